Source: an optimization exercise on an open RTL-to-GDS flow (aim: small area, a short achievable clock period and few clock cycles per item). Production flows keep margins and buffers that such runs may drop. Where RTL was checked, it was by simulation tests only, not by an equivalence proof against the original. Order is by start time. A run may have started before the one above it ended, and the first run may already hold edits. Some runs may be left out. An edit can pass the tests and still lose a function that they never use. For runs 2, 3, 20, 21, 24, 27, 28 and 31, only the layout was checked, not whether the RTL still works. Power and IR drop assume default switching activity.

==> flow/design.v <==
module FSM(
    input wire  CLK,
    input wire  START,
    input wire  NRST,
    output reg  EN1,
    output reg  EN2,
    output reg  EN3,
    output reg  OUT_STROBE
);
parameter IDLE  = 2'b00;
parameter C0    = 2'b01;
parameter C1    = 2'b10;
parameter STOP  = 2'b11;
reg     [1:0]   state;
always @(posedge CLK or negedge NRST) begin
    if(!NRST)   state <= IDLE;
    else case(state)
        IDLE:   if(START)   state   <= C0;
                else        state   <= IDLE;
        C0:                 state   <= C1;
        C1:                 state   <= STOP;
        STOP:               state   <= STOP;
    endcase
end
always @(*) begin
    case(state)
        IDLE:   begin       EN1         <= 1'b1;
                            EN2         <= 1'b0;
                            EN3         <= 1'b0;
                            OUT_STROBE  <= 1'b0;
        end
        C0:     begin       EN1         <= 1'b1;
                            EN2         <= 1'b1;
                            EN3         <= 1'b0;
                            OUT_STROBE  <= 1'b0;
        end
        C1:     begin       EN1         <= 1'b1;
                            EN2         <= 1'b1;
                            EN3         <= 1'b1;
                            OUT_STROBE  <= 1'b0;
        end
        STOP:   begin       EN1         <= 1'b0;
                            EN2         <= 1'b0;
                            EN3         <= 1'b0;
                            OUT_STROBE  <= 1'b1;
        end
    endcase
end
endmodule
module Multiplier(
    input   wire            CLK,
    input   wire            NRST,
    input   wire            EN,
    input   wire    [7:0]   A,
    input   wire    [7:0]   B,    
    output  reg     [15:0]  C
);
wire [15:0] P;
assign P = $signed(A) * $signed(B);
always @(posedge CLK or negedge NRST) begin
    if(!NRST)       C   <= 0;
    else if(EN)     C   <= P;
end
endmodule
module Accumulator(
    input wire          CLK,
    input wire          NRST,
    input wire          EN2,
    input wire          EN3,
    input wire  [15:0]  IN,
    output reg  [16:0]  OUT
);
    reg [16:0]  FF;
    wire [16:0] D;
always @(posedge CLK or negedge NRST) begin
    if(!NRST) begin
        FF  <= 0;
        OUT <= 0;
    end else begin
        if(EN2) FF <= D;
        if(EN3) OUT <= D;
    end
end
assign D = $signed({IN[15],IN}) + $signed(FF);
endmodule
module MatrixMultiplier(
input   wire            CLK,
input   wire            NRST,  
input   wire            START,
input   wire    [7:0]   A,
input   wire    [7:0]   B,
output  wire    [16:0]  OUT,
output  wire            OUT_STROBE
);
wire            [15:0]  C;
wire                    EN1;
wire                    EN2;
wire                    EN3;
FSM U1(
    .CLK(CLK),
    .START(START),
    .NRST(NRST),
    .EN1(EN1),
    .EN2(EN2),
    .EN3(EN3),
    .OUT_STROBE(OUT_STROBE)
);
Multiplier U2(
    .CLK(CLK),
    .NRST(NRST),
    .EN(EN1),
    .A(A),
    .B(B),
    .C(C)
);
Accumulator U3(
    .CLK(CLK),
    .NRST(NRST),
    .EN2(EN2),
    .EN3(EN3),
    .IN(C),
    .OUT(OUT)
);
endmodule
==> flow/run.sh <==
#!/bin/bash
# synth_recipe.tcl (not shown) runs the flow's synth.tcl, then flattens the netlist and writes it again
# the make line also repeats each setting of config.mk as NAME=value (left out here)
make -C /OpenROAD-flow-scripts/flow DESIGN_CONFIG=/design/flow/config.mk WORK_HOME=/design/flow/orfs CLKGATE_MAP_FILE= SYNTH_SCRIPT=/design/flow/synth_recipe.tcl finish
==> flow/config.mk <==
export PLATFORM = sky130hd
export DESIGN_NAME = MatrixMultiplier
export DESIGN_NICKNAME = MatrixMultiplier
export VERILOG_FILES = /design/flow/design.v
export SDC_FILE = /design/flow/constraint.sdc
export NUM_CORES = 4
export LEC_CHECK = 0
export CAP_MARGIN = 20
export CORE_MARGIN = 2
export CORE_UTILIZATION = 40
export SLEW_MARGIN = 20
==> flow/constraint.sdc <==
create_clock -name core_clock -period 5.5 [get_ports {CLK}]
set_input_delay 1.1000 -clock core_clock [delete_from_list [all_inputs] [get_ports {CLK}]]
set_output_delay 1.1000 -clock core_clock [all_outputs]
set_load 0.01 [all_outputs]
==> flow_metrics.py, run 1 <==
metrics = {
    "outcome": {
        "outcome": "no timing/DRC/antenna violations",
    },
    "logic_synthesis": {
        "avgSynthCellArea_um2": 9.60,
        "synth_area_um2": 5390,
        "synth_nets": 685,
        "synth.most_common_cell": "inv_1",
        "synth_cells": 561,
        "yosysTopAreaCell": "dfrtp_1",
        "synth_edf_count": 0,
        "synth-seq-area-share": 0.242,
        "synthFlopType": "dfrtp_1",
        "ys_ff_latch": 52,
        "synthTopCellsByArea": "dfrtp_1 24%, fa_1 21%, ha_1 11%",
        "synth_top_area_share": 0.242,
        "yosys-top-cells-count": "90 x inv_1, 56 x fa_1, 52 x dfrtp_1",
        "synth_cell_type_count": 55,
        "yosys_warnings": 3,
        "async_reset_ff_frac": 1.00,
    },
    "sta": {
        "final_max_slew_viol_count": 0,
        "worst_pin_slew_ns": 0.971,
        "holdWs_ns": 0.495,
        "post-route-min-period_ns": 5.21,
        "fin_crit_sh": 0.948,
        "relSlewSlack": 0.353,
        "rsz0062_at_grt": "false",
        "fmax_mhz": 192,
        "clock-skew-final_ns": 0.00343,
        "final-hold-violation-count": 0,
        "setup_ws_ns": 0.287,
        "finalSetupViolCount": 0,
    },
    "die": {
        "die_w_um": 120,
        "std_cell_rows": 42,
        "die-height_um": 120,
        "die_area_um2": 14400,
        "start_util": 0.408,
        "core_um2": 13200,
        "ioPinCount": 37,
    },
    "power_and_ir_drop": {
        "p_total_mw": 3.44,
        "p_per_area_nw_per_um2": 540,
        "p_int_mw": 1.92,
        "power_frac_clock": 0.102,
        "power_frac_seq": 0.189,
        "ir_worst_vdd_uv": 210,
        "power.leakage_nw": 3.00,
        "swShare": 0.441,
        "p_sw_mw": 1.52,
        "power_frac_comb": 0.709,
    },
    "worst_setup_path": {
        "start_kind": "input pin",
        "critPathKind": "input pin to register",
        "cp_max_fo": 5,
        "critPathArrivalTime_ns": 5.38,
        "cp-end-kind": "register",
        "required_ns": 5.67,
    },
    "detailed_routing": {
        "viasPerCell": 4.99,
        "dr.first_iter.drc_count": 161,
        "drt-met1-wl_um": 5180,
        "wl_met2_um": 5180,
        "drt-total-wl_um": 10900,
        "dr.pass1.iters": 4,
        "drc": 0,
        "ant_nets": 0,
        "wl_met3_um": 282,
        "highest_layer": "met4",
        "vias": 4024,
        "wl_per_cell_um": 13.5,
    },
    "finish": {
        "layout.cells.non_filler": 806,
        "num-nets-final": 753,
        "area_delta_synth_final_pct": 18.2,
        "utilization": 0.482,
        "antenna_cells": 0,
        "final_layout_size_suffix_gt1_frac": 0.135,
    },
    "grt": {
        "grt_remaining_overflow": 0,
        "grt_max_degree": 53,
        "grt_usage": 0.164,
        "grt_pass1_wl_um": 19500,
        "first_global_vias": 4251,
        "antenna_found_initial": 0,
    },
    "clock_tree": {
        "h-tree-depth": 2,
        "path_clk_slew_ns": 0.06,
        "cts_tree": "built",
        "numCtsBuffers": 5,
        "cts.sinks": 52,
        "clock_latency_ns": 0.30,
        "cts_setup_buffers": 0,
        "cts_buffer_depth": 2,
        "cts_root_buf": "clkbuf_16",
    },
    "placement": {
        "dpl.hpwl_um": 8820,
        "place_inst": 798,
        "post-place-ws_ns": -0.0675,
        "place_congestion": 0.881,
        "portBuffers": 36,
    },
    "flow_run": {
        "drv_cap": 0,
    },
    "hold_path": {
        "hold_class": "register to register",
    },
}
## cell type report
type | instances | area, um2
well taps | 176 | 220
repair buffers | 72 | 633
inverters | 90 | 338
clock inverters | 3 | 42.5
flip-flops and latches | 52 | 1300
fillers | 1222 | 6830
clock buffers | 5 | 125
multi-input cells | 408 | 3700
## power groups by stage
| stage | clock network, mW | registers (mW) | logic [mW] |
|---|---|---|---|
| 6_report | 0.351 | 0.648 | 2.44 |
| 5_1_grt | 0.379 | 0.672 | 2.75 |
| 4_1_cts | 0.361 | 0.652 | 2.44 |
| 3_5_place_dp | 0 | 0.657 | 2.42 |
| 3_3_place_gp | 0 | 0.655 | 2.36 |
| 2_1_floorplan | 0 | 0.660 | 1.72 |
## final timing paths
path | start | end | slack, ns | cells after the start
hold reg to reg | U2.C[8] | U2.C[8] | 0.49 | 2
hold / removal | U2.C[8] | U2.C[8] | 0.49 | 2
max in group asynchronous | NRST | U3.OUT[12] | 4.14 | 2
setup / recovery | A[7] | U2.C[14] | 0.29 | 17
setup reg to reg | U1.state[1] | U3.FF[16] | 3.03 | 6
min in group asynchronous | NRST | U3.FF[3] | 0.92 | 2
## placed cells by master (no fill, tap or decap), types with 3 or more instances in the layout
master / instances
xnor2_1: 16
dlymetal6s2s_1: 3
inv_1: 90
buf_4: 36
and2_1: 31
nor3_1: 8
a21o_1: 11
nor2b_1: 6
nor2_1: 31
xor2_1: 8
a21oi_1: 17
a211oi_1: 8
fa_1: 56
o311ai_0: 3
dfrtp_1: 52
clkdlybuf4s50_1: 32
nand4_1: 3
nand3_1: 5
mux2_2: 26
nand2b_1: 6
ha_1: 49
nand2_1: 50
o21a_1: 5
a311o_1: 3
o21ai_0: 26
clkbuf_16: 5
## repair_timing
action,4_1_cts,5_1_grt
gates resized for setup,0,4
endpoints found under the setup margin,0,3
hold buffers,0,0
## per-stage QoR
step / TNS (ns) / area [um2]
6_report: 0 / 6360
5_1_grt: 0 / 6360
4_1_cts: 0 / 6350
3_5_place_dp: -0.149 / 6180
3_3_place_gp: -0.0000484 / 6180
2_1_floorplan: 0 / 5390
## state kept, by name, summed over array words and instances (netlist names)
register  flops
U1.state      2
U2.C         16
U3.FF        17
U3.OUT       17
## critical path: stages
cell and delay, ns:
clkdlybuf4s50_1 0.58, nand2_1 0.16, buf_4 0.17, fa_1 0.50, inv_1 0.05, fa_1 0.46
fa_1 0.54, inv_1 0.05, fa_1 0.52, inv_1 0.04, ha_1 0.31, o21a_1 0.17
o21ai_0 0.20, nand2b_1 0.08, a31oi_1 0.20, xor2_1 0.15, o21ai_0 0.08
## cell families after synthesis
family / Yosys count / synth area share
multiplexers: 28 / 0.0581
flip-flops: 52 / 0.242
adder cells (fa/ha/maj): 105 / 0.322
AO/OA/AOI/OAI: 96 / 0.125
AND/OR/NAND/NOR: 155 / 0.143
buffers and inverters: 101 / 0.0713
XOR/XNOR: 24 / 0.0390
## per-layer routing
layer / global-route usage / up-vias
li1: - / 1994
met1: 0.209 / 1938
met2: 0.290 / 75
met3: 0.0195 / 17
met4: 0.0529 / 0
met5: 0 / -
Testbench counts, summed over its fixed seeds: cycles 7,200, items 2,400.
==> inputs of run 2 (changes only) <==
==> flow/design.v (replaced) <==
module FSM(
    input  wire CLK,
    input  wire NRST,
    input  wire START,
    output reg  FIRST,    
    output reg  DONE,     
    output wire IDLE
);
assign IDLE = ~FIRST & ~DONE;
always @(posedge CLK or negedge NRST) begin
    if (!NRST) begin
        FIRST <= 1'b0;
        DONE  <= 1'b0;
    end else begin
        FIRST <= IDLE & START;
        DONE  <= DONE | FIRST;
    end
end
endmodule
module Multiplier(
    input  wire [7:0]  A,
    input  wire [7:0]  B,
    output wire [15:0] P
);
assign P = $signed(A) * $signed(B);
endmodule
module Accumulator(
    input  wire         CLK,
    input  wire         CLR,     
    input  wire         HOLD,    
    input  wire [7:0]   A,
    input  wire [7:0]   B,
    output wire [16:0]  OUT
);
wire [7:0] Ag = A & {8{~HOLD}};
reg st_0_0;
wire st_0_1 = 1'b0;
reg st_1_0;
wire st_1_1 = 1'b0;
reg st_2_0;
wire st_2_1 = 1'b0;
reg st_3_0;
wire st_3_1 = 1'b0;
reg st_4_0;
wire st_4_1 = 1'b0;
reg st_5_0;
wire st_5_1 = 1'b0;
reg st_6_0;
wire st_6_1 = 1'b0;
reg st_7_0;
reg st_7_1;
reg st_8_0;
reg st_8_1;
reg st_9_0;
reg st_9_1;
reg st_10_0;
reg st_10_1;
reg st_11_0;
reg st_11_1;
reg st_12_0;
reg st_12_1;
reg st_13_0;
reg st_13_1;
reg st_14_0;
reg st_14_1;
reg st_15_0;
wire st_15_1 = 1'b0;
reg st_16_0;
wire st_16_1 = 1'b0;
wire pp_0_0 = (Ag[0] & B[0]);
wire pp_0_1 = (Ag[0] & B[1]);
wire pp_0_2 = (Ag[0] & B[2]);
wire pp_0_3 = (Ag[0] & B[3]);
wire pp_0_4 = (Ag[0] & B[4]);
wire pp_0_5 = (Ag[0] & B[5]);
wire pp_0_6 = (Ag[0] & B[6]);
wire pp_0_7 = ~(Ag[0] & B[7]);
wire pp_1_0 = (Ag[1] & B[0]);
wire pp_1_1 = (Ag[1] & B[1]);
wire pp_1_2 = (Ag[1] & B[2]);
wire pp_1_3 = (Ag[1] & B[3]);
wire pp_1_4 = (Ag[1] & B[4]);
wire pp_1_5 = (Ag[1] & B[5]);
wire pp_1_6 = (Ag[1] & B[6]);
wire pp_1_7 = ~(Ag[1] & B[7]);
wire pp_2_0 = (Ag[2] & B[0]);
wire pp_2_1 = (Ag[2] & B[1]);
wire pp_2_2 = (Ag[2] & B[2]);
wire pp_2_3 = (Ag[2] & B[3]);
wire pp_2_4 = (Ag[2] & B[4]);
wire pp_2_5 = (Ag[2] & B[5]);
wire pp_2_6 = (Ag[2] & B[6]);
wire pp_2_7 = ~(Ag[2] & B[7]);
wire pp_3_0 = (Ag[3] & B[0]);
wire pp_3_1 = (Ag[3] & B[1]);
wire pp_3_2 = (Ag[3] & B[2]);
wire pp_3_3 = (Ag[3] & B[3]);
wire pp_3_4 = (Ag[3] & B[4]);
wire pp_3_5 = (Ag[3] & B[5]);
wire pp_3_6 = (Ag[3] & B[6]);
wire pp_3_7 = ~(Ag[3] & B[7]);
wire pp_4_0 = (Ag[4] & B[0]);
wire pp_4_1 = (Ag[4] & B[1]);
wire pp_4_2 = (Ag[4] & B[2]);
wire pp_4_3 = (Ag[4] & B[3]);
wire pp_4_4 = (Ag[4] & B[4]);
wire pp_4_5 = (Ag[4] & B[5]);
wire pp_4_6 = (Ag[4] & B[6]);
wire pp_4_7 = ~(Ag[4] & B[7]);
wire pp_5_0 = (Ag[5] & B[0]);
wire pp_5_1 = (Ag[5] & B[1]);
wire pp_5_2 = (Ag[5] & B[2]);
wire pp_5_3 = (Ag[5] & B[3]);
wire pp_5_4 = (Ag[5] & B[4]);
wire pp_5_5 = (Ag[5] & B[5]);
wire pp_5_6 = (Ag[5] & B[6]);
wire pp_5_7 = ~(Ag[5] & B[7]);
wire pp_6_0 = (Ag[6] & B[0]);
wire pp_6_1 = (Ag[6] & B[1]);
wire pp_6_2 = (Ag[6] & B[2]);
wire pp_6_3 = (Ag[6] & B[3]);
wire pp_6_4 = (Ag[6] & B[4]);
wire pp_6_5 = (Ag[6] & B[5]);
wire pp_6_6 = (Ag[6] & B[6]);
wire pp_6_7 = ~(Ag[6] & B[7]);
wire pp_7_0 = ~(Ag[7] & B[0]);
wire pp_7_1 = ~(Ag[7] & B[1]);
wire pp_7_2 = ~(Ag[7] & B[2]);
wire pp_7_3 = ~(Ag[7] & B[3]);
wire pp_7_4 = ~(Ag[7] & B[4]);
wire pp_7_5 = ~(Ag[7] & B[5]);
wire pp_7_6 = ~(Ag[7] & B[6]);
wire pp_7_7 = (Ag[7] & B[7]);
wire sg_0_0 = st_0_0 & ~CLR;
wire sg_0_1 = st_0_1 & ~CLR;
wire sg_1_0 = st_1_0 & ~CLR;
wire sg_1_1 = st_1_1 & ~CLR;
wire sg_2_0 = st_2_0 & ~CLR;
wire sg_2_1 = st_2_1 & ~CLR;
wire sg_3_0 = st_3_0 & ~CLR;
wire sg_3_1 = st_3_1 & ~CLR;
wire sg_4_0 = st_4_0 & ~CLR;
wire sg_4_1 = st_4_1 & ~CLR;
wire sg_5_0 = st_5_0 & ~CLR;
wire sg_5_1 = st_5_1 & ~CLR;
wire sg_6_0 = st_6_0 & ~CLR;
wire sg_6_1 = st_6_1 & ~CLR;
wire sg_7_0 = st_7_0 & ~CLR;
wire sg_7_1 = st_7_1 & ~CLR;
wire sg_8_0 = st_8_0 & ~CLR;
wire sg_8_1 = st_8_1 & ~CLR;
wire sg_9_0 = st_9_0 & ~CLR;
wire sg_9_1 = st_9_1 & ~CLR;
wire sg_10_0 = st_10_0 & ~CLR;
wire sg_10_1 = st_10_1 & ~CLR;
wire sg_11_0 = st_11_0 & ~CLR;
wire sg_11_1 = st_11_1 & ~CLR;
wire sg_12_0 = st_12_0 & ~CLR;
wire sg_12_1 = st_12_1 & ~CLR;
wire sg_13_0 = st_13_0 & ~CLR;
wire sg_13_1 = st_13_1 & ~CLR;
wire sg_14_0 = st_14_0 & ~CLR;
wire sg_14_1 = st_14_1 & ~CLR;
wire sg_15_0 = st_15_0 & ~CLR;
wire sg_15_1 = st_15_1 & ~CLR;
wire sg_16_0 = st_16_0 & ~CLR;
wire sg_16_1 = st_16_1 & ~CLR;
wire s1105 = sg_0_0 ^ sg_0_1 ^ pp_0_0;
wire c1106 = (sg_0_0 & sg_0_1) | (sg_0_0 & pp_0_0) | (sg_0_1 & pp_0_0);
wire s1107 = sg_1_0 ^ sg_1_1 ^ pp_0_1;
wire c1108 = (sg_1_0 & sg_1_1) | (sg_1_0 & pp_0_1) | (sg_1_1 & pp_0_1);
wire s1109 = pp_1_0 ^ c1106 ^ s1107;
wire c1110 = (pp_1_0 & c1106) | (pp_1_0 & s1107) | (c1106 & s1107);
wire s1111 = sg_2_0 ^ sg_2_1 ^ pp_0_2;
wire c1112 = (sg_2_0 & sg_2_1) | (sg_2_0 & pp_0_2) | (sg_2_1 & pp_0_2);
wire s1113 = pp_1_1 ^ pp_2_0 ^ c1108;
wire c1114 = (pp_1_1 & pp_2_0) | (pp_1_1 & c1108) | (pp_2_0 & c1108);
wire s1115 = s1111 ^ c1110 ^ s1113;
wire c1116 = (s1111 & c1110) | (s1111 & s1113) | (c1110 & s1113);
wire s1117 = sg_3_0 ^ sg_3_1 ^ pp_0_3;
wire c1118 = (sg_3_0 & sg_3_1) | (sg_3_0 & pp_0_3) | (sg_3_1 & pp_0_3);
wire s1119 = pp_1_2 ^ pp_2_1 ^ pp_3_0;
wire c1120 = (pp_1_2 & pp_2_1) | (pp_1_2 & pp_3_0) | (pp_2_1 & pp_3_0);
wire s1121 = c1112 ^ s1117 ^ s1119;
wire c1122 = (c1112 & s1117) | (c1112 & s1119) | (s1117 & s1119);
wire s1123 = c1114 ^ s1121 ^ c1116;
wire c1124 = (c1114 & s1121) | (c1114 & c1116) | (s1121 & c1116);
wire s1125 = sg_4_0 ^ sg_4_1 ^ pp_0_4;
wire c1126 = (sg_4_0 & sg_4_1) | (sg_4_0 & pp_0_4) | (sg_4_1 & pp_0_4);
wire s1127 = pp_1_3 ^ pp_2_2 ^ pp_3_1;
wire c1128 = (pp_1_3 & pp_2_2) | (pp_1_3 & pp_3_1) | (pp_2_2 & pp_3_1);
wire s1129 = pp_4_0 ^ c1118 ^ c1120;
wire c1130 = (pp_4_0 & c1118) | (pp_4_0 & c1120) | (c1118 & c1120);
wire s1131 = s1125 ^ s1127 ^ c1122;
wire c1132 = (s1125 & s1127) | (s1125 & c1122) | (s1127 & c1122);
wire s1133 = s1129 ^ s1131 ^ c1124;
wire c1134 = (s1129 & s1131) | (s1129 & c1124) | (s1131 & c1124);
wire s1135 = sg_5_0 ^ sg_5_1 ^ pp_0_5;
wire c1136 = (sg_5_0 & sg_5_1) | (sg_5_0 & pp_0_5) | (sg_5_1 & pp_0_5);
wire s1137 = pp_1_4 ^ pp_2_3 ^ pp_3_2;
wire c1138 = (pp_1_4 & pp_2_3) | (pp_1_4 & pp_3_2) | (pp_2_3 & pp_3_2);
wire s1139 = pp_4_1 ^ pp_5_0 ^ c1126;
wire c1140 = (pp_4_1 & pp_5_0) | (pp_4_1 & c1126) | (pp_5_0 & c1126);
wire s1141 = c1128 ^ s1135 ^ s1137;
wire c1142 = (c1128 & s1135) | (c1128 & s1137) | (s1135 & s1137);
wire s1143 = c1130 ^ s1139 ^ s1141;
wire c1144 = (c1130 & s1139) | (c1130 & s1141) | (s1139 & s1141);
wire s1145 = c1132 ^ s1143 ^ c1134;
wire c1146 = (c1132 & s1143) | (c1132 & c1134) | (s1143 & c1134);
wire s1147 = sg_6_0 ^ sg_6_1 ^ pp_0_6;
wire c1148 = (sg_6_0 & sg_6_1) | (sg_6_0 & pp_0_6) | (sg_6_1 & pp_0_6);
wire s1149 = pp_1_5 ^ pp_2_4 ^ pp_3_3;
wire c1150 = (pp_1_5 & pp_2_4) | (pp_1_5 & pp_3_3) | (pp_2_4 & pp_3_3);
wire s1151 = pp_4_2 ^ pp_5_1 ^ pp_6_0;
wire c1152 = (pp_4_2 & pp_5_1) | (pp_4_2 & pp_6_0) | (pp_5_1 & pp_6_0);
wire s1153 = c1136 ^ c1138 ^ s1147;
wire c1154 = (c1136 & c1138) | (c1136 & s1147) | (c1138 & s1147);
wire s1155 = s1149 ^ s1151 ^ c1140;
wire c1156 = (s1149 & s1151) | (s1149 & c1140) | (s1151 & c1140);
wire s1157 = c1142 ^ s1153 ^ s1155;
wire c1158 = (c1142 & s1153) | (c1142 & s1155) | (s1153 & s1155);
wire s1159 = c1144 ^ s1157 ^ c1146;
wire c1160 = (c1144 & s1157) | (c1144 & c1146) | (s1157 & c1146);
wire s1161 = sg_7_0 ^ sg_7_1 ^ pp_0_7;
wire c1162 = (sg_7_0 & sg_7_1) | (sg_7_0 & pp_0_7) | (sg_7_1 & pp_0_7);
wire s1163 = pp_1_6 ^ pp_2_5 ^ pp_3_4;
wire c1164 = (pp_1_6 & pp_2_5) | (pp_1_6 & pp_3_4) | (pp_2_5 & pp_3_4);
wire s1165 = pp_4_3 ^ pp_5_2 ^ pp_6_1;
wire c1166 = (pp_4_3 & pp_5_2) | (pp_4_3 & pp_6_1) | (pp_5_2 & pp_6_1);
wire s1167 = pp_7_0 ^ c1148 ^ c1150;
wire c1168 = (pp_7_0 & c1148) | (pp_7_0 & c1150) | (c1148 & c1150);
wire s1169 = c1152 ^ s1161 ^ s1163;
wire c1170 = (c1152 & s1161) | (c1152 & s1163) | (s1161 & s1163);
wire s1171 = s1165 ^ c1154 ^ s1167;
wire c1172 = (s1165 & c1154) | (s1165 & s1167) | (c1154 & s1167);
wire s1173 = s1169 ^ c1156 ^ s1171;
wire c1174 = (s1169 & c1156) | (s1169 & s1171) | (c1156 & s1171);
wire s1175 = c1158 ^ s1173;
wire c1176 = c1158 & s1173;
wire s1177 = 1'b1 ^ sg_8_0 ^ sg_8_1;
wire c1178 = (1'b1 & sg_8_0) | (1'b1 & sg_8_1) | (sg_8_0 & sg_8_1);
wire s1179 = pp_1_7 ^ pp_2_6 ^ pp_3_5;
wire c1180 = (pp_1_7 & pp_2_6) | (pp_1_7 & pp_3_5) | (pp_2_6 & pp_3_5);
wire s1181 = pp_4_4 ^ pp_5_3 ^ pp_6_2;
wire c1182 = (pp_4_4 & pp_5_3) | (pp_4_4 & pp_6_2) | (pp_5_3 & pp_6_2);
wire s1183 = pp_7_1 ^ s1177 ^ c1162;
wire c1184 = (pp_7_1 & s1177) | (pp_7_1 & c1162) | (s1177 & c1162);
wire s1185 = c1164 ^ c1166 ^ s1179;
wire c1186 = (c1164 & c1166) | (c1164 & s1179) | (c1166 & s1179);
wire s1187 = s1181 ^ c1168 ^ c1170;
wire c1188 = (s1181 & c1168) | (s1181 & c1170) | (c1168 & c1170);
wire s1189 = s1183 ^ s1185 ^ c1172;
wire c1190 = (s1183 & s1185) | (s1183 & c1172) | (s1185 & c1172);
wire s1191 = s1187 ^ c1174 ^ s1189;
wire c1192 = (s1187 & c1174) | (s1187 & s1189) | (c1174 & s1189);
wire s1193 = sg_9_0 ^ sg_9_1 ^ c1178;
wire c1194 = (sg_9_0 & sg_9_1) | (sg_9_0 & c1178) | (sg_9_1 & c1178);
wire s1195 = pp_2_7 ^ pp_3_6 ^ pp_4_5;
wire c1196 = (pp_2_7 & pp_3_6) | (pp_2_7 & pp_4_5) | (pp_3_6 & pp_4_5);
wire s1197 = pp_5_4 ^ pp_6_3 ^ pp_7_2;
wire c1198 = (pp_5_4 & pp_6_3) | (pp_5_4 & pp_7_2) | (pp_6_3 & pp_7_2);
wire s1199 = c1180 ^ c1182 ^ s1193;
wire c1200 = (c1180 & c1182) | (c1180 & s1193) | (c1182 & s1193);
wire s1201 = s1195 ^ s1197 ^ c1184;
wire c1202 = (s1195 & s1197) | (s1195 & c1184) | (s1197 & c1184);
wire s1203 = c1186 ^ s1199 ^ c1188;
wire c1204 = (c1186 & s1199) | (c1186 & c1188) | (s1199 & c1188);
wire s1205 = s1201 ^ c1190 ^ s1203;
wire c1206 = (s1201 & c1190) | (s1201 & s1203) | (c1190 & s1203);
wire s1207 = sg_10_0 ^ sg_10_1 ^ pp_3_7;
wire c1208 = (sg_10_0 & sg_10_1) | (sg_10_0 & pp_3_7) | (sg_10_1 & pp_3_7);
wire s1209 = pp_4_6 ^ pp_5_5 ^ pp_6_4;
wire c1210 = (pp_4_6 & pp_5_5) | (pp_4_6 & pp_6_4) | (pp_5_5 & pp_6_4);
wire s1211 = pp_7_3 ^ c1194 ^ c1196;
wire c1212 = (pp_7_3 & c1194) | (pp_7_3 & c1196) | (c1194 & c1196);
wire s1213 = c1198 ^ s1207 ^ s1209;
wire c1214 = (c1198 & s1207) | (c1198 & s1209) | (s1207 & s1209);
wire s1215 = c1200 ^ s1211 ^ s1213;
wire c1216 = (c1200 & s1211) | (c1200 & s1213) | (s1211 & s1213);
wire s1217 = c1202 ^ s1215 ^ c1204;
wire c1218 = (c1202 & s1215) | (c1202 & c1204) | (s1215 & c1204);
wire s1219 = sg_11_0 ^ sg_11_1 ^ pp_4_7;
wire c1220 = (sg_11_0 & sg_11_1) | (sg_11_0 & pp_4_7) | (sg_11_1 & pp_4_7);
wire s1221 = pp_5_6 ^ pp_6_5 ^ pp_7_4;
wire c1222 = (pp_5_6 & pp_6_5) | (pp_5_6 & pp_7_4) | (pp_6_5 & pp_7_4);
wire s1223 = c1208 ^ c1210 ^ s1219;
wire c1224 = (c1208 & c1210) | (c1208 & s1219) | (c1210 & s1219);
wire s1225 = s1221 ^ c1212 ^ c1214;
wire c1226 = (s1221 & c1212) | (s1221 & c1214) | (c1212 & c1214);
wire s1227 = s1223 ^ c1216 ^ s1225;
wire c1228 = (s1223 & c1216) | (s1223 & s1225) | (c1216 & s1225);
wire s1229 = sg_12_0 ^ sg_12_1 ^ pp_5_7;
wire c1230 = (sg_12_0 & sg_12_1) | (sg_12_0 & pp_5_7) | (sg_12_1 & pp_5_7);
wire s1231 = pp_6_6 ^ pp_7_5 ^ c1220;
wire c1232 = (pp_6_6 & pp_7_5) | (pp_6_6 & c1220) | (pp_7_5 & c1220);
wire s1233 = c1222 ^ s1229 ^ c1224;
wire c1234 = (c1222 & s1229) | (c1222 & c1224) | (s1229 & c1224);
wire s1235 = s1231 ^ c1226 ^ s1233;
wire c1236 = (s1231 & c1226) | (s1231 & s1233) | (c1226 & s1233);
wire s1237 = sg_13_0 ^ sg_13_1 ^ pp_6_7;
wire c1238 = (sg_13_0 & sg_13_1) | (sg_13_0 & pp_6_7) | (sg_13_1 & pp_6_7);
wire s1239 = pp_7_6 ^ c1230 ^ s1237;
wire c1240 = (pp_7_6 & c1230) | (pp_7_6 & s1237) | (c1230 & s1237);
wire s1241 = c1232 ^ s1239 ^ c1234;
wire c1242 = (c1232 & s1239) | (c1232 & c1234) | (s1239 & c1234);
wire s1243 = sg_14_0 ^ sg_14_1 ^ pp_7_7;
wire c1244 = (sg_14_0 & sg_14_1) | (sg_14_0 & pp_7_7) | (sg_14_1 & pp_7_7);
wire s1245 = c1238 ^ s1243 ^ c1240;
wire c1246 = (c1238 & s1243) | (c1238 & c1240) | (s1243 & c1240);
wire s1247 = 1'b1 ^ sg_15_0 ^ sg_15_1;
wire c1248 = (1'b1 & sg_15_0) | (1'b1 & sg_15_1) | (sg_15_0 & sg_15_1);
wire s1249 = s1247 ^ c1244 ^ c1246;
wire c1250 = (s1247 & c1244) | (s1247 & c1246) | (c1244 & c1246);
wire s1251 = 1'b1 ^ sg_16_0 ^ sg_16_1;
wire c1252 = (1'b1 & sg_16_0) | (1'b1 & sg_16_1) | (sg_16_0 & sg_16_1);
wire s1253 = c1248 ^ s1251 ^ c1250;
wire c1254 = (c1248 & s1251) | (c1248 & c1250) | (s1251 & c1250);
always @(posedge CLK) begin
    st_0_0 <= s1105;
    st_1_0 <= s1109;
    st_2_0 <= s1115;
    st_3_0 <= s1123;
    st_4_0 <= s1133;
    st_5_0 <= s1145;
    st_6_0 <= s1159;
    st_7_0 <= s1175;
    st_7_1 <= c1160;
    st_8_0 <= c1176;
    st_8_1 <= s1191;
    st_9_0 <= c1192;
    st_9_1 <= s1205;
    st_10_0 <= c1206;
    st_10_1 <= s1217;
    st_11_0 <= s1227;
    st_11_1 <= c1218;
    st_12_0 <= c1228;
    st_12_1 <= s1235;
    st_13_0 <= c1236;
    st_13_1 <= s1241;
    st_14_0 <= s1245;
    st_14_1 <= c1242;
    st_15_0 <= s1249;
    st_16_0 <= s1253;
end
wire [16:0] r0 = {st_16_0, st_15_0, st_14_0, st_13_0, st_12_0, st_11_0, st_10_0, st_9_0, st_8_0, st_7_0, st_6_0, st_5_0, st_4_0, st_3_0, st_2_0, st_1_0, st_0_0};
wire [16:0] r1 = {1'b0, 1'b0, st_14_1, st_13_1, st_12_1, st_11_1, st_10_1, st_9_1, st_8_1, st_7_1, 1'b0, 1'b0, 1'b0, 1'b0, 1'b0, 1'b0, 1'b0};
assign OUT = r0 + r1;
endmodule
module MatrixMultiplier(
input   wire            CLK,
input   wire            NRST,  
input   wire            START,
input   wire    [7:0]   A,
input   wire    [7:0]   B,
output  wire    [16:0]  OUT,
output  wire            OUT_STROBE
);
wire first, done, idle;
FSM U1(.CLK(CLK), .NRST(NRST), .START(START), .FIRST(first), .DONE(done), .IDLE(idle));
Accumulator U3(.CLK(CLK), .CLR(idle), .HOLD(done), .A(A), .B(B), .OUT(OUT));
assign OUT_STROBE = done;
endmodule
==> run 2 against run 1 <==
  * Fmax grew 17%
  * Power shrank 44%
  * Synthesized cell count shrank 43%
  * Hold slack gained 0.078 ns
  * Die area shrank 40%
  * Register-to-register slack lost 1.5 ns
==> flow_metrics.py, run 2 <==
metrics = {
    "finish": {
        "layout_commonest_cell": "fa_1",
        "antenna_cells": 0,
        "final_layout_size_suffix_gt1_frac": 0.0375,
        "multi_input_area_um2": 2290,
        "final_cell_mix": "64 x fa_1, 62 x inv_1, 53 x and2_1",
        "regArea_um2": 551,
        "num-nets-final": 448,
        "area_delta_synth_final_pct": 14.9,
        "n_fill_cell": 766,
        "final_cell_area_um2": 3610,
    },
    "worst_setup_path": {
        "critPathKind": "input pin to register",
        "rrSetupSlack_ns": 1.54,
        "r2r_start": "U1.DONE",
        "start_kind": "input pin",
        "cp-end-kind": "register",
        "worstReg2RegEnd": "U3.st_6_0",
        "critPathArrivalTime_ns": 4.61,
        "cp_max_fo": 8,
        "r2r_cells": 12,
        "required_ns": 5.67,
    },
    "logic_synthesis": {
        "synth_area_um2": 3150,
        "synth-seq-area-share": 0.175,
        "yosys_warnings": 2,
        "muxShareOfSynthArea": 0,
        "synth_cell_type_count": 30,
        "synth_nets": 417,
        "synth_edf_count": 0,
        "synthTopCellsByArea": "fa_1 41%, dfxtp_1 16%, and2_1 11%",
        "yosys-top-cells-count": "64 x fa_1, 62 x inv_1, 53 x and2_1",
        "synth-xor-area-share": 0.0251,
        "yosysTopAreaCell": "fa_1",
        "avgSynthCellArea_um2": 9.92,
        "synth_fa_ha_area_frac": 0.475,
        "ys_ff_latch": 27,
        "synth_top_area_share": 0.407,
        "synth.most_common_cell": "fa_1",
        "synthFlopType": "dfxtp_1",
        "async_reset_ff_frac": 0.0741,
        "synth-simple-area-share": 0.192,
        "synth_top_family_by_area": "adder cells",
        "synth_compound_area_frac": 0.0374,
        "synth_cells": 317,
    },
    "die": {
        "die_w_um": 92.7,
        "core_um2": 7690,
        "die-height_um": 92.7,
        "die_area_um2": 8590,
        "start_util": 0.409,
        "std_cell_rows": 32,
        "ioPinCount": 37,
    },
    "detailed_routing": {
        "drt-total-wl_um": 6390,
        "wl_per_cell_um": 14.2,
        "vias": 2028,
        "dr.pass1.iters": 4,
        "drc": 0,
        "ant_nets": 0,
        "dr.first_iter.drc_count": 61,
        "viasPerCell": 4.52,
    },
    "outcome": {
        "outcome": "no timing/DRC/antenna violations",
    },
    "sta": {
        "fin_tns_setup_ns": 0,
        "final-hold-violation-count": 0,
        "post-route-min-period_ns": 4.45,
        "rsz0062_at_grt": "false",
        "clock-skew-final_ns": 0.00343,
        "finalSetupViolCount": 0,
        "fmax_mhz": 225,
        "final_max_slew_viol_count": 0,
        "fin_crit_sh": 0.809,
        "relSlewSlack": 0.572,
        "worst_pin_slew_ns": 0.641,
    },
    "clock_tree": {
        "cts_tree": "built",
        "cts.sinks": 27,
        "clock_latency_ns": 0.28,
        "h-tree-depth": 1,
        "path_clk_slew_ns": 0.10,
        "cts_root_buf": "clkbuf_8",
        "numCtsBuffers": 3,
        "cts_setup_buffers": 0,
        "cts_buffer_depth": 2,
        "ctsResizeCount": 0,
        "hold_buffers": 0,
    },
    "hold_path": {
        "holdPathEnd": "U1.FIRST",
        "hold_class": "register to register",
        "hp-start": "U1.FIRST",
        "min_path_cells": 2,
    },
    "power_and_ir_drop": {
        "p_per_area_nw_per_um2": 535,
        "ir_worst_vdd_uv": 167,
        "power.leakage_nw": 1.67,
    },
    "grt": {
        "antenna_found_initial": 0,
        "grt_usage": 0.172,
        "first_global_vias": 2254,
        "grt_pass1_wl_um": 11400,
        "grt_remaining_overflow": 0,
        "grt_max_degree": 26,
    },
    "placement": {
        "dpl.hpwl_um": 5470,
        "portBuffers": 36,
        "place_congestion": 0.894,
        "placed_area_um2": 3570,
    },
    "flow_run": {
        "drv_cap": 0,
    },
}
run 2: cell types whose count changed in the layout (fill, tap and decap cells not counted), sizes merged, moves of 9 or more:
cell    delta
buf       -37
a21oi     -14
o21ai     -23
a211oi     -9
nand2     -12
dfxtp     +25
ha        -32
a21o      -10
inv       -27
nor2      -23
dfrtp     -50
mux2      -26
and2      +22
run 2: kinds of logic (layout without fill, tap and decap cells):
kind of cell | after synthesis | count (layout)
AOI/OAI and AO/OA | 14 | 14
xor gates and xnor gates | 9 | 9
adders and majority gates | 81 | 81
buffers and inverters | 73 | 103
DFF | 27 | 27
and+or+nand+nor | 113 | 113
run 2: critical path, cell delays in order:
cell,delay [ns]
clkdlybuf4s50_1,0.44
nor2b_1,0.39
nand2_1,0.15
fa_1,0.55
inv_1,0.05
fa_1,0.42
inv_1,0.09
fa_1,0.17
inv_1,0.05
fa_1,0.39
fa_1,0.40
fa_1,0.43
run 2: metal layers:
layer,vias up,GRT usage,part of all wire
li1,981,-,-
met1,1002,0.269,0.50
met2,40,0.260,0.46
met3,5,0.0163,0.031
met4,0,0.0404,0.012
met5,-,0,0
run 2: area by class of cell:
cell class | instances | area share
repair buffers | 36 | 0.0997
clock inverters | 1 | 0.00138
clock buffers | 3 | 0.0114
flip-flops and latches | 27 | 0.152
inverters | 63 | 0.0654
multi-input cells | 217 | 0.634
well taps | 102 | 0.0353
run 2: power by group:
part           total, mW  leakage (nW)  internal [mW]  switching, mW
Combinational       1.44          1.41          0.726          0.717
Sequential         0.374         0.233          0.312         0.0613
Clock              0.116        0.0255         0.0510         0.0655
Total               1.93          1.67           1.09          0.843
run 2: how the worst max path moves through the flow:
stage,startpoint,to,slack (ns),cells past startpoint
3_5_place_dp,A[1],U3.st_6_0,0.70,12
6_report,A[1],U3.st_6_0,1.05,12
2_1_floorplan,A[1],U3.st_6_0,1.43,11
4_1_cts,A[1],U3.st_6_0,1.01,12
5_1_grt,A[2],U3.st_6_0,0.80,12
3_3_place_gp,A[1],U3.st_6_0,0.85,12
run 2: stage by stage:
| step | power [mW] | hold slack [ns] | utilization | cells | worst slack [ns] |
|---|---|---|---|---|---|
| 2_1_floorplan | 1.35 | 0.542 | - | 317 | 1.43 |
| 3_3_place_gp | 1.81 | 0.560 | 0.464 | 445 | 0.854 |
| 3_5_place_dp | 1.85 | 0.560 | 0.464 | 445 | 0.702 |
| 4_1_cts | 1.97 | 0.579 | 0.470 | 449 | 1.01 |
| 5_1_grt | 2.22 | 0.600 | 0.470 | 449 | 0.803 |
| 6_report | 1.93 | 0.573 | 0.470 | 449 | 1.05 |
==> inputs of run 3 (changes only) <==
--- a/flow/config.mk
+++ b/flow/config.mk
@@ -8,4 +8,5 @@
 export CAP_MARGIN = 20
 export CORE_MARGIN = 2
 export CORE_UTILIZATION = 40
+export SETUP_SLACK_MARGIN = 2.0
 export SLEW_MARGIN = 20
==> run 3 against run 2 <==
  * Still clean
  * Fmax grew 15%
  * Cell area grew 10%
  * Clock power is essentially flat
  * Non-clock buffer count grew 21
  * Sequential share of layout area shrank 1.3 points
  * Sequential cell count is the same
  * Synthesized area is the same
  * Hold slack gained 0.026 ns
  * Die area is the same
  * Register-to-register slack gained 0.30 ns
==> flow_metrics.py, run 3 <==
metrics = {
    "outcome": {
        "outcome": "no timing/DRC/antenna violations",
    },
    "grt": {
        "grt_pass1_wl_um": 11900,
        "first_global_vias": 2484,
        "grt_max_degree": 26,
        "antenna_found_initial": 0,
        "grt_usage": 0.178,
        "grt_remaining_overflow": 0,
    },
    "detailed_routing": {
        "drt-total-wl_um": 6820,
        "dr.pass1.iters": 5,
        "ant_nets": 0,
        "wl_per_cell_um": 14.5,
        "dr.first_iter.drc_count": 54,
        "drc": 0,
        "viasPerCell": 4.59,
        "vias": 2157,
    },
    "worst_setup_path": {
        "critPathArrivalTime_ns": 4.09,
        "required_ns": 5.72,
        "cp_max_fo": 4,
        "cp-end-kind": "register",
        "critPathKind": "input pin to register",
        "start_kind": "input pin",
    },
    "sta": {
        "fin_crit_sh": 0.704,
        "rsz0062_at_grt": "true",
        "clock-skew-final_ns": 0.00792,
        "relSlewSlack": 0.771,
        "final-hold-violation-count": 0,
        "worst_pin_slew_ns": 0.343,
        "final_max_slew_viol_count": 0,
        "finalSetupViolCount": 0,
        "post-route-min-period_ns": 3.87,
        "fmax_mhz": 258,
        "setup_ws_ns": 1.63,
        "holdWs_ns": 0.598,
        "fin_tns_setup_ns": 0,
    },
    "logic_synthesis": {
        "synth-seq-area-share": 0.175,
        "yosys_warnings": 2,
        "avgSynthCellArea_um2": 9.92,
        "synth_nets": 417,
        "synth_cell_type_count": 30,
        "synth_edf_count": 0,
        "synthTopCellsByArea": "fa_1 41%, dfxtp_1 16%, and2_1 11%",
        "yosys-top-cells-count": "64 x fa_1, 62 x inv_1, 53 x and2_1",
        "async_reset_ff_frac": 0.0741,
        "synth_top_area_share": 0.407,
        "synth_cells": 317,
        "ys_ff_latch": 27,
        "synthFlopType": "dfxtp_1",
        "synth.most_common_cell": "fa_1",
        "yosysTopAreaCell": "fa_1",
        "synth_area_um2": 3150,
    },
    "hold_path": {
        "hold_class": "register to register",
    },
    "power_and_ir_drop": {
        "power_frac_seq": 0.188,
        "power.leakage_nw": 1.84,
        "power_frac_clock": 0.058,
        "p_sw_mw": 0.876,
        "power_frac_comb": 0.755,
        "swShare": 0.440,
        "p_int_mw": 1.11,
        "p_total_mw": 1.99,
        "ir_worst_vdd_uv": 153,
        "p_per_area_nw_per_um2": 499,
    },
    "clock_tree": {
        "numCtsBuffers": 3,
        "path_clk_slew_ns": 0.10,
        "cts_root_buf": "clkbuf_8",
        "cts_buffer_depth": 2,
        "h-tree-depth": 1,
        "hold_buffers": 0,
        "cts_tree": "built",
        "cts.sinks": 27,
        "clock_latency_ns": 0.28,
    },
    "die": {
        "start_util": 0.409,
        "die_area_um2": 8590,
        "die_w_um": 92.7,
        "ioPinCount": 37,
        "std_cell_rows": 32,
        "core_um2": 7690,
        "die-height_um": 92.7,
    },
    "placement": {
        "portBuffers": 36,
        "place_congestion": 0.827,
        "post-place-ws_ns": 1.02,
        "place_inst": 445,
        "placed_area_um2": 3610,
        "dpl.hpwl_um": 5240,
    },
    "flow_run": {
        "drv_cap": 0,
    },
    "finish": {
        "final_cell_area_um2": 3990,
        "utilization": 0.519,
        "num-nets-final": 469,
        "antenna_cells": 0,
        "layout.cells.non_filler": 470,
        "area_delta_synth_final_pct": 26.8,
        "layout_commonest_cell": "inv_1",
        "final_layout_size_suffix_gt1_frac": 0.310,
        "final_cell_mix": "46 x inv_1, 45 x fa_1, 40 x and2_1",
    },
}
## run 3: cell type report
| type | instances | area [um2] |
|---|---|---|
| clock buffer | 3 | 41.3 |
| clock inverter | 1 | 5.00 |
| fill | 731 | 3700 |
| inverter | 63 | 239 |
| multi-input combinational | 217 | 2480 |
| sequential | 27 | 556 |
| tap | 102 | 128 |
| timing repair buffer | 57 | 539 |
## run 3: power by group through the flow
| stage | clock (mW) | combinational, mW | sequential, mW |
|---|---|---|---|
| after floorplan | 0 | 1.01 | 0.356 |
| after global placement | 0 | 1.44 | 0.379 |
| after detailed placement | 0 | 1.47 | 0.379 |
| after CTS | 0.119 | 1.48 | 0.374 |
| after global routing | 0.128 | 1.75 | 0.387 |
| final | 0.115 | 1.50 | 0.374 |
## run 3: path summary, 6_finish.rpt
path	from	endpoint	cells past startpoint	slack, ns
worst max-delay path	A[2]	U3.st_6_0	11	1.63
worst min-delay path	U1.FIRST	U1.FIRST	2	0.60
worst max register to register	U1.DONE	U3.st_6_0	12	1.84
worst min register to register	U1.FIRST	U1.FIRST	2	0.60
max in group asynchronous	NRST	U1.DONE	1	4.38
min in group asynchronous	NRST	U1.FIRST	1	0.98
## run 3: critical path, cell delays in order
cell	delay, ns
buf_6	0.09
nor2b_4	0.14
buf_6	0.12
and2_4	0.14
fa_1	0.49
inv_2	0.04
fa_1	0.49
fa_1	0.57
inv_2	0.04
fa_2	0.36
fa_2	0.52
## run 3: logic make-up (layout without fill, tap and decap cells)
group                      count (synthesis)  after routing  synth area share
and+or+nand+nor                          113            113             0.192
xor gates and xnor gates                   9              9            0.0251
DFF                                       27             27             0.175
buffers and inverters                     73            124            0.0959
adders and majority gates                 81             81             0.475
AOI/OAI and AO/OA                         14             14            0.0374
## run 3: metal layers
layer / vias to the layer above / global-route usage / share of wire
met3: 6 / 0.0155 / 0.031
met5: - / 0 / 0
met1: 1086 / 0.261 / 0.49
met2: 43 / 0.290 / 0.46
met4: 0 / 0.0404 / 0.012
li1: 1022 / - / -
## run 3: what timing repair did
| item | 4_1_cts | 5_1_grt |
|---|---|---|
| setup buffers | 18 | 3 |
| setup endpoints to repair | 23 | 15 |
| pin swaps | 23 | 24 |
| gates resized for setup | 88 | 37 |
==> inputs of run 4 (changes only) <==
==> flow/design.v (replaced) <==
module FSM(
    input  wire CLK,
    input  wire NRST,
    input  wire START,
    output reg  FIRST,    
    output reg  DONE,     
    output wire IDLE
);
assign IDLE = ~FIRST & ~DONE;
always @(posedge CLK or negedge NRST) begin
    if (!NRST) begin
        FIRST <= 1'b0;
        DONE  <= 1'b0;
    end else begin
        FIRST <= IDLE & START;
        DONE  <= DONE | FIRST;
    end
end
endmodule
module Multiplier(
    input  wire [7:0]  A,
    input  wire [7:0]  B,
    output wire [15:0] P
);
assign P = $signed(A) * $signed(B);
endmodule
module Accumulator(
    input  wire         CLK,
    input  wire         CLR,     
    input  wire         HOLD,    
    input  wire [7:0]   A,
    input  wire [7:0]   B,
    output wire [16:0]  OUT
);
wire [7:0] Ag = A & {8{~HOLD}};
reg st_0_0;
wire st_0_1 = 1'b0;
reg st_1_0;
wire st_1_1 = 1'b0;
reg st_2_0;
wire st_2_1 = 1'b0;
reg st_3_0;
wire st_3_1 = 1'b0;
reg st_4_0;
wire st_4_1 = 1'b0;
reg st_5_0;
reg st_5_1;
reg st_6_0;
wire st_6_1 = 1'b0;
reg st_7_0;
reg st_7_1;
reg st_8_0;
reg st_8_1;
reg st_9_0;
reg st_9_1;
reg st_10_0;
reg st_10_1;
reg st_11_0;
reg st_11_1;
reg st_12_0;
reg st_12_1;
reg st_13_0;
reg st_13_1;
reg st_14_0;
reg st_14_1;
reg st_15_0;
wire st_15_1 = 1'b0;
reg st_16_0;
wire st_16_1 = 1'b0;
wire pp_0_0 = (Ag[0] & B[0]);
wire pp_0_1 = (Ag[0] & B[1]);
wire pp_0_2 = (Ag[0] & B[2]);
wire pp_0_3 = (Ag[0] & B[3]);
wire pp_0_4 = (Ag[0] & B[4]);
wire pp_0_5 = (Ag[0] & B[5]);
wire pp_0_6 = (Ag[0] & B[6]);
wire pp_0_7 = ~(Ag[0] & B[7]);
wire pp_1_0 = (Ag[1] & B[0]);
wire pp_1_1 = (Ag[1] & B[1]);
wire pp_1_2 = (Ag[1] & B[2]);
wire pp_1_3 = (Ag[1] & B[3]);
wire pp_1_4 = (Ag[1] & B[4]);
wire pp_1_5 = (Ag[1] & B[5]);
wire pp_1_6 = (Ag[1] & B[6]);
wire pp_1_7 = ~(Ag[1] & B[7]);
wire pp_2_0 = (Ag[2] & B[0]);
wire pp_2_1 = (Ag[2] & B[1]);
wire pp_2_2 = (Ag[2] & B[2]);
wire pp_2_3 = (Ag[2] & B[3]);
wire pp_2_4 = (Ag[2] & B[4]);
wire pp_2_5 = (Ag[2] & B[5]);
wire pp_2_6 = (Ag[2] & B[6]);
wire pp_2_7 = ~(Ag[2] & B[7]);
wire pp_3_0 = (Ag[3] & B[0]);
wire pp_3_1 = (Ag[3] & B[1]);
wire pp_3_2 = (Ag[3] & B[2]);
wire pp_3_3 = (Ag[3] & B[3]);
wire pp_3_4 = (Ag[3] & B[4]);
wire pp_3_5 = (Ag[3] & B[5]);
wire pp_3_6 = (Ag[3] & B[6]);
wire pp_3_7 = ~(Ag[3] & B[7]);
wire pp_4_0 = (Ag[4] & B[0]);
wire pp_4_1 = (Ag[4] & B[1]);
wire pp_4_2 = (Ag[4] & B[2]);
wire pp_4_3 = (Ag[4] & B[3]);
wire pp_4_4 = (Ag[4] & B[4]);
wire pp_4_5 = (Ag[4] & B[5]);
wire pp_4_6 = (Ag[4] & B[6]);
wire pp_4_7 = ~(Ag[4] & B[7]);
wire pp_5_0 = (Ag[5] & B[0]);
wire pp_5_1 = (Ag[5] & B[1]);
wire pp_5_2 = (Ag[5] & B[2]);
wire pp_5_3 = (Ag[5] & B[3]);
wire pp_5_4 = (Ag[5] & B[4]);
wire pp_5_5 = (Ag[5] & B[5]);
wire pp_5_6 = (Ag[5] & B[6]);
wire pp_5_7 = ~(Ag[5] & B[7]);
wire pp_6_0 = (Ag[6] & B[0]);
wire pp_6_1 = (Ag[6] & B[1]);
wire pp_6_2 = (Ag[6] & B[2]);
wire pp_6_3 = (Ag[6] & B[3]);
wire pp_6_4 = (Ag[6] & B[4]);
wire pp_6_5 = (Ag[6] & B[5]);
wire pp_6_6 = (Ag[6] & B[6]);
wire pp_6_7 = ~(Ag[6] & B[7]);
wire pp_7_0 = ~(Ag[7] & B[0]);
wire pp_7_1 = ~(Ag[7] & B[1]);
wire pp_7_2 = ~(Ag[7] & B[2]);
wire pp_7_3 = ~(Ag[7] & B[3]);
wire pp_7_4 = ~(Ag[7] & B[4]);
wire pp_7_5 = ~(Ag[7] & B[5]);
wire pp_7_6 = ~(Ag[7] & B[6]);
wire pp_7_7 = (Ag[7] & B[7]);
wire sg_0_0 = st_0_0 & ~CLR;
wire sg_0_1 = st_0_1 & ~CLR;
wire sg_1_0 = st_1_0 & ~CLR;
wire sg_1_1 = st_1_1 & ~CLR;
wire sg_2_0 = st_2_0 & ~CLR;
wire sg_2_1 = st_2_1 & ~CLR;
wire sg_3_0 = st_3_0 & ~CLR;
wire sg_3_1 = st_3_1 & ~CLR;
wire sg_4_0 = st_4_0 & ~CLR;
wire sg_4_1 = st_4_1 & ~CLR;
wire sg_5_0 = st_5_0 & ~CLR;
wire sg_5_1 = st_5_1 & ~CLR;
wire sg_6_0 = st_6_0 & ~CLR;
wire sg_6_1 = st_6_1 & ~CLR;
wire sg_7_0 = st_7_0 & ~CLR;
wire sg_7_1 = st_7_1 & ~CLR;
wire sg_8_0 = st_8_0 & ~CLR;
wire sg_8_1 = st_8_1 & ~CLR;
wire sg_9_0 = st_9_0 & ~CLR;
wire sg_9_1 = st_9_1 & ~CLR;
wire sg_10_0 = st_10_0 & ~CLR;
wire sg_10_1 = st_10_1 & ~CLR;
wire sg_11_0 = st_11_0 & ~CLR;
wire sg_11_1 = st_11_1 & ~CLR;
wire sg_12_0 = st_12_0 & ~CLR;
wire sg_12_1 = st_12_1 & ~CLR;
wire sg_13_0 = st_13_0 & ~CLR;
wire sg_13_1 = st_13_1 & ~CLR;
wire sg_14_0 = st_14_0 & ~CLR;
wire sg_14_1 = st_14_1 & ~CLR;
wire sg_15_0 = st_15_0 & ~CLR;
wire sg_15_1 = st_15_1 & ~CLR;
wire sg_16_0 = st_16_0 & ~CLR;
wire sg_16_1 = st_16_1 & ~CLR;
wire s959 = sg_0_0 ^ sg_0_1 ^ pp_0_0;
wire c960 = (sg_0_0 & sg_0_1) | (sg_0_0 & pp_0_0) | (sg_0_1 & pp_0_0);
wire s961 = sg_1_0 ^ sg_1_1 ^ pp_0_1;
wire c962 = (sg_1_0 & sg_1_1) | (sg_1_0 & pp_0_1) | (sg_1_1 & pp_0_1);
wire s963 = pp_1_0 ^ c960 ^ s961;
wire c964 = (pp_1_0 & c960) | (pp_1_0 & s961) | (c960 & s961);
wire s965 = sg_2_0 ^ sg_2_1 ^ pp_0_2;
wire c966 = (sg_2_0 & sg_2_1) | (sg_2_0 & pp_0_2) | (sg_2_1 & pp_0_2);
wire s967 = pp_1_1 ^ pp_2_0 ^ c962;
wire c968 = (pp_1_1 & pp_2_0) | (pp_1_1 & c962) | (pp_2_0 & c962);
wire s969 = s965 ^ c964 ^ s967;
wire c970 = (s965 & c964) | (s965 & s967) | (c964 & s967);
wire s971 = sg_3_0 ^ sg_3_1 ^ pp_0_3;
wire c972 = (sg_3_0 & sg_3_1) | (sg_3_0 & pp_0_3) | (sg_3_1 & pp_0_3);
wire s973 = pp_1_2 ^ pp_2_1 ^ pp_3_0;
wire c974 = (pp_1_2 & pp_2_1) | (pp_1_2 & pp_3_0) | (pp_2_1 & pp_3_0);
wire s975 = c966 ^ s971 ^ s973;
wire c976 = (c966 & s971) | (c966 & s973) | (s971 & s973);
wire s977 = c968 ^ s975 ^ c970;
wire c978 = (c968 & s975) | (c968 & c970) | (s975 & c970);
wire s979 = sg_4_0 ^ sg_4_1 ^ pp_0_4;
wire c980 = (sg_4_0 & sg_4_1) | (sg_4_0 & pp_0_4) | (sg_4_1 & pp_0_4);
wire s981 = pp_1_3 ^ pp_2_2 ^ pp_3_1;
wire c982 = (pp_1_3 & pp_2_2) | (pp_1_3 & pp_3_1) | (pp_2_2 & pp_3_1);
wire s983 = pp_4_0 ^ c972 ^ c974;
wire c984 = (pp_4_0 & c972) | (pp_4_0 & c974) | (c972 & c974);
wire s985 = s979 ^ s981 ^ c976;
wire c986 = (s979 & s981) | (s979 & c976) | (s981 & c976);
wire s987 = s983 ^ s985 ^ c978;
wire c988 = (s983 & s985) | (s983 & c978) | (s985 & c978);
wire s989 = sg_5_0 ^ sg_5_1 ^ pp_0_5;
wire c990 = (sg_5_0 & sg_5_1) | (sg_5_0 & pp_0_5) | (sg_5_1 & pp_0_5);
wire s991 = pp_1_4 ^ pp_2_3 ^ pp_3_2;
wire c992 = (pp_1_4 & pp_2_3) | (pp_1_4 & pp_3_2) | (pp_2_3 & pp_3_2);
wire s993 = pp_4_1 ^ pp_5_0 ^ c980;
wire c994 = (pp_4_1 & pp_5_0) | (pp_4_1 & c980) | (pp_5_0 & c980);
wire s995 = c982 ^ s989 ^ s991;
wire c996 = (c982 & s989) | (c982 & s991) | (s989 & s991);
wire s997 = c984 ^ s993 ^ s995;
wire c998 = (c984 & s993) | (c984 & s995) | (s993 & s995);
wire s999 = c986 ^ s997;
wire c1000 = c986 & s997;
wire s1001 = sg_6_0 ^ sg_6_1 ^ pp_0_6;
wire c1002 = (sg_6_0 & sg_6_1) | (sg_6_0 & pp_0_6) | (sg_6_1 & pp_0_6);
wire s1003 = pp_1_5 ^ pp_2_4 ^ pp_3_3;
wire c1004 = (pp_1_5 & pp_2_4) | (pp_1_5 & pp_3_3) | (pp_2_4 & pp_3_3);
wire s1005 = pp_4_2 ^ pp_5_1 ^ pp_6_0;
wire c1006 = (pp_4_2 & pp_5_1) | (pp_4_2 & pp_6_0) | (pp_5_1 & pp_6_0);
wire s1007 = c990 ^ c992 ^ s1001;
wire c1008 = (c990 & c992) | (c990 & s1001) | (c992 & s1001);
wire s1009 = s1003 ^ s1005 ^ c994;
wire c1010 = (s1003 & s1005) | (s1003 & c994) | (s1005 & c994);
wire s1011 = c996 ^ s1007 ^ s1009;
wire c1012 = (c996 & s1007) | (c996 & s1009) | (s1007 & s1009);
wire s1013 = c998 ^ c1000 ^ s1011;
wire c1014 = (c998 & c1000) | (c998 & s1011) | (c1000 & s1011);
wire s1015 = sg_7_0 ^ sg_7_1 ^ pp_0_7;
wire c1016 = (sg_7_0 & sg_7_1) | (sg_7_0 & pp_0_7) | (sg_7_1 & pp_0_7);
wire s1017 = pp_1_6 ^ pp_2_5 ^ pp_3_4;
wire c1018 = (pp_1_6 & pp_2_5) | (pp_1_6 & pp_3_4) | (pp_2_5 & pp_3_4);
wire s1019 = pp_4_3 ^ pp_5_2 ^ pp_6_1;
wire c1020 = (pp_4_3 & pp_5_2) | (pp_4_3 & pp_6_1) | (pp_5_2 & pp_6_1);
wire s1021 = pp_7_0 ^ c1002 ^ c1004;
wire c1022 = (pp_7_0 & c1002) | (pp_7_0 & c1004) | (c1002 & c1004);
wire s1023 = c1006 ^ s1015 ^ s1017;
wire c1024 = (c1006 & s1015) | (c1006 & s1017) | (s1015 & s1017);
wire s1025 = s1019 ^ c1008 ^ s1021;
wire c1026 = (s1019 & c1008) | (s1019 & s1021) | (c1008 & s1021);
wire s1027 = s1023 ^ c1010 ^ s1025;
wire c1028 = (s1023 & c1010) | (s1023 & s1025) | (c1010 & s1025);
wire s1029 = c1012 ^ s1027;
wire c1030 = c1012 & s1027;
wire s1031 = 1'b1 ^ sg_8_0 ^ sg_8_1;
wire c1032 = (1'b1 & sg_8_0) | (1'b1 & sg_8_1) | (sg_8_0 & sg_8_1);
wire s1033 = pp_1_7 ^ pp_2_6 ^ pp_3_5;
wire c1034 = (pp_1_7 & pp_2_6) | (pp_1_7 & pp_3_5) | (pp_2_6 & pp_3_5);
wire s1035 = pp_4_4 ^ pp_5_3 ^ pp_6_2;
wire c1036 = (pp_4_4 & pp_5_3) | (pp_4_4 & pp_6_2) | (pp_5_3 & pp_6_2);
wire s1037 = pp_7_1 ^ s1031 ^ c1016;
wire c1038 = (pp_7_1 & s1031) | (pp_7_1 & c1016) | (s1031 & c1016);
wire s1039 = c1018 ^ c1020 ^ s1033;
wire c1040 = (c1018 & c1020) | (c1018 & s1033) | (c1020 & s1033);
wire s1041 = s1035 ^ c1022 ^ c1024;
wire c1042 = (s1035 & c1022) | (s1035 & c1024) | (c1022 & c1024);
wire s1043 = s1037 ^ s1039 ^ c1026;
wire c1044 = (s1037 & s1039) | (s1037 & c1026) | (s1039 & c1026);
wire s1045 = s1041 ^ c1028 ^ s1043;
wire c1046 = (s1041 & c1028) | (s1041 & s1043) | (c1028 & s1043);
wire s1047 = sg_9_0 ^ sg_9_1 ^ c1032;
wire c1048 = (sg_9_0 & sg_9_1) | (sg_9_0 & c1032) | (sg_9_1 & c1032);
wire s1049 = pp_2_7 ^ pp_3_6 ^ pp_4_5;
wire c1050 = (pp_2_7 & pp_3_6) | (pp_2_7 & pp_4_5) | (pp_3_6 & pp_4_5);
wire s1051 = pp_5_4 ^ pp_6_3 ^ pp_7_2;
wire c1052 = (pp_5_4 & pp_6_3) | (pp_5_4 & pp_7_2) | (pp_6_3 & pp_7_2);
wire s1053 = c1034 ^ c1036 ^ s1047;
wire c1054 = (c1034 & c1036) | (c1034 & s1047) | (c1036 & s1047);
wire s1055 = s1049 ^ s1051 ^ c1038;
wire c1056 = (s1049 & s1051) | (s1049 & c1038) | (s1051 & c1038);
wire s1057 = c1040 ^ s1053 ^ c1042;
wire c1058 = (c1040 & s1053) | (c1040 & c1042) | (s1053 & c1042);
wire s1059 = s1055 ^ c1044 ^ s1057;
wire c1060 = (s1055 & c1044) | (s1055 & s1057) | (c1044 & s1057);
wire s1061 = sg_10_0 ^ sg_10_1 ^ pp_3_7;
wire c1062 = (sg_10_0 & sg_10_1) | (sg_10_0 & pp_3_7) | (sg_10_1 & pp_3_7);
wire s1063 = pp_4_6 ^ pp_5_5 ^ pp_6_4;
wire c1064 = (pp_4_6 & pp_5_5) | (pp_4_6 & pp_6_4) | (pp_5_5 & pp_6_4);
wire s1065 = pp_7_3 ^ c1048 ^ c1050;
wire c1066 = (pp_7_3 & c1048) | (pp_7_3 & c1050) | (c1048 & c1050);
wire s1067 = c1052 ^ s1061 ^ s1063;
wire c1068 = (c1052 & s1061) | (c1052 & s1063) | (s1061 & s1063);
wire s1069 = c1054 ^ s1065 ^ s1067;
wire c1070 = (c1054 & s1065) | (c1054 & s1067) | (s1065 & s1067);
wire s1071 = c1056 ^ s1069 ^ c1058;
wire c1072 = (c1056 & s1069) | (c1056 & c1058) | (s1069 & c1058);
wire s1073 = sg_11_0 ^ sg_11_1 ^ pp_4_7;
wire c1074 = (sg_11_0 & sg_11_1) | (sg_11_0 & pp_4_7) | (sg_11_1 & pp_4_7);
wire s1075 = pp_5_6 ^ pp_6_5 ^ pp_7_4;
wire c1076 = (pp_5_6 & pp_6_5) | (pp_5_6 & pp_7_4) | (pp_6_5 & pp_7_4);
wire s1077 = c1062 ^ c1064 ^ s1073;
wire c1078 = (c1062 & c1064) | (c1062 & s1073) | (c1064 & s1073);
wire s1079 = s1075 ^ c1066 ^ c1068;
wire c1080 = (s1075 & c1066) | (s1075 & c1068) | (c1066 & c1068);
wire s1081 = s1077 ^ c1070 ^ s1079;
wire c1082 = (s1077 & c1070) | (s1077 & s1079) | (c1070 & s1079);
wire s1083 = sg_12_0 ^ sg_12_1 ^ pp_5_7;
wire c1084 = (sg_12_0 & sg_12_1) | (sg_12_0 & pp_5_7) | (sg_12_1 & pp_5_7);
wire s1085 = pp_6_6 ^ pp_7_5 ^ c1074;
wire c1086 = (pp_6_6 & pp_7_5) | (pp_6_6 & c1074) | (pp_7_5 & c1074);
wire s1087 = c1076 ^ s1083 ^ c1078;
wire c1088 = (c1076 & s1083) | (c1076 & c1078) | (s1083 & c1078);
wire s1089 = s1085 ^ c1080 ^ s1087;
wire c1090 = (s1085 & c1080) | (s1085 & s1087) | (c1080 & s1087);
wire s1091 = sg_13_0 ^ sg_13_1 ^ pp_6_7;
wire c1092 = (sg_13_0 & sg_13_1) | (sg_13_0 & pp_6_7) | (sg_13_1 & pp_6_7);
wire s1093 = pp_7_6 ^ c1084 ^ s1091;
wire c1094 = (pp_7_6 & c1084) | (pp_7_6 & s1091) | (c1084 & s1091);
wire s1095 = c1086 ^ s1093 ^ c1088;
wire c1096 = (c1086 & s1093) | (c1086 & c1088) | (s1093 & c1088);
wire s1097 = sg_14_0 ^ sg_14_1 ^ pp_7_7;
wire c1098 = (sg_14_0 & sg_14_1) | (sg_14_0 & pp_7_7) | (sg_14_1 & pp_7_7);
wire s1099 = c1092 ^ s1097 ^ c1094;
wire c1100 = (c1092 & s1097) | (c1092 & c1094) | (s1097 & c1094);
wire s1101 = 1'b1 ^ sg_15_0 ^ sg_15_1;
wire c1102 = (1'b1 & sg_15_0) | (1'b1 & sg_15_1) | (sg_15_0 & sg_15_1);
wire s1103 = s1101 ^ c1098 ^ c1100;
wire c1104 = (s1101 & c1098) | (s1101 & c1100) | (c1098 & c1100);
wire s1105 = 1'b1 ^ sg_16_0 ^ sg_16_1;
wire c1106 = (1'b1 & sg_16_0) | (1'b1 & sg_16_1) | (sg_16_0 & sg_16_1);
wire s1107 = c1102 ^ s1105 ^ c1104;
wire c1108 = (c1102 & s1105) | (c1102 & c1104) | (s1105 & c1104);
always @(posedge CLK) begin
    st_0_0 <= s959;
    st_1_0 <= s963;
    st_2_0 <= s969;
    st_3_0 <= s977;
    st_4_0 <= s987;
    st_5_0 <= s999;
    st_5_1 <= c988;
    st_6_0 <= s1013;
    st_7_0 <= c1014;
    st_7_1 <= s1029;
    st_8_0 <= c1030;
    st_8_1 <= s1045;
    st_9_0 <= c1046;
    st_9_1 <= s1059;
    st_10_0 <= c1060;
    st_10_1 <= s1071;
    st_11_0 <= s1081;
    st_11_1 <= c1072;
    st_12_0 <= c1082;
    st_12_1 <= s1089;
    st_13_0 <= c1090;
    st_13_1 <= s1095;
    st_14_0 <= s1099;
    st_14_1 <= c1096;
    st_15_0 <= s1103;
    st_16_0 <= s1107;
end
wire [16:0] r0 = {st_16_0, st_15_0, st_14_0, st_13_0, st_12_0, st_11_0, st_10_0, st_9_0, st_8_0, st_7_0, st_6_0, st_5_0, st_4_0, st_3_0, st_2_0, st_1_0, st_0_0};
wire [16:0] r1 = {1'b0, 1'b0, st_14_1, st_13_1, st_12_1, st_11_1, st_10_1, st_9_1, st_8_1, st_7_1, 1'b0, st_5_1, 1'b0, 1'b0, 1'b0, 1'b0, 1'b0};
assign OUT = r0 + r1;
endmodule
module MatrixMultiplier(
input   wire            CLK,
input   wire            NRST,  
input   wire            START,
input   wire    [7:0]   A,
input   wire    [7:0]   B,
output  wire    [16:0]  OUT,
output  wire            OUT_STROBE
);
wire first, done, idle;
FSM U1(.CLK(CLK), .NRST(NRST), .START(START), .FIRST(first), .DONE(done), .IDLE(idle));
Accumulator U3(.CLK(CLK), .CLR(idle), .HOLD(done), .A(A), .B(B), .OUT(OUT));
assign OUT_STROBE = done;
endmodule
--- a/flow/config.mk
+++ b/flow/config.mk
@@ -8,5 +8,4 @@
 export CAP_MARGIN = 20
 export CORE_MARGIN = 2
 export CORE_UTILIZATION = 40
-export SETUP_SLACK_MARGIN = 2.0
 export SLEW_MARGIN = 20
==> run 4 against run 3 <==
  * Via count shrank 2.4%
  * Sequential power up 2%
  * Critical endpoint is now U3.st_8_1
  * Critical path depth did not move
  * Register-to-register slack lost 0.06 ns
  * Power increased by 1.6%
  * Synthesized area rose by 2.7%
  * Critical path type unchanged
  * Routed wire length shrank 10%
  * Clock-buffer cell count rose by 1
  * Fmax decreased by 7.3%
  * Worst setup slack worse by 0.31 ns
  * Sequential share of layout area grew 1.4 points
  * Still clean
==> flow_metrics.py, run 4 <==
metrics = {
    "worst_setup_path": {
        "critPathCapture": "U3.st_8_1",
        "critPathKind": "input pin to register",
        "r2r_start": "U1.DONE",
        "cp-end-kind": "register",
        "critPathArrivalTime_ns": 4.36,
        "r2r_cells": 9,
        "startpoint": "A[1]",
        "required_ns": 5.68,
        "start_kind": "input pin",
        "rrSetupSlack_ns": 1.78,
        "worstReg2RegEnd": "U3.st_6_0",
        "cp_max_fo": 8,
    },
    "clock_tree": {
        "cts_root_buf": "clkbuf_8",
        "cts_buffer_depth": 2,
        "cts.sinks": 28,
        "numCtsBuffers": 3,
        "hold_buffers": 0,
        "h-tree-depth": 1,
        "clock_latency_ns": 0.29,
        "path_clk_slew_ns": 0.11,
        "cts_setup_buffers": 0,
        "cts_tree": "built",
        "ctsResizeCount": 0,
    },
    "finish": {
        "area_delta_synth_final_pct": 15.0,
        "layout_commonest_cell": "fa_1",
        "num-nets-final": 460,
        "antenna_cells": 0,
        "final_layout_size_suffix_gt1_frac": 0.0279,
        "n_fill_cell": 776,
        "utilization": 0.478,
        "final_cell_mix": "63 x fa_1, 60 x inv_1, 50 x and2_1",
        "layout.cells.non_filler": 460,
    },
    "logic_synthesis": {
        "yosys-top-cells-count": "63 x fa_1, 60 x inv_1, 50 x and2_1",
        "synthTopCellsByArea": "fa_1 39%, dfxtp_1 16%, and2_1 9.7%",
        "yosys_warnings": 2,
        "synth-seq-area-share": 0.177,
        "synthFlopType": "dfxtp_1",
        "synth_cells": 327,
        "synth_area_um2": 3230,
        "yosysTopAreaCell": "fa_1",
        "ys_ff_latch": 28,
        "synth_nets": 428,
        "synth_cell_type_count": 34,
        "synth_edf_count": 0,
        "async_reset_ff_frac": 0.0714,
        "synth_top_area_share": 0.391,
        "avgSynthCellArea_um2": 9.88,
        "synth.most_common_cell": "fa_1",
    },
    "die": {
        "ioPinCount": 37,
        "start_util": 0.416,
        "core_um2": 7770,
        "std_cell_rows": 32,
        "die-height_um": 93.9,
        "die_w_um": 93.9,
        "die_area_um2": 8810,
    },
    "power_and_ir_drop": {
        "ir_worst_vdd_uv": 226,
        "power.leakage_nw": 1.68,
        "p_per_area_nw_per_um2": 545,
        "p_total_mw": 2.02,
    },
    "placement": {
        "place_congestion": 0.798,
        "portBuffers": 36,
        "dpl.hpwl_um": 5170,
        "place_inst": 456,
    },
    "grt": {
        "grt_max_degree": 27,
        "antenna_found_initial": 0,
        "grt_remaining_overflow": 0,
        "first_global_vias": 2349,
        "grt_usage": 0.161,
        "grt_pass1_wl_um": 11000,
    },
    "sta": {
        "final-hold-violation-count": 0,
        "fin_tns_setup_ns": 0,
        "fmax_mhz": 239,
        "rsz0062_at_grt": "false",
        "worst_pin_slew_ns": 0.789,
        "clock-skew-final_ns": 0.0178,
        "relSlewSlack": 0.474,
        "fin_crit_sh": 0.759,
        "finalSetupViolCount": 0,
        "post-route-min-period_ns": 4.18,
        "final_max_slew_viol_count": 0,
    },
    "detailed_routing": {
        "dr.pass1.iters": 4,
        "vias": 2106,
        "viasPerCell": 4.58,
        "drc": 0,
        "drt-total-wl_um": 6120,
        "dr.first_iter.drc_count": 44,
        "ant_nets": 0,
        "wl_per_cell_um": 13.3,
    },
    "hold_path": {
        "hold_class": "register to register",
    },
    "flow_run": {
        "drv_cap": 0,
    },
    "outcome": {
        "outcome": "no timing/DRC/antenna violations",
    },
}
-- run 4: cell count changes in the layout (fill, tap and decap cells not counted), moves of 12 or more --
| cell | delta |
|---|---|
| and2_4 | -13 |
| buf_4 | -12 |
| buf_6 | -12 |
| clkdlybuf4s50_1 | +20 |
| fa_1 | +18 |
| fa_2 | -19 |
| inv_1 | +14 |
| inv_2 | -16 |
-- run 4: cell families (layout without fill, tap and decap cells) --
| group | after synthesis | in the layout | share of synthesized area |
|---|---|---|---|
| xor gates and xnor gates | 11 | 11 | 0.0298 |
| buffers and inverters | 69 | 100 | 0.0876 |
| AOI/OAI and AO/OA | 17 | 17 | 0.0511 |
| DFF | 28 | 28 | 0.177 |
| adders and majority gates | 82 | 82 | 0.464 |
| and+or+nand+nor | 120 | 120 | 0.191 |
-- run 4: layout make-up --
class / instances / area [um2] / share of cell area
inverters: 60 / 225 / 0.0606
multi-input cells: 230 / 2380 / 0.640
repair buffers: 36 / 360 / 0.0970
clock buffers: 4 / 55.1 / 0.0148
well taps: 102 / 128 / 0.0344
flip-flops and latches: 28 / 571 / 0.154
-- run 4: stage by stage --
stage	cell area (um2)	hold slack, ns	setup WS, ns
floorplan	3230	0.532	1.67
finish	3710	0.569	1.32
CTS	3710	0.571	1.30
global placement	3660	0.549	1.04
detailed placement	3660	0.553	0.983
global route	3710	0.624	1.11
-- run 4: worst min path at each step --
stage,startpoint,endpoint,cells past startpoint
2_1_floorplan,U1.FIRST,U1.FIRST,2
3_3_place_gp,U1.FIRST,U1.FIRST,2
3_5_place_dp,U1.FIRST,U1.FIRST,2
4_1_cts,U1.FIRST,U1.FIRST,2
5_1_grt,U1.FIRST,U1.FIRST,2
6_report,U1.FIRST,U1.FIRST,2
-- run 4: power breakdown --
group / internal (mW) / switching (mW) / leakage (nW)
sequential: 0.320 / 0.0633 / 0.241
combinational: 0.754 / 0.751 / 1.41
clock: 0.0643 / 0.0713 / 0.0288
-- run 4: per-layer routing --
layer  vias to the layer above  GRT usage  routed length [um]  part of all wire
li1                       1036          -                   -                 -
met1                      1026      0.241                3140              0.51
met2                        39      0.257                2750              0.45
met3                         5     0.0128                 154             0.025
met4                         0     0.0362                  64             0.010
met5                         -          0                   0                 0
-- run 4: worst max-delay path, stage by stage --
cell             delay, ns
clkdlybuf4s50_1       0.44
nor2b_1               0.39
nand2_1               0.15
fa_1                  0.44
inv_1                 0.08
fa_1                  0.41
inv_1                 0.08
fa_1                  0.42
fa_1                  0.36
inv_1                 0.08
fa_1                  0.40
Testbench counts for the RTL of run 4, summed over its fixed seeds: cycles 4,800, items 2,400.
==> inputs of run 5 (changes only) <==
--- a/flow/config.mk
+++ b/flow/config.mk
@@ -8,4 +8,5 @@
 export CAP_MARGIN = 20
 export CORE_MARGIN = 2
 export CORE_UTILIZATION = 40
+export SETUP_SLACK_MARGIN = 3.0
 export SLEW_MARGIN = 20
==> run 5 against run 4 <==
  * Worst setup slack better by 0.65 ns
  * Via count up 11%
  * Still clean on timing, DRC and antenna
  * Sequential share of layout area down 2.0 points
  * Critical path depth up 2
  * Die area unchanged
  * Synthesized cell count unchanged
  * Cell count up 6.3%
  * Critical endpoint is now U3.st_9_1
  * Sequential cell count unchanged
  * Cell area up 19%
  * Global-route usage up 1.6 points
  * Sequential power up 9.7%
  * Combinational power up 17%
==> flow_metrics.py, run 5 <==
metrics = {
    "logic_synthesis": {
        "synth_top_area_share": 0.391,
        "avgSynthCellArea_um2": 9.88,
        "muxShareOfSynthArea": 0,
        "yosysTopAreaCell": "fa_1",
        "synth_area_um2": 3230,
        "synth_fa_ha_area_frac": 0.464,
        "synth-seq-area-share": 0.177,
        "synth_compound_area_frac": 0.0511,
        "yosys_warnings": 2,
        "synth_cells": 327,
        "yosys-top-cells-count": "63 x fa_1, 60 x inv_1, 50 x and2_1",
        "synth-simple-area-share": 0.191,
        "synthTopCellsByArea": "fa_1 39%, dfxtp_1 16%, and2_1 9.7%",
        "synth-xor-area-share": 0.0298,
        "ys_ff_latch": 28,
        "synth_cell_type_count": 34,
        "synth_nets": 428,
        "synth.most_common_cell": "fa_1",
        "async_reset_ff_frac": 0.0714,
        "synth_top_family_by_area": "adder cells",
        "synth_edf_count": 0,
        "synthFlopType": "dfxtp_1",
    },
    "power_and_ir_drop": {
        "power_frac_comb": 0.748,
        "power_frac_seq": 0.179,
        "p_per_area_nw_per_um2": 532,
        "power_frac_clock": 0.072,
        "power.leakage_nw": 1.91,
        "swShare": 0.443,
        "p_total_mw": 2.34,
        "ir_worst_vdd_uv": 224,
        "p_sw_mw": 1.04,
        "p_int_mw": 1.31,
    },
    "finish": {
        "final_layout_size_suffix_gt1_frac": 0.463,
        "antenna_cells": 0,
        "num-nets-final": 489,
        "final_cell_mix": "39 x inv_1, 36 x nand2_1, 35 x fa_1",
        "area_delta_synth_final_pct": 36.4,
        "layout.cells.non_filler": 489,
        "n_fill_cell": 699,
        "layout_commonest_cell": "inv_1",
    },
    "sta": {
        "final_max_slew_viol_count": 0,
        "rsz0062_at_grt": "true",
        "post-route-min-period_ns": 3.52,
        "relSlewSlack": 0.829,
        "finalSetupViolCount": 0,
        "holdWs_ns": 0.612,
        "final-hold-violation-count": 0,
        "fin_crit_sh": 0.640,
        "worst_pin_slew_ns": 0.256,
        "clock-skew-final_ns": 0.00436,
        "fmax_mhz": 284,
        "fin_tns_setup_ns": 0,
    },
    "clock_tree": {
        "cts_tree": "built",
        "cts_buffer_depth": 2,
        "path_clk_slew_ns": 0.11,
        "numCtsBuffers": 3,
        "cts_root_buf": "clkbuf_8",
        "hold_buffers": 0,
        "h-tree-depth": 1,
        "clock_latency_ns": 0.28,
        "cts.sinks": 28,
    },
    "worst_setup_path": {
        "critPathKind": "input pin to register",
        "start_kind": "input pin",
        "required_ns": 5.74,
        "critPathArrivalTime_ns": 3.76,
        "cp_max_fo": 3,
        "cp-end-kind": "register",
    },
    "placement": {
        "place_congestion": 0.801,
        "dpl.hpwl_um": 5230,
        "place_inst": 456,
        "portBuffers": 36,
    },
    "outcome": {
        "outcome": "no timing/DRC/antenna violations",
    },
    "grt": {
        "first_global_vias": 2591,
        "grt_max_degree": 17,
        "grt_pass1_wl_um": 12400,
        "grt_remaining_overflow": 0,
        "antenna_found_initial": 0,
        "grt_usage": 0.177,
    },
    "detailed_routing": {
        "viasPerCell": 4.78,
        "vias": 2336,
        "dr.pass1.iters": 4,
        "drc": 0,
        "wl_per_cell_um": 14.5,
        "drt-total-wl_um": 7070,
        "ant_nets": 0,
        "dr.first_iter.drc_count": 48,
    },
    "die": {
        "ioPinCount": 37,
        "std_cell_rows": 32,
        "die_w_um": 93.9,
        "die-height_um": 93.9,
        "core_um2": 7770,
        "die_area_um2": 8810,
        "start_util": 0.416,
    },
    "hold_path": {
        "hold_class": "register to register",
    },
    "flow_run": {
        "drv_cap": 0,
    },
}
[run 5: cell counts after synthesis]
No cell type changed its count.
[run 5: per-stage QoR]
| step | instance area (um2) | utilization | setup WS (ns) |
|---|---|---|---|
| after floorplan | 3330 | - | 1.85 |
| after global placement | 3760 | 0.484 | 1.09 |
| after detailed placement | 3760 | 0.484 | 1.03 |
| after CTS | 4300 | 0.554 | 1.93 |
| after global routing | 4410 | 0.567 | 1.91 |
| final | 4410 | 0.567 | 1.98 |
[run 5: worst paths after layout]
kind                            from         end  slack, ns  cells after the start
min in group asynchronous       NRST     U1.DONE       0.96                      1
hold / removal             U3.st_0_0   U3.st_0_0       0.61                      2
setup reg to reg             U1.DONE  U3.st_10_1       2.06                     10
setup / recovery                A[3]   U3.st_9_1       1.98                     13
max in group asynchronous       NRST     U1.DONE       4.40                      1
hold reg to reg            U3.st_0_0   U3.st_0_0       0.61                      2
[run 5: final cells by class]
type	instances	area [um2]	share of cell area
Clock buffer	3	41.3	0.00937
Tap cell	102	128	0.0290
Inverter	60	229	0.0520
Timing Repair Buffer	64	549	0.125
Timing Repair inverter	1	7.51	0.00170
Multi-Input combinational cell	230	2830	0.643
Sequential cell	28	588	0.133
Clock inverter	1	30.0	0.00682
[run 5: power by group through the flow]
stage               clock, mW  combinational, mW  sequential (mW)
floorplan                   0               1.08            0.374
global placement            0               1.52            0.393
detailed placement          0               1.55            0.395
CTS                     0.173               1.69            0.421
global route            0.180               2.02            0.434
finish                  0.170               1.75            0.420
[run 5: kinds of logic (layout without fill, tap and decap cells)]
group,after synthesis,count (layout)
simple gates,120,120
fa+ha+maj,82,82
buf+inv,69,129
flops,28,28
compound gates,17,17
xor+xnor,11,11
[run 5: worst max-delay path, stage by stage]
cell	delay [ns]
buf_6	0.09
nor2b_4	0.13
buf_6	0.12
and2_1	0.15
fa_1	0.50
inv_2	0.05
fa_2	0.35
inv_2	0.06
fa_1	0.15
inv_1	0.05
fa_1	0.47
inv_1	0.05
fa_2	0.50
[run 5: routing by layer]
metal  share of wire  global-route usage  vias to the layer above
li1                -                   -                     1099
met2            0.48               0.289                       37
met5               0                   0                        -
met3           0.025              0.0161                        7
met1            0.48               0.258                     1193
met4           0.011              0.0386                        0
[run 5: repair_timing]
item / 4_1_cts / 5_1_grt
cloned: 1 / 0
resized for setup: 197 / 36
endpoints found under the setup margin: 38 / 33
buffers inserted: 22 / 6
pin swaps: 46 / 24
==> inputs of run 6 (changes only) <==
--- a/flow/config.mk
+++ b/flow/config.mk
@@ -8,5 +8,5 @@
 export CAP_MARGIN = 20
 export CORE_MARGIN = 2
 export CORE_UTILIZATION = 40
-export SETUP_SLACK_MARGIN = 3.0
+export SETUP_SLACK_MARGIN = 1.5
 export SLEW_MARGIN = 20
==> run 6 against run 5 <==
  * Synthesized area unchanged
  * Worst setup slack lost 0.36 ns
  * Power decreased by 13%
  * Via count fell by 8.2%
  * Die area did not move
  * Clock-buffer cell count grew 1
  * Sequential share of layout area up 1.5 points
  * Cell area down 13%
  * Critical path type unchanged
  * Highest routed layer unchanged
==> flow_metrics.py, run 6 <==
metrics = {
    "grt": {
        "met1_usage": 0.243,
        "grt_usage": 0.162,
        "grt_pass1_wl_um": 11100,
        "met2_usage": 0.257,
        "antenna_found_initial": 0,
        "grt_remaining_overflow": 0,
        "grt_max_degree": 27,
        "gr-usage-met3": 0.0128,
        "top_usage_layer": "met2",
        "first_global_vias": 2355,
    },
    "finish": {
        "final_layout_size_suffix_gt1_frac": 0.0924,
        "num-nets-final": 470,
        "n_fill_cell": 768,
        "layout.cells.non_filler": 470,
        "area_delta_synth_final_pct": 19.3,
        "layout_commonest_cell": "fa_1",
        "final_cell_area_um2": 3850,
        "antenna_cells": 0,
        "final_cell_mix": "61 x fa_1, 58 x inv_1, 50 x and2_1",
    },
    "detailed_routing": {
        "wl_per_cell_um": 13.6,
        "dr.pass1.iters": 4,
        "ant_nets": 0,
        "drt-total-wl_um": 6400,
        "drc": 0,
        "viasPerCell": 4.56,
        "vias": 2145,
        "dr.first_iter.drc_count": 56,
    },
    "worst_setup_path": {
        "required_ns": 5.69,
        "critPathArrivalTime_ns": 4.07,
        "cp_max_fo": 6,
        "r2r_start": "U1.DONE",
        "start_kind": "input pin",
        "worstReg2RegEnd": "U3.st_6_0",
        "critPathKind": "input pin to register",
        "rrSetupSlack_ns": 1.79,
        "cp-end-kind": "register",
        "r2r_cells": 10,
    },
    "die": {
        "start_util": 0.416,
        "die_area_um2": 8810,
        "ioPinCount": 37,
        "die_w_um": 93.9,
        "std_cell_rows": 32,
        "die-height_um": 93.9,
        "core_um2": 7770,
    },
    "logic_synthesis": {
        "avgSynthCellArea_um2": 9.88,
        "async_reset_ff_frac": 0.0714,
        "synthFlopType": "dfxtp_1",
        "ys_ff_latch": 28,
        "synth_area_um2": 3230,
        "synthTopCellsByArea": "fa_1 39%, dfxtp_1 16%, and2_1 9.7%",
        "yosys_warnings": 2,
        "synth_edf_count": 0,
        "yosysTopAreaCell": "fa_1",
        "yosys-top-cells-count": "63 x fa_1, 60 x inv_1, 50 x and2_1",
        "synth-seq-area-share": 0.177,
        "synth_cell_type_count": 34,
        "synth_cells": 327,
        "synth_nets": 428,
        "synth_top_area_share": 0.391,
        "synth.most_common_cell": "fa_1",
    },
    "hold_path": {
        "min_path_cells": 2,
        "hold_class": "register to register",
        "hp-start": "U3.st_0_0",
        "holdPathEnd": "U3.st_0_0",
    },
    "clock_tree": {
        "cts_tree": "built",
        "numCtsBuffers": 3,
        "cts_root_buf": "clkbuf_8",
        "hold_buffers": 0,
        "path_clk_slew_ns": 0.12,
        "cts.sinks": 28,
        "h-tree-depth": 1,
        "cts_buffer_depth": 2,
        "clock_latency_ns": 0.29,
    },
    "sta": {
        "clock-skew-final_ns": 0.0194,
        "fin_tns_setup_ns": 0,
        "rsz0062_at_grt": "true",
        "worst_pin_slew_ns": 0.630,
        "final_max_slew_viol_count": 0,
        "relSlewSlack": 0.580,
        "finalSetupViolCount": 0,
        "final-hold-violation-count": 0,
        "fin_crit_sh": 0.706,
        "post-route-min-period_ns": 3.88,
        "fmax_mhz": 258,
        "setup_ws_ns": 1.62,
    },
    "power_and_ir_drop": {
        "ir_worst_vdd_uv": 228,
        "power.leakage_nw": 1.78,
        "p_int_mw": 1.15,
        "p_per_area_nw_per_um2": 530,
        "power_frac_comb": 0.745,
        "power_frac_clock": 0.067,
        "power_frac_seq": 0.188,
        "p_sw_mw": 0.894,
        "swShare": 0.438,
    },
    "placement": {
        "place_inst": 456,
        "portBuffers": 36,
        "dpl.hpwl_um": 5170,
        "place_congestion": 0.798,
        "placed_area_um2": 3660,
        "post-place-ws_ns": 0.983,
    },
    "flow_run": {
        "drv_cap": 0,
    },
    "outcome": {
        "outcome": "no timing/DRC/antenna violations",
    },
}
run 6: how the worst max path moves through the flow:
stage / start / endpoint / slack [ns]
global route: A[4] / U3.st_10_1 / 1.49
global placement: A[1] / U3.st_8_1 / 1.04
floorplan: A[1] / U3.st_8_1 / 1.67
detailed placement: A[1] / U3.st_8_1 / 0.98
finish: A[1] / U3.st_7_1 / 1.62
CTS: A[1] / U3.st_8_1 / 1.44
run 6: final cells by class:
type | count | area (um2) | area share
Multi-Input combinational cell | 230 | 2430 | 0.630
Sequential cell | 28 | 571 | 0.148
Timing Repair Buffer | 45 | 435 | 0.113
Inverter | 60 | 229 | 0.0595
Tap cell | 102 | 128 | 0.0331
Clock buffer | 4 | 55.1 | 0.0143
Timing Repair inverter | 1 | 7.51 | 0.00195
run 6: metrics by stage:
step | hold slack [ns] | total power [mW] | util
5_1_grt | 0.658 | 2.32 | 0.496
3_5_place_dp | 0.553 | 1.92 | 0.471
6_report | 0.601 | 2.04 | 0.496
3_3_place_gp | 0.549 | 1.88 | 0.471
4_1_cts | 0.571 | 2.06 | 0.480
2_1_floorplan | 0.532 | 1.41 | -
run 6: worst max-delay path: stages:
cell	delay, ns
clkdlybuf4s50_1	0.40
nor2b_4	0.14
and2_1	0.20
fa_1	0.46
fa_1	0.41
inv_1	0.09
fa_1	0.44
fa_2	0.53
inv_1	0.04
ha_1	0.27
run 6: layer usage:
layer / wire length (um) / vias up
li1: - / 1058
met1: 3240 / 1040
met2: 2890 / 41
met3: 178 / 6
met4: 93 / 0
met5: 0 / -
run 6: logic make-up after synthesis:
family	Yosys count	synth area share
compound gates	17	0.0511
xor+xnor	11	0.0298
flops	28	0.177
simple gates	120	0.191
buf+inv	69	0.0876
fa+ha+maj	82	0.464
run 6: power by group through the flow:
stage	registers, mW	logic [mW]	clock network [mW]
final	0.385	1.52	0.136
after global routing	0.399	1.77	0.146
after CTS	0.385	1.54	0.138
after detailed placement	0.389	1.53	0
after global placement	0.383	1.49	0
after floorplan	0.366	1.04	0
run 6: what timing repair did:
action | CTS | global route
resized for setup | 4 | 18
gates cloned | 0 | 1
setup buffers | 0 | 9
hold endpoints to repair | 0 | 0
setup endpoints to repair | 8 | 14
==> inputs of run 7 (changes only) <==
==> flow/flow/run.sh (new file) <==
#!/bin/bash
# Standard ORFS layout; only the port buffers are the plain buf_1 (sized up by repair as needed)
# instead of the delay-cell buffer buffer_ports picks by default.
set -euo pipefail
bash standard.sh "BUFFER_PORTS_ARGS=-buffer_cell sky130_fd_sc_hd__buf_1" finish > standard_make.log 2>&1
==> flow/standard.sh (new file) <==
#!/bin/bash
# synth_recipe.tcl (not shown) runs the flow's synth.tcl, then flattens the netlist and writes it again
# the make line also repeats each setting of config.mk as NAME=value (left out here)
make -C /OpenROAD-flow-scripts/flow DESIGN_CONFIG=/design/flow/config.mk WORK_HOME=/design/flow/orfs CLKGATE_MAP_FILE= SYNTH_SCRIPT=/design/flow/synth_recipe.tcl "${@:-finish}"
removed: flow/run.sh
==> run 7 against run 6 <==
  * Global-route usage decreased by 0.11 points
  * Clock power about the same
  * Largest power group unchanged
  * Cell area decreased by 9.4%
  * Largest cell class unchanged
  * Clock skew decreased by 0.0042 ns
  * Synthesized cell count unchanged
  * Highest routed layer unchanged
  * Worst setup slack improved by 0.056 ns
  * Die area unchanged
==> flow_metrics.py, run 7 <==
metrics = {
    "logic_synthesis": {
        "yosys_warnings": 2,
        "synthFlopType": "dfxtp_1",
        "ys_ff_latch": 28,
        "synth.most_common_cell": "fa_1",
        "synth_edf_count": 0,
        "yosysTopAreaCell": "fa_1",
        "synth_cell_type_count": 34,
        "synth_nets": 428,
        "synth_area_um2": 3230,
        "async_reset_ff_frac": 0.0714,
        "synthTopCellsByArea": "fa_1 39%, dfxtp_1 16%, and2_1 9.7%",
        "synth_top_area_share": 0.391,
        "synth-seq-area-share": 0.177,
        "yosys-top-cells-count": "63 x fa_1, 60 x inv_1, 50 x and2_1",
        "synth_cells": 327,
        "avgSynthCellArea_um2": 9.88,
    },
    "worst_setup_path": {
        "cp_max_fo": 8,
        "startpoint": "A[1]",
        "critPathKind": "input pin to register",
        "r2r_cells": 9,
        "critPathArrivalTime_ns": 4.00,
        "crit_family": "adder cells",
        "cp-end-kind": "register",
        "rrSetupSlack_ns": 1.80,
        "r2r_start": "U1.DONE",
        "critPathMostFrequentCell": "fa_1",
        "cp_cell_sequence": "buf_1 > nor2b_1 > nand2_1 > fa_1 > inv_1 > fa_1 > inv_1 > fa_1 > fa_1 > inv_1 > fa_1",
        "slowest_delay_ns": 0.44,
        "start_kind": "input pin",
        "critPathCapture": "U3.st_8_1",
        "path_buf_inv": 4,
        "worstReg2RegEnd": "U3.st_6_0",
        "cp_slowest_cell": "fa_1",
        "crit_cells": 11,
        "required_ns": 5.68,
    },
    "die": {
        "die_w_um": 93.9,
        "ioPinCount": 37,
        "die-height_um": 93.9,
        "std_cell_rows": 32,
        "start_util": 0.416,
        "core_um2": 7770,
        "die_area_um2": 8810,
    },
    "power_and_ir_drop": {
        "p_total_mw": 1.84,
        "power.leakage_nw": 1.59,
        "ir_worst_vdd_uv": 179,
        "p_per_area_nw_per_um2": 527,
    },
    "grt": {
        "grt_usage": 0.161,
        "grt_max_degree": 27,
        "grt_remaining_overflow": 0,
        "first_global_vias": 2368,
        "grt_pass1_wl_um": 11200,
        "antenna_found_initial": 0,
    },
    "finish": {
        "layout_commonest_cell": "fa_1",
        "antenna_cells": 0,
        "area_delta_synth_final_pct": 8.06,
        "final_layout_size_suffix_gt1_frac": 0.0279,
        "num-nets-final": 460,
        "multi_input_area_um2": 2380,
        "n_fill_cell": 763,
        "regArea_um2": 571,
        "final_cell_mix": "63 x fa_1, 60 x inv_1, 50 x and2_1",
    },
    "clock_tree": {
        "path_clk_slew_ns": 0.11,
        "ctsResizeCount": 0,
        "hold_buffers": 0,
        "cts_buffer_depth": 2,
        "numCtsBuffers": 3,
        "cts.sinks": 28,
        "cts_root_buf": "clkbuf_8",
        "cts_tree": "built",
        "clock_latency_ns": 0.28,
        "h-tree-depth": 1,
        "cts_setup_buffers": 0,
    },
    "detailed_routing": {
        "vias": 2096,
        "ant_nets": 0,
        "viasPerCell": 4.56,
        "dr.pass1.iters": 4,
        "drc": 0,
        "dr.first_iter.drc_count": 53,
        "drt-total-wl_um": 6060,
        "wl_per_cell_um": 13.2,
    },
    "outcome": {
        "outcome": "no timing/DRC/antenna violations",
    },
    "placement": {
        "dpl.hpwl_um": 5130,
        "portBuffers": 36,
        "place_congestion": 0.819,
    },
    "sta": {
        "post-route-min-period_ns": 3.83,
        "fin_tns_setup_ns": 0,
        "worst_pin_slew_ns": 0.755,
        "fmax_mhz": 261,
        "rsz0062_at_grt": "false",
        "clock-skew-final_ns": 0.0152,
        "finalSetupViolCount": 0,
        "relSlewSlack": 0.496,
        "fin_crit_sh": 0.696,
        "final_max_slew_viol_count": 0,
        "final-hold-violation-count": 0,
    },
    "hold_path": {
        "hold_class": "register to register",
    },
    "flow_run": {
        "drv_cap": 0,
    },
}
==> run 7: layout make-up <==
| class | count | share of cell area |
|---|---|---|
| clock buffer | 4 | 0.0158 |
| inverter | 60 | 0.0645 |
| multi-input combinational | 230 | 0.681 |
| sequential | 28 | 0.163 |
| tap | 102 | 0.0366 |
| timing repair buffer | 36 | 0.0387 |
==> run 7: worst min path at each step <==
stage               startpoint        to  slack, ns  cells past startpoint
floorplan             U1.FIRST  U1.FIRST       0.53                      2
global placement      U1.FIRST  U1.FIRST       0.55                      2
detailed placement    U1.FIRST  U1.FIRST       0.55                      2
CTS                   U1.FIRST  U1.FIRST       0.57                      2
global route              NRST  U1.FIRST       0.58                      1
finish                U1.FIRST  U1.FIRST       0.56                      2
==> run 7: report_power, final <==
| group | internal [mW] | switching [mW] | total (mW) |
|---|---|---|---|
| Sequential | 0.320 | 0.0603 | 0.380 |
| Clock | 0.0642 | 0.0696 | 0.134 |
| Combinational | 0.574 | 0.753 | 1.33 |
| Total | 0.957 | 0.883 | 1.84 |
==> run 7: cell families (layout without fill, tap and decap cells) <==
kind of cell,Yosys count,count (layout),share of synthesized area
buffers and inverters,69,100,0.0876
adder cells (fa/ha/maj),82,82,0.464
XOR/XNOR,11,11,0.0298
AO/OA/AOI/OAI,17,17,0.0511
flip-flops,28,28,0.177
AND/OR/NAND/NOR,120,120,0.191
==> run 7: layer usage <==
layer | global-route usage | wire length, um | vias up
li1 | - | - | 1039
met1 | 0.244 | 3210 | 1025
met2 | 0.253 | 2660 | 30
met3 | 0.0112 | 144 | 2
met4 | 0.0362 | 47 | 0
met5 | 0 | 0 | -
==> run 7: tightest hold or removal path, delay by kind of cell, from the launching register on <==
family           cells  cell delay (ns)
AND/OR/NAND/NOR      2             0.20
flip-flops           1             0.33
==> run 7: through the flow <==
stage	worst slack (ns)	hold WS (ns)	area, um2	std cells	util
after floorplan	1.67	0.532	3230	327	-
after global placement	1.43	0.548	3430	456	0.442
after detailed placement	1.34	0.553	3430	456	0.442
after CTS	1.65	0.568	3490	460	0.449
after global routing	1.52	0.576	3490	460	0.449
final	1.67	0.564	3490	460	0.449
==> inputs of run 8 (changes only) <==
==> flow/flow/run.sh (replaced) <==
#!/bin/bash
# Standard ORFS layout with two changes:
#  - after the standard synthesis, flow/fapol.py picks each full adder's polarity (a full
#    adder is self-dual) so that fewer inverters sit between adders; registers are untouched;
#  - the port buffers are buf_1 (sized up by repair as needed) instead of the delay-cell
#    buffer that buffer_ports picks by default.
set -euo pipefail
R=orfs/results/sky130hd/MatrixMultiplier/base
bash standard.sh synth > standard_synth.log 2>&1
cp $R/1_2_yosys.v yosys_netlist_orig.v
python3 flow/fapol.py yosys_netlist_orig.v $R/1_2_yosys.v > fapol.log 2>&1
rm -f $R/1_synth.odb $R/1_synth.sdc
bash standard.sh synth > standard_synth2.log 2>&1
bash standard.sh "BUFFER_PORTS_ARGS=-buffer_cell sky130_fd_sc_hd__buf_1" finish > standard_finish.log 2>&1
==> flow/flow/fapol.py (new file) <==
#!/usr/bin/env python3
"""Choose the polarity of each full adder in a Yosys netlist so that fewer inverters are needed.

A full adder is self-dual: inverting its three inputs inverts both outputs.  Yosys's
extract_fa picks each adder's polarity from whatever form ABC left the logic in, and puts
an inverter wherever two adders disagree.  This pass flips adders (swapping the nets on
their pins for the opposite-polarity nets) to minimise the inverters, then removes the
inverters left without loads.  Registers, ports and all other cells are untouched.

usage: fapol.py IN.v OUT.v
"""
import re, sys
from collections import defaultdict

src = open(sys.argv[1]).read()
OUTPINS = {'X', 'Y', 'Q', 'Q_N', 'SUM', 'COUT', 'HI', 'LO'}
cell_re = re.compile(r'^(\s*)(sky130_fd_sc_hd__\w+)\s+(\S+)\s*\((.*?)\);\n', re.S | re.M)
pin_re = re.compile(r'\.(\w+)\(\s*(.*?)\s*\)(?=\s*,|\s*$)', re.S)

cells = []   # [type, name, {pin: net}, order]
spans = []
for m in cell_re.finditer(src):
    pins = {}
    order = []
    for pm in pin_re.finditer(m.group(4)):
        pins[pm.group(1)] = pm.group(2).strip()
        order.append(pm.group(1))
    cells.append([m.group(2), m.group(3), pins, order])
    spans.append((m.start(), m.end()))
head = src[:spans[0][0]]
tail = src[spans[-1][1]:]
# port nets
ports = set()
for m in re.finditer(r'^\s*(input|output)\s+(\[(\d+):(\d+)\]\s+)?(\S+);', head, re.M):
    nm = m.group(5)
    if m.group(2):
        hi, lo = int(m.group(3)), int(m.group(4))
        for i in range(min(hi, lo), max(hi, lo) + 1):
            ports.add(f'{nm}[{i}]')
    ports.add(nm)

def is_inv(t): return re.match(r'sky130_fd_sc_hd__(clk)?inv_\d+$', t) is not None
def is_fa(t): return re.match(r'sky130_fd_sc_hd__fa_\d+$', t) is not None

driver = {}
for ci, (t, n, pins, _) in enumerate(cells):
    for p, net in pins.items():
        if p in OUTPINS:
            driver[net] = (ci, p)

def root(net):
    par = 0
    chain = [(net, 0)]
    while net in driver and is_inv(cells[driver[net][0]][0]):
        net = cells[driver[net][0]][2]['A']
        par ^= 1
        chain.append((net, par))
    return net, par

# consumers: (ci, pin) of non-inverter cells
roots = {}
cons = defaultdict(list)   # root -> [(ci, pin, parity)]
chainnets = defaultdict(dict)  # root -> {net: parity}
for ci, (t, n, pins, _) in enumerate(cells):
    for p, net in pins.items():
        if p in OUTPINS:
            continue
        r, par = root(net)
        if is_inv(t):
            continue
        cons[r].append((ci, p, par))
for net in list(driver.keys()) + list(ports):
    r, par = root(net)
    chainnets[r][net] = par
for r in list(cons.keys()):
    chainnets[r][r] = 0

# frozen roots: chain touches a port, or root not driven by a cell
frozen = set()
for r, nets in chainnets.items():
    if r not in driver or any(x in ports for x in nets):
        frozen.add(r)

fas = [ci for ci, c in enumerate(cells) if is_fa(c[0])]
flip = {ci: 0 for ci in fas}
for r in frozen:
    if r in driver and driver[r][0] in flip:
        del flip[driver[r][0]]   # its output polarity is pinned

def produced(r):
    if r in driver and driver[r][0] in flip:
        return flip[driver[r][0]]
    return 0

def root_cost(r):
    needs = set()
    for ci, p, par in cons[r]:
        q = par ^ (flip.get(ci, 0))
        # stored parity par is relative to the original netlist, where r carries r^0
        needs.add(q)
    if r in frozen:
        have = set(chainnets[r].values())
        return len(needs - have) + sum(1 for x, v in chainnets[r].items() if v == 1 and x != r)
    P = produced(r)
    return 1 if (needs - {P}) else 0

rootset = set(cons.keys()) | set(chainnets.keys())
def total():
    return sum(root_cost(r) for r in rootset)

# roots each FA touches
touch = defaultdict(set)
for r in rootset:
    for ci, p, par in cons[r]:
        if ci in flip:
            touch[ci].add(r)
    if r in driver and driver[r][0] in flip:
        touch[driver[r][0]].add(r)

before = total()
improved = True
while improved:
    improved = False
    for ci in flip:
        rs = touch[ci]
        c0 = sum(root_cost(r) for r in rs)
        flip[ci] ^= 1
        c1 = sum(root_cost(r) for r in rs)
        if c1 < c0:
            improved = True
        else:
            flip[ci] ^= 1
after = total()

# rewrite
newcells = []
ninv = [0]
invnet = {}
def get_inv(net):
    if net not in invnet:
        ninv[0] += 1
        nn = f'_fapol_n{ninv[0]}_'
        newcells.append(['sky130_fd_sc_hd__inv_1', f'_fapol_i{ninv[0]}_', {'A': net, 'Y': nn}, ['A', 'Y']])
        invnet[net] = nn
    return invnet[net]

for r in rootset:
    if r in frozen:
        have = {}
        for x, v in chainnets[r].items():
            have.setdefault(v, x)
        for ci, p, par in cons[r]:
            q = par ^ flip.get(ci, 0)
            if q in have:
                cells[ci][2][p] = have[q]
            else:
                cells[ci][2][p] = get_inv(have[1 - q])
        continue
    P = produced(r)
    for ci, p, par in cons[r]:
        q = par ^ flip.get(ci, 0)
        cells[ci][2][p] = r if q == P else get_inv(r)

# drop inverters without loads (repeat for chains)
used = defaultdict(int)
allcells = cells + newcells
dead = set()
while True:
    used = defaultdict(int)
    for k, c in enumerate(allcells):
        if k in dead:
            continue
        for p, net in c[2].items():
            if p not in OUTPINS:
                used[net] += 1
    more = False
    for k, c in enumerate(allcells):
        if k in dead or not is_inv(c[0]):
            continue
        y = c[2]['Y']
        if used[y] == 0 and y not in ports:
            dead.add(k); more = True
    if not more:
        break

kept_inv = sum(1 for k, c in enumerate(allcells) if k not in dead and is_inv(c[0]))
orig_inv = sum(1 for c in cells if is_inv(c[0]))
out = [head]
decl = ''.join(f'  wire {nn};\n' for nn in invnet.values())
out[0] = head.rstrip('\n') + '\n' + decl if decl else head
for k, (t, n, pins, order) in enumerate(allcells):
    if k in dead:
        continue
    body = ',\n'.join(f'    .{p}({pins[p]})' for p in order)
    # keep a space after escaped identifiers
    body = re.sub(r'(\\\S+)\)', r'\1 )', body)
    out.append(f'  {t} {n} (\n{body}\n  );\n')
out.append(tail)
open(sys.argv[2], 'w').write(''.join(out))
print(f'fapol: {len(fas)} full adders, {sum(flip.values())} flipped; inverters {orig_inv} -> {kept_inv} (cost {before} -> {after})', file=sys.stderr)
==> run 8 against run 7 <==
  * Still clean
  * Critical path depth fell by 3
  * Via count fell by 2.9%
  * Non-clock buffer count did not move
  * Die area fell by 3.0%
  * Core utilization fell by 0.44 points
  * Sequential cell count did not move
  * Worst setup slack got worse by 0.016 ns
  * Synthesized cell count fell by 8.3%
  * Critical endpoint is now U3.st_9_1
  * Largest power group unchanged
==> flow_metrics.py, run 8 <==
metrics = {
    "outcome": {
        "outcome": "no timing/DRC/antenna violations",
    },
    "sta": {
        "worst_pin_slew_ns": 0.601,
        "finalSetupViolCount": 0,
        "final_max_slew_viol_count": 0,
        "fin_tns_setup_ns": 0,
        "final-hold-violation-count": 0,
        "clock-skew-final_ns": 0.00662,
        "relSlewSlack": 0.599,
        "fmax_mhz": 260,
        "rsz0062_at_grt": "false",
        "post-route-min-period_ns": 3.84,
        "fin_crit_sh": 0.698,
    },
    "power_and_ir_drop": {
        "ir_worst_vdd_uv": 287,
        "p_per_area_nw_per_um2": 539,
        "p_total_mw": 1.83,
        "power.leakage_nw": 1.52,
    },
    "grt": {
        "grt_remaining_overflow": 0,
        "grt_max_degree": 27,
        "grt_usage": 0.157,
        "first_global_vias": 2204,
        "antenna_found_initial": 0,
        "grt_pass1_wl_um": 10600,
    },
    "finish": {
        "area_delta_synth_final_pct": 8.76,
        "n_fill_cell": 728,
        "layout_commonest_cell": "fa_1",
        "final_cell_mix": "63 x fa_1, 50 x and2_1, 44 x nand2_1",
        "final_layout_size_suffix_gt1_frac": 0.0392,
        "antenna_cells": 0,
        "regArea_um2": 571,
        "num-nets-final": 434,
        "multi_input_area_um2": 2380,
    },
    "worst_setup_path": {
        "cp_max_fo": 8,
        "required_ns": 5.65,
        "r2r_cells": 9,
        "critPathArrivalTime_ns": 3.99,
        "rrSetupSlack_ns": 1.87,
        "critPathKind": "input pin to register",
        "cp-end-kind": "register",
        "r2r_start": "U1.DONE",
        "worstReg2RegEnd": "U3.st_10_1",
        "start_kind": "input pin",
    },
    "detailed_routing": {
        "viasPerCell": 4.69,
        "drt-total-wl_um": 6130,
        "wl_per_cell_um": 14.1,
        "vias": 2036,
        "dr.pass1.iters": 4,
        "drc": 0,
        "dr.first_iter.drc_count": 69,
        "ant_nets": 0,
    },
    "die": {
        "core_um2": 7650,
        "die-height_um": 92.4,
        "start_util": 0.409,
        "die_w_um": 92.4,
        "std_cell_rows": 32,
        "die_area_um2": 8540,
        "ioPinCount": 37,
    },
    "flow_run": {
        "drv_cap": 0,
    },
    "clock_tree": {
        "ctsResizeCount": 0,
        "path_clk_slew_ns": 0.09,
        "hold_buffers": 0,
        "cts_root_buf": "clkbuf_8",
        "cts_setup_buffers": 0,
        "cts_tree": "built",
        "cts_buffer_depth": 2,
        "h-tree-depth": 1,
        "clock_latency_ns": 0.27,
        "numCtsBuffers": 3,
        "cts.sinks": 28,
    },
    "logic_synthesis": {
        "synth_nets": 401,
        "yosys_warnings": 2,
        "avgSynthCellArea_um2": 10.4,
        "synth_area_um2": 3130,
        "synth_cells": 300,
    },
    "placement": {
        "portBuffers": 36,
        "dpl.hpwl_um": 5030,
        "place_congestion": 0.796,
    },
    "hold_path": {
        "hold_class": "input pin to asynchronous set/reset pin",
    },
}
[run 8: stage by stage]
| step | util | worst slack (ns) | area [um2] | hold slack (ns) | std cells |
|---|---|---|---|---|---|
| final | 0.445 | 1.66 | 3400 | 0.589 | 434 |
| after global routing | 0.445 | 1.56 | 3400 | 0.586 | 434 |
| after CTS | 0.443 | 1.60 | 3390 | 0.583 | 433 |
| after detailed placement | 0.436 | 1.39 | 3330 | 0.567 | 429 |
| after global placement | 0.436 | 1.44 | 3330 | 0.547 | 429 |
| after floorplan | - | 1.69 | 3130 | 0.532 | 300 |
[run 8: area by class of cell]
type | instances | share of cell area
timing repair buffer | 36 | 0.0397
inverter | 33 | 0.0375
clock buffer | 4 | 0.0162
tap | 102 | 0.0375
sequential | 28 | 0.168
multi-input combinational | 230 | 0.699
timing repair inverter | 1 | 0.00221
[run 8: how the worst max path moves through the flow]
stage	startpoint	end	slack, ns	depth (start not counted)
after global routing	A[3]	U3.st_9_1	1.56	8
after global placement	A[3]	U3.st_9_1	1.44	8
after floorplan	A[1]	U3.st_8_1	1.69	8
after detailed placement	A[1]	U3.st_8_1	1.39	9
final	A[3]	U3.st_9_1	1.66	8
after CTS	U1.DONE	U3.st_9_1	1.60	9
[run 8: metal layers]
| metal | vias to the layer above | GRT usage | wire length, um |
|---|---|---|---|
| li1 | 985 | - | - |
| met1 | 1019 | 0.231 | 3090 |
| met2 | 28 | 0.253 | 2840 |
| met3 | 4 | 0.0187 | 146 |
| met4 | 0 | 0.0299 | 61 |
| met5 | - | 0 | 0 |
[run 8: critical path, cell delays in order]
cell and delay [ns]:
buf_1 0.06, nor2b_1 0.44, and2_1 0.22, fa_1 0.45, fa_1 0.41, fa_1 0.39
fa_1 0.50, fa_1 0.41
[run 8: where the power goes]
group	internal (mW)	switching (mW)	total, mW
sequential	0.320	0.0604	0.380
clock	0.0641	0.0643	0.128
combinational	0.578	0.748	1.33
total	0.961	0.873	1.83
==> inputs of run 9 (changes only) <==
--- a/flow/flow/run.sh
+++ b/flow/flow/run.sh
@@ -1,7 +1,8 @@
 #!/bin/bash
 # Standard ORFS layout with two changes:
 #  - after the standard synthesis, flow/fapol.py picks each full adder's polarity (a full
-#    adder is self-dual) so that fewer inverters sit between adders; registers are untouched;
+#    adder is self-dual) and swaps single-output gates for their complements, so that few
+#    inverters remain between adders; registers are untouched;
 #  - the port buffers are buf_1 (sized up by repair as needed) instead of the delay-cell
 #    buffer that buffer_ports picks by default.
 set -euo pipefail
--- a/flow/flow/fapol.py
+++ b/flow/flow/fapol.py
@@ -40,6 +40,23 @@
     ports.add(nm)
 
 def is_inv(t): return re.match(r'sky130_fd_sc_hd__(clk)?inv_\d+$', t) is not None
+COMP = {}
+for a, b in [('nand2', 'and2'), ('nor2', 'or2'), ('nand3', 'and3'), ('nor3', 'or3'),
+             ('nand4', 'and4'), ('nor4', 'or4'), ('xor2', 'xnor2'), ('a21oi', 'a21o'),
+             ('o21ai', 'o21a'), ('a22oi', 'a22o'), ('o22ai', 'o22a'), ('a211oi', 'a211o'),
+             ('o211ai', 'o211a'), ('a31oi', 'a31o'), ('o31ai', 'o31a'), ('a32oi', 'a32o'),
+             ('nor2b', 'or2b'), ('nand2b', 'and2b'), ('xor3', 'xnor3')]:
+    COMP[a] = b
+    COMP[b] = a
+def outpin(base):
+    if base in ('xor2', 'xor3'):
+        return 'X'
+    if base in ('xnor2', 'xnor3'):
+        return 'X' if base == 'xnor3' else 'Y'
+    return 'Y' if (base.endswith('i') or base.startswith('n')) else 'X'
+def swappable(t):
+    m = re.match(r'sky130_fd_sc_hd__(\w+?)_(\d+)$', t)
+    return m is not None and m.group(1) in COMP
 def is_fa(t): return re.match(r'sky130_fd_sc_hd__fa_\d+$', t) is not None
 
 driver = {}
@@ -101,6 +118,8 @@
     if r in frozen:
         have = set(chainnets[r].values())
         return len(needs - have) + sum(1 for x, v in chainnets[r].items() if v == 1 and x != r)
+    if r in driver and swappable(cells[driver[r][0]][0]) and r not in ports:
+        return 1 if len(needs) > 1 else 0
     P = produced(r)
     return 1 if (needs - {P}) else 0
 
@@ -118,6 +137,42 @@
         touch[driver[r][0]].add(r)
 
 before = total()
+# start from a 2-colouring of the adder-to-adder connections: flip[X] ^ flip[Y] should equal
+# the parity of the inverter chain between them (then that link needs no inverter)
+adj = defaultdict(list)
+for r in rootset:
+    if r in driver and driver[r][0] in flip:
+        x = driver[r][0]
+        for ci, p, par in cons[r]:
+            if ci in flip:
+                adj[x].append((ci, par))
+                adj[ci].append((x, par))
+seen = {}
+comps = []
+for s0 in flip:
+    if s0 in seen:
+        continue
+    seen[s0] = 0
+    comp = [s0]
+    stack = [s0]
+    while stack:
+        x = stack.pop()
+        for y, par in adj[x]:
+            if y not in seen:
+                seen[y] = seen[x] ^ par
+                comp.append(y)
+                stack.append(y)
+    comps.append(comp)
+for comp in comps:
+    best = None
+    for g in (0, 1):
+        for x in comp:
+            flip[x] = seen[x] ^ g
+        c = total()
+        if best is None or c < best[0]:
+            best = (c, g)
+    for x in comp:
+        flip[x] = seen[x] ^ best[1]
 improved = True
 while improved:
     improved = False
@@ -134,6 +189,7 @@
 
 # rewrite
 newcells = []
+swapped = [0]
 ninv = [0]
 invnet = {}
 def get_inv(net):
@@ -157,6 +213,18 @@
                 cells[ci][2][p] = get_inv(have[1 - q])
         continue
     P = produced(r)
+    needs = set(par ^ flip.get(ci, 0) for ci, p, par in cons[r])
+    if r in driver and swappable(cells[driver[r][0]][0]) and needs == {1}:
+        dc = cells[driver[r][0]]
+        m = re.match(r'sky130_fd_sc_hd__(\w+?)_(\d+)$', dc[0])
+        base = m.group(1); nb = COMP[base]
+        op, np_ = outpin(base), outpin(nb)
+        assert dc[2][op] == r
+        dc[0] = f'sky130_fd_sc_hd__{nb}_1'
+        del dc[2][op]; dc[2][np_] = r
+        dc[3] = [np_ if x == op else x for x in dc[3]]
+        swapped[0] += 1
+        P = 1
     for ci, p, par in cons[r]:
         q = par ^ flip.get(ci, 0)
         cells[ci][2][p] = r if q == P else get_inv(r)
@@ -197,4 +265,4 @@
     out.append(f'  {t} {n} (\n{body}\n  );\n')
 out.append(tail)
 open(sys.argv[2], 'w').write(''.join(out))
-print(f'fapol: {len(fas)} full adders, {sum(flip.values())} flipped; inverters {orig_inv} -> {kept_inv} (cost {before} -> {after})', file=sys.stderr)
+print(f'fapol: {len(fas)} full adders, {sum(flip.values())} flipped, {swapped[0]} gates swapped; inverters {orig_inv} -> {kept_inv} (cost {before} -> {after})', file=sys.stderr)
==> run 9 against run 8 <==
  * Clock-buffer cell count shrank 1
  * Core utilization increased by 0.23 points
  * Cell count decreased by 5.5%
  * First-iteration DRC count decreased by 29%
  * Critical path depth did not move
  * Synthesized cell count down 9.0%
  * Sequential power barely moved
  * Sequential share of layout area did not move
  * Clock skew grew 0.0015 ns
  * Register-to-register slack got worse by 0.02 ns
  * Via count down 2.7%
  * Still clean on timing, DRC and antenna
  * Global-route usage up 0.64 points
==> flow_metrics.py, run 9 <==
metrics = {
    "sta": {
        "finalSetupViolCount": 0,
        "fin_tns_setup_ns": 0,
        "final-hold-violation-count": 0,
        "final_max_slew_viol_count": 0,
        "fmax_mhz": 268,
        "setup_ws_ns": 1.77,
        "clock-skew-final_ns": 0.00809,
        "rsz0062_at_grt": "false",
        "post-route-min-period_ns": 3.73,
        "fin_crit_sh": 0.678,
        "relSlewSlack": 0.554,
        "worst_pin_slew_ns": 0.667,
    },
    "finish": {
        "layout_commonest_cell": "and2_1",
        "final_cell_area_um2": 3400,
        "num-nets-final": 410,
        "area_delta_synth_final_pct": 10.2,
        "final_layout_size_suffix_gt1_frac": 0.0519,
        "final_cell_mix": "74 x and2_1, 63 x fa_1, 36 x buf_1",
        "utilization": 0.447,
        "antenna_cells": 0,
    },
    "worst_setup_path": {
        "worstReg2RegEnd": "U3.st_8_1",
        "critPathKind": "input pin to register",
        "critPathArrivalTime_ns": 3.89,
        "r2r_start": "U1.DONE",
        "rrSetupSlack_ns": 1.85,
        "start_kind": "input pin",
        "required_ns": 5.67,
        "cp_max_fo": 8,
        "r2r_cells": 8,
        "cp-end-kind": "register",
    },
    "outcome": {
        "outcome": "no timing/DRC/antenna violations",
    },
    "logic_synthesis": {
        "yosys_warnings": 2,
        "synth_nets": 374,
        "avgSynthCellArea_um2": 11.3,
        "synth_area_um2": 3090,
        "synth_cells": 273,
    },
    "placement": {
        "placed_area_um2": 3290,
        "post-place-ws_ns": 1.42,
        "portBuffers": 36,
        "dpl.hpwl_um": 4980,
        "place_congestion": 0.763,
    },
    "power_and_ir_drop": {
        "p_per_area_nw_per_um2": 545,
        "power_frac_clock": 0.093,
        "p_sw_mw": 0.844,
        "p_int_mw": 1.01,
        "swShare": 0.456,
        "power_frac_seq": 0.204,
        "ir_worst_vdd_uv": 359,
        "power_frac_comb": 0.703,
        "power.leakage_nw": 1.44,
    },
    "die": {
        "start_util": 0.406,
        "die_w_um": 91.8,
        "core_um2": 7610,
        "ioPinCount": 37,
        "std_cell_rows": 32,
        "die-height_um": 91.8,
        "die_area_um2": 8440,
    },
    "clock_tree": {
        "path_clk_slew_ns": 0.11,
        "numCtsBuffers": 3,
        "clock_latency_ns": 0.29,
        "cts_root_buf": "clkbuf_8",
        "cts.sinks": 28,
        "hold_buffers": 0,
        "cts_tree": "built",
        "h-tree-depth": 1,
        "cts_buffer_depth": 2,
    },
    "detailed_routing": {
        "vias": 1982,
        "dr.first_iter.drc_count": 49,
        "viasPerCell": 4.83,
        "drc": 0,
        "dr.pass1.iters": 4,
        "drt-total-wl_um": 6030,
        "ant_nets": 0,
        "wl_per_cell_um": 14.7,
    },
    "grt": {
        "gr-usage-met3": 0.0181,
        "grt_max_degree": 27,
        "grt_pass1_wl_um": 10900,
        "grt_usage": 0.164,
        "top_usage_layer": "met2",
        "antenna_found_initial": 0,
        "met2_usage": 0.298,
        "met1_usage": 0.210,
        "grt_remaining_overflow": 0,
        "first_global_vias": 2281,
    },
    "flow_run": {
        "drv_cap": 0,
    },
    "hold_path": {
        "hold_class": "input pin to asynchronous set/reset pin",
    },
}
-- run 9: worst max-delay path: stages --
cell and delay [ns]:
buf_1 0.06, nor2b_1 0.40, nand2_1 0.14, fa_1 0.47
fa_1 0.42, fa_1 0.38, fa_1 0.51, fa_1 0.41
-- run 9: what timing repair did --
item | 4_1_cts | 5_1_grt
buffers inserted | 0 | 3
endpoints found under the setup margin | 0 | 6
gates resized for setup | 0 | 3
hold endpoints to repair | 0 | 0
-- run 9: metrics by stage --
step           total power, mW  hold WS (ns)  instances
2_1_floorplan             1.38         0.532        273
3_3_place_gp              1.68         0.549        402
3_5_place_dp              1.72         0.578        402
4_1_cts                   1.90         0.576        406
5_1_grt                   2.11         0.570        410
6_report                  1.85         0.575        410
-- run 9: cell type report --
cell class,instances,area (um2)
tap,102,128
multi-input combinational,230,2440
fill,775,4210
inverter,6,26.3
clock buffer,3,41.3
clock inverter,1,30.0
sequential,28,571
timing repair inverter,1,5.00
timing repair buffer,39,158
-- run 9: worst max path at each step --
| stage | startpoint | to | slack (ns) |
|---|---|---|---|
| after global routing | A[0] | U3.st_9_1 | 1.57 |
| after global placement | A[3] | U3.st_9_1 | 1.51 |
| after detailed placement | A[0] | U3.st_9_1 | 1.42 |
| after CTS | U1.DONE | U3.st_9_1 | 1.60 |
| after floorplan | A[2] | U3.st_9_1 | 1.75 |
| final | A[0] | U3.st_9_1 | 1.77 |
-- run 9: per-layer routing --
layer	share of wire	routed length [um]
met5	0	0
met4	0.011	65
met3	0.023	138
met2	0.52	3140
met1	0.45	2690
-- run 9: power by group through the flow --
stage	Combinational (mW)	Sequential, mW	Clock, mW
finish	1.30	0.378	0.173
global route	1.54	0.393	0.184
CTS	1.34	0.379	0.177
detailed placement	1.33	0.383	0
global placement	1.30	0.381	0
floorplan	1.02	0.363	0
==> inputs of run 10 (changes only) <==
--- a/flow/config.mk
+++ b/flow/config.mk
@@ -8,5 +8,5 @@
 export CAP_MARGIN = 20
 export CORE_MARGIN = 2
 export CORE_UTILIZATION = 40
-export SETUP_SLACK_MARGIN = 1.5
+export SETUP_SLACK_MARGIN = 2.5
 export SLEW_MARGIN = 20
==> run 10 against run 9 <==
  * Still clean
  * Combinational power up 19%
  * Die area unchanged
  * Synthesized cell count unchanged
  * Clock skew up 0.0031 ns
  * Register-to-register slack better by 0.28 ns
  * Clock-buffer cell count unchanged
  * Fmax up 6.2%
  * Core utilization up 6.7 points
  * First-iteration DRC count up 8.2%
  * Largest power group unchanged
==> flow_metrics.py, run 10 <==
metrics = {
    "placement": {
        "post-place-ws_ns": 1.55,
        "dpl.hpwl_um": 5190,
        "place_congestion": 0.792,
        "portBuffers": 36,
    },
    "clock_tree": {
        "cts.sinks": 28,
        "clock_latency_ns": 0.29,
        "path_clk_slew_ns": 0.11,
        "numCtsBuffers": 3,
        "hold_buffers": 0,
        "cts_tree": "built",
        "cts_buffer_depth": 2,
        "cts_root_buf": "clkbuf_8",
        "h-tree-depth": 1,
    },
    "finish": {
        "final_layout_size_suffix_gt1_frac": 0.358,
        "layout_commonest_cell": "and2_1",
        "num-nets-final": 429,
        "antenna_cells": 0,
        "final_cell_mix": "64 x and2_1, 33 x fa_1, 30 x fa_2",
        "area_delta_synth_final_pct": 26.8,
    },
    "die": {
        "die_area_um2": 8440,
        "die_w_um": 91.8,
        "ioPinCount": 37,
        "die-height_um": 91.8,
        "start_util": 0.406,
        "core_um2": 7610,
        "std_cell_rows": 32,
    },
    "sta": {
        "rsz0062_at_grt": "true",
        "relSlewSlack": 0.768,
        "setup_ws_ns": 1.99,
        "final-hold-violation-count": 0,
        "worst_pin_slew_ns": 0.348,
        "clock-skew-final_ns": 0.0112,
        "fmax_mhz": 285,
        "post-route-min-period_ns": 3.51,
        "final_max_slew_viol_count": 0,
        "finalSetupViolCount": 0,
        "fin_tns_setup_ns": 0,
        "holdWs_ns": 0.585,
        "fin_crit_sh": 0.638,
    },
    "power_and_ir_drop": {
        "p_per_area_nw_per_um2": 542,
        "power.leakage_nw": 1.56,
        "p_total_mw": 2.12,
        "ir_worst_vdd_uv": 404,
    },
    "worst_setup_path": {
        "critPathArrivalTime_ns": 3.74,
        "cp_cell_sequence": "buf_1 > nor2b_4 > and2_4 > fa_2 > fa_1 > fa_2 > fa_2 > fa_2",
        "slowest_delay_ns": 0.52,
        "critPathMostFrequentCell": "fa_2",
        "start_kind": "input pin",
        "required_ns": 5.73,
        "startpoint": "A[3]",
        "r2r_start": "U1.DONE",
        "cp_max_fo": 5,
        "cp_slowest_cell": "fa_1",
        "critPathKind": "input pin to register",
        "cp-end-kind": "register",
    },
    "grt": {
        "first_global_vias": 2446,
        "grt_max_degree": 17,
        "grt_pass1_wl_um": 12300,
        "grt_remaining_overflow": 0,
        "grt_usage": 0.186,
        "antenna_found_initial": 0,
    },
    "detailed_routing": {
        "dr.first_iter.drc_count": 53,
        "ant_nets": 0,
        "drc": 0,
        "wl_per_cell_um": 16.2,
        "vias": 2097,
        "drt-total-wl_um": 6940,
        "viasPerCell": 4.89,
        "dr.pass1.iters": 4,
    },
    "logic_synthesis": {
        "yosys_warnings": 2,
        "synth_nets": 374,
        "synth_cells": 273,
        "synth_area_um2": 3090,
        "avgSynthCellArea_um2": 11.3,
    },
    "hold_path": {
        "hold_class": "input pin to asynchronous set/reset pin",
    },
    "flow_run": {
        "drv_cap": 0,
    },
    "outcome": {
        "outcome": "no timing/DRC/antenna violations",
    },
}
-- run 10: path summary, 6_finish.rpt --
check	end	slack [ns]	cells past startpoint
max	U3.st_8_1	1.99	8
min	U1.DONE	0.58	1
max reg2reg	U3.st_6_0	2.13	9
min reg2reg	U3.st_0_0	0.65	2
max in group asynchronous	U1.DONE	4.76	1
min in group core_clock	U3.st_0_0	0.65	2
-- run 10: routing by layer --
metal,track usage,routed length [um],part of all wire
met1,0.238,2860,0.41
met5,0,0,0
met3,0.0296,226,0.033
met4,0.0261,51,0.0074
met2,0.340,3810,0.55
-- run 10: stage by stage --
step | instance area (um2) | cells | util
floorplan | 3160 | 273 | -
global placement | 3360 | 402 | 0.442
detailed placement | 3360 | 402 | 0.442
CTS | 3780 | 423 | 0.497
global route | 3910 | 429 | 0.514
finish | 3910 | 429 | 0.514
-- run 10: final cells by class --
type	instances	area [um2]
fillers	711	3690
multi-input cells	230	2760
flip-flops and latches	28	582
repair buffers	57	328
well taps	102	128
clock buffers	3	41.3
clock inverters	1	30.0
inverters	6	26.3
repair inverters	2	15.0
-- run 10: repair_timing --
action / in CTS / in global routing
endpoints found under the setup margin: 28 / 27
resized for setup: 58 / 25
setup buffers: 15 / 6
pin swaps: 18 / 15
gates cloned: 2 / 0
hold endpoints to repair: 0 / 0
-- run 10: report_power, final --
group | internal, mW | switching, mW
sequential | 0.324 | 0.0783
combinational | 0.756 | 0.792
clock | 0.0976 | 0.0711
total | 1.18 | 0.941
-- run 10: worst max-delay path, delay by kind of cell --
family | cells | cell delay (ns)
AND/OR/NAND/NOR | 2 | 0.29
adder cells (fa/ha/maj) | 5 | 2.26
buffers and inverters | 1 | 0.07
==> inputs of run 11 (changes only) <==
==> flow/flow/run.sh (replaced) <==
#!/bin/bash
# Standard ORFS layout with two changes:
#  - synthesis leaves full and half adders to ABC as plain gates (no ADDER_MAP_FILE);
#  - the port buffers are buf_1 (sized up by repair as needed) instead of the delay-cell
#    buffer that buffer_ports picks by default.
set -euo pipefail
bash standard.sh "ADDER_MAP_FILE=" "BUFFER_PORTS_ARGS=-buffer_cell sky130_fd_sc_hd__buf_1" finish > standard_finish.log 2>&1
--- a/flow/config.mk
+++ b/flow/config.mk
@@ -8,5 +8,5 @@
 export CAP_MARGIN = 20
 export CORE_MARGIN = 2
 export CORE_UTILIZATION = 40
-export SETUP_SLACK_MARGIN = 2.5
+export SETUP_SLACK_MARGIN = 1.5
 export SLEW_MARGIN = 20
removed: flow/flow/fapol.py
==> run 11 against run 10 <==
  * Still clean on timing, DRC and antenna
  * Sequential cell count did not move
  * Power rose by 0.27%
  * First-iteration DRC count rose to 2.9 times the previous value
  * Sequential power rose by 13%
  * Critical path type is now register to output pin
==> flow_metrics.py, run 11 <==
metrics = {
    "power_and_ir_drop": {
        "ir_worst_vdd_uv": 179,
        "p_per_area_nw_per_um2": 519,
        "power.leakage_nw": 1.47,
    },
    "logic_synthesis": {
        "synth_top_area_share": 0.169,
        "yosys_warnings": 2,
        "async_reset_ff_frac": 0.0714,
        "synthFlopType": "dfxtp_1",
        "synth_edf_count": 0,
        "synth_nets": 543,
        "yosysTopAreaCell": "xnor2_1",
        "synth-seq-area-share": 0.147,
        "synth_cells": 524,
        "ys_ff_latch": 28,
        "synth.most_common_cell": "nand2_1",
        "synthTopCellsByArea": "xnor2_1 17%, dfxtp_1 13%, maj3_1 9.3%",
        "avgSynthCellArea_um2": 7.43,
        "yosys-top-cells-count": "80 x nand2_1, 75 x xnor2_1, 55 x nor2_1",
        "synth_area_um2": 3890,
        "synth_cell_type_count": 53,
    },
    "worst_setup_path": {
        "critPathKind": "register to output pin",
        "required_ns": 4.40,
        "cp_cell_sequence": "a41oi_1 > o21ai_1 > o2111ai_1 > a31oi_1 > maj3_1 > a21oi_1 > nor2_1 > xor2_1 > buf_1",
        "cp_max_fo": 7,
        "start_kind": "register",
        "path_buf_inv": 1,
        "cp_slowest_cell": "dfxtp_1",
        "crit_family": "compound AO/OA/AOI/OAI gates",
        "critPathArrivalTime_ns": 2.66,
        "crit_cells": 9,
        "cp-end-kind": "output pin",
        "slowest_delay_ns": 0.50,
        "r2r_cells": 8,
    },
    "sta": {
        "setup_ws_ns": 1.74,
        "holdWs_ns": 0.499,
        "relSlewSlack": 0.433,
        "fin_tns_setup_ns": 0,
        "final_max_slew_viol_count": 0,
        "clock-skew-final_ns": 0.00617,
        "fin_crit_sh": 0.684,
        "fmax_mhz": 266,
        "final-hold-violation-count": 0,
        "finalSetupViolCount": 0,
        "post-route-min-period_ns": 3.76,
        "rsz0062_at_grt": "false",
        "worst_pin_slew_ns": 0.850,
    },
    "clock_tree": {
        "cts_buffer_depth": 2,
        "numCtsBuffers": 3,
        "cts_tree": "built",
        "h-tree-depth": 1,
        "cts.sinks": 28,
        "cts_root_buf": "clkbuf_8",
        "path_clk_slew_ns": 0.11,
        "clock_latency_ns": 0.29,
    },
    "outcome": {
        "outcome": "no timing/DRC/antenna violations",
    },
    "grt": {
        "grt_pass1_wl_um": 15100,
        "antenna_found_initial": 0,
        "grt_remaining_overflow": 0,
        "first_global_vias": 3205,
        "grt_max_degree": 53,
        "grt_usage": 0.178,
    },
    "detailed_routing": {
        "dr.first_iter.drc_count": 156,
        "ant_nets": 0,
        "dr.pass1.iters": 5,
        "vias": 3546,
        "viasPerCell": 5.36,
        "wl_per_cell_um": 14.2,
        "drc": 0,
        "drt-total-wl_um": 9380,
    },
    "die": {
        "std_cell_rows": 36,
        "die_area_um2": 10500,
        "die-height_um": 103,
        "ioPinCount": 37,
        "core_um2": 9590,
        "die_w_um": 103,
        "start_util": 0.406,
    },
    "finish": {
        "num-nets-final": 549,
        "layout_commonest_cell": "nand2_1",
        "antenna_cells": 0,
        "final_layout_size_suffix_gt1_frac": 0.0359,
        "utilization": 0.426,
        "area_delta_synth_final_pct": 5.04,
        "final_cell_area_um2": 4090,
        "final_cell_mix": "80 x nand2_1, 75 x xnor2_1, 55 x nor2_1",
    },
    "hold_path": {
        "min_path_cells": 1,
        "hold_class": "register to register",
    },
    "placement": {
        "portBuffers": 36,
        "dpl.hpwl_um": 7380,
        "place_congestion": 0.826,
        "post-place-ws_ns": 1.72,
        "placed_area_um2": 4040,
    },
    "flow_run": {
        "drv_cap": 0,
    },
}
run 11: cell count changes in the layout (fill, tap and decap cells not counted), moves of 18 or more:
cell	before	now
a21oi_1	0	18
and2_1	64	8
fa_1	33	0
fa_2	30	0
maj3_1	0	36
nand2_1	19	80
nor2_1	5	55
xnor2_1	8	75
xor2_1	3	32
run 11: report_power, final:
part	switching, mW	internal, mW	total, mW
logic	0.784	0.744	1.53
clock network	0.0780	0.0645	0.143
registers	0.139	0.315	0.454
run 11: worst paths after layout:
kind	slack, ns	from	to
worst max-delay path	1.74	U3.st_5_0	OUT[15]
worst min-delay path	0.50	U3.st_16_0	U3.st_16_0
worst max register to register	2.19	U1.DONE	U3.st_9_0
max in group asynchronous	4.81	NRST	U1.DONE
worst min register to register	0.50	U3.st_16_0	U3.st_16_0
min in group asynchronous	0.56	NRST	U1.DONE
run 11: layer usage:
| metal | vias to the layer above | part of all wire | GRT usage |
|---|---|---|---|
| met5 | - | 0 | 0 |
| li1 | 1796 | - | - |
| met2 | 79 | 0.48 | 0.305 |
| met1 | 1662 | 0.47 | 0.245 |
| met4 | 0 | 0.0099 | 0.0369 |
| met3 | 9 | 0.045 | 0.0142 |
run 11: cell families (layout without fill, tap and decap cells):
group | after synthesis | in the layout | synth area share
buffers and inverters | 45 | 50 | 0.0540
flip-flops | 28 | 28 | 0.147
XOR/XNOR | 117 | 117 | 0.300
AND/OR/NAND/NOR | 196 | 196 | 0.225
adder cells (fa/ha/maj) | 40 | 40 | 0.104
AO/OA/AOI/OAI | 98 | 98 | 0.171
run 11: per-stage QoR:
stage	cells	total power [mW]
after global placement	658	1.95
final	662	2.12
after detailed placement	658	2.00
after floorplan	524	1.72
after CTS	662	2.14
after global routing	662	2.33
run 11: repair_timing:
item	CTS	global route
gates resized for setup	0	1
endpoints found under the setup margin	0	2
hold buffers	0	0
buffers inserted	0	0
hold endpoints to repair	0	0
run 11: worst reg2reg max path, delay by kind of cell, from the launching register on:
kind	cells	cell delay [ns]
xor+xnor	3	0.83
fa+ha+maj	2	0.74
flops	1	0.92
simple gates	2	0.26
buf+inv	1	0.45
run 11: area by class of cell:
| class | instances | area, um2 |
|---|---|---|
| clock buffer | 4 | 55.1 |
| fill | 980 | 5500 |
| inverter | 7 | 26.3 |
| multi-input combinational | 451 | 3110 |
| sequential | 28 | 572 |
| tap | 133 | 166 |
| timing repair buffer | 39 | 158 |
==> inputs of run 12 (changes only) <==
==> flow/flow/run.sh (replaced) <==
#!/bin/bash
# Standard ORFS layout with two changes:
#  - after the standard synthesis, flow/fapol.py picks each full adder's polarity (a full
#    adder is self-dual) and swaps single-output gates for their complements, so that few
#    inverters remain between adders; registers are untouched;
#  - the port buffers are buf_1 (sized up by repair as needed) instead of the delay-cell
#    buffer that buffer_ports picks by default.
set -euo pipefail
R=orfs/results/sky130hd/MatrixMultiplier/base
bash standard.sh synth > standard_synth.log 2>&1
cp $R/1_2_yosys.v yosys_netlist_orig.v
python3 flow/fapol.py yosys_netlist_orig.v $R/1_2_yosys.v > fapol.log 2>&1
rm -f $R/1_synth.odb $R/1_synth.sdc
bash standard.sh synth > standard_synth2.log 2>&1
bash standard.sh "BUFFER_PORTS_ARGS=-buffer_cell sky130_fd_sc_hd__buf_1" finish > standard_finish.log 2>&1
==> flow/flow/fapol.py: back to that of run 9 <==
--- a/flow/config.mk
+++ b/flow/config.mk
@@ -7,6 +7,6 @@
 export LEC_CHECK = 0
 export CAP_MARGIN = 20
 export CORE_MARGIN = 2
-export CORE_UTILIZATION = 40
-export SETUP_SLACK_MARGIN = 1.5
+export CORE_UTILIZATION = 75
+export SETUP_SLACK_MARGIN = 2.0
 export SLEW_MARGIN = 20
==> run 12 against run 11 <==
  * Hold slack better by 0.079 ns
  * Still clean
  * Sequential share of layout area rose by 2.6 points
  * Cell area fell by 16%
  * Die area shrank 56%
  * Clock skew shrank 0.0026 ns
==> flow_metrics.py, run 12 <==
metrics = {
    "flow_run": {
        "drv_cap": 0,
    },
    "sta": {
        "fin_crit_sh": 0.641,
        "fin_tns_setup_ns": 0,
        "rsz0062_at_grt": "true",
        "clock-skew-final_ns": 0.00359,
        "finalSetupViolCount": 0,
        "final_max_slew_viol_count": 0,
        "final-hold-violation-count": 0,
        "fmax_mhz": 283,
        "relSlewSlack": 0.734,
        "post-route-min-period_ns": 3.53,
        "worst_pin_slew_ns": 0.397,
    },
    "detailed_routing": {
        "vias": 2070,
        "ant_nets": 0,
        "dr.pass1.iters": 4,
        "dr.first_iter.drc_count": 97,
        "wl_per_cell_um": 17.6,
        "drt-total-wl_um": 6360,
        "drc": 0,
        "viasPerCell": 5.73,
    },
    "worst_setup_path": {
        "required_ns": 5.67,
        "critPathKind": "input pin to register",
        "cp_cell_sequence": "buf_1 > and2_4 > fa_1 > fa_2 > fa_2 > fa_1 > fa_1",
        "rrSetupSlack_ns": 2.16,
        "crit_family": "adder cells",
        "start_kind": "input pin",
        "path_buf_inv": 1,
        "cp-end-kind": "register",
        "critPathMostFrequentCell": "fa_1",
        "slowest_delay_ns": 0.50,
        "cp_slowest_cell": "fa_1",
        "critPathArrivalTime_ns": 3.69,
        "cp_max_fo": 8,
    },
    "die": {
        "core_um2": 3970,
        "die_area_um2": 4650,
        "die-height_um": 68.2,
        "start_util": 0.777,
        "std_cell_rows": 23,
        "ioPinCount": 37,
        "die_w_um": 68.2,
    },
    "clock_tree": {
        "path_clk_slew_ns": 0.10,
        "h-tree-depth": 1,
        "cts_root_buf": "clkbuf_8",
        "cts_tree": "built",
        "cts.sinks": 28,
        "cts_buffer_depth": 2,
        "hold_buffers": 0,
        "clock_latency_ns": 0.28,
        "numCtsBuffers": 3,
    },
    "power_and_ir_drop": {
        "power.leakage_nw": 1.48,
        "ir_worst_vdd_uv": 449,
        "p_per_area_nw_per_um2": 556,
    },
    "placement": {
        "place_inst": 350,
        "placed_area_um2": 3280,
        "place_congestion": 0.883,
        "portBuffers": 36,
        "dpl.hpwl_um": 5000,
    },
    "grt": {
        "first_global_vias": 2221,
        "grt_pass1_wl_um": 10300,
        "grt_remaining_overflow": 0,
        "antenna_found_initial": 0,
        "grt_max_degree": 17,
        "grt_usage": 0.313,
    },
    "logic_synthesis": {
        "yosys_warnings": 2,
        "avgSynthCellArea_um2": 11.3,
        "synth_cells": 273,
        "synth_nets": 374,
        "synth_area_um2": 3090,
    },
    "finish": {
        "final_layout_size_suffix_gt1_frac": 0.145,
        "area_delta_synth_final_pct": 11.9,
        "antenna_cells": 0,
        "layout.cells.non_filler": 361,
        "final_cell_area_um2": 3450,
        "final_cell_mix": "70 x and2_1, 55 x fa_1, 33 x buf_1",
        "num-nets-final": 413,
        "layout_commonest_cell": "and2_1",
    },
    "outcome": {
        "outcome": "no timing/DRC/antenna violations",
    },
    "hold_path": {
        "hold_class": "input pin to asynchronous set/reset pin",
    },
}
## run 12: worst paths after layout
path                            from   endpoint  cells after the start
max reg2reg                  U1.DONE  U3.st_9_1                      8
max                             B[6]  U3.st_9_1                      7
min in group core_clock    U3.st_0_0  U3.st_0_0                      2
min                             NRST    U1.DONE                      1
max in group asynchronous       NRST    U1.DONE                      1
min reg2reg                U3.st_0_0  U3.st_0_0                      2
## run 12: power by group
group | internal, mW | switching (mW)
combinational | 0.623 | 0.750
sequential | 0.319 | 0.0592
clock | 0.0976 | 0.0720
## run 12: timing repair
item                       4_1_cts  5_1_grt
resized for setup               12        5
setup endpoints to repair       15        8
pin swaps                        2        1
cloned                           1        0
buffers inserted                 2        4
## run 12: routing by layer
metal | part of all wire | routed length [um] | up-vias | GRT usage
met5 | 0 | 0 | - | 0
met4 | 0.013 | 85 | 0 | 0.113
met3 | 0.034 | 217 | 9 | 0.0428
met2 | 0.54 | 3460 | 59 | 0.559
met1 | 0.41 | 2600 | 1060 | 0.387
li1 | - | - | 942 | -
## run 12: worst register-to-register path: stages (launching register included)
cell	delay [ns]
dfrtp_4	0.52
nor2_4	0.12
clkinvlp_4	0.17
and2_1	0.24
fa_1	0.52
fa_2	0.39
fa_2	0.35
fa_1	0.50
fa_1	0.41
## run 12: cell type report
class                   count  area, um2
clock buffers               3       41.3
fillers                   229        517
repair inverters            1       7.51
clock inverters             1       30.0
well taps                  50       62.6
repair buffers             42        184
flip-flops and latches     28        574
multi-input cells         230       2530
inverters                   6       26.3
## run 12: per-stage QoR
| stage | hold slack [ns] | setup slack (ns) | total power [mW] | utilization |
|---|---|---|---|---|
| global route | 0.582 | 1.96 | 2.14 | 0.870 |
| global placement | 0.549 | 1.66 | 1.66 | 0.826 |
| detailed placement | 0.566 | 1.62 | 1.73 | 0.826 |
| floorplan | 0.532 | 1.86 | 1.39 | - |
| finish | 0.578 | 1.97 | 1.92 | 0.870 |
| CTS | 0.576 | 1.97 | 1.92 | 0.856 |
==> inputs of run 13 (changes only) <==
--- a/flow/config.mk
+++ b/flow/config.mk
@@ -7,6 +7,6 @@
 export LEC_CHECK = 0
 export CAP_MARGIN = 20
 export CORE_MARGIN = 2
-export CORE_UTILIZATION = 75
-export SETUP_SLACK_MARGIN = 2.0
+export CORE_UTILIZATION = 60
+export SETUP_SLACK_MARGIN = 2.5
 export SLEW_MARGIN = 20
==> run 13 against run 12 <==
  * Critical path depth increased by 1
  * Synthesized area unchanged
  * Critical path type unchanged
  * Via count increased by 3.4%
  * Cell area increased by 11%
  * Hold slack improved by 0.0068 ns
  * Clock power increased by 4%
  * First-iteration DRC count decreased by 54%
  * Die area increased by 23%
  * Sequential share of layout area decreased by 1.4 points
  * Core utilization decreased by 11 points
  * Combinational power increased by about 10%
==> flow_metrics.py, run 13 <==
metrics = {
    "outcome": {
        "outcome": "no timing/DRC/antenna violations",
    },
    "clock_tree": {
        "clock_latency_ns": 0.30,
        "hold_buffers": 0,
        "cts_root_buf": "clkbuf_8",
        "path_clk_slew_ns": 0.10,
        "cts_buffer_depth": 2,
        "cts.sinks": 28,
        "cts_tree": "built",
        "h-tree-depth": 1,
        "numCtsBuffers": 3,
    },
    "grt": {
        "grt_pass1_wl_um": 10800,
        "grt_max_degree": 17,
        "grt_remaining_overflow": 0,
        "antenna_found_initial": 0,
        "grt_usage": 0.265,
        "first_global_vias": 2173,
    },
    "sta": {
        "finalSetupViolCount": 0,
        "fin_tns_setup_ns": 0,
        "setup_ws_ns": 2.02,
        "relSlewSlack": 0.763,
        "final-hold-violation-count": 0,
        "fin_crit_sh": 0.632,
        "post-route-min-period_ns": 3.48,
        "final_max_slew_viol_count": 0,
        "fmax_mhz": 288,
        "clock-skew-final_ns": 0.0134,
        "rsz0062_at_grt": "true",
        "worst_pin_slew_ns": 0.356,
        "holdWs_ns": 0.585,
    },
    "worst_setup_path": {
        "start_kind": "input pin",
        "critPathArrivalTime_ns": 3.65,
        "required_ns": 5.68,
        "cp_cell_sequence": "buf_1 > nor2b_4 > and2_4 > fa_2 > fa_1 > fa_2 > fa_1 > fa_2",
        "crit_family": "adder cells",
        "cp-end-kind": "register",
        "cp_max_fo": 6,
        "slowest_delay_ns": 0.56,
        "path_buf_inv": 1,
        "cp_slowest_cell": "fa_1",
        "critPathKind": "input pin to register",
        "critPathMostFrequentCell": "fa_2",
    },
    "die": {
        "die_area_um2": 5730,
        "ioPinCount": 37,
        "die_w_um": 75.7,
        "die-height_um": 75.7,
        "core_um2": 5040,
        "start_util": 0.612,
        "std_cell_rows": 26,
    },
    "finish": {
        "area_delta_synth_final_pct": 23.7,
        "final_cell_mix": "67 x and2_1, 32 x fa_2, 31 x fa_1",
        "n_fill_cell": 345,
        "utilization": 0.757,
        "layout_commonest_cell": "and2_1",
        "final_cell_area_um2": 3820,
        "antenna_cells": 0,
        "num-nets-final": 427,
        "layout.cells.non_filler": 395,
        "final_layout_size_suffix_gt1_frac": 0.351,
    },
    "placement": {
        "post-place-ws_ns": 1.61,
        "portBuffers": 36,
        "place_congestion": 0.874,
        "dpl.hpwl_um": 5000,
        "place_inst": 370,
        "placed_area_um2": 3320,
    },
    "logic_synthesis": {
        "synth_area_um2": 3090,
        "yosys_warnings": 2,
        "synth_nets": 374,
        "synth_cells": 273,
        "avgSynthCellArea_um2": 11.3,
    },
    "detailed_routing": {
        "wl_per_cell_um": 17.4,
        "ant_nets": 0,
        "vias": 2140,
        "dr.pass1.iters": 4,
        "dr.first_iter.drc_count": 45,
        "viasPerCell": 5.42,
        "drc": 0,
        "drt-total-wl_um": 6860,
    },
    "power_and_ir_drop": {
        "p_per_area_nw_per_um2": 547,
        "power.leakage_nw": 1.55,
        "ir_worst_vdd_uv": 389,
        "p_total_mw": 2.09,
    },
    "hold_path": {
        "hold_class": "input pin to asynchronous set/reset pin",
    },
    "flow_run": {
        "drv_cap": 0,
    },
}
[run 13: worst reg2reg max path, stage by stage, from the launching register on]
cell	delay, ns
dfrtp_4	0.50
nor2_4	0.21
clkinvlp_4	0.20
and2_1	0.22
fa_2	0.40
fa_2	0.40
fa_2	0.38
fa_1	0.56
fa_2	0.43
[run 13: repair_timing]
item                       CTS  global route
gates resized for setup     55            23
pin swaps                   17             8
setup buffers               17             1
setup endpoints to repair   28            26
cloned                       3             0
[run 13: report_power, final]
part | total, mW | switching [mW] | internal [mW]
sequential | 0.399 | 0.0757 | 0.323
clock | 0.177 | 0.0789 | 0.0978
combinational | 1.51 | 0.783 | 0.732
[run 13: final cells by class]
class / count / area (um2) / area share
clock buffers: 3 / 41.3 / 0.0108
clock inverters: 1 / 30.0 / 0.00786
inverters: 6 / 26.3 / 0.00688
multi-input cells: 230 / 2740 / 0.716
flip-flops and latches: 28 / 582 / 0.152
well taps: 70 / 87.6 / 0.0229
repair buffers: 54 / 294 / 0.0770
repair inverters: 3 / 22.5 / 0.00590
[run 13: metal layers]
metal / GRT usage / wire length (um) / up-vias
met3: 0.0410 / 283 / 21
met2: 0.446 / 3520 / 65
met5: 0 / 0 / -
met1: 0.342 / 2790 / 1077
met4: 0.115 / 260 / 0
li1: - / - / 977
[run 13: path summary, 6_finish.rpt]
| path | startpoint | endpoint | slack [ns] | cells after the start |
|---|---|---|---|---|
| worst max register to register | U1.DONE | U3.st_8_1 | 2.10 | 8 |
| min in group core_clock | U3.st_0_0 | U3.st_0_0 | 0.60 | 2 |
| worst min-delay path | NRST | U1.DONE | 0.59 | 1 |
| max in group asynchronous | NRST | U1.DONE | 4.76 | 1 |
| worst min register to register | U3.st_0_0 | U3.st_0_0 | 0.60 | 2 |
| worst max-delay path | A[3] | U3.st_8_1 | 2.02 | 8 |
==> inputs of run 14 (changes only) <==
--- a/flow/config.mk
+++ b/flow/config.mk
@@ -5,8 +5,9 @@
 export SDC_FILE = /design/flow/constraint.sdc
 export NUM_CORES = 4
 export LEC_CHECK = 0
+export ABC_AREA = 1
 export CAP_MARGIN = 20
 export CORE_MARGIN = 2
 export CORE_UTILIZATION = 60
-export SETUP_SLACK_MARGIN = 2.5
+export SETUP_SLACK_MARGIN = 2.0
 export SLEW_MARGIN = 20
==> run 14 against run 13 <==
  * Sequential share of layout area is 0.59 points higher
  * Still clean on timing, DRC and antenna
  * Non-clock buffer count is 3 lower
  * Fmax is 1.2% lower
  * Cell count is 18% higher
==> flow_metrics.py, run 14 <==
metrics = {
    "worst_setup_path": {
        "slowest_delay_ns": 0.54,
        "cp-end-kind": "register",
        "path_buf_inv": 2,
        "cp_max_fo": 4,
        "crit_family": "adder cells",
        "cp_slowest_cell": "fa_1",
        "required_ns": 5.66,
        "cp_cell_sequence": "clkbuf_2 > nand2_4 > inv_4 > and2_4 > fa_2 > fa_1 > fa_2 > fa_1 > fa_1",
        "critPathArrivalTime_ns": 3.68,
        "critPathMostFrequentCell": "fa_1",
        "critPathKind": "input pin to register",
        "start_kind": "input pin",
    },
    "sta": {
        "fin_tns_setup_ns": 0,
        "fmax_mhz": 284,
        "finalSetupViolCount": 0,
        "relSlewSlack": 0.822,
        "fin_crit_sh": 0.640,
        "rsz0062_at_grt": "true",
        "setup_ws_ns": 1.98,
        "final-hold-violation-count": 0,
        "clock-skew-final_ns": 0.0106,
        "post-route-min-period_ns": 3.52,
        "final_max_slew_viol_count": 0,
        "worst_pin_slew_ns": 0.267,
    },
    "grt": {
        "grt_remaining_overflow": 0,
        "antenna_found_initial": 0,
        "first_global_vias": 2400,
        "grt_usage": 0.253,
        "grt_pass1_wl_um": 11500,
        "grt_max_degree": 16,
    },
    "placement": {
        "portBuffers": 36,
        "post-place-ws_ns": 1.62,
        "placed_area_um2": 3410,
        "place_congestion": 0.871,
        "dpl.hpwl_um": 5610,
    },
    "clock_tree": {
        "cts_root_buf": "clkbuf_8",
        "h-tree-depth": 1,
        "clock_latency_ns": 0.28,
        "cts.sinks": 28,
        "cts_buffer_depth": 2,
        "hold_buffers": 0,
        "cts_tree": "built",
        "path_clk_slew_ns": 0.11,
        "numCtsBuffers": 3,
    },
    "detailed_routing": {
        "ant_nets": 0,
        "dr.pass1.iters": 5,
        "wl_per_cell_um": 14.1,
        "drt-total-wl_um": 6610,
        "viasPerCell": 4.94,
        "dr.first_iter.drc_count": 95,
        "vias": 2312,
        "drc": 0,
    },
    "power_and_ir_drop": {
        "p_per_area_nw_per_um2": 510,
        "ir_worst_vdd_uv": 336,
        "power.leakage_nw": 1.83,
    },
    "logic_synthesis": {
        "synth_area_um2": 3170,
        "yosys_warnings": 2,
        "synth_nets": 451,
        "synth_cells": 350,
        "avgSynthCellArea_um2": 9.05,
    },
    "finish": {
        "layout_commonest_cell": "fa_1",
        "area_delta_synth_final_pct": 13.8,
        "antenna_cells": 0,
        "utilization": 0.706,
        "num-nets-final": 500,
        "final_cell_area_um2": 3610,
        "final_layout_size_suffix_gt1_frac": 0.126,
        "final_cell_mix": "57 x fa_1, 55 x nand2_1, 50 x nor2_1",
    },
    "die": {
        "die-height_um": 76.7,
        "std_cell_rows": 26,
        "ioPinCount": 37,
        "die_w_um": 76.7,
        "start_util": 0.620,
        "die_area_um2": 5880,
        "core_um2": 5110,
    },
    "outcome": {
        "outcome": "no timing/DRC/antenna violations",
    },
    "flow_run": {
        "drv_cap": 0,
    },
    "hold_path": {
        "hold_class": "input pin to asynchronous set/reset pin",
    },
}
[run 14: final timing paths]
kind                       slack [ns]   endpoint  depth (start not counted)  startpoint
hold reg to reg                  0.62  U3.st_0_0                          3   U3.st_0_0
max in group asynchronous        4.80   U1.FIRST                          1        NRST
setup / recovery                 1.98  U3.st_8_1                          9        A[1]
setup reg to reg                 2.15  U3.st_8_1                          9     U1.DONE
hold / removal                   0.58    U1.DONE                          1        NRST
min in group core_clock          0.62  U3.st_0_0                          3   U3.st_0_0
[run 14: layout make-up]
class                   instances  area (um2)
repair buffers                 51         272
fillers                       440        1500
flip-flops and latches         28         571
well taps                      70        87.6
inverters                      49         194
clock buffers                   4        55.1
multi-input cells             266        2430
[run 14: through the flow]
stage | total power [mW] | instances | hold WS [ns]
CTS | 1.86 | 457 | 0.578
detailed placement | 1.71 | 450 | 0.611
floorplan | 1.39 | 350 | 0.549
global route | 2.10 | 468 | 0.582
global placement | 1.67 | 450 | 0.595
finish | 1.84 | 468 | 0.575
[run 14: repair_timing]
action	in CTS	in global routing
pin swaps	2	7
endpoints found under the setup margin	8	8
resized for setup	5	14
buffers inserted	3	11
[run 14: power breakdown]
group	internal [mW]	total, mW	switching (mW)
Sequential	0.321	0.377	0.0561
Combinational	0.569	1.33	0.758
Clock	0.0643	0.135	0.0709
[run 14: per-layer routing]
metal,wire length (um),track usage,vias to the layer above
met5,0,0,-
met4,23,0.0364,0
met3,379,0.0529,4
met2,3020,0.397,62
met1,3180,0.376,1106
li1,-,-,1140
==> inputs of run 15 (changes only) <==
==> flow/flow/run.sh (replaced) <==
#!/bin/bash
# Standard ORFS layout with these changes:
#  - after the standard synthesis, flow/fapol.py picks each full adder's polarity (a full
#    adder is self-dual) and swaps single-output gates for their complements, so that few
#    inverters remain between adders;
#  - flow/decomp.py then rebuilds the full adders on the worst paths (by OpenSTA on the
#    netlist) from two XORs and a majority gate, the latest input through one XOR;
#    registers and ports are untouched by both;
#  - the port buffers are buf_1 (sized up by repair as needed) instead of the delay-cell
#    buffer that buffer_ports picks by default.
set -euo pipefail
R=orfs/results/sky130hd/MatrixMultiplier/base
bash standard.sh synth > standard_synth.log 2>&1
cp $R/1_2_yosys.v yosys_netlist_orig.v
python3 flow/fapol.py yosys_netlist_orig.v netlist_fapol.v > fapol.log 2>&1
python3 flow/decomp.py netlist_fapol.v $R/1_2_yosys.v "$FLOW_HOME/platforms/sky130hd" constraint.sdc ${DECOMP_MAX:-20} > decomp.log 2>&1
rm -f $R/1_synth.odb $R/1_synth.sdc
bash standard.sh synth > standard_synth2.log 2>&1
bash standard.sh "BUFFER_PORTS_ARGS=-buffer_cell sky130_fd_sc_hd__buf_1" finish > standard_finish.log 2>&1
==> flow/flow/decomp.py (new file) <==
#!/usr/bin/env python3
"""Rebuild the slowest full adders of a netlist from faster gates.

The sky130 full-adder cell is dense but slow from every input to SUM.  For the adders on
the worst paths (by OpenSTA on the netlist, without wires) this pass builds
SUM = (x ^ y) ^ z and COUT = maj(x, y, z), with z the input that arrives last, so that z
reaches SUM through one XOR.  It repeats while the worst slack improves, up to a limit on
the number of adders rebuilt.  Registers, ports and all other cells are untouched.

usage: decomp.py IN.v OUT.v PLATFORM_DIR SDC [MAX_ADDERS]
"""
import re, sys, subprocess, os, tempfile

inp, outp, plat, sdc = sys.argv[1:5]
lib = plat + '/lib/sky130_fd_sc_hd__tt_025C_1v80.lib'
maxn = int(sys.argv[5]) if len(sys.argv) > 5 else 24
src = open(inp).read()
cell_re = re.compile(r'^(\s*)(sky130_fd_sc_hd__\w+)\s+(\S+)\s*\((.*?)\);\n', re.S | re.M)
pin_re = re.compile(r'\.(\w+)\(\s*(.*?)\s*\)(?=\s*,|\s*$)', re.S)
cells = []
spans = []
for m in cell_re.finditer(src):
    pins = {}
    order = []
    for pm in pin_re.finditer(m.group(4)):
        pins[pm.group(1)] = pm.group(2).strip()
        order.append(pm.group(1))
    cells.append([m.group(2), m.group(3), pins, order])
    spans.append((m.start(), m.end()))
head = src[:spans[0][0]]
tail = src[spans[-1][1]:]
newwires = []

def emit(path):
    out = [head.rstrip('\n') + '\n' + ''.join(f'  wire {w};\n' for w in newwires)]
    for t, n, pins, order in cells:
        body = ',\n'.join(f'    .{p}({pins[p]})' for p in order)
        body = re.sub(r'(\\\S+)\)', r'\1 )', body)
        out.append(f'  {t} {n} (\n{body}\n  );\n')
    out.append(tail)
    open(path, 'w').write(''.join(out))

def esc(n):
    return n if not n.startswith('\\') else n

def sta(path):
    tcl = f'''read_lef {plat}/lef/sky130_fd_sc_hd.tlef
read_lef {plat}/lef/sky130_fd_sc_hd_merged.lef
read_liberty {lib}
read_verilog {path}
link_design MatrixMultiplier
read_sdc {sdc}
puts "WS [worst_slack -max]"
foreach c [get_cells -filter "ref_name =~ sky130_fd_sc_hd__fa_*"] {{
  set nm [get_full_name $c]
  set line "FA $nm"
  foreach p {{A B CIN SUM COUT}} {{
    set pin [get_pins $nm/$p]
    append line " [get_property $pin slack_max] [get_property $pin arrival_max_rise] [get_property $pin arrival_max_fall]"
  }}
  puts $line
}}
'''
    tf = path + '.sta.tcl'
    open(tf, 'w').write(tcl)
    r = subprocess.run(['openroad', '-no_init', '-exit', tf], capture_output=True, text=True)
    log.write(r.stdout + r.stderr)
    ws = None
    fas = {}
    for line in r.stdout.splitlines():
        if line.startswith('WS '):
            ws = float(line.split()[1])
        elif line.startswith('FA '):
            f = line.split()
            name = f[1]
            v = [float(x) for x in f[2:]]
            arr = {p: max(v[3 * k + 1], v[3 * k + 2]) for k, p in enumerate(['A', 'B', 'CIN', 'SUM', 'COUT'])}
            slk = min(v[3 * 3], v[3 * 4])
            fas[name] = (slk, arr)
    return ws, fas

log = open(outp + '.log', 'w')
work = outp + '.tmp.v'
emit(work)
ws, fas = sta(work)
log.write(f'start WS {ws}\n')
print(f'decomp: start worst slack {ws:.3f}', file=sys.stderr)
byname = {c[1]: c for c in cells}
done = 0
k = 0
best = (ws, [list(map(lambda x: x if not isinstance(x, dict) else dict(x), c)) for c in cells], list(newwires))
while done < maxn:
    cand = [(s, n) for n, (s, a) in fas.items() if s < ws + 0.05]
    if not cand:
        break
    cand.sort()
    step = 0
    for s, n in cand:
        if done >= maxn:
            break
        c = byname[n]
        arr = fas[n][1]
        ins = sorted(['A', 'B', 'CIN'], key=lambda p: arr[p])
        x, y, z = (c[2][p] for p in ins)
        s_net, co_net = c[2]['SUM'], c[2]['COUT']
        k += 1
        t = f'_dc_t{k}_'
        newwires.append(t)
        # replace the adder cell in place by three gates
        c[0] = 'sky130_fd_sc_hd__xor2_1'
        c[1] = f'_dc_x{k}_'
        c[2] = {'A': x, 'B': y, 'X': t}
        c[3] = ['A', 'B', 'X']
        cells.append(['sky130_fd_sc_hd__xor2_1', f'_dc_s{k}_', {'A': t, 'B': z, 'X': s_net}, ['A', 'B', 'X']])
        cells.append(['sky130_fd_sc_hd__maj3_1', f'_dc_m{k}_', {'A': x, 'B': z, 'C': y, 'X': co_net}, ['A', 'B', 'C', 'X']])
        del byname[n]
        done += 1
        step += 1
    emit(work)
    ws2, fas2 = sta(work)
    log.write(f'step {step} adders, total {done}: WS {ws2}\n')
    print(f'decomp: {done} adders rebuilt, worst slack {ws2:.3f}', file=sys.stderr)
    if ws2 <= best[0] + 0.005:
        break
    best = (ws2, [[c[0], c[1], dict(c[2]), list(c[3])] for c in cells], list(newwires))
    ws, fas = ws2, fas2
    byname = {c[1]: c for c in cells}
cells = best[1]
newwires = best[2]
emit(outp)
print(f'decomp: kept worst slack {best[0]:.3f}', file=sys.stderr)
os.remove(work)
--- a/flow/flow/fapol.py
+++ b/flow/flow/fapol.py
@@ -48,6 +48,17 @@
              ('nor2b', 'or2b'), ('nand2b', 'and2b'), ('xor3', 'xnor3')]:
     COMP[a] = b
     COMP[b] = a
+AREA1 = {'nand2': 3.7536, 'and2': 6.256, 'nor2': 3.7536, 'or2': 6.256, 'nand3': 5.0048, 'and3': 6.256,
+         'nor3': 5.0048, 'or3': 6.256, 'nand4': 6.256, 'and4': 8.7584, 'nor4': 6.256, 'or4': 7.5072,
+         'xor2': 8.7584, 'xnor2': 8.7584, 'a21oi': 5.0048, 'a21o': 7.5072, 'o21ai': 5.0048, 'o21a': 7.5072,
+         'a22oi': 7.5072, 'a22o': 8.7584, 'o22ai': 6.256, 'o22a': 8.7584, 'a211oi': 7.5072, 'a211o': 8.7584,
+         'o211ai': 7.5072, 'o211a': 10.0096, 'a31oi': 6.256, 'a31o': 8.7584, 'o31ai': 7.5072, 'o31a': 8.7584,
+         'a32oi': 8.7584, 'a32o': 10.0096, 'nor2b': 6.256, 'or2b': 7.5072, 'nand2b': 6.256, 'and2b': 7.5072,
+         'xor3': 23.7728, 'xnor3': 22.5216}
+INV = 3.7536
+def swap_cost(t):
+    base = re.match(r'sky130_fd_sc_hd__(\w+?)_(\d+)$', t).group(1)
+    return AREA1[COMP[base]] - AREA1[base]
 def outpin(base):
     if base in ('xor2', 'xor3'):
         return 'X'
@@ -117,11 +128,14 @@
         needs.add(q)
     if r in frozen:
         have = set(chainnets[r].values())
-        return len(needs - have) + sum(1 for x, v in chainnets[r].items() if v == 1 and x != r)
+        return INV * (len(needs - have) + sum(1 for x, v in chainnets[r].items() if v == 1 and x != r))
     if r in driver and swappable(cells[driver[r][0]][0]) and r not in ports:
-        return 1 if len(needs) > 1 else 0
+        if needs == {1}:
+            return min(INV, swap_cost(cells[driver[r][0]][0]))
+        return INV if len(needs) > 1 else 0
     P = produced(r)
-    return 1 if (needs - {P}) else 0
+    pen = 5.0 if (r in driver and driver[r][0] in flip) else 0.0
+    return INV + pen if (needs - {P}) else 0
 
 rootset = set(cons.keys()) | set(chainnets.keys())
 def total():
@@ -214,7 +228,7 @@
         continue
     P = produced(r)
     needs = set(par ^ flip.get(ci, 0) for ci, p, par in cons[r])
-    if r in driver and swappable(cells[driver[r][0]][0]) and needs == {1}:
+    if r in driver and swappable(cells[driver[r][0]][0]) and needs == {1} and swap_cost(cells[driver[r][0]][0]) < INV:
         dc = cells[driver[r][0]]
         m = re.match(r'sky130_fd_sc_hd__(\w+?)_(\d+)$', dc[0])
         base = m.group(1); nb = COMP[base]
@@ -265,4 +279,4 @@
     out.append(f'  {t} {n} (\n{body}\n  );\n')
 out.append(tail)
 open(sys.argv[2], 'w').write(''.join(out))
-print(f'fapol: {len(fas)} full adders, {sum(flip.values())} flipped, {swapped[0]} gates swapped; inverters {orig_inv} -> {kept_inv} (cost {before} -> {after})', file=sys.stderr)
+print(f'fapol: {len(fas)} full adders, {sum(flip.values())} flipped, {swapped[0]} gates swapped; inverters {orig_inv} -> {kept_inv} (cost {before:.1f} -> {after:.1f} um2)', file=sys.stderr)
--- a/flow/config.mk
+++ b/flow/config.mk
@@ -5,7 +5,6 @@
 export SDC_FILE = /design/flow/constraint.sdc
 export NUM_CORES = 4
 export LEC_CHECK = 0
-export ABC_AREA = 1
 export CAP_MARGIN = 20
 export CORE_MARGIN = 2
 export CORE_UTILIZATION = 60
==> run 15 against run 14 <==
  * Synthesized area rose by 1.9%
  * Cell area fell by 1.8%
  * Power rose by 5.1%
  * Largest power group unchanged
  * Highest routed layer unchanged
==> flow_metrics.py, run 15 <==
metrics = {
    "sta": {
        "finalSetupViolCount": 0,
        "worst_pin_slew_ns": 0.470,
        "setup_ws_ns": 2.10,
        "final_max_slew_viol_count": 0,
        "clock-skew-final_ns": 0.00469,
        "fin_tns_setup_ns": 0,
        "rsz0062_at_grt": "true",
        "fin_crit_sh": 0.619,
        "post-route-min-period_ns": 3.40,
        "relSlewSlack": 0.686,
        "fmax_mhz": 294,
        "final-hold-violation-count": 0,
    },
    "finish": {
        "layout.cells.non_filler": 418,
        "n_fill_cell": 445,
        "area_delta_synth_final_pct": 9.61,
        "layout_commonest_cell": "and2_1",
        "num-nets-final": 431,
        "final_layout_size_suffix_gt1_frac": 0.0718,
        "final_cell_area_um2": 3540,
        "antenna_cells": 0,
        "final_cell_mix": "74 x and2_1, 44 x fa_1, 41 x xor2_1",
    },
    "grt": {
        "grt_max_degree": 17,
        "met1_usage": 0.368,
        "grt_pass1_wl_um": 11000,
        "grt_usage": 0.238,
        "gr-usage-met3": 0.0186,
        "top_usage_layer": "met2",
        "first_global_vias": 2285,
        "grt_remaining_overflow": 0,
        "met2_usage": 0.370,
        "antenna_found_initial": 0,
    },
    "logic_synthesis": {
        "synth_nets": 393,
        "avgSynthCellArea_um2": 10.4,
        "synth_cells": 311,
        "yosys_warnings": 2,
        "synth_area_um2": 3230,
    },
    "die": {
        "std_cell_rows": 26,
        "ioPinCount": 37,
        "die_area_um2": 5990,
        "start_util": 0.628,
        "core_um2": 5140,
        "die_w_um": 77.4,
        "die-height_um": 77.4,
    },
    "worst_setup_path": {
        "cp_max_fo": 8,
        "r2r_cells": 10,
        "cp-end-kind": "register",
        "start_kind": "input pin",
        "cp_cell_sequence": "buf_1 > nor2b_1 > and2_1 > fa_1 > fa_1 > fa_1 > fa_1",
        "slowest_delay_ns": 0.51,
        "critPathMostFrequentCell": "fa_1",
        "cp_slowest_cell": "fa_1",
        "critPathArrivalTime_ns": 3.58,
        "required_ns": 5.67,
        "critPathKind": "input pin to register",
    },
    "clock_tree": {
        "h-tree-depth": 1,
        "hold_buffers": 0,
        "cts_root_buf": "clkbuf_8",
        "cts.sinks": 28,
        "clock_latency_ns": 0.28,
        "numCtsBuffers": 3,
        "path_clk_slew_ns": 0.10,
        "cts_buffer_depth": 2,
        "cts_tree": "built",
    },
    "detailed_routing": {
        "dr.pass1.iters": 4,
        "viasPerCell": 5.29,
        "dr.first_iter.drc_count": 127,
        "vias": 2211,
        "wl_per_cell_um": 15.2,
        "drt-total-wl_um": 6370,
        "ant_nets": 0,
        "drc": 0,
    },
    "placement": {
        "portBuffers": 36,
        "post-place-ws_ns": 1.68,
        "placed_area_um2": 3390,
        "place_congestion": 0.873,
        "place_inst": 408,
        "dpl.hpwl_um": 5140,
    },
    "power_and_ir_drop": {
        "ir_worst_vdd_uv": 383,
        "p_per_area_nw_per_um2": 546,
        "power.leakage_nw": 1.57,
    },
    "outcome": {
        "outcome": "no timing/DRC/antenna violations",
    },
    "hold_path": {
        "hold_class": "input pin to asynchronous set/reset pin",
    },
    "flow_run": {
        "drv_cap": 0,
    },
}
run 15: layer usage:
metal  vias to the layer above  part of all wire
met5                         -                 0
met3                         6             0.041
met1                      1076              0.51
met4                         0            0.0066
li1                       1081                 -
met2                        48              0.44
run 15: report_power, final:
part | switching, mW | internal [mW]
logic | 0.754 | 0.633
registers | 0.0614 | 0.319
clock network | 0.0692 | 0.0976
total | 0.885 | 1.05
run 15: worst max-delay path: cells and delay by family:
family | cells | cell delay [ns]
adders and majority gates | 4 | 1.80
buffers and inverters | 1 | 0.06
and+or+nand+nor | 2 | 0.62
run 15: timing repair:
item,CTS,global route
buffers inserted,2,3
gates resized for setup,4,7
cloned,1,0
endpoints found under the setup margin,3,15
run 15: final timing paths:
path / to / startpoint / slack, ns
setup / recovery: U3.st_10_1 / A[4] / 2.10
hold / removal: U1.DONE / NRST / 0.58
setup reg to reg: U3.st_10_1 / U1.DONE / 2.13
hold reg to reg: U3.st_0_0 / U3.st_0_0 / 0.63
max in group asynchronous: U1.FIRST / NRST / 4.80
min in group core_clock: U3.st_0_0 / U3.st_0_0 / 0.63
run 15: per-stage QoR:
stage | utilization | hold slack (ns) | power (mW)
finish | 0.689 | 0.578 | 1.93
global route | 0.689 | 0.573 | 2.19
CTS | 0.680 | 0.571 | 1.96
detailed placement | 0.660 | 0.565 | 1.78
global placement | 0.660 | 0.560 | 1.74
floorplan | - | 0.532 | 1.48
run 15: layout make-up:
type / instances / area [um2] / area share
clock inverters: 1 / 30.0 / 0.00848
multi-input cells: 268 / 2600 / 0.736
repair buffers: 41 / 173 / 0.0488
repair inverters: 1 / 7.51 / 0.00212
flip-flops and latches: 28 / 571 / 0.161
clock buffers: 3 / 41.3 / 0.0117
well taps: 70 / 87.6 / 0.0247
inverters: 6 / 26.3 / 0.00742
==> inputs of run 16 (changes only) <==
--- a/flow/config.mk
+++ b/flow/config.mk
@@ -8,5 +8,5 @@
 export CAP_MARGIN = 20
 export CORE_MARGIN = 2
 export CORE_UTILIZATION = 60
-export SETUP_SLACK_MARGIN = 2.0
+export SETUP_SLACK_MARGIN = 2.3
 export SLEW_MARGIN = 20
==> run 16 against run 15 <==
  * Still clean
  * Cell area is 5.2% higher
  * Via count up 3.3%
  * Global-route usage is 0.56 points higher
  * Fmax up 5.2%
  * Largest power group unchanged
  * Register-to-register slack gained 0.20 ns
  * Largest cell class unchanged
  * Synthesized area did not move
  * Hold slack better by 0.0066 ns
==> flow_metrics.py, run 16 <==
metrics = {
    "outcome": {
        "outcome": "no timing/DRC/antenna violations",
    },
    "detailed_routing": {
        "wl_per_cell_um": 15.9,
        "drc": 0,
        "dr.first_iter.drc_count": 86,
        "vias": 2283,
        "dr.pass1.iters": 4,
        "drt-total-wl_um": 6720,
        "ant_nets": 0,
        "viasPerCell": 5.38,
    },
    "power_and_ir_drop": {
        "p_per_area_nw_per_um2": 528,
        "ir_worst_vdd_uv": 478,
        "p_total_mw": 1.97,
        "power.leakage_nw": 1.64,
    },
    "clock_tree": {
        "path_clk_slew_ns": 0.10,
        "cts_root_buf": "clkbuf_8",
        "cts.sinks": 28,
        "cts_buffer_depth": 2,
        "clock_latency_ns": 0.28,
        "h-tree-depth": 1,
        "cts_tree": "built",
        "numCtsBuffers": 3,
    },
    "die": {
        "die_area_um2": 5990,
        "die_w_um": 77.4,
        "start_util": 0.628,
        "ioPinCount": 37,
        "std_cell_rows": 26,
        "core_um2": 5140,
        "die-height_um": 77.4,
    },
    "sta": {
        "worst_pin_slew_ns": 0.338,
        "fmax_mhz": 309,
        "rsz0062_at_grt": "true",
        "clock-skew-final_ns": 0.00361,
        "final-hold-violation-count": 0,
        "post-route-min-period_ns": 3.23,
        "fin_crit_sh": 0.588,
        "fin_tns_setup_ns": 0,
        "relSlewSlack": 0.775,
        "finalSetupViolCount": 0,
        "final_max_slew_viol_count": 0,
    },
    "logic_synthesis": {
        "synth_nets": 393,
        "avgSynthCellArea_um2": 10.4,
        "yosys_warnings": 2,
        "synth_cells": 311,
        "synth_area_um2": 3230,
    },
    "finish": {
        "num-nets-final": 437,
        "final_cell_mix": "66 x and2_1, 41 x xor2_1, 32 x fa_1",
        "area_delta_synth_final_pct": 15.3,
        "regArea_um2": 574,
        "layout.cells.non_filler": 424,
        "final_layout_size_suffix_gt1_frac": 0.215,
        "layout_commonest_cell": "and2_1",
        "multi_input_area_um2": 2760,
        "antenna_cells": 0,
        "n_fill_cell": 423,
    },
    "placement": {
        "place_inst": 408,
        "portBuffers": 36,
        "dpl.hpwl_um": 5160,
        "place_congestion": 0.804,
    },
    "flow_run": {
        "drv_cap": 0,
    },
    "worst_setup_path": {
        "startpoint": "A[4]",
        "required_ns": 5.67,
        "cp_max_fo": 6,
        "critPathKind": "input pin to register",
        "r2r_start": "U1.DONE",
        "critPathArrivalTime_ns": 3.40,
        "cp-end-kind": "register",
        "start_kind": "input pin",
    },
    "hold_path": {
        "hold_class": "input pin to asynchronous set/reset pin",
    },
    "grt": {
        "grt_usage": 0.244,
        "antenna_found_initial": 0,
        "grt_pass1_wl_um": 11400,
        "grt_max_degree": 16,
        "first_global_vias": 2399,
        "grt_remaining_overflow": 0,
    },
}
run 16: layout make-up:
| cell class | count | share of cell area |
|---|---|---|
| multi-input cells | 268 | 0.741 |
| flip-flops and latches | 28 | 0.154 |
| repair buffers | 47 | 0.0602 |
| well taps | 70 | 0.0235 |
| clock buffers | 4 | 0.0121 |
| inverters | 6 | 0.00706 |
| repair inverters | 1 | 0.00202 |
run 16: critical path, cell delays in order:
cell and delay [ns]:
buf_1 0.08, nor2b_4 0.22, and2_1 0.17, fa_1 0.44
fa_1 0.48, fa_1 0.51, fa_1 0.40
run 16: path summary, 6_finish.rpt:
kind                               to  slack [ns]  depth (start not counted)
max                        U3.st_10_1        2.27                          7
min reg2reg                 U3.st_0_0        0.60                          2
max reg2reg                U3.st_10_1        2.33                         10
min                           U1.DONE        0.58                          1
min in group core_clock     U3.st_0_0        0.60                          2
max in group asynchronous     U1.DONE        4.78                          1
run 16: stage by stage:
stage / hold WS [ns] / util / instance area, um2 / setup WS (ns)
after floorplan: 0.532 / - / 3290 / 2.10
after global placement: 0.545 / 0.672 / 3460 / 1.78
after detailed placement: 0.557 / 0.672 / 3460 / 1.75
after CTS: 0.580 / 0.706 / 3630 / 2.28
after global routing: 0.584 / 0.724 / 3720 / 2.20
final: 0.584 / 0.724 / 3720 / 2.27
run 16: report_power, final:
part | internal (mW) | switching [mW] | leakage [nW] | total, mW
sequential | 0.320 | 0.0604 | 0.241 | 0.380
combinational | 0.675 | 0.794 | 1.38 | 1.47
clock | 0.0521 | 0.0649 | 0.0228 | 0.117
run 16: layer usage:
metal,routed length (um),global-route usage,share of wire
met3,258,0.0337,0.038
met5,0,0,0
met1,3220,0.341,0.48
met4,46,0.0304,0.0068
met2,3200,0.417,0.48
run 16: repair_timing:
action	in CTS	in global routing
endpoints found under the setup margin	22	17
buffers inserted	8	3
hold buffers	0	0
gates cloned	1	0
gates resized for setup	19	23
pin swaps	2	12
==> inputs of run 17 (changes only) <==
==> flow/flow/run.sh (replaced) <==
#!/bin/bash
# Standard ORFS layout with two changes:
#  - after the standard synthesis, flow/fapol.py picks each full adder's polarity (a full
#    adder is self-dual) and swaps single-output gates for their complements, so that few
#    inverters remain between adders; registers are untouched;
#  - the port buffers are buf_1 (sized up by repair as needed) instead of the delay-cell
#    buffer that buffer_ports picks by default.
set -euo pipefail
R=orfs/results/sky130hd/MatrixMultiplier/base
bash standard.sh synth > standard_synth.log 2>&1
cp $R/1_2_yosys.v yosys_netlist_orig.v
python3 flow/fapol.py yosys_netlist_orig.v $R/1_2_yosys.v > fapol.log 2>&1
rm -f $R/1_synth.odb $R/1_synth.sdc
bash standard.sh synth > standard_synth2.log 2>&1
bash standard.sh "BUFFER_PORTS_ARGS=-buffer_cell sky130_fd_sc_hd__buf_1" finish > standard_finish.log 2>&1
==> flow/flow/fapol.py: back to that of run 9 <==
removed: flow/flow/decomp.py
==> run 17 against run 16 <==
  * Still clean
  * Synthesized cell count decreased by 12%
  * Sequential power hardly changed
  * Cell area rose by 1.4%
  * Clock power increased by about 50%
  * Combinational power shrank 3%
  * Cell count down 6.4%
  * Sequential cell count did not move
  * Global-route usage is 1.8 points higher
  * Clock-buffer cell count shrank 1
  * Hold slack got worse by 0.0080 ns
  * Critical endpoint is now U3.st_9_1
==> flow_metrics.py, run 17 <==
metrics = {
    "worst_setup_path": {
        "cp-end-kind": "register",
        "crit_family": "adder cells",
        "critPathArrivalTime_ns": 3.72,
        "path_buf_inv": 1,
        "slowest_delay_ns": 0.53,
        "cp_slowest_cell": "fa_2",
        "required_ns": 5.69,
        "critPathKind": "input pin to register",
        "start_kind": "input pin",
        "cp_max_fo": 6,
        "cp_cell_sequence": "buf_1 > nor2b_4 > and2_4 > fa_1 > fa_2 > fa_2 > fa_2 > fa_1",
        "critPathMostFrequentCell": "fa_2",
    },
    "placement": {
        "dpl.hpwl_um": 4980,
        "portBuffers": 36,
        "placed_area_um2": 3320,
        "place_congestion": 0.855,
    },
    "grt": {
        "antenna_found_initial": 1,
        "grt_remaining_overflow": 0,
        "grt_usage": 0.262,
        "grt_max_degree": 17,
        "grt_pass1_wl_um": 10600,
        "first_global_vias": 2198,
    },
    "finish": {
        "final_cell_mix": "59 x and2_1, 33 x fa_1, 30 x fa_2, 30 x buf_1, 25 x dfxtp_1",
        "n_fill_cell": 375,
        "area_delta_synth_final_pct": 22.3,
        "layout_commonest_cell": "and2_1",
        "num-nets-final": 429,
        "final_cell_area_um2": 3780,
        "antenna_cells": 0,
        "final_layout_size_suffix_gt1_frac": 0.318,
    },
    "clock_tree": {
        "cts_tree": "built",
        "cts_root_buf": "clkbuf_8",
        "path_clk_slew_ns": 0.12,
        "clock_latency_ns": 0.30,
        "cts.sinks": 28,
        "hold_buffers": 0,
        "numCtsBuffers": 3,
        "h-tree-depth": 1,
        "cts_buffer_depth": 2,
    },
    "detailed_routing": {
        "drc": 0,
        "dr.pass1.iters": 4,
        "wl_per_cell_um": 16.9,
        "dr.first_iter.drc_count": 49,
        "ant_nets": 0,
        "viasPerCell": 5.38,
        "drt-total-wl_um": 6700,
        "vias": 2136,
    },
    "die": {
        "start_util": 0.612,
        "die_area_um2": 5730,
        "die-height_um": 75.7,
        "ioPinCount": 37,
        "core_um2": 5040,
        "die_w_um": 75.7,
        "std_cell_rows": 26,
    },
    "flow_run": {
        "drv_cap": 0,
    },
    "power_and_ir_drop": {
        "ir_worst_vdd_uv": 442,
        "p_per_area_nw_per_um2": 526,
        "power.leakage_nw": 1.57,
    },
    "logic_synthesis": {
        "synth_nets": 374,
        "avgSynthCellArea_um2": 11.3,
        "synth_cells": 273,
        "yosys_warnings": 2,
        "synth_area_um2": 3090,
    },
    "sta": {
        "final_max_slew_viol_count": 0,
        "fin_tns_setup_ns": 0,
        "final-hold-violation-count": 0,
        "relSlewSlack": 0.767,
        "worst_pin_slew_ns": 0.350,
        "rsz0062_at_grt": "true",
        "fmax_mhz": 283,
        "holdWs_ns": 0.576,
        "fin_crit_sh": 0.641,
        "finalSetupViolCount": 0,
        "post-route-min-period_ns": 3.53,
        "clock-skew-final_ns": 0.0128,
    },
    "hold_path": {
        "hold_class": "input pin to asynchronous set/reset pin",
    },
    "outcome": {
        "outcome": "no timing/DRC/antenna violations",
    },
}
## run 17: where the power goes
group          internal [mW]  switching, mW
Sequential             0.320         0.0612
Combinational          0.682          0.747
Clock                 0.0978         0.0780
Total                   1.10          0.887
## run 17: worst register-to-register path, cell delays in order (launching register included)
cell and delay, ns:
dfrtp_4 0.50, nor2_4 0.19, buf_12 0.13, clkinvlp_4 0.13
buf_6 0.15, and2_4 0.15, fa_2 0.60, fa_2 0.45
fa_2 0.54, fa_2 0.42
## run 17: what timing repair did
item                       CTS  global route
buffers inserted            15             5
setup endpoints to repair   22            21
resized for setup           37            29
pin swaps                   14            18
gates cloned                 2             1
## run 17: worst paths after layout
path	start	slack, ns	end	cells after the start
setup / recovery	A[3]	1.97	U3.st_9_1	8
hold / removal	NRST	0.58	U1.DONE	1
setup reg to reg	U1.DONE	2.14	U3.st_10_1	9
hold reg to reg	U3.st_0_0	0.61	U3.st_0_0	2
max in group asynchronous	NRST	4.78	U1.DONE	1
min in group core_clock	U3.st_0_0	0.61	U3.st_0_0	2
## run 17: per-layer routing
metal  GRT usage  wire length, um
met3      0.0344              235
met2       0.441             3400
met4      0.0682              130
met5           0               12
met1       0.362             2920
## run 17: final cells by class
type | count | area (um2) | share of cell area
clock inverter | 1 | 30.0 | 0.00795
timing repair buffer | 56 | 329 | 0.0871
clock buffer | 3 | 41.3 | 0.0109
timing repair inverter | 3 | 22.5 | 0.00596
multi-input combinational | 230 | 2660 | 0.705
inverter | 6 | 26.3 | 0.00696
sequential | 28 | 576 | 0.152
tap | 70 | 87.6 | 0.0232
## run 17: through the flow
step	utilization	std cells	total power, mW	worst slack [ns]
floorplan	-	273	1.40	1.86
global placement	0.659	370	1.68	1.62
detailed placement	0.659	370	1.72	1.57
CTS	0.722	391	1.95	2.00
global route	0.749	397	2.24	1.94
finish	0.749	397	1.99	1.97
==> inputs of run 18 (changes only) <==
--- a/flow/config.mk
+++ b/flow/config.mk
@@ -8,5 +8,5 @@
 export CAP_MARGIN = 20
 export CORE_MARGIN = 2
 export CORE_UTILIZATION = 60
-export SETUP_SLACK_MARGIN = 2.3
+export SETUP_SLACK_MARGIN = 2.0
 export SLEW_MARGIN = 20
==> run 18 against run 17 <==
  * Critical path type unchanged
  * Via count down 3.8%
  * Core utilization down 4.9 points
  * Sequential cell count unchanged
  * Clock power about the same
  * Routed wire length down 3.1%
  * Synthesized area unchanged
  * Sequential power about the same
  * Largest cell class unchanged
  * Non-clock buffer count down 10
  * Clock-buffer cell count unchanged
  * Clock skew down 0.0046 ns
  * Hold slack better by 0.010 ns
  * Critical path depth unchanged
==> flow_metrics.py, run 18 <==
metrics = {
    "detailed_routing": {
        "viasPerCell": 5.32,
        "dr.first_iter.drc_count": 75,
        "drt-total-wl_um": 6500,
        "dr.pass1.iters": 4,
        "drc": 0,
        "ant_nets": 0,
        "vias": 2055,
        "wl_per_cell_um": 16.8,
    },
    "grt": {
        "grt_remaining_overflow": 0,
        "grt_pass1_wl_um": 10800,
        "antenna_found_initial": 0,
        "first_global_vias": 2230,
        "grt_usage": 0.266,
        "grt_max_degree": 17,
    },
    "clock_tree": {
        "h-tree-depth": 1,
        "clock_latency_ns": 0.29,
        "numCtsBuffers": 3,
        "path_clk_slew_ns": 0.11,
        "cts_buffer_depth": 2,
        "cts_tree": "built",
        "cts_root_buf": "clkbuf_8",
        "cts.sinks": 28,
    },
    "die": {
        "core_um2": 5040,
        "die_w_um": 75.7,
        "start_util": 0.612,
        "std_cell_rows": 26,
        "die_area_um2": 5730,
        "die-height_um": 75.7,
        "ioPinCount": 37,
    },
    "outcome": {
        "outcome": "no timing/DRC/antenna violations",
    },
    "finish": {
        "antenna_cells": 0,
        "area_delta_synth_final_pct": 14.3,
        "utilization": 0.700,
        "final_layout_size_suffix_gt1_frac": 0.174,
        "num-nets-final": 418,
        "n_fill_cell": 407,
        "layout_commonest_cell": "and2_1",
        "final_cell_mix": "67 x and2_1, 55 x fa_1, 31 x buf_1",
    },
    "power_and_ir_drop": {
        "ir_worst_vdd_uv": 430,
        "power.leakage_nw": 1.51,
        "p_per_area_nw_per_um2": 539,
    },
    "placement": {
        "post-place-ws_ns": 1.60,
        "dpl.hpwl_um": 5080,
        "place_congestion": 0.812,
        "portBuffers": 36,
    },
    "worst_setup_path": {
        "cp-end-kind": "register",
        "critPathKind": "input pin to register",
        "critPathArrivalTime_ns": 3.64,
        "start_kind": "input pin",
        "required_ns": 5.67,
        "cp_max_fo": 8,
    },
    "sta": {
        "post-route-min-period_ns": 3.47,
        "fmax_mhz": 288,
        "rsz0062_at_grt": "true",
        "fin_crit_sh": 0.631,
        "finalSetupViolCount": 0,
        "clock-skew-final_ns": 0.00820,
        "fin_tns_setup_ns": 0,
        "holdWs_ns": 0.587,
        "relSlewSlack": 0.758,
        "setup_ws_ns": 2.03,
        "final-hold-violation-count": 0,
        "final_max_slew_viol_count": 0,
        "worst_pin_slew_ns": 0.361,
    },
    "logic_synthesis": {
        "synth_cells": 273,
        "synth_area_um2": 3090,
        "yosys_warnings": 2,
        "avgSynthCellArea_um2": 11.3,
        "synth_nets": 374,
    },
    "flow_run": {
        "drv_cap": 0,
    },
    "hold_path": {
        "hold_class": "input pin to asynchronous set/reset pin",
    },
}
==> run 18: cell types whose count changed in the layout (fill, tap and decap cells not counted), moves of 5 or more <==
| cell | delta |
|---|---|
| and2_1 | +8 |
| and2_4 | -8 |
| buf_2 | -5 |
| buf_4 | -6 |
| fa_1 | +22 |
| fa_2 | -22 |
==> run 18: metal layers <==
| layer | global-route usage | share of wire | vias to the layer above |
|---|---|---|---|
| met5 | 0 | 0 | - |
| met4 | 0.0877 | 0.020 | 0 |
| met3 | 0.0265 | 0.020 | 11 |
| met2 | 0.483 | 0.55 | 35 |
| met1 | 0.333 | 0.41 | 1052 |
| li1 | - | - | 957 |
==> run 18: critical path: stages <==
cell	delay, ns
buf_1	0.07
nor2b_4	0.22
and2_1	0.18
fa_1	0.44
fa_1	0.54
fa_1	0.42
ha_2	0.20
fa_1	0.45
==> run 18: final timing paths <==
check                           startpoint         to  slack (ns)  cells past startpoint
worst min register to register   U3.st_0_0  U3.st_0_0        0.63                      2
worst max-delay path                  A[0]  U3.st_6_0        2.03                      8
min in group core_clock          U3.st_0_0  U3.st_0_0        0.63                      2
worst max register to register     U1.DONE  U3.st_6_0        2.15                     10
max in group asynchronous             NRST    U1.DONE        4.75                      1
worst min-delay path                  NRST   U1.FIRST        0.59                      1
==> run 18: power by group <==
group / switching, mW / leakage [nW] / internal, mW / total (mW)
Combinational: 0.729 / 1.23 / 0.616 / 1.35
Sequential: 0.0626 / 0.241 / 0.319 / 0.382
Clock: 0.0767 / 0.0357 / 0.0977 / 0.174
==> run 18: repair_timing <==
| action | in CTS | in global routing |
|---|---|---|
| hold buffers | 0 | 0 |
| setup endpoints to repair | 17 | 9 |
| gates resized for setup | 12 | 10 |
| pin swaps | 2 | 3 |
| setup buffers | 6 | 4 |
| gates cloned | 2 | 0 |
==> run 18: cell type report <==
type | instances | area (um2) | area share
multi-input cells | 230 | 2530 | 0.716
flip-flops and latches | 28 | 574 | 0.163
repair buffers | 46 | 229 | 0.0649
well taps | 70 | 87.6 | 0.0248
clock buffers | 3 | 41.3 | 0.0117
clock inverters | 1 | 30.0 | 0.00851
inverters | 6 | 26.3 | 0.00744
repair inverters | 2 | 15.0 | 0.00425
==> run 18: stage by stage <==
stage	power, mW	area [um2]	std cells
floorplan	1.39	3140	273
CTS	1.93	3480	382
global placement	1.69	3300	370
detailed placement	1.73	3300	370
global route	2.14	3530	386
finish	1.90	3530	386
==> inputs of run 19 (changes only) <==
--- a/flow/config.mk
+++ b/flow/config.mk
@@ -8,5 +8,7 @@
 export CAP_MARGIN = 20
 export CORE_MARGIN = 2
 export CORE_UTILIZATION = 60
+export CTS_CLUSTER_DIAMETER = 200
+export CTS_CLUSTER_SIZE = 32
 export SETUP_SLACK_MARGIN = 2.0
 export SLEW_MARGIN = 20
==> run 19 against run 18 <==
  * Cell area shrank 2.1%
  * Combinational power hardly changed
  * Fmax down 0.44%
  * Largest power group unchanged
  * Critical endpoint unchanged
  * Critical path type unchanged
  * Non-clock buffer count shrank 7
==> flow_metrics.py, run 19 <==
metrics = {
    "outcome": {
        "outcome": "no timing/DRC/antenna violations",
    },
    "sta": {
        "relSlewSlack": 0.751,
        "post-route-min-period_ns": 3.49,
        "worst_pin_slew_ns": 0.369,
        "fin_crit_sh": 0.634,
        "finalSetupViolCount": 0,
        "fmax_mhz": 287,
        "fin_tns_setup_ns": 0,
        "final_max_slew_viol_count": 0,
        "rsz0062_at_grt": "true",
        "clock-skew-final_ns": 0.00551,
        "final-hold-violation-count": 0,
    },
    "hold_path": {
        "hold_class": "input pin to asynchronous set/reset pin",
    },
    "die": {
        "core_um2": 5040,
        "start_util": 0.612,
        "ioPinCount": 37,
        "std_cell_rows": 26,
        "die-height_um": 75.7,
        "die_w_um": 75.7,
        "die_area_um2": 5730,
    },
    "clock_tree": {
        "cts_buffer_depth": 2,
        "cts_root_buf": "clkbuf_8",
        "clock_latency_ns": 0.28,
        "numCtsBuffers": 3,
        "hold_buffers": 0,
        "cts.sinks": 28,
        "path_clk_slew_ns": 0.11,
        "h-tree-depth": 1,
        "cts_tree": "built",
    },
    "placement": {
        "place_congestion": 0.823,
        "dpl.hpwl_um": 5040,
        "portBuffers": 36,
    },
    "grt": {
        "antenna_found_initial": 0,
        "grt_remaining_overflow": 0,
        "grt_max_degree": 17,
        "grt_usage": 0.260,
        "grt_pass1_wl_um": 10700,
        "first_global_vias": 2232,
    },
    "detailed_routing": {
        "viasPerCell": 5.31,
        "drc": 0,
        "dr.first_iter.drc_count": 62,
        "drt-total-wl_um": 6330,
        "dr.pass1.iters": 4,
        "wl_per_cell_um": 16.7,
        "vias": 2012,
        "ant_nets": 0,
    },
    "logic_synthesis": {
        "yosys_warnings": 2,
        "synth_area_um2": 3090,
        "synth_nets": 374,
        "synth_cells": 273,
        "avgSynthCellArea_um2": 11.3,
    },
    "finish": {
        "multi_input_area_um2": 2520,
        "antenna_cells": 0,
        "num-nets-final": 411,
        "final_layout_size_suffix_gt1_frac": 0.149,
        "layout_commonest_cell": "and2_1",
        "regArea_um2": 572,
        "final_cell_mix": "68 x and2_1, 55 x fa_1, 32 x buf_1",
        "n_fill_cell": 409,
        "area_delta_synth_final_pct": 12.0,
        "utilization": 0.685,
    },
    "worst_setup_path": {
        "required_ns": 5.66,
        "critPathKind": "input pin to register",
        "start_kind": "input pin",
        "cp-end-kind": "register",
        "cp_max_fo": 8,
        "critPathArrivalTime_ns": 3.65,
    },
    "power_and_ir_drop": {
        "power.leakage_nw": 1.47,
        "ir_worst_vdd_uv": 427,
        "p_per_area_nw_per_um2": 546,
    },
    "flow_run": {
        "drv_cap": 0,
    },
}
-- run 19: changes by cell type in the layout (fill, tap and decap cells not counted) --
cell        delta
clkbuf_2       -2
and2_4         -1
dfrtp_4        -1
and2_1         +1
dfrtp_2        +1
buf_2          +1
clkinvlp_4     -1
buf_4          -6
buf_1          +1
buf_12         -1
clkinvlp_2     +1
-- run 19: worst paths after layout --
kind,to,cells past startpoint,slack (ns),from
worst max-delay path,U3.st_6_0,7,2.01,B[2]
worst min-delay path,U1.FIRST,1,0.57,NRST
worst max register to register,U3.st_8_1,8,2.11,U1.DONE
worst min register to register,U3.st_0_0,2,0.62,U3.st_0_0
max in group asynchronous,U1.DONE,1,4.79,NRST
min in group core_clock,U3.st_0_0,2,0.62,U3.st_0_0
-- run 19: report_power, final --
group	internal [mW]	total, mW	leakage, nW	switching [mW]
Combinational	0.609	1.34	1.19	0.730
Sequential	0.319	0.377	0.241	0.0580
Clock	0.0977	0.170	0.0357	0.0722
Total	1.03	1.89	1.47	0.860
-- run 19: critical path, stage by stage --
cell    delay [ns]
buf_1         0.30
and2_1        0.22
fa_1          0.42
fa_1          0.53
fa_1          0.42
ha_2          0.20
fa_1          0.46
-- run 19: routing by layer --
layer	part of all wire	global-route usage
met1	0.42	0.323
met2	0.53	0.471
met3	0.026	0.0384
met4	0.020	0.0721
met5	0	0
-- run 19: cell type report --
class	count	area share
multi-input combinational	230	0.730
sequential	28	0.165
timing repair buffer	39	0.0471
tap	70	0.0253
clock buffer	3	0.0119
clock inverter	1	0.00869
inverter	6	0.00760
timing repair inverter	2	0.00362
-- run 19: timing repair --
item                                    in CTS  in global routing
endpoints found under the setup margin      16                  7
buffers inserted                             3                  0
pin swaps                                    0                  3
gates resized for setup                     12                  6
cloned                                       1                  1
-- run 19: through the flow --
stage	std cells	power [mW]	area, um2	hold slack [ns]	setup slack, ns
6_report	379	1.89	3460	0.575	2.01
5_1_grt	379	2.13	3460	0.577	1.95
4_1_cts	378	1.92	3440	0.575	2.01
3_5_place_dp	370	1.73	3300	0.563	1.55
3_3_place_gp	370	1.69	3300	0.548	1.66
2_1_floorplan	273	1.39	3140	0.532	1.86
==> inputs of run 20 (changes only) <==
==> flow/design.v (replaced) <==
module FSM(
    input  wire CLK,
    input  wire NRST,
    input  wire START,
    output reg  FIRST,    
    output reg  DONE,     
    output wire IDLE
);
assign IDLE = ~FIRST & ~DONE;
always @(posedge CLK or negedge NRST) begin
    if (!NRST) begin
        FIRST <= 1'b0;
        DONE  <= 1'b0;
    end else begin
        FIRST <= IDLE & START;
        DONE  <= DONE | FIRST;
    end
end
endmodule
module Multiplier(
    input  wire [7:0]  A,
    input  wire [7:0]  B,
    output wire [15:0] P
);
assign P = $signed(A) * $signed(B);
endmodule
module Accumulator(
    input  wire         CLK,
    input  wire         CLR,     
    input  wire         HOLD,    
    input  wire [7:0]   A,
    input  wire [7:0]   B,
    output wire [16:0]  OUT
);
wire [16:0] OUTv;
wire [7:0] Ag = A & {8{~HOLD}};
wire EN = ~HOLD;
reg st_0_0;
reg st_0_1;
reg st_1_0;
reg st_2_0;
reg st_3_0;
reg st_4_0;
reg st_5_0;
reg st_5_1;
reg st_6_0;
reg st_6_1;
reg st_7_0;
reg st_7_1;
reg st_8_0;
reg st_8_1;
reg st_9_0;
reg st_9_1;
reg st_10_0;
reg st_10_1;
reg st_11_0;
reg st_11_1;
reg st_12_0;
reg st_12_1;
reg st_13_0;
reg st_13_1;
reg st_14_0;
reg st_14_1;
reg st_15_0;
reg st_16_0;
wire pp_0_0 = (Ag[0] & B[0]);
wire pp_0_1 = (Ag[0] & B[1]);
wire pp_0_2 = (Ag[0] & B[2]);
wire pp_0_3 = (Ag[0] & B[3]);
wire pp_0_4 = (Ag[0] & B[4]);
wire pp_0_5 = (Ag[0] & B[5]);
wire pp_0_6 = (Ag[0] & B[6]);
wire pp_0_7 = ~(Ag[0] & B[7]);
wire pp_1_0 = (Ag[1] & B[0]);
wire pp_1_1 = (Ag[1] & B[1]);
wire pp_1_2 = (Ag[1] & B[2]);
wire pp_1_3 = (Ag[1] & B[3]);
wire pp_1_4 = (Ag[1] & B[4]);
wire pp_1_5 = (Ag[1] & B[5]);
wire pp_1_6 = (Ag[1] & B[6]);
wire pp_1_7 = ~(Ag[1] & B[7]);
wire pp_2_0 = (Ag[2] & B[0]);
wire pp_2_1 = (Ag[2] & B[1]);
wire pp_2_2 = (Ag[2] & B[2]);
wire pp_2_3 = (Ag[2] & B[3]);
wire pp_2_4 = (Ag[2] & B[4]);
wire pp_2_5 = (Ag[2] & B[5]);
wire pp_2_6 = (Ag[2] & B[6]);
wire pp_2_7 = ~(Ag[2] & B[7]);
wire pp_3_0 = (Ag[3] & B[0]);
wire pp_3_1 = (Ag[3] & B[1]);
wire pp_3_2 = (Ag[3] & B[2]);
wire pp_3_3 = (Ag[3] & B[3]);
wire pp_3_4 = (Ag[3] & B[4]);
wire pp_3_5 = (Ag[3] & B[5]);
wire pp_3_6 = (Ag[3] & B[6]);
wire pp_3_7 = ~(Ag[3] & B[7]);
wire pp_4_0 = (Ag[4] & B[0]);
wire pp_4_1 = (Ag[4] & B[1]);
wire pp_4_2 = (Ag[4] & B[2]);
wire pp_4_3 = (Ag[4] & B[3]);
wire pp_4_4 = (Ag[4] & B[4]);
wire pp_4_5 = (Ag[4] & B[5]);
wire pp_4_6 = (Ag[4] & B[6]);
wire pp_4_7 = ~(Ag[4] & B[7]);
wire pp_5_0 = (Ag[5] & B[0]);
wire pp_5_1 = (Ag[5] & B[1]);
wire pp_5_2 = (Ag[5] & B[2]);
wire pp_5_3 = (Ag[5] & B[3]);
wire pp_5_4 = (Ag[5] & B[4]);
wire pp_5_5 = (Ag[5] & B[5]);
wire pp_5_6 = (Ag[5] & B[6]);
wire pp_5_7 = ~(Ag[5] & B[7]);
wire pp_6_0 = (Ag[6] & B[0]);
wire pp_6_1 = (Ag[6] & B[1]);
wire pp_6_2 = (Ag[6] & B[2]);
wire pp_6_3 = (Ag[6] & B[3]);
wire pp_6_4 = (Ag[6] & B[4]);
wire pp_6_5 = (Ag[6] & B[5]);
wire pp_6_6 = (Ag[6] & B[6]);
wire pp_6_7 = ~(Ag[6] & B[7]);
wire pp_7_0 = ~(Ag[7] & B[0]);
wire pp_7_1 = ~(Ag[7] & B[1]);
wire pp_7_2 = ~(Ag[7] & B[2]);
wire pp_7_3 = ~(Ag[7] & B[3]);
wire pp_7_4 = ~(Ag[7] & B[4]);
wire pp_7_5 = ~(Ag[7] & B[5]);
wire pp_7_6 = ~(Ag[7] & B[6]);
wire pp_7_7 = (Ag[7] & B[7]);
wire sg_0 = OUTv[0] & ~CLR;
wire sg_1 = OUTv[1] & ~CLR;
wire sg_2 = OUTv[2] & ~CLR;
wire sg_3 = OUTv[3] & ~CLR;
wire sg_4 = OUTv[4] & ~CLR;
wire sg_5 = OUTv[5] & ~CLR;
wire sg_6 = OUTv[6] & ~CLR;
wire sg_7 = OUTv[7] & ~CLR;
wire sg_8 = OUTv[8] & ~CLR;
wire sg_9 = OUTv[9] & ~CLR;
wire sg_10 = OUTv[10] & ~CLR;
wire sg_11 = OUTv[11] & ~CLR;
wire sg_12 = OUTv[12] & ~CLR;
wire sg_13 = OUTv[13] & ~CLR;
wire sg_14 = OUTv[14] & ~CLR;
wire sg_15 = OUTv[15] & ~CLR;
wire sg_16 = OUTv[16] & ~CLR;
wire s1 = sg_1 ^ pp_0_1 ^ pp_1_0;
wire c2 = (sg_1 & pp_0_1) | (sg_1 & pp_1_0) | (pp_0_1 & pp_1_0);
wire s3 = sg_2 ^ pp_0_2 ^ pp_1_1;
wire c4 = (sg_2 & pp_0_2) | (sg_2 & pp_1_1) | (pp_0_2 & pp_1_1);
wire s5 = pp_2_0 ^ c2 ^ s3;
wire c6 = (pp_2_0 & c2) | (pp_2_0 & s3) | (c2 & s3);
wire s7 = sg_3 ^ pp_0_3 ^ pp_1_2;
wire c8 = (sg_3 & pp_0_3) | (sg_3 & pp_1_2) | (pp_0_3 & pp_1_2);
wire s9 = pp_2_1 ^ pp_3_0 ^ c4;
wire c10 = (pp_2_1 & pp_3_0) | (pp_2_1 & c4) | (pp_3_0 & c4);
wire s11 = s7 ^ c6 ^ s9;
wire c12 = (s7 & c6) | (s7 & s9) | (c6 & s9);
wire s13 = sg_4 ^ pp_0_4 ^ pp_1_3;
wire c14 = (sg_4 & pp_0_4) | (sg_4 & pp_1_3) | (pp_0_4 & pp_1_3);
wire s15 = pp_2_2 ^ pp_3_1 ^ pp_4_0;
wire c16 = (pp_2_2 & pp_3_1) | (pp_2_2 & pp_4_0) | (pp_3_1 & pp_4_0);
wire s17 = c8 ^ s13 ^ s15;
wire c18 = (c8 & s13) | (c8 & s15) | (s13 & s15);
wire s19 = c10 ^ s17 ^ c12;
wire c20 = (c10 & s17) | (c10 & c12) | (s17 & c12);
wire s21 = sg_5 ^ pp_0_5 ^ pp_1_4;
wire c22 = (sg_5 & pp_0_5) | (sg_5 & pp_1_4) | (pp_0_5 & pp_1_4);
wire s23 = pp_2_3 ^ pp_3_2 ^ pp_4_1;
wire c24 = (pp_2_3 & pp_3_2) | (pp_2_3 & pp_4_1) | (pp_3_2 & pp_4_1);
wire s25 = pp_5_0 ^ c14 ^ c16;
wire c26 = (pp_5_0 & c14) | (pp_5_0 & c16) | (c14 & c16);
wire s27 = s21 ^ s23 ^ c18;
wire c28 = (s21 & s23) | (s21 & c18) | (s23 & c18);
wire s29 = s25 ^ s27;
wire c30 = s25 & s27;
wire s31 = sg_6 ^ pp_0_6 ^ pp_1_5;
wire c32 = (sg_6 & pp_0_6) | (sg_6 & pp_1_5) | (pp_0_6 & pp_1_5);
wire s33 = pp_2_4 ^ pp_3_3 ^ pp_4_2;
wire c34 = (pp_2_4 & pp_3_3) | (pp_2_4 & pp_4_2) | (pp_3_3 & pp_4_2);
wire s35 = pp_5_1 ^ pp_6_0 ^ c22;
wire c36 = (pp_5_1 & pp_6_0) | (pp_5_1 & c22) | (pp_6_0 & c22);
wire s37 = c24 ^ s31 ^ s33;
wire c38 = (c24 & s31) | (c24 & s33) | (s31 & s33);
wire s39 = c26 ^ s35 ^ s37;
wire c40 = (c26 & s35) | (c26 & s37) | (s35 & s37);
wire s41 = c28 ^ s39;
wire c42 = c28 & s39;
wire s43 = pp_0_7 ^ pp_1_6 ^ pp_2_5;
wire c44 = (pp_0_7 & pp_1_6) | (pp_0_7 & pp_2_5) | (pp_1_6 & pp_2_5);
wire s45 = pp_3_4 ^ pp_4_3 ^ pp_5_2;
wire c46 = (pp_3_4 & pp_4_3) | (pp_3_4 & pp_5_2) | (pp_4_3 & pp_5_2);
wire s47 = pp_6_1 ^ pp_7_0 ^ sg_7;
wire c48 = (pp_6_1 & pp_7_0) | (pp_6_1 & sg_7) | (pp_7_0 & sg_7);
wire s49 = c32 ^ c34 ^ s43;
wire c50 = (c32 & c34) | (c32 & s43) | (c34 & s43);
wire s51 = s45 ^ s47 ^ c36;
wire c52 = (s45 & s47) | (s45 & c36) | (s47 & c36);
wire s53 = c38 ^ s49 ^ s51;
wire c54 = (c38 & s49) | (c38 & s51) | (s49 & s51);
wire s55 = c40 ^ c42;
wire c56 = c40 & c42;
wire s57 = 1'b1 ^ pp_1_7 ^ pp_2_6;
wire c58 = (1'b1 & pp_1_7) | (1'b1 & pp_2_6) | (pp_1_7 & pp_2_6);
wire s59 = pp_3_5 ^ pp_4_4 ^ pp_5_3;
wire c60 = (pp_3_5 & pp_4_4) | (pp_3_5 & pp_5_3) | (pp_4_4 & pp_5_3);
wire s61 = pp_6_2 ^ pp_7_1 ^ sg_8;
wire c62 = (pp_6_2 & pp_7_1) | (pp_6_2 & sg_8) | (pp_7_1 & sg_8);
wire s63 = c44 ^ c46 ^ s57;
wire c64 = (c44 & c46) | (c44 & s57) | (c46 & s57);
wire s65 = s59 ^ c48 ^ s61;
wire c66 = (s59 & c48) | (s59 & s61) | (c48 & s61);
wire s67 = c50 ^ s63 ^ s65;
wire c68 = (c50 & s63) | (c50 & s65) | (s63 & s65);
wire s69 = c52 ^ c54 ^ s67;
wire c70 = (c52 & c54) | (c52 & s67) | (c54 & s67);
wire s71 = pp_2_7 ^ pp_3_6 ^ pp_4_5;
wire c72 = (pp_2_7 & pp_3_6) | (pp_2_7 & pp_4_5) | (pp_3_6 & pp_4_5);
wire s73 = pp_5_4 ^ pp_6_3 ^ pp_7_2;
wire c74 = (pp_5_4 & pp_6_3) | (pp_5_4 & pp_7_2) | (pp_6_3 & pp_7_2);
wire s75 = sg_9 ^ c58 ^ c60;
wire c76 = (sg_9 & c58) | (sg_9 & c60) | (c58 & c60);
wire s77 = s71 ^ s73 ^ c62;
wire c78 = (s71 & s73) | (s71 & c62) | (s73 & c62);
wire s79 = c64 ^ s75 ^ c66;
wire c80 = (c64 & s75) | (c64 & c66) | (s75 & c66);
wire s81 = s77 ^ c68 ^ s79;
wire c82 = (s77 & c68) | (s77 & s79) | (c68 & s79);
wire s83 = pp_3_7 ^ pp_4_6 ^ pp_5_5;
wire c84 = (pp_3_7 & pp_4_6) | (pp_3_7 & pp_5_5) | (pp_4_6 & pp_5_5);
wire s85 = pp_6_4 ^ pp_7_3 ^ sg_10;
wire c86 = (pp_6_4 & pp_7_3) | (pp_6_4 & sg_10) | (pp_7_3 & sg_10);
wire s87 = c72 ^ c74 ^ s83;
wire c88 = (c72 & c74) | (c72 & s83) | (c74 & s83);
wire s89 = s85 ^ c76 ^ c78;
wire c90 = (s85 & c76) | (s85 & c78) | (c76 & c78);
wire s91 = s87 ^ c80 ^ s89;
wire c92 = (s87 & c80) | (s87 & s89) | (c80 & s89);
wire s93 = pp_4_7 ^ pp_5_6 ^ pp_6_5;
wire c94 = (pp_4_7 & pp_5_6) | (pp_4_7 & pp_6_5) | (pp_5_6 & pp_6_5);
wire s95 = pp_7_4 ^ sg_11 ^ c84;
wire c96 = (pp_7_4 & sg_11) | (pp_7_4 & c84) | (sg_11 & c84);
wire s97 = s93 ^ c86 ^ c88;
wire c98 = (s93 & c86) | (s93 & c88) | (c86 & c88);
wire s99 = s95 ^ c90 ^ s97;
wire c100 = (s95 & c90) | (s95 & s97) | (c90 & s97);
wire s101 = pp_5_7 ^ pp_6_6 ^ pp_7_5;
wire c102 = (pp_5_7 & pp_6_6) | (pp_5_7 & pp_7_5) | (pp_6_6 & pp_7_5);
wire s103 = sg_12 ^ c94 ^ s101;
wire c104 = (sg_12 & c94) | (sg_12 & s101) | (c94 & s101);
wire s105 = c96 ^ s103 ^ c98;
wire c106 = (c96 & s103) | (c96 & c98) | (s103 & c98);
wire s107 = pp_6_7 ^ pp_7_6 ^ sg_13;
wire c108 = (pp_6_7 & pp_7_6) | (pp_6_7 & sg_13) | (pp_7_6 & sg_13);
wire s109 = c102 ^ s107 ^ c104;
wire c110 = (c102 & s107) | (c102 & c104) | (s107 & c104);
wire s111 = pp_7_7 ^ sg_14 ^ c108;
wire c112 = (pp_7_7 & sg_14) | (pp_7_7 & c108) | (sg_14 & c108);
wire s113 = 1'b1 ^ sg_15 ^ c112;
wire c114 = (1'b1 & sg_15) | (1'b1 & c112) | (sg_15 & c112);
wire s115 = 1'b1 ^ sg_16 ^ c114;
wire c116 = (1'b1 & sg_16) | (1'b1 & c114) | (sg_16 & c114);
always @(posedge CLK) begin
    st_0_0 <= sg_0;
    st_0_1 <= pp_0_0;
    st_1_0 <= s1;
    st_2_0 <= s5;
    st_3_0 <= s11;
    st_4_0 <= s19;
    st_5_0 <= c20;
    st_5_1 <= s29;
    st_6_0 <= c30;
    st_6_1 <= s41;
    st_7_0 <= s53;
    st_7_1 <= s55;
    st_8_0 <= c56;
    st_8_1 <= s69;
    st_9_0 <= c70;
    st_9_1 <= s81;
    st_10_0 <= c82;
    st_10_1 <= s91;
    st_11_0 <= c92;
    st_11_1 <= s99;
    st_12_0 <= c100;
    st_12_1 <= s105;
    st_13_0 <= s109;
    st_13_1 <= c106;
    st_14_0 <= s111;
    st_14_1 <= c110;
    st_15_0 <= s113;
    st_16_0 <= s115;
end
wire [16:0] r0 = {st_16_0, st_15_0, st_14_0, st_13_0, st_12_0, st_11_0, st_10_0, st_9_0, st_8_0, st_7_0, st_6_0, st_5_0, st_4_0, st_3_0, st_2_0, st_1_0, st_0_0};
wire [16:0] r1 = {1'b0, 1'b0, st_14_1, st_13_1, st_12_1, st_11_1, st_10_1, st_9_1, st_8_1, st_7_1, st_6_1, st_5_1, 1'b0, 1'b0, 1'b0, 1'b0, st_0_1};
wire [16:0] r2 = {1'b0, 1'b0, 1'b0, 1'b0, 1'b0, 1'b0, 1'b0, 1'b0, 1'b0, 1'b0, 1'b0, 1'b0, 1'b0, 1'b0, 1'b0, 1'b0, 1'b0};
assign OUTv = r0 + r1;
assign OUT = OUTv;
endmodule
module MatrixMultiplier(
input   wire            CLK,
input   wire            NRST,  
input   wire            START,
input   wire    [7:0]   A,
input   wire    [7:0]   B,
output  wire    [16:0]  OUT,
output  wire            OUT_STROBE
);
wire first, done, idle;
FSM U1(.CLK(CLK), .NRST(NRST), .START(START), .FIRST(first), .DONE(done), .IDLE(idle));
Accumulator U3(.CLK(CLK), .CLR(idle), .HOLD(done), .A(A), .B(B), .OUT(OUT));
assign OUT_STROBE = done;
endmodule
--- a/flow/config.mk
+++ b/flow/config.mk
@@ -8,7 +8,5 @@
 export CAP_MARGIN = 20
 export CORE_MARGIN = 2
 export CORE_UTILIZATION = 60
-export CTS_CLUSTER_DIAMETER = 200
-export CTS_CLUSTER_SIZE = 32
 export SETUP_SLACK_MARGIN = 2.0
 export SLEW_MARGIN = 20
==> run 20 against run 19 <==
  * Still clean
  * Synthesized cell count rose by 5.1%
  * Synthesized area fell by 2.3%
  * Non-clock buffer count rose by 10
  * Hold slack improved by 0.025 ns
  * Power rose by 11%
  * Routed wire length rose by 7.8%
  * Clock skew barely moved
  * Global-route usage fell by 0.48 points
  * Critical path type is now register to register
  * Largest power group unchanged
  * Highest routed layer unchanged
==> flow_metrics.py, run 20 <==
metrics = {
    "die": {
        "die_w_um": 74.9,
        "start_util": 0.630,
        "std_cell_rows": 25,
        "ioPinCount": 37,
        "die-height_um": 74.9,
        "core_um2": 4790,
        "die_area_um2": 5610,
    },
    "logic_synthesis": {
        "synth_nets": 375,
        "avgSynthCellArea_um2": 10.5,
        "synth_cells": 287,
        "yosys_warnings": 2,
        "synth_area_um2": 3020,
    },
    "worst_setup_path": {
        "critPathKind": "register to register",
        "cp_max_fo": 10,
        "r2r_cells": 8,
        "cp_cell_sequence": "nor2_4 > clkinvlp_4 > and2_1 > fa_2 > fa_2 > fa_1 > fa_2 > fa_1",
        "critPathArrivalTime_ns": 3.62,
        "critPathCapture": "U3.st_8_1",
        "rrSetupSlack_ns": 2.03,
        "startpoint": "U1.DONE",
        "path_buf_inv": 1,
        "r2r_start": "U1.DONE",
        "critPathMostFrequentCell": "fa_2",
        "worstReg2RegEnd": "U3.st_8_1",
        "start_kind": "register",
        "crit_family": "adder cells",
        "required_ns": 5.65,
        "slowest_delay_ns": 0.59,
        "cp_slowest_cell": "dfrtp_4",
        "cp-end-kind": "register",
        "crit_cells": 8,
    },
    "placement": {
        "placed_area_um2": 3220,
        "place_congestion": 0.861,
        "post-place-ws_ns": 1.52,
        "portBuffers": 36,
        "place_inst": 384,
        "dpl.hpwl_um": 5250,
    },
    "finish": {
        "final_cell_area_um2": 3540,
        "layout_commonest_cell": "and2_1",
        "layout.cells.non_filler": 405,
        "utilization": 0.740,
        "final_layout_size_suffix_gt1_frac": 0.163,
        "antenna_cells": 0,
        "area_delta_synth_final_pct": 17.4,
        "final_cell_mix": "62 x and2_1, 49 x fa_1, 36 x buf_1",
        "num-nets-final": 425,
    },
    "power_and_ir_drop": {
        "power_frac_clock": 0.088,
        "power_frac_seq": 0.190,
        "ir_worst_vdd_uv": 392,
        "p_per_area_nw_per_um2": 590,
        "power_frac_comb": 0.722,
        "power.leakage_nw": 1.54,
        "swShare": 0.469,
        "p_sw_mw": 0.980,
        "p_int_mw": 1.11,
    },
    "grt": {
        "first_global_vias": 2151,
        "grt_usage": 0.255,
        "grt_pass1_wl_um": 10500,
        "grt_remaining_overflow": 0,
        "antenna_found_initial": 0,
        "grt_max_degree": 15,
    },
    "clock_tree": {
        "cts_tree": "built",
        "cts.sinks": 30,
        "hold_buffers": 0,
        "cts_root_buf": "clkbuf_8",
        "numCtsBuffers": 5,
        "h-tree-depth": 2,
        "clock_latency_ns": 0.28,
        "path_clk_slew_ns": 0.06,
        "cts_buffer_depth": 2,
    },
    "detailed_routing": {
        "drt-total-wl_um": 6830,
        "viasPerCell": 5.60,
        "vias": 2266,
        "drc": 0,
        "wl_per_cell_um": 16.9,
        "ant_nets": 0,
        "dr.first_iter.drc_count": 135,
        "dr.pass1.iters": 4,
    },
    "outcome": {
        "outcome": "no timing/DRC/antenna violations",
    },
    "sta": {
        "setup_ws_ns": 2.03,
        "fin_crit_sh": 0.631,
        "post-route-min-period_ns": 3.47,
        "clock-skew-final_ns": 0.00510,
        "fin_tns_setup_ns": 0,
        "final-hold-violation-count": 0,
        "relSlewSlack": 0.721,
        "final_max_slew_viol_count": 0,
        "worst_pin_slew_ns": 0.416,
        "fmax_mhz": 288,
        "finalSetupViolCount": 0,
        "rsz0062_at_grt": "true",
    },
    "hold_path": {
        "hold_class": "input pin to asynchronous set/reset pin",
    },
    "flow_run": {
        "drv_cap": 0,
    },
}
-- run 20: cell types whose count changed in the layout (fill, tap and decap cells not counted), sizes merged, moves of 4 or more --
cell and change:
and3 +4, buf +12, fa -11, and2 -10, a21oi +7, o21ai +5
-- run 20: how the worst min path moves through the flow --
stage | endpoint | slack (ns) | depth (start not counted)
2_1_floorplan | U1.FIRST | 0.59 | 2
3_3_place_gp | U3.st_0_0 | 0.58 | 2
3_5_place_dp | U3.st_0_0 | 0.58 | 2
4_1_cts | U1.FIRST | 0.60 | 1
5_1_grt | U1.FIRST | 0.61 | 1
6_report | U1.FIRST | 0.60 | 1
-- run 20: per-stage QoR --
stage               hold slack [ns]  power [mW]
global placement              0.575        1.80
CTS                           0.604        2.06
global route                  0.606        2.33
detailed placement            0.576        1.84
finish                        0.600        2.09
floorplan                     0.592        1.45
-- run 20: worst reg2reg max path, cell delays in order, from the launching register on --
cell and delay [ns]:
dfrtp_4 0.59, nor2_4 0.22, clkinvlp_4 0.23, and2_1 0.24, fa_2 0.40, fa_2 0.37
fa_1 0.49, fa_2 0.37, fa_1 0.43
-- run 20: repair_timing --
item	4_1_cts	5_1_grt
pin swaps	2	3
endpoints found under the setup margin	8	8
setup buffers	2	11
resized for setup	13	15
-- run 20: final cells by class --
class                   instances  area (um2)
clock buffers                   7        86.3
clock inverters                 1        5.00
fillers                       379        1240
inverters                       9        37.5
multi-input cells             242        2480
flip-flops and latches         30         614
well taps                      67        83.8
repair buffers                 49         233
-- run 20: per-layer routing --
layer	track usage	share of wire
met2	0.382	0.47
met1	0.392	0.47
met4	0.0595	0.0081
met5	0	0
met3	0.0415	0.058
-- run 20: power by group through the flow --
stage / clock network, mW / registers, mW / logic, mW
finish: 0.183 / 0.397 / 1.51
global route: 0.199 / 0.406 / 1.72
CTS: 0.187 / 0.392 / 1.48
detailed placement: 0 / 0.390 / 1.45
global placement: 0 / 0.388 / 1.41
floorplan: 0 / 0.376 / 1.07
==> inputs of run 21 (changes only) <==
==> flow/design.v (replaced) <==
module FSM(
    input  wire CLK,
    input  wire NRST,
    input  wire START,
    output reg  RUN,      
    output reg  DONE,     
    output wire IDLE
);
assign IDLE = ~RUN;
always @(posedge CLK or negedge NRST) begin
    if (!NRST) begin
        RUN  <= 1'b0;
        DONE <= 1'b0;
    end else begin
        RUN  <= RUN | START;
        DONE <= RUN;
    end
end
endmodule
module Multiplier(
    input  wire [7:0]  A,
    input  wire [7:0]  B,
    output wire [15:0] P
);
assign P = $signed(A) * $signed(B);
endmodule
module Accumulator(
    input  wire         CLK,
    input  wire         CLR,     
    input  wire         HOLD,    
    input  wire [7:0]   A,
    input  wire [7:0]   B,
    output wire [16:0]  OUT
);
wire [7:0] Ag = A & {8{~HOLD}};
reg st_0_0;
wire st_0_1 = 1'b0;
reg st_1_0;
wire st_1_1 = 1'b0;
reg st_2_0;
wire st_2_1 = 1'b0;
reg st_3_0;
wire st_3_1 = 1'b0;
reg st_4_0;
wire st_4_1 = 1'b0;
reg st_5_0;
reg st_5_1;
reg st_6_0;
wire st_6_1 = 1'b0;
reg st_7_0;
reg st_7_1;
reg st_8_0;
reg st_8_1;
reg st_9_0;
reg st_9_1;
reg st_10_0;
reg st_10_1;
reg st_11_0;
reg st_11_1;
reg st_12_0;
reg st_12_1;
reg st_13_0;
reg st_13_1;
reg st_14_0;
reg st_14_1;
reg st_15_0;
wire st_15_1 = 1'b0;
reg st_16_0;
wire st_16_1 = 1'b0;
wire pp_0_0 = (Ag[0] & B[0]);
wire pp_0_1 = (Ag[0] & B[1]);
wire pp_0_2 = (Ag[0] & B[2]);
wire pp_0_3 = (Ag[0] & B[3]);
wire pp_0_4 = (Ag[0] & B[4]);
wire pp_0_5 = (Ag[0] & B[5]);
wire pp_0_6 = (Ag[0] & B[6]);
wire pp_0_7 = ~(Ag[0] & B[7]);
wire pp_1_0 = (Ag[1] & B[0]);
wire pp_1_1 = (Ag[1] & B[1]);
wire pp_1_2 = (Ag[1] & B[2]);
wire pp_1_3 = (Ag[1] & B[3]);
wire pp_1_4 = (Ag[1] & B[4]);
wire pp_1_5 = (Ag[1] & B[5]);
wire pp_1_6 = (Ag[1] & B[6]);
wire pp_1_7 = ~(Ag[1] & B[7]);
wire pp_2_0 = (Ag[2] & B[0]);
wire pp_2_1 = (Ag[2] & B[1]);
wire pp_2_2 = (Ag[2] & B[2]);
wire pp_2_3 = (Ag[2] & B[3]);
wire pp_2_4 = (Ag[2] & B[4]);
wire pp_2_5 = (Ag[2] & B[5]);
wire pp_2_6 = (Ag[2] & B[6]);
wire pp_2_7 = ~(Ag[2] & B[7]);
wire pp_3_0 = (Ag[3] & B[0]);
wire pp_3_1 = (Ag[3] & B[1]);
wire pp_3_2 = (Ag[3] & B[2]);
wire pp_3_3 = (Ag[3] & B[3]);
wire pp_3_4 = (Ag[3] & B[4]);
wire pp_3_5 = (Ag[3] & B[5]);
wire pp_3_6 = (Ag[3] & B[6]);
wire pp_3_7 = ~(Ag[3] & B[7]);
wire pp_4_0 = (Ag[4] & B[0]);
wire pp_4_1 = (Ag[4] & B[1]);
wire pp_4_2 = (Ag[4] & B[2]);
wire pp_4_3 = (Ag[4] & B[3]);
wire pp_4_4 = (Ag[4] & B[4]);
wire pp_4_5 = (Ag[4] & B[5]);
wire pp_4_6 = (Ag[4] & B[6]);
wire pp_4_7 = ~(Ag[4] & B[7]);
wire pp_5_0 = (Ag[5] & B[0]);
wire pp_5_1 = (Ag[5] & B[1]);
wire pp_5_2 = (Ag[5] & B[2]);
wire pp_5_3 = (Ag[5] & B[3]);
wire pp_5_4 = (Ag[5] & B[4]);
wire pp_5_5 = (Ag[5] & B[5]);
wire pp_5_6 = (Ag[5] & B[6]);
wire pp_5_7 = ~(Ag[5] & B[7]);
wire pp_6_0 = (Ag[6] & B[0]);
wire pp_6_1 = (Ag[6] & B[1]);
wire pp_6_2 = (Ag[6] & B[2]);
wire pp_6_3 = (Ag[6] & B[3]);
wire pp_6_4 = (Ag[6] & B[4]);
wire pp_6_5 = (Ag[6] & B[5]);
wire pp_6_6 = (Ag[6] & B[6]);
wire pp_6_7 = ~(Ag[6] & B[7]);
wire pp_7_0 = ~(Ag[7] & B[0]);
wire pp_7_1 = ~(Ag[7] & B[1]);
wire pp_7_2 = ~(Ag[7] & B[2]);
wire pp_7_3 = ~(Ag[7] & B[3]);
wire pp_7_4 = ~(Ag[7] & B[4]);
wire pp_7_5 = ~(Ag[7] & B[5]);
wire pp_7_6 = ~(Ag[7] & B[6]);
wire pp_7_7 = (Ag[7] & B[7]);
wire sg_0_0 = st_0_0 & ~CLR;
wire sg_0_1 = st_0_1 & ~CLR;
wire sg_1_0 = st_1_0 & ~CLR;
wire sg_1_1 = st_1_1 & ~CLR;
wire sg_2_0 = st_2_0 & ~CLR;
wire sg_2_1 = st_2_1 & ~CLR;
wire sg_3_0 = st_3_0 & ~CLR;
wire sg_3_1 = st_3_1 & ~CLR;
wire sg_4_0 = st_4_0 & ~CLR;
wire sg_4_1 = st_4_1 & ~CLR;
wire sg_5_0 = st_5_0 & ~CLR;
wire sg_5_1 = st_5_1 & ~CLR;
wire sg_6_0 = st_6_0 & ~CLR;
wire sg_6_1 = st_6_1 & ~CLR;
wire sg_7_0 = st_7_0 & ~CLR;
wire sg_7_1 = st_7_1 & ~CLR;
wire sg_8_0 = st_8_0 & ~CLR;
wire sg_8_1 = st_8_1 & ~CLR;
wire sg_9_0 = st_9_0 & ~CLR;
wire sg_9_1 = st_9_1 & ~CLR;
wire sg_10_0 = st_10_0 & ~CLR;
wire sg_10_1 = st_10_1 & ~CLR;
wire sg_11_0 = st_11_0 & ~CLR;
wire sg_11_1 = st_11_1 & ~CLR;
wire sg_12_0 = st_12_0 & ~CLR;
wire sg_12_1 = st_12_1 & ~CLR;
wire sg_13_0 = st_13_0 & ~CLR;
wire sg_13_1 = st_13_1 & ~CLR;
wire sg_14_0 = st_14_0 & ~CLR;
wire sg_14_1 = st_14_1 & ~CLR;
wire sg_15_0 = st_15_0 & ~CLR;
wire sg_15_1 = st_15_1 & ~CLR;
wire sg_16_0 = st_16_0 & ~CLR;
wire sg_16_1 = st_16_1 & ~CLR;
wire s959 = sg_0_0 ^ sg_0_1 ^ pp_0_0;
wire c960 = (sg_0_0 & sg_0_1) | (sg_0_0 & pp_0_0) | (sg_0_1 & pp_0_0);
wire s961 = sg_1_0 ^ sg_1_1 ^ pp_0_1;
wire c962 = (sg_1_0 & sg_1_1) | (sg_1_0 & pp_0_1) | (sg_1_1 & pp_0_1);
wire s963 = pp_1_0 ^ c960 ^ s961;
wire c964 = (pp_1_0 & c960) | (pp_1_0 & s961) | (c960 & s961);
wire s965 = sg_2_0 ^ sg_2_1 ^ pp_0_2;
wire c966 = (sg_2_0 & sg_2_1) | (sg_2_0 & pp_0_2) | (sg_2_1 & pp_0_2);
wire s967 = pp_1_1 ^ pp_2_0 ^ c962;
wire c968 = (pp_1_1 & pp_2_0) | (pp_1_1 & c962) | (pp_2_0 & c962);
wire s969 = s965 ^ c964 ^ s967;
wire c970 = (s965 & c964) | (s965 & s967) | (c964 & s967);
wire s971 = sg_3_0 ^ sg_3_1 ^ pp_0_3;
wire c972 = (sg_3_0 & sg_3_1) | (sg_3_0 & pp_0_3) | (sg_3_1 & pp_0_3);
wire s973 = pp_1_2 ^ pp_2_1 ^ pp_3_0;
wire c974 = (pp_1_2 & pp_2_1) | (pp_1_2 & pp_3_0) | (pp_2_1 & pp_3_0);
wire s975 = c966 ^ s971 ^ s973;
wire c976 = (c966 & s971) | (c966 & s973) | (s971 & s973);
wire s977 = c968 ^ s975 ^ c970;
wire c978 = (c968 & s975) | (c968 & c970) | (s975 & c970);
wire s979 = sg_4_0 ^ sg_4_1 ^ pp_0_4;
wire c980 = (sg_4_0 & sg_4_1) | (sg_4_0 & pp_0_4) | (sg_4_1 & pp_0_4);
wire s981 = pp_1_3 ^ pp_2_2 ^ pp_3_1;
wire c982 = (pp_1_3 & pp_2_2) | (pp_1_3 & pp_3_1) | (pp_2_2 & pp_3_1);
wire s983 = pp_4_0 ^ c972 ^ c974;
wire c984 = (pp_4_0 & c972) | (pp_4_0 & c974) | (c972 & c974);
wire s985 = s979 ^ s981 ^ c976;
wire c986 = (s979 & s981) | (s979 & c976) | (s981 & c976);
wire s987 = s983 ^ s985 ^ c978;
wire c988 = (s983 & s985) | (s983 & c978) | (s985 & c978);
wire s989 = sg_5_0 ^ sg_5_1 ^ pp_0_5;
wire c990 = (sg_5_0 & sg_5_1) | (sg_5_0 & pp_0_5) | (sg_5_1 & pp_0_5);
wire s991 = pp_1_4 ^ pp_2_3 ^ pp_3_2;
wire c992 = (pp_1_4 & pp_2_3) | (pp_1_4 & pp_3_2) | (pp_2_3 & pp_3_2);
wire s993 = pp_4_1 ^ pp_5_0 ^ c980;
wire c994 = (pp_4_1 & pp_5_0) | (pp_4_1 & c980) | (pp_5_0 & c980);
wire s995 = c982 ^ s989 ^ s991;
wire c996 = (c982 & s989) | (c982 & s991) | (s989 & s991);
wire s997 = c984 ^ s993 ^ s995;
wire c998 = (c984 & s993) | (c984 & s995) | (s993 & s995);
wire s999 = c986 ^ s997;
wire c1000 = c986 & s997;
wire s1001 = sg_6_0 ^ sg_6_1 ^ pp_0_6;
wire c1002 = (sg_6_0 & sg_6_1) | (sg_6_0 & pp_0_6) | (sg_6_1 & pp_0_6);
wire s1003 = pp_1_5 ^ pp_2_4 ^ pp_3_3;
wire c1004 = (pp_1_5 & pp_2_4) | (pp_1_5 & pp_3_3) | (pp_2_4 & pp_3_3);
wire s1005 = pp_4_2 ^ pp_5_1 ^ pp_6_0;
wire c1006 = (pp_4_2 & pp_5_1) | (pp_4_2 & pp_6_0) | (pp_5_1 & pp_6_0);
wire s1007 = c990 ^ c992 ^ s1001;
wire c1008 = (c990 & c992) | (c990 & s1001) | (c992 & s1001);
wire s1009 = s1003 ^ s1005 ^ c994;
wire c1010 = (s1003 & s1005) | (s1003 & c994) | (s1005 & c994);
wire s1011 = c996 ^ s1007 ^ s1009;
wire c1012 = (c996 & s1007) | (c996 & s1009) | (s1007 & s1009);
wire s1013 = c998 ^ c1000 ^ s1011;
wire c1014 = (c998 & c1000) | (c998 & s1011) | (c1000 & s1011);
wire s1015 = sg_7_0 ^ sg_7_1 ^ pp_0_7;
wire c1016 = (sg_7_0 & sg_7_1) | (sg_7_0 & pp_0_7) | (sg_7_1 & pp_0_7);
wire s1017 = pp_1_6 ^ pp_2_5 ^ pp_3_4;
wire c1018 = (pp_1_6 & pp_2_5) | (pp_1_6 & pp_3_4) | (pp_2_5 & pp_3_4);
wire s1019 = pp_4_3 ^ pp_5_2 ^ pp_6_1;
wire c1020 = (pp_4_3 & pp_5_2) | (pp_4_3 & pp_6_1) | (pp_5_2 & pp_6_1);
wire s1021 = pp_7_0 ^ c1002 ^ c1004;
wire c1022 = (pp_7_0 & c1002) | (pp_7_0 & c1004) | (c1002 & c1004);
wire s1023 = c1006 ^ s1015 ^ s1017;
wire c1024 = (c1006 & s1015) | (c1006 & s1017) | (s1015 & s1017);
wire s1025 = s1019 ^ c1008 ^ s1021;
wire c1026 = (s1019 & c1008) | (s1019 & s1021) | (c1008 & s1021);
wire s1027 = s1023 ^ c1010 ^ s1025;
wire c1028 = (s1023 & c1010) | (s1023 & s1025) | (c1010 & s1025);
wire s1029 = c1012 ^ s1027;
wire c1030 = c1012 & s1027;
wire s1031 = 1'b1 ^ sg_8_0 ^ sg_8_1;
wire c1032 = (1'b1 & sg_8_0) | (1'b1 & sg_8_1) | (sg_8_0 & sg_8_1);
wire s1033 = pp_1_7 ^ pp_2_6 ^ pp_3_5;
wire c1034 = (pp_1_7 & pp_2_6) | (pp_1_7 & pp_3_5) | (pp_2_6 & pp_3_5);
wire s1035 = pp_4_4 ^ pp_5_3 ^ pp_6_2;
wire c1036 = (pp_4_4 & pp_5_3) | (pp_4_4 & pp_6_2) | (pp_5_3 & pp_6_2);
wire s1037 = pp_7_1 ^ s1031 ^ c1016;
wire c1038 = (pp_7_1 & s1031) | (pp_7_1 & c1016) | (s1031 & c1016);
wire s1039 = c1018 ^ c1020 ^ s1033;
wire c1040 = (c1018 & c1020) | (c1018 & s1033) | (c1020 & s1033);
wire s1041 = s1035 ^ c1022 ^ c1024;
wire c1042 = (s1035 & c1022) | (s1035 & c1024) | (c1022 & c1024);
wire s1043 = s1037 ^ s1039 ^ c1026;
wire c1044 = (s1037 & s1039) | (s1037 & c1026) | (s1039 & c1026);
wire s1045 = s1041 ^ c1028 ^ s1043;
wire c1046 = (s1041 & c1028) | (s1041 & s1043) | (c1028 & s1043);
wire s1047 = sg_9_0 ^ sg_9_1 ^ c1032;
wire c1048 = (sg_9_0 & sg_9_1) | (sg_9_0 & c1032) | (sg_9_1 & c1032);
wire s1049 = pp_2_7 ^ pp_3_6 ^ pp_4_5;
wire c1050 = (pp_2_7 & pp_3_6) | (pp_2_7 & pp_4_5) | (pp_3_6 & pp_4_5);
wire s1051 = pp_5_4 ^ pp_6_3 ^ pp_7_2;
wire c1052 = (pp_5_4 & pp_6_3) | (pp_5_4 & pp_7_2) | (pp_6_3 & pp_7_2);
wire s1053 = c1034 ^ c1036 ^ s1047;
wire c1054 = (c1034 & c1036) | (c1034 & s1047) | (c1036 & s1047);
wire s1055 = s1049 ^ s1051 ^ c1038;
wire c1056 = (s1049 & s1051) | (s1049 & c1038) | (s1051 & c1038);
wire s1057 = c1040 ^ s1053 ^ c1042;
wire c1058 = (c1040 & s1053) | (c1040 & c1042) | (s1053 & c1042);
wire s1059 = s1055 ^ c1044 ^ s1057;
wire c1060 = (s1055 & c1044) | (s1055 & s1057) | (c1044 & s1057);
wire s1061 = sg_10_0 ^ sg_10_1 ^ pp_3_7;
wire c1062 = (sg_10_0 & sg_10_1) | (sg_10_0 & pp_3_7) | (sg_10_1 & pp_3_7);
wire s1063 = pp_4_6 ^ pp_5_5 ^ pp_6_4;
wire c1064 = (pp_4_6 & pp_5_5) | (pp_4_6 & pp_6_4) | (pp_5_5 & pp_6_4);
wire s1065 = pp_7_3 ^ c1048 ^ c1050;
wire c1066 = (pp_7_3 & c1048) | (pp_7_3 & c1050) | (c1048 & c1050);
wire s1067 = c1052 ^ s1061 ^ s1063;
wire c1068 = (c1052 & s1061) | (c1052 & s1063) | (s1061 & s1063);
wire s1069 = c1054 ^ s1065 ^ s1067;
wire c1070 = (c1054 & s1065) | (c1054 & s1067) | (s1065 & s1067);
wire s1071 = c1056 ^ s1069 ^ c1058;
wire c1072 = (c1056 & s1069) | (c1056 & c1058) | (s1069 & c1058);
wire s1073 = sg_11_0 ^ sg_11_1 ^ pp_4_7;
wire c1074 = (sg_11_0 & sg_11_1) | (sg_11_0 & pp_4_7) | (sg_11_1 & pp_4_7);
wire s1075 = pp_5_6 ^ pp_6_5 ^ pp_7_4;
wire c1076 = (pp_5_6 & pp_6_5) | (pp_5_6 & pp_7_4) | (pp_6_5 & pp_7_4);
wire s1077 = c1062 ^ c1064 ^ s1073;
wire c1078 = (c1062 & c1064) | (c1062 & s1073) | (c1064 & s1073);
wire s1079 = s1075 ^ c1066 ^ c1068;
wire c1080 = (s1075 & c1066) | (s1075 & c1068) | (c1066 & c1068);
wire s1081 = s1077 ^ c1070 ^ s1079;
wire c1082 = (s1077 & c1070) | (s1077 & s1079) | (c1070 & s1079);
wire s1083 = sg_12_0 ^ sg_12_1 ^ pp_5_7;
wire c1084 = (sg_12_0 & sg_12_1) | (sg_12_0 & pp_5_7) | (sg_12_1 & pp_5_7);
wire s1085 = pp_6_6 ^ pp_7_5 ^ c1074;
wire c1086 = (pp_6_6 & pp_7_5) | (pp_6_6 & c1074) | (pp_7_5 & c1074);
wire s1087 = c1076 ^ s1083 ^ c1078;
wire c1088 = (c1076 & s1083) | (c1076 & c1078) | (s1083 & c1078);
wire s1089 = s1085 ^ c1080 ^ s1087;
wire c1090 = (s1085 & c1080) | (s1085 & s1087) | (c1080 & s1087);
wire s1091 = sg_13_0 ^ sg_13_1 ^ pp_6_7;
wire c1092 = (sg_13_0 & sg_13_1) | (sg_13_0 & pp_6_7) | (sg_13_1 & pp_6_7);
wire s1093 = pp_7_6 ^ c1084 ^ s1091;
wire c1094 = (pp_7_6 & c1084) | (pp_7_6 & s1091) | (c1084 & s1091);
wire s1095 = c1086 ^ s1093 ^ c1088;
wire c1096 = (c1086 & s1093) | (c1086 & c1088) | (s1093 & c1088);
wire s1097 = sg_14_0 ^ sg_14_1 ^ pp_7_7;
wire c1098 = (sg_14_0 & sg_14_1) | (sg_14_0 & pp_7_7) | (sg_14_1 & pp_7_7);
wire s1099 = c1092 ^ s1097 ^ c1094;
wire c1100 = (c1092 & s1097) | (c1092 & c1094) | (s1097 & c1094);
wire s1101 = 1'b1 ^ sg_15_0 ^ sg_15_1;
wire c1102 = (1'b1 & sg_15_0) | (1'b1 & sg_15_1) | (sg_15_0 & sg_15_1);
wire s1103 = s1101 ^ c1098 ^ c1100;
wire c1104 = (s1101 & c1098) | (s1101 & c1100) | (c1098 & c1100);
wire s1105 = 1'b1 ^ sg_16_0 ^ sg_16_1;
wire c1106 = (1'b1 & sg_16_0) | (1'b1 & sg_16_1) | (sg_16_0 & sg_16_1);
wire s1107 = c1102 ^ s1105 ^ c1104;
wire c1108 = (c1102 & s1105) | (c1102 & c1104) | (s1105 & c1104);
always @(posedge CLK) begin
    st_0_0 <= s959;
    st_1_0 <= s963;
    st_2_0 <= s969;
    st_3_0 <= s977;
    st_4_0 <= s987;
    st_5_0 <= s999;
    st_5_1 <= c988;
    st_6_0 <= s1013;
    st_7_0 <= c1014;
    st_7_1 <= s1029;
    st_8_0 <= c1030;
    st_8_1 <= s1045;
    st_9_0 <= c1046;
    st_9_1 <= s1059;
    st_10_0 <= c1060;
    st_10_1 <= s1071;
    st_11_0 <= s1081;
    st_11_1 <= c1072;
    st_12_0 <= c1082;
    st_12_1 <= s1089;
    st_13_0 <= c1090;
    st_13_1 <= s1095;
    st_14_0 <= s1099;
    st_14_1 <= c1096;
    st_15_0 <= s1103;
    st_16_0 <= s1107;
end
wire [16:0] r0 = {st_16_0, st_15_0, st_14_0, st_13_0, st_12_0, st_11_0, st_10_0, st_9_0, st_8_0, st_7_0, st_6_0, st_5_0, st_4_0, st_3_0, st_2_0, st_1_0, st_0_0};
wire [16:0] r1 = {1'b0, 1'b0, st_14_1, st_13_1, st_12_1, st_11_1, st_10_1, st_9_1, st_8_1, st_7_1, 1'b0, st_5_1, 1'b0, 1'b0, 1'b0, 1'b0, 1'b0};
assign OUT = r0 + r1;
endmodule
module MatrixMultiplier(
input   wire            CLK,
input   wire            NRST,  
input   wire            START,
input   wire    [7:0]   A,
input   wire    [7:0]   B,
output  wire    [16:0]  OUT,
output  wire            OUT_STROBE
);
wire run, done, idle;
FSM U1(.CLK(CLK), .NRST(NRST), .START(START), .RUN(run), .DONE(done), .IDLE(idle));
Accumulator U3(.CLK(CLK), .CLR(idle), .HOLD(done), .A(A), .B(B), .OUT(OUT));
assign OUT_STROBE = done;
endmodule
==> run 21 against run 20 <==
  * Still clean
  * Global-route usage fell by 1.1 points
  * Hold slack worse by 0.031 ns
  * Clock skew grew 0.0049 ns
  * Fmax fell by 0.76%
  * Worst setup slack got worse by 0.027 ns
  * Via count down 13%
  * Sequential power decreased by 9.3%
  * First-iteration DRC count shrank 29%
  * Critical endpoint unchanged
  * Largest power group unchanged
==> flow_metrics.py, run 21 <==
metrics = {
    "outcome": {
        "outcome": "no timing/DRC/antenna violations",
    },
    "clock_tree": {
        "clock_latency_ns": 0.29,
        "cts_setup_buffers": 0,
        "hold_buffers": 0,
        "path_clk_slew_ns": 0.11,
        "numCtsBuffers": 3,
        "cts.sinks": 28,
        "cts_buffer_depth": 2,
        "cts_tree": "built",
        "cts_root_buf": "clkbuf_8",
        "h-tree-depth": 1,
    },
    "logic_synthesis": {
        "synth_nets": 372,
        "yosys_warnings": 2,
        "synth_cells": 271,
        "synth_area_um2": 3070,
        "avgSynthCellArea_um2": 11.3,
    },
    "detailed_routing": {
        "wl_per_cell_um": 15.8,
        "drc": 0,
        "dr.first_iter.drc_count": 96,
        "ant_nets": 0,
        "dr.pass1.iters": 4,
        "drt-total-wl_um": 5890,
        "viasPerCell": 5.27,
        "vias": 1966,
    },
    "grt": {
        "grt_max_degree": 29,
        "grt_pass1_wl_um": 10100,
        "met2_usage": 0.420,
        "top_usage_layer": "met2",
        "met1_usage": 0.334,
        "grt_remaining_overflow": 0,
        "antenna_found_initial": 0,
        "gr-usage-met3": 0.0344,
        "grt_usage": 0.244,
        "first_global_vias": 2085,
    },
    "flow_run": {
        "drv_cap": 0,
    },
    "finish": {
        "final_cell_area_um2": 3410,
        "final_layout_size_suffix_gt1_frac": 0.119,
        "layout_commonest_cell": "and2_1",
        "layout.cells.non_filler": 373,
        "num-nets-final": 405,
        "n_fill_cell": 431,
        "utilization": 0.680,
        "antenna_cells": 0,
        "area_delta_synth_final_pct": 10.9,
        "final_cell_mix": "69 x and2_1, 54 x fa_1, 34 x buf_1",
    },
    "sta": {
        "setup_ws_ns": 2.00,
        "rsz0062_at_grt": "true",
        "relSlewSlack": 0.491,
        "fmax_mhz": 286,
        "post-route-min-period_ns": 3.50,
        "final-hold-violation-count": 0,
        "clock-skew-final_ns": 0.0100,
        "worst_pin_slew_ns": 0.763,
        "fin_tns_setup_ns": 0,
        "final_max_slew_viol_count": 0,
        "fin_crit_sh": 0.635,
        "finalSetupViolCount": 0,
    },
    "power_and_ir_drop": {
        "swShare": 0.442,
        "power_frac_seq": 0.218,
        "p_per_area_nw_per_um2": 484,
        "power_frac_clock": 0.102,
        "power_frac_comb": 0.680,
        "p_sw_mw": 0.730,
        "p_int_mw": 0.921,
        "ir_worst_vdd_uv": 366,
        "power.leakage_nw": 1.42,
    },
    "worst_setup_path": {
        "rrSetupSlack_ns": 2.13,
        "worstReg2RegEnd": "U3.st_9_1",
        "r2r_start": "U1.RUN",
        "r2r_cells": 6,
        "start_kind": "input pin",
        "required_ns": 5.67,
        "cp_max_fo": 8,
        "critPathKind": "input pin to register",
        "critPathArrivalTime_ns": 3.66,
        "cp-end-kind": "register",
    },
    "die": {
        "die_area_um2": 5710,
        "core_um2": 5010,
        "die-height_um": 75.6,
        "ioPinCount": 37,
        "start_util": 0.614,
        "die_w_um": 75.6,
        "std_cell_rows": 26,
    },
    "placement": {
        "place_congestion": 0.814,
        "portBuffers": 36,
        "place_inst": 369,
        "dpl.hpwl_um": 4740,
        "placed_area_um2": 3300,
        "post-place-ws_ns": 1.63,
    },
    "hold_path": {
        "hold_class": "input pin to asynchronous set/reset pin",
    },
}
[run 21: how the worst max path moves through the flow]
stage	slack [ns]	from	depth (start not counted)	endpoint
final	2.00	A[2]	8	U3.st_8_1
after global routing	1.94	A[0]	8	U3.st_6_0
after CTS	2.00	A[1]	8	U3.st_8_1
after detailed placement	1.63	B[4]	7	U3.st_8_1
after global placement	1.64	A[4]	7	U3.st_6_0
after floorplan	1.81	A[2]	7	U3.st_8_1
[run 21: metrics by stage]
stage               total power, mW  hold WS [ns]
floorplan                      1.24         0.458
global placement               1.47         0.570
detailed placement             1.50         0.591
CTS                            1.68         0.561
global route                   1.89         0.559
finish                         1.65         0.569
[run 21: metal layers]
layer	wire length, um	vias up
met5	0	-
met4	44	0
met3	106	4
met2	3050	24
met1	2690	1006
li1	-	932
[run 21: critical path, cell delays in order]
cell,delay [ns]
buf_1,0.07
nor2b_4,0.14
and2_4,0.18
fa_2,0.39
fa_1,0.51
fa_2,0.45
fa_2,0.40
fa_1,0.42
[run 21: power groups by stage]
stage | Combinational (mW) | Clock, mW | Sequential, mW
floorplan | 0.891 | 0 | 0.349
global placement | 1.11 | 0 | 0.365
detailed placement | 1.13 | 0 | 0.366
CTS | 1.15 | 0.173 | 0.361
global route | 1.33 | 0.181 | 0.374
finish | 1.12 | 0.169 | 0.360
[run 21: layout make-up]
class / instances / area, um2 / area share
clock buffers: 3 / 41.3 / 0.0121
repair buffers: 36 / 138 / 0.0404
inverters: 4 / 15.0 / 0.00441
well taps: 70 / 87.6 / 0.0257
clock inverters: 1 / 30.0 / 0.00881
multi-input cells: 231 / 2530 / 0.741
flip-flops and latches: 28 / 571 / 0.167
[run 21: timing repair]
action                     4_1_cts  5_1_grt
pin swaps                        2        0
resized for setup                5        4
setup endpoints to repair        7        8
==> inputs of run 22 (changes only) <==
==> flow/design.v (replaced) <==
module FSM(
    input  wire CLK,
    input  wire NRST,
    input  wire START,
    output reg  RUN,      
    output reg  DONE,     
    output wire IDLE
);
assign IDLE = ~RUN;
always @(posedge CLK or negedge NRST) begin
    if (!NRST) begin
        RUN  <= 1'b0;
        DONE <= 1'b0;
    end else begin
        RUN  <= RUN | START;
        DONE <= RUN;
    end
end
endmodule
module Multiplier(
    input  wire [7:0]  A,
    input  wire [7:0]  B,
    output wire [15:0] P
);
assign P = $signed(A) * $signed(B);
endmodule
module Accumulator(
    input  wire         CLK,
    input  wire         CLR,     
    input  wire         HOLD,    
    input  wire [7:0]   A,
    input  wire [7:0]   B,
    output wire [16:0]  OUT
);
wire [16:0] OUTv;
wire [7:0] Ag = A & {8{~HOLD}};
wire EN = ~HOLD;
reg st_0_0;
reg st_0_1;
reg st_1_0;
reg st_2_0;
reg st_3_0;
reg st_4_0;
reg st_5_0;
reg st_5_1;
reg st_6_0;
reg st_6_1;
reg st_7_0;
reg st_7_1;
reg st_8_0;
reg st_8_1;
reg st_9_0;
reg st_9_1;
reg st_10_0;
reg st_10_1;
reg st_11_0;
reg st_11_1;
reg st_12_0;
reg st_12_1;
reg st_13_0;
reg st_13_1;
reg st_14_0;
reg st_14_1;
reg st_15_0;
reg st_16_0;
wire pp_0_0 = (Ag[0] & B[0]);
wire pp_0_1 = (Ag[0] & B[1]);
wire pp_0_2 = (Ag[0] & B[2]);
wire pp_0_3 = (Ag[0] & B[3]);
wire pp_0_4 = (Ag[0] & B[4]);
wire pp_0_5 = (Ag[0] & B[5]);
wire pp_0_6 = (Ag[0] & B[6]);
wire pp_0_7 = ~(Ag[0] & B[7]);
wire pp_1_0 = (Ag[1] & B[0]);
wire pp_1_1 = (Ag[1] & B[1]);
wire pp_1_2 = (Ag[1] & B[2]);
wire pp_1_3 = (Ag[1] & B[3]);
wire pp_1_4 = (Ag[1] & B[4]);
wire pp_1_5 = (Ag[1] & B[5]);
wire pp_1_6 = (Ag[1] & B[6]);
wire pp_1_7 = ~(Ag[1] & B[7]);
wire pp_2_0 = (Ag[2] & B[0]);
wire pp_2_1 = (Ag[2] & B[1]);
wire pp_2_2 = (Ag[2] & B[2]);
wire pp_2_3 = (Ag[2] & B[3]);
wire pp_2_4 = (Ag[2] & B[4]);
wire pp_2_5 = (Ag[2] & B[5]);
wire pp_2_6 = (Ag[2] & B[6]);
wire pp_2_7 = ~(Ag[2] & B[7]);
wire pp_3_0 = (Ag[3] & B[0]);
wire pp_3_1 = (Ag[3] & B[1]);
wire pp_3_2 = (Ag[3] & B[2]);
wire pp_3_3 = (Ag[3] & B[3]);
wire pp_3_4 = (Ag[3] & B[4]);
wire pp_3_5 = (Ag[3] & B[5]);
wire pp_3_6 = (Ag[3] & B[6]);
wire pp_3_7 = ~(Ag[3] & B[7]);
wire pp_4_0 = (Ag[4] & B[0]);
wire pp_4_1 = (Ag[4] & B[1]);
wire pp_4_2 = (Ag[4] & B[2]);
wire pp_4_3 = (Ag[4] & B[3]);
wire pp_4_4 = (Ag[4] & B[4]);
wire pp_4_5 = (Ag[4] & B[5]);
wire pp_4_6 = (Ag[4] & B[6]);
wire pp_4_7 = ~(Ag[4] & B[7]);
wire pp_5_0 = (Ag[5] & B[0]);
wire pp_5_1 = (Ag[5] & B[1]);
wire pp_5_2 = (Ag[5] & B[2]);
wire pp_5_3 = (Ag[5] & B[3]);
wire pp_5_4 = (Ag[5] & B[4]);
wire pp_5_5 = (Ag[5] & B[5]);
wire pp_5_6 = (Ag[5] & B[6]);
wire pp_5_7 = ~(Ag[5] & B[7]);
wire pp_6_0 = (Ag[6] & B[0]);
wire pp_6_1 = (Ag[6] & B[1]);
wire pp_6_2 = (Ag[6] & B[2]);
wire pp_6_3 = (Ag[6] & B[3]);
wire pp_6_4 = (Ag[6] & B[4]);
wire pp_6_5 = (Ag[6] & B[5]);
wire pp_6_6 = (Ag[6] & B[6]);
wire pp_6_7 = ~(Ag[6] & B[7]);
wire pp_7_0 = ~(Ag[7] & B[0]);
wire pp_7_1 = ~(Ag[7] & B[1]);
wire pp_7_2 = ~(Ag[7] & B[2]);
wire pp_7_3 = ~(Ag[7] & B[3]);
wire pp_7_4 = ~(Ag[7] & B[4]);
wire pp_7_5 = ~(Ag[7] & B[5]);
wire pp_7_6 = ~(Ag[7] & B[6]);
wire pp_7_7 = (Ag[7] & B[7]);
wire sg_0 = OUTv[0] & ~CLR;
wire sg_1 = OUTv[1] & ~CLR;
wire sg_2 = OUTv[2] & ~CLR;
wire sg_3 = OUTv[3] & ~CLR;
wire sg_4 = OUTv[4] & ~CLR;
wire sg_5 = OUTv[5] & ~CLR;
wire sg_6 = OUTv[6] & ~CLR;
wire sg_7 = OUTv[7] & ~CLR;
wire sg_8 = OUTv[8] & ~CLR;
wire sg_9 = OUTv[9] & ~CLR;
wire sg_10 = OUTv[10] & ~CLR;
wire sg_11 = OUTv[11] & ~CLR;
wire sg_12 = OUTv[12] & ~CLR;
wire sg_13 = OUTv[13] & ~CLR;
wire sg_14 = OUTv[14] & ~CLR;
wire sg_15 = OUTv[15] & ~CLR;
wire sg_16 = OUTv[16] & ~CLR;
wire s1 = sg_1 ^ pp_0_1 ^ pp_1_0;
wire c2 = (sg_1 & pp_0_1) | (sg_1 & pp_1_0) | (pp_0_1 & pp_1_0);
wire s3 = sg_2 ^ pp_0_2 ^ pp_1_1;
wire c4 = (sg_2 & pp_0_2) | (sg_2 & pp_1_1) | (pp_0_2 & pp_1_1);
wire s5 = pp_2_0 ^ c2 ^ s3;
wire c6 = (pp_2_0 & c2) | (pp_2_0 & s3) | (c2 & s3);
wire s7 = sg_3 ^ pp_0_3 ^ pp_1_2;
wire c8 = (sg_3 & pp_0_3) | (sg_3 & pp_1_2) | (pp_0_3 & pp_1_2);
wire s9 = pp_2_1 ^ pp_3_0 ^ c4;
wire c10 = (pp_2_1 & pp_3_0) | (pp_2_1 & c4) | (pp_3_0 & c4);
wire s11 = s7 ^ c6 ^ s9;
wire c12 = (s7 & c6) | (s7 & s9) | (c6 & s9);
wire s13 = sg_4 ^ pp_0_4 ^ pp_1_3;
wire c14 = (sg_4 & pp_0_4) | (sg_4 & pp_1_3) | (pp_0_4 & pp_1_3);
wire s15 = pp_2_2 ^ pp_3_1 ^ pp_4_0;
wire c16 = (pp_2_2 & pp_3_1) | (pp_2_2 & pp_4_0) | (pp_3_1 & pp_4_0);
wire s17 = c8 ^ s13 ^ s15;
wire c18 = (c8 & s13) | (c8 & s15) | (s13 & s15);
wire s19 = c10 ^ s17 ^ c12;
wire c20 = (c10 & s17) | (c10 & c12) | (s17 & c12);
wire s21 = sg_5 ^ pp_0_5 ^ pp_1_4;
wire c22 = (sg_5 & pp_0_5) | (sg_5 & pp_1_4) | (pp_0_5 & pp_1_4);
wire s23 = pp_2_3 ^ pp_3_2 ^ pp_4_1;
wire c24 = (pp_2_3 & pp_3_2) | (pp_2_3 & pp_4_1) | (pp_3_2 & pp_4_1);
wire s25 = pp_5_0 ^ c14 ^ c16;
wire c26 = (pp_5_0 & c14) | (pp_5_0 & c16) | (c14 & c16);
wire s27 = s21 ^ s23 ^ c18;
wire c28 = (s21 & s23) | (s21 & c18) | (s23 & c18);
wire s29 = s25 ^ s27;
wire c30 = s25 & s27;
wire s31 = sg_6 ^ pp_0_6 ^ pp_1_5;
wire c32 = (sg_6 & pp_0_6) | (sg_6 & pp_1_5) | (pp_0_6 & pp_1_5);
wire s33 = pp_2_4 ^ pp_3_3 ^ pp_4_2;
wire c34 = (pp_2_4 & pp_3_3) | (pp_2_4 & pp_4_2) | (pp_3_3 & pp_4_2);
wire s35 = pp_5_1 ^ pp_6_0 ^ c22;
wire c36 = (pp_5_1 & pp_6_0) | (pp_5_1 & c22) | (pp_6_0 & c22);
wire s37 = c24 ^ s31 ^ s33;
wire c38 = (c24 & s31) | (c24 & s33) | (s31 & s33);
wire s39 = c26 ^ s35 ^ s37;
wire c40 = (c26 & s35) | (c26 & s37) | (s35 & s37);
wire s41 = c28 ^ s39;
wire c42 = c28 & s39;
wire s43 = pp_0_7 ^ pp_1_6 ^ pp_2_5;
wire c44 = (pp_0_7 & pp_1_6) | (pp_0_7 & pp_2_5) | (pp_1_6 & pp_2_5);
wire s45 = pp_3_4 ^ pp_4_3 ^ pp_5_2;
wire c46 = (pp_3_4 & pp_4_3) | (pp_3_4 & pp_5_2) | (pp_4_3 & pp_5_2);
wire s47 = pp_6_1 ^ pp_7_0 ^ sg_7;
wire c48 = (pp_6_1 & pp_7_0) | (pp_6_1 & sg_7) | (pp_7_0 & sg_7);
wire s49 = c32 ^ c34 ^ s43;
wire c50 = (c32 & c34) | (c32 & s43) | (c34 & s43);
wire s51 = s45 ^ s47 ^ c36;
wire c52 = (s45 & s47) | (s45 & c36) | (s47 & c36);
wire s53 = c38 ^ s49 ^ s51;
wire c54 = (c38 & s49) | (c38 & s51) | (s49 & s51);
wire s55 = c40 ^ c42;
wire c56 = c40 & c42;
wire s57 = 1'b1 ^ pp_1_7 ^ pp_2_6;
wire c58 = (1'b1 & pp_1_7) | (1'b1 & pp_2_6) | (pp_1_7 & pp_2_6);
wire s59 = pp_3_5 ^ pp_4_4 ^ pp_5_3;
wire c60 = (pp_3_5 & pp_4_4) | (pp_3_5 & pp_5_3) | (pp_4_4 & pp_5_3);
wire s61 = pp_6_2 ^ pp_7_1 ^ sg_8;
wire c62 = (pp_6_2 & pp_7_1) | (pp_6_2 & sg_8) | (pp_7_1 & sg_8);
wire s63 = c44 ^ c46 ^ s57;
wire c64 = (c44 & c46) | (c44 & s57) | (c46 & s57);
wire s65 = s59 ^ c48 ^ s61;
wire c66 = (s59 & c48) | (s59 & s61) | (c48 & s61);
wire s67 = c50 ^ s63 ^ s65;
wire c68 = (c50 & s63) | (c50 & s65) | (s63 & s65);
wire s69 = c52 ^ c54 ^ s67;
wire c70 = (c52 & c54) | (c52 & s67) | (c54 & s67);
wire s71 = pp_2_7 ^ pp_3_6 ^ pp_4_5;
wire c72 = (pp_2_7 & pp_3_6) | (pp_2_7 & pp_4_5) | (pp_3_6 & pp_4_5);
wire s73 = pp_5_4 ^ pp_6_3 ^ pp_7_2;
wire c74 = (pp_5_4 & pp_6_3) | (pp_5_4 & pp_7_2) | (pp_6_3 & pp_7_2);
wire s75 = sg_9 ^ c58 ^ c60;
wire c76 = (sg_9 & c58) | (sg_9 & c60) | (c58 & c60);
wire s77 = s71 ^ s73 ^ c62;
wire c78 = (s71 & s73) | (s71 & c62) | (s73 & c62);
wire s79 = c64 ^ s75 ^ c66;
wire c80 = (c64 & s75) | (c64 & c66) | (s75 & c66);
wire s81 = s77 ^ c68 ^ s79;
wire c82 = (s77 & c68) | (s77 & s79) | (c68 & s79);
wire s83 = pp_3_7 ^ pp_4_6 ^ pp_5_5;
wire c84 = (pp_3_7 & pp_4_6) | (pp_3_7 & pp_5_5) | (pp_4_6 & pp_5_5);
wire s85 = pp_6_4 ^ pp_7_3 ^ sg_10;
wire c86 = (pp_6_4 & pp_7_3) | (pp_6_4 & sg_10) | (pp_7_3 & sg_10);
wire s87 = c72 ^ c74 ^ s83;
wire c88 = (c72 & c74) | (c72 & s83) | (c74 & s83);
wire s89 = s85 ^ c76 ^ c78;
wire c90 = (s85 & c76) | (s85 & c78) | (c76 & c78);
wire s91 = s87 ^ c80 ^ s89;
wire c92 = (s87 & c80) | (s87 & s89) | (c80 & s89);
wire s93 = pp_4_7 ^ pp_5_6 ^ pp_6_5;
wire c94 = (pp_4_7 & pp_5_6) | (pp_4_7 & pp_6_5) | (pp_5_6 & pp_6_5);
wire s95 = pp_7_4 ^ sg_11 ^ c84;
wire c96 = (pp_7_4 & sg_11) | (pp_7_4 & c84) | (sg_11 & c84);
wire s97 = s93 ^ c86 ^ c88;
wire c98 = (s93 & c86) | (s93 & c88) | (c86 & c88);
wire s99 = s95 ^ c90 ^ s97;
wire c100 = (s95 & c90) | (s95 & s97) | (c90 & s97);
wire s101 = pp_5_7 ^ pp_6_6 ^ pp_7_5;
wire c102 = (pp_5_7 & pp_6_6) | (pp_5_7 & pp_7_5) | (pp_6_6 & pp_7_5);
wire s103 = sg_12 ^ c94 ^ s101;
wire c104 = (sg_12 & c94) | (sg_12 & s101) | (c94 & s101);
wire s105 = c96 ^ s103 ^ c98;
wire c106 = (c96 & s103) | (c96 & c98) | (s103 & c98);
wire s107 = pp_6_7 ^ pp_7_6 ^ sg_13;
wire c108 = (pp_6_7 & pp_7_6) | (pp_6_7 & sg_13) | (pp_7_6 & sg_13);
wire s109 = c102 ^ s107 ^ c104;
wire c110 = (c102 & s107) | (c102 & c104) | (s107 & c104);
wire s111 = pp_7_7 ^ sg_14 ^ c108;
wire c112 = (pp_7_7 & sg_14) | (pp_7_7 & c108) | (sg_14 & c108);
wire s113 = 1'b1 ^ sg_15 ^ c112;
wire c114 = (1'b1 & sg_15) | (1'b1 & c112) | (sg_15 & c112);
wire s115 = 1'b1 ^ sg_16 ^ c114;
wire c116 = (1'b1 & sg_16) | (1'b1 & c114) | (sg_16 & c114);
always @(posedge CLK) begin
    st_0_0 <= sg_0;
    st_0_1 <= pp_0_0;
    st_1_0 <= s1;
    st_2_0 <= s5;
    st_3_0 <= s11;
    st_4_0 <= s19;
    st_5_0 <= c20;
    st_5_1 <= s29;
    st_6_0 <= c30;
    st_6_1 <= s41;
    st_7_0 <= s53;
    st_7_1 <= s55;
    st_8_0 <= c56;
    st_8_1 <= s69;
    st_9_0 <= c70;
    st_9_1 <= s81;
    st_10_0 <= c82;
    st_10_1 <= s91;
    st_11_0 <= c92;
    st_11_1 <= s99;
    st_12_0 <= c100;
    st_12_1 <= s105;
    st_13_0 <= s109;
    st_13_1 <= c106;
    st_14_0 <= s111;
    st_14_1 <= c110;
    st_15_0 <= s113;
    st_16_0 <= s115;
end
wire [16:0] r0 = {st_16_0, st_15_0, st_14_0, st_13_0, st_12_0, st_11_0, st_10_0, st_9_0, st_8_0, st_7_0, st_6_0, st_5_0, st_4_0, st_3_0, st_2_0, st_1_0, st_0_0};
wire [16:0] r1 = {1'b0, 1'b0, st_14_1, st_13_1, st_12_1, st_11_1, st_10_1, st_9_1, st_8_1, st_7_1, st_6_1, st_5_1, 1'b0, 1'b0, 1'b0, 1'b0, st_0_1};
wire [16:0] r2 = {1'b0, 1'b0, 1'b0, 1'b0, 1'b0, 1'b0, 1'b0, 1'b0, 1'b0, 1'b0, 1'b0, 1'b0, 1'b0, 1'b0, 1'b0, 1'b0, 1'b0};
assign OUTv = r0 + r1;
assign OUT = OUTv;
endmodule
module MatrixMultiplier(
input   wire            CLK,
input   wire            NRST,  
input   wire            START,
input   wire    [7:0]   A,
input   wire    [7:0]   B,
output  wire    [16:0]  OUT,
output  wire            OUT_STROBE
);
wire run, done, idle;
FSM U1(.CLK(CLK), .NRST(NRST), .START(START), .RUN(run), .DONE(done), .IDLE(idle));
Accumulator U3(.CLK(CLK), .CLR(idle), .HOLD(done), .A(A), .B(B), .OUT(OUT));
assign OUT_STROBE = done;
endmodule
==> run 22 against run 21 <==
  * Still clean
  * Core utilization increased by 1.1 points
  * Hold slack got worse by 0.0016 ns
  * Routed wire length is 0.80% higher
  * Clock power rose by 12%
  * Clock skew increased by 0.0040 ns
  * First-iteration DRC count rose by 19%
  * Via count increased by 0.31%
  * Sequential power is 3% higher
  * Worst setup slack gained 0.11 ns
  * Critical path type unchanged
  * Largest cell class unchanged
==> flow_metrics.py, run 22 <==
metrics = {
    "outcome": {
        "outcome": "no timing/DRC/antenna violations",
    },
    "flow_run": {
        "drv_cap": 0,
    },
    "sta": {
        "final-hold-violation-count": 0,
        "fmax_mhz": 295,
        "relSlewSlack": 0.567,
        "post-route-min-period_ns": 3.39,
        "finalSetupViolCount": 0,
        "holdWs_ns": 0.567,
        "final_max_slew_viol_count": 0,
        "worst_pin_slew_ns": 0.650,
        "clock-skew-final_ns": 0.0140,
        "rsz0062_at_grt": "true",
        "fin_crit_sh": 0.616,
        "fin_tns_setup_ns": 0,
    },
    "detailed_routing": {
        "wl_per_cell_um": 15.8,
        "viasPerCell": 5.24,
        "drt-total-wl_um": 5940,
        "dr.first_iter.drc_count": 114,
        "ant_nets": 0,
        "drc": 0,
        "dr.pass1.iters": 4,
        "vias": 1972,
    },
    "die": {
        "die_w_um": 74.1,
        "die-height_um": 74.1,
        "core_um2": 4720,
        "start_util": 0.625,
        "std_cell_rows": 25,
        "die_area_um2": 5490,
        "ioPinCount": 37,
    },
    "placement": {
        "portBuffers": 36,
        "place_inst": 368,
        "dpl.hpwl_um": 4820,
        "place_congestion": 0.832,
    },
    "worst_setup_path": {
        "slowest_delay_ns": 0.56,
        "path_buf_inv": 1,
        "required_ns": 5.68,
        "critPathKind": "input pin to register",
        "start_kind": "input pin",
        "critPathMostFrequentCell": "fa_1",
        "cp-end-kind": "register",
        "critPathArrivalTime_ns": 3.56,
        "cp_slowest_cell": "fa_1",
        "crit_family": "adder cells",
        "cp_cell_sequence": "buf_1 > nor2b_2 > and2_1 > fa_1 > fa_1 > fa_1 > fa_1",
        "r2r_cells": 9,
        "cp_max_fo": 8,
        "crit_cells": 7,
    },
    "logic_synthesis": {
        "avgSynthCellArea_um2": 10.8,
        "synth_area_um2": 2950,
        "yosys_warnings": 2,
        "synth_cells": 273,
        "synth_nets": 362,
    },
    "finish": {
        "antenna_cells": 0,
        "regArea_um2": 611,
        "multi_input_area_um2": 2320,
        "layout_commonest_cell": "and2_1",
        "n_fill_cell": 390,
        "final_cell_mix": "62 x and2_1, 49 x fa_1, 36 x buf_1",
        "area_delta_synth_final_pct": 10.7,
        "num-nets-final": 397,
        "layout.cells.non_filler": 376,
        "final_layout_size_suffix_gt1_frac": 0.104,
        "utilization": 0.692,
    },
    "power_and_ir_drop": {
        "ir_worst_vdd_uv": 418,
        "p_total_mw": 1.78,
        "power.leakage_nw": 1.42,
        "p_per_area_nw_per_um2": 544,
    },
    "grt": {
        "first_global_vias": 2004,
        "antenna_found_initial": 0,
        "grt_usage": 0.256,
        "grt_max_degree": 21,
        "grt_remaining_overflow": 0,
        "grt_pass1_wl_um": 10100,
    },
    "clock_tree": {
        "cts.sinks": 30,
        "hold_buffers": 0,
        "clock_latency_ns": 0.29,
        "h-tree-depth": 2,
        "path_clk_slew_ns": 0.08,
        "cts_setup_buffers": 0,
        "cts_tree": "built",
        "cts_buffer_depth": 2,
        "numCtsBuffers": 5,
        "cts_root_buf": "clkbuf_8",
    },
    "hold_path": {
        "hold_class": "input pin to asynchronous set/reset pin",
    },
}
-- run 22: repair_timing --
action / in CTS / in global routing
resized for setup: 3 / 9
pin swaps: 0 / 0
setup endpoints to repair: 3 / 11
-- run 22: power by group --
group          leakage (nW)  internal (mW)  switching, mW
clock                0.0482          0.101         0.0890
sequential            0.251          0.327         0.0456
combinational          1.12          0.532          0.681
total                  1.42          0.960          0.816
-- run 22: worst paths after layout --
kind	start	endpoint	slack, ns
worst max-delay path	A[4]	U3.st_8_1	2.11
worst min-delay path	NRST	U1.RUN	0.57
worst max register to register	U3.st_6_1	U3.st_8_1	2.12
worst min register to register	U3.st_0_0	U3.st_0_0	0.62
max in group asynchronous	NRST	U1.DONE	4.81
min in group core_clock	U3.st_0_0	U3.st_0_0	0.62
-- run 22: layer usage --
metal / global-route usage / up-vias / routed length [um]
li1: - / 947 / -
met2: 0.369 / 37 / 2580
met5: 0 / - / 0
met4: 0.0687 / 0 / 53
met3: 0.0501 / 5 / 193
met1: 0.399 / 983 / 3100
-- run 22: worst reg2reg max path: stages (launching register included) --
cell and delay (ns):
dfxtp_1 0.30, ha_1 0.35, nand4_2 0.15, o221a_4 0.30, xnor2_2 0.14, and2_4 0.18, fa_1 0.50, fa_1 0.43
fa_1 0.52, fa_1 0.41
-- run 22: cell type report --
class,instances,area share
clock buffers,7,0.0264
flip-flops and latches,30,0.187
well taps,67,0.0257
repair buffers,36,0.0414
multi-input cells,227,0.709
clock inverters,1,0.00153
inverters,8,0.00919
-- run 22: through the flow --
stage | instance area (um2) | worst slack (ns)
6_report | 3270 | 2.11
5_1_grt | 3270 | 1.98
4_1_cts | 3240 | 2.00
3_5_place_dp | 3140 | 1.57
3_3_place_gp | 3140 | 1.69
2_1_floorplan | 2970 | 1.90
Testbench counts for the RTL of run 22, summed over its fixed seeds: cycles 4,800, items 2,400.
==> inputs of run 23 (changes only) <==
--- a/flow/config.mk
+++ b/flow/config.mk
@@ -8,5 +8,5 @@
 export CAP_MARGIN = 20
 export CORE_MARGIN = 2
 export CORE_UTILIZATION = 60
-export SETUP_SLACK_MARGIN = 2.0
+export SETUP_SLACK_MARGIN = 2.3
 export SLEW_MARGIN = 20
==> run 23 against run 22 <==
  * Via count up 6.6%
  * Global-route usage increased by 0.87 points
  * Power increased by 11%
  * Synthesized area did not move
  * Largest power group unchanged
  * Core utilization increased by 8.0 points
  * Critical path type unchanged
  * Register-to-register slack improved by 0.07 ns
  * Clock power barely moved
==> flow_metrics.py, run 23 <==
metrics = {
    "placement": {
        "dpl.hpwl_um": 4800,
        "placed_area_um2": 3150,
        "post-place-ws_ns": 1.58,
        "place_inst": 368,
        "place_congestion": 0.876,
        "portBuffers": 36,
    },
    "sta": {
        "rsz0062_at_grt": "true",
        "clock-skew-final_ns": 0.00771,
        "final_max_slew_viol_count": 0,
        "final-hold-violation-count": 0,
        "setup_ws_ns": 2.18,
        "fin_crit_sh": 0.604,
        "finalSetupViolCount": 0,
        "fmax_mhz": 301,
        "post-route-min-period_ns": 3.32,
        "fin_tns_setup_ns": 0,
        "relSlewSlack": 0.537,
        "worst_pin_slew_ns": 0.695,
    },
    "outcome": {
        "outcome": "no timing/DRC/antenna violations",
    },
    "die": {
        "die-height_um": 74.1,
        "std_cell_rows": 25,
        "die_w_um": 74.1,
        "start_util": 0.625,
        "core_um2": 4720,
        "die_area_um2": 5490,
        "ioPinCount": 37,
    },
    "finish": {
        "final_cell_area_um2": 3650,
        "antenna_cells": 0,
        "multi_input_area_um2": 2550,
        "final_layout_size_suffix_gt1_frac": 0.296,
        "n_fill_cell": 336,
        "layout_commonest_cell": "and2_1",
        "utilization": 0.772,
        "area_delta_synth_final_pct": 23.6,
        "final_cell_mix": "54 x and2_1, 38 x fa_1, 28 x buf_1",
        "layout.cells.non_filler": 391,
        "regArea_um2": 619,
        "num-nets-final": 412,
    },
    "power_and_ir_drop": {
        "power_frac_clock": 0.096,
        "power_frac_comb": 0.705,
        "swShare": 0.453,
        "p_sw_mw": 0.896,
        "power_frac_seq": 0.199,
        "p_per_area_nw_per_um2": 542,
        "p_int_mw": 1.08,
        "ir_worst_vdd_uv": 476,
        "power.leakage_nw": 1.55,
    },
    "detailed_routing": {
        "dr.first_iter.drc_count": 143,
        "dr.pass1.iters": 4,
        "drc": 0,
        "viasPerCell": 5.38,
        "ant_nets": 0,
        "wl_per_cell_um": 16.9,
        "drt-total-wl_um": 6620,
        "vias": 2102,
    },
    "worst_setup_path": {
        "start_kind": "input pin",
        "critPathKind": "input pin to register",
        "cp_max_fo": 8,
        "crit_family": "adder cells",
        "required_ns": 5.66,
        "cp-end-kind": "register",
        "critPathArrivalTime_ns": 3.48,
        "slowest_delay_ns": 0.57,
        "cp_cell_sequence": "buf_1 > nor2b_4 > and2_4 > fa_1 > fa_1 > fa_1 > fa_1",
        "critPathMostFrequentCell": "fa_1",
        "path_buf_inv": 1,
        "cp_slowest_cell": "fa_1",
    },
    "logic_synthesis": {
        "synth_nets": 362,
        "yosys_warnings": 2,
        "avgSynthCellArea_um2": 10.8,
        "synth_area_um2": 2950,
        "synth_cells": 273,
    },
    "grt": {
        "first_global_vias": 2114,
        "grt_usage": 0.265,
        "grt_pass1_wl_um": 10700,
        "grt_max_degree": 21,
        "antenna_found_initial": 0,
        "grt_remaining_overflow": 0,
    },
    "clock_tree": {
        "cts_buffer_depth": 2,
        "numCtsBuffers": 5,
        "clock_latency_ns": 0.28,
        "h-tree-depth": 2,
        "path_clk_slew_ns": 0.07,
        "cts_tree": "built",
        "cts.sinks": 30,
        "cts_root_buf": "clkbuf_8",
    },
    "hold_path": {
        "hold_class": "input pin to asynchronous set/reset pin",
    },
    "flow_run": {
        "drv_cap": 0,
    },
}
-- run 23: worst paths after layout --
check	startpoint	endpoint	slack (ns)	cells past startpoint
setup / recovery	A[3]	U3.st_8_1	2.18	7
hold / removal	NRST	U1.DONE	0.58	1
setup reg to reg	U3.st_5_1	U3.st_7_1	2.19	10
hold reg to reg	U3.st_16_0	U3.st_16_0	0.62	3
max in group asynchronous	NRST	U1.RUN	4.79	1
min in group core_clock	U3.st_16_0	U3.st_16_0	0.62	3
-- run 23: through the flow --
step,hold WS [ns],total power [mW]
floorplan,0.352,1.31
global placement,0.592,1.55
detailed placement,0.597,1.60
CTS,0.577,1.88
global route,0.575,2.18
finish,0.583,1.98
-- run 23: area by class of cell --
cell class / instances / area share
clock inverters: 2 / 0.00343
multi-input cells: 227 / 0.699
flip-flops and latches: 30 / 0.170
well taps: 67 / 0.0230
repair buffers: 51 / 0.0741
inverters: 8 / 0.00824
clock buffers: 6 / 0.0226
-- run 23: metal layers --
| metal | track usage | wire length [um] | vias up |
|---|---|---|---|
| met1 | 0.410 | 3240 | 1051 |
| met3 | 0.0542 | 294 | 9 |
| met4 | 0.0687 | 82 | 0 |
| met2 | 0.383 | 3000 | 59 |
| li1 | - | - | 983 |
| met5 | 0 | 0 | - |
-- run 23: power by group through the flow --
stage	Combinational, mW	Sequential, mW	Clock (mW)
after floorplan	0.945	0.364	0
after global placement	1.18	0.375	0
after detailed placement	1.22	0.378	0
after CTS	1.30	0.388	0.193
after global routing	1.57	0.402	0.203
final	1.39	0.393	0.190
-- run 23: repair_timing --
| action | 4_1_cts | 5_1_grt |
|---|---|---|
| gates resized for setup | 51 | 21 |
| pin swaps | 19 | 13 |
| endpoints found under the setup margin | 21 | 18 |
| buffers inserted | 8 | 7 |
| hold buffers | 0 | 0 |
==> inputs of run 24 (changes only) <==
--- a/flow/design.v
+++ b/flow/design.v
@@ -63,6 +63,7 @@
 reg st_14_1;
 reg st_15_0;
 reg st_16_0;
+reg st_16_1;
 wire pp_0_0 = (Ag[0] & B[0]);
 wire pp_0_1 = (Ag[0] & B[1]);
 wire pp_0_2 = (Ag[0] & B[2]);
@@ -186,12 +187,12 @@
 wire c40 = (c26 & s35) | (c26 & s37) | (s35 & s37);
 wire s41 = c28 ^ s39;
 wire c42 = c28 & s39;
-wire s43 = pp_0_7 ^ pp_1_6 ^ pp_2_5;
-wire c44 = (pp_0_7 & pp_1_6) | (pp_0_7 & pp_2_5) | (pp_1_6 & pp_2_5);
-wire s45 = pp_3_4 ^ pp_4_3 ^ pp_5_2;
-wire c46 = (pp_3_4 & pp_4_3) | (pp_3_4 & pp_5_2) | (pp_4_3 & pp_5_2);
-wire s47 = pp_6_1 ^ pp_7_0 ^ sg_7;
-wire c48 = (pp_6_1 & pp_7_0) | (pp_6_1 & sg_7) | (pp_7_0 & sg_7);
+wire s43 = sg_7 ^ pp_0_7 ^ pp_1_6;
+wire c44 = (sg_7 & pp_0_7) | (sg_7 & pp_1_6) | (pp_0_7 & pp_1_6);
+wire s45 = pp_2_5 ^ pp_3_4 ^ pp_4_3;
+wire c46 = (pp_2_5 & pp_3_4) | (pp_2_5 & pp_4_3) | (pp_3_4 & pp_4_3);
+wire s47 = pp_5_2 ^ pp_6_1 ^ pp_7_0;
+wire c48 = (pp_5_2 & pp_6_1) | (pp_5_2 & pp_7_0) | (pp_6_1 & pp_7_0);
 wire s49 = c32 ^ c34 ^ s43;
 wire c50 = (c32 & c34) | (c32 & s43) | (c34 & s43);
 wire s51 = s45 ^ s47 ^ c36;
@@ -206,22 +207,22 @@
 wire c60 = (pp_3_5 & pp_4_4) | (pp_3_5 & pp_5_3) | (pp_4_4 & pp_5_3);
 wire s61 = pp_6_2 ^ pp_7_1 ^ sg_8;
 wire c62 = (pp_6_2 & pp_7_1) | (pp_6_2 & sg_8) | (pp_7_1 & sg_8);
-wire s63 = c44 ^ c46 ^ s57;
-wire c64 = (c44 & c46) | (c44 & s57) | (c46 & s57);
-wire s65 = s59 ^ c48 ^ s61;
-wire c66 = (s59 & c48) | (s59 & s61) | (c48 & s61);
+wire s63 = c44 ^ c46 ^ c48;
+wire c64 = (c44 & c46) | (c44 & c48) | (c46 & c48);
+wire s65 = s57 ^ s59 ^ s61;
+wire c66 = (s57 & s59) | (s57 & s61) | (s59 & s61);
 wire s67 = c50 ^ s63 ^ s65;
 wire c68 = (c50 & s63) | (c50 & s65) | (s63 & s65);
-wire s69 = c52 ^ c54 ^ s67;
-wire c70 = (c52 & c54) | (c52 & s67) | (c54 & s67);
+wire s69 = c52 ^ s67 ^ c54;
+wire c70 = (c52 & s67) | (c52 & c54) | (s67 & c54);
 wire s71 = pp_2_7 ^ pp_3_6 ^ pp_4_5;
 wire c72 = (pp_2_7 & pp_3_6) | (pp_2_7 & pp_4_5) | (pp_3_6 & pp_4_5);
 wire s73 = pp_5_4 ^ pp_6_3 ^ pp_7_2;
 wire c74 = (pp_5_4 & pp_6_3) | (pp_5_4 & pp_7_2) | (pp_6_3 & pp_7_2);
 wire s75 = sg_9 ^ c58 ^ c60;
 wire c76 = (sg_9 & c58) | (sg_9 & c60) | (c58 & c60);
-wire s77 = s71 ^ s73 ^ c62;
-wire c78 = (s71 & s73) | (s71 & c62) | (s73 & c62);
+wire s77 = c62 ^ s71 ^ s73;
+wire c78 = (c62 & s71) | (c62 & s73) | (s71 & s73);
 wire s79 = c64 ^ s75 ^ c66;
 wire c80 = (c64 & s75) | (c64 & c66) | (s75 & c66);
 wire s81 = s77 ^ c68 ^ s79;
@@ -246,20 +247,20 @@
 wire c100 = (s95 & c90) | (s95 & s97) | (c90 & s97);
 wire s101 = pp_5_7 ^ pp_6_6 ^ pp_7_5;
 wire c102 = (pp_5_7 & pp_6_6) | (pp_5_7 & pp_7_5) | (pp_6_6 & pp_7_5);
-wire s103 = sg_12 ^ c94 ^ s101;
-wire c104 = (sg_12 & c94) | (sg_12 & s101) | (c94 & s101);
+wire s103 = c94 ^ sg_12 ^ s101;
+wire c104 = (c94 & sg_12) | (c94 & s101) | (sg_12 & s101);
 wire s105 = c96 ^ s103 ^ c98;
 wire c106 = (c96 & s103) | (c96 & c98) | (s103 & c98);
-wire s107 = pp_6_7 ^ pp_7_6 ^ sg_13;
-wire c108 = (pp_6_7 & pp_7_6) | (pp_6_7 & sg_13) | (pp_7_6 & sg_13);
-wire s109 = c102 ^ s107 ^ c104;
-wire c110 = (c102 & s107) | (c102 & c104) | (s107 & c104);
+wire s107 = pp_6_7 ^ pp_7_6 ^ c102;
+wire c108 = (pp_6_7 & pp_7_6) | (pp_6_7 & c102) | (pp_7_6 & c102);
+wire s109 = sg_13 ^ c104 ^ s107;
+wire c110 = (sg_13 & c104) | (sg_13 & s107) | (c104 & s107);
 wire s111 = pp_7_7 ^ sg_14 ^ c108;
 wire c112 = (pp_7_7 & sg_14) | (pp_7_7 & c108) | (sg_14 & c108);
 wire s113 = 1'b1 ^ sg_15 ^ c112;
 wire c114 = (1'b1 & sg_15) | (1'b1 & c112) | (sg_15 & c112);
-wire s115 = 1'b1 ^ sg_16 ^ c114;
-wire c116 = (1'b1 & sg_16) | (1'b1 & c114) | (sg_16 & c114);
+wire s115 = 1'b1 ^ sg_16;
+wire c116 = 1'b1 & sg_16;
 always @(posedge CLK) begin
     st_0_0 <= sg_0;
     st_0_1 <= pp_0_0;
@@ -275,8 +276,8 @@
     st_7_1 <= s55;
     st_8_0 <= c56;
     st_8_1 <= s69;
-    st_9_0 <= c70;
-    st_9_1 <= s81;
+    st_9_0 <= s81;
+    st_9_1 <= c70;
     st_10_0 <= c82;
     st_10_1 <= s91;
     st_11_0 <= c92;
@@ -285,13 +286,14 @@
     st_12_1 <= s105;
     st_13_0 <= s109;
     st_13_1 <= c106;
-    st_14_0 <= s111;
-    st_14_1 <= c110;
+    st_14_0 <= c110;
+    st_14_1 <= s111;
     st_15_0 <= s113;
     st_16_0 <= s115;
+    st_16_1 <= c114;
 end
 wire [16:0] r0 = {st_16_0, st_15_0, st_14_0, st_13_0, st_12_0, st_11_0, st_10_0, st_9_0, st_8_0, st_7_0, st_6_0, st_5_0, st_4_0, st_3_0, st_2_0, st_1_0, st_0_0};
-wire [16:0] r1 = {1'b0, 1'b0, st_14_1, st_13_1, st_12_1, st_11_1, st_10_1, st_9_1, st_8_1, st_7_1, st_6_1, st_5_1, 1'b0, 1'b0, 1'b0, 1'b0, st_0_1};
+wire [16:0] r1 = {st_16_1, 1'b0, st_14_1, st_13_1, st_12_1, st_11_1, st_10_1, st_9_1, st_8_1, st_7_1, st_6_1, st_5_1, 1'b0, 1'b0, 1'b0, 1'b0, st_0_1};
 wire [16:0] r2 = {1'b0, 1'b0, 1'b0, 1'b0, 1'b0, 1'b0, 1'b0, 1'b0, 1'b0, 1'b0, 1'b0, 1'b0, 1'b0, 1'b0, 1'b0, 1'b0, 1'b0};
 assign OUTv = r0 + r1;
 assign OUT = OUTv;
--- a/flow/config.mk
+++ b/flow/config.mk
@@ -8,5 +8,5 @@
 export CAP_MARGIN = 20
 export CORE_MARGIN = 2
 export CORE_UTILIZATION = 60
-export SETUP_SLACK_MARGIN = 2.3
+export SETUP_SLACK_MARGIN = 2.0
 export SLEW_MARGIN = 20
==> run 24 against run 23 <==
  * Global-route usage decreased by 2.3 points
  * Clock skew increased by 0.0030 ns
  * First-iteration DRC count decreased by 52%
  * Power decreased by 7.4%
  * Routed wire length decreased by 5.2%
  * Sequential cell count increased by 1
  * Fmax decreased by 3.4%
  * Combinational power decreased by 9%
  * Largest cell class unchanged
  * Clock power decreased by 4%
  * Still clean on timing, DRC and antenna
  * Hold slack improved by 0.0050 ns
  * Clock-buffer cell count increased by 1
==> flow_metrics.py, run 24 <==
metrics = {
    "sta": {
        "finalSetupViolCount": 0,
        "fin_tns_setup_ns": 0,
        "final-hold-violation-count": 0,
        "rsz0062_at_grt": "true",
        "final_max_slew_viol_count": 0,
        "post-route-min-period_ns": 3.44,
        "fin_crit_sh": 0.626,
        "relSlewSlack": 0.556,
        "worst_pin_slew_ns": 0.666,
        "clock-skew-final_ns": 0.0107,
        "setup_ws_ns": 2.06,
        "holdWs_ns": 0.588,
        "fmax_mhz": 291,
    },
    "clock_tree": {
        "cts.sinks": 31,
        "path_clk_slew_ns": 0.07,
        "cts_tree": "built",
        "numCtsBuffers": 5,
        "cts_root_buf": "clkbuf_8",
        "clock_latency_ns": 0.28,
        "cts_buffer_depth": 2,
        "h-tree-depth": 2,
        "hold_buffers": 0,
    },
    "finish": {
        "multi_input_area_um2": 2500,
        "area_delta_synth_final_pct": 12.6,
        "regArea_um2": 631,
        "layout_commonest_cell": "and2_1",
        "final_layout_size_suffix_gt1_frac": 0.119,
        "final_cell_area_um2": 3480,
        "antenna_cells": 0,
        "num-nets-final": 415,
        "final_cell_mix": "63 x and2_1, 47 x fa_1, 35 x buf_1",
        "n_fill_cell": 419,
        "layout.cells.non_filler": 397,
        "utilization": 0.690,
    },
    "placement": {
        "placed_area_um2": 3280,
        "place_inst": 388,
        "dpl.hpwl_um": 5050,
        "place_congestion": 0.826,
        "post-place-ws_ns": 1.64,
        "portBuffers": 36,
    },
    "detailed_routing": {
        "viasPerCell": 5.35,
        "drt-total-wl_um": 6280,
        "vias": 2122,
        "dr.first_iter.drc_count": 69,
        "dr.pass1.iters": 4,
        "wl_per_cell_um": 15.8,
        "drc": 0,
        "ant_nets": 0,
    },
    "flow_run": {
        "drv_cap": 0,
    },
    "worst_setup_path": {
        "cp-end-kind": "register",
        "start_kind": "input pin",
        "critPathKind": "input pin to register",
        "cp_max_fo": 8,
        "critPathArrivalTime_ns": 3.59,
        "required_ns": 5.65,
    },
    "outcome": {
        "outcome": "no timing/DRC/antenna violations",
    },
    "die": {
        "core_um2": 5040,
        "ioPinCount": 37,
        "die_area_um2": 5740,
        "std_cell_rows": 26,
        "start_util": 0.613,
        "die-height_um": 75.8,
        "die_w_um": 75.8,
    },
    "grt": {
        "grt_pass1_wl_um": 10100,
        "antenna_found_initial": 0,
        "first_global_vias": 2037,
        "grt_usage": 0.241,
        "grt_max_degree": 24,
        "grt_remaining_overflow": 0,
    },
    "logic_synthesis": {
        "yosys_warnings": 2,
        "synth_cells": 289,
        "synth_nets": 378,
        "avgSynthCellArea_um2": 10.7,
        "synth_area_um2": 3090,
    },
    "power_and_ir_drop": {
        "p_per_area_nw_per_um2": 526,
        "p_total_mw": 1.83,
        "power.leakage_nw": 1.48,
        "ir_worst_vdd_uv": 269,
    },
    "hold_path": {
        "hold_class": "input pin to asynchronous set/reset pin",
    },
}
run 24: worst paths after layout:
check                            from         end  slack [ns]  depth (start not counted)
min reg2reg                U3.st_16_1  U3.st_16_0        0.63                          3
min                              NRST     U1.DONE        0.59                          1
max in group asynchronous        NRST      U1.RUN        4.78                          1
max                              A[0]   U3.st_8_1        2.06                          8
min in group core_clock    U3.st_16_1  U3.st_16_0        0.63                          3
max reg2reg                 U3.st_5_1   U3.st_8_1        2.08                          9
run 24: area by class of cell:
type	count	share of cell area
clock inverters	1	0.00144
repair buffers	37	0.0414
clock buffers	7	0.0248
flip-flops and latches	31	0.181
well taps	70	0.0252
multi-input cells	243	0.717
inverters	8	0.00863
run 24: power by group:
group	total, mW	switching (mW)	leakage [nW]	internal [mW]
combinational	1.27	0.703	1.17	0.563
sequential	0.384	0.0486	0.260	0.335
clock	0.182	0.0809	0.0482	0.101
run 24: critical path, stage by stage:
cell	delay (ns)
buf_1	0.07
nor2b_2	0.19
and2_1	0.21
fa_2	0.38
fa_2	0.35
fa_1	0.49
fa_2	0.36
fa_1	0.44
run 24: timing repair:
item	in CTS	in global routing
resized for setup	6	18
pin swaps	1	2
setup buffers	1	0
setup endpoints to repair	5	12
run 24: routing by layer:
| metal | up-vias | part of all wire | global-route usage |
|---|---|---|---|
| met3 | 10 | 0.045 | 0.0357 |
| met4 | 0 | 0.014 | 0.0741 |
| li1 | 1023 | - | - |
| met2 | 66 | 0.43 | 0.352 |
| met5 | - | 0 | 0 |
| met1 | 1023 | 0.51 | 0.373 |
==> inputs of run 25 (changes only) <==
==> flow/design.v: back to that of run 22 <==
--- a/flow/config.mk
+++ b/flow/config.mk
@@ -8,5 +8,5 @@
 export CAP_MARGIN = 20
 export CORE_MARGIN = 2
 export CORE_UTILIZATION = 60
-export SETUP_SLACK_MARGIN = 2.0
+export SETUP_SLACK_MARGIN = 1.7
 export SLEW_MARGIN = 20
==> run 25 against run 24 <==
  * Sequential cell count is 1 lower
  * First-iteration DRC count is 97% higher
  * Power is 3.3% lower
  * Cell area is 7.5% lower
  * Non-clock buffer count is 1 lower
  * Critical path depth is 1 lower
  * Synthesized cell count is 5.5% lower
  * Routed wire length is 9.3% lower
  * Via count is 5.6% lower
  * Hold slack worse by 0.0033 ns
  * Highest routed layer unchanged
  * Combinational power is 4% lower
  * Core utilization is 0.87 points lower
==> flow_metrics.py, run 25 <==
metrics = {
    "finish": {
        "num-nets-final": 397,
        "final_cell_mix": "65 x and2_1, 52 x fa_1, 36 x buf_1",
        "antenna_cells": 0,
        "layout.cells.non_filler": 376,
        "final_cell_area_um2": 3220,
        "layout_commonest_cell": "and2_1",
        "area_delta_synth_final_pct": 9.08,
        "final_layout_size_suffix_gt1_frac": 0.0485,
    },
    "clock_tree": {
        "cts_root_buf": "clkbuf_8",
        "clock_latency_ns": 0.28,
        "path_clk_slew_ns": 0.07,
        "h-tree-depth": 2,
        "cts_setup_buffers": 0,
        "ctsResizeCount": 0,
        "cts_tree": "built",
        "hold_buffers": 0,
        "numCtsBuffers": 5,
        "cts_buffer_depth": 2,
        "cts.sinks": 30,
    },
    "grt": {
        "grt_remaining_overflow": 0,
        "grt_pass1_wl_um": 9690,
        "antenna_found_initial": 0,
        "grt_max_degree": 21,
        "grt_usage": 0.241,
        "first_global_vias": 2031,
    },
    "logic_synthesis": {
        "synth_area_um2": 2950,
        "synth_nets": 362,
        "avgSynthCellArea_um2": 10.8,
        "yosys_warnings": 2,
        "synth_cells": 273,
    },
    "worst_setup_path": {
        "r2r_start": "U3.st_6_1",
        "worstReg2RegEnd": "U3.st_8_1",
        "crit_family": "adder cells",
        "cp_max_fo": 8,
        "required_ns": 5.65,
        "cp-end-kind": "register",
        "critPathArrivalTime_ns": 3.72,
        "critPathKind": "input pin to register",
        "cp_slowest_cell": "fa_1",
        "r2r_cells": 9,
        "path_buf_inv": 1,
        "critPathMostFrequentCell": "fa_1",
        "cp_cell_sequence": "buf_1 > nor2b_1 > nand2_1 > fa_1 > fa_1 > fa_1 > fa_1",
        "slowest_delay_ns": 0.55,
        "crit_cells": 7,
        "rrSetupSlack_ns": 2.07,
        "start_kind": "input pin",
    },
    "placement": {
        "place_inst": 368,
        "portBuffers": 36,
        "place_congestion": 0.846,
        "placed_area_um2": 3130,
        "dpl.hpwl_um": 4650,
    },
    "detailed_routing": {
        "dr.first_iter.drc_count": 136,
        "vias": 2004,
        "drt-total-wl_um": 5690,
        "ant_nets": 0,
        "viasPerCell": 5.33,
        "wl_per_cell_um": 15.1,
        "drc": 0,
        "dr.pass1.iters": 4,
    },
    "flow_run": {
        "drv_cap": 0,
    },
    "die": {
        "core_um2": 4720,
        "die_w_um": 74.1,
        "std_cell_rows": 25,
        "start_util": 0.625,
        "ioPinCount": 37,
        "die_area_um2": 5490,
        "die-height_um": 74.1,
    },
    "sta": {
        "worst_pin_slew_ns": 0.666,
        "post-route-min-period_ns": 3.57,
        "fmax_mhz": 280,
        "relSlewSlack": 0.556,
        "finalSetupViolCount": 0,
        "clock-skew-final_ns": 0.0120,
        "final-hold-violation-count": 0,
        "final_max_slew_viol_count": 0,
        "fin_crit_sh": 0.650,
        "fin_tns_setup_ns": 0,
        "rsz0062_at_grt": "false",
    },
    "hold_path": {
        "hold_class": "input pin to asynchronous set/reset pin",
    },
    "power_and_ir_drop": {
        "power.leakage_nw": 1.41,
        "p_total_mw": 1.77,
        "p_per_area_nw_per_um2": 550,
        "ir_worst_vdd_uv": 400,
    },
    "outcome": {
        "outcome": "no timing/DRC/antenna violations",
    },
}
-- run 25: area by class of cell --
class	instances	area [um2]
clock inverters	1	5.00
repair buffers	36	135
multi-input cells	227	2270
clock buffers	7	86.3
inverters	8	30.0
well taps	67	83.8
flip-flops and latches	30	611
fillers	380	1510
-- run 25: worst reg2reg max path: stages, from the launching register on --
cell and delay (ns):
dfxtp_1 0.31, ha_1 0.34, a21oi_1 0.25, o221a_4 0.27, xnor2_1 0.14, and2_1 0.19
fa_1 0.44, fa_1 0.46, fa_1 0.50, fa_1 0.40
-- run 25: how the worst max path moves through the flow --
| stage | slack (ns) | end | startpoint |
|---|---|---|---|
| floorplan | 1.79 | U3.st_8_1 | A[0] |
| global placement | 1.67 | U3.st_8_1 | A[0] |
| detailed placement | 1.64 | U3.st_8_1 | A[7] |
| CTS | 1.94 | U3.st_8_1 | A[7] |
| global route | 1.77 | U3.st_8_1 | A[0] |
| finish | 1.93 | U3.st_8_1 | A[7] |
-- run 25: report_power, final --
group | leakage, nW | switching (mW) | internal, mW | total, mW
combinational | 1.11 | 0.687 | 0.529 | 1.22
clock | 0.0482 | 0.0812 | 0.101 | 0.182
sequential | 0.251 | 0.0456 | 0.327 | 0.373
total | 1.41 | 0.814 | 0.957 | 1.77
-- run 25: layer usage --
| metal | track usage | vias up | routed length, um |
|---|---|---|---|
| met2 | 0.364 | 56 | 2510 |
| met3 | 0.0325 | 6 | 207 |
| met1 | 0.362 | 990 | 2880 |
| met5 | 0 | - | 0 |
| met4 | 0.0788 | 0 | 95 |
| li1 | - | 952 | - |
-- run 25: through the flow --
stage | hold WS (ns) | worst slack, ns | utilization
2_1_floorplan | 0.352 | 1.79 | -
3_3_place_gp | 0.601 | 1.67 | 0.662
3_5_place_dp | 0.609 | 1.64 | 0.662
4_1_cts | 0.580 | 1.94 | 0.681
5_1_grt | 0.581 | 1.77 | 0.681
6_report | 0.584 | 1.93 | 0.681
Testbench counts for the RTL of run 25, summed over its fixed seeds: cycles 4,800, items 2,400.
==> inputs of run 26 (changes only) <==
==> flow/flow/run.sh (replaced) <==
#!/bin/bash
# Standard ORFS layout with these changes:
#  - flow/fapol.py then picks each full adder's polarity (a full adder is self-dual) and
#    swaps single-output gates for their complements, so that few inverters remain between
#    adders; registers and ports are untouched by both;
#  - the port buffers are buf_1 (sized up by repair as needed) instead of the delay-cell
#    buffer that buffer_ports picks by default.
set -euo pipefail
R=orfs/results/sky130hd/MatrixMultiplier/base
bash standard.sh synth > standard_synth.log 2>&1
cp $R/1_2_yosys.v yosys_netlist_orig.v
python3 flow/unfactor.py yosys_netlist_orig.v netlist_unfactor.v > unfactor.log 2>&1
python3 flow/fapol.py netlist_unfactor.v $R/1_2_yosys.v > fapol.log 2>&1
rm -f $R/1_synth.odb $R/1_synth.sdc
bash standard.sh synth > standard_synth2.log 2>&1
bash standard.sh "BUFFER_PORTS_ARGS=-buffer_cell sky130_fd_sc_hd__buf_1" finish > standard_finish.log 2>&1
==> flow/flow/unfactor.py (new file) <==
#!/usr/bin/env python3
"""Fold the gating of an input port into the gates that use it.

ABC shares the hold gating of each operand bit (g = a & ~hold) between the eight
partial-product gates that use it, which puts a gate with eight loads between the input
port and the adder tree.  This pass gives each partial-product gate the gating input
itself (g & b becomes and3(a, b, en); ~(g & b) becomes nand3(a, b, en)), with en = ~hold
from one new inverter, and removes the shared gates.  Registers and ports are untouched.

usage: unfactor.py IN.v OUT.v
"""
import re, sys
from collections import defaultdict

src = open(sys.argv[1]).read()
OUTPINS = {'X', 'Y', 'Q', 'Q_N', 'SUM', 'COUT', 'HI', 'LO'}
cell_re = re.compile(r'^(\s*)(sky130_fd_sc_hd__\w+)\s+(\S+)\s*\((.*?)\);\n', re.S | re.M)
pin_re = re.compile(r'\.(\w+)\(\s*(.*?)\s*\)(?=\s*,|\s*$)', re.S)
cells = []
spans = []
for m in cell_re.finditer(src):
    pins = {}
    order = []
    for pm in pin_re.finditer(m.group(4)):
        pins[pm.group(1)] = pm.group(2).strip()
        order.append(pm.group(1))
    cells.append([m.group(2), m.group(3), pins, order])
    spans.append((m.start(), m.end()))
head = src[:spans[0][0]]
tail = src[spans[-1][1]:]
inputs = set()
for m in re.finditer(r'^\s*input\s+(\[(\d+):(\d+)\]\s+)?(\S+);', head, re.M):
    nm = m.group(4)
    if m.group(1):
        for i in range(min(int(m.group(2)), int(m.group(3))), max(int(m.group(2)), int(m.group(3))) + 1):
            inputs.add(f'{nm}[{i}]')
    else:
        inputs.add(nm)

def base(t):
    return re.match(r'sky130_fd_sc_hd__(\w+?)_(\d+)$', t).group(1)

loads = defaultdict(list)
for ci, c in enumerate(cells):
    for p, n in c[2].items():
        if p not in OUTPINS:
            loads[n].append((ci, p))

dead = set()
newcells = []
newwires = []
en_of = {}   # hold net -> en net
folded = 0
for gi, g in enumerate(cells):
    if base(g[0]) != 'nor2b':
        continue
    h, a = g[2]['A'], g[2]['B_N']        # Y = ~h & a
    if a not in inputs:
        continue
    y = g[2]['Y']
    ls = loads[y]
    bufs = []
    # look through buffers ABC put after the shared gate
    while len(ls) == 1 and re.match(r'(clk)?buf$', base(cells[ls[0][0]][0])):
        bufs.append(ls[0][0])
        ls = loads[cells[ls[0][0]][2]['X']]
    if not ls or any(base(cells[ci][0]) not in ('and2', 'nand2') for ci, p in ls):
        continue
    if h not in en_of:
        en = f'_unf_en{len(en_of)}_'
        newwires.append(en)
        newcells.append(['sky130_fd_sc_hd__inv_1', f'_unf_i{len(en_of)}_', {'A': h, 'Y': en}, ['A', 'Y']])
        en_of[h] = en
    en = en_of[h]
    for ci, p in ls:
        c = cells[ci]
        other = c[2]['B' if p == 'A' else 'A']
        if base(c[0]) == 'and2':
            c[0] = 'sky130_fd_sc_hd__and3_1'
            c[2] = {'A': a, 'B': other, 'C': en, 'X': c[2]['X']}
            c[3] = ['A', 'B', 'C', 'X']
        else:
            c[0] = 'sky130_fd_sc_hd__nand3_1'
            c[2] = {'A': a, 'B': other, 'C': en, 'Y': c[2]['Y']}
            c[3] = ['A', 'B', 'C', 'Y']
        folded += 1
    dead.add(gi)
    dead.update(bufs)

out = [head.rstrip('\n') + '\n' + ''.join(f'  wire {w};\n' for w in newwires)]
for k, (t, n, pins, order) in enumerate(cells + newcells):
    if k in dead:
        continue
    body = ',\n'.join(f'    .{p}({pins[p]})' for p in order)
    body = re.sub(r'(\\\S+)\)', r'\1 )', body)
    out.append(f'  {t} {n} (\n{body}\n  );\n')
out.append(tail)
open(sys.argv[2], 'w').write(''.join(out))
print(f'unfactor: {len(dead)} shared gating gates removed, {folded} gates given the gating input', file=sys.stderr)
--- a/flow/config.mk
+++ b/flow/config.mk
@@ -8,5 +8,5 @@
 export CAP_MARGIN = 20
 export CORE_MARGIN = 2
 export CORE_UTILIZATION = 60
-export SETUP_SLACK_MARGIN = 1.7
+export SETUP_SLACK_MARGIN = 2.3
 export SLEW_MARGIN = 20
==> run 26 against run 25 <==
  * Via count grew 9.9%
  * Sequential share of layout area down 1.1 points
  * Still clean
  * Global-route usage increased by 3.4 points
  * Cell area up 7.1%
  * Sequential cell count unchanged
  * Synthesized cell count is 3.7% lower
  * Combinational power grew 7%
  * Worst setup slack better by 0.29 ns
  * Largest cell class unchanged
==> flow_metrics.py, run 26 <==
metrics = {
    "detailed_routing": {
        "wl_per_cell_um": 18.6,
        "dr.first_iter.drc_count": 102,
        "ant_nets": 0,
        "viasPerCell": 6.04,
        "drt-total-wl_um": 6780,
        "dr.pass1.iters": 4,
        "drc": 0,
        "vias": 2203,
    },
    "logic_synthesis": {
        "yosys_warnings": 2,
        "synth_nets": 352,
        "synth_cells": 263,
        "avgSynthCellArea_um2": 11.1,
        "synth_area_um2": 2910,
    },
    "worst_setup_path": {
        "cp-end-kind": "register",
        "r2r_start": "U3.st_6_0",
        "cp_max_fo": 3,
        "critPathArrivalTime_ns": 3.44,
        "r2r_cells": 9,
        "startpoint": "U3.st_6_0",
        "critPathKind": "register to register",
        "rrSetupSlack_ns": 2.21,
        "required_ns": 5.66,
        "start_kind": "register",
    },
    "clock_tree": {
        "cts.sinks": 30,
        "clock_latency_ns": 0.28,
        "cts_buffer_depth": 2,
        "cts_tree": "built",
        "numCtsBuffers": 5,
        "path_clk_slew_ns": 0.07,
        "cts_root_buf": "clkbuf_8",
        "hold_buffers": 0,
        "h-tree-depth": 2,
    },
    "placement": {
        "post-place-ws_ns": 1.83,
        "dpl.hpwl_um": 4930,
        "place_inst": 348,
        "portBuffers": 36,
        "place_congestion": 0.831,
    },
    "grt": {
        "grt_usage": 0.274,
        "grt_max_degree": 21,
        "grt_pass1_wl_um": 10900,
        "grt_remaining_overflow": 0,
        "antenna_found_initial": 0,
        "first_global_vias": 2215,
    },
    "die": {
        "ioPinCount": 37,
        "std_cell_rows": 25,
        "die-height_um": 73.6,
        "die_w_um": 73.6,
        "die_area_um2": 5420,
        "core_um2": 4690,
        "start_util": 0.620,
    },
    "sta": {
        "final_max_slew_viol_count": 0,
        "rsz0062_at_grt": "true",
        "clock-skew-final_ns": 0.00655,
        "worst_pin_slew_ns": 0.551,
        "fmax_mhz": 304,
        "post-route-min-period_ns": 3.29,
        "finalSetupViolCount": 0,
        "setup_ws_ns": 2.21,
        "relSlewSlack": 0.630,
        "fin_crit_sh": 0.598,
        "final-hold-violation-count": 0,
        "fin_tns_setup_ns": 0,
    },
    "finish": {
        "final_cell_mix": "49 x and3_1, 48 x fa_1, 24 x dfxtp_1",
        "num-nets-final": 399,
        "layout_commonest_cell": "and3_1",
        "antenna_cells": 0,
        "area_delta_synth_final_pct": 18.4,
        "layout.cells.non_filler": 365,
        "utilization": 0.734,
        "final_layout_size_suffix_gt1_frac": 0.238,
    },
    "power_and_ir_drop": {
        "p_per_area_nw_per_um2": 546,
        "p_total_mw": 1.88,
        "power.leakage_nw": 1.62,
        "ir_worst_vdd_uv": 277,
    },
    "flow_run": {
        "drv_cap": 0,
    },
    "outcome": {
        "outcome": "no timing/DRC/antenna violations",
    },
    "hold_path": {
        "hold_class": "input pin to asynchronous set/reset pin",
    },
}
-- run 26: where the power goes --
group,internal (mW),leakage [nW],switching [mW],total (mW)
Combinational,0.586,1.32,0.726,1.31
Sequential,0.328,0.252,0.0591,0.387
Clock,0.101,0.0482,0.0810,0.182
Total,1.01,1.62,0.866,1.88
-- run 26: stage by stage --
| stage | hold WS, ns | cell area (um2) |
|---|---|---|
| after detailed placement | 0.613 | 3110 |
| after CTS | 0.576 | 3360 |
| after global placement | 0.597 | 3110 |
| final | 0.582 | 3450 |
| after global routing | 0.581 | 3450 |
| after floorplan | 0.352 | 2930 |
-- run 26: critical path, cell delays in order, from the launching register on --
cell and delay, ns:
dfxtp_1 0.33, ha_4 0.29, nand4_4 0.11, o221a_4 0.29, xnor2_2 0.14, and2_4 0.17, fa_1 0.49, fa_1 0.42
fa_1 0.51, fa_1 0.41
-- run 26: final cells by class --
type | count | area, um2
well taps | 54 | 67.6
fillers | 345 | 1250
flip-flops and latches | 30 | 617
multi-input cells | 219 | 2410
repair buffers | 42 | 206
clock buffers | 7 | 86.3
repair inverters | 3 | 20.0
clock inverters | 1 | 5.00
inverters | 9 | 37.5
-- run 26: final timing paths --
path	endpoint
max	U3.st_8_1
min	U1.RUN
max reg2reg	U3.st_8_1
min reg2reg	U3.st_0_0
max in group asynchronous	U1.DONE
min in group core_clock	U3.st_0_0
-- run 26: what timing repair did --
item,CTS,global route
pin swaps,7,10
setup endpoints to repair,22,16
gates cloned,3,0
setup buffers,4,2
resized for setup,33,20
-- run 26: metal layers --
layer	track usage	vias to the layer above	share of wire
met5	0	-	0
li1	-	1012	-
met2	0.419	79	0.46
met4	0.0929	0	0.014
met3	0.0933	7	0.078
met1	0.369	1105	0.45
==> inputs of run 27 (changes only) <==
--- a/flow/design.v
+++ b/flow/design.v
@@ -127,23 +127,23 @@
 wire pp_7_5 = ~(Ag[7] & B[5]);
 wire pp_7_6 = ~(Ag[7] & B[6]);
 wire pp_7_7 = (Ag[7] & B[7]);
-wire sg_0 = OUTv[0] & ~CLR;
-wire sg_1 = OUTv[1] & ~CLR;
-wire sg_2 = OUTv[2] & ~CLR;
-wire sg_3 = OUTv[3] & ~CLR;
-wire sg_4 = OUTv[4] & ~CLR;
-wire sg_5 = OUTv[5] & ~CLR;
-wire sg_6 = OUTv[6] & ~CLR;
-wire sg_7 = OUTv[7] & ~CLR;
-wire sg_8 = OUTv[8] & ~CLR;
-wire sg_9 = OUTv[9] & ~CLR;
-wire sg_10 = OUTv[10] & ~CLR;
-wire sg_11 = OUTv[11] & ~CLR;
-wire sg_12 = OUTv[12] & ~CLR;
-wire sg_13 = OUTv[13] & ~CLR;
-wire sg_14 = OUTv[14] & ~CLR;
-wire sg_15 = OUTv[15] & ~CLR;
-wire sg_16 = OUTv[16] & ~CLR;
+wire sg_0 = OUTv[0];
+wire sg_1 = OUTv[1];
+wire sg_2 = OUTv[2];
+wire sg_3 = OUTv[3];
+wire sg_4 = OUTv[4];
+wire sg_5 = OUTv[5];
+wire sg_6 = OUTv[6];
+wire sg_7 = OUTv[7];
+wire sg_8 = OUTv[8];
+wire sg_9 = OUTv[9];
+wire sg_10 = OUTv[10];
+wire sg_11 = OUTv[11];
+wire sg_12 = OUTv[12];
+wire sg_13 = OUTv[13];
+wire sg_14 = OUTv[14];
+wire sg_15 = OUTv[15];
+wire sg_16 = OUTv[16];
 wire s1 = sg_1 ^ pp_0_1 ^ pp_1_0;
 wire c2 = (sg_1 & pp_0_1) | (sg_1 & pp_1_0) | (pp_0_1 & pp_1_0);
 wire s3 = sg_2 ^ pp_0_2 ^ pp_1_1;
@@ -293,7 +293,7 @@
 wire [16:0] r0 = {st_16_0, st_15_0, st_14_0, st_13_0, st_12_0, st_11_0, st_10_0, st_9_0, st_8_0, st_7_0, st_6_0, st_5_0, st_4_0, st_3_0, st_2_0, st_1_0, st_0_0};
 wire [16:0] r1 = {1'b0, 1'b0, st_14_1, st_13_1, st_12_1, st_11_1, st_10_1, st_9_1, st_8_1, st_7_1, st_6_1, st_5_1, 1'b0, 1'b0, 1'b0, 1'b0, st_0_1};
 wire [16:0] r2 = {1'b0, 1'b0, 1'b0, 1'b0, 1'b0, 1'b0, 1'b0, 1'b0, 1'b0, 1'b0, 1'b0, 1'b0, 1'b0, 1'b0, 1'b0, 1'b0, 1'b0};
-assign OUTv = r0 + r1;
+assign OUTv = (r0 & {17{~CLR}}) + (r1 & {17{~CLR}});
 assign OUT = OUTv;
 endmodule
 module MatrixMultiplier(
--- a/flow/config.mk
+++ b/flow/config.mk
@@ -8,5 +8,5 @@
 export CAP_MARGIN = 20
 export CORE_MARGIN = 2
 export CORE_UTILIZATION = 60
-export SETUP_SLACK_MARGIN = 2.3
+export SETUP_SLACK_MARGIN = 2.0
 export SLEW_MARGIN = 20
==> run 27 against run 26 <==
  * Largest cell class unchanged
  * Sequential share of layout area is 1.7 points lower
  * Highest routed layer unchanged
  * Synthesized area rose by 5.9%
  * Clock-buffer cell count shrank 2
==> flow_metrics.py, run 27 <==
metrics = {
    "clock_tree": {
        "cts_tree": "built",
        "cts_root_buf": "clkbuf_8",
        "numCtsBuffers": 5,
        "clock_latency_ns": 0.29,
        "cts.sinks": 30,
        "cts_buffer_depth": 2,
        "hold_buffers": 0,
        "path_clk_slew_ns": 0.07,
        "h-tree-depth": 2,
    },
    "grt": {
        "grt_usage": 0.265,
        "grt_max_degree": 65,
        "met2_usage": 0.399,
        "gr-usage-met3": 0.0265,
        "grt_pass1_wl_um": 11000,
        "met1_usage": 0.405,
        "first_global_vias": 2152,
        "top_usage_layer": "met1",
        "antenna_found_initial": 0,
        "grt_remaining_overflow": 0,
    },
    "sta": {
        "fin_tns_setup_ns": 0,
        "fin_crit_sh": 0.697,
        "finalSetupViolCount": 0,
        "relSlewSlack": 0.681,
        "rsz0062_at_grt": "true",
        "setup_ws_ns": 1.66,
        "post-route-min-period_ns": 3.84,
        "holdWs_ns": 0.584,
        "final_max_slew_viol_count": 0,
        "final-hold-violation-count": 0,
        "clock-skew-final_ns": 0.00602,
        "worst_pin_slew_ns": 0.478,
        "fmax_mhz": 261,
    },
    "finish": {
        "final_layout_size_suffix_gt1_frac": 0.295,
        "multi_input_area_um2": 2650,
        "layout_commonest_cell": "and3_1",
        "antenna_cells": 0,
        "regArea_um2": 614,
        "layout.cells.non_filler": 402,
        "area_delta_synth_final_pct": 23.3,
        "final_cell_mix": "50 x and3_1, 44 x fa_1, 28 x dfxtp_1",
        "n_fill_cell": 337,
        "utilization": 0.754,
        "num-nets-final": 419,
    },
    "worst_setup_path": {
        "required_ns": 4.40,
        "cp_max_fo": 7,
        "cp-end-kind": "output pin",
        "start_kind": "register",
        "cp_slowest_cell": "dfrtp_4",
        "critPathArrivalTime_ns": 2.74,
        "cp_cell_sequence": "buf_6 > buf_6 > and2_4 > ha_4 > a21oi_2 > nor2b_1 > o21ai_1 > nand2_1 > a311o_1 > xnor2_1 > buf_2",
        "critPathMostFrequentCell": "buf_6",
        "slowest_delay_ns": 0.52,
        "critPathKind": "register to output pin",
    },
    "detailed_routing": {
        "dr.pass1.iters": 4,
        "ant_nets": 0,
        "wl_per_cell_um": 18.4,
        "dr.first_iter.drc_count": 120,
        "viasPerCell": 5.67,
        "drc": 0,
        "vias": 2281,
        "drt-total-wl_um": 7390,
    },
    "logic_synthesis": {
        "synth_cells": 290,
        "synth_nets": 378,
        "synth_area_um2": 3080,
        "yosys_warnings": 2,
        "avgSynthCellArea_um2": 10.6,
    },
    "die": {
        "ioPinCount": 37,
        "die_area_um2": 5730,
        "die-height_um": 75.7,
        "die_w_um": 75.7,
        "start_util": 0.611,
        "core_um2": 5040,
        "std_cell_rows": 26,
    },
    "placement": {
        "post-place-ws_ns": 1.39,
        "portBuffers": 36,
        "place_congestion": 0.799,
        "dpl.hpwl_um": 5030,
        "place_inst": 376,
    },
    "outcome": {
        "outcome": "no timing/DRC/antenna violations",
    },
    "power_and_ir_drop": {
        "ir_worst_vdd_uv": 330,
        "p_per_area_nw_per_um2": 586,
        "power.leakage_nw": 1.74,
    },
    "flow_run": {
        "drv_cap": 0,
    },
    "hold_path": {
        "hold_class": "input pin to asynchronous set/reset pin",
    },
}
[run 27: area by class of cell]
| type | instances | share of cell area |
|---|---|---|
| multi-input combinational | 230 | 0.696 |
| sequential | 30 | 0.162 |
| timing repair buffer | 55 | 0.0800 |
| tap | 70 | 0.0230 |
| clock buffer | 5 | 0.0181 |
| clock inverter | 3 | 0.0119 |
| inverter | 9 | 0.00889 |
[run 27: power breakdown]
part           internal [mW]  switching, mW  total (mW)
logic                  0.807          0.839        1.65
clock network          0.135         0.0907       0.225
registers              0.325         0.0307       0.356
[run 27: through the flow]
stage	instance area, um2	power (mW)
finish	3800	2.23
global route	3800	2.43
CTS	3680	2.05
detailed placement	3250	1.55
global placement	3250	1.52
floorplan	3180	1.40
[run 27: worst max-delay path: cells and delay by family (launching register included)]
family                     cells  cell delay [ns]
adders and majority gates      1             0.27
buffers and inverters          3             0.41
DFF                            1             0.52
xor gates and xnor gates       1             0.17
and+or+nand+nor                3             0.33
AOI/OAI and AO/OA              3             0.75
[run 27: timing repair]
item,in CTS,in global routing
gates resized for setup,43,27
setup endpoints to repair,33,26
pin swaps,25,22
setup buffers,15,3
[run 27: worst paths after layout]
kind,cells past startpoint,startpoint,slack (ns),to
worst min-delay path,1,NRST,0.58,U1.RUN
max in group asynchronous,1,NRST,4.78,U1.RUN
worst min register to register,2,U3.st_0_1,0.60,U3.st_0_0
worst max register to register,11,U1.RUN,1.72,U3.st_8_1
worst max-delay path,11,U1.RUN,1.66,OUT[15]
min in group core_clock,2,U3.st_0_1,0.60,U3.st_0_0
[run 27: layer usage]
layer  part of all wire  routed length [um]  vias up
met2               0.45                3350       77
met4              0.023                 170        0
met5                  0                   0        -
met3              0.037                 272       16
met1               0.49                3600     1140
li1                   -                   -     1048
==> inputs of run 28 (changes only) <==
==> flow/design.v (replaced) <==
module FSM(
    input  wire CLK,
    input  wire NRST,
    input  wire START,
    output reg  RUN,      
    output reg  DONE,     
    output wire IDLE
);
assign IDLE = ~RUN;
always @(posedge CLK or negedge NRST) begin
    if (!NRST) begin
        RUN  <= 1'b0;
        DONE <= 1'b0;
    end else begin
        RUN  <= RUN | START;
        DONE <= RUN;
    end
end
endmodule
module Multiplier(
    input  wire [7:0]  A,
    input  wire [7:0]  B,
    output wire [15:0] P
);
assign P = $signed(A) * $signed(B);
endmodule
module Accumulator(
    input  wire         CLK,
    input  wire         CLR,     
    input  wire         HOLD,    
    input  wire [7:0]   A,
    input  wire [7:0]   B,
    output wire [16:0]  OUT
);
wire [16:0] OUTv;
wire [7:0] Ag = A & {8{~HOLD}};
wire EN = ~HOLD;
reg st_0_0;
reg st_0_1;
reg st_1_0;
reg st_2_0;
reg st_3_0;
reg st_4_0;
reg st_5_0;
reg st_5_1;
reg st_6_0;
reg st_6_1;
reg st_7_0;
reg st_7_1;
reg st_8_0;
reg st_8_1;
reg st_9_0;
reg st_9_1;
reg st_10_0;
reg st_10_1;
reg st_11_0;
reg st_11_1;
reg st_12_0;
reg st_12_1;
reg st_13_0;
reg st_13_1;
reg st_14_0;
reg st_14_1;
reg st_15_0;
reg st_16_0;
reg st_16_1;
wire pp_0_0 = (Ag[0] & B[0]);
wire pp_0_1 = (Ag[0] & B[1]);
wire pp_0_2 = (Ag[0] & B[2]);
wire pp_0_3 = (Ag[0] & B[3]);
wire pp_0_4 = (Ag[0] & B[4]);
wire pp_0_5 = (Ag[0] & B[5]);
wire pp_0_6 = (Ag[0] & B[6]);
wire pp_0_7 = ~(Ag[0] & B[7]);
wire pp_1_0 = (Ag[1] & B[0]);
wire pp_1_1 = (Ag[1] & B[1]);
wire pp_1_2 = (Ag[1] & B[2]);
wire pp_1_3 = (Ag[1] & B[3]);
wire pp_1_4 = (Ag[1] & B[4]);
wire pp_1_5 = (Ag[1] & B[5]);
wire pp_1_6 = (Ag[1] & B[6]);
wire pp_1_7 = ~(Ag[1] & B[7]);
wire pp_2_0 = (Ag[2] & B[0]);
wire pp_2_1 = (Ag[2] & B[1]);
wire pp_2_2 = (Ag[2] & B[2]);
wire pp_2_3 = (Ag[2] & B[3]);
wire pp_2_4 = (Ag[2] & B[4]);
wire pp_2_5 = (Ag[2] & B[5]);
wire pp_2_6 = (Ag[2] & B[6]);
wire pp_2_7 = ~(Ag[2] & B[7]);
wire pp_3_0 = (Ag[3] & B[0]);
wire pp_3_1 = (Ag[3] & B[1]);
wire pp_3_2 = (Ag[3] & B[2]);
wire pp_3_3 = (Ag[3] & B[3]);
wire pp_3_4 = (Ag[3] & B[4]);
wire pp_3_5 = (Ag[3] & B[5]);
wire pp_3_6 = (Ag[3] & B[6]);
wire pp_3_7 = ~(Ag[3] & B[7]);
wire pp_4_0 = (Ag[4] & B[0]);
wire pp_4_1 = (Ag[4] & B[1]);
wire pp_4_2 = (Ag[4] & B[2]);
wire pp_4_3 = (Ag[4] & B[3]);
wire pp_4_4 = (Ag[4] & B[4]);
wire pp_4_5 = (Ag[4] & B[5]);
wire pp_4_6 = (Ag[4] & B[6]);
wire pp_4_7 = ~(Ag[4] & B[7]);
wire pp_5_0 = (Ag[5] & B[0]);
wire pp_5_1 = (Ag[5] & B[1]);
wire pp_5_2 = (Ag[5] & B[2]);
wire pp_5_3 = (Ag[5] & B[3]);
wire pp_5_4 = (Ag[5] & B[4]);
wire pp_5_5 = (Ag[5] & B[5]);
wire pp_5_6 = (Ag[5] & B[6]);
wire pp_5_7 = ~(Ag[5] & B[7]);
wire pp_6_0 = (Ag[6] & B[0]);
wire pp_6_1 = (Ag[6] & B[1]);
wire pp_6_2 = (Ag[6] & B[2]);
wire pp_6_3 = (Ag[6] & B[3]);
wire pp_6_4 = (Ag[6] & B[4]);
wire pp_6_5 = (Ag[6] & B[5]);
wire pp_6_6 = (Ag[6] & B[6]);
wire pp_6_7 = ~(Ag[6] & B[7]);
wire pp_7_0 = ~(Ag[7] & B[0]);
wire pp_7_1 = ~(Ag[7] & B[1]);
wire pp_7_2 = ~(Ag[7] & B[2]);
wire pp_7_3 = ~(Ag[7] & B[3]);
wire pp_7_4 = ~(Ag[7] & B[4]);
wire pp_7_5 = ~(Ag[7] & B[5]);
wire pp_7_6 = ~(Ag[7] & B[6]);
wire pp_7_7 = (Ag[7] & B[7]);
wire sg_0 = OUTv[0] & ~CLR;
wire sg_1 = OUTv[1] & ~CLR;
wire sg_2 = OUTv[2] & ~CLR;
wire sg_3 = OUTv[3] & ~CLR;
wire sg_4 = OUTv[4] & ~CLR;
wire sg_5 = OUTv[5] & ~CLR;
wire sg_6 = OUTv[6] & ~CLR;
wire sg_7 = OUTv[7] & ~CLR;
wire sg_8 = OUTv[8] & ~CLR;
wire sg_9 = OUTv[9] & ~CLR;
wire sg_10 = OUTv[10] & ~CLR;
wire sg_11 = OUTv[11] & ~CLR;
wire sg_12 = OUTv[12] & ~CLR;
wire sg_13 = OUTv[13] & ~CLR;
wire sg_14 = OUTv[14] & ~CLR;
wire sg_15 = OUTv[15] & ~CLR;
wire sg_16 = OUTv[16] & ~CLR;
wire s1 = sg_1 ^ pp_0_1 ^ pp_1_0;
wire c2 = (sg_1 & pp_0_1) | (sg_1 & pp_1_0) | (pp_0_1 & pp_1_0);
wire s3 = sg_2 ^ pp_0_2 ^ pp_1_1;
wire c4 = (sg_2 & pp_0_2) | (sg_2 & pp_1_1) | (pp_0_2 & pp_1_1);
wire s5 = pp_2_0 ^ c2 ^ s3;
wire c6 = (pp_2_0 & c2) | (pp_2_0 & s3) | (c2 & s3);
wire s7 = pp_0_3 ^ pp_1_2 ^ pp_2_1;
wire c8 = (pp_0_3 & pp_1_2) | (pp_0_3 & pp_2_1) | (pp_1_2 & pp_2_1);
wire s9 = pp_3_0 ^ sg_3 ^ c4;
wire c10 = (pp_3_0 & sg_3) | (pp_3_0 & c4) | (sg_3 & c4);
wire s11 = s7 ^ c6 ^ s9;
wire c12 = (s7 & c6) | (s7 & s9) | (c6 & s9);
wire s13 = pp_0_4 ^ pp_1_3 ^ pp_2_2;
wire c14 = (pp_0_4 & pp_1_3) | (pp_0_4 & pp_2_2) | (pp_1_3 & pp_2_2);
wire s15 = pp_3_1 ^ pp_4_0 ^ sg_4;
wire c16 = (pp_3_1 & pp_4_0) | (pp_3_1 & sg_4) | (pp_4_0 & sg_4);
wire s17 = c8 ^ s13 ^ s15;
wire c18 = (c8 & s13) | (c8 & s15) | (s13 & s15);
wire s19 = c10 ^ s17 ^ c12;
wire c20 = (c10 & s17) | (c10 & c12) | (s17 & c12);
wire s21 = pp_0_5 ^ pp_1_4 ^ pp_2_3;
wire c22 = (pp_0_5 & pp_1_4) | (pp_0_5 & pp_2_3) | (pp_1_4 & pp_2_3);
wire s23 = pp_3_2 ^ pp_4_1 ^ pp_5_0;
wire c24 = (pp_3_2 & pp_4_1) | (pp_3_2 & pp_5_0) | (pp_4_1 & pp_5_0);
wire s25 = sg_5 ^ c14 ^ s21;
wire c26 = (sg_5 & c14) | (sg_5 & s21) | (c14 & s21);
wire s27 = s23 ^ c16 ^ s25;
wire c28 = (s23 & c16) | (s23 & s25) | (c16 & s25);
wire s29 = c18 ^ s27;
wire c30 = c18 & s27;
wire s31 = pp_0_6 ^ pp_1_5 ^ pp_2_4;
wire c32 = (pp_0_6 & pp_1_5) | (pp_0_6 & pp_2_4) | (pp_1_5 & pp_2_4);
wire s33 = pp_3_3 ^ pp_4_2 ^ pp_5_1;
wire c34 = (pp_3_3 & pp_4_2) | (pp_3_3 & pp_5_1) | (pp_4_2 & pp_5_1);
wire s35 = pp_6_0 ^ sg_6 ^ c22;
wire c36 = (pp_6_0 & sg_6) | (pp_6_0 & c22) | (sg_6 & c22);
wire s37 = c24 ^ s31 ^ s33;
wire c38 = (c24 & s31) | (c24 & s33) | (s31 & s33);
wire s39 = c26 ^ s35 ^ s37;
wire c40 = (c26 & s35) | (c26 & s37) | (s35 & s37);
wire s41 = c28 ^ s39;
wire c42 = c28 & s39;
wire s43 = pp_0_7 ^ pp_1_6 ^ pp_2_5;
wire c44 = (pp_0_7 & pp_1_6) | (pp_0_7 & pp_2_5) | (pp_1_6 & pp_2_5);
wire s45 = pp_3_4 ^ pp_4_3 ^ pp_5_2;
wire c46 = (pp_3_4 & pp_4_3) | (pp_3_4 & pp_5_2) | (pp_4_3 & pp_5_2);
wire s47 = pp_6_1 ^ pp_7_0 ^ c32;
wire c48 = (pp_6_1 & pp_7_0) | (pp_6_1 & c32) | (pp_7_0 & c32);
wire s49 = c34 ^ s43 ^ s45;
wire c50 = (c34 & s43) | (c34 & s45) | (s43 & s45);
wire s51 = sg_7 ^ c36 ^ c38;
wire c52 = (sg_7 & c36) | (sg_7 & c38) | (c36 & c38);
wire s53 = s47 ^ s49 ^ c40;
wire c54 = (s47 & s49) | (s47 & c40) | (s49 & c40);
wire s55 = s51 ^ c42;
wire c56 = s51 & c42;
wire s57 = 1'b1 ^ pp_1_7 ^ pp_2_6;
wire c58 = (1'b1 & pp_1_7) | (1'b1 & pp_2_6) | (pp_1_7 & pp_2_6);
wire s59 = pp_3_5 ^ pp_4_4 ^ pp_5_3;
wire c60 = (pp_3_5 & pp_4_4) | (pp_3_5 & pp_5_3) | (pp_4_4 & pp_5_3);
wire s61 = pp_6_2 ^ pp_7_1 ^ c44;
wire c62 = (pp_6_2 & pp_7_1) | (pp_6_2 & c44) | (pp_7_1 & c44);
wire s63 = c46 ^ s57 ^ s59;
wire c64 = (c46 & s57) | (c46 & s59) | (s57 & s59);
wire s65 = sg_8 ^ c48 ^ c50;
wire c66 = (sg_8 & c48) | (sg_8 & c50) | (c48 & c50);
wire s67 = s61 ^ s63 ^ c52;
wire c68 = (s61 & s63) | (s61 & c52) | (s63 & c52);
wire s69 = s65 ^ c54 ^ s67;
wire c70 = (s65 & c54) | (s65 & s67) | (c54 & s67);
wire s71 = pp_2_7 ^ pp_3_6 ^ pp_4_5;
wire c72 = (pp_2_7 & pp_3_6) | (pp_2_7 & pp_4_5) | (pp_3_6 & pp_4_5);
wire s73 = pp_5_4 ^ pp_6_3 ^ pp_7_2;
wire c74 = (pp_5_4 & pp_6_3) | (pp_5_4 & pp_7_2) | (pp_6_3 & pp_7_2);
wire s75 = c58 ^ c60 ^ s71;
wire c76 = (c58 & c60) | (c58 & s71) | (c60 & s71);
wire s77 = s73 ^ sg_9 ^ c62;
wire c78 = (s73 & sg_9) | (s73 & c62) | (sg_9 & c62);
wire s79 = c64 ^ s75 ^ c66;
wire c80 = (c64 & s75) | (c64 & c66) | (s75 & c66);
wire s81 = s77 ^ c68 ^ s79;
wire c82 = (s77 & c68) | (s77 & s79) | (c68 & s79);
wire s83 = pp_3_7 ^ pp_4_6 ^ pp_5_5;
wire c84 = (pp_3_7 & pp_4_6) | (pp_3_7 & pp_5_5) | (pp_4_6 & pp_5_5);
wire s85 = pp_6_4 ^ pp_7_3 ^ c72;
wire c86 = (pp_6_4 & pp_7_3) | (pp_6_4 & c72) | (pp_7_3 & c72);
wire s87 = c74 ^ s83 ^ sg_10;
wire c88 = (c74 & s83) | (c74 & sg_10) | (s83 & sg_10);
wire s89 = c76 ^ s85 ^ s87;
wire c90 = (c76 & s85) | (c76 & s87) | (s85 & s87);
wire s91 = c78 ^ s89 ^ c80;
wire c92 = (c78 & s89) | (c78 & c80) | (s89 & c80);
wire s93 = pp_4_7 ^ pp_5_6 ^ pp_6_5;
wire c94 = (pp_4_7 & pp_5_6) | (pp_4_7 & pp_6_5) | (pp_5_6 & pp_6_5);
wire s95 = pp_7_4 ^ c84 ^ s93;
wire c96 = (pp_7_4 & c84) | (pp_7_4 & s93) | (c84 & s93);
wire s97 = sg_11 ^ c86 ^ c88;
wire c98 = (sg_11 & c86) | (sg_11 & c88) | (c86 & c88);
wire s99 = s95 ^ c90 ^ s97;
wire c100 = (s95 & c90) | (s95 & s97) | (c90 & s97);
wire s101 = pp_5_7 ^ pp_6_6 ^ pp_7_5;
wire c102 = (pp_5_7 & pp_6_6) | (pp_5_7 & pp_7_5) | (pp_6_6 & pp_7_5);
wire s103 = c94 ^ s101 ^ sg_12;
wire c104 = (c94 & s101) | (c94 & sg_12) | (s101 & sg_12);
wire s105 = c96 ^ s103 ^ c98;
wire c106 = (c96 & s103) | (c96 & c98) | (s103 & c98);
wire s107 = pp_6_7 ^ pp_7_6 ^ c102;
wire c108 = (pp_6_7 & pp_7_6) | (pp_6_7 & c102) | (pp_7_6 & c102);
wire s109 = sg_13 ^ s107 ^ c104;
wire c110 = (sg_13 & s107) | (sg_13 & c104) | (s107 & c104);
wire s111 = pp_7_7 ^ sg_14 ^ c108;
wire c112 = (pp_7_7 & sg_14) | (pp_7_7 & c108) | (sg_14 & c108);
wire s113 = 1'b1 ^ sg_15 ^ c112;
wire c114 = (1'b1 & sg_15) | (1'b1 & c112) | (sg_15 & c112);
wire s115 = 1'b1 ^ sg_16;
wire c116 = 1'b1 & sg_16;
always @(posedge CLK) begin
    st_0_0 <= sg_0;
    st_0_1 <= pp_0_0;
    st_1_0 <= s1;
    st_2_0 <= s5;
    st_3_0 <= s11;
    st_4_0 <= s19;
    st_5_0 <= c20;
    st_5_1 <= s29;
    st_6_0 <= c30;
    st_6_1 <= s41;
    st_7_0 <= s53;
    st_7_1 <= s55;
    st_8_0 <= c56;
    st_8_1 <= s69;
    st_9_0 <= c70;
    st_9_1 <= s81;
    st_10_0 <= c82;
    st_10_1 <= s91;
    st_11_0 <= s99;
    st_11_1 <= c92;
    st_12_0 <= c100;
    st_12_1 <= s105;
    st_13_0 <= s109;
    st_13_1 <= c106;
    st_14_0 <= s111;
    st_14_1 <= c110;
    st_15_0 <= s113;
    st_16_0 <= s115;
    st_16_1 <= c114;
end
wire [16:0] r0 = {st_16_0, st_15_0, st_14_0, st_13_0, st_12_0, st_11_0, st_10_0, st_9_0, st_8_0, st_7_0, st_6_0, st_5_0, st_4_0, st_3_0, st_2_0, st_1_0, st_0_0};
wire [16:0] r1 = {st_16_1, 1'b0, st_14_1, st_13_1, st_12_1, st_11_1, st_10_1, st_9_1, st_8_1, st_7_1, st_6_1, st_5_1, 1'b0, 1'b0, 1'b0, 1'b0, st_0_1};
wire [16:0] r2 = {1'b0, 1'b0, 1'b0, 1'b0, 1'b0, 1'b0, 1'b0, 1'b0, 1'b0, 1'b0, 1'b0, 1'b0, 1'b0, 1'b0, 1'b0, 1'b0, 1'b0};
assign OUTv = r0 + r1;
assign OUT = OUTv;
endmodule
module MatrixMultiplier(
input   wire            CLK,
input   wire            NRST,  
input   wire            START,
input   wire    [7:0]   A,
input   wire    [7:0]   B,
output  wire    [16:0]  OUT,
output  wire            OUT_STROBE
);
wire run, done, idle;
FSM U1(.CLK(CLK), .NRST(NRST), .START(START), .RUN(run), .DONE(done), .IDLE(idle));
Accumulator U3(.CLK(CLK), .CLR(idle), .HOLD(done), .A(A), .B(B), .OUT(OUT));
assign OUT_STROBE = done;
endmodule
==> run 28 against run 27 <==
  * Still clean
  * Clock-buffer cell count unchanged
  * First-iteration DRC count is 8.3% lower
  * Non-clock buffer count shrank 13
  * Clock skew is 0.0074 ns higher
  * Cell count grew 1.5%
  * Cell area fell by 5.5%
  * Die area increased by 1.6%
  * Sequential power up 2%
  * Global-route usage down 1.6 points
  * Sequential share of layout area grew 1.4 points
  * Worst setup slack improved by 0.40 ns
  * Critical path type is now input pin to register
  * Critical endpoint is now U3.st_8_1
  * Highest routed layer unchanged
==> flow_metrics.py, run 28 <==
metrics = {
    "detailed_routing": {
        "drt-total-wl_um": 6800,
        "viasPerCell": 5.80,
        "wl_per_cell_um": 16.7,
        "ant_nets": 0,
        "dr.pass1.iters": 4,
        "dr.first_iter.drc_count": 110,
        "drc": 0,
        "vias": 2368,
    },
    "worst_setup_path": {
        "cp-end-kind": "register",
        "slowest_delay_ns": 0.51,
        "critPathKind": "input pin to register",
        "critPathMostFrequentCell": "fa_1",
        "cp_max_fo": 8,
        "crit_family": "adder cells",
        "start_kind": "input pin",
        "path_buf_inv": 1,
        "cp_slowest_cell": "fa_1",
        "rrSetupSlack_ns": 2.11,
        "cp_cell_sequence": "buf_2 > and3_4 > fa_1 > fa_2 > fa_1 > fa_1 > fa_1",
        "critPathArrivalTime_ns": 3.61,
        "required_ns": 5.68,
    },
    "power_and_ir_drop": {
        "p_total_mw": 1.66,
        "p_per_area_nw_per_um2": 463,
        "ir_worst_vdd_uv": 500,
        "power.leakage_nw": 1.70,
    },
    "logic_synthesis": {
        "synth_nets": 381,
        "synth_cells": 293,
        "avgSynthCellArea_um2": 10.7,
        "yosys_warnings": 2,
        "synth_area_um2": 3130,
    },
    "grt": {
        "grt_max_degree": 33,
        "first_global_vias": 2397,
        "grt_usage": 0.249,
        "grt_remaining_overflow": 0,
        "grt_pass1_wl_um": 11600,
        "antenna_found_initial": 0,
    },
    "sta": {
        "post-route-min-period_ns": 3.43,
        "holdWs_ns": 0.570,
        "clock-skew-final_ns": 0.0134,
        "fin_crit_sh": 0.624,
        "relSlewSlack": 0.571,
        "final_max_slew_viol_count": 0,
        "worst_pin_slew_ns": 0.644,
        "rsz0062_at_grt": "true",
        "fin_tns_setup_ns": 0,
        "final-hold-violation-count": 0,
        "finalSetupViolCount": 0,
        "fmax_mhz": 291,
    },
    "finish": {
        "final_layout_size_suffix_gt1_frac": 0.204,
        "area_delta_synth_final_pct": 14.6,
        "final_cell_mix": "47 x fa_1, 40 x and3_1, 29 x dfxtp_1",
        "num-nets-final": 425,
        "layout_commonest_cell": "fa_1",
        "antenna_cells": 0,
        "layout.cells.non_filler": 408,
        "utilization": 0.708,
    },
    "hold_path": {
        "hold_class": "input pin to asynchronous set/reset pin",
    },
    "clock_tree": {
        "path_clk_slew_ns": 0.08,
        "clock_latency_ns": 0.29,
        "cts.sinks": 31,
        "cts_tree": "built",
        "cts_root_buf": "clkbuf_8",
        "hold_buffers": 0,
        "numCtsBuffers": 5,
        "cts_buffer_depth": 2,
        "h-tree-depth": 2,
    },
    "die": {
        "std_cell_rows": 26,
        "start_util": 0.618,
        "core_um2": 5070,
        "die_area_um2": 5820,
        "die_w_um": 76.3,
        "ioPinCount": 37,
        "die-height_um": 76.3,
    },
    "placement": {
        "dpl.hpwl_um": 5270,
        "portBuffers": 36,
        "place_inst": 392,
        "place_congestion": 0.876,
    },
    "outcome": {
        "outcome": "no timing/DRC/antenna violations",
    },
    "flow_run": {
        "drv_cap": 0,
    },
}
-- run 28: where the power goes --
| part | switching, mW | leakage (nW) | internal (mW) | total (mW) |
|---|---|---|---|---|
| clock | 0.0970 | 0.0443 | 0.0903 | 0.187 |
| combinational | 0.628 | 1.39 | 0.487 | 1.12 |
| sequential | 0.0449 | 0.259 | 0.317 | 0.362 |
| total | 0.770 | 1.70 | 0.894 | 1.66 |
-- run 28: path summary, 6_finish.rpt --
kind	cells past startpoint	to	from
min in group core_clock	2	U3.st_0_0	U3.st_0_0
worst min register to register	2	U3.st_0_0	U3.st_0_0
worst max register to register	8	U3.st_8_1	U1.DONE
worst min-delay path	1	U1.DONE	NRST
max in group asynchronous	1	U1.RUN	NRST
worst max-delay path	7	U3.st_8_1	B[6]
-- run 28: layout make-up --
| type | instances | area [um2] |
|---|---|---|
| Fill cell | 415 | 1480 |
| Clock inverter | 3 | 25.0 |
| Multi-Input combinational cell | 244 | 2520 |
| Sequential cell | 31 | 631 |
| Clock buffer | 5 | 68.8 |
| Timing Repair inverter | 2 | 15.0 |
| Timing Repair Buffer | 42 | 198 |
| Tap cell | 70 | 87.6 |
| Inverter | 11 | 45.0 |
-- run 28: per-layer routing --
metal | vias to the layer above | track usage | wire [um] | share of wire
met4 | 0 | 0.0473 | 53 | 0.0078
li1 | 1115 | - | - | -
met1 | 1193 | 0.366 | 3260 | 0.48
met2 | 54 | 0.402 | 3250 | 0.48
met3 | 6 | 0.0355 | 242 | 0.036
met5 | - | 0 | 0 | 0
-- run 28: timing repair --
| item | CTS | global route |
|---|---|---|
| gates resized for setup | 12 | 13 |
| endpoints found under the setup margin | 9 | 10 |
| gates cloned | 2 | 0 |
| buffers inserted | 1 | 5 |
| pin swaps | 1 | 2 |
-- run 28: per-stage QoR --
stage / instance area, um2 / setup slack, ns
final: 3590 / 2.07
after global routing: 3590 / 1.99
after CTS: 3520 / 2.00
after detailed placement: 3390 / 1.60
after global placement: 3390 / 1.63
after floorplan: 3210 / 1.97
==> inputs of run 29 (changes only) <==
==> flow/design.v: back to that of run 22 <==
==> run 29 against run 28 <==
  * Hold slack improved by 0.017 ns
  * Critical path type is now register to register
  * Worst setup slack lost 0.021 ns
  * Global-route usage increased by 0.57 points
==> flow_metrics.py, run 29 <==
metrics = {
    "sta": {
        "final-hold-violation-count": 0,
        "fmax_mhz": 289,
        "rsz0062_at_grt": "false",
        "relSlewSlack": 0.643,
        "final_max_slew_viol_count": 0,
        "clock-skew-final_ns": 0.00872,
        "post-route-min-period_ns": 3.45,
        "finalSetupViolCount": 0,
        "setup_ws_ns": 2.05,
        "worst_pin_slew_ns": 0.535,
        "fin_crit_sh": 0.628,
        "fin_tns_setup_ns": 0,
    },
    "detailed_routing": {
        "dr.first_iter.drc_count": 117,
        "vias": 2081,
        "viasPerCell": 5.76,
        "ant_nets": 0,
        "dr.pass1.iters": 4,
        "wl_per_cell_um": 17.7,
        "drc": 0,
        "drt-total-wl_um": 6390,
    },
    "grt": {
        "grt_remaining_overflow": 0,
        "grt_max_degree": 65,
        "antenna_found_initial": 0,
        "grt_pass1_wl_um": 9980,
        "grt_usage": 0.255,
        "first_global_vias": 2022,
    },
    "finish": {
        "multi_input_area_um2": 2330,
        "layout_commonest_cell": "fa_1",
        "area_delta_synth_final_pct": 13.6,
        "antenna_cells": 0,
        "final_cell_mix": "51 x fa_1, 50 x and3_1, 34 x buf_1",
        "num-nets-final": 395,
        "final_layout_size_suffix_gt1_frac": 0.117,
        "utilization": 0.705,
        "layout.cells.non_filler": 361,
        "regArea_um2": 613,
        "n_fill_cell": 361,
    },
    "die": {
        "start_util": 0.620,
        "die_w_um": 73.6,
        "core_um2": 4690,
        "die_area_um2": 5420,
        "ioPinCount": 37,
        "die-height_um": 73.6,
        "std_cell_rows": 25,
    },
    "worst_setup_path": {
        "critPathArrivalTime_ns": 3.62,
        "cp_max_fo": 3,
        "critPathKind": "register to register",
        "cp-end-kind": "register",
        "start_kind": "register",
        "required_ns": 5.67,
    },
    "placement": {
        "place_inst": 349,
        "portBuffers": 36,
        "dpl.hpwl_um": 5000,
        "post-place-ws_ns": 1.74,
        "place_congestion": 0.848,
    },
    "power_and_ir_drop": {
        "ir_worst_vdd_uv": 297,
        "power.leakage_nw": 1.59,
        "p_per_area_nw_per_um2": 549,
    },
    "clock_tree": {
        "cts_root_buf": "clkbuf_8",
        "path_clk_slew_ns": 0.07,
        "numCtsBuffers": 5,
        "cts.sinks": 30,
        "cts_tree": "built",
        "cts_buffer_depth": 2,
        "hold_buffers": 0,
        "h-tree-depth": 2,
        "clock_latency_ns": 0.29,
    },
    "logic_synthesis": {
        "yosys_warnings": 2,
        "avgSynthCellArea_um2": 11.1,
        "synth_cells": 263,
        "synth_area_um2": 2910,
        "synth_nets": 352,
    },
    "flow_run": {
        "drv_cap": 0,
    },
    "hold_path": {
        "hold_class": "input pin to asynchronous set/reset pin",
    },
    "outcome": {
        "outcome": "no timing/DRC/antenna violations",
    },
}
[run 29: worst max-delay path, cell delays in order, from the launching register on]
cell and delay (ns):
dfxtp_2 0.34, ha_4 0.17, ha_4 0.16, buf_4 0.14, a31oi_1 0.21, xnor2_1 0.15, and2_4 0.20, fa_1 0.51
fa_1 0.57, fa_1 0.42, ha_1 0.19, ha_1 0.27
[run 29: final cells by class]
class / count / share of cell area
Timing Repair Buffer: 41 / 0.0530
Multi-Input combinational cell: 219 / 0.703
Sequential cell: 30 / 0.185
Inverter: 9 / 0.0102
Tap cell: 54 / 0.0204
Clock inverter: 1 / 0.00151
Clock buffer: 7 / 0.0261
[run 29: metrics by stage]
stage          hold slack (ns)  instance area [um2]  total power [mW]
2_1_floorplan            0.352                 2910              1.30
3_5_place_dp             0.618                 3090              1.60
6_report                 0.587                 3310              1.82
4_1_cts                  0.581                 3180              1.79
3_3_place_gp             0.597                 3090              1.56
5_1_grt                  0.581                 3310              2.02
[run 29: report_power, final]
| group | switching, mW | leakage (nW) | internal (mW) |
|---|---|---|---|
| sequential | 0.0552 | 0.252 | 0.327 |
| clock | 0.0840 | 0.0482 | 0.101 |
| combinational | 0.697 | 1.29 | 0.551 |
| total | 0.837 | 1.59 | 0.978 |
[run 29: final timing paths]
check                      startpoint         end  slack, ns  cells past startpoint
max                         U3.st_0_1   U3.st_7_1       2.05                     11
max in group asynchronous        NRST      U1.RUN       4.79                      1
min reg2reg                U3.st_16_0  U3.st_16_0       0.62                      3
min                              NRST     U1.DONE       0.59                      1
max reg2reg                 U3.st_0_1   U3.st_7_1       2.05                     11
min in group core_clock    U3.st_16_0  U3.st_16_0       0.62                      3
[run 29: metal layers]
layer | up-vias | track usage | part of all wire
met3 | 11 | 0.0357 | 0.042
met2 | 51 | 0.371 | 0.44
met4 | 0 | 0.0909 | 0.021
met5 | - | 0 | 0
li1 | 1004 | - | -
met1 | 1015 | 0.391 | 0.49
[run 29: what timing repair did]
item / CTS / global route
endpoints found under the hold margin: 0 / 0
gates cloned: 0 / 0
endpoints found under the setup margin: 1 / 4
pin swaps: 0 / 5
resized for setup: 1 / 17
buffers inserted: 0 / 4
Testbench counts for the RTL of run 29, summed over its fixed seeds: cycles 4,800, items 2,400.
==> inputs of run 30 (changes only) <==
==> flow/flow/run.sh (replaced) <==
#!/bin/bash
# Standard ORFS layout with these changes:
#  - flow/fapol.py then picks each full adder's polarity (a full adder is self-dual) and
#    swaps single-output gates for their complements, so that few inverters remain between
#    adders; registers and ports are untouched by both;
#  - flow/decomp.py then rebuilds the full adders on the worst paths (by OpenSTA on the
#    netlist) from two XORs and a majority gate, the latest input through one XOR;
#  - the port buffers are buf_1 (sized up by repair as needed) instead of the delay-cell
#    buffer that buffer_ports picks by default.
set -euo pipefail
R=orfs/results/sky130hd/MatrixMultiplier/base
bash standard.sh synth > standard_synth.log 2>&1
cp $R/1_2_yosys.v yosys_netlist_orig.v
python3 flow/unfactor.py yosys_netlist_orig.v netlist_unfactor.v > unfactor.log 2>&1
python3 flow/fapol.py netlist_unfactor.v netlist_fapol.v > fapol.log 2>&1
python3 flow/decomp.py netlist_fapol.v $R/1_2_yosys.v "$FLOW_HOME/platforms/sky130hd" constraint.sdc 16 > decomp.log 2>&1
rm -f $R/1_synth.odb $R/1_synth.sdc
bash standard.sh synth > standard_synth2.log 2>&1
bash standard.sh "BUFFER_PORTS_ARGS=-buffer_cell sky130_fd_sc_hd__buf_1" finish > standard_finish.log 2>&1
==> flow/flow/decomp.py: back to that of run 15 <==
==> run 30 against run 29 <==
  * Still clean
  * Global-route usage grew 0.31 points
  * Hold slack better by 0.00094 ns
  * Core utilization down 1.0 points
  * Clock skew fell by 0.0024 ns
  * Power rose by 0.98%
  * First-iteration DRC count is 6.8% lower
  * Highest routed layer unchanged
==> flow_metrics.py, run 30 <==
metrics = {
    "clock_tree": {
        "hold_buffers": 0,
        "clock_latency_ns": 0.28,
        "path_clk_slew_ns": 0.06,
        "h-tree-depth": 2,
        "cts_buffer_depth": 2,
        "cts_setup_buffers": 0,
        "numCtsBuffers": 5,
        "cts.sinks": 30,
        "cts_root_buf": "clkbuf_8",
        "cts_tree": "built",
    },
    "sta": {
        "fmax_mhz": 299,
        "fin_crit_sh": 0.608,
        "post-route-min-period_ns": 3.34,
        "rsz0062_at_grt": "false",
        "setup_ws_ns": 2.16,
        "final_max_slew_viol_count": 0,
        "relSlewSlack": 0.646,
        "fin_tns_setup_ns": 0,
        "clock-skew-final_ns": 0.00633,
        "worst_pin_slew_ns": 0.531,
        "holdWs_ns": 0.588,
        "final-hold-violation-count": 0,
        "finalSetupViolCount": 0,
    },
    "die": {
        "die_w_um": 75.1,
        "core_um2": 4790,
        "die_area_um2": 5640,
        "ioPinCount": 37,
        "start_util": 0.633,
        "die-height_um": 75.1,
        "std_cell_rows": 25,
    },
    "detailed_routing": {
        "dr.first_iter.drc_count": 109,
        "dr.pass1.iters": 4,
        "drt-total-wl_um": 6430,
        "vias": 2267,
        "wl_per_cell_um": 16.0,
        "ant_nets": 0,
        "viasPerCell": 5.65,
        "drc": 0,
    },
    "power_and_ir_drop": {
        "swShare": 0.468,
        "p_int_mw": 0.976,
        "power_frac_comb": 0.709,
        "power_frac_seq": 0.203,
        "power.leakage_nw": 1.62,
        "ir_worst_vdd_uv": 308,
        "p_total_mw": 1.83,
        "p_per_area_nw_per_um2": 552,
        "power_frac_clock": 0.088,
        "p_sw_mw": 0.857,
    },
    "grt": {
        "grt_max_degree": 65,
        "first_global_vias": 2200,
        "grt_remaining_overflow": 0,
        "antenna_found_initial": 0,
        "grt_pass1_wl_um": 10700,
        "grt_usage": 0.258,
    },
    "logic_synthesis": {
        "synth_nets": 368,
        "synth_area_um2": 3030,
        "synth_cells": 295,
        "yosys_warnings": 2,
        "avgSynthCellArea_um2": 10.3,
    },
    "finish": {
        "utilization": 0.694,
        "area_delta_synth_final_pct": 9.66,
        "antenna_cells": 0,
        "final_cell_area_um2": 3320,
        "layout.cells.non_filler": 401,
        "final_cell_mix": "50 x and3_1, 37 x xor2_1, 36 x fa_1, 36 x buf_1, 28 x dfxtp_1",
        "n_fill_cell": 404,
        "layout_commonest_cell": "and3_1",
        "num-nets-final": 407,
        "final_layout_size_suffix_gt1_frac": 0.0569,
    },
    "worst_setup_path": {
        "start_kind": "register",
        "critPathKind": "register to register",
        "cp_max_fo": 4,
        "critPathArrivalTime_ns": 3.50,
        "required_ns": 5.66,
        "cp-end-kind": "register",
    },
    "flow_run": {
        "drv_cap": 0,
    },
    "placement": {
        "placed_area_um2": 3230,
        "dpl.hpwl_um": 5120,
        "place_congestion": 0.813,
        "portBuffers": 36,
        "post-place-ws_ns": 1.91,
        "place_inst": 394,
    },
    "hold_path": {
        "hold_class": "input pin to asynchronous set/reset pin",
    },
    "outcome": {
        "outcome": "no timing/DRC/antenna violations",
    },
}
run 30: worst paths after layout:
kind | to | startpoint | slack (ns) | cells past startpoint
setup / recovery | U3.st_9_0 | U3.st_0_1 | 2.16 | 10
hold / removal | U1.DONE | NRST | 0.59 | 1
setup reg to reg | U3.st_9_0 | U3.st_0_1 | 2.16 | 10
hold reg to reg | U3.st_0_0 | U3.st_0_0 | 0.61 | 2
max in group asynchronous | U1.RUN | NRST | 4.79 | 1
min in group core_clock | U3.st_0_0 | U3.st_0_0 | 0.61 | 2
run 30: critical path: stages, from the launching register on:
cell and delay [ns]:
dfxtp_1 0.34, ha_1 0.17, ha_2 0.22, nand3_1 0.09, o221a_4 0.26, xnor2_1 0.19, and2_1 0.20, fa_1 0.44
fa_1 0.51, fa_1 0.44, maj3_1 0.36
run 30: final cells by class:
type | instances | area (um2) | share of cell area
multi-input cells | 251 | 2370 | 0.714
flip-flops and latches | 30 | 611 | 0.184
repair buffers | 37 | 143 | 0.0429
well taps | 67 | 83.8 | 0.0252
clock buffers | 5 | 68.8 | 0.0207
inverters | 9 | 33.8 | 0.0102
clock inverters | 2 | 10.0 | 0.00301
run 30: what timing repair did:
action | in CTS | in global routing
resized for setup | 0 | 3
setup endpoints to repair | 0 | 2
endpoints found under the hold margin | 0 | 0
run 30: layer usage:
| metal | track usage | vias up | wire length [um] | share of wire |
|---|---|---|---|---|
| li1 | - | 1114 | - | - |
| met5 | 0 | - | 0 | 0 |
| met4 | 0.0774 | 0 | 104 | 0.016 |
| met2 | 0.380 | 49 | 2720 | 0.42 |
| met3 | 0.0361 | 9 | 199 | 0.031 |
| met1 | 0.395 | 1095 | 3410 | 0.53 |
run 30: power groups by stage:
| stage | sequential, mW | combinational (mW) | clock, mW |
|---|---|---|---|
| 2_1_floorplan | 0.363 | 1.02 | 0 |
| 3_3_place_gp | 0.373 | 1.26 | 0 |
| 3_5_place_dp | 0.373 | 1.30 | 0 |
| 4_1_cts | 0.369 | 1.30 | 0.166 |
| 5_1_grt | 0.381 | 1.50 | 0.175 |
| 6_report | 0.371 | 1.30 | 0.162 |
==> inputs of run 31 (changes only) <==
--- a/flow/design.v
+++ b/flow/design.v
@@ -42,7 +42,6 @@
 reg st_3_0;
 reg st_4_0;
 reg st_5_0;
-reg st_5_1;
 reg st_6_0;
 reg st_6_1;
 reg st_7_0;
@@ -172,8 +171,8 @@
 wire c26 = (pp_5_0 & c14) | (pp_5_0 & c16) | (c14 & c16);
 wire s27 = s21 ^ s23 ^ c18;
 wire c28 = (s21 & s23) | (s21 & c18) | (s23 & c18);
-wire s29 = s25 ^ s27;
-wire c30 = s25 & s27;
+wire s29 = s25 ^ s27 ^ c20;
+wire c30 = (s25 & s27) | (s25 & c20) | (s27 & c20);
 wire s31 = sg_6 ^ pp_0_6 ^ pp_1_5;
 wire c32 = (sg_6 & pp_0_6) | (sg_6 & pp_1_5) | (pp_0_6 & pp_1_5);
 wire s33 = pp_2_4 ^ pp_3_3 ^ pp_4_2;
@@ -267,10 +266,9 @@
     st_2_0 <= s5;
     st_3_0 <= s11;
     st_4_0 <= s19;
-    st_5_0 <= c20;
-    st_5_1 <= s29;
-    st_6_0 <= c30;
-    st_6_1 <= s41;
+    st_5_0 <= s29;
+    st_6_0 <= s41;
+    st_6_1 <= c30;
     st_7_0 <= s53;
     st_7_1 <= s55;
     st_8_0 <= c56;
@@ -291,7 +289,7 @@
     st_16_0 <= s115;
 end
 wire [16:0] r0 = {st_16_0, st_15_0, st_14_0, st_13_0, st_12_0, st_11_0, st_10_0, st_9_0, st_8_0, st_7_0, st_6_0, st_5_0, st_4_0, st_3_0, st_2_0, st_1_0, st_0_0};
-wire [16:0] r1 = {1'b0, 1'b0, st_14_1, st_13_1, st_12_1, st_11_1, st_10_1, st_9_1, st_8_1, st_7_1, st_6_1, st_5_1, 1'b0, 1'b0, 1'b0, 1'b0, st_0_1};
+wire [16:0] r1 = {1'b0, 1'b0, st_14_1, st_13_1, st_12_1, st_11_1, st_10_1, st_9_1, st_8_1, st_7_1, st_6_1, 1'b0, 1'b0, 1'b0, 1'b0, 1'b0, st_0_1};
 wire [16:0] r2 = {1'b0, 1'b0, 1'b0, 1'b0, 1'b0, 1'b0, 1'b0, 1'b0, 1'b0, 1'b0, 1'b0, 1'b0, 1'b0, 1'b0, 1'b0, 1'b0, 1'b0};
 assign OUTv = r0 + r1;
 assign OUT = OUTv;
==> flow/flow/run.sh (replaced) <==
#!/bin/bash
# Standard ORFS layout with these changes:
#  - flow/fapol.py then picks each full adder's polarity (a full adder is self-dual) and
#    swaps single-output gates for their complements, so that few inverters remain between
#    adders; registers and ports are untouched by both;
#  - the port buffers are buf_1 (sized up by repair as needed) instead of the delay-cell
#    buffer that buffer_ports picks by default.
set -euo pipefail
R=orfs/results/sky130hd/MatrixMultiplier/base
bash standard.sh synth > standard_synth.log 2>&1
cp $R/1_2_yosys.v yosys_netlist_orig.v
python3 flow/unfactor.py yosys_netlist_orig.v netlist_unfactor.v > unfactor.log 2>&1
python3 flow/fapol.py netlist_unfactor.v $R/1_2_yosys.v > fapol.log 2>&1
rm -f $R/1_synth.odb $R/1_synth.sdc
bash standard.sh synth > standard_synth2.log 2>&1
bash standard.sh "BUFFER_PORTS_ARGS=-buffer_cell sky130_fd_sc_hd__buf_1" finish > standard_finish.log 2>&1
removed: flow/flow/decomp.py
==> run 31 against run 30 <==
  * Fmax down 2.2%
  * Synthesized area down 3.8%
  * Via count fell by 4.1%
  * Sequential cell count decreased by 1
  * Non-clock buffer count increased by 3
  * Die area is 3.6% lower
  * Worst setup slack got worse by 0.075 ns
  * Combinational power decreased by 8%
  * Hold slack worse by 0.0069 ns
  * Cell count fell by 8.0%
  * First-iteration DRC count grew 28%
  * Largest cell class unchanged
==> flow_metrics.py, run 31 <==
metrics = {
    "outcome": {
        "outcome": "no timing/DRC/antenna violations",
    },
    "clock_tree": {
        "clock_latency_ns": 0.29,
        "h-tree-depth": 2,
        "cts_tree": "built",
        "cts.sinks": 29,
        "cts_buffer_depth": 2,
        "path_clk_slew_ns": 0.06,
        "numCtsBuffers": 5,
        "cts_root_buf": "clkbuf_8",
    },
    "placement": {
        "portBuffers": 36,
        "place_congestion": 0.857,
        "dpl.hpwl_um": 4880,
        "place_inst": 355,
    },
    "power_and_ir_drop": {
        "power_frac_clock": 0.127,
        "swShare": 0.445,
        "p_total_mw": 1.80,
        "ir_worst_vdd_uv": 340,
        "power_frac_seq": 0.203,
        "power.leakage_nw": 1.60,
        "power_frac_comb": 0.669,
        "p_int_mw": 0.998,
        "p_sw_mw": 0.801,
        "p_per_area_nw_per_um2": 550,
    },
    "finish": {
        "area_delta_synth_final_pct": 12.3,
        "num-nets-final": 401,
        "utilization": 0.698,
        "final_cell_mix": "52 x fa_1, 50 x and3_1, 30 x buf_1",
        "final_layout_size_suffix_gt1_frac": 0.0889,
        "antenna_cells": 0,
        "multi_input_area_um2": 2270,
        "n_fill_cell": 393,
        "layout_commonest_cell": "fa_1",
        "layout.cells.non_filler": 369,
        "regArea_um2": 592,
    },
    "grt": {
        "first_global_vias": 2047,
        "met1_usage": 0.409,
        "grt_usage": 0.256,
        "grt_remaining_overflow": 0,
        "gr-usage-met3": 0.0521,
        "met2_usage": 0.344,
        "grt_max_degree": 33,
        "grt_pass1_wl_um": 10200,
        "antenna_found_initial": 0,
        "top_usage_layer": "met1",
    },
    "sta": {
        "holdWs_ns": 0.581,
        "final_max_slew_viol_count": 0,
        "final-hold-violation-count": 0,
        "clock-skew-final_ns": 0.00627,
        "relSlewSlack": 0.599,
        "rsz0062_at_grt": "true",
        "post-route-min-period_ns": 3.42,
        "finalSetupViolCount": 0,
        "fin_tns_setup_ns": 0,
        "fmax_mhz": 292,
        "fin_crit_sh": 0.622,
        "worst_pin_slew_ns": 0.601,
    },
    "die": {
        "die_area_um2": 5430,
        "die_w_um": 73.7,
        "start_util": 0.621,
        "ioPinCount": 37,
        "core_um2": 4690,
        "std_cell_rows": 25,
        "die-height_um": 73.7,
    },
    "worst_setup_path": {
        "cp_max_fo": 8,
        "r2r_cells": 6,
        "required_ns": 5.67,
        "start_kind": "input pin",
        "cp-end-kind": "register",
        "critPathArrivalTime_ns": 3.58,
        "critPathKind": "input pin to register",
    },
    "flow_run": {
        "drv_cap": 0,
    },
    "logic_synthesis": {
        "synth_nets": 356,
        "yosys_warnings": 2,
        "synth_cells": 269,
        "avgSynthCellArea_um2": 10.8,
        "synth_area_um2": 2910,
    },
    "detailed_routing": {
        "drc": 0,
        "dr.pass1.iters": 4,
        "ant_nets": 0,
        "vias": 2175,
        "drt-total-wl_um": 6350,
        "dr.first_iter.drc_count": 140,
        "wl_per_cell_um": 17.2,
        "viasPerCell": 5.89,
    },
    "hold_path": {
        "hold_class": "input pin to asynchronous set/reset pin",
    },
}
## run 31: area by class of cell
cell class,instances,area share
multi-input combinational,227,0.695
inverter,9,0.0115
clock inverter,1,0.00917
timing repair buffer,40,0.0528
timing repair inverter,2,0.00382
clock buffer,7,0.0264
tap,54,0.0206
sequential,29,0.181
## run 31: critical path, cell delays in order
cell    delay [ns]
buf_1         0.16
and3_1        0.22
fa_1          0.38
fa_1          0.40
fa_1          0.46
fa_1          0.40
fa_1          0.45
## run 31: power by group through the flow
| stage | logic (mW) | clock network (mW) | registers (mW) |
|---|---|---|---|
| after global routing | 1.39 | 0.241 | 0.373 |
| after detailed placement | 1.20 | 0 | 0.369 |
| after global placement | 1.15 | 0 | 0.369 |
| final | 1.20 | 0.229 | 0.366 |
| after CTS | 1.20 | 0.233 | 0.365 |
| after floorplan | 0.917 | 0 | 0.357 |
## run 31: routing by layer
layer,up-vias,part of all wire
met4,0,0.015
met3,8,0.053
met2,73,0.41
met1,1048,0.52
li1,1046,-
met5,-,0
## run 31: final timing paths
check | start | endpoint | slack, ns
min in group core_clock | U3.st_0_0 | U3.st_0_0 | 0.62
max in group asynchronous | NRST | U1.RUN | 4.80
max reg2reg | U1.DONE | U3.st_8_1 | 2.10
max | B[4] | U3.st_8_1 | 2.08
min | NRST | U1.DONE | 0.58
min reg2reg | U3.st_0_0 | U3.st_0_0 | 0.62
## run 31: metrics by stage
| stage | cell area, um2 | setup WS [ns] |
|---|---|---|
| after CTS | 3220 | 1.97 |
| after detailed placement | 3100 | 1.66 |
| after global routing | 3270 | 1.94 |
| final | 3270 | 2.08 |
| after floorplan | 2920 | 2.04 |
| after global placement | 3100 | 1.75 |
## run 31: what timing repair did
item / CTS / global route
endpoints found under the setup margin: 7 / 7
buffers inserted: 0 / 4
gates cloned: 1 / 1
hold buffers: 0 / 0
pin swaps: 0 / 1
gates resized for setup: 2 / 10
==> inputs of run 32 (changes only) <==
--- a/flow/design.v
+++ b/flow/design.v
@@ -42,6 +42,7 @@
 reg st_3_0;
 reg st_4_0;
 reg st_5_0;
+reg st_5_1;
 reg st_6_0;
 reg st_6_1;
 reg st_7_0;
@@ -171,8 +172,8 @@
 wire c26 = (pp_5_0 & c14) | (pp_5_0 & c16) | (c14 & c16);
 wire s27 = s21 ^ s23 ^ c18;
 wire c28 = (s21 & s23) | (s21 & c18) | (s23 & c18);
-wire s29 = s25 ^ s27 ^ c20;
-wire c30 = (s25 & s27) | (s25 & c20) | (s27 & c20);
+wire s29 = s25 ^ s27;
+wire c30 = s25 & s27;
 wire s31 = sg_6 ^ pp_0_6 ^ pp_1_5;
 wire c32 = (sg_6 & pp_0_6) | (sg_6 & pp_1_5) | (pp_0_6 & pp_1_5);
 wire s33 = pp_2_4 ^ pp_3_3 ^ pp_4_2;
@@ -266,9 +267,10 @@
     st_2_0 <= s5;
     st_3_0 <= s11;
     st_4_0 <= s19;
-    st_5_0 <= s29;
-    st_6_0 <= s41;
-    st_6_1 <= c30;
+    st_5_0 <= c20;
+    st_5_1 <= s29;
+    st_6_0 <= c30;
+    st_6_1 <= s41;
     st_7_0 <= s53;
     st_7_1 <= s55;
     st_8_0 <= c56;
@@ -289,7 +291,7 @@
     st_16_0 <= s115;
 end
 wire [16:0] r0 = {st_16_0, st_15_0, st_14_0, st_13_0, st_12_0, st_11_0, st_10_0, st_9_0, st_8_0, st_7_0, st_6_0, st_5_0, st_4_0, st_3_0, st_2_0, st_1_0, st_0_0};
-wire [16:0] r1 = {1'b0, 1'b0, st_14_1, st_13_1, st_12_1, st_11_1, st_10_1, st_9_1, st_8_1, st_7_1, st_6_1, 1'b0, 1'b0, 1'b0, 1'b0, 1'b0, st_0_1};
+wire [16:0] r1 = {1'b0, 1'b0, st_14_1, st_13_1, st_12_1, st_11_1, st_10_1, st_9_1, st_8_1, st_7_1, st_6_1, st_5_1, 1'b0, 1'b0, 1'b0, 1'b0, st_0_1};
 wire [16:0] r2 = {1'b0, 1'b0, 1'b0, 1'b0, 1'b0, 1'b0, 1'b0, 1'b0, 1'b0, 1'b0, 1'b0, 1'b0, 1'b0, 1'b0, 1'b0, 1'b0, 1'b0};
 assign OUTv = r0 + r1;
 assign OUT = OUTv;
--- a/flow/config.mk
+++ b/flow/config.mk
@@ -7,6 +7,6 @@
 export LEC_CHECK = 0
 export CAP_MARGIN = 20
 export CORE_MARGIN = 2
-export CORE_UTILIZATION = 60
+export CORE_UTILIZATION = 70
 export SETUP_SLACK_MARGIN = 2.0
 export SLEW_MARGIN = 20
==> run 32 against run 31 <==
  * Non-clock buffer count down 3
  * Global-route usage grew 3.4 points
  * First-iteration DRC count fell by 4.3%
  * Clock skew increased by 0.0014 ns
  * Synthesized area is 0.13% lower
  * Sequential cell count up 1
  * Critical path type is now register to register
  * Highest routed layer unchanged
==> flow_metrics.py, run 32 <==
metrics = {
    "outcome": {
        "outcome": "no timing/DRC/antenna violations",
    },
    "sta": {
        "fin_tns_setup_ns": 0,
        "fmax_mhz": 293,
        "worst_pin_slew_ns": 0.515,
        "finalSetupViolCount": 0,
        "relSlewSlack": 0.657,
        "rsz0062_at_grt": "true",
        "post-route-min-period_ns": 3.41,
        "clock-skew-final_ns": 0.00767,
        "fin_crit_sh": 0.621,
        "final_max_slew_viol_count": 0,
        "holdWs_ns": 0.597,
        "final-hold-violation-count": 0,
    },
    "worst_setup_path": {
        "required_ns": 5.65,
        "rrSetupSlack_ns": 2.09,
        "cp-end-kind": "register",
        "cp_max_fo": 3,
        "critPathKind": "register to register",
        "start_kind": "register",
        "startpoint": "U3.st_5_1",
        "r2r_start": "U3.st_5_1",
        "critPathArrivalTime_ns": 3.57,
        "worstReg2RegEnd": "U3.st_8_1",
        "r2r_cells": 9,
    },
    "grt": {
        "grt_pass1_wl_um": 9500,
        "grt_remaining_overflow": 0,
        "grt_max_degree": 65,
        "first_global_vias": 1917,
        "grt_usage": 0.290,
        "antenna_found_initial": 0,
    },
    "logic_synthesis": {
        "synth_area_um2": 2910,
        "synth_nets": 352,
        "synth_cells": 263,
        "avgSynthCellArea_um2": 11.1,
        "yosys_warnings": 2,
    },
    "power_and_ir_drop": {
        "p_total_mw": 1.79,
        "ir_worst_vdd_uv": 337,
        "power.leakage_nw": 1.56,
        "p_per_area_nw_per_um2": 553,
    },
    "clock_tree": {
        "cts_buffer_depth": 2,
        "cts_root_buf": "clkbuf_8",
        "cts.sinks": 30,
        "cts_tree": "built",
        "cts_setup_buffers": 0,
        "clock_latency_ns": 0.28,
        "path_clk_slew_ns": 0.06,
        "h-tree-depth": 2,
        "hold_buffers": 0,
        "numCtsBuffers": 5,
        "ctsResizeCount": 0,
    },
    "die": {
        "start_util": 0.728,
        "ioPinCount": 37,
        "std_cell_rows": 23,
        "die_w_um": 68.5,
        "die_area_um2": 4690,
        "die-height_um": 68.5,
        "core_um2": 4000,
    },
    "placement": {
        "portBuffers": 36,
        "dpl.hpwl_um": 4870,
        "place_congestion": 0.903,
        "place_inst": 345,
    },
    "detailed_routing": {
        "dr.pass1.iters": 4,
        "drt-total-wl_um": 6170,
        "viasPerCell": 5.96,
        "wl_per_cell_um": 17.5,
        "drc": 0,
        "ant_nets": 0,
        "dr.first_iter.drc_count": 134,
        "vias": 2103,
    },
    "finish": {
        "regArea_um2": 611,
        "final_cell_mix": "51 x fa_1, 49 x and3_1, 36 x buf_1",
        "layout.cells.non_filler": 353,
        "multi_input_area_um2": 2290,
        "final_layout_size_suffix_gt1_frac": 0.0825,
        "n_fill_cell": 272,
        "layout_commonest_cell": "fa_1",
        "num-nets-final": 391,
        "antenna_cells": 0,
        "area_delta_synth_final_pct": 10.9,
    },
    "hold_path": {
        "hold_class": "input pin to asynchronous set/reset pin",
    },
    "flow_run": {
        "drv_cap": 0,
    },
}
==> run 32: power breakdown <==
part / internal, mW / total, mW / switching (mW)
combinational: 0.534 / 1.23 / 0.694
clock: 0.101 / 0.183 / 0.0819
sequential: 0.326 / 0.376 / 0.0499
==> run 32: metal layers <==
metal  global-route usage  share of wire  vias up  routed length [um]
met5                    0              0        -                   0
met4               0.0775         0.0065        0                  40
met3               0.0559          0.060        4                 371
met2                0.425           0.46       80                2850
met1                0.443           0.47     1025                2910
li1                     -              -      994                   -
==> run 32: stage by stage <==
step | utilization | instance area, um2 | setup WS, ns
after floorplan | - | 2910 | 2.05
after global placement | 0.771 | 3080 | 1.80
after detailed placement | 0.771 | 3080 | 1.76
after CTS | 0.794 | 3180 | 2.03
after global routing | 0.807 | 3230 | 1.96
final | 0.807 | 3230 | 2.09
==> run 32: critical path, cell delays in order (launching register included) <==
cell	delay (ns)
dfxtp_1	0.30
ha_1	0.33
nand4_2	0.14
o221a_4	0.31
xnor2_1	0.21
and2_4	0.19
fa_1	0.42
fa_1	0.47
fa_1	0.51
fa_1	0.40
==> run 32: cell type report <==
type,count,share of cell area
clock buffers,7,0.0267
clock inverters,1,0.00155
multi-input cells,219,0.709
flip-flops and latches,30,0.189
repair buffers,37,0.0442
inverters,9,0.0105
well taps,50,0.0194
==> run 32: worst max-delay path by stage <==
stage | endpoint | slack, ns | depth (start not counted)
2_1_floorplan | U3.st_8_1 | 2.05 | 6
3_3_place_gp | U3.st_8_1 | 1.80 | 7
3_5_place_dp | U3.st_8_1 | 1.76 | 7
4_1_cts | U3.st_8_1 | 2.03 | 9
5_1_grt | U3.st_8_1 | 1.96 | 10
6_report | U3.st_8_1 | 2.09 | 9
Testbench counts for the RTL of run 32, summed over its fixed seeds: cycles 4,800, items 2,400.
==> inputs of run 33 (changes only) <==
--- a/flow/config.mk
+++ b/flow/config.mk
@@ -8,5 +8,6 @@
 export CAP_MARGIN = 20
 export CORE_MARGIN = 2
 export CORE_UTILIZATION = 70
-export SETUP_SLACK_MARGIN = 2.0
+export SETUP_SLACK_MARGIN = 2.3
 export SLEW_MARGIN = 20
+export TNS_END_PERCENT = 20
==> run 33 against run 32 <==
  * Still clean
  * Cell count rose by 0.85%
  * Core utilization is 3.3 points higher
  * Fmax increased by 2.2%
  * Combinational power up 8%
  * Non-clock buffer count rose by 4
  * Clock-buffer cell count down 2
  * Die area did not move
  * Critical endpoint unchanged
  * Largest cell class unchanged
  * Largest power group unchanged
==> flow_metrics.py, run 33 <==
metrics = {
    "finish": {
        "multi_input_area_um2": 2380,
        "num-nets-final": 395,
        "layout_commonest_cell": "and3_1",
        "area_delta_synth_final_pct": 15.5,
        "final_layout_size_suffix_gt1_frac": 0.196,
        "n_fill_cell": 228,
        "antenna_cells": 0,
        "regArea_um2": 613,
        "final_cell_mix": "49 x and3_1, 48 x fa_1, 26 x dfxtp_1",
    },
    "sta": {
        "clock-skew-final_ns": 0.00602,
        "fmax_mhz": 299,
        "final_max_slew_viol_count": 0,
        "finalSetupViolCount": 0,
        "rsz0062_at_grt": "true",
        "worst_pin_slew_ns": 0.539,
        "final-hold-violation-count": 0,
        "relSlewSlack": 0.641,
        "fin_tns_setup_ns": 0,
        "setup_ws_ns": 2.16,
        "post-route-min-period_ns": 3.34,
        "fin_crit_sh": 0.607,
    },
    "clock_tree": {
        "path_clk_slew_ns": 0.06,
        "cts_buffer_depth": 2,
        "h-tree-depth": 2,
        "cts.sinks": 30,
        "numCtsBuffers": 5,
        "clock_latency_ns": 0.27,
        "cts_tree": "built",
        "cts_root_buf": "clkbuf_8",
    },
    "placement": {
        "dpl.hpwl_um": 4850,
        "place_congestion": 0.865,
        "portBuffers": 36,
        "post-place-ws_ns": 1.84,
    },
    "grt": {
        "first_global_vias": 2126,
        "antenna_found_initial": 0,
        "grt_remaining_overflow": 0,
        "grt_max_degree": 65,
        "grt_usage": 0.311,
        "grt_pass1_wl_um": 10400,
    },
    "die": {
        "die_w_um": 68.5,
        "core_um2": 4000,
        "die_area_um2": 4690,
        "ioPinCount": 37,
        "start_util": 0.728,
        "std_cell_rows": 23,
        "die-height_um": 68.5,
    },
    "power_and_ir_drop": {
        "power.leakage_nw": 1.62,
        "p_per_area_nw_per_um2": 559,
        "ir_worst_vdd_uv": 342,
    },
    "logic_synthesis": {
        "yosys_warnings": 2,
        "synth_area_um2": 2910,
        "avgSynthCellArea_um2": 11.1,
        "synth_nets": 352,
        "synth_cells": 263,
    },
    "worst_setup_path": {
        "critPathKind": "input pin to register",
        "start_kind": "input pin",
        "required_ns": 5.65,
        "cp_max_fo": 8,
        "critPathArrivalTime_ns": 3.49,
        "cp-end-kind": "register",
    },
    "detailed_routing": {
        "drt-met1-wl_um": 2950,
        "wl_met3_um": 406,
        "viasPerCell": 6.01,
        "wl_met2_um": 3020,
        "dr.pass1.iters": 4,
        "wl_per_cell_um": 18.1,
        "dr.first_iter.drc_count": 120,
        "vias": 2138,
        "ant_nets": 0,
        "drt-total-wl_um": 6460,
        "highest_layer": "met4",
        "drc": 0,
    },
    "hold_path": {
        "hold_class": "input pin to asynchronous set/reset pin",
    },
    "flow_run": {
        "drv_cap": 0,
    },
    "outcome": {
        "outcome": "no timing/DRC/antenna violations",
    },
}
run 33: cell types whose count changed in the layout (fill, tap and decap cells not counted), sizes merged:
cell and change:
clkbuf +6, buf -4, clkinv +1
run 33: area by class of cell:
class                   count  area share
clock buffers               5      0.0205
clock inverters             2     0.00298
inverters                   9      0.0100
multi-input cells         219       0.708
flip-flops and latches     30       0.182
well taps                  50      0.0186
repair buffers             41      0.0573
run 33: final timing paths:
path,from,end,slack [ns],cells past startpoint
setup / recovery,B[4],U3.st_8_1,2.16,7
setup reg to reg,U3.st_5_1,U3.st_7_1,2.17,10
max in group asynchronous,NRST,U1.RUN,4.79,1
min in group core_clock,U3.st_0_0,U3.st_0_0,0.63,2
hold / removal,NRST,U1.DONE,0.59,1
hold reg to reg,U3.st_0_0,U3.st_0_0,0.63,2
run 33: metal layers:
metal / track usage / vias up
met5: 0 / -
met4: 0.0800 / 0
met3: 0.0477 / 8
met2: 0.482 / 74
met1: 0.461 / 1055
li1: - / 1001
run 33: where the power goes:
part,switching [mW],internal (mW)
Clock,0.0804,0.0847
Sequential,0.0588,0.327
Combinational,0.733,0.597
run 33: what timing repair did:
| action | 4_1_cts | 5_1_grt |
|---|---|---|
| gates resized for setup | 19 | 25 |
| setup endpoints to repair | 15 | 23 |
| setup buffers | 1 | 3 |
| pin swaps | 3 | 7 |
| hold buffers | 0 | 0 |
run 33: critical path, cell delays in order:
cell and delay [ns]:
buf_2 0.16, and3_1 0.20, fa_1 0.38, fa_2 0.36
fa_1 0.47, fa_2 0.37, fa_1 0.45
run 33: metrics by stage:
step	area (um2)	total power, mW	utilization	cells	hold WS [ns]
after floorplan	2920	1.30	-	263	0.352
after global placement	3090	1.56	0.772	345	0.599
after detailed placement	3090	1.62	0.772	345	0.607
after CTS	3260	1.82	0.816	353	0.592
after global routing	3360	2.11	0.840	356	0.600
final	3360	1.88	0.840	356	0.592
==> inputs of run 34 (changes only) <==
--- a/flow/config.mk
+++ b/flow/config.mk
@@ -8,6 +8,6 @@
 export CAP_MARGIN = 20
 export CORE_MARGIN = 2
 export CORE_UTILIZATION = 70
-export SETUP_SLACK_MARGIN = 2.3
+export SETUP_SLACK_MARGIN = 2.0
 export SLEW_MARGIN = 20
 export TNS_END_PERCENT = 20
==> run 34 against run 33 <==
  * Still clean on timing, DRC and antenna
  * Die area did not move
  * Cell count fell by 0.84%
  * Synthesized area did not move
  * Clock power rose by 9.7%
  * Sequential power fell by 2%
  * Critical path depth rose by 3
  * Critical path type is now register to register
  * Largest power group unchanged
  * Highest routed layer unchanged
==> flow_metrics.py, run 34 <==
metrics = {
    "detailed_routing": {
        "wl_met3_um": 450,
        "vias": 2137,
        "drt-total-wl_um": 6380,
        "drt-met1-wl_um": 2900,
        "ant_nets": 0,
        "viasPerCell": 6.05,
        "dr.pass1.iters": 4,
        "highest_layer": "met4",
        "dr.first_iter.drc_count": 174,
        "drc": 0,
        "wl_met2_um": 3000,
        "wl_per_cell_um": 18.1,
    },
    "die": {
        "die_area_um2": 4690,
        "die-height_um": 68.5,
        "std_cell_rows": 23,
        "ioPinCount": 37,
        "die_w_um": 68.5,
        "core_um2": 4000,
        "start_util": 0.728,
    },
    "clock_tree": {
        "ctsResizeCount": 0,
        "cts_setup_buffers": 0,
        "cts.sinks": 30,
        "h-tree-depth": 2,
        "path_clk_slew_ns": 0.06,
        "cts_tree": "built",
        "numCtsBuffers": 5,
        "cts_root_buf": "clkbuf_8",
        "clock_latency_ns": 0.28,
        "hold_buffers": 0,
        "cts_buffer_depth": 2,
    },
    "sta": {
        "fin_crit_sh": 0.628,
        "setup_ws_ns": 2.05,
        "fmax_mhz": 289,
        "rsz0062_at_grt": "true",
        "fin_tns_setup_ns": 0,
        "final_max_slew_viol_count": 0,
        "final-hold-violation-count": 0,
        "clock-skew-final_ns": 0.00187,
        "worst_pin_slew_ns": 0.510,
        "relSlewSlack": 0.660,
        "post-route-min-period_ns": 3.45,
        "finalSetupViolCount": 0,
    },
    "outcome": {
        "outcome": "no timing/DRC/antenna violations",
    },
    "grt": {
        "grt_max_degree": 65,
        "antenna_found_initial": 0,
        "grt_pass1_wl_um": 9890,
        "grt_remaining_overflow": 0,
        "first_global_vias": 1991,
        "grt_usage": 0.303,
    },
    "power_and_ir_drop": {
        "p_per_area_nw_per_um2": 563,
        "ir_worst_vdd_uv": 311,
        "power.leakage_nw": 1.58,
    },
    "logic_synthesis": {
        "synth_nets": 352,
        "synth_area_um2": 2910,
        "avgSynthCellArea_um2": 11.1,
        "synth_cells": 263,
        "yosys_warnings": 2,
    },
    "worst_setup_path": {
        "start_kind": "register",
        "required_ns": 5.67,
        "cp_max_fo": 3,
        "critPathArrivalTime_ns": 3.62,
        "cp-end-kind": "register",
        "critPathKind": "register to register",
    },
    "hold_path": {
        "hold_class": "input pin to asynchronous set/reset pin",
    },
    "placement": {
        "place_congestion": 0.922,
        "dpl.hpwl_um": 5090,
        "portBuffers": 36,
        "placed_area_um2": 3080,
        "post-place-ws_ns": 1.74,
    },
    "finish": {
        "layout_commonest_cell": "fa_1",
        "final_layout_size_suffix_gt1_frac": 0.0858,
        "antenna_cells": 0,
        "final_cell_area_um2": 3230,
        "final_cell_mix": "51 x fa_1, 50 x and3_1, 34 x buf_1",
        "num-nets-final": 391,
        "area_delta_synth_final_pct": 10.9,
    },
    "flow_run": {
        "drv_cap": 0,
    },
}
-- run 34: cell count changes in the layout (fill, tap and decap cells not counted), sizes merged --
cell    before  now
clkbuf      13    9
buf         33   35
clkinv       2    1
-- run 34: path summary, 6_finish.rpt --
kind,startpoint,to,slack (ns),cells past startpoint
worst max register to register,U3.st_5_1,U3.st_7_1,2.05,10
max in group asynchronous,NRST,U1.RUN,4.77,1
worst max-delay path,U3.st_5_1,U3.st_7_1,2.05,10
min in group core_clock,U3.st_16_0,U3.st_16_0,0.63,3
worst min-delay path,NRST,U1.DONE,0.60,1
worst min register to register,U3.st_16_0,U3.st_16_0,0.63,3
-- run 34: layout make-up --
class	instances	area [um2]
multi-input cells	219	2280
fillers	272	773
flip-flops and latches	30	611
repair buffers	37	145
clock buffers	7	86.3
well taps	50	62.6
inverters	9	33.8
clock inverters	1	5.00
-- run 34: layer usage --
layer | vias up | track usage
met5 | - | 0
met1 | 1050 | 0.459
met3 | 4 | 0.0461
met4 | 0 | 0.0750
met2 | 88 | 0.460
li1 | 995 | -
-- run 34: report_power, final --
| part | internal [mW] | switching [mW] |
|---|---|---|
| logic | 0.544 | 0.715 |
| clock network | 0.101 | 0.0806 |
| registers | 0.326 | 0.0502 |
| total | 0.971 | 0.846 |
-- run 34: through the flow --
stage | util | std cells | hold WS, ns | power [mW]
floorplan | - | 263 | 0.352 | 1.30
global placement | 0.771 | 345 | 0.598 | 1.54
detailed placement | 0.771 | 345 | 0.626 | 1.62
CTS | 0.794 | 353 | 0.591 | 1.81
global route | 0.807 | 353 | 0.588 | 2.03
finish | 0.807 | 353 | 0.598 | 1.82
-- run 34: critical path, stage by stage (launching register included) --
cell and delay (ns):
dfxtp_1 0.30, ha_1 0.33, and3_2 0.19, a31oi_1 0.23, xnor2_1 0.16, and2_1 0.21, fa_1 0.50, fa_1 0.53
fa_1 0.42, ha_1 0.20, ha_1 0.26
==> inputs of run 35 (changes only) <==
==> flow/flow/run.sh (replaced) <==
#!/bin/bash
# Standard ORFS layout with these changes:
#  - flow/fapol.py then picks each full adder's polarity (a full adder is self-dual) and
#    swaps single-output gates for their complements, so that few inverters remain between
#    adders; registers and ports are untouched by both;
#  - flow/decomp.py then rebuilds the full adders on the worst paths (by OpenSTA on the
#    netlist) from two XORs and a majority gate, the latest input through one XOR;
#  - the port buffers are buf_1 (sized up by repair as needed) instead of the delay-cell
#    buffer that buffer_ports picks by default.
set -euo pipefail
R=orfs/results/sky130hd/MatrixMultiplier/base
bash standard.sh synth > standard_synth.log 2>&1
cp $R/1_2_yosys.v yosys_netlist_orig.v
python3 flow/unfactor.py yosys_netlist_orig.v netlist_unfactor.v > unfactor.log 2>&1
python3 flow/fapol.py netlist_unfactor.v netlist_fapol.v > fapol.log 2>&1
python3 flow/decomp.py netlist_fapol.v $R/1_2_yosys.v "$FLOW_HOME/platforms/sky130hd" constraint.sdc 52 > decomp.log 2>&1
rm -f $R/1_synth.odb $R/1_synth.sdc
bash standard.sh synth > standard_synth2.log 2>&1
bash standard.sh "BUFFER_PORTS_ARGS=-buffer_cell sky130_fd_sc_hd__buf_1" finish > standard_finish.log 2>&1
==> flow/flow/decomp.py: back to that of run 15 <==
==> run 35 against run 34 <==
  * Cell count is 21% higher
  * Global-route usage is 1.2 points lower
  * Fmax is 5.6% higher
  * First-iteration DRC count is 29% lower
  * Critical path type is now register to output pin
  * Critical endpoint is now OUT[14]
  * Core utilization is 1.4 points lower
  * Cell area is 7.0% higher
  * Via count is 17% higher
  * Non-clock buffer count stayed put
  * Sequential power is 2% lower
==> flow_metrics.py, run 35 <==
metrics = {
    "worst_setup_path": {
        "critPathArrivalTime_ns": 2.17,
        "start_kind": "register",
        "critPathKind": "register to output pin",
        "startpoint": "U3.st_6_1",
        "cp-end-kind": "output pin",
        "r2r_start": "U3.st_6_1",
        "cp_max_fo": 3,
        "required_ns": 4.40,
    },
    "sta": {
        "finalSetupViolCount": 0,
        "setup_ws_ns": 2.23,
        "final-hold-violation-count": 0,
        "relSlewSlack": 0.642,
        "holdWs_ns": 0.588,
        "rsz0062_at_grt": "false",
        "fmax_mhz": 306,
        "clock-skew-final_ns": 0.00270,
        "fin_tns_setup_ns": 0,
        "worst_pin_slew_ns": 0.537,
        "fin_crit_sh": 0.595,
        "final_max_slew_viol_count": 0,
        "post-route-min-period_ns": 3.27,
    },
    "finish": {
        "final_layout_size_suffix_gt1_frac": 0.0453,
        "regArea_um2": 611,
        "final_cell_mix": "77 x xor2_1, 50 x and3_1, 36 x maj3_1, 36 x buf_1, 28 x dfxtp_1",
        "num-nets-final": 427,
        "utilization": 0.793,
        "layout_commonest_cell": "xor2_1",
        "n_fill_cell": 329,
        "area_delta_synth_final_pct": 8.54,
        "antenna_cells": 0,
        "multi_input_area_um2": 2500,
    },
    "flow_run": {
        "drv_cap": 0,
    },
    "clock_tree": {
        "cts_tree": "built",
        "path_clk_slew_ns": 0.06,
        "cts_root_buf": "clkbuf_8",
        "clock_latency_ns": 0.28,
        "cts.sinks": 30,
        "h-tree-depth": 2,
        "hold_buffers": 0,
        "numCtsBuffers": 5,
        "cts_buffer_depth": 2,
        "ctsResizeCount": 0,
        "cts_setup_buffers": 0,
    },
    "grt": {
        "antenna_found_initial": 0,
        "grt_usage": 0.291,
        "first_global_vias": 2465,
        "grt_pass1_wl_um": 11600,
        "grt_remaining_overflow": 0,
        "grt_max_degree": 65,
    },
    "outcome": {
        "outcome": "no timing/DRC/antenna violations",
    },
    "die": {
        "std_cell_rows": 24,
        "die_w_um": 71.4,
        "start_util": 0.730,
        "ioPinCount": 37,
        "die_area_um2": 5100,
        "core_um2": 4350,
        "die-height_um": 71.4,
    },
    "detailed_routing": {
        "drt-total-wl_um": 6910,
        "drc": 0,
        "dr.first_iter.drc_count": 124,
        "dr.pass1.iters": 5,
        "viasPerCell": 5.85,
        "ant_nets": 0,
        "vias": 2500,
        "wl_per_cell_um": 16.2,
    },
    "logic_synthesis": {
        "avgSynthCellArea_um2": 9.49,
        "yosys_warnings": 2,
        "synth_cells": 335,
        "synth_area_um2": 3180,
        "synth_nets": 388,
    },
    "power_and_ir_drop": {
        "p_per_area_nw_per_um2": 574,
        "power.leakage_nw": 1.74,
        "ir_worst_vdd_uv": 272,
    },
    "placement": {
        "portBuffers": 36,
        "post-place-ws_ns": 2.16,
        "place_congestion": 0.928,
        "dpl.hpwl_um": 5430,
    },
    "hold_path": {
        "hold_class": "input pin to asynchronous set/reset pin",
    },
}
[run 35: area by class of cell]
| type | instances | area share |
|---|---|---|
| timing repair buffer | 37 | 0.0413 |
| inverter | 9 | 0.00979 |
| tap | 52 | 0.0188 |
| sequential | 30 | 0.177 |
| clock buffer | 6 | 0.0239 |
| multi-input combinational | 291 | 0.726 |
| clock inverter | 2 | 0.00362 |
[run 35: path summary, 6_finish.rpt]
path	end	slack [ns]	depth (start not counted)
min	U1.RUN	0.59	1
max	OUT[14]	2.23	7
max in group asynchronous	U1.DONE	4.79	1
max reg2reg	U3.st_9_0	2.34	10
min in group core_clock	U3.st_0_0	0.61	2
min reg2reg	U3.st_0_0	0.61	2
[run 35: report_power, final]
group | total [mW] | internal (mW) | switching (mW)
combinational | 1.43 | 0.617 | 0.808
sequential | 0.371 | 0.326 | 0.0446
clock | 0.185 | 0.100 | 0.0845
[run 35: critical path, cell delays in order, from the launching register on]
cell      delay, ns
dfxtp_1        0.30
ha_1           0.34
a21oi_1        0.26
o221a_4        0.27
o21ai_2        0.10
a221oi_2       0.28
xnor2_1        0.17
buf_1          0.17
[run 35: per-layer routing]
layer / part of all wire / GRT usage
met2: 0.48 / 0.479
met4: 0.014 / 0.0839
met5: 0 / 0
met1: 0.47 / 0.404
met3: 0.037 / 0.0352
[run 35: through the flow]
step / area [um2] / power (mW) / std cells
after global routing: 3450 / 2.17 / 427
after global placement: 3360 / 1.74 / 419
after detailed placement: 3360 / 1.79 / 419
after CTS: 3450 / 1.99 / 427
final: 3450 / 1.98 / 427
after floorplan: 3180 / 1.49 / 335
==> inputs of run 36 (changes only) <==
==> flow/flow/run.sh (replaced) <==
#!/bin/bash
# Standard ORFS layout with these changes:
#  - flow/fapol.py then picks each full adder's polarity (a full adder is self-dual) and
#    swaps single-output gates for their complements, so that few inverters remain between
#    adders; registers and ports are untouched by both;
#  - the port buffers are buf_1 (sized up by repair as needed) instead of the delay-cell
#    buffer that buffer_ports picks by default.
set -euo pipefail
R=orfs/results/sky130hd/MatrixMultiplier/base
bash standard.sh synth > standard_synth.log 2>&1
cp $R/1_2_yosys.v yosys_netlist_orig.v
python3 flow/unfactor.py yosys_netlist_orig.v netlist_unfactor.v > unfactor.log 2>&1
python3 flow/fapol.py netlist_unfactor.v $R/1_2_yosys.v > fapol.log 2>&1
rm -f $R/1_synth.odb $R/1_synth.sdc
bash standard.sh synth > standard_synth2.log 2>&1
bash standard.sh "BUFFER_PORTS_ARGS=-buffer_cell sky130_fd_sc_hd__buf_1" finish > standard_finish.log 2>&1
--- a/flow/config.mk
+++ b/flow/config.mk
@@ -5,6 +5,7 @@
 export SDC_FILE = /design/flow/constraint.sdc
 export NUM_CORES = 4
 export LEC_CHECK = 0
+export ABC_CLOCK_PERIOD_IN_PS = 2500
 export CAP_MARGIN = 20
 export CORE_MARGIN = 2
 export CORE_UTILIZATION = 70
removed: flow/flow/decomp.py
==> run 36 against run 35 <==
  * Cell count decreased by 17%
  * Hold slack got worse by 0.0025 ns
  * Die area is 8.0% lower
  * Via count decreased by 15%
  * Register-to-register slack worse by 0.24 ns
  * Cell area fell by 5.4%
  * Fmax down 3.8%
  * Sequential cell count stayed put
  * Combinational power down 13%
  * Sequential power increased by 2%
==> flow_metrics.py, run 36 <==
metrics = {
    "outcome": {
        "outcome": "no timing/DRC/antenna violations",
    },
    "detailed_routing": {
        "dr.pass1.iters": 4,
        "vias": 2114,
        "ant_nets": 0,
        "drt-total-wl_um": 6230,
        "wl_per_cell_um": 17.7,
        "dr.first_iter.drc_count": 112,
        "viasPerCell": 5.99,
        "drc": 0,
    },
    "worst_setup_path": {
        "critPathArrivalTime_ns": 3.57,
        "cp_max_fo": 8,
        "cp_cell_sequence": "buf_1 > and3_1 > fa_1 > fa_1 > fa_1 > fa_2 > fa_1",
        "critPathKind": "input pin to register",
        "critPathMostFrequentCell": "fa_1",
        "rrSetupSlack_ns": 2.10,
        "r2r_start": "U3.st_7_1",
        "startpoint": "B[4]",
        "required_ns": 5.67,
        "cp-end-kind": "register",
        "start_kind": "input pin",
        "cp_slowest_cell": "fa_1",
        "slowest_delay_ns": 0.46,
        "worstReg2RegEnd": "U3.st_8_1",
        "r2r_cells": 9,
    },
    "flow_run": {
        "drv_cap": 0,
    },
    "sta": {
        "fin_tns_setup_ns": 0,
        "relSlewSlack": 0.654,
        "final_max_slew_viol_count": 0,
        "clock-skew-final_ns": 0.0123,
        "worst_pin_slew_ns": 0.519,
        "fin_crit_sh": 0.618,
        "final-hold-violation-count": 0,
        "finalSetupViolCount": 0,
        "fmax_mhz": 294,
        "rsz0062_at_grt": "false",
        "post-route-min-period_ns": 3.40,
    },
    "clock_tree": {
        "clock_latency_ns": 0.29,
        "cts_buffer_depth": 2,
        "hold_buffers": 0,
        "cts_root_buf": "clkbuf_8",
        "cts_tree": "built",
        "cts.sinks": 30,
        "path_clk_slew_ns": 0.07,
        "h-tree-depth": 2,
        "numCtsBuffers": 5,
    },
    "logic_synthesis": {
        "synth_area_um2": 2910,
        "avgSynthCellArea_um2": 11.1,
        "synth_cells": 263,
        "yosys_warnings": 2,
        "synth_nets": 352,
    },
    "die": {
        "die_w_um": 68.5,
        "die-height_um": 68.5,
        "start_util": 0.728,
        "core_um2": 4000,
        "ioPinCount": 37,
        "std_cell_rows": 23,
        "die_area_um2": 4690,
    },
    "finish": {
        "layout_commonest_cell": "fa_1",
        "final_cell_mix": "51 x fa_1, 49 x and3_1, 35 x buf_1",
        "final_layout_size_suffix_gt1_frac": 0.0924,
        "layout.cells.non_filler": 353,
        "n_fill_cell": 259,
        "utilization": 0.816,
        "area_delta_synth_final_pct": 12.2,
        "num-nets-final": 391,
        "antenna_cells": 0,
        "final_cell_area_um2": 3260,
    },
    "placement": {
        "dpl.hpwl_um": 5100,
        "place_inst": 345,
        "placed_area_um2": 3080,
        "place_congestion": 0.904,
        "portBuffers": 36,
    },
    "grt": {
        "grt_pass1_wl_um": 9900,
        "grt_max_degree": 65,
        "antenna_found_initial": 0,
        "grt_remaining_overflow": 0,
        "first_global_vias": 1991,
        "grt_usage": 0.298,
    },
    "power_and_ir_drop": {
        "ir_worst_vdd_uv": 327,
        "power.leakage_nw": 1.58,
        "p_per_area_nw_per_um2": 569,
    },
    "hold_path": {
        "hold_class": "input pin to asynchronous set/reset pin",
    },
}
[run 36: routing by layer]
layer / routed length, um / vias to the layer above / track usage
met5: 0 / - / 0
met4: 70 / 0 / 0.0675
met3: 302 / 8 / 0.0296
met2: 2950 / 70 / 0.466
met1: 2910 / 1044 / 0.452
li1: - / 992 / -
[run 36: worst max-delay path: cells and delay by family]
kind | cells | cell delay (ns)
fa+ha+maj | 5 | 2.05
buf+inv | 1 | 0.17
simple gates | 1 | 0.23
[run 36: metrics by stage]
stage / hold WS, ns / setup slack (ns) / power, mW
floorplan: 0.352 / 2.05 / 1.30
global placement: 0.598 / 1.80 / 1.54
detailed placement: 0.629 / 1.73 / 1.62
CTS: 0.587 / 2.03 / 1.86
global route: 0.599 / 1.99 / 2.07
finish: 0.586 / 2.10 / 1.86
[run 36: report_power, final]
group / total [mW] / switching, mW / internal, mW / leakage, nW
registers: 0.380 / 0.0536 / 0.326 / 0.251
clock network: 0.229 / 0.0813 / 0.147 / 0.0585
logic: 1.25 / 0.709 / 0.539 / 1.27
total: 1.86 / 0.844 / 1.01 / 1.58
[run 36: cell type report]
type / count / area [um2] / share of cell area
tap: 50 / 62.6 / 0.0192
clock buffer: 7 / 86.3 / 0.0264
clock inverter: 1 / 30.0 / 0.00920
multi-input combinational: 219 / 2300 / 0.704
inverter: 9 / 33.8 / 0.0103
sequential: 30 / 611 / 0.187
timing repair buffer: 37 / 144 / 0.0441
[run 36: repair_timing]
action	in CTS	in global routing
gates resized for setup	1	12
buffers inserted	0	0
setup endpoints to repair	1	5
pin swaps	0	1
gates cloned	0	0
[run 36: how the worst max path moves through the flow]
| stage | endpoint |
|---|---|
| 6_report | U3.st_8_1 |
| 3_5_place_dp | U3.st_8_1 |
| 5_1_grt | U3.st_8_1 |
| 4_1_cts | U3.st_8_1 |
| 3_3_place_gp | U3.st_8_1 |
| 2_1_floorplan | U3.st_8_1 |
==> inputs of run 37 (changes only) <==
--- a/flow/config.mk
+++ b/flow/config.mk
@@ -5,10 +5,11 @@
 export SDC_FILE = /design/flow/constraint.sdc
 export NUM_CORES = 4
 export LEC_CHECK = 0
-export ABC_CLOCK_PERIOD_IN_PS = 2500
 export CAP_MARGIN = 20
 export CORE_MARGIN = 2
 export CORE_UTILIZATION = 70
+export CTS_CLUSTER_DIAMETER = 200
+export CTS_CLUSTER_SIZE = 32
 export SETUP_SLACK_MARGIN = 2.0
 export SLEW_MARGIN = 20
 export TNS_END_PERCENT = 20
==> run 37 against run 36 <==
  * Still clean
  * Synthesized area unchanged
  * Synthesized cell count unchanged
  * Sequential share of layout area up 0.26 points
  * Cell area down 1.2%
  * Sequential power about the same
  * Power down 3.3%
  * Register-to-register slack about the same
  * Largest power group unchanged
  * Highest routed layer unchanged
==> flow_metrics.py, run 37 <==
metrics = {
    "die": {
        "start_util": 0.728,
        "std_cell_rows": 23,
        "core_um2": 4000,
        "die_w_um": 68.5,
        "ioPinCount": 37,
        "die_area_um2": 4690,
        "die-height_um": 68.5,
    },
    "clock_tree": {
        "h-tree-depth": 2,
        "clock_latency_ns": 0.28,
        "path_clk_slew_ns": 0.07,
        "cts_root_buf": "clkbuf_8",
        "cts_buffer_depth": 2,
        "numCtsBuffers": 5,
        "hold_buffers": 0,
        "cts_tree": "built",
        "cts.sinks": 30,
    },
    "sta": {
        "finalSetupViolCount": 0,
        "fin_crit_sh": 0.627,
        "holdWs_ns": 0.585,
        "fin_tns_setup_ns": 0,
        "post-route-min-period_ns": 3.45,
        "clock-skew-final_ns": 0.00713,
        "worst_pin_slew_ns": 0.523,
        "final_max_slew_viol_count": 0,
        "rsz0062_at_grt": "true",
        "fmax_mhz": 290,
        "setup_ws_ns": 2.05,
        "final-hold-violation-count": 0,
        "relSlewSlack": 0.651,
    },
    "hold_path": {
        "hold_class": "input pin to asynchronous set/reset pin",
    },
    "worst_setup_path": {
        "start_kind": "input pin",
        "required_ns": 5.66,
        "cp_slowest_cell": "fa_1",
        "cp-end-kind": "register",
        "critPathArrivalTime_ns": 3.61,
        "slowest_delay_ns": 0.46,
        "r2r_cells": 9,
        "critPathMostFrequentCell": "fa_1",
        "crit_family": "adder cells",
        "cp_max_fo": 8,
        "cp_cell_sequence": "buf_1 > and3_4 > fa_1 > fa_1 > fa_1 > fa_1 > fa_1",
        "rrSetupSlack_ns": 2.10,
        "r2r_start": "U3.st_7_1",
        "path_buf_inv": 1,
        "worstReg2RegEnd": "U3.st_8_1",
        "critPathKind": "input pin to register",
    },
    "placement": {
        "place_congestion": 0.906,
        "post-place-ws_ns": 1.77,
        "portBuffers": 36,
        "dpl.hpwl_um": 4990,
    },
    "detailed_routing": {
        "vias": 2119,
        "ant_nets": 0,
        "viasPerCell": 5.99,
        "drt-total-wl_um": 6110,
        "drc": 0,
        "dr.pass1.iters": 4,
        "wl_per_cell_um": 17.3,
        "dr.first_iter.drc_count": 141,
    },
    "finish": {
        "antenna_cells": 0,
        "final_layout_size_suffix_gt1_frac": 0.0855,
        "area_delta_synth_final_pct": 10.8,
        "layout_commonest_cell": "fa_1",
        "n_fill_cell": 270,
        "num-nets-final": 392,
        "final_cell_mix": "52 x fa_1, 49 x and3_1, 36 x buf_1",
    },
    "logic_synthesis": {
        "synth_area_um2": 2910,
        "synth_nets": 352,
        "avgSynthCellArea_um2": 11.1,
        "synth_cells": 263,
        "yosys_warnings": 2,
    },
    "power_and_ir_drop": {
        "p_per_area_nw_per_um2": 557,
        "ir_worst_vdd_uv": 312,
        "power.leakage_nw": 1.58,
    },
    "grt": {
        "met2_usage": 0.459,
        "gr-usage-met3": 0.0888,
        "grt_max_degree": 65,
        "first_global_vias": 2079,
        "grt_usage": 0.298,
        "grt_remaining_overflow": 0,
        "top_usage_layer": "met2",
        "grt_pass1_wl_um": 9870,
        "met1_usage": 0.415,
        "antenna_found_initial": 0,
    },
    "flow_run": {
        "drv_cap": 0,
    },
    "outcome": {
        "outcome": "no timing/DRC/antenna violations",
    },
}
## run 37: worst max path at each step
stage / start / end / slack, ns / cells past startpoint
after global placement: B[5] / U3.st_8_1 / 1.80 / 7
final: B[5] / U3.st_8_1 / 2.05 / 7
after CTS: U3.st_6_1 / U3.st_8_1 / 2.01 / 9
after global routing: U3.st_0_0 / U3.st_8_1 / 1.94 / 10
after detailed placement: B[5] / U3.st_8_1 / 1.77 / 7
after floorplan: B[5] / U3.st_8_1 / 2.05 / 6
## run 37: what timing repair did
action	in CTS	in global routing
gates resized for setup	0	9
setup buffers	0	1
endpoints found under the setup margin	0	6
## run 37: area by class of cell
| class | instances | area, um2 | area share |
|---|---|---|---|
| Timing Repair Buffer | 38 | 150 | 0.0465 |
| Sequential cell | 30 | 612 | 0.190 |
| Inverter | 9 | 33.8 | 0.0105 |
| Tap cell | 50 | 62.6 | 0.0194 |
| Multi-Input combinational cell | 219 | 2280 | 0.706 |
| Clock buffer | 7 | 86.3 | 0.0268 |
| Clock inverter | 1 | 5.00 | 0.00155 |
## run 37: through the flow
stage               std cells  instance area [um2]  power [mW]   util
floorplan                 263                 2910        1.30      -
global route              354                 3230        2.02  0.806
global placement          345                 3080        1.55  0.771
CTS                       353                 3180        1.79  0.794
detailed placement        345                 3080        1.60  0.771
finish                    354                 3230        1.80  0.806
## run 37: power by group
part           switching (mW)  internal (mW)
Combinational           0.696          0.541
Clock                  0.0799          0.101
Sequential             0.0505          0.326
Total                   0.827          0.969
## run 37: metal layers
metal | wire, um | share of wire | vias up
met2 | 2820 | 0.46 | 72
met4 | 68 | 0.011 | 0
met5 | 0 | 0 | -
li1 | - | - | 1000
met1 | 2800 | 0.46 | 1039
met3 | 420 | 0.069 | 8

port drivers added, routing unchanged:
How much do the figures lean on ideal ports? The routed layouts below were timed once more, with nothing changed but the port constraints.
Step 1 sets driving cells, clkbuf_16 on the clock port and buf_2 on the other inputs (assumed; they add their load-dependent delay and slew).
Step 2, shift: input delay + t, output delay - t, t = (earliest + latest rising clock arrival at the registers) / 2. This alone moves slack from input paths to output paths.
Slacks: ideal ports / drivers / drivers and shift; pairs: ideal ports / drivers.
| run | t (ns) | slack for setup (ns) | clock arrival spread, ns | slew at the worst register clock pin (ns) | pins driven straight from the clock port |
|---|---|---|---|---|---|
| run 1 | 0.330 | 0.287 / 0.295 / -0.034 | 0.004 / 0.003 | 0.07 / 0.07 | 1 |
| run 2 | 0.308 | 1.051 / 1.059 / 0.751 | 0.004 / 0.004 | 0.10 / 0.10 | 1 |
| run 3 | 0.299 | 1.630 / 1.626 / 1.327 | 0.008 / 0.008 | 0.10 / 0.10 | 1 |
| run 4 | 0.310 | 1.324 / 1.329 / 1.019 | 0.018 / 0.018 | 0.11 / 0.11 | 1 |
| run 5 | 0.312 | 1.978 / 1.976 / 1.664 | 0.004 / 0.004 | 0.11 / 0.11 | 1 |
| run 6 | 0.310 | 1.619 / 1.626 / 1.315 | 0.020 / 0.019 | 0.12 / 0.12 | 1 |
| run 7 | 0.305 | 1.675 / 1.680 / 1.375 | 0.016 / 0.016 | 0.11 / 0.11 | 1 |
| run 8 | 0.305 | 1.659 / 1.669 / 1.364 | 0.007 / 0.008 | 0.10 / 0.10 | 1 |
| run 9 | 0.314 | 1.773 / 1.780 / 1.467 | 0.009 / 0.009 | 0.11 / 0.11 | 1 |
| run 10 | 0.310 | 1.991 / 2.001 / 1.691 | 0.012 / 0.012 | 0.11 / 0.11 | 1 |
| run 11 | 0.320 | 1.738 / 1.708 / 1.709 | 0.007 / 0.006 | 0.11 / 0.11 | 1 |
| run 12 | 0.304 | 1.973 / 1.974 / 1.669 | 0.004 / 0.003 | 0.11 / 0.11 | 1 |
| run 13 | 0.319 | 2.025 / 2.030 / 1.711 | 0.014 / 0.013 | 0.12 / 0.12 | 1 |
| run 14 | 0.304 | 1.982 / 1.981 / 1.676 | 0.011 / 0.011 | 0.11 / 0.11 | 1 |
| run 15 | 0.308 | 2.096 / 2.099 / 1.790 | 0.005 / 0.005 | 0.10 / 0.10 | 1 |
| run 16 | 0.304 | 2.266 / 2.262 / 1.958 | 0.003 / 0.004 | 0.10 / 0.10 | 1 |
| run 17 | 0.319 | 1.972 / 1.974 / 1.655 | 0.013 / 0.014 | 0.12 / 0.12 | 1 |
| run 18 | 0.319 | 2.030 / 2.033 / 1.715 | 0.008 / 0.009 | 0.11 / 0.11 | 1 |
| run 19 | 0.310 | 2.014 / 2.021 / 1.711 | 0.006 / 0.005 | 0.11 / 0.11 | 1 |
| run 20 | 0.304 | 2.032 / 2.032 / 1.801 | 0.005 / 0.005 | 0.07 / 0.07 | 1 |
| run 21 | 0.313 | 2.005 / 2.015 / 1.702 | 0.011 / 0.010 | 0.11 / 0.11 | 1 |
| run 22 | 0.315 | 2.113 / 2.118 / 1.803 | 0.014 / 0.014 | 0.08 / 0.08 | 1 |
| run 23 | 0.307 | 2.178 / 2.183 / 1.875 | 0.008 / 0.007 | 0.07 / 0.07 | 1 |
| run 24 | 0.306 | 2.060 / 2.051 / 1.758 | 0.011 / 0.011 | 0.07 / 0.07 | 1 |
| run 25 | 0.302 | 1.926 / 1.934 / 1.632 | 0.012 / 0.012 | 0.07 / 0.07 | 1 |
| run 26 | 0.312 | 2.213 / 2.213 / 1.931 | 0.007 / 0.006 | 0.07 / 0.07 | 1 |
| run 27 | 0.309 | 1.664 / 1.639 / 1.722 | 0.006 / 0.006 | 0.07 / 0.07 | 1 |
| run 28 | 0.311 | 2.066 / 2.065 / 1.753 | 0.013 / 0.013 | 0.08 / 0.08 | 1 |
| run 29 | 0.308 | 2.045 / 2.045 / 1.783 | 0.008 / 0.009 | 0.07 / 0.07 | 1 |
| run 30 | 0.305 | 2.156 / 2.156 / 1.910 | 0.006 / 0.007 | 0.06 / 0.06 | 1 |
| run 31 | 0.314 | 2.081 / 2.081 / 1.774 | 0.006 / 0.006 | 0.06 / 0.06 | 1 |
| run 32 | 0.304 | 2.087 / 2.087 / 1.792 | 0.007 / 0.008 | 0.07 / 0.07 | 1 |
| run 33 | 0.301 | 2.160 / 2.171 / 1.870 | 0.006 / 0.006 | 0.06 / 0.06 | 1 |
| run 34 | 0.302 | 2.045 / 2.045 / 1.785 | 0.001 / 0.002 | 0.06 / 0.06 | 1 |
| run 35 | 0.309 | 2.227 / 2.201 / 2.145 | 0.003 / 0.003 | 0.06 / 0.06 | 1 |
| run 36 | 0.305 | 2.099 / 2.103 / 1.798 | 0.012 / 0.013 | 0.07 / 0.07 | 1 |
| run 37 | 0.303 | 2.054 / 2.060 / 1.757 | 0.007 / 0.007 | 0.07 / 0.07 | 1 |
With both steps, setup timing fails in run 1, where it was met with ideal ports. The setup slack of run 1, which loses most, moves by +0.008 ns with the drivers and by -0.321 ns with both steps.
